This design comes from an exercise in tuning for small area, a short achievable clock period and few clock cycles on the open sky130 flow, not from production work.
Where RTL was checked, it was by simulation tests only, not by an equivalence proof against the original.
Runs are listed by start time; runs that overlapped did not see each other's results, and the first one shown may already differ from the original design.
Some runs may be left out. An edit can pass the tests and still lose a function that they never use.
Function not checked in runs 5 and 9 to 16: the RTL went through the layout flow alone.

File: design/flow/config.mk
export PLATFORM = sky130hd
export DESIGN_NAME = JAM
export DESIGN_NICKNAME = JAM
export VERILOG_FILES = /design/flow/design.v
export SDC_FILE = /design/flow/constraint.sdc
export NUM_CORES = 4
export LEC_CHECK = 0
export CAP_MARGIN = 20
export CORE_MARGIN = 2
export CORE_UTILIZATION = 40
export PLACE_DENSITY = 0.6
export SLEW_MARGIN = 20
File: design/flow/constraint.sdc
create_clock -name core_clock -period 4.5 [get_ports {CLK}]
set_input_delay 0.9000 -clock core_clock [delete_from_list [all_inputs] [get_ports {CLK}]]
set_output_delay 0.9000 -clock core_clock [all_outputs]
set_load 0.01 [all_outputs]
File: design/flow/design.v
module JAM (
    input CLK,
    input RST,
    output reg [2:0] W,
    output reg [2:0] J,
    input [6:0] Cost,
    output reg [3:0] MatchCount,
    output reg [9:0] MinCost,
    output Valid
);
    parameter [2:0] IDLE = 3'd0, DELAY_CLK = 3'd1, CAL = 3'd2, FIND_PNT = 3'd3, FIND_CPNT =3'd4,SORT = 3'd5, RESULT = 3'd6;
    reg [2:0] state,next_state;
    reg [2:0] n[0:7];
    reg [3:0] cal_counter; 
    reg finish,find_fin,change_fin;
    reg [9:0] sum;
    integer i;
    assign Valid = (state==RESULT);
    always @(posedge CLK or posedge RST) begin
        if(RST) state <= IDLE;
        else state <= next_state;
    end
    always @(*) begin
        case(state)
            IDLE: next_state = DELAY_CLK;
            DELAY_CLK: next_state = CAL;
            CAL: next_state = (cal_counter == 4'd8)? FIND_PNT : CAL;  
            FIND_PNT: 
                if(finish) next_state = RESULT; 
                else if(find_fin) next_state = FIND_CPNT;
                else next_state = FIND_PNT;
            FIND_CPNT: next_state = (change_fin)? SORT:FIND_CPNT;
            SORT: next_state = CAL;
            RESULT: next_state = RESULT;
            default: next_state = IDLE;
        endcase
    end
    always @(posedge CLK) begin
        if(state==IDLE) cal_counter <= 4'd0;
        else if(state==CAL) cal_counter <= cal_counter + 4'd1;
        else cal_counter <= 4'd0;
    end
    always @(*) begin
        W = cal_counter[2:0];
        J = n[cal_counter[2:0]];
    end
    always @(posedge CLK) begin
        case(state)
            CAL: sum <= sum + Cost;
            default: sum <= 10'd0;
        endcase
    end
    always @(posedge CLK) begin
        if(state==IDLE) MinCost <= 10'd0;
        else if(state==CAL && cal_counter==4'd8) begin
            if(MinCost==10'd0) MinCost <= sum;
            else if(sum < MinCost) MinCost <= sum;
            else;
        end
        else;
    end
    always @(posedge CLK) begin
        if(state==IDLE) MatchCount <= 4'd1;
        else if(state==CAL && cal_counter==4'd8 && MinCost != 10'd0) begin
            if(sum == MinCost) MatchCount <= MatchCount + 4'd1;
            else if(sum < MinCost) MatchCount <= 1'b1;
            else;
        end
        else;
    end
    reg [2:0] point;
    reg [2:0] p_counter;
    wire [2:0] p_counter_minus1;
    assign p_counter_minus1 = p_counter - 3'd1;
    always @(posedge CLK) begin  
        if(next_state==FIND_PNT) p_counter <= p_counter - 3'd1;  
        else p_counter <= 3'd7;
    end
    always @(posedge CLK) begin
        if(state==IDLE) {point,find_fin} <= 4'd0;
        else if(next_state==FIND_PNT) begin  
            if(n[p_counter] > n[p_counter_minus1]) begin
                point <= p_counter_minus1;
                find_fin <= 1'b1;
            end
            else;
        end
        else find_fin <= 1'b0;
    end
    always @(posedge CLK) begin
        if(next_state==FIND_PNT&&p_counter==3'd0) finish <= 1'b1;  
        else finish <= 1'b0;
    end
    reg [2:0] c_counter;
    reg [2:0] mini_max;
    reg [2:0] c_point;
    always @(posedge CLK) begin
        if(next_state==FIND_CPNT) c_counter <= c_counter + 3'd1;  
        else c_counter <= 3'd0;
    end
    always @(posedge CLK) begin
        if(state==IDLE) {c_point,mini_max} <= {3'd0,3'd7};
        else if(next_state==FIND_CPNT) begin  
            if(n[point + c_counter] > n[point]) begin
                if(mini_max >= n[point + c_counter]) begin
                    mini_max <= n[point + c_counter];
                    c_point <= point + c_counter;
                end
                else;
            end
            else;
        end
        else mini_max <= 3'd7;
    end
    always @(posedge CLK) begin
        if(state==IDLE) change_fin <= 1'b0;
        else if(next_state==FIND_CPNT && point + c_counter == 3'd7) change_fin <= 1'b1;  
        else if(next_state==FIND_CPNT && (mini_max == n[point] + 3'd1) && mini_max != 3'd7) change_fin <= 1'b1;
        else change_fin <= 1'b0;
    end
    always @(posedge CLK) begin
        if(state==IDLE) for(i=0;i<8;i=i+1) n[i] <= i;
        else if(next_state==SORT) begin
            n[point] <= n[c_point];
            n[c_point] <= n[point];
        end
        else if(state==SORT) begin
            case(point)
                3'd0:begin
                    n[1] <= n[7];
                    n[2] <= n[6];
                    n[3] <= n[5];
                    n[7] <= n[1];
                    n[6] <= n[2];
                    n[5] <= n[3];
                end
                3'd1:begin
                    n[2] <= n[7];
                    n[3] <= n[6];
                    n[4] <= n[5];
                    n[7] <= n[2];
                    n[6] <= n[3];
                    n[5] <= n[4];
                end
                3'd2:begin
                    n[3] <= n[7];
                    n[4] <= n[6];
                    n[7] <= n[3];
                    n[6] <= n[4];
                end
                3'd3:begin
                    n[4] <= n[7];
                    n[5] <= n[6];
                    n[7] <= n[4];
                    n[6] <= n[5];
                end
                3'd4:begin
                    n[5] <= n[7];
                    n[7] <= n[5];
                end
                3'd5:begin
                    n[6] <= n[7];
                    n[7] <= n[6];
                end
                default:;
            endcase
        end
        else;
    end
endmodule
File: design/flow/run.sh
#!/bin/bash
# synth_recipe.tcl (not shown) runs the flow's synth.tcl, then flattens the netlist and writes it again
# the make line also repeats each setting of config.mk as NAME=value (left out here)
make -C /OpenROAD-flow-scripts/flow DESIGN_CONFIG=/design/flow/config.mk WORK_HOME=/design/flow/orfs CLKGATE_MAP_FILE= SYNTH_SCRIPT=/design/flow/synth_recipe.tcl finish
==> results of run 1 <==
[layout make-up]
class	instances	area, sq um	share of cell area
clock buffers	10	239	0.0365
clock inverters	6	67.6	0.0103
inverters	37	139	0.0212
multi-input cells	452	3720	0.567
flip-flops and latches	79	1840	0.280
well taps	184	230	0.0351
repair buffers	34	328	0.0500
[logic make-up after synthesis]
| logic type | after synthesis | synth area share |
|---|---|---|
| AOI/OAI and AO/OA | 152 | 0.181 |
| xor gates and xnor gates | 14 | 0.0209 |
| adders and majority gates | 36 | 0.0795 |
| buffers and inverters | 75 | 0.0528 |
| DFF | 79 | 0.314 |
| muxes | 66 | 0.192 |
| and+or+nand+nor | 184 | 0.161 |
[layer usage]
metal | global-route usage | up-vias
li1 | - | 2310
met1 | 0.299 | 2401
met4 | 0.129 | 0
met5 | 0 | -
met3 | 0.0424 | 71
met2 | 0.344 | 291
[flip-flops by register name (all words and copies together) (netlist names), 3 cells and up, named ones only]
| name | count |
|---|---|
| cal_counter | 4 |
| state | 3 |
| MatchCount | 4 |
| c_counter | 3 |
| p_counter | 3 |
| sum | 10 |
| point | 3 |
| mini_max | 3 |
| MinCost | 10 |
| c_point | 3 |
| n | 24 |
[synthesized netlist by cell type, drive strengths merged, types with 9 or more instances]
cell | instances | area, sq um
ha | 34 | 425
nand2 | 49 | 184
mux2 | 16 | 180
a22o | 9 | 78.8
buf | 15 | 83.8
nor2b | 13 | 81.3
mux2i | 16 | 176
mux4 | 34 | 766
o22ai | 9 | 56.3
nor3 | 16 | 96.4
o21ai | 31 | 155
inv | 37 | 139
nor2 | 45 | 169
and2 | 10 | 62.6
a21oi | 26 | 134
edfxtp | 24 | 721
dfxtp | 52 | 1040
nand3 | 12 | 60.1
clkbuf | 23 | 86.3
[how the worst max path moves through the flow]
stage	slack, ns	to
detailed placement	0.73	c_point[0]$_SDFFE_PP0P_
global route	0.36	flop
global placement	0.85	flop
finish	0.69	c_point[0]$_SDFFE_PP0P_
floorplan	0.98	flop
CTS	0.68	c_point[0]$_SDFFE_PP0P_
[per-stage QoR]
| stage | hold WS (ns) | cells | instance area [sq um] |
|---|---|---|---|
| 3_5_place_dp | 0.448 | 786 | 6250 |
| 4_1_cts | 0.467 | 802 | 6560 |
| 2_1_floorplan | 0.421 | 606 | 5860 |
| 6_report | 0.465 | 802 | 6560 |
| 5_1_grt | 0.494 | 802 | 6560 |
| 3_3_place_gp | 0.433 | 786 | 6250 |
==> flow_summary.toml, run 1 <==
[route]
postRouteWirelength_um = 17200
first_pass_iters = 7
ant_nets = 0
wl_per_cell_um = 21.5
topRoutingLayerUsed = "met4"
drc = 0
via_per_inst = 6.33
drt_iter0_markers = 563
vias = 5073
met3_length_um = 1620
dr_wl_met2_um = 7700
wl_met1_um = 7050

[floorplanning]
dieHeight_um = 125
dieWidth_um = 125
ios = 30
dieArea_sq_mm = 0.0156
coreArea_sq_mm = 0.0144
rows = 44
start_util = 0.406

[clock_network]
cts_resized = 0
worstSkewPairLatency_ns = 0.35
cts-root-buf = "clkbuf_16"
clkSinkCount = 79
cts_tree = "built"
cts_made_buffers = 9
cts_hold_buf = 0
path_clk_slew_ns = 0.07
post_cts_buffers = 0
clockBufferDepth = 2
htreeDepth = 3

[sta]
period_share = 0.847
setup_tns_ns = 0
finalSetupViolations = 0
fmax_mhz = 262
tightest_slew_ns = 0.994
relSlewSlack = 0.319
rsz0062_at_grt = "no"
finClkSkew_ns = 0.00980
finalWorstSetupSlack_ns = 0.689
hold_violations = 0
final_max_slew_viol_count = 0
period_minus_slack_ns = 3.81

[finish]
syn_to_final_growth_pct = 11.9
num_antenna_cells = 0
final_core_util = 0.455
fin_nets = 658
fillers = 1371
drive_above_1_share = 0.136
final_common_cell = "dfxtp_1"
layout_common_cells = "dfxtp_1, nand2_1, nor2_1"

[critical_path]
cp.depth = 14
crit_top_cell = "ha_1"
end_kind = "flop"
r2r_setup_slack_ns = 0.69
cp.required_ns = 4.76
worst_r2r_path_depth = 14
critPathMaxStageDelay_ns = 0.73
critPathMaxFanout = 9
crit_arrival_ns = 4.07
r2r_start = "point[0]$_SDFFE_PP0P_"
critPathKind = "reg -> reg"
cp-startpoint = "point[0]$_SDFFE_PP0P_"
critPathBufInv = 1
cpMaxStageDelayCell = "fa_1"
cp_top_family = "adder cells"
cp-start-kind = "flop"
cp_cell_sequence = "ha_1 -> fa_1 -> mux2_2 -> o22ai_1 -> o21ai_0 -> o21ai_1 -> inv_1 -> ha_1 -> nand2b_1 -> a21oi_1 -> nor2b_1 -> o221ai_1 -> or2_4 -> mux2i_1"
r2r_end = "c_point[0]$_SDFFE_PP0P_"

[synth]
async_flop_share = 0.0380
ys.flop_type = "dfxtp_1"
synth_edf_count = 24
avgSynthCellArea_sq_um = 9.66
synthCells = 606
ys_seq_elements = 79
syn_area_sq_mm = 0.00586
ys_types = 71
yosys_warnings = 1
ys_seq_area_frac = 0.314

[global_route]
antenna_found_initial = 0
grt_pass1_vias = 5068
grt_max_degree = 24
grt_util_all_layers = 0.225
grt_first_pass_wirelength_um = 27600
grt-ovfl-total = 0

[worst_hold_path]
whs_endpoint = "c_counter[0]$_SDFF_PN0_"
hp-class = "reg -> reg"
worstHoldStart = "c_counter[0]$_SDFF_PN0_"
hold_depth = 1

[job]
max-cap-violations = 0

[place]
dp_hpwl_um = 12100
preCtsSetupSlack_ns = 0.727
port_buffers = 29
place.gp.congestion = 0.973

[status]
status = "timing/DRC/antenna clean"
Testbench counts, summed over its fixed seeds: cycles 18,591,584.
Power of run 1 is not shown: the default activity estimate is doubtful for this run.
==> run 2, diff against run 1 <==
==> design/flow/design.v (replaced) <==
module JAM (
    input CLK,
    input RST,
    output [2:0] W,
    output [2:0] J,
    input [6:0] Cost,
    output [3:0] MatchCount,
    output [9:0] MinCost,
    output Valid
);
    localparam [1:0] P1 = 2'd0, P2 = 2'd1, DFS = 2'd2, DONE = 2'd3;
    reg [1:0] ph;
    reg [5:0] t;           
    reg       jv;          
    reg [7:0] used;        
    reg [6:0] u [0:7];
    reg [6:0] v [0:7];
    reg [9:0] lb [1:7];    
    reg [9:0] lb0;         
    reg [2:0] js [0:6];    
    reg [6:0] last;        
    reg [9:0] best;
    reg [3:0] cnt;
    reg [6:0] gmin;
    reg [2:0] gj;
    reg [9:0] g2;
    assign Valid = (ph == DONE);
    assign MinCost = best;
    assign MatchCount = cnt;
    wire [2:0] hi = t[5:3];
    wire [2:0] lo = t[2:0];
    assign W = (ph == P2) ? lo : hi;
    assign J = (ph == P2) ? hi : lo;
    wire [6:0] uw = u[W];
    wire [6:0] vj = v[J];
    wire [6:0] red = Cost - uw;                  
    wire [6:0] pv  = (ph == P2) ? red : Cost;    
    wire [6:0] acc = (ph == P2) ? vj : uw;       
    wire       first = (lo == 3'd0);
    wire       lastc = (lo == 3'd7);
    wire [6:0] rmin = (first || pv < acc) ? pv : acc;
    wire       gfree = (ph == P2) ? used[lo] : (~used[lo] || hi == 3'd0);
    wire [6:0] gcur = first ? 7'd127 : gmin;
    wire       gtake = gfree && (pv <= gcur);
    wire [6:0] gval = gtake ? pv : gcur;
    wire [2:0] gidx = gtake ? lo : gj;
    wire [2:0] k = hi;
    wire [2:0] j = lo;
    wire [9:0] lbk = (k == 3'd0) ? lb0 : lb[k];
    wire [9:0] base = lbk - {3'd0, uw} - {3'd0, vj};        
    wire [10:0] room = {1'b0, best} - {1'b0, base};       
    wire       rneg = room[10];
    wire       rbig = !rneg && (room[9:7] != 3'd0);           
    wire       le = rbig || (!rneg && Cost <= room[6:0]);
    wire       eq = !rneg && !rbig && (Cost == room[6:0]);
    wire [9:0] s = base + {3'd0, Cost};
    wire       leaf = (k == 3'd7);
    wire       desc = jv && !leaf && le;
    function [2:0] lowest;
        input [7:0] m;
        begin
            casez (m)
                8'b???????1: lowest = 3'd0;
                8'b??????10: lowest = 3'd1;
                8'b?????100: lowest = 3'd2;
                8'b????1000: lowest = 3'd3;
                8'b???10000: lowest = 3'd4;
                8'b??100000: lowest = 3'd5;
                8'b?1000000: lowest = 3'd6;
                default:     lowest = 3'd7;
            endcase
        end
    endfunction
    function [7:0] above;    
        input [2:0] x;
        begin
            above = 8'hfe << x;
        end
    endfunction
    wire [7:0] jbit = 8'd1 << j;
    wire [7:0] nextm = ~used & above(j);          
    wire       has_next = jv && (nextm != 8'd0);
    wire [2:0] nextj = lowest(nextm);
    wire [2:0] downj = lowest(~(used | jbit));    
    wire [2:0] km1 = k - 3'd1;
    wire [2:0] jsp = js[km1];
    wire [2:0] popj = lowest(~used & above(jsp));
    wire       popv = ~last[km1];
    integer i;
    always @(posedge CLK or posedge RST) begin
        if (RST) begin
            ph <= P1;
            t <= 6'd0;
        end else begin
            case (ph)
                P1: begin
                    t <= t + 6'd1;
                    if (t == 6'd63) ph <= P2;
                end
                P2: begin
                    t <= t + 6'd1;
                    if (t == 6'd63) ph <= DFS;
                end
                DFS: begin
                    if (desc) t <= {k + 3'd1, downj};
                    else if (has_next) t <= {k, nextj};
                    else if (k == 3'd0) ph <= DONE;
                    else t <= {km1, popj};
                end
                default: ;
            endcase
        end
    end
    always @(posedge CLK) begin
        case (ph)
            P1: begin
                u[hi] <= rmin;
                gmin <= gval;
                gj <= gidx;
                if (lastc) begin
                    lb0 <= (hi == 3'd0) ? {3'd0, rmin} : lb0 + {3'd0, rmin};
                    best <= ((hi == 3'd0) ? 10'd0 : best) + {3'd0, gval};
                    used <= ((hi == 3'd0) ? 8'd0 : used) | (8'd1 << gidx);
                end
            end
            P2: begin
                v[hi] <= rmin;
                gmin <= gval;
                gj <= gidx;
                if (lastc) begin
                    lb0 <= lb0 + {3'd0, rmin};
                    g2 <= ((hi == 3'd0) ? lb0 : g2) + {3'd0, gval};
                    used <= used & ~(8'd1 << gidx);
                    if (hi == 3'd7) begin
                        if (g2 + {3'd0, gval} < best) best <= g2 + {3'd0, gval};
                        cnt <= 4'd0;
                        jv <= 1'b1;
                    end
                end
            end
            DFS: begin
                if (jv && leaf) begin
                    if (le && !eq) begin
                        best <= s;
                        cnt <= 4'd1;
                    end else if (eq) cnt <= cnt + 4'd1;
                end
                if (desc) begin
                    lb[k + 3'd1] <= s;
                    js[k] <= j;
                    last[k] <= ~has_next;
                    used <= used | jbit;
                    jv <= 1'b1;
                end else if (has_next) begin
                    jv <= 1'b1;
                end else begin
                    used <= used & ~(8'd1 << jsp);
                    jv <= popv;
                end
            end
            default: ;
        endcase
    end
endmodule
==> run 2 against run 1 <==
- now fails the layout checks on negative setup slack
- area after synthesis grew to 2.8 times the previous value
- setup slack worse by 2.9 ns
- sequential share of layout area is 6.4 points higher
- first-iteration DRC count is 110% higher
- die area grew to 2.8 times the previous value
- highest routed layer unchanged
==> flow_summary.toml, run 2 <==
[clock_network]
cts-root-buf = "clkbuf_16"
cts_made_buffers = 30
path_clk_slew_ns = 0.06
cts_hold_buf = 0
worstSkewPairLatency_ns = 0.59
htreeDepth = 1
clockBufferDepth = 3
cts_tree = "built"
clkSinkCount = 271

[finish]
layout_common_cells = "buf_4, edfxtp_1, inv_1"
num_antenna_cells = 0
largest-register = "lb"
final_common_cell = "buf_4"
fin_nets = 1975
drive_above_1_share = 0.425
largest_register_ffs = 70
syn_to_final_growth_pct = 42.2
largestRegisters = "lb x70, u x56, v x56"
final_core_util = 0.576

[job]
max-cap-violations = 0

[synth]
synth_adder_area_share = 0.0945
ys_seq_area_frac = 0.489
yosysMostFrequentCell = "edfxtp_1"
synth_commonest_cells = "edfxtp_1, inv_1, ha_1"
ys_types = 101
synth_edf_count = 263
ys_seq_elements = 271
synth_compound_area_frac = 0.165
yosys_warnings = 1
yosys.area_share.simple = 0.0973
yosysTopAreaCell = "edfxtp_1"
synth_area_leaders = "edfxtp_1, ha_1, mux4_2, a21oi_1, inv_1"
synth_mux_area_frac = 0.0792
async_flop_share = 0.0295
synthCells = 1415
ys.flop_type = "edfxtp_1"
synth_xor_area_frac = 0.0299
avgSynthCellArea_sq_um = 11.7
synth.top_cell.area_share = 0.477
synth_top_family_by_area = "compound AO/OA/AOI/OAI gates"
syn_area_sq_mm = 0.0165

[sta]
finalSetupViolations = 340
finalWorstSetupSlack_ns = -2.20
relSlewSlack = 0.298
rsz0062_at_grt = "yes"
period_minus_slack_ns = 6.70
hold_violations = 0
final_max_slew_viol_count = 0
setup_tns_ns = -456.75
period_share = 1.49
fmax_mhz = 149
tightest_slew_ns = 1.05
hold_ws_ns = 0.567
finClkSkew_ns = 0.0278

[critical_path]
cp.required_ns = 4.80
critPathBufInv = 13
cp_top_family = "buffers and inverters"
cp.depth = 31
critPathMaxStageDelay_ns = 0.53
end_kind = "flop"
critPathMaxFanout = 10
worst_r2r_path_depth = 31
critPathKind = "reg -> reg"
cp-start-kind = "flop"
cpMaxStageDelayCell = "mux4_2"
crit_arrival_ns = 7.00

[floorplanning]
dieHeight_um = 207
start_util = 0.405
ios = 30
dieWidth_um = 207
dieArea_sq_mm = 0.0430
rows = 74
coreArea_sq_mm = 0.0408

[route]
postRouteWirelength_um = 53200
drt_iter0_markers = 1165
via_per_inst = 5.64
drc = 0
first_pass_iters = 7
wl_per_cell_um = 22.1
vias = 13600
ant_nets = 0

[global_route]
grt_first_pass_wirelength_um = 79200
grt_pass1_vias = 13400
grt_util_all_layers = 0.237
antenna_found_initial = 0
grt-ovfl-total = 0
grt_max_degree = 31

[worst_hold_path]
hp-class = "reg -> reg"
hold_depth = 2

[place]
dp_hpwl_um = 38600
port_buffers = 29
place.gp.congestion = 0.897
preCtsSetupSlack_ns = -2.44

[status]
so.violations = "negative setup slack"
status = "finished with violations"
[run 2: cell types whose count changed after synthesis, moves of 48 or more]
cell / before / now
edfxtp_1: 24 / 263
dfxtp_1: 52 / 0
inv_1: 35 / 107
o21ai_0: 26 / 74
ha_1: 34 / 105
a21oi_1: 25 / 83
nor2_1: 45 / 96
[run 2: metal layers]
layer,vias up,global-route usage,part of all wire
met2,392,0.405,0.49
met4,0,0.0596,0.027
met1,6814,0.317,0.43
met3,92,0.0336,0.049
li1,6269,-,-
met5,-,0,0
[run 2: metrics by stage]
stage,std cells,area (sq um)
after CTS,2383,22400
after floorplan,1415,16800
after global placement,2272,20200
after detailed placement,2272,20200
after global routing,2405,23500
final,2405,23500
[run 2: worst reg2reg max path: cells and delay by family (launching register included)]
family,cells,cell delay (ns)
AOI/OAI and AO/OA,4,0.61
muxes,3,1.05
buffers and inverters,13,1.79
DFF,1,0.39
and+or+nand+nor,7,1.24
adders and majority gates,4,1.34
[run 2: kinds of logic after synthesis]
group                    Yosys count
multiplexers                      86
AO/OA/AOI/OAI                    386
AND/OR/NAND/NOR                  326
buffers and inverters            174
flip-flops                       271
adder cells (fa/ha/maj)          118
XOR/XNOR                          54
[run 2: final cells by class]
cell class | instances | area (sq um)
clock buffers | 32 | 779
flip-flops and latches | 271 | 8100
well taps | 532 | 666
inverters | 113 | 430
fillers | 3211 | 17300
repair buffers | 462 | 3950
multi-input cells | 971 | 9300
clock inverters | 24 | 303
[run 2: worst paths after layout]
path / endpoint / start / slack (ns)
min: last[3]$_DFFE_PP_ / last[3]$_DFFE_PP_ / 0.57
max reg2reg: lb[4][2]$_DFFE_PP_ / ph[1]$_DFFE_PP0P_ / -2.20
min reg2reg: last[3]$_DFFE_PP_ / last[3]$_DFFE_PP_ / 0.57
min in group asynchronous: t[0]$_DFFE_PP0P_ / RST / 0.61
max: lb[4][2]$_DFFE_PP_ / ph[1]$_DFFE_PP0P_ / -2.20
max in group asynchronous: t[3]$_DFFE_PP0P_ / RST / 3.58
[run 2: timing repair]
action / CTS / global route
pin swaps: 55 / 114
setup endpoints to repair: 340 / 349
resized for setup: 130 / 188
gates cloned: 2 / 3
setup buffers: 54 / 30
Testbench counts for the RTL of run 2, summed over its fixed seeds: cycles 29,529.
Power of run 2 is left out: the tool's default activity adds up to more than one toggle a clock period on the data nets, which glitch-free logic cannot reach.
==> run 3, diff against run 2 <==
==> design/flow/design.v (replaced) <==
module JAM (
    input CLK,
    input RST,
    output [2:0] W,
    output [2:0] J,
    input [6:0] Cost,
    output [3:0] MatchCount,
    output [9:0] MinCost,
    output Valid
);
    localparam [2:0] P1 = 3'd0, P2 = 3'd1, GAP = 3'd2, GAP2 = 3'd5, DFS = 3'd3, DONE = 3'd4;
    reg [2:0]  ph;
    reg [5:0]  t;           
    reg [5:0]  tq;          
    reg [6:0]  Creg;
    reg [6:0]  u [0:7];
    reg [6:0]  v [0:7];
    reg [7:0]  tb;          
    reg [63:0] tm;          
    reg [9:0]  lb0;         
    reg [9:0]  lb [1:7];    
    reg [10:0] sg;          
    reg [9:0]  best;
    reg [3:0]  cnt;
    reg [2:0]  js [0:6];    
    reg [6:0]  rds;         
    reg [7:0]  used;
    reg        jv;          
    reg        rd;          
    assign Valid = (ph == DONE);
    assign MinCost = best;
    assign MatchCount = cnt;
    wire [2:0] hi = t[5:3];
    wire [2:0] lo = t[2:0];
    assign W = (ph == P2) ? lo : hi;
    assign J = (ph == P2) ? hi : lo;
    integer i;
    function [2:0] lowest;
        input [7:0] m;
        begin
            casez (m)
                8'b???????1: lowest = 3'd0;
                8'b??????10: lowest = 3'd1;
                8'b?????100: lowest = 3'd2;
                8'b????1000: lowest = 3'd3;
                8'b???10000: lowest = 3'd4;
                8'b??100000: lowest = 3'd5;
                8'b?1000000: lowest = 3'd6;
                default:     lowest = 3'd7;
            endcase
        end
    endfunction
    wire [2:0] qhi = tq[5:3];
    wire [2:0] qlo = tq[2:0];
    wire [6:0] uq  = u[qlo];
    wire [6:0] red = Creg - uq;
    wire [6:0] vq  = v[qhi];
    wire       qfirst = (qlo == 3'd0);
    wire       qlast  = (qlo == 3'd7);
    wire [6:0] umin = (qfirst || Creg < u[qhi]) ? Creg : u[qhi];
    wire       vlt = qfirst || red < vq;
    wire       veq = !qfirst && red == vq;
    wire [6:0] vmin = vlt ? red : vq;
    wire [7:0] qbit = 8'd1 << qlo;
    wire [7:0] tbn = vlt ? qbit : veq ? (tb | qbit) : tb;
    reg        qp;          
    reg        qv;          
    wire [2:0] k = hi;
    wire [2:0] j = lo;
    wire       leaf = (k == 3'd7);
    wire [7:0] jbit = 8'd1 << j;
    wire [7:0] above = 8'hfe << j;
    wire [7:0] Tk  = tm[{k, 3'd0} +: 8];
    wire [2:0] kp1 = k + 3'd1;
    wire [2:0] km1 = k - 3'd1;
    wire [7:0] Tk1 = tm[{kp1, 3'd0} +: 8];
    wire [7:0] Tkm = tm[{km1, 3'd0} +: 8];
    wire [10:0] room = sg + {4'd0, u[k]} + {4'd0, v[j]};
    wire       rneg = room[10];
    wire       rbig = !rneg && (room[9:7] != 3'd0);
    wire       le = rbig || (!rneg && Cost <= room[6:0]);
    wire       eq = !rneg && !rbig && (Cost == room[6:0]);
    wire [10:0] sgd = room - {4'd0, Cost};             
    wire [9:0] s = best - sgd[9:0];                    
    wire       nzk = (sg != 11'd0);
    wire [7:0] m0 = Tk & ~used & above;
    wire [7:0] m1a = ~Tk & ~used & {8{nzk}};
    wire [7:0] m1b = m1a & above;
    wire       st_v = jv && (rd ? (m1b != 8'd0) : (m0 != 8'd0 || m1a != 8'd0));
    wire [2:0] st_j = rd ? lowest(m1b) : (m0 != 8'd0) ? lowest(m0) : lowest(m1a);
    wire       st_r = rd || (m0 == 8'd0);
    wire [7:0] usedn = used | jbit;
    wire [7:0] d0 = Tk1 & ~usedn;
    wire       d0v = (d0 != 8'd0);
    wire [2:0] dn_j = d0v ? lowest(d0) : lowest(~usedn);
    wire       desc = jv && !leaf && le && !(eq && !d0v);
    wire [2:0] jsp = js[km1];
    wire       rdp = rds[km1];
    wire [9:0] lbp = (km1 == 3'd0) ? lb0 : lb[km1];
    wire [10:0] sgp = {1'b0, best} - {1'b0, lbp};
    wire       nzp = (sgp != 11'd0);
    wire [7:0] abp = 8'hfe << jsp;
    wire [7:0] p0 = Tkm & ~used & abp;
    wire [7:0] p1a = ~Tkm & ~used & {8{nzp}};
    wire [7:0] p1b = p1a & abp;
    wire       pp_v = !sgp[10] && (rdp ? (p1b != 8'd0) : (p0 != 8'd0 || p1a != 8'd0));
    wire [2:0] pp_j = rdp ? lowest(p1b) : (p0 != 8'd0) ? lowest(p0) : lowest(p1a);
    wire       pp_r = rdp || (p0 == 8'd0);
    wire       better = jv && leaf && le && !eq;
    always @(posedge CLK or posedge RST) begin
        if (RST) begin
            ph <= P1;
            t <= 6'd0;
            qv <= 1'b0;
        end else begin
            qv <= (ph == P1) || (ph == P2);
            case (ph)
                P1: begin
                    t <= t + 6'd1;
                    if (t == 6'd63) ph <= P2;
                end
                P2: begin
                    t <= t + 6'd1;
                    if (t == 6'd63) ph <= GAP;
                end
                GAP: ph <= GAP2;
                GAP2: begin
                    ph <= DFS;
                    t <= {3'd0, (tm[7:0] != 8'd0) ? lowest(tm[7:0]) : 3'd0};
                end
                DFS: begin
                    if (better) ;                     
                    else if (desc) t <= {kp1, dn_j};
                    else if (st_v) t <= {k, st_j};
                    else if (k == 3'd0) ph <= DONE;
                    else t <= {km1, pp_j};
                end
                default: ;
            endcase
        end
    end
    always @(posedge CLK) begin
        Creg <= Cost;
        tq <= t;
        qp <= (ph != P1);
        if (qv && !qp) begin
            u[qhi] <= umin;
            if (qlast) lb0 <= ((qhi == 3'd0) ? 10'd0 : lb0) + {3'd0, umin};
        end
        if (qv && qp) begin
            v[qhi] <= vmin;
            tb <= tbn;
            if (qlast) begin
                lb0 <= lb0 + {3'd0, vmin};
                for (i = 0; i < 8; i = i + 1) tm[8*i + qhi] <= tbn[i];
            end
        end
        case (ph)
            GAP2: begin
                best <= 10'h3ff;
                sg <= {1'b0, ~lb0};
                cnt <= 4'd0;
                used <= 8'd0;
                jv <= 1'b1;
                rd <= (tm[7:0] == 8'd0);
            end
            DFS: begin
                if (jv && leaf) begin
                    if (le && !eq) begin
                        best <= s;
                        cnt <= 4'd1;
                    end else if (eq) cnt <= cnt + 4'd1;
                end
                if (better) begin
                    jv <= 1'b0;
                end else if (desc) begin
                    lb[kp1] <= s;
                    sg <= sgd;
                    js[k] <= j;
                    rds[k] <= rd;
                    used <= usedn;
                    rd <= !d0v;
                    jv <= 1'b1;
                end else if (st_v) begin
                    rd <= st_r;
                    jv <= 1'b1;
                end else begin
                    used <= used & ~(8'd1 << jsp);
                    sg <= sgp;
                    rd <= pp_r;
                    jv <= pp_v;
                end
            end
            default: ;
        endcase
    end
endmodule
==> run 3 against run 2 <==
- the layout still fails its checks (negative setup slack)
- die area is 38% higher
- final area up 34%
- setup slack better by 1.3 ns
- area after synthesis up 38%
- first-iteration DRC count grew 62%
- hold slack lost 0.0012 ns
- register-to-register slack improved by 1.3 ns
- sequential share of layout area is 1.9 points lower
- clock skew fell by 0.0077 ns
- count of clock-buffer cells in the layout is 19 higher
- wire length grew 51%
- critical path type unchanged
==> flow_summary.toml, run 3 <==
[finish]
final_common_cell = "buf_4"
fin_cells = 3370
drive_above_1_share = 0.390
fin_nets = 2702
final_core_util = 0.559
largest_register_ffs = 70
syn_to_final_growth_pct = 37.8
num_antenna_cells = 0
layout_common_cells = "buf_4, edfxtp_1, nand2_1"
largest-register = "lb"
largestRegisters = "lb x70, tm x64"

[route]
via_per_inst = 5.95
first_pass_iters = 6
wl_per_cell_um = 23.9
drc = 0
postRouteWirelength_um = 80500
ant_nets = 0
drt_iter0_markers = 1889
vias = 20100

[global_route]
antenna_found_initial = 1
grt_first_pass_wirelength_um = 121000
grt_max_degree = 44
grt_util_all_layers = 0.266
grt-ovfl-total = 0
grt_pass1_vias = 19800

[clock_network]
cts-root-buf = "clkbuf_16"
cts_hold_buf = 0
cts_made_buffers = 41
htreeDepth = 2
worstSkewPairLatency_ns = 0.57
clkSinkCount = 351
cts_tree = "built"
path_clk_slew_ns = 0.07
clockBufferDepth = 3

[synth]
synth_xor_area_frac = 0.0138
syn_area_sq_mm = 0.0229
ys_seq_area_frac = 0.447
async_flop_share = 0.0285
ys_seq_elements = 351
synth_top_family_by_area = "compound AO/OA/AOI/OAI gates"
synth_area_leaders = "edfxtp_1, mux4_2, ha_1, mux2i_1, o21ai_0"
synth.top_cell.area_share = 0.416
synth_compound_area_frac = 0.164
avgSynthCellArea_sq_um = 10.8
ys.flop_type = "edfxtp_1"
yosysMostFrequentCell = "edfxtp_1"
yosys.area_share.simple = 0.124
synth_mux_area_frac = 0.141
yosys_warnings = 1
yosysTopAreaCell = "edfxtp_1"
synth_commonest_cells = "edfxtp_1, nand2_1, nor2_1"
ys_types = 100
synth_adder_area_share = 0.0647
synthCells = 2113
synth_edf_count = 317

[worst_hold_path]
hp-class = "reg -> reg"
whs_endpoint = "lb0[8]$_DFF_P_"
hold_depth = 1
worstHoldStart = "lb0[8]$_DFF_P_"

[sta]
relSlewSlack = 0.277
finalSetupViolations = 284
finClkSkew_ns = 0.0201
tightest_slew_ns = 1.08
final_max_slew_viol_count = 0
rsz0062_at_grt = "yes"
period_share = 1.19
finalWorstSetupSlack_ns = -0.863
period_minus_slack_ns = 5.36
hold_violations = 0
fmax_mhz = 186
setup_tns_ns = -146.70

[critical_path]
r2r_start = "t[0]$_DFFE_PP0P_"
r2r_setup_slack_ns = -0.86
cpMaxStageDelayCell = "or4_4"
crit_arrival_ns = 5.87
crit_top_cell = "buf_6"
critPathKind = "reg -> reg"
critPathMaxFanout = 7
cp.required_ns = 5.01
end_kind = "flop"
r2r_end = "t[3]$_DFFE_PP0P_"
cp-start-kind = "flop"
worst_r2r_path_depth = 24
cp_cell_sequence = "buf_12 -> buf_4 -> mux4_2 -> mux2i_4 -> fa_1 -> inv_2 -> ha_4 -> fa_2 -> a21o_1 -> a21oi_2 -> xnor2_2 -> ha_4 -> buf_6 -> nand3_4 -> o21bai_4 -> a211oi_4 -> o21a_1 -> and3b_2 -> buf_6 -> buf_6 -> o21ai_2 -> o211ai_1 -> or4_4 -> nand2_4"
critPathMaxStageDelay_ns = 0.55

[floorplanning]
ios = 30
coreArea_sq_mm = 0.0565
start_util = 0.405
dieWidth_um = 243
rows = 87
dieHeight_um = 243
dieArea_sq_mm = 0.0592

[place]
dp_hpwl_um = 58800
preCtsSetupSlack_ns = -1.25
dp.cells = 3201
place.gp.congestion = 0.953
port_buffers = 29

[status]
so.violations = "negative setup slack"
status = "finished with violations"

[job]
max-cap-violations = 0
[run 3: changes by cell type after synthesis, moves of 51 or more]
cell      delta
mux4_2      +51
nor2_1      +65
nand2_1     +90
clkbuf_1    +54
mux2i_1     +72
edfxtp_1    +54
o21ai_0     +72
[run 3: worst max-delay path by stage]
| stage | from | to | slack [ns] | depth (start not counted) |
|---|---|---|---|---|
| global route | t[0]$_DFFE_PP0P_ | t[3]$_DFFE_PP0P_ | -1.07 | 24 |
| floorplan | t[3]$_DFFE_PP0P_ | best[9]$_SDFFCE_PN1P_ | -1.09 | 29 |
| global placement | t[1]$_DFFE_PP0P_ | t[0]$_DFFE_PP0P_ | -1.19 | 24 |
| CTS | t[0]$_DFFE_PP0P_ | best[9]$_SDFFCE_PN1P_ | -0.78 | 23 |
| finish | t[0]$_DFFE_PP0P_ | t[3]$_DFFE_PP0P_ | -0.86 | 24 |
| detailed placement | t[1]$_DFFE_PP0P_ | t[0]$_DFFE_PP0P_ | -1.25 | 25 |
[run 3: worst max-delay path, delay by kind of cell (launching register included)]
family | cells | cell delay, ns
multiplexers | 2 | 0.43
adder cells (fa/ha/maj) | 4 | 1.39
XOR/XNOR | 1 | 0.15
buffers and inverters | 6 | 0.66
AND/OR/NAND/NOR | 4 | 0.90
AO/OA/AOI/OAI | 7 | 1.35
flip-flops | 1 | 0.39
[run 3: repair_timing]
action,in CTS,in global routing
gates resized for setup,231,197
setup buffers,75,53
endpoints found under the setup margin,291,323
pin swaps,86,115
gates cloned,3,0
[run 3: kinds of logic after synthesis]
family	after synthesis
multiplexers	220
AO/OA/AOI/OAI	570
AND/OR/NAND/NOR	586
adder cells (fa/ha/maj)	110
XOR/XNOR	36
buffers and inverters	240
flip-flops	351
[run 3: layer usage]
layer / vias to the layer above / wire (um) / global-route usage
li1: 8998 / - / -
met1: 10000 / 34200 / 0.365
met2: 842 / 37900 / 0.431
met3: 163 / 5610 / 0.0432
met4: 0 / 2750 / 0.0891
met5: - / 0 / 0
[run 3: layout make-up]
class / instances / area (sq um)
fill: 4632 / 24900
timing repair buffer: 548 / 4860
clock inverter: 23 / 253
tap: 756 / 946
multi-input combinational: 1522 / 13700
sequential: 351 / 10300
inverter: 119 / 455
clock buffer: 51 / 1110
[run 3: metrics by stage]
stage	instance area [sq um]	hold WS [ns]
6_report	31600	0.566
5_1_grt	31600	0.593
4_1_cts	30600	0.564
3_5_place_dp	27500	0.552
3_3_place_gp	27500	0.539
2_1_floorplan	23600	0.396
Testbench counts for the RTL of run 3, summed over its fixed seeds: cycles 16,838.
Power of run 3 is not shown: the default activity estimate is doubtful for this run.
==> run 4, diff against run 3 <==
==> design/flow/design.v (replaced) <==
module JAM (
    input CLK,
    input RST,
    output [2:0] W,
    output [2:0] J,
    input [6:0] Cost,
    output [3:0] MatchCount,
    output [9:0] MinCost,
    output Valid
);
    localparam [2:0] P1 = 3'd0, P2 = 3'd1, GAP = 3'd2, GAP2 = 3'd5, DFS = 3'd3, DONE = 3'd4;
    reg [2:0]  ph;
    reg [5:0]  t;           
    reg [5:0]  tq;          
    reg        qp;          
    reg        qv;          
    reg [6:0]  Creg;
    reg [6:0]  u [0:7];
    reg [6:0]  v [0:7];
    reg [7:0]  tb;          
    reg [63:0] tm;          
    reg [9:0]  lb0;         
    reg [9:0]  lb [1:6];    
    reg [10:0] S;           
    reg [6:0]  U;           
    reg [6:0]  V;           
    reg [9:0]  best;
    reg [3:0]  cnt;
    reg [2:0]  js [0:6];    
    reg [2:0]  nj [0:6];    
    reg [6:0]  nr;          
    reg [6:0]  lastf;       
    reg [7:0]  used;
    reg        jv;          
    reg        rd;          
    reg        upd;         
    assign Valid = (ph == DONE);
    assign MinCost = best;
    assign MatchCount = cnt;
    wire [2:0] hi = t[5:3];
    wire [2:0] lo = t[2:0];
    assign W = (ph == P2) ? lo : hi;
    assign J = (ph == P2) ? hi : lo;
    integer i, a, b;
    function [2:0] lowest;
        input [7:0] m;
        begin
            casez (m)
                8'b???????1: lowest = 3'd0;
                8'b??????10: lowest = 3'd1;
                8'b?????100: lowest = 3'd2;
                8'b????1000: lowest = 3'd3;
                8'b???10000: lowest = 3'd4;
                8'b??100000: lowest = 3'd5;
                8'b?1000000: lowest = 3'd6;
                default:     lowest = 3'd7;
            endcase
        end
    endfunction
    wire       indfs = (ph == DFS);
    wire [2:0] k = hi;
    wire [2:0] j = lo;
    wire [2:0] kp1 = k + 3'd1;
    wire [2:0] qhi = tq[5:3];
    wire [2:0] qlo = tq[2:0];
    wire [6:0] udn = u[indfs ? kp1 : qlo];           
    wire [6:0] red = Creg - udn;
    wire       qfirst = (qlo == 3'd0);
    wire       qlast  = (qlo == 3'd7);
    wire [6:0] umin = (qfirst || Creg < U) ? Creg : U;
    wire       vlt = qfirst || red < V;
    wire       veq = !qfirst && red == V;
    wire [6:0] vmin = vlt ? red : V;
    wire [7:0] qbit = 8'd1 << qlo;
    wire [7:0] tbn = vlt ? qbit : veq ? (tb | qbit) : tb;
    wire       leaf = (k == 3'd7);
    wire [7:0] jbit = 8'd1 << j;
    wire [7:0] above = 8'hfe << j;
    wire [7:0] Tk  = tm[{k, 3'd0} +: 8];
    wire [7:0] Tk1 = tm[{kp1, 3'd0} +: 8];
    wire [10:0] room = S + {4'd0, U} + {4'd0, V};
    wire       rneg = room[10];
    wire       rbig = !rneg && (room[9:7] != 3'd0);
    wire       le = rbig || (!rneg && Cost <= room[6:0]);
    wire       eq = !rneg && !rbig && (Cost == room[6:0]);
    wire [10:0] sgd = room - {4'd0, Cost};             
    wire       sok = !S[10];
    wire       nzk = sok && (S != 11'd0);
    wire [7:0] m0 = Tk & ~used & above & {8{sok}};
    wire [7:0] m1a = ~Tk & ~used & {8{nzk}};
    wire [7:0] m1b = m1a & above;
    wire       st_v = jv && (rd ? (m1b != 8'd0) : (m0 != 8'd0 || m1a != 8'd0));
    wire [2:0] st_j = rd ? lowest(m1b) : (m0 != 8'd0) ? lowest(m0) : lowest(m1a);
    wire       st_r = rd || (m0 == 8'd0);
    wire [7:0] usedn = used | jbit;
    wire [7:0] d0 = Tk1 & ~usedn;
    wire       d0v = (d0 != 8'd0);
    wire [2:0] dn_j = d0v ? lowest(d0) : lowest(~usedn);
    wire       desc = jv && !leaf && le && !(eq && !d0v);
    wire       better = jv && leaf && le && !eq;
    wire [7:0] below = ~(8'hff << k);                  
    wire [7:0] openl = {1'b0, ~lastf} & below;
    wire       popok = (openl != 8'd0);
    reg  [2:0] pl;
    always @(*) begin
        pl = 3'd0;
        for (a = 0; a < 7; a = a + 1) if (openl[a]) pl = a;
    end
    reg  [7:0] freed;       
    always @(*) begin
        freed = 8'd0;
        for (b = 0; b < 7; b = b + 1)
            if (b >= pl && b < k) freed = freed | (8'd1 << js[b]);
    end
    wire [2:0] pj = nj[pl];
    wire [9:0] lbp = (pl == 3'd0) ? lb0 : lb[pl];
    wire [2:0] fj = (tm[7:0] != 8'd0) ? lowest(tm[7:0]) : 3'd0;
    wire [2:0] vs = indfs ? (st_v ? st_j : pj) : fj;
    wire [6:0] vstay = v[vs];
    wire [6:0] vdown = v[dn_j];
    wire [6:0] upop = u[pl];
    always @(posedge CLK or posedge RST) begin
        if (RST) begin
            ph <= P1;
            t <= 6'd0;
            qv <= 1'b0;
        end else begin
            qv <= (ph == P1) || (ph == P2);
            case (ph)
                P1: begin
                    t <= t + 6'd1;
                    if (t == 6'd63) ph <= P2;
                end
                P2: begin
                    t <= t + 6'd1;
                    if (t == 6'd63) ph <= GAP;
                end
                GAP: ph <= GAP2;
                GAP2: begin
                    ph <= DFS;
                    t <= {3'd0, fj};
                end
                DFS: begin
                    if (upd || better) ;
                    else if (desc) t <= {kp1, dn_j};
                    else if (st_v) t <= {k, st_j};
                    else if (!popok) ph <= DONE;
                    else t <= {pl, pj};
                end
                default: ;
            endcase
        end
    end
    always @(posedge CLK) begin
        Creg <= Cost;
        tq <= t;
        qp <= (ph != P1);
        if (qv && !qp) begin
            U <= umin;
            if (qlast) begin
                u[qhi] <= umin;
                lb0 <= ((qhi == 3'd0) ? 10'd0 : lb0) + {3'd0, umin};
            end
        end
        if (qv && qp) begin
            V <= vmin;
            tb <= tbn;
            if (qlast) begin
                v[qhi] <= vmin;
                lb0 <= lb0 + {3'd0, vmin};
                for (i = 0; i < 8; i = i + 1) tm[8*i + qhi] <= tbn[i];
            end
        end
        case (ph)
            GAP2: begin
                best <= 10'h3ff;
                S <= {1'b0, ~lb0};
                U <= u[0];
                V <= vstay;
                cnt <= 4'd0;
                used <= 8'd0;
                jv <= 1'b1;
                upd <= 1'b0;
                rd <= (tm[7:0] == 8'd0);
            end
            DFS: begin
                if (k != 3'd0 && k != 3'd7) lb[k] <= best - S[9:0];
                if (upd) begin
                    best <= best - S[9:0];
                    cnt <= 4'd1;
                    upd <= 1'b0;
                end else if (better) begin
                    S <= sgd;
                    jv <= 1'b0;
                    upd <= 1'b1;
                end else begin
                    if (jv && leaf && eq) cnt <= cnt + 4'd1;
                    if (desc) begin
                        S <= sgd;
                        U <= udn;
                        V <= vdown;
                        js[k] <= j;
                        nj[k] <= st_j;
                        nr[k] <= st_r;
                        lastf[k] <= !st_v;
                        used <= usedn;
                        rd <= !d0v;
                        jv <= 1'b1;
                    end else if (st_v) begin
                        V <= vstay;
                        rd <= st_r;
                        jv <= 1'b1;
                    end else begin
                        S <= {1'b0, best} - {1'b0, lbp};
                        U <= upop;
                        V <= vstay;
                        used <= used & ~freed;
                        rd <= nr[pl];
                        jv <= 1'b1;
                    end
                end
            end
            default: ;
        endcase
    end
endmodule
==> run 4 against run 3 <==
- the layout still fails its checks (negative setup slack)
- via count rose by 4.9%
- fmax decreased by 5.8%
- final cell count rose by 3.1%
- hold slack got worse by 0.0039 ns
- critical path depth up 8
- synthesized cell count rose by 11%
- critical endpoint is now lb0[9]$_DFF_P_
==> flow_summary.toml, run 4 <==
[critical_path]
critPathKind = "reg -> reg"
cpMaxStageDelayCell = "dfrtp_4"
crit_arrival_ns = 6.17
cp-startpoint = "t[3]$_DFFE_PP0P_"
critPathMaxFanout = 11
cp-start-kind = "flop"
cp.required_ns = 4.98
critPathMaxStageDelay_ns = 0.52
end_kind = "flop"
r2r_start = "t[3]$_DFFE_PP0P_"

[synth]
yosys_warnings = 1
synth_commonest_cells = "edfxtp_1, nand2_1, nor2_1"
async_flop_share = 0.0260
synth_area_leaders = "edfxtp_1, ha_1, mux2i_1, nand2_1, o21ai_0"
synth_edf_count = 336
syn_area_sq_mm = 0.0238
avgSynthCellArea_sq_um = 10.2
ys_seq_elements = 384
synthCells = 2342
ys.flop_type = "edfxtp_1"
synth.top_cell.area_share = 0.424
ys_types = 97
ys_seq_area_frac = 0.467
yosysTopAreaCell = "edfxtp_1"
yosysMostFrequentCell = "edfxtp_1"

[clock_network]
htreeDepth = 2
cts-root-buf = "clkbuf_16"
cts_tree = "built"
clockBufferDepth = 3
path_clk_slew_ns = 0.07
clkSinkCount = 384
worstSkewPairLatency_ns = 0.59
cts_made_buffers = 43

[sta]
relSlewSlack = 0.213
tightest_slew_ns = 1.18
final_max_slew_viol_count = 0
finClkSkew_ns = 0.0328
finalSetupViolations = 146
rsz0062_at_grt = "yes"
period_minus_slack_ns = 5.70
period_share = 1.27
fmax_mhz = 176
finalWorstSetupSlack_ns = -1.20
hold_ws_ns = 0.562
hold_violations = 0

[finish]
num_antenna_cells = 0
fillers = 5246
fin_nets = 2788
final_common_cell = "edfxtp_1"
drive_above_1_share = 0.255
largestRegisters = "tm x64, lb x60"
largest_register_ffs = 64
syn_to_final_growth_pct = 26.5
final_core_util = 0.511
layout_common_cells = "edfxtp_1, buf_4, nand2_1"
largest-register = "tm"

[global_route]
grt_max_degree = 79
antenna_found_initial = 1
grt_util_all_layers = 0.272
grt_first_pass_wirelength_um = 126000
grt_pass1_vias = 20700
grt-ovfl-total = 0

[job]
max-cap-violations = 0

[place]
port_buffers = 29
place.gp.congestion = 0.966
dp_hpwl_um = 63600

[route]
wl_per_cell_um = 24.5
drc = 0
first_pass_iters = 6
vias = 21000
drt_iter0_markers = 2043
postRouteWirelength_um = 85000
ant_nets = 0
via_per_inst = 6.05

[floorplanning]
coreArea_sq_mm = 0.0589
rows = 89
dieWidth_um = 248
start_util = 0.404
dieArea_sq_mm = 0.0614
dieHeight_um = 248
ios = 30

[worst_hold_path]
hp-class = "reg -> reg"
worstHoldStart = "nr[5]$_DFFE_PP_"

[status]
status = "finished with violations"
so.violations = "negative setup slack"
[run 4: cell count changes in the layout (fill, tap and decap cells not counted), moves of 15 or more]
cell,delta
dfxtp_1,+18
o21ai_0,+16
mux4_2,-64
a21o_1,+31
edfxtp_1,+19
a211oi_1,+22
a31oi_1,+28
nand2_1,+82
xnor2_1,+15
nor2_1,+43
a21oi_2,-15
a21oi_1,+42
buf_4,-100
buf_6,-26
[run 4: critical path, delay by kind of cell (launching register included)]
| family | cells | cell delay [ns] |
|---|---|---|
| xor gates and xnor gates | 2 | 0.35 |
| DFF | 1 | 0.52 |
| AOI/OAI and AO/OA | 14 | 2.30 |
| and+or+nand+nor | 6 | 0.58 |
| buffers and inverters | 7 | 0.90 |
| adders and majority gates | 3 | 0.92 |
[run 4: cells by family (layout without fill, tap and decap cells)]
kind of cell / count (synthesis) / in the layout / share of synthesized area
buffers and inverters: 232 / 591 / 0.0418
AO/OA/AOI/OAI: 695 / 695 / 0.194
XOR/XNOR: 47 / 47 / 0.0173
flip-flops: 384 / 384 / 0.467
AND/OR/NAND/NOR: 714 / 714 / 0.140
adder cells (fa/ha/maj): 110 / 110 / 0.0623
multiplexers: 160 / 160 / 0.0782
[run 4: final cells by class]
type | count | area [sq um] | area share
Tap cell | 773 | 967 | 0.0322
Sequential cell | 384 | 11100 | 0.369
Clock inverter | 22 | 166 | 0.00553
Multi-Input combinational cell | 1726 | 12700 | 0.422
Clock buffer | 55 | 1140 | 0.0379
Timing Repair Buffer | 409 | 3600 | 0.120
Inverter | 105 | 403 | 0.0134
[run 4: what timing repair did]
action                     CTS  global route
hold buffers                 0             0
cloned                       3             1
gates resized for setup    119           147
setup buffers               47            13
setup endpoints to repair  213           225
pin swaps                   46            54
[run 4: path summary, 6_finish.rpt]
path | end | depth (start not counted) | slack [ns]
setup / recovery | lb0[9]$_DFF_P_ | 32 | -1.20
hold / removal | nr[5]$_DFFE_PP_ | 2 | 0.56
setup reg to reg | lb0[9]$_DFF_P_ | 32 | -1.20
hold reg to reg | nr[5]$_DFFE_PP_ | 2 | 0.56
max in group asynchronous | t[3]$_DFFE_PP0P_ | 2 | 3.36
min in group asynchronous | t[5]$_DFFE_PP0P_ | 2 | 0.79
[run 4: metrics by stage]
stage                     area (sq um)  std cells  TNS, ns  setup WS [ns]
after floorplan                  24100       2342  -169.07          -2.24
after global placement           27300       3346   -80.56          -1.21
after detailed placement         27300       3346   -94.74          -1.31
after CTS                        29400       3469   -59.40          -1.08
after global routing             30100       3474  -127.50          -1.60
final                            30100       3474   -75.50          -1.20
[run 4: routing by layer]
layer  part of all wire  track usage  vias to the layer above  wire length (um)
met4              0.044        0.119                        2              3730
met1               0.40        0.351                    10300             34400
met5            0.00015            0                        -                13
met2               0.47        0.450                      984             40400
li1                   -            -                     9527                 -
met3              0.076       0.0437                      208              6500
Testbench counts for the RTL of run 4, summed over its fixed seeds: cycles 14,703.
Power of run 4 is not shown: the default activity estimate is doubtful for this run.
==> run 5, diff against run 4 <==
--- a/design/flow/design.v
+++ b/design/flow/design.v
@@ -8,13 +8,15 @@
     output [9:0] MinCost,
     output Valid
 );
-    localparam [2:0] P1 = 3'd0, P2 = 3'd1, GAP = 3'd2, GAP2 = 3'd5, DFS = 3'd3, DONE = 3'd4;
+    localparam [2:0] P1 = 3'd0, P2 = 3'd1, GAP = 3'd2, GAP2 = 3'd5, GAP3 = 3'd6, DFS = 3'd3, DONE = 3'd4;
     reg [2:0]  ph;
     reg [5:0]  t;           
     reg [5:0]  tq;          
     reg        qp;          
     reg        qv;          
-    reg [6:0]  Creg;
+    reg [6:0]  Creg;        
+    reg        pendq;       
+    reg        pend;        
     reg [6:0]  u [0:7];
     reg [6:0]  v [0:7];
     reg [7:0]  tb;          
@@ -63,14 +65,13 @@
     wire [2:0] kp1 = k + 3'd1;
     wire [2:0] qhi = tq[5:3];
     wire [2:0] qlo = tq[2:0];
-    wire [6:0] udn = u[indfs ? kp1 : qlo];           
-    wire [6:0] red = Creg - udn;
+    wire [6:0] udn = u[indfs ? kp1 : lo];            
     wire       qfirst = (qlo == 3'd0);
     wire       qlast  = (qlo == 3'd7);
     wire [6:0] umin = (qfirst || Creg < U) ? Creg : U;
-    wire       vlt = qfirst || red < V;
-    wire       veq = !qfirst && red == V;
-    wire [6:0] vmin = vlt ? red : V;
+    wire       vlt = qfirst || Creg < V;
+    wire       veq = !qfirst && Creg == V;
+    wire [6:0] vmin = vlt ? Creg : V;
     wire [7:0] qbit = 8'd1 << qlo;
     wire [7:0] tbn = vlt ? qbit : veq ? (tb | qbit) : tb;
     wire       leaf = (k == 3'd7);
@@ -136,7 +137,8 @@
                     if (t == 6'd63) ph <= GAP;
                 end
                 GAP: ph <= GAP2;
-                GAP2: begin
+                GAP2: ph <= GAP3;
+                GAP3: begin
                     ph <= DFS;
                     t <= {3'd0, fj};
                 end
@@ -152,27 +154,27 @@
         end
     end
     always @(posedge CLK) begin
-        Creg <= Cost;
+        Creg <= (ph == P2) ? Cost - udn : Cost;
         tq <= t;
         qp <= (ph != P1);
+        pend <= qv && qlast;
+        pendq <= qp;
+        if (pend) lb0 <= lb0 + {3'd0, pendq ? V : U};
         if (qv && !qp) begin
             U <= umin;
-            if (qlast) begin
-                u[qhi] <= umin;
-                lb0 <= ((qhi == 3'd0) ? 10'd0 : lb0) + {3'd0, umin};
-            end
+            if (qlast) u[qhi] <= umin;
+            if (tq == 6'd0) lb0 <= 10'd0;
         end
         if (qv && qp) begin
             V <= vmin;
             tb <= tbn;
             if (qlast) begin
                 v[qhi] <= vmin;
-                lb0 <= lb0 + {3'd0, vmin};
                 for (i = 0; i < 8; i = i + 1) tm[8*i + qhi] <= tbn[i];
             end
         end
         case (ph)
-            GAP2: begin
+            GAP3: begin
                 best <= 10'h3ff;
                 S <= {1'b0, ~lb0};
                 U <= u[0];
==> run 5 against run 4 <==
- still fails the layout checks on negative setup slack
- area after synthesis fell by 0.58%
- count of clock-buffer cells in the layout increased by 7
- fmax grew 26%
- clock skew is 0.014 ns lower
- non-clock buffer count is 178 lower
- die area down 0.57%
- hold slack got worse by 0.16 ns
- utilization down 3.0 points
- critical path type unchanged
- critical endpoint is now S[9]$_DFFE_PP_
- largest cell class unchanged
==> flow_summary.toml, run 5 <==
[critical_path]
critPathMaxFanout = 4
critPathKind = "reg -> reg"
cpMaxStageDelayCell = "dfrtp_1"
crit_top_cell = "o21ai_2"
worst_r2r_path_depth = 26
cp_top_family = "compound AO/OA/AOI/OAI gates"
cp-start-kind = "flop"
crit_arrival_ns = 4.86
cp.required_ns = 4.83
end_kind = "flop"
r2r_start = "t[4]$_DFFE_PP0P_"
critPathBufInv = 4
r2r_end = "S[9]$_DFFE_PP_"
r2r_setup_slack_ns = -0.03
critPathMaxStageDelay_ns = 0.39

[finish]
syn_to_final_growth_pct = 19.2
drive_above_1_share = 0.180
num_antenna_cells = 0
final_core_util = 0.480
largest_register_ffs = 64
postLayoutCellArea_sq_mm = 0.0282
regArea_sq_mm = 0.0111
fin_nets = 2582
fillers = 5265
multi_input_area_sq_mm = 0.0120
largestRegisters = "tm x64, lb x60"
largest-register = "tm"
layout_common_cells = "edfxtp_1, nand2_1, buf_4"
fin_cells = 3281
final_common_cell = "edfxtp_1"

[clock_network]
cts_tree = "built"
clkSinkCount = 386
worstSkewPairLatency_ns = 0.59
cts_hold_buf = 0
clockBufferDepth = 3
cts_made_buffers = 46
cts-root-buf = "clkbuf_16"
path_clk_slew_ns = 0.06
htreeDepth = 2

[synth]
synth_xor_area_frac = 0.0148
ys.flop_type = "edfxtp_1"
yosys.area_share.simple = 0.143
yosys_warnings = 1
yosysTopAreaCell = "edfxtp_1"
ys_types = 94
synth.top_cell.area_share = 0.427
synth_edf_count = 336
synth_adder_area_share = 0.0586
synth_commonest_cells = "edfxtp_1, nand2_1, nor2_1"
ys_seq_elements = 386
syn_area_sq_mm = 0.0236
synth_top_family_by_area = "compound AO/OA/AOI/OAI gates"
ys_seq_area_frac = 0.471
synthCells = 2305
synth_mux_area_frac = 0.0887
synth_compound_area_frac = 0.182
avgSynthCellArea_sq_um = 10.3
synth_area_leaders = "edfxtp_1, ha_1, mux2i_1, nand2_1, o21ai_0"
yosysMostFrequentCell = "edfxtp_1"
async_flop_share = 0.0259

[place]
port_buffers = 29
dpl_cell_area_sq_mm = 0.0260
dp_hpwl_um = 56900
dp.cells = 3162
place.gp.congestion = 0.914

[route]
postRouteWirelength_um = 76900
drt_iter0_markers = 2094
wl_per_cell_um = 23.4
via_per_inst = 6.01
first_pass_iters = 7
vias = 19700
drc = 0
ant_nets = 0

[sta]
tightest_slew_ns = 1.20
finalSetupViolations = 2
rsz0062_at_grt = "yes"
fmax_mhz = 221
period_minus_slack_ns = 4.53
relSlewSlack = 0.197
finalWorstSetupSlack_ns = -0.0306
finClkSkew_ns = 0.0190
period_share = 1.01
hold_violations = 0
final_max_slew_viol_count = 0

[worst_hold_path]
whs_endpoint = "pendq$_DFF_P_"
hold_depth = 0
hp-class = "reg -> reg"
worstHoldStart = "qp$_DFF_P_"

[floorplanning]
ios = 30
dieHeight_um = 247
start_util = 0.403
dieWidth_um = 247
dieArea_sq_mm = 0.0611
rows = 89
coreArea_sq_mm = 0.0587

[job]
max-cap-violations = 0

[global_route]
antenna_found_initial = 0
grt_util_met1 = 0.332
grt_first_pass_wirelength_um = 116000
use_met3 = 0.0349
grt_max_degree = 65
use_met2 = 0.413
grt-ovfl-total = 0
grt_util_all_layers = 0.250
grt.busiest_layer = "met2"
grt_pass1_vias = 19000

[status]
status = "finished with violations"
so.violations = "negative setup slack"
## run 5: cell types whose count changed in the layout (fill, tap and decap cells not counted), moves of 18 or more
cell	change
a31oi_1	-23
buf_4	-136
buf_6	-32
nand2_1	+32
nand3_1	+28
o21ai_0	+68
o21ai_1	-18
o22ai_1	+19
## run 5: kinds of logic after synthesis
logic type,Yosys count
buf+inv,231
flops,386
fa+ha+maj,103
compound gates,648
mux,167
simple gates,730
xor+xnor,40
## run 5: layout make-up
class,count,share of cell area
multi-input cells,1688,0.427
flip-flops and latches,386,0.395
repair buffers,231,0.0707
clock buffers,62,0.0463
well taps,773,0.0343
inverters,117,0.0162
clock inverters,24,0.0103
## run 5: what timing repair did
item / in CTS / in global routing
pin swaps: 16 / 36
setup buffers: 14 / 16
resized for setup: 14 / 59
setup endpoints to repair: 83 / 97
cloned: 0 / 2
## run 5: worst reg2reg max path: cells and delay by family, from the launching register on
family | cells | cell delay, ns
and+or+nand+nor | 4 | 0.48
adders and majority gates | 3 | 0.52
buffers and inverters | 4 | 0.40
xor gates and xnor gates | 1 | 0.16
AOI/OAI and AO/OA | 12 | 1.93
DFF | 1 | 0.39
muxes | 2 | 0.40
## run 5: routing by layer
metal,vias to the layer above,part of all wire
met5,-,0
met4,0,0.040
met3,180,0.062
met2,828,0.47
met1,9675,0.43
li1,9030,-
## run 5: how the worst max path moves through the flow
stage | slack, ns | cells past startpoint | end | startpoint
6_report | -0.03 | 26 | S[9]$_DFFE_PP_ | t[4]$_DFFE_PP0P_
3_5_place_dp | -0.16 | 18 | js[1][0]$_DFFE_PP_ | S[2]$_DFFE_PP_
2_1_floorplan | -0.13 | 28 | S[9]$_DFFE_PP_ | t[4]$_DFFE_PP0P_
4_1_cts | -0.002 | 26 | S[9]$_DFFE_PP_ | t[4]$_DFFE_PP0P_
5_1_grt | -0.26 | 26 | S[9]$_DFFE_PP_ | t[4]$_DFFE_PP0P_
3_3_place_gp | -0.07 | 18 | S[1]$_DFFE_PP_ | S[2]$_DFFE_PP_
## run 5: per-stage QoR
stage	worst slack, ns	setup TNS [ns]	hold WS (ns)
3_5_place_dp	-0.159	-6.98	0.394
6_report	-0.0306	-0.0443	0.405
3_3_place_gp	-0.0684	-1.65	0.390
4_1_cts	-0.00181	-0.00181	0.402
2_1_floorplan	-0.127	-0.522	0.373
5_1_grt	-0.262	-2.50	0.410
Power of run 5 is not shown: default switching activity piles up to over one toggle a cycle in this logic, so the estimate is an artifact.
==> run 6, diff against run 5 <==
--- a/design/flow/design.v
+++ b/design/flow/design.v
@@ -15,7 +15,6 @@
     reg        qp;          
     reg        qv;          
     reg [6:0]  Creg;        
-    reg        pendq;       
     reg        pend;        
     reg [6:0]  u [0:7];
     reg [6:0]  v [0:7];
@@ -24,7 +23,7 @@
     reg [9:0]  lb0;         
     reg [9:0]  lb [1:6];    
     reg [10:0] S;           
-    reg [6:0]  U;           
+    reg [10:0] A;           
     reg [6:0]  V;           
     reg [9:0]  best;
     reg [3:0]  cnt;
@@ -32,6 +31,8 @@
     reg [2:0]  nj [0:6];    
     reg [6:0]  nr;          
     reg [6:0]  lastf;       
+    reg [2:0]  PL;          
+    reg        PLv;         
     reg [7:0]  used;
     reg        jv;          
     reg        rd;          
@@ -68,7 +69,6 @@
     wire [6:0] udn = u[indfs ? kp1 : lo];            
     wire       qfirst = (qlo == 3'd0);
     wire       qlast  = (qlo == 3'd7);
-    wire [6:0] umin = (qfirst || Creg < U) ? Creg : U;
     wire       vlt = qfirst || Creg < V;
     wire       veq = !qfirst && Creg == V;
     wire [6:0] vmin = vlt ? Creg : V;
@@ -79,13 +79,13 @@
     wire [7:0] above = 8'hfe << j;
     wire [7:0] Tk  = tm[{k, 3'd0} +: 8];
     wire [7:0] Tk1 = tm[{kp1, 3'd0} +: 8];
-    wire [10:0] room = S + {4'd0, U} + {4'd0, V};
-    wire       rneg = room[10];
-    wire       rbig = !rneg && (room[9:7] != 3'd0);
-    wire       le = rbig || (!rneg && Cost <= room[6:0]);
-    wire       eq = !rneg && !rbig && (Cost == room[6:0]);
-    wire [10:0] sgd = room - {4'd0, Cost};             
     wire       sok = !S[10];
+    wire [7:0] r7 = {1'b0, A[6:0]} + {1'b0, V};
+    wire       rbig = (A[10:7] != 4'd0) || r7[7];
+    wire       le = sok && (rbig || Cost <= r7[6:0]);
+    wire       eq = sok && !rbig && (Cost == r7[6:0]);
+    wire [10:0] sgd = A + {4'd0, V} - {4'd0, Cost};    
+    wire [10:0] adn = sgd + {4'd0, udn};                
     wire       nzk = sok && (S != 11'd0);
     wire [7:0] m0 = Tk & ~used & above & {8{sok}};
     wire [7:0] m1a = ~Tk & ~used & {8{nzk}};
@@ -99,27 +99,26 @@
     wire [2:0] dn_j = d0v ? lowest(d0) : lowest(~usedn);
     wire       desc = jv && !leaf && le && !(eq && !d0v);
     wire       better = jv && leaf && le && !eq;
-    wire [7:0] below = ~(8'hff << k);                  
-    wire [7:0] openl = {1'b0, ~lastf} & below;
-    wire       popok = (openl != 8'd0);
-    reg  [2:0] pl;
+    wire [7:0] openl = {1'b0, ~lastf} & ~(8'hff << PL);    
+    reg  [2:0] pl2;
     always @(*) begin
-        pl = 3'd0;
-        for (a = 0; a < 7; a = a + 1) if (openl[a]) pl = a;
+        pl2 = 3'd0;
+        for (a = 0; a < 7; a = a + 1) if (openl[a]) pl2 = a;
     end
     reg  [7:0] freed;       
     always @(*) begin
         freed = 8'd0;
         for (b = 0; b < 7; b = b + 1)
-            if (b >= pl && b < k) freed = freed | (8'd1 << js[b]);
-    end
-    wire [2:0] pj = nj[pl];
-    wire [9:0] lbp = (pl == 3'd0) ? lb0 : lb[pl];
+            if (b >= PL && b < k) freed = freed | (8'd1 << js[b]);
+    end
+    wire [2:0] pj = nj[PL];
+    wire [9:0] lbp = (PL == 3'd0) ? lb0 : lb[PL];
+    wire [10:0] sp = {1'b0, best} - {1'b0, lbp};
+    wire [10:0] ap = sp + {4'd0, u[PL]};
     wire [2:0] fj = (tm[7:0] != 8'd0) ? lowest(tm[7:0]) : 3'd0;
     wire [2:0] vs = indfs ? (st_v ? st_j : pj) : fj;
     wire [6:0] vstay = v[vs];
     wire [6:0] vdown = v[dn_j];
-    wire [6:0] upop = u[pl];
     always @(posedge CLK or posedge RST) begin
         if (RST) begin
             ph <= P1;
@@ -146,8 +145,8 @@
                     if (upd || better) ;
                     else if (desc) t <= {kp1, dn_j};
                     else if (st_v) t <= {k, st_j};
-                    else if (!popok) ph <= DONE;
-                    else t <= {pl, pj};
+                    else if (!PLv) ph <= DONE;
+                    else t <= {PL, pj};
                 end
                 default: ;
             endcase
@@ -158,31 +157,31 @@
         tq <= t;
         qp <= (ph != P1);
         pend <= qv && qlast;
-        pendq <= qp;
-        if (pend) lb0 <= lb0 + {3'd0, pendq ? V : U};
-        if (qv && !qp) begin
-            U <= umin;
-            if (qlast) u[qhi] <= umin;
-            if (tq == 6'd0) lb0 <= 10'd0;
-        end
-        if (qv && qp) begin
+        if (pend) lb0 <= lb0 + {3'd0, V};
+        if (qv) begin
             V <= vmin;
-            tb <= tbn;
-            if (qlast) begin
-                v[qhi] <= vmin;
-                for (i = 0; i < 8; i = i + 1) tm[8*i + qhi] <= tbn[i];
+            if (!qp) begin
+                if (qlast) u[qhi] <= vmin;
+                if (tq == 6'd0) lb0 <= 10'd0;
+            end else begin
+                tb <= tbn;
+                if (qlast) begin
+                    v[qhi] <= vmin;
+                    for (i = 0; i < 8; i = i + 1) tm[8*i + qhi] <= tbn[i];
+                end
             end
         end
         case (ph)
             GAP3: begin
                 best <= 10'h3ff;
                 S <= {1'b0, ~lb0};
-                U <= u[0];
+                A <= {1'b0, ~lb0} + {4'd0, u[0]};
                 V <= vstay;
                 cnt <= 4'd0;
                 used <= 8'd0;
                 jv <= 1'b1;
                 upd <= 1'b0;
+                PLv <= 1'b0;
                 rd <= (tm[7:0] == 8'd0);
             end
             DFS: begin
@@ -199,12 +198,16 @@
                     if (jv && leaf && eq) cnt <= cnt + 4'd1;
                     if (desc) begin
                         S <= sgd;
-                        U <= udn;
+                        A <= adn;
                         V <= vdown;
                         js[k] <= j;
                         nj[k] <= st_j;
                         nr[k] <= st_r;
                         lastf[k] <= !st_v;
+                        if (st_v) begin
+                            PL <= k;
+                            PLv <= 1'b1;
+                        end
                         used <= usedn;
                         rd <= !d0v;
                         jv <= 1'b1;
@@ -213,12 +216,14 @@
                         rd <= st_r;
                         jv <= 1'b1;
                     end else begin
-                        S <= {1'b0, best} - {1'b0, lbp};
-                        U <= upop;
+                        S <= sp;
+                        A <= ap;
                         V <= vstay;
                         used <= used & ~freed;
-                        rd <= nr[pl];
+                        rd <= nr[PL];
                         jv <= 1'b1;
+                        PL <= pl2;
+                        PLv <= (openl != 8'd0);
                     end
                 end
             end
==> run 6 against run 5 <==
- now clean on timing, DRC and antenna
- utilization is 1.2 points lower
- sequential share of layout area is 1.2 points higher
- global-route usage is 2.0 points lower
- synthesized cell count is 3.3% lower
- non-clock buffer count is 34 lower
- die area is 2.9% higher
- critical endpoint is now V[6]$_DFF_P_
==> flow_summary.toml, run 6 <==
[worst_hold_path]
worstHoldStart = "lb0[9]$_DFF_P_"
hold_depth = 2
hp-class = "reg -> reg"

[critical_path]
r2r_start = "t[4]$_DFFE_PP0P_"
critPathBufInv = 1
cp.depth = 13
crit_top_cell = "mux2i_2"
cp-startpoint = "t[4]$_DFFE_PP0P_"
critPathMaxFanout = 22
crit_arrival_ns = 4.90
cp_top_family = "compound AO/OA/AOI/OAI gates"
cpMaxStageDelayCell = "mux4_1"
critPathMaxStageDelay_ns = 0.60
end_kind = "flop"
critPathKind = "reg -> reg"
cp-start-kind = "flop"
cp.required_ns = 4.98
cp_cell_sequence = "buf_12 -> mux2_1 -> o22a_1 -> a2111o_1 -> a21o_1 -> a211oi_1 -> a311oi_2 -> mux2i_2 -> o21a_1 -> mux4_1 -> mux2i_2 -> nand3_1 -> a221o_1"
worst_r2r_path_depth = 13

[route]
drt_iter0_markers = 2020
first_pass_iters = 5
postRouteWirelength_um = 72700
ant_nets = 0
via_per_inst = 5.87
wl_per_cell_um = 22.9
vias = 18700
drc = 0

[clock_network]
cts_tree = "built"
cts_made_buffers = 45
path_clk_slew_ns = 0.06
htreeDepth = 2
clockBufferDepth = 3
clkSinkCount = 396
worstSkewPairLatency_ns = 0.60
cts-root-buf = "clkbuf_16"

[job]
max-cap-violations = 0

[sta]
period_minus_slack_ns = 4.42
rsz0062_at_grt = "yes"
hold_violations = 0
period_share = 0.982
final_max_slew_viol_count = 0
fmax_mhz = 226
relSlewSlack = 0.258
setup_tns_ns = 0
finClkSkew_ns = 0.0362
finalSetupViolations = 0
tightest_slew_ns = 1.11

[synth]
syn_area_sq_mm = 0.0244
ys_seq_area_frac = 0.472
async_flop_share = 0.0253
synth_commonest_cells = "edfxtp_1, nand2_1, nor2_1"
yosys_warnings = 1
yosysTopAreaCell = "edfxtp_1"
avgSynthCellArea_sq_um = 10.9
ys_types = 94
ys.flop_type = "edfxtp_1"
ys_seq_elements = 396
synth_area_leaders = "edfxtp_1, ha_1, mux4_2, mux2i_1, o21ai_0"
synth.top_cell.area_share = 0.433
yosysMostFrequentCell = "edfxtp_1"
synthCells = 2228
synth_edf_count = 351

[place]
place.gp.congestion = 0.923
port_buffers = 29
dp_hpwl_um = 54500

[finish]
syn_to_final_growth_pct = 15.9
layout_common_cells = "edfxtp_1, nand2_1, nor2_1"
final_common_cell = "edfxtp_1"
largestRegisters = "tm x64, lb x60"
largest-register = "tm"
fin_nets = 2494
largest_register_ffs = 64
drive_above_1_share = 0.168

[status]
status = "timing/DRC/antenna clean"

[global_route]
grt_first_pass_wirelength_um = 111000
grt_pass1_vias = 18500
grt-ovfl-total = 0
grt_max_degree = 65
grt_util_all_layers = 0.230
antenna_found_initial = 0

[floorplanning]
dieWidth_um = 251
coreArea_sq_mm = 0.0602
ios = 30
dieHeight_um = 251
dieArea_sq_mm = 0.0629
rows = 90
start_util = 0.404
-- run 6: cell types whose count changed after synthesis, sizes merged, moves of 20 or more --
cell	before	now
nand2	270	186
o21ai	191	152
nand3	65	29
mux4	30	61
o22ai	36	10
mux2	31	51
-- run 6: area by class of cell --
class | count | area, sq um
fillers | 5443 | 32000
diodes | 1 | 2.50
clock inverters | 25 | 223
inverters | 129 | 487
clock buffers | 58 | 1210
flip-flops and latches | 396 | 11500
multi-input cells | 1592 | 12100
well taps | 782 | 978
repair buffers | 197 | 1750
-- run 6: through the flow --
step	cells	util	hold WS [ns]	area (sq um)	setup slack (ns)
after detailed placement	3084	0.441	0.548	26600	-0.187
after global placement	3084	0.441	0.545	26600	-0.133
after floorplan	2228	-	0.407	24500	-0.00185
after CTS	3167	0.465	0.556	28000	0.0189
final	3180	0.469	0.559	28200	0.0806
after global routing	3179	0.468	0.590	28200	-0.0650
-- run 6: worst register-to-register path, cell delays in order, from the launching register on --
cell,delay (ns)
dfrtp_1,0.40
buf_12,0.21
mux2_1,0.41
o22a_1,0.26
a2111o_1,0.44
a21o_1,0.17
a211oi_1,0.35
a311oi_2,0.16
mux2i_2,0.31
o21a_1,0.29
mux4_1,0.60
mux2i_2,0.26
nand3_1,0.12
a221o_1,0.32
-- run 6: worst paths after layout --
check                                          to  slack, ns
worst min-delay path               lb0[9]$_DFF_P_       0.56
worst max-delay path                 V[6]$_DFF_P_       0.08
max in group asynchronous        t[3]$_DFFE_PP0P_       3.37
min in group asynchronous       ph[0]$_DFFE_PP0P_       0.76
worst min register to register     lb0[9]$_DFF_P_       0.56
worst max register to register       V[6]$_DFF_P_       0.08
-- run 6: cell families (layout without fill, tap and decap cells) --
| group | after synthesis | in the layout | synth area share |
|---|---|---|---|
| buffers and inverters | 240 | 409 | 0.0402 |
| multiplexers | 218 | 218 | 0.124 |
| adder cells (fa/ha/maj) | 124 | 124 | 0.0683 |
| AND/OR/NAND/NOR | 601 | 601 | 0.116 |
| AO/OA/AOI/OAI | 583 | 583 | 0.157 |
| XOR/XNOR | 66 | 66 | 0.0237 |
| flip-flops | 396 | 396 | 0.472 |
| other | 0 | 1 | 0 |
-- run 6: per-layer routing --
layer | GRT usage | vias to the layer above | wire, um
met4 | 0.0754 | 0 | 1980
met1 | 0.322 | 9227 | 32400
met5 | 0 | - | 0
li1 | - | 8664 | -
met3 | 0.0277 | 113 | 4580
met2 | 0.371 | 677 | 33800
-- run 6: repair_timing --
item / CTS / global route
hold buffers: 0 / 0
endpoints found under the hold margin: 0 / 0
cloned: 0 / 1
pin swaps: 0 / 5
resized for setup: 2 / 32
endpoints found under the setup margin: 8 / 77
setup buffers: 0 / 11
Testbench counts for the RTL of run 6, summed over its fixed seeds: cycles 14,735.
Power of run 6 is not shown: the default activity estimate is doubtful for this run.
==> run 7, diff against run 6 <==
--- a/design/flow/config.mk
+++ b/design/flow/config.mk
@@ -5,8 +5,10 @@
 export SDC_FILE = /design/flow/constraint.sdc
 export NUM_CORES = 4
 export LEC_CHECK = 0
+export ABC_CLOCK_PERIOD_IN_PS = 3500
 export CAP_MARGIN = 20
 export CORE_MARGIN = 2
 export CORE_UTILIZATION = 40
 export PLACE_DENSITY = 0.6
+export SETUP_SLACK_MARGIN = 1.0
 export SLEW_MARGIN = 20
==> run 7 against run 6 <==
- via count increased by 4.6%
- area after synthesis is the same
- clock skew hardly changed
- global-route usage is 1.2 points higher
- final cell count is 3.1% higher
- hold slack got worse by 0.048 ns
==> flow_summary.toml, run 7 <==
[status]
status = "timing/DRC/antenna clean"

[finish]
fin_cells = 3277
regArea_sq_mm = 0.0115
multi_input_area_sq_mm = 0.0133
final_common_cell = "edfxtp_1"
syn_to_final_growth_pct = 27.0
fillers = 5167
largestRegisters = "tm x64, lb x60"
drive_above_1_share = 0.285
fin_nets = 2592
largest-register = "tm"
largest_register_ffs = 64
postLayoutCellArea_sq_mm = 0.0309
num_antenna_cells = 0
layout_common_cells = "edfxtp_1, buf_4, nand2_1"

[synth]
synth_compound_area_frac = 0.157
synth_xor_area_frac = 0.0237
avgSynthCellArea_sq_um = 10.9
ys_types = 94
yosysTopAreaCell = "edfxtp_1"
synth_adder_area_share = 0.0683
yosys.area_share.simple = 0.116
synth_area_leaders = "edfxtp_1, ha_1, mux4_2, mux2i_1, o21ai_0"
synth_top_family_by_area = "compound AO/OA/AOI/OAI gates"
synth_edf_count = 351
async_flop_share = 0.0253
ys_seq_area_frac = 0.472
yosys_warnings = 1
syn_area_sq_mm = 0.0244
ys_seq_elements = 396
synth_commonest_cells = "edfxtp_1, nand2_1, nor2_1"
synth.top_cell.area_share = 0.433
synthCells = 2228
ys.flop_type = "edfxtp_1"
yosysMostFrequentCell = "edfxtp_1"
synth_mux_area_frac = 0.124

[route]
vias = 19500
drc = 0
wl_per_cell_um = 23.5
postRouteWirelength_um = 77200
drt_iter0_markers = 1950
ant_nets = 0
via_per_inst = 5.96
first_pass_iters = 5

[sta]
tightest_slew_ns = 1.21
fmax_mhz = 239
finalSetupViolations = 0
final_max_slew_viol_count = 0
hold_violations = 0
relSlewSlack = 0.193
finClkSkew_ns = 0.0361
period_minus_slack_ns = 4.18
rsz0062_at_grt = "yes"
period_share = 0.928

[global_route]
antenna_found_initial = 0
grt_max_degree = 65
grt_pass1_vias = 19200
grt-ovfl-total = 0
grt_util_all_layers = 0.241
grt_first_pass_wirelength_um = 117000

[critical_path]
end_kind = "flop"
worst_r2r_path_depth = 16
cp.required_ns = 4.99
crit_arrival_ns = 4.67
r2r_setup_slack_ns = 0.32
r2r_end = "V[6]$_DFF_P_"
cp-start-kind = "flop"
critPathKind = "reg -> reg"
r2r_start = "t[2]$_DFFE_PP0P_"
critPathMaxFanout = 7

[worst_hold_path]
hp-class = "reg -> reg"
whs_endpoint = "tq[1]$_DFF_P_"
worstHoldStart = "t[1]$_DFFE_PP0P_"
hold_depth = 0

[place]
dp.cells = 3080
dp_hpwl_um = 54600
port_buffers = 29
dpl_cell_area_sq_mm = 0.0268
place.gp.congestion = 0.931

[floorplanning]
rows = 90
dieHeight_um = 251
start_util = 0.404
dieArea_sq_mm = 0.0629
coreArea_sq_mm = 0.0602
dieWidth_um = 251
ios = 30

[clock_network]
htreeDepth = 2
worstSkewPairLatency_ns = 0.60
cts_made_buffers = 44
path_clk_slew_ns = 0.07
clkSinkCount = 396
cts-root-buf = "clkbuf_16"
cts_tree = "built"
clockBufferDepth = 3

[job]
max-cap-violations = 0
[run 7: cell counts after synthesis]
No cell type changed its count.
[run 7: area by class of cell]
| class | instances | share of cell area |
|---|---|---|
| multi-input cells | 1592 | 0.431 |
| flip-flops and latches | 396 | 0.372 |
| repair buffers | 296 | 0.0965 |
| clock buffers | 49 | 0.0372 |
| well taps | 782 | 0.0316 |
| inverters | 129 | 0.0165 |
| clock inverters | 33 | 0.0153 |
[run 7: how the worst max path moves through the flow]
stage                           startpoint             end  slack [ns]  cells after the start
final                     t[2]$_DFFE_PP0P_    V[6]$_DFF_P_        0.32                     16
after global routing        A[0]$_DFFE_PP_  S[1]$_DFFE_PP_        0.23                     23
after CTS                 t[4]$_DFFE_PP0P_    V[6]$_DFF_P_        0.43                     16
after detailed placement           Cost[1]  A[9]$_DFFE_PP_       -0.10                     18
after global placement             Cost[1]  A[9]$_DFFE_PP_       -0.06                     18
after floorplan           t[3]$_DFFE_PP0P_  A[9]$_DFFE_PP_        0.08                     26
[run 7: kinds of logic (layout without fill, tap and decap cells)]
group	count (synthesis)	in the layout
AO/OA/AOI/OAI	583	583
AND/OR/NAND/NOR	601	601
adder cells (fa/ha/maj)	124	124
XOR/XNOR	66	66
flip-flops	396	396
buffers and inverters	240	507
multiplexers	218	218
[run 7: critical path, cell delays in order (launching register included)]
cell and delay [ns]:
dfrtp_1 0.52, clkinv_1 0.39, o21ai_1 0.34, buf_4 0.17
o32a_1 0.18, and3_4 0.20, buf_6 0.11, nand3_4 0.08
o211ai_4 0.26, mux2i_1 0.26, buf_4 0.16, o21a_4 0.16
mux4_2 0.51, mux2i_2 0.18, buf_4 0.16, nand3_2 0.06
a221o_1 0.33
[run 7: stage by stage]
stage	util	hold slack [ns]	setup WS, ns	setup TNS (ns)
after CTS	0.498	0.484	0.431	0
after global placement	0.445	0.471	-0.0566	-0.198
after global routing	0.513	0.507	0.228	0
final	0.513	0.511	0.324	0
after detailed placement	0.445	0.457	-0.103	-1.43
after floorplan	-	0.407	0.0839	0
[run 7: repair_timing]
item	in CTS	in global routing
hold buffers	0	0
gates cloned	8	1
setup buffers	66	40
endpoints found under the setup margin	339	219
pin swaps	70	86
gates resized for setup	186	160
[run 7: layer usage]
metal,vias to the layer above,routed length [um],GRT usage
met2,772,36500,0.399
met5,-,0,0
met3,130,5030,0.0294
li1,8877,-,-
met4,0,1920,0.0616
met1,9764,33700,0.337
Power of run 7 is not shown: the default activity estimate is doubtful for this run.
==> run 8, diff against run 7 <==
--- a/design/flow/design.v
+++ b/design/flow/design.v
@@ -8,7 +8,7 @@
     output [9:0] MinCost,
     output Valid
 );
-    localparam [2:0] P1 = 3'd0, P2 = 3'd1, GAP = 3'd2, GAP2 = 3'd5, GAP3 = 3'd6, DFS = 3'd3, DONE = 3'd4;
+    localparam [2:0] P1 = 3'd0, P2 = 3'd1, GAP = 3'd2, GAP2 = 3'd5, GAP3 = 3'd6, DFS = 3'd3, FIN = 3'd7, DONE = 3'd4;
     reg [2:0]  ph;
     reg [5:0]  t;           
     reg [5:0]  tq;          
@@ -37,6 +37,7 @@
     reg        jv;          
     reg        rd;          
     reg        upd;         
+    reg [3:0]  pc;          
     assign Valid = (ph == DONE);
     assign MinCost = best;
     assign MatchCount = cnt;
@@ -97,8 +98,28 @@
     wire [7:0] d0 = Tk1 & ~usedn;
     wire       d0v = (d0 != 8'd0);
     wire [2:0] dn_j = d0v ? lowest(d0) : lowest(~usedn);
-    wire       desc = jv && !leaf && le && !(eq && !d0v);
+    wire       bulk = (k == 3'd3) && eq;
+    wire       desc = jv && !leaf && le && !(eq && (!d0v || k == 3'd3));
     wire       better = jv && leaf && le && !eq;
+    reg  [1:0] rk [0:7];    
+    reg  [3:0] M [0:3];     
+    reg  [4:0] p4;
+    integer c, r, s0, s1, s2;
+    always @(*) begin
+        rk[0] = 2'd0;
+        for (c = 1; c < 8; c = c + 1) rk[c] = rk[c-1] + {1'b0, ~usedn[c-1]};
+        for (r = 0; r < 4; r = r + 1) begin
+            M[r] = 4'd0;
+            for (c = 0; c < 8; c = c + 1)
+                if (!usedn[c] && tm[8*(4+r) + c]) M[r] = M[r] | (4'd1 << rk[c]);
+        end
+        p4 = 5'd0;
+        for (s0 = 0; s0 < 4; s0 = s0 + 1)
+            for (s1 = 0; s1 < 4; s1 = s1 + 1)
+                for (s2 = 0; s2 < 4; s2 = s2 + 1)
+                    if (s0 != s1 && s0 != s2 && s1 != s2)
+                        p4 = p4 + {4'd0, M[0][s0] & M[1][s1] & M[2][s2] & M[3][6 - s0 - s1 - s2]};
+    end
     wire [7:0] openl = {1'b0, ~lastf} & ~(8'hff << PL);    
     reg  [2:0] pl2;
     always @(*) begin
@@ -137,6 +158,7 @@
                 end
                 GAP: ph <= GAP2;
                 GAP2: ph <= GAP3;
+                FIN: ph <= DONE;
                 GAP3: begin
                     ph <= DFS;
                     t <= {3'd0, fj};
@@ -145,7 +167,7 @@
                     if (upd || better) ;
                     else if (desc) t <= {kp1, dn_j};
                     else if (st_v) t <= {k, st_j};
-                    else if (!PLv) ph <= DONE;
+                    else if (!PLv) ph <= FIN;
                     else t <= {PL, pj};
                 end
                 default: ;
@@ -181,11 +203,13 @@
                 used <= 8'd0;
                 jv <= 1'b1;
                 upd <= 1'b0;
+                pc <= 4'd0;
                 PLv <= 1'b0;
                 rd <= (tm[7:0] == 8'd0);
             end
             DFS: begin
                 if (k != 3'd0 && k != 3'd7) lb[k] <= best - S[9:0];
+                pc <= (jv && bulk) ? p4[3:0] : 4'd0;
                 if (upd) begin
                     best <= best - S[9:0];
                     cnt <= 4'd1;
@@ -195,7 +219,7 @@
                     jv <= 1'b0;
                     upd <= 1'b1;
                 end else begin
-                    if (jv && leaf && eq) cnt <= cnt + 4'd1;
+                    cnt <= cnt + pc + {3'd0, jv && leaf && eq};
                     if (desc) begin
                         S <= sgd;
                         A <= adn;
@@ -227,6 +251,7 @@
                     end
                 end
             end
+            FIN: cnt <= cnt + pc;
             default: ;
         endcase
     end
==> design/flow/config.mk (replaced) <==
export PLATFORM = sky130hd
export DESIGN_NAME = JAM
export DESIGN_NICKNAME = JAM
export VERILOG_FILES = /design/flow/design.v
export SDC_FILE = /design/flow/constraint.sdc
export NUM_CORES = 4
export LEC_CHECK = 0
export CAP_MARGIN = 20
export CORE_MARGIN = 2
export CORE_UTILIZATION = 40
export PLACE_DENSITY = 0.6
export SLEW_MARGIN = 20
==> run 8 against run 7 <==
- now fails the layout checks on negative setup slack
- fmax fell by 40%
- hold slack improved by 0.043 ns
- non-clock buffer count grew 83
- highest routed layer unchanged
==> flow_summary.toml, run 8 <==
[status]
status = "finished with violations"
so.violations = "negative setup slack"

[synth]
yosys_warnings = 3
avgSynthCellArea_sq_um = 10.1
ys_seq_elements = 400
yosysMostFrequentCell = "edfxtp_1"
synth.top_cell.area_share = 0.394
async_flop_share = 0.0250
ys_types = 91
synth_commonest_cells = "edfxtp_1, nor2_1, nand2_1"
synth_edf_count = 355
syn_area_sq_mm = 0.0271
yosysTopAreaCell = "edfxtp_1"
ys_seq_area_frac = 0.429
synthCells = 2677
ys.flop_type = "edfxtp_1"
synth_area_leaders = "edfxtp_1, ha_1, mux4_2, o21ai_0, nor2_1"

[global_route]
grt.busiest_layer = "met2"
antenna_found_initial = 2
use_met3 = 0.0378
grt_max_degree = 65
grt_first_pass_wirelength_um = 141000
grt_util_met1 = 0.352
use_met2 = 0.434
grt-ovfl-total = 0
grt_pass1_vias = 23100
grt_util_all_layers = 0.262

[sta]
finalSetupViolations = 5
hold_ws_ns = 0.554
period_share = 1.55
relSlewSlack = 0.289
hold_violations = 0
fmax_mhz = 144
rsz0062_at_grt = "yes"
tightest_slew_ns = 1.06
final_max_slew_viol_count = 0
period_minus_slack_ns = 6.96
finClkSkew_ns = 0.0222
finalWorstSetupSlack_ns = -2.46

[critical_path]
critPathBufInv = 4
critPathKind = "reg -> reg"
r2r_setup_slack_ns = -2.46
cp_cell_sequence = "buf_6 -> ha_4 -> a21oi_4 -> inv_2 -> fa_1 -> inv_2 -> ha_4 -> ha_4 -> ha_4 -> xor2_4 -> xor2_2 -> nand2_2 -> o221ai_4 -> nand2_2 -> or3b_4 -> fa_1 -> inv_2 -> fa_2 -> fa_1 -> fa_1 -> fa_1 -> ha_4 -> fa_2 -> and2_4"
crit_arrival_ns = 7.32
cp-start-kind = "flop"
critPathMaxFanout = 5
cpMaxStageDelayCell = "fa_1"
critPathMaxStageDelay_ns = 0.56
cp.required_ns = 4.86
cp_top_family = "adder cells"
end_kind = "flop"

[route]
drc = 0
first_pass_iters = 6
wl_per_cell_um = 23.9
postRouteWirelength_um = 93000
ant_nets = 0
drt_iter0_markers = 2687
vias = 23300
via_per_inst = 6.01

[worst_hold_path]
hp-class = "reg -> reg"

[finish]
drive_above_1_share = 0.215
fin_nets = 3138
regArea_sq_mm = 0.0116
multi_input_area_sq_mm = 0.0148
final_core_util = 0.490
fillers = 6164
layout_common_cells = "edfxtp_1, buf_4, nand2_1, nor2_1, o21ai_0"
syn_to_final_growth_pct = 21.2
largest-register = "tm"
largestRegisters = "tm x64, lb x60"
final_common_cell = "edfxtp_1"
largest_register_ffs = 64

[clock_network]
cts_tree = "built"
path_clk_slew_ns = 0.06
cts_made_buffers = 47
cts-root-buf = "clkbuf_16"
cts_hold_buf = 0
clockBufferDepth = 3
worstSkewPairLatency_ns = 0.61
htreeDepth = 2
clkSinkCount = 400

[floorplanning]
start_util = 0.404
dieWidth_um = 264
ios = 30
dieArea_sq_mm = 0.0698
dieHeight_um = 264
rows = 95
coreArea_sq_mm = 0.0670

[place]
port_buffers = 29
dp_hpwl_um = 70800
place.gp.congestion = 0.958

[job]
max-cap-violations = 0
[run 8: worst paths after layout]
path	depth (start not counted)	start	endpoint
setup / recovery	24	t[0]$_DFFE_PP0P_	pc[1]$_SDFFCE_PN0N_
hold / removal	1	ph[1]$_DFFE_PP0P_	qv$_DFF_PP0_
setup reg to reg	24	t[0]$_DFFE_PP0P_	pc[1]$_SDFFCE_PN0N_
hold reg to reg	1	ph[1]$_DFFE_PP0P_	qv$_DFF_PP0_
max in group asynchronous	2	RST	t[1]$_DFFE_PP0P_
min in group asynchronous	2	RST	t[4]$_DFFE_PP0P_
[run 8: logic make-up after synthesis]
logic type / count (synthesis) / synth area share
DFF: 400 / 0.429
xor gates and xnor gates: 76 / 0.0246
muxes: 174 / 0.0943
buffers and inverters: 302 / 0.0450
AOI/OAI and AO/OA: 769 / 0.188
adders and majority gates: 159 / 0.0829
and+or+nand+nor: 797 / 0.136
[run 8: metal layers]
| metal | wire length [um] | vias up |
|---|---|---|
| li1 | - | 10700 |
| met1 | 38900 | 11400 |
| met2 | 43800 | 1037 |
| met3 | 6880 | 183 |
| met4 | 3320 | 0 |
| met5 | 0 | - |
[run 8: final cells by class]
class | count | area share
diodes | 1 | 0.0000762
clock buffers | 60 | 0.0385
clock inverters | 28 | 0.00984
inverters | 167 | 0.0194
multi-input cells | 1975 | 0.450
flip-flops and latches | 400 | 0.354
well taps | 873 | 0.0333
repair buffers | 379 | 0.0945
[run 8: repair_timing]
item	in CTS	in global routing
buffers inserted	9	16
pin swaps	19	17
cloned	0	2
endpoints found under the setup margin	108	136
resized for setup	29	52
[run 8: through the flow]
stage / area, sq um / TNS [ns] / instances / setup WS [ns]
final: 32800 / -9.43 / 3883 / -2.46
after global routing: 32800 / -12.82 / 3882 / -2.72
after CTS: 32400 / -9.43 / 3864 / -2.46
after detailed placement: 30600 / -21.50 / 3767 / -2.61
after global placement: 30600 / -21.13 / 3767 / -2.59
after floorplan: 27300 / -9.50 / 2677 / -2.44
Testbench counts for the RTL of run 8, summed over its fixed seeds: cycles 10,483.
Power of run 8 is not shown: the default activity estimate is doubtful for this run.
==> run 9, diff against run 8 <==
--- a/design/flow/design.v
+++ b/design/flow/design.v
@@ -34,6 +34,7 @@
     reg [2:0]  PL;          
     reg        PLv;         
     reg [7:0]  used;
+    reg [7:0]  Trow;        
     reg        jv;          
     reg        rd;          
     reg        upd;         
@@ -46,6 +47,21 @@
     assign W = (ph == P2) ? lo : hi;
     assign J = (ph == P2) ? hi : lo;
     integer i, a, b;
+    function [7:0] lowbit;
+        input [7:0] m;
+        begin
+            lowbit = m & (~m + 8'd1);
+        end
+    endfunction
+    function [6:0] pick;
+        input [7:0] oh;
+        input [55:0] vals;
+        integer x;
+        begin
+            pick = 7'd0;
+            for (x = 0; x < 8; x = x + 1) pick = pick | (vals[7*x +: 7] & {7{oh[x]}});
+        end
+    endfunction
     function [2:0] lowest;
         input [7:0] m;
         begin
@@ -78,13 +94,20 @@
     wire       leaf = (k == 3'd7);
     wire [7:0] jbit = 8'd1 << j;
     wire [7:0] above = 8'hfe << j;
-    wire [7:0] Tk  = tm[{k, 3'd0} +: 8];
+    wire [7:0] Tk  = Trow;
     wire [7:0] Tk1 = tm[{kp1, 3'd0} +: 8];
     wire       sok = !S[10];
-    wire [7:0] r7 = {1'b0, A[6:0]} + {1'b0, V};
-    wire       rbig = (A[10:7] != 4'd0) || r7[7];
-    wire       le = sok && (rbig || Cost <= r7[6:0]);
-    wire       eq = sok && !rbig && (Cost == r7[6:0]);
+    wire [7:0] xa = {1'b0, A[6:0]};
+    wire [7:0] xb = {1'b0, V};
+    wire [7:0] xc = ~{1'b0, Cost};
+    wire [7:0] cs_s = xa ^ xb ^ xc;
+    wire [7:0] cs_c = (xa & xb) | (xa & xc) | (xb & xc);
+    wire [8:0] geq = {1'b0, cs_s} + {cs_c, 1'b1};     
+    wire [7:0] zs = xa ^ xb ^ {1'b0, Cost};             
+    wire [7:0] zc = {(xa[6:0] & xb[6:0]) | ((xa[6:0] | xb[6:0]) & zs[6:0]), 1'b0};
+    wire       abig = (A[10:7] != 4'd0);
+    wire       le = sok && (abig || geq[8]);
+    wire       eq = sok && !abig && (zs == zc) && !((xa[7] & xb[7]) | ((xa[7] | xb[7]) & zs[7]));
     wire [10:0] sgd = A + {4'd0, V} - {4'd0, Cost};    
     wire [10:0] adn = sgd + {4'd0, udn};                
     wire       nzk = sok && (S != 11'd0);
@@ -92,12 +115,14 @@
     wire [7:0] m1a = ~Tk & ~used & {8{nzk}};
     wire [7:0] m1b = m1a & above;
     wire       st_v = jv && (rd ? (m1b != 8'd0) : (m0 != 8'd0 || m1a != 8'd0));
-    wire [2:0] st_j = rd ? lowest(m1b) : (m0 != 8'd0) ? lowest(m0) : lowest(m1a);
+    wire [7:0] st_m = rd ? m1b : (m0 != 8'd0) ? m0 : m1a;
+    wire [2:0] st_j = lowest(st_m);
     wire       st_r = rd || (m0 == 8'd0);
     wire [7:0] usedn = used | jbit;
     wire [7:0] d0 = Tk1 & ~usedn;
     wire       d0v = (d0 != 8'd0);
-    wire [2:0] dn_j = d0v ? lowest(d0) : lowest(~usedn);
+    wire [7:0] dn_m = d0v ? d0 : ~usedn;
+    wire [2:0] dn_j = lowest(dn_m);
     wire       bulk = (k == 3'd3) && eq;
     wire       desc = jv && !leaf && le && !(eq && (!d0v || k == 3'd3));
     wire       better = jv && leaf && le && !eq;
@@ -137,9 +162,11 @@
     wire [10:0] sp = {1'b0, best} - {1'b0, lbp};
     wire [10:0] ap = sp + {4'd0, u[PL]};
     wire [2:0] fj = (tm[7:0] != 8'd0) ? lowest(tm[7:0]) : 3'd0;
-    wire [2:0] vs = indfs ? (st_v ? st_j : pj) : fj;
-    wire [6:0] vstay = v[vs];
-    wire [6:0] vdown = v[dn_j];
+    wire [55:0] vall = {v[7], v[6], v[5], v[4], v[3], v[2], v[1], v[0]};
+    wire [6:0] vst  = pick(lowbit(st_m), vall);
+    wire [6:0] vpop = v[indfs ? pj : fj];
+    wire [6:0] vstay = st_v ? vst : vpop;
+    wire [6:0] vdown = pick(lowbit(dn_m), vall);
     always @(posedge CLK or posedge RST) begin
         if (RST) begin
             ph <= P1;
@@ -198,7 +225,7 @@
                 best <= 10'h3ff;
                 S <= {1'b0, ~lb0};
                 A <= {1'b0, ~lb0} + {4'd0, u[0]};
-                V <= vstay;
+                V <= vpop;
                 cnt <= 4'd0;
                 used <= 8'd0;
                 jv <= 1'b1;
@@ -206,6 +233,7 @@
                 pc <= 4'd0;
                 PLv <= 1'b0;
                 rd <= (tm[7:0] == 8'd0);
+                Trow <= tm[7:0];
             end
             DFS: begin
                 if (k != 3'd0 && k != 3'd7) lb[k] <= best - S[9:0];
@@ -233,6 +261,7 @@
                             PLv <= 1'b1;
                         end
                         used <= usedn;
+                        Trow <= Tk1;
                         rd <= !d0v;
                         jv <= 1'b1;
                     end else if (st_v) begin
@@ -242,7 +271,8 @@
                     end else begin
                         S <= sp;
                         A <= ap;
-                        V <= vstay;
+                        V <= vpop;
+                        Trow <= tm[{PL, 3'd0} +: 8];
                         used <= used & ~freed;
                         rd <= nr[PL];
                         jv <= 1'b1;
==> run 9 against run 8 <==
- the layout still fails its checks (negative setup slack)
- clock skew up 0.027 ns
- utilization down 0.41 points
- die area up 0.71%
- flip-flop and latch count up 8
- critical path depth up 8
- final cell count down 1.7%
- count of clock-buffer cells in the layout up 2
- wire length up 1.4%
- non-clock buffer count down 47
- fmax about the same
- synthesized cell count down 0.71%
==> flow_summary.toml, run 9 <==
[route]
wl_per_cell_um = 24.7
vias = 22900
first_pass_iters = 6
drt_iter0_markers = 2172
postRouteWirelength_um = 94300
via_per_inst = 6.00
drc = 0
ant_nets = 0

[finish]
regArea_sq_mm = 0.0119
num_antenna_cells = 0
largestRegisters = "tm x64, lb x60"
drive_above_1_share = 0.197
largest_register_ffs = 64
layout_common_cells = "edfxtp_1, buf_4, nor2_1"
final_common_cell = "edfxtp_1"
largest-register = "tm"
fin_nets = 3064
fillers = 6199
fin_cells = 3818
syn_to_final_growth_pct = 20.0
multi_input_area_sq_mm = 0.0147

[sta]
period_share = 1.55
finalWorstSetupSlack_ns = -2.45
rsz0062_at_grt = "yes"
tightest_slew_ns = 1.16
hold_violations = 0
period_minus_slack_ns = 6.95
relSlewSlack = 0.215
fmax_mhz = 144
finalSetupViolations = 4
finClkSkew_ns = 0.0490
final_max_slew_viol_count = 0

[floorplanning]
rows = 95
dieWidth_um = 265
dieHeight_um = 265
start_util = 0.405
coreArea_sq_mm = 0.0674
ios = 30
dieArea_sq_mm = 0.0703

[clock_network]
htreeDepth = 2
path_clk_slew_ns = 0.06
cts_tree = "built"
cts_made_buffers = 49
cts-root-buf = "clkbuf_16"
cts_hold_buf = 0
clkSinkCount = 408
worstSkewPairLatency_ns = 0.63
clockBufferDepth = 3

[place]
place.gp.congestion = 0.945
dp_hpwl_um = 72100
dp.cells = 3721
preCtsSetupSlack_ns = -2.55
port_buffers = 29

[synth]
avgSynthCellArea_sq_um = 10.3
synthCells = 2658
synth_area_leaders = "edfxtp_1, ha_1, mux2i_1, mux4_2, nor2_1"
synth.top_cell.area_share = 0.400
yosysMostFrequentCell = "edfxtp_1"
ys_types = 87
yosys_warnings = 3
ys.flop_type = "edfxtp_1"
synth_commonest_cells = "edfxtp_1, nor2_1, nand2_1"
synth_edf_count = 363
syn_area_sq_mm = 0.0273
ys_seq_elements = 408
yosysTopAreaCell = "edfxtp_1"
async_flop_share = 0.0245
ys_seq_area_frac = 0.434

[status]
so.violations = "negative setup slack"
status = "finished with violations"

[global_route]
grt_pass1_vias = 22700
grt_first_pass_wirelength_um = 143000
grt-ovfl-total = 0
grt_util_all_layers = 0.266
grt_max_degree = 65
antenna_found_initial = 1

[worst_hold_path]
hp-class = "reg -> reg"

[critical_path]
critPathMaxFanout = 5
crit_arrival_ns = 7.33
cp-start-kind = "flop"
cp.required_ns = 4.87
cpMaxStageDelayCell = "fa_1"
end_kind = "flop"
critPathMaxStageDelay_ns = 0.52
critPathKind = "reg -> reg"

[job]
max-cap-violations = 0
-- run 9: cell type report --
cell class	count	area share
Sequential cell	408	0.362
Multi-Input combinational cell	1948	0.449
Timing Repair Buffer	332	0.0826
Clock buffer	62	0.0390
Tap cell	873	0.0334
Inverter	165	0.0190
Clock inverter	30	0.0147
-- run 9: what timing repair did --
item                       4_1_cts  5_1_grt
buffers inserted                 1        3
resized for setup                9       22
gates cloned                     0        0
pin swaps                        7        0
setup endpoints to repair        4       27
-- run 9: cell families after synthesis --
group,share of synthesized area
AO/OA/AOI/OAI,0.160
XOR/XNOR,0.0238
adder cells (fa/ha/maj),0.0789
buffers and inverters,0.0434
flip-flops,0.434
multiplexers,0.112
AND/OR/NAND/NOR,0.148
-- run 9: worst max-delay path, delay by kind of cell (launching register included) --
kind / cells / cell delay, ns
flip-flops: 1 / 0.41
buffers and inverters: 10 / 0.85
XOR/XNOR: 3 / 0.49
AO/OA/AOI/OAI: 4 / 0.73
adder cells (fa/ha/maj): 11 / 3.90
AND/OR/NAND/NOR: 4 / 0.29
-- run 9: routing by layer --
layer,vias up,wire length [um],global-route usage,share of wire
met5,-,0,0,0
met1,11300,40200,0.356,0.43
met4,0,3190,0.0863,0.034
met3,177,6190,0.0369,0.066
li1,10400,-,-,-
met2,950,44700,0.446,0.47
-- run 9: metrics by stage --
stage / cell area [sq um] / hold slack [ns] / setup TNS [ns] / utilization
finish: 32700 / 0.557 / -9.31 / 0.485
global route: 32700 / 0.607 / -10.48 / 0.485
CTS: 32600 / 0.567 / -9.36 / 0.484
detailed placement: 30800 / 0.552 / -47.62 / 0.457
global placement: 30800 / 0.537 / -37.62 / 0.457
floorplan: 27600 / 0.449 / -10.11 / -
-- run 9: path summary, 6_finish.rpt --
path	slack (ns)	depth (start not counted)	startpoint	end
min in group asynchronous	0.69	2	RST	t[3]$_DFFE_PP0P_
worst max register to register	-2.45	32	t[1]$_DFFE_PP0P_	pc[3]$_SDFFCE_PN0N_
worst min register to register	0.56	2	nr[3]$_DFFE_PP_	nr[3]$_DFFE_PP_
worst max-delay path	-2.45	32	t[1]$_DFFE_PP0P_	pc[3]$_SDFFCE_PN0N_
worst min-delay path	0.56	2	nr[3]$_DFFE_PP_	nr[3]$_DFFE_PP_
max in group asynchronous	3.46	2	RST	t[2]$_DFFE_PP0P_
Power of run 9 is not shown: the default activity estimate is doubtful for this run.
==> run 10, diff against run 9 <==
--- a/design/flow/design.v
+++ b/design/flow/design.v
@@ -8,8 +8,8 @@
     output [9:0] MinCost,
     output Valid
 );
-    localparam [2:0] P1 = 3'd0, P2 = 3'd1, GAP = 3'd2, GAP2 = 3'd5, GAP3 = 3'd6, DFS = 3'd3, FIN = 3'd7, DONE = 3'd4;
-    reg [2:0]  ph;
+    localparam [3:0] P1 = 4'd0, P2 = 4'd1, GAP = 4'd2, GAP2 = 4'd5, GAP3 = 4'd6, DFS = 4'd3, FIN = 4'd7, FIN2 = 4'd8, DONE = 4'd4;
+    reg [3:0]  ph;
     reg [5:0]  t;           
     reg [5:0]  tq;          
     reg        qp;          
@@ -39,6 +39,8 @@
     reg        rd;          
     reg        upd;         
     reg [3:0]  pc;          
+    reg [7:0]  F4;          
+    reg        f4v;         
     assign Valid = (ph == DONE);
     assign MinCost = best;
     assign MatchCount = cnt;
@@ -93,21 +95,19 @@
     wire [7:0] tbn = vlt ? qbit : veq ? (tb | qbit) : tb;
     wire       leaf = (k == 3'd7);
     wire [7:0] jbit = 8'd1 << j;
+    wire [7:0] usedn = used | jbit;
     wire [7:0] above = 8'hfe << j;
     wire [7:0] Tk  = Trow;
     wire [7:0] Tk1 = tm[{kp1, 3'd0} +: 8];
     wire       sok = !S[10];
     wire [7:0] xa = {1'b0, A[6:0]};
     wire [7:0] xb = {1'b0, V};
-    wire [7:0] xc = ~{1'b0, Cost};
-    wire [7:0] cs_s = xa ^ xb ^ xc;
-    wire [7:0] cs_c = (xa & xb) | (xa & xc) | (xb & xc);
-    wire [8:0] geq = {1'b0, cs_s} + {cs_c, 1'b1};     
     wire [7:0] zs = xa ^ xb ^ {1'b0, Cost};             
     wire [7:0] zc = {(xa[6:0] & xb[6:0]) | ((xa[6:0] | xb[6:0]) & zs[6:0]), 1'b0};
     wire       abig = (A[10:7] != 4'd0);
-    wire       le = sok && (abig || geq[8]);
     wire       eq = sok && !abig && (zs == zc) && !((xa[7] & xb[7]) | ((xa[7] | xb[7]) & zs[7]));
+    wire [9:0] gsum = {2'b0, A[7:0]} + {3'b0, V} - {3'b0, Cost} - {7'b0, dfc};
+    wire       le = sok && ((A[10:8] != 3'd0) || !gsum[9]);
     wire [10:0] sgd = A + {4'd0, V} - {4'd0, Cost};    
     wire [10:0] adn = sgd + {4'd0, udn};                
     wire       nzk = sok && (S != 11'd0);
@@ -118,32 +118,53 @@
     wire [7:0] st_m = rd ? m1b : (m0 != 8'd0) ? m0 : m1a;
     wire [2:0] st_j = lowest(st_m);
     wire       st_r = rd || (m0 == 8'd0);
-    wire [7:0] usedn = used | jbit;
     wire [7:0] d0 = Tk1 & ~usedn;
     wire       d0v = (d0 != 8'd0);
     wire [7:0] dn_m = d0v ? d0 : ~usedn;
     wire [2:0] dn_j = lowest(dn_m);
     wire       bulk = (k == 3'd3) && eq;
+    reg  [7:0] drow, dcol, colany;
+    reg  [2:0] ndr, ndc;
+    integer e, f;
+    always @(*) begin
+        colany = 8'd0;
+        for (e = 0; e < 8; e = e + 1) begin
+            drow[e] = (e > k) && ((tm[8*e +: 8] & ~usedn) == 8'd0);
+            if (e > k) colany = colany | tm[8*e +: 8];
+        end
+        dcol = ~usedn & ~colany;
+        ndr = 3'd0;
+        ndc = 3'd0;
+        for (f = 0; f < 8; f = f + 1) begin
+            ndr = ndr + {2'd0, drow[f]};
+            ndc = ndc + {2'd0, dcol[f]};
+        end
+    end
+    wire [2:0] dfc = (ndr > ndc) ? ndr : ndc;
     wire       desc = jv && !leaf && le && !(eq && (!d0v || k == 3'd3));
     wire       better = jv && leaf && le && !eq;
     reg  [1:0] rk [0:7];    
     reg  [3:0] M [0:3];     
+    reg  [2:0] p3 [0:3];    
     reg  [4:0] p4;
     integer c, r, s0, s1, s2;
     always @(*) begin
         rk[0] = 2'd0;
-        for (c = 1; c < 8; c = c + 1) rk[c] = rk[c-1] + {1'b0, ~usedn[c-1]};
+        for (c = 1; c < 8; c = c + 1) rk[c] = rk[c-1] + {1'b0, F4[c-1]};
         for (r = 0; r < 4; r = r + 1) begin
             M[r] = 4'd0;
             for (c = 0; c < 8; c = c + 1)
-                if (!usedn[c] && tm[8*(4+r) + c]) M[r] = M[r] | (4'd1 << rk[c]);
+                if (F4[c] && tm[8*(4+r) + c]) M[r] = M[r] | (4'd1 << rk[c]);
         end
         p4 = 5'd0;
-        for (s0 = 0; s0 < 4; s0 = s0 + 1)
+        for (s0 = 0; s0 < 4; s0 = s0 + 1) begin
+            p3[s0] = 3'd0;
             for (s1 = 0; s1 < 4; s1 = s1 + 1)
                 for (s2 = 0; s2 < 4; s2 = s2 + 1)
                     if (s0 != s1 && s0 != s2 && s1 != s2)
-                        p4 = p4 + {4'd0, M[0][s0] & M[1][s1] & M[2][s2] & M[3][6 - s0 - s1 - s2]};
+                        p3[s0] = p3[s0] + {2'd0, M[1][s1] & M[2][s2] & M[3][6 - s0 - s1 - s2]};
+            p4 = p4 + (M[0][s0] ? {2'd0, p3[s0]} : 5'd0);
+        end
     end
     wire [7:0] openl = {1'b0, ~lastf} & ~(8'hff << PL);    
     reg  [2:0] pl2;
@@ -185,7 +206,8 @@
                 end
                 GAP: ph <= GAP2;
                 GAP2: ph <= GAP3;
-                FIN: ph <= DONE;
+                FIN: ph <= FIN2;
+                FIN2: ph <= DONE;
                 GAP3: begin
                     ph <= DFS;
                     t <= {3'd0, fj};
@@ -231,13 +253,16 @@
                 jv <= 1'b1;
                 upd <= 1'b0;
                 pc <= 4'd0;
+                f4v <= 1'b0;
                 PLv <= 1'b0;
                 rd <= (tm[7:0] == 8'd0);
                 Trow <= tm[7:0];
             end
             DFS: begin
                 if (k != 3'd0 && k != 3'd7) lb[k] <= best - S[9:0];
-                pc <= (jv && bulk) ? p4[3:0] : 4'd0;
+                F4 <= ~usedn;
+                f4v <= jv && bulk;
+                pc <= f4v ? p4[3:0] : 4'd0;
                 if (upd) begin
                     best <= best - S[9:0];
                     cnt <= 4'd1;
@@ -281,7 +306,11 @@
                     end
                 end
             end
-            FIN: cnt <= cnt + pc;
+            FIN: begin
+                cnt <= cnt + pc;
+                pc <= f4v ? p4[3:0] : 4'd0;
+            end
+            FIN2: cnt <= cnt + pc;
             default: ;
         endcase
     end
==> run 10 against run 9 <==
- the layout still fails its checks (negative setup slack)
- synthesized cell count up 7.2%
- fmax down 14%
- largest cell class unchanged
- critical endpoint is now nj[4][2]$_DFFE_PP_
- global-route usage up 2.5 points
==> flow_summary.toml, run 10 <==
[status]
status = "finished with violations"
so.violations = "negative setup slack"

[critical_path]
cpMaxStageDelayCell = "fa_2"
critPathMaxStageDelay_ns = 0.57
crit_top_cell = "fa_1"
critPathKind = "reg -> reg"
cp.required_ns = 4.81
end_kind = "flop"
crit_arrival_ns = 8.42
critPathMaxFanout = 6
cp-start-kind = "flop"

[clock_network]
clkSinkCount = 418
cts_made_buffers = 50
worstSkewPairLatency_ns = 0.60
cts_hold_buf = 0
path_clk_slew_ns = 0.06
cts-root-buf = "clkbuf_16"
htreeDepth = 2
cts_tree = "built"
clockBufferDepth = 3

[job]
max-cap-violations = 0

[synth]
ys_seq_area_frac = 0.422
syn_area_sq_mm = 0.0288
ys_seq_elements = 418
async_flop_share = 0.0263
ys_types = 87
synth_area_leaders = "edfxtp_1, ha_1, mux4_2, mux2i_1, fa_1"
yosysTopAreaCell = "edfxtp_1"
yosysMostFrequentCell = "edfxtp_1"
yosys_warnings = 4
avgSynthCellArea_sq_um = 10.1
synth_edf_count = 372
ys.flop_type = "edfxtp_1"
synthCells = 2849
synth_commonest_cells = "edfxtp_1, nand2_1, nor2_1"
synth.top_cell.area_share = 0.388

[floorplanning]
ios = 30
rows = 98
start_util = 0.403
dieArea_sq_mm = 0.0741
dieHeight_um = 272
dieWidth_um = 272
coreArea_sq_mm = 0.0714

[route]
vias = 25500
first_pass_iters = 10
ant_nets = 0
postRouteWirelength_um = 110000
wl_per_cell_um = 26.0
drc = 0
via_per_inst = 6.06
drt_iter0_markers = 2840

[global_route]
grt-ovfl-total = 0
grt_max_degree = 65
antenna_found_initial = 4
grt_first_pass_wirelength_um = 162000
grt_util_all_layers = 0.291
grt_pass1_vias = 25100

[sta]
finalWorstSetupSlack_ns = -3.61
period_share = 1.80
fmax_mhz = 123
tightest_slew_ns = 1.17
rsz0062_at_grt = "yes"
finalSetupViolations = 169
setup_tns_ns = -580.85
hold_violations = 0
relSlewSlack = 0.217
finClkSkew_ns = 0.0206
final_max_slew_viol_count = 0
period_minus_slack_ns = 8.11

[place]
port_buffers = 29
place.gp.congestion = 0.986
preCtsSetupSlack_ns = -3.67
dp_hpwl_um = 85800
dpl_cell_area_sq_mm = 0.0336

[finish]
final_core_util = 0.502
postLayoutCellArea_sq_mm = 0.0358
fin_nets = 3417
final_common_cell = "buf_4"
syn_to_final_growth_pct = 24.4
largest-register = "tm"
drive_above_1_share = 0.237
regArea_sq_mm = 0.0122
largest_register_ffs = 64
multi_input_area_sq_mm = 0.0161
largestRegisters = "tm x64, lb x60"
layout_common_cells = "buf_4, edfxtp_1, nand2_1"
fillers = 6503

[worst_hold_path]
hp-class = "reg -> reg"
[run 10: changes by cell type in the layout (fill, tap and decap cells not counted), moves of 17 or more]
cell,change
nand2_1,+44
fa_1,+17
inv_1,+27
mux2i_1,-19
nor2_1,-22
o21ai_1,+20
o21ai_0,+19
a22o_1,+17
a22oi_1,+37
buf_4,+131
[run 10: critical path, delay by kind of cell (launching register included)]
family | cells | cell delay (ns)
simple gates | 7 | 0.99
compound gates | 8 | 1.53
flops | 1 | 0.48
fa+ha+maj | 10 | 3.63
mux | 1 | 0.33
buf+inv | 7 | 0.84
[run 10: per-layer routing]
metal / part of all wire / track usage
met5: 0.00025 / 0
met4: 0.036 / 0.0957
met3: 0.087 / 0.0499
met2: 0.45 / 0.465
met1: 0.42 / 0.403
[run 10: timing repair]
item	in CTS	in global routing
setup endpoints to repair	169	169
pin swaps	23	7
cloned	0	2
resized for setup	35	14
buffers inserted	9	7
[run 10: kinds of logic after synthesis]
family | Yosys count | share of synthesized area
xor+xnor | 76 | 0.0231
simple gates | 835 | 0.136
mux | 211 | 0.0997
buf+inv | 345 | 0.0458
fa+ha+maj | 188 | 0.0958
flops | 418 | 0.422
compound gates | 776 | 0.177
[run 10: path summary, 6_finish.rpt]
check / start / to / slack (ns) / depth (start not counted)
max in group asynchronous: RST / t[2]$_DFFE_PP0P_ / 3.20 / 2
worst max-delay path: t[1]$_DFFE_PP0P_ / nj[4][2]$_DFFE_PP_ / -3.61 / 33
min in group asynchronous: RST / ph[3]$_DFFE_PP0P_ / 0.86 / 2
worst min register to register: ph[2]$_DFFE_PP0P_ / qp$_DFF_P_ / 0.52 / 2
worst max register to register: t[1]$_DFFE_PP0P_ / nj[4][2]$_DFFE_PP_ / -3.61 / 33
worst min-delay path: ph[2]$_DFFE_PP0P_ / qp$_DFF_P_ / 0.52 / 2
[run 10: per-stage QoR]
step,hold slack [ns],std cells
2_1_floorplan,0.398,2849
3_3_place_gp,0.501,4100
3_5_place_dp,0.503,4100
4_1_cts,0.504,4201
5_1_grt,0.527,4211
6_report,0.522,4212
[run 10: area by class of cell]
cell class              count  share of cell area
diodes                      2            0.000140
well taps                 950              0.0332
clock inverters            33              0.0142
clock buffers              59              0.0368
flip-flops and latches    418               0.339
inverters                 195              0.0212
multi-input cells        2086               0.449
repair buffers            469               0.106
Power of run 10 is not shown: the default activity estimate is doubtful for this run.
==> run 11, diff against run 10 <==
--- a/design/flow/design.v
+++ b/design/flow/design.v
@@ -8,17 +8,15 @@
     output [9:0] MinCost,
     output Valid
 );
-    localparam [3:0] P1 = 4'd0, P2 = 4'd1, GAP = 4'd2, GAP2 = 4'd5, GAP3 = 4'd6, DFS = 4'd3, FIN = 4'd7, FIN2 = 4'd8, DONE = 4'd4;
+    localparam [3:0] P1 = 4'd0, P2 = 4'd1, GAP = 4'd2, GAP3 = 4'd6, DFS = 4'd3, FIN = 4'd7, FIN2 = 4'd8, DONE = 4'd4;
     reg [3:0]  ph;
     reg [5:0]  t;           
-    reg [5:0]  tq;          
     reg        qp;          
     reg        qv;          
     reg [6:0]  Creg;        
     reg        pend;        
     reg [6:0]  u [0:7];
     reg [6:0]  v [0:7];
-    reg [7:0]  tb;          
     reg [63:0] tm;          
     reg [9:0]  lb0;         
     reg [9:0]  lb [1:6];    
@@ -83,6 +81,8 @@
     wire [2:0] k = hi;
     wire [2:0] j = lo;
     wire [2:0] kp1 = k + 3'd1;
+    wire [5:0] tq = t - 6'd1;                        
+    wire [7:0] tb = Trow;                            
     wire [2:0] qhi = tq[5:3];
     wire [2:0] qlo = tq[2:0];
     wire [6:0] udn = u[indfs ? kp1 : lo];            
@@ -92,6 +92,7 @@
     wire       veq = !qfirst && Creg == V;
     wire [6:0] vmin = vlt ? Creg : V;
     wire [7:0] qbit = 8'd1 << qlo;
+    wire [9:0] lb0s = lb0 + {3'd0, V};               
     wire [7:0] tbn = vlt ? qbit : veq ? (tb | qbit) : tb;
     wire       leaf = (k == 3'd7);
     wire [7:0] jbit = 8'd1 << j;
@@ -102,12 +103,15 @@
     wire       sok = !S[10];
     wire [7:0] xa = {1'b0, A[6:0]};
     wire [7:0] xb = {1'b0, V};
+    wire [7:0] xc = ~{1'b0, Cost};
+    wire [7:0] cs_s = xa ^ xb ^ xc;
+    wire [7:0] cs_c = (xa & xb) | (xa & xc) | (xb & xc);
+    wire [8:0] geq = {1'b0, cs_s} + {cs_c, 1'b1};     
     wire [7:0] zs = xa ^ xb ^ {1'b0, Cost};             
     wire [7:0] zc = {(xa[6:0] & xb[6:0]) | ((xa[6:0] | xb[6:0]) & zs[6:0]), 1'b0};
     wire       abig = (A[10:7] != 4'd0);
     wire       eq = sok && !abig && (zs == zc) && !((xa[7] & xb[7]) | ((xa[7] | xb[7]) & zs[7]));
-    wire [9:0] gsum = {2'b0, A[7:0]} + {3'b0, V} - {3'b0, Cost} - {7'b0, dfc};
-    wire       le = sok && ((A[10:8] != 3'd0) || !gsum[9]);
+    wire       le = sok && (abig || geq[8]);
     wire [10:0] sgd = A + {4'd0, V} - {4'd0, Cost};    
     wire [10:0] adn = sgd + {4'd0, udn};                
     wire       nzk = sok && (S != 11'd0);
@@ -124,25 +128,27 @@
     wire [2:0] dn_j = lowest(dn_m);
     wire       bulk = (k == 3'd3) && eq;
     reg  [7:0] drow, dcol, colany;
-    reg  [2:0] ndr, ndc;
+    reg  [3:0] ndr, ndc;
     integer e, f;
     always @(*) begin
         colany = 8'd0;
         for (e = 0; e < 8; e = e + 1) begin
-            drow[e] = (e > k) && ((tm[8*e +: 8] & ~usedn) == 8'd0);
-            if (e > k) colany = colany | tm[8*e +: 8];
+            drow[e] = (e >= k) && ((tm[8*e +: 8] & ~used) == 8'd0);
+            if (e >= k) colany = colany | tm[8*e +: 8];
         end
-        dcol = ~usedn & ~colany;
-        ndr = 3'd0;
-        ndc = 3'd0;
+        dcol = ~used & ~colany;
+        ndr = 4'd0;
+        ndc = 4'd0;
         for (f = 0; f < 8; f = f + 1) begin
-            ndr = ndr + {2'd0, drow[f]};
-            ndc = ndc + {2'd0, dcol[f]};
+            ndr = ndr + {3'd0, drow[f]};
+            ndc = ndc + {3'd0, dcol[f]};
         end
     end
-    wire [2:0] dfc = (ndr > ndc) ? ndr : ndc;
-    wire       desc = jv && !leaf && le && !(eq && (!d0v || k == 3'd3));
-    wire       better = jv && leaf && le && !eq;
+    wire [3:0] dfc = (ndr > ndc) ? ndr : ndc;
+    wire       dead = (S[10:4] == 7'd0) && (S[3:0] < dfc);
+    wire       desc = jv && !dead && !leaf && le && !(eq && (!d0v || k == 3'd3));
+    wire       better = jv && !dead && leaf && le && !eq;
+    wire       stay = st_v && !dead;
     reg  [1:0] rk [0:7];    
     reg  [3:0] M [0:3];     
     reg  [2:0] p3 [0:3];    
@@ -204,8 +210,7 @@
                     t <= t + 6'd1;
                     if (t == 6'd63) ph <= GAP;
                 end
-                GAP: ph <= GAP2;
-                GAP2: ph <= GAP3;
+                GAP: ph <= GAP3;
                 FIN: ph <= FIN2;
                 FIN2: ph <= DONE;
                 GAP3: begin
@@ -215,8 +220,8 @@
                 DFS: begin
                     if (upd || better) ;
                     else if (desc) t <= {kp1, dn_j};
-                    else if (st_v) t <= {k, st_j};
-                    else if (!PLv) ph <= FIN;
+                    else if (stay) t <= {k, st_j};
+                    else if (!PLv) ph <= (f4v || bulk || pc != 4'd0) ? FIN : DONE;
                     else t <= {PL, pj};
                 end
                 default: ;
@@ -225,17 +230,16 @@
     end
     always @(posedge CLK) begin
         Creg <= (ph == P2) ? Cost - udn : Cost;
-        tq <= t;
         qp <= (ph != P1);
         pend <= qv && qlast;
-        if (pend) lb0 <= lb0 + {3'd0, V};
+        if (pend) lb0 <= lb0s;
         if (qv) begin
             V <= vmin;
             if (!qp) begin
                 if (qlast) u[qhi] <= vmin;
                 if (tq == 6'd0) lb0 <= 10'd0;
             end else begin
-                tb <= tbn;
+                Trow <= tbn;
                 if (qlast) begin
                     v[qhi] <= vmin;
                     for (i = 0; i < 8; i = i + 1) tm[8*i + qhi] <= tbn[i];
@@ -245,8 +249,8 @@
         case (ph)
             GAP3: begin
                 best <= 10'h3ff;
-                S <= {1'b0, ~lb0};
-                A <= {1'b0, ~lb0} + {4'd0, u[0]};
+                S <= {1'b0, ~lb0s};
+                A <= {1'b0, ~lb0s} + {4'd0, u[0]};
                 V <= vpop;
                 cnt <= 4'd0;
                 used <= 8'd0;
@@ -261,7 +265,7 @@
             DFS: begin
                 if (k != 3'd0 && k != 3'd7) lb[k] <= best - S[9:0];
                 F4 <= ~usedn;
-                f4v <= jv && bulk;
+                f4v <= jv && !dead && bulk;
                 pc <= f4v ? p4[3:0] : 4'd0;
                 if (upd) begin
                     best <= best - S[9:0];
@@ -272,7 +276,7 @@
                     jv <= 1'b0;
                     upd <= 1'b1;
                 end else begin
-                    cnt <= cnt + pc + {3'd0, jv && leaf && eq};
+                    cnt <= cnt + pc + {3'd0, jv && !dead && leaf && eq};
                     if (desc) begin
                         S <= sgd;
                         A <= adn;
@@ -289,7 +293,7 @@
                         Trow <= Tk1;
                         rd <= !d0v;
                         jv <= 1'b1;
-                    end else if (st_v) begin
+                    end else if (stay) begin
                         V <= vstay;
                         rd <= st_r;
                         jv <= 1'b1;
==> run 11 against run 10 <==
- still fails the layout checks on negative setup slack
- final area increased by 2.4%
- final cell count is 3.9% higher
- global-route usage is 2.2 points higher
- count of clock-buffer cells in the layout is 1 higher
- fmax up 15%
- highest routed layer is now met4
==> flow_summary.toml, run 11 <==
[status]
status = "finished with violations"
so.violations = "negative setup slack"

[clock_network]
path_clk_slew_ns = 0.06
cts_made_buffers = 47
cts-root-buf = "clkbuf_16"
clkSinkCount = 404
worstSkewPairLatency_ns = 0.60
clockBufferDepth = 3
cts_hold_buf = 0
htreeDepth = 2
cts_tree = "built"

[synth]
synth_commonest_cells = "edfxtp_1, nand2_1, nor2_1"
ys_types = 94
ys.flop_type = "edfxtp_1"
ys_seq_elements = 404
yosys_warnings = 4
async_flop_share = 0.0272
yosysTopAreaCell = "edfxtp_1"
ys_seq_area_frac = 0.407
synth.top_cell.area_share = 0.371
yosysMostFrequentCell = "edfxtp_1"
synthCells = 2981
avgSynthCellArea_sq_um = 9.66
synth_edf_count = 356
syn_area_sq_mm = 0.0288
synth_area_leaders = "edfxtp_1, ha_1, nand2_1, o21ai_0, mux2i_1"

[floorplanning]
start_util = 0.403
rows = 98
ios = 30
coreArea_sq_mm = 0.0714
dieHeight_um = 272
dieWidth_um = 272
dieArea_sq_mm = 0.0741

[global_route]
grt_first_pass_wirelength_um = 173000
grt-ovfl-total = 0
grt_max_degree = 65
antenna_found_initial = 3
grt_util_all_layers = 0.313
grt_pass1_vias = 26400

[sta]
rsz0062_at_grt = "yes"
final_max_slew_viol_count = 0
setup_tns_ns = -403.27
hold_violations = 0
finalWorstSetupSlack_ns = -2.54
tightest_slew_ns = 1.10
period_share = 1.56
finalSetupViolations = 168
hold_ws_ns = 0.532
finClkSkew_ns = 0.0162
period_minus_slack_ns = 7.04
fmax_mhz = 142
relSlewSlack = 0.263

[critical_path]
critPathMaxFanout = 7
worst_r2r_path_depth = 27
cpMaxStageDelayCell = "fa_2"
end_kind = "flop"
crit_arrival_ns = 7.51
crit_top_cell = "fa_1"
r2r_setup_slack_ns = -2.54
critPathKind = "reg -> reg"
critPathBufInv = 4
cp_top_family = "adder cells"
critPathMaxStageDelay_ns = 0.55
cp.depth = 27
cp-start-kind = "flop"
cp.required_ns = 4.97

[job]
max-cap-violations = 0

[finish]
largest-register = "tm"
largest_register_ffs = 64
largestRegisters = "tm x64, lb x60"
drive_above_1_share = 0.251
syn_to_final_growth_pct = 27.3
regArea_sq_mm = 0.0117
fin_nets = 3581
fillers = 6440
layout_common_cells = "buf_4, edfxtp_1, nand2_1"
multi_input_area_sq_mm = 0.0170
final_common_cell = "buf_4"
fin_cells = 4376

[route]
first_pass_iters = 7
wl_per_cell_um = 27.1
ant_nets = 0
drc = 0
postRouteWirelength_um = 119000
via_per_inst = 6.14
drt_iter0_markers = 3220
vias = 26900

[place]
dp_hpwl_um = 91500
port_buffers = 29
place.gp.congestion = 1.07
dp.cells = 4243

[worst_hold_path]
hp-class = "reg -> reg"
hold_depth = 2
[run 11: cell count changes after synthesis, moves of 16 or more]
cell      previous run  this run
a22o_1              37        20
o21ai_0            194       212
nand2_1            283       320
a21oi_1            165       181
nand3_1             57        73
and3_1              20        39
edfxtp_1           372       356
[run 11: path summary, 6_finish.rpt]
| check | from | to |
|---|---|---|
| setup reg to reg | t[4]$_DFFE_PP0P_ | flop |
| hold reg to reg | lb0[9]$_DFF_P_ | lb0[9]$_DFF_P_ |
| setup / recovery | t[4]$_DFFE_PP0P_ | flop |
| hold / removal | lb0[9]$_DFF_P_ | lb0[9]$_DFF_P_ |
| max in group asynchronous | RST | t[5]$_DFFE_PP0P_ |
| min in group asynchronous | RST | t[1]$_DFFE_PP0P_ |
[run 11: per-layer routing]
| metal | GRT usage | routed length [um] |
|---|---|---|
| met1 | 0.443 | 51300 |
| met2 | 0.478 | 51700 |
| met3 | 0.0567 | 11000 |
| met4 | 0.119 | 4760 |
| met5 | 0 | 0 |
[run 11: repair_timing]
action                     in CTS  in global routing
pin swaps                      62                 45
setup endpoints to repair     168                169
cloned                          1                  1
gates resized for setup       136                 96
buffers inserted               32                 19
[run 11: per-stage QoR]
stage               instance area, sq um  utilization  setup WS [ns]
floorplan                          29400            -          -2.80
global placement                   33600        0.471          -2.99
detailed placement                 33600        0.471          -3.17
CTS                                36100        0.506          -2.56
global route                       36700        0.514          -2.80
finish                             36700        0.514          -2.54
[run 11: cells by family after synthesis]
family                   after synthesis  synth area share
AO/OA/AOI/OAI                        841             0.192
AND/OR/NAND/NOR                      936             0.153
buffers and inverters                352            0.0480
adder cells (fa/ha/maj)              183            0.0910
XOR/XNOR                              75            0.0228
flip-flops                           404             0.407
multiplexers                         190            0.0868
[run 11: final cells by class]
cell class                 instances  area share
multi-input combinational       2225       0.464
sequential                       404       0.319
timing repair buffer             513       0.119
clock buffer                      60      0.0354
tap                              950      0.0324
inverter                         198      0.0209
clock inverter                    25     0.00847
antenna                            1   0.0000683
[run 11: worst register-to-register path, delay by kind of cell (launching register included)]
| kind | cells | cell delay, ns |
|---|---|---|
| adder cells (fa/ha/maj) | 8 | 2.89 |
| multiplexers | 1 | 0.31 |
| AO/OA/AOI/OAI | 9 | 2.30 |
| buffers and inverters | 4 | 0.46 |
| AND/OR/NAND/NOR | 5 | 0.62 |
| flip-flops | 1 | 0.38 |
Power of run 11 is not shown: the default activity estimate is doubtful for this run.
==> run 12, diff against run 11 <==
--- a/design/flow/config.mk
+++ b/design/flow/config.mk
@@ -5,6 +5,7 @@
 export SDC_FILE = /design/flow/constraint.sdc
 export NUM_CORES = 4
 export LEC_CHECK = 0
+export ABC_AREA = 1
 export CAP_MARGIN = 20
 export CORE_MARGIN = 2
 export CORE_UTILIZATION = 40
==> run 12 against run 11 <==
- the layout still fails its checks (negative setup slack)
- synthesized cell count grew 33%
- non-clock buffer count grew 12
- wire length grew 2.9%
- final cell count grew 23%
- hold slack gained 0.028 ns
- setup slack gained 0.27 ns
- register-to-register slack gained 0.27 ns
- highest routed layer is now met5
==> flow_summary.toml, run 12 <==
[status]
status = "finished with violations"
so.violations = "negative setup slack"

[place]
place.gp.congestion = 1.06
dpl_cell_area_sq_mm = 0.0351
port_buffers = 29
dp_hpwl_um = 93300

[synth]
synth_area_leaders = "edfxtp_1, nand2_1, inv_1, nand3_1, ha_1"
ys_types = 68
ys_seq_elements = 404
async_flop_share = 0.0272
avgSynthCellArea_sq_um = 7.65
synth_edf_count = 356
ys.flop_type = "edfxtp_1"
synth.top_cell.area_share = 0.353
yosysTopAreaCell = "edfxtp_1"
synth_commonest_cells = "nand2_1, inv_1, edfxtp_1"
syn_area_sq_mm = 0.0302
ys_seq_area_frac = 0.387
synthCells = 3953
yosysMostFrequentCell = "nand2_1"
yosys_warnings = 4

[route]
drc = 0
ant_nets = 0
via_per_inst = 5.77
drt_iter0_markers = 3608
vias = 31100
wl_met1_um = 51800
postRouteWirelength_um = 122000
topRoutingLayerUsed = "met5"
first_pass_iters = 8
dr_wl_met2_um = 52500
wl_per_cell_um = 22.6
met3_length_um = 13400

[sta]
relSlewSlack = 0.345
finClkSkew_ns = 0.0429
period_minus_slack_ns = 6.77
period_share = 1.51
final_max_slew_viol_count = 0
tightest_slew_ns = 0.978
fmax_mhz = 148
finalSetupViolations = 169
finalWorstSetupSlack_ns = -2.27
rsz0062_at_grt = "yes"
hold_violations = 0

[critical_path]
cpMaxStageDelayCell = "fa_1"
crit_arrival_ns = 7.14
cp-start-kind = "flop"
cp.required_ns = 4.87
critPathMaxFanout = 7
critPathMaxStageDelay_ns = 0.52
critPathKind = "reg -> reg"
end_kind = "flop"

[clock_network]
cts-root-buf = "clkbuf_16"
worstSkewPairLatency_ns = 0.63
clkSinkCount = 404
path_clk_slew_ns = 0.06
htreeDepth = 2
cts_hold_buf = 0
cts_made_buffers = 49
cts_tree = "built"
clockBufferDepth = 3

[finish]
drive_above_1_share = 0.195
num_antenna_cells = 0
largest_register_ffs = 64
syn_to_final_growth_pct = 26.5
fin_nets = 4578
layout_common_cells = "nand2_1, inv_1, buf_4"
largestRegisters = "tm x64, lb x60"
final_core_util = 0.512
postLayoutCellArea_sq_mm = 0.0383
final_common_cell = "nand2_1"
largest-register = "tm"

[floorplanning]
dieWidth_um = 279
coreArea_sq_mm = 0.0747
rows = 100
start_util = 0.405
dieHeight_um = 279
ios = 30
dieArea_sq_mm = 0.0778

[global_route]
grt_util_all_layers = 0.308
grt_pass1_vias = 29200
grt_first_pass_wirelength_um = 182000
grt_max_degree = 65
antenna_found_initial = 1
grt-ovfl-total = 0

[job]
max-cap-violations = 0

[worst_hold_path]
hp-class = "reg -> reg"
run 12: cell count changes in the layout (fill, tap and decap cells not counted), sizes merged, moves of 41 or more:
cell	change
inv	+292
mux2	-46
mux2i	-102
mux4	-42
nand2	+674
nand3	+281
nand4	+46
nor2	+146
o21ai	+88
o22ai	+41
run 12: worst paths after layout:
path / start / end / slack, ns / cells past startpoint
max: t[4]$_DFFE_PP0P_ / A[5]$_DFFE_PP_ / -2.27 / 36
min: ph[0]$_DFFE_PP0P_ / qp$_DFF_P_ / 0.56 / 2
max reg2reg: t[4]$_DFFE_PP0P_ / A[5]$_DFFE_PP_ / -2.27 / 36
min reg2reg: ph[0]$_DFFE_PP0P_ / qp$_DFF_P_ / 0.56 / 2
max in group asynchronous: RST / t[3]$_DFFE_PP0P_ / 3.31 / 2
min in group asynchronous: RST / ph[0]$_DFFE_PP0P_ / 0.70 / 2
run 12: what timing repair did:
item / 4_1_cts / 5_1_grt
gates resized for setup: 155 / 82
pin swaps: 58 / 48
setup endpoints to repair: 169 / 170
setup buffers: 43 / 14
gates cloned: 7 / 1
run 12: layout make-up:
type	instances	area [sq um]
fillers	7050	36400
multi-input cells	2912	17200
flip-flops and latches	404	11700
repair buffers	525	4530
inverters	494	1880
clock buffers	59	1260
well taps	969	1210
clock inverters	32	457
run 12: worst max-delay path, delay by kind of cell, from the launching register on:
family | cells | cell delay (ns)
fa+ha+maj | 9 | 3.04
simple gates | 12 | 1.48
compound gates | 8 | 0.98
buf+inv | 7 | 0.62
flops | 1 | 0.39
run 12: through the flow:
stage | TNS (ns) | std cells | worst slack [ns] | hold WS (ns)
3_3_place_gp | -328.13 | 5248 | -2.42 | 0.528
5_1_grt | -389.78 | 5395 | -2.50 | 0.586
2_1_floorplan | -323.84 | 3953 | -2.31 | 0.478
6_report | -355.21 | 5395 | -2.27 | 0.560
3_5_place_dp | -345.57 | 5248 | -2.45 | 0.550
4_1_cts | -331.96 | 5386 | -2.28 | 0.559
run 12: cell families (layout without fill, tap and decap cells):
kind of cell    after synthesis  after routing  synth area share
fa+ha+maj                   183            183            0.0866
compound gates              792            793             0.157
simple gates               1871           1873             0.265
xor+xnor                     63             63            0.0196
buf+inv                     640           1110            0.0843
flops                       404            404             0.387
run 12: routing by layer:
metal / global-route usage / vias to the layer above
met5: 0 / -
met4: 0.0984 / 4
met3: 0.0572 / 281
met2: 0.470 / 1749
met1: 0.441 / 14600
li1: - / 14400
Power of run 12 is not shown: the default activity estimate is doubtful for this run.
==> run 13, diff against run 12 <==
--- a/design/flow/design.v
+++ b/design/flow/design.v
@@ -8,10 +8,11 @@
     output [9:0] MinCost,
     output Valid
 );
-    localparam [3:0] P1 = 4'd0, P2 = 4'd1, GAP = 4'd2, GAP3 = 4'd6, DFS = 4'd3, FIN = 4'd7, FIN2 = 4'd8, DONE = 4'd4;
+    localparam [3:0] P1 = 4'd0, CH = 4'd5, P2 = 4'd1, GAP = 4'd2, GAP3 = 4'd6, DFS = 4'd3, FIN = 4'd7, FIN2 = 4'd8, DONE = 4'd4;
     reg [3:0]  ph;
     reg [5:0]  t;           
     reg        qp;          
+    reg [5:0]  tq;          
     reg        qv;          
     reg [6:0]  Creg;        
     reg        pend;        
@@ -81,7 +82,6 @@
     wire [2:0] k = hi;
     wire [2:0] j = lo;
     wire [2:0] kp1 = k + 3'd1;
-    wire [5:0] tq = t - 6'd1;                        
     wire [7:0] tb = Trow;                            
     wire [2:0] qhi = tq[5:3];
     wire [2:0] qlo = tq[2:0];
@@ -92,7 +92,15 @@
     wire       veq = !qfirst && Creg == V;
     wire [6:0] vmin = vlt ? Creg : V;
     wire [7:0] qbit = 8'd1 << qlo;
-    wire [9:0] lb0s = lb0 + {3'd0, V};               
+    wire [9:0] lb0s = lb0 + {3'd0, pend ? V : 7'd0};    
+    reg  [7:0] color;
+    integer g;
+    always @(*) begin
+        color = (ph == CH) ? tbn : tm[63:56];
+        for (g = 0; g < 7; g = g + 1) color = color | tm[8*g +: 8];
+    end
+    wire [7:0] need = ~color;
+    wire [7:0] needn = need & (8'hfe << hi);        
     wire [7:0] tbn = vlt ? qbit : veq ? (tb | qbit) : tb;
     wire       leaf = (k == 3'd7);
     wire [7:0] jbit = 8'd1 << j;
@@ -127,9 +135,16 @@
     wire [7:0] dn_m = d0v ? d0 : ~usedn;
     wire [2:0] dn_j = lowest(dn_m);
     wire       bulk = (k == 3'd3) && eq;
+    function two;           
+        input [7:0] m;
+        begin
+            two = (m[0] & (|m[7:1])) | (m[1] & (|m[7:2])) | (m[2] & (|m[7:3])) |
+                  (m[3] & (|m[7:4])) | (m[4] & (|m[7:5])) | (m[5] & (|m[7:6])) |
+                  (m[6] & m[7]);
+        end
+    endfunction
     reg  [7:0] drow, dcol, colany;
-    reg  [3:0] ndr, ndc;
-    integer e, f;
+    integer e;
     always @(*) begin
         colany = 8'd0;
         for (e = 0; e < 8; e = e + 1) begin
@@ -137,15 +152,10 @@
             if (e >= k) colany = colany | tm[8*e +: 8];
         end
         dcol = ~used & ~colany;
-        ndr = 4'd0;
-        ndc = 4'd0;
-        for (f = 0; f < 8; f = f + 1) begin
-            ndr = ndr + {3'd0, drow[f]};
-            ndc = ndc + {3'd0, dcol[f]};
-        end
     end
-    wire [3:0] dfc = (ndr > ndc) ? ndr : ndc;
-    wire       dead = (S[10:4] == 7'd0) && (S[3:0] < dfc);
+    wire       sz0 = (S == 11'd0);
+    wire       sz1 = (S == 11'd1);
+    wire       dead = (sz0 && (drow != 8'd0 || dcol != 8'd0)) || (sz1 && (two(drow) || two(dcol)));
     wire       desc = jv && !dead && !leaf && le && !(eq && (!d0v || k == 3'd3));
     wire       better = jv && !dead && leaf && le && !eq;
     wire       stay = st_v && !dead;
@@ -204,11 +214,18 @@
             case (ph)
                 P1: begin
                     t <= t + 6'd1;
-                    if (t == 6'd63) ph <= P2;
+                    if (t == 6'd63) ph <= CH;
+                end
+                CH: begin
+                    if (need != 8'd0) begin
+                        ph <= P2;
+                        t <= {lowest(need), 3'd0};
+                    end else ph <= GAP3;
                 end
                 P2: begin
-                    t <= t + 6'd1;
-                    if (t == 6'd63) ph <= GAP;
+                    if (lo != 3'd7) t <= t + 6'd1;
+                    else if (needn != 8'd0) t <= {lowest(needn), 3'd0};
+                    else ph <= GAP;
                 end
                 GAP: ph <= GAP3;
                 FIN: ph <= FIN2;
@@ -231,15 +248,20 @@
     always @(posedge CLK) begin
         Creg <= (ph == P2) ? Cost - udn : Cost;
         qp <= (ph != P1);
+        tq <= t;
         pend <= qv && qlast;
         if (pend) lb0 <= lb0s;
         if (qv) begin
             V <= vmin;
+            Trow <= tbn;
             if (!qp) begin
-                if (qlast) u[qhi] <= vmin;
+                if (qhi == 3'd0) v[qlo] <= 7'd0;
+                if (qlast) begin
+                    u[qhi] <= vmin;
+                    tm[8*qhi +: 8] <= tbn;
+                end
                 if (tq == 6'd0) lb0 <= 10'd0;
             end else begin
-                Trow <= tbn;
                 if (qlast) begin
                     v[qhi] <= vmin;
                     for (i = 0; i < 8; i = i + 1) tm[8*i + qhi] <= tbn[i];
--- a/design/flow/config.mk
+++ b/design/flow/config.mk
@@ -5,7 +5,6 @@
 export SDC_FILE = /design/flow/constraint.sdc
 export NUM_CORES = 4
 export LEC_CHECK = 0
-export ABC_AREA = 1
 export CAP_MARGIN = 20
 export CORE_MARGIN = 2
 export CORE_UTILIZATION = 40
==> run 13 against run 12 <==
- the layout still fails its checks (negative setup slack)
- first-iteration DRC count grew 6.5%
- flip-flop and latch count grew 6
- utilization shrank 2.8 points
- synthesized cell count shrank 18%
- final cell count shrank 15%
- final area shrank 4.0%
- highest routed layer unchanged
==> flow_summary.toml, run 13 <==
[critical_path]
cpMaxStageDelayCell = "fa_2"
critPathBufInv = 6
end_kind = "flop"
r2r_start = "F4[1]$_DFFE_PP_"
critPathKind = "reg -> reg"
cp.required_ns = 4.89
cp.depth = 28
cp_top_family = "adder cells"
worst_r2r_path_depth = 28
cp-startpoint = "F4[1]$_DFFE_PP_"
critPathMaxStageDelay_ns = 0.64
cp-start-kind = "flop"
critPathMaxFanout = 6
crit_arrival_ns = 7.29

[synth]
synth_area_leaders = "edfxtp_1, ha_1, mux4_2, nand2_1, mux2i_1"
synth_edf_count = 356
avgSynthCellArea_sq_um = 9.49
ys_seq_elements = 410
ys_seq_area_frac = 0.386
yosys_warnings = 4
synth_commonest_cells = "edfxtp_1, nand2_1, nor2_1"
yosysTopAreaCell = "edfxtp_1"
synth.top_cell.area_share = 0.349
yosysMostFrequentCell = "edfxtp_1"
ys_types = 107
ys.flop_type = "edfxtp_1"
synthCells = 3229
syn_area_sq_mm = 0.0307
async_flop_share = 0.0268

[finish]
fillers = 7158
largest_register_ffs = 64
largestRegisters = "tm x64, lb x60"
largest-register = "tm"
syn_to_final_growth_pct = 19.9
final_common_cell = "buf_4"
layout_common_cells = "buf_4, edfxtp_1, nand2_1"
fin_nets = 3694
drive_above_1_share = 0.207

[status]
so.violations = "negative setup slack"
status = "finished with violations"

[floorplanning]
start_util = 0.404
dieArea_sq_mm = 0.0789
dieWidth_um = 281
rows = 101
coreArea_sq_mm = 0.0759
ios = 30
dieHeight_um = 281

[route]
ant_nets = 0
vias = 29300
drt_iter0_markers = 3844
first_pass_iters = 8
drc = 0
wl_per_cell_um = 26.8
postRouteWirelength_um = 123000
via_per_inst = 6.36

[place]
place.gp.congestion = 1.06
dp_hpwl_um = 93100
port_buffers = 29

[sta]
fmax_mhz = 145
hold_violations = 0
period_share = 1.53
setup_tns_ns = -7.40
tightest_slew_ns = 1.05
finClkSkew_ns = 0.0245
rsz0062_at_grt = "yes"
finalSetupViolations = 4
final_max_slew_viol_count = 0
period_minus_slack_ns = 6.90
relSlewSlack = 0.296
finalWorstSetupSlack_ns = -2.40

[worst_hold_path]
worstHoldStart = "lb0[9]$_DFF_P_"
hold_depth = 2
hp-class = "reg -> reg"

[clock_network]
path_clk_slew_ns = 0.06
cts_tree = "built"
clkSinkCount = 410
cts_hold_buf = 0
cts_made_buffers = 49
cts-root-buf = "clkbuf_16"
clockBufferDepth = 3
worstSkewPairLatency_ns = 0.63
htreeDepth = 2

[global_route]
grt_util_all_layers = 0.308
grt_max_degree = 71
grt-ovfl-total = 0
antenna_found_initial = 5
grt_first_pass_wirelength_um = 181000
grt_pass1_vias = 28200

[job]
max-cap-violations = 0
==> run 13: cell types whose count changed after synthesis, sizes merged, moves of 47 or more <==
cell / delta
mux2i: +111
clkbuf: +79
mux2: +50
nor2b: +49
inv: -308
a22oi: +48
nand3: -255
o21ai: -138
nand2: -689
a221oi: +74
nor2: -81
mux4: +56
a31oi: +47
==> run 13: worst register-to-register path, delay by kind of cell, from the launching register on <==
family                     cells  cell delay [ns]
adders and majority gates     12             4.39
xor gates and xnor gates       3             0.51
AOI/OAI and AO/OA              3             0.48
and+or+nand+nor                4             0.46
buffers and inverters          6             0.42
DFF                            1             0.41
==> run 13: timing repair <==
item | in CTS | in global routing
pin swaps | 8 | 8
setup endpoints to repair | 6 | 44
setup buffers | 3 | 5
gates resized for setup | 14 | 38
==> run 13: through the flow <==
step / std cells / cell area, sq um / hold WS, ns / setup WS (ns) / utilization
floorplan: 3229 / 30900 / 0.461 / -2.40 / -
global placement: 4499 / 34900 / 0.511 / -2.53 / 0.459
CTS: 4592 / 36600 / 0.524 / -2.41 / 0.481
global route: 4597 / 36800 / 0.528 / -2.62 / 0.484
detailed placement: 4499 / 34900 / 0.515 / -2.52 / 0.459
finish: 4598 / 36800 / 0.524 / -2.40 / 0.484
==> run 13: final timing paths <==
check | to | slack [ns]
worst max register to register | pc[3]$_SDFFCE_PN0P_ | -2.40
max in group asynchronous | t[3]$_DFFE_PP0P_ | 3.34
worst min-delay path | lb0[9]$_DFF_P_ | 0.52
worst max-delay path | pc[3]$_SDFFCE_PN0P_ | -2.40
min in group asynchronous | ph[3]$_DFFE_PP0P_ | 0.71
worst min register to register | lb0[9]$_DFF_P_ | 0.52
==> run 13: cells by family (layout without fill, tap and decap cells) <==
family	count (synthesis)	after routing	synth area share
simple gates	1038	1038	0.163
flops	410	410	0.386
mux	217	217	0.0964
buf+inv	388	726	0.0512
xor+xnor	83	83	0.0237
fa+ha+maj	158	158	0.0732
compound gates	935	935	0.207
other cells	0	1	0
==> run 13: layer usage <==
layer  vias up  track usage  part of all wire
li1      12900            -                 -
met1     14000        0.390              0.39
met2      1835        0.473              0.44
met3       505       0.0858              0.11
met4         6        0.172             0.066
met5         -            0           0.00039
==> run 13: layout make-up <==
class                      instances  area, sq um  area share
timing repair buffer             453         3590      0.0977
clock inverter                    36          360     0.00980
multi-input combinational       2431        17700       0.482
clock buffer                      54         1260      0.0344
inverter                         183          687      0.0187
sequential                       410        11800       0.322
antenna                            1         2.50   0.0000681
tap                             1030         1290      0.0351
Power of run 13 is not shown: the default activity estimate is doubtful for this run.
==> run 14, diff against run 13 <==
--- a/design/flow/design.v
+++ b/design/flow/design.v
@@ -38,7 +38,7 @@
     reg        rd;          
     reg        upd;         
     reg [3:0]  pc;          
-    reg [7:0]  F4;          
+    reg [15:0] M4;          
     reg        f4v;         
     assign Valid = (ph == DONE);
     assign MinCost = best;
@@ -159,29 +159,44 @@
     wire       desc = jv && !dead && !leaf && le && !(eq && (!d0v || k == 3'd3));
     wire       better = jv && !dead && leaf && le && !eq;
     wire       stay = st_v && !dead;
-    reg  [1:0] rk [0:7];    
-    reg  [3:0] M [0:3];     
-    reg  [2:0] p3 [0:3];    
-    reg  [4:0] p4;
-    integer c, r, s0, s1, s2;
+    reg  [7:0] fs [0:3];    
+    reg  [7:0] rest;
+    reg [15:0] M4n;         
+    integer c, r, q;
     always @(*) begin
-        rk[0] = 2'd0;
-        for (c = 1; c < 8; c = c + 1) rk[c] = rk[c-1] + {1'b0, F4[c-1]};
-        for (r = 0; r < 4; r = r + 1) begin
-            M[r] = 4'd0;
-            for (c = 0; c < 8; c = c + 1)
-                if (F4[c] && tm[8*(4+r) + c]) M[r] = M[r] | (4'd1 << rk[c]);
-        end
-        p4 = 5'd0;
-        for (s0 = 0; s0 < 4; s0 = s0 + 1) begin
-            p3[s0] = 3'd0;
-            for (s1 = 0; s1 < 4; s1 = s1 + 1)
-                for (s2 = 0; s2 < 4; s2 = s2 + 1)
-                    if (s0 != s1 && s0 != s2 && s1 != s2)
-                        p3[s0] = p3[s0] + {2'd0, M[1][s1] & M[2][s2] & M[3][6 - s0 - s1 - s2]};
-            p4 = p4 + (M[0][s0] ? {2'd0, p3[s0]} : 5'd0);
+        rest = ~usedn;
+        for (q = 0; q < 4; q = q + 1) begin
+            for (c = 0; c < 8; c = c + 1) fs[q][c] = rest[c] && ((rest & ~(8'hff << c)) == 8'd0);
+            rest = rest & ~fs[q];
         end
+        for (r = 0; r < 4; r = r + 1)
+            for (q = 0; q < 4; q = q + 1)
+                M4n[4*r + q] = |(tm[8*(4+r) +: 8] & fs[q]);
     end
+    function [2:0] perm3;
+        input [15:0] m;
+        input [1:0] x;
+        reg [1:0] a, b, cc;
+        reg [5:0] tt;
+        begin
+            a = (x == 2'd0) ? 2'd1 : 2'd0;
+            b = (x <= 2'd1) ? 2'd2 : 2'd1;
+            cc = (x == 2'd3) ? 2'd2 : 2'd3;
+            tt[0] = m[4+a] & m[8+b] & m[12+cc];
+            tt[1] = m[4+a] & m[8+cc] & m[12+b];
+            tt[2] = m[4+b] & m[8+a] & m[12+cc];
+            tt[3] = m[4+b] & m[8+cc] & m[12+a];
+            tt[4] = m[4+cc] & m[8+a] & m[12+b];
+            tt[5] = m[4+cc] & m[8+b] & m[12+a];
+            perm3 = ({2'd0, tt[0]} + {2'd0, tt[1]} + {2'd0, tt[2]}) +
+                    ({2'd0, tt[3]} + {2'd0, tt[4]} + {2'd0, tt[5]});
+        end
+    endfunction
+    wire [3:0] q0 = M4[0] ? {1'b0, perm3(M4, 2'd0)} : 4'd0;
+    wire [3:0] q1 = M4[1] ? {1'b0, perm3(M4, 2'd1)} : 4'd0;
+    wire [3:0] q2 = M4[2] ? {1'b0, perm3(M4, 2'd2)} : 4'd0;
+    wire [3:0] q3 = M4[3] ? {1'b0, perm3(M4, 2'd3)} : 4'd0;
+    wire [3:0] p4 = (q0 + q1) + (q2 + q3);
     wire [7:0] openl = {1'b0, ~lastf} & ~(8'hff << PL);    
     reg  [2:0] pl2;
     always @(*) begin
@@ -286,9 +301,9 @@
             end
             DFS: begin
                 if (k != 3'd0 && k != 3'd7) lb[k] <= best - S[9:0];
-                F4 <= ~usedn;
+                M4 <= M4n;
                 f4v <= jv && !dead && bulk;
-                pc <= f4v ? p4[3:0] : 4'd0;
+                pc <= f4v ? p4 : 4'd0;
                 if (upd) begin
                     best <= best - S[9:0];
                     cnt <= 4'd1;
@@ -334,7 +349,7 @@
             end
             FIN: begin
                 cnt <= cnt + pc;
-                pc <= f4v ? p4[3:0] : 4'd0;
+                pc <= f4v ? p4 : 4'd0;
             end
             FIN2: cnt <= cnt + pc;
             default: ;
==> run 14 against run 13 <==
- still fails the layout checks on negative setup slack
- via count up 1.7%
- final cell count is 1.0% higher
- fmax is 47% higher
- register-to-register slack better by 2.2 ns
- critical path type unchanged
==> flow_summary.toml, run 14 <==
[route]
postRouteWirelength_um = 125000
wl_per_cell_um = 26.9
drc = 0
first_pass_iters = 6
via_per_inst = 6.40
ant_nets = 0
vias = 29700
drt_iter0_markers = 4262

[global_route]
grt_pass1_vias = 27900
grt_first_pass_wirelength_um = 184000
antenna_found_initial = 3
grt_util_all_layers = 0.302
grt-ovfl-total = 0
grt_max_degree = 101

[synth]
synth_compound_area_frac = 0.219
yosys_warnings = 2
synth.top_cell.area_share = 0.350
synth_xor_area_frac = 0.0221
yosys.area_share.simple = 0.176
synth_edf_count = 364
synth_area_leaders = "edfxtp_1, ha_1, nand2_1, nor2_1, a21oi_1"
syn_area_sq_mm = 0.0312
ys_seq_elements = 418
ys_types = 103
ys_seq_area_frac = 0.386
synth_mux_area_frac = 0.0775
ys.flop_type = "edfxtp_1"
avgSynthCellArea_sq_um = 9.30
async_flop_share = 0.0263
synth_commonest_cells = "edfxtp_1, nand2_1, nor2_1"
yosysTopAreaCell = "edfxtp_1"
synthCells = 3361
synth_top_family_by_area = "compound AO/OA/AOI/OAI gates"
yosysMostFrequentCell = "edfxtp_1"
synth_adder_area_share = 0.0681

[place]
preCtsSetupSlack_ns = -0.446
port_buffers = 29
dp.cells = 4547
place.gp.congestion = 1.05
dp_hpwl_um = 95700

[sta]
finClkSkew_ns = 0.0458
relSlewSlack = 0.313
period_minus_slack_ns = 4.71
hold_violations = 0
rsz0062_at_grt = "yes"
finalWorstSetupSlack_ns = -0.207
tightest_slew_ns = 1.02
finalSetupViolations = 2
fmax_mhz = 212
period_share = 1.05
hold_ws_ns = 0.528
final_max_slew_viol_count = 0

[finish]
final_common_cell = "edfxtp_1"
largestRegisters = "tm x64, lb x60"
largest_register_ffs = 64
fillers = 7313
drive_above_1_share = 0.174
fin_cells = 4646
layout_common_cells = "edfxtp_1, buf_4, nand2_1"
syn_to_final_growth_pct = 17.5
largest-register = "tm"
fin_nets = 3721
final_core_util = 0.475

[clock_network]
clockBufferDepth = 3
worstSkewPairLatency_ns = 0.65
cts_tree = "built"
htreeDepth = 2
cts-root-buf = "clkbuf_16"
path_clk_slew_ns = 0.06
clkSinkCount = 418
cts_made_buffers = 50

[floorplanning]
start_util = 0.404
dieWidth_um = 283
dieHeight_um = 283
dieArea_sq_mm = 0.0804
ios = 30
coreArea_sq_mm = 0.0773
rows = 102

[critical_path]
critPathKind = "reg -> reg"
cp-start-kind = "flop"
end_kind = "flop"
worst_r2r_path_depth = 17
critPathMaxFanout = 4
cp.required_ns = 4.87
crit_arrival_ns = 5.08
r2r_setup_slack_ns = -0.21
r2r_end = "pc[3]$_SDFFCE_PN0P_"
r2r_start = "M4[5]$_DFFE_PP_"

[status]
so.violations = "negative setup slack"
status = "finished with violations"

[worst_hold_path]
worstHoldStart = "lb0[2]$_DFF_P_"
hp-class = "reg -> reg"
whs_endpoint = "lb0[2]$_DFF_P_"
hold_depth = 2

[job]
max-cap-violations = 0
-- run 14: cell types whose count changed in the layout (fill, tap and decap cells not counted), sizes merged, moves of 12 or more --
| cell | change |
|---|---|
| and2 | +28 |
| o22ai | +12 |
| a221oi | -12 |
| a21oi | -13 |
| o31ai | +16 |
| o21ai | +14 |
| buf | -81 |
| o221ai | -13 |
| mux4 | -18 |
| nand2 | +28 |
| nor4 | +18 |
| nor2b | +23 |
-- run 14: through the flow --
| stage | area, sq um | TNS (ns) |
|---|---|---|
| 6_report | 36700 | -0.276 |
| 2_1_floorplan | 31300 | -0.215 |
| 5_1_grt | 36700 | -0.559 |
| 3_5_place_dp | 34700 | -51.47 |
| 4_1_cts | 36500 | -0.253 |
| 3_3_place_gp | 34700 | -55.06 |
-- run 14: timing repair --
item | CTS | global route
setup endpoints to repair | 33 | 133
hold buffers | 0 | 0
pin swaps | 15 | 19
endpoints found under the hold margin | 0 | 0
resized for setup | 7 | 54
buffers inserted | 0 | 4
-- run 14: how the worst max path moves through the flow --
stage,to,slack (ns),start,depth (start not counted)
2_1_floorplan,A[10]$_DFFE_PP_,-0.12,flop,23
3_3_place_gp,flop,-0.48,Cost[1],16
3_5_place_dp,flop,-0.45,Cost[1],16
4_1_cts,pc[3]$_SDFFCE_PN0P_,-0.19,M4[11]$_DFFE_PP_,17
5_1_grt,pc[3]$_SDFFCE_PN0P_,-0.36,M4[5]$_DFFE_PP_,17
6_report,pc[3]$_SDFFCE_PN0P_,-0.21,M4[5]$_DFFE_PP_,17
-- run 14: cell type report --
class                      instances  area, sq um  area share
clock buffer                      59         1310      0.0355
clock inverter                    35          423      0.0115
multi-input combinational       2537        17900       0.488
tap                             1040         1300      0.0354
sequential                       418        12100       0.329
antenna                            1         2.50   0.0000682
timing repair buffer             372         3010      0.0819
inverter                         184          691      0.0188
-- run 14: logic make-up (layout without fill, tap and decap cells) --
| logic type | count (synthesis) | count (layout) |
|---|---|---|
| compound gates | 986 | 986 |
| mux | 188 | 188 |
| xor+xnor | 79 | 79 |
| flops | 418 | 418 |
| fa+ha+maj | 149 | 149 |
| simple gates | 1135 | 1135 |
| other cells | 0 | 1 |
| buf+inv | 406 | 650 |
-- run 14: worst max-delay path, stage by stage, from the launching register on --
cell,delay (ns)
edfxtp_1,0.44
and3_4,0.22
fa_1,0.52
inv_1,0.05
fa_1,0.48
inv_1,0.05
ha_2,0.16
fa_1,0.50
nand2_2,0.07
fa_1,0.56
inv_2,0.04
fa_1,0.50
ha_2,0.17
inv_2,0.03
fa_2,0.32
xor2_1,0.15
xnor2_1,0.15
nor2_1,0.05
-- run 14: per-layer routing --
metal / routed length, um / share of wire / vias to the layer above / GRT usage
met1: 50300 / 0.40 / 14300 / 0.413
met4: 7080 / 0.057 / 4 / 0.146
met2: 53900 / 0.43 / 1884 / 0.456
met5: 57 / 0.00046 / - / 0
li1: - / - / 13100 / -
met3: 13700 / 0.11 / 411 / 0.0607
Power of run 14 is not shown: the default activity estimate is doubtful for this run.
==> run 15, diff against run 14 <==
--- a/design/flow/design.v
+++ b/design/flow/design.v
@@ -8,7 +8,7 @@
     output [9:0] MinCost,
     output Valid
 );
-    localparam [3:0] P1 = 4'd0, CH = 4'd5, P2 = 4'd1, GAP = 4'd2, GAP3 = 4'd6, DFS = 4'd3, FIN = 4'd7, FIN2 = 4'd8, DONE = 4'd4;
+    localparam [3:0] P1 = 4'd0, CH = 4'd5, P2 = 4'd1, GAP = 4'd2, GAP3 = 4'd6, DFS = 4'd3, FIN = 4'd7, DONE = 4'd4;
     reg [3:0]  ph;
     reg [5:0]  t;           
     reg        qp;          
@@ -40,6 +40,8 @@
     reg [3:0]  pc;          
     reg [15:0] M4;          
     reg        f4v;         
+    reg [11:0] qr;          
+    reg        qv2;         
     assign Valid = (ph == DONE);
     assign MinCost = best;
     assign MatchCount = cnt;
@@ -192,11 +194,11 @@
                     ({2'd0, tt[3]} + {2'd0, tt[4]} + {2'd0, tt[5]});
         end
     endfunction
-    wire [3:0] q0 = M4[0] ? {1'b0, perm3(M4, 2'd0)} : 4'd0;
-    wire [3:0] q1 = M4[1] ? {1'b0, perm3(M4, 2'd1)} : 4'd0;
-    wire [3:0] q2 = M4[2] ? {1'b0, perm3(M4, 2'd2)} : 4'd0;
-    wire [3:0] q3 = M4[3] ? {1'b0, perm3(M4, 2'd3)} : 4'd0;
-    wire [3:0] p4 = (q0 + q1) + (q2 + q3);
+    wire [2:0] q0 = M4[0] ? perm3(M4, 2'd0) : 3'd0;
+    wire [2:0] q1 = M4[1] ? perm3(M4, 2'd1) : 3'd0;
+    wire [2:0] q2 = M4[2] ? perm3(M4, 2'd2) : 3'd0;
+    wire [2:0] q3 = M4[3] ? perm3(M4, 2'd3) : 3'd0;
+    wire [3:0] p4 = ({1'b0, qr[2:0]} + {1'b0, qr[5:3]}) + ({1'b0, qr[8:6]} + {1'b0, qr[11:9]});
     wire [7:0] openl = {1'b0, ~lastf} & ~(8'hff << PL);    
     reg  [2:0] pl2;
     always @(*) begin
@@ -243,8 +245,7 @@
                     else ph <= GAP;
                 end
                 GAP: ph <= GAP3;
-                FIN: ph <= FIN2;
-                FIN2: ph <= DONE;
+                FIN: if (!f4v && !qv2) ph <= DONE;
                 GAP3: begin
                     ph <= DFS;
                     t <= {3'd0, fj};
@@ -253,7 +254,7 @@
                     if (upd || better) ;
                     else if (desc) t <= {kp1, dn_j};
                     else if (stay) t <= {k, st_j};
-                    else if (!PLv) ph <= (f4v || bulk || pc != 4'd0) ? FIN : DONE;
+                    else if (!PLv) ph <= (f4v || qv2 || (jv && !dead && bulk)) ? FIN : DONE;
                     else t <= {PL, pj};
                 end
                 default: ;
@@ -262,6 +263,11 @@
     end
     always @(posedge CLK) begin
         Creg <= (ph == P2) ? Cost - udn : Cost;
+        M4 <= M4n;
+        f4v <= indfs && jv && !dead && bulk && !upd;
+        qr <= {q3, q2, q1, q0};
+        qv2 <= f4v;
+        pc <= qv2 ? p4 : 4'd0;
         qp <= (ph != P1);
         tq <= t;
         pend <= qv && qlast;
@@ -293,17 +299,12 @@
                 used <= 8'd0;
                 jv <= 1'b1;
                 upd <= 1'b0;
-                pc <= 4'd0;
-                f4v <= 1'b0;
                 PLv <= 1'b0;
                 rd <= (tm[7:0] == 8'd0);
                 Trow <= tm[7:0];
             end
             DFS: begin
                 if (k != 3'd0 && k != 3'd7) lb[k] <= best - S[9:0];
-                M4 <= M4n;
-                f4v <= jv && !dead && bulk;
-                pc <= f4v ? p4 : 4'd0;
                 if (upd) begin
                     best <= best - S[9:0];
                     cnt <= 4'd1;
@@ -347,11 +348,7 @@
                     end
                 end
             end
-            FIN: begin
-                cnt <= cnt + pc;
-                pc <= f4v ? p4 : 4'd0;
-            end
-            FIN2: cnt <= cnt + pc;
+            FIN: cnt <= cnt + pc;
             default: ;
         endcase
     end
==> run 15 against run 14 <==
- the run now finishes clean
- die area decreased by 0.31%
- global-route usage increased by 0.27 points
- area after synthesis decreased by 0.31%
==> flow_summary.toml, run 15 <==
[synth]
yosysTopAreaCell = "edfxtp_1"
synth_edf_count = 343
syn_area_sq_mm = 0.0311
ys_seq_area_frac = 0.388
async_flop_share = 0.0233
ys_seq_elements = 430
yosys_warnings = 2
ys_types = 107
synth_area_leaders = "edfxtp_1, dfxtp_1, ha_1, nand2_1, mux4_2"
yosysMostFrequentCell = "edfxtp_1"
synth_commonest_cells = "edfxtp_1, nand2_1, nor2_1"
synthCells = 3306
ys.flop_type = "edfxtp_1"
avgSynthCellArea_sq_um = 9.42
synth.top_cell.area_share = 0.331

[finish]
layout_common_cells = "edfxtp_1, nand2_1, buf_4"
num_antenna_cells = 0
largestRegisters = "tm x64, lb x60"
drive_above_1_share = 0.168
final_common_cell = "edfxtp_1"
syn_to_final_growth_pct = 17.0
largest-register = "tm"
largest_register_ffs = 64
postLayoutCellArea_sq_mm = 0.0365
fin_nets = 3651

[route]
drc = 0
via_per_inst = 6.42
ant_nets = 0
first_pass_iters = 9
postRouteWirelength_um = 126000
wl_per_cell_um = 27.5
drt_iter0_markers = 3928
vias = 29400

[sta]
finalWorstSetupSlack_ns = 0.201
finClkSkew_ns = 0.0254
period_minus_slack_ns = 4.30
period_share = 0.955
relSlewSlack = 0.270
hold_violations = 0
final_max_slew_viol_count = 0
hold_ws_ns = 0.397
setup_tns_ns = 0
finalSetupViolations = 0
tightest_slew_ns = 1.09
fmax_mhz = 233

[critical_path]
cp-startpoint = "t[3]$_DFFE_PP0P_"
end_kind = "flop"
critPathKind = "reg -> reg"
critPathMaxFanout = 15
cp.required_ns = 4.75
r2r_start = "t[3]$_DFFE_PP0P_"
cp-start-kind = "flop"
critPathMaxStageDelay_ns = 0.47
cp_cell_sequence = "inv_2 -> buf_4 -> ha_1 -> nand3b_4 -> a21oi_1 -> o221ai_1 -> a211oi_1 -> a22oi_1 -> nand3_1 -> or3_1 -> o21ai_1 -> nand4_1 -> buf_4 -> buf_4 -> nor2_1"
crit_top_cell = "buf_4"
cpMaxStageDelayCell = "or3_1"
crit_arrival_ns = 4.55
critPathBufInv = 4
cp_top_family = "simple AND/OR/NAND/NOR gates"

[floorplanning]
dieWidth_um = 283
dieHeight_um = 283
rows = 102
coreArea_sq_mm = 0.0772
dieArea_sq_mm = 0.0801
start_util = 0.403
ios = 30

[global_route]
grt_util_met1 = 0.409
use_met3 = 0.0640
grt_first_pass_wirelength_um = 185000
grt_max_degree = 76
antenna_found_initial = 2
grt_pass1_vias = 28200
grt.busiest_layer = "met2"
grt-ovfl-total = 0
grt_util_all_layers = 0.304
use_met2 = 0.464

[clock_network]
clockBufferDepth = 3
cts_tree = "built"
clkSinkCount = 430
worstSkewPairLatency_ns = 0.63
cts-root-buf = "clkbuf_16"
cts_made_buffers = 51
path_clk_slew_ns = 0.07
htreeDepth = 2

[place]
port_buffers = 29
dp_hpwl_um = 94300
dpl_cell_area_sq_mm = 0.0345
preCtsSetupSlack_ns = -0.371
place.gp.congestion = 1.02

[job]
max-cap-violations = 0

[status]
status = "timing/DRC/antenna clean"

[worst_hold_path]
worstHoldStart = "f4v$_DFF_P_"
hp-class = "reg -> reg"
==> run 15: changes by cell type in the layout (fill, tap and decap cells not counted), sizes merged, moves of 17 or more <==
cell / change
nor2: -35
mux4: +18
nand3: -24
mux2: -18
edfxtp: -21
and2: -20
a21oi: +27
o21ai: -26
dfxtp: +34
a22oi: +17
a211oi: +23
buf: -18
==> run 15: path summary, 6_finish.rpt <==
kind,slack [ns],to,cells after the start
min in group asynchronous,0.76,ph[0]$_DFFE_PP0P_,2
worst min-delay path,0.40,qv2$_DFF_P_,0
max in group asynchronous,3.33,t[4]$_DFFE_PP0P_,2
worst max-delay path,0.20,nj[1][1]$_DFFE_PP_,15
worst min register to register,0.40,qv2$_DFF_P_,0
worst max register to register,0.20,nj[1][1]$_DFFE_PP_,15
==> run 15: area by class of cell <==
cell class | count | area, sq um
Multi-Input combinational cell | 2460 | 17500
Clock buffer | 62 | 1380
Inverter | 195 | 732
Tap cell | 1040 | 1300
Clock inverter | 34 | 415
Sequential cell | 430 | 12100
Timing Repair Buffer | 355 | 2980
Fill cell | 7349 | 40800
==> run 15: cell families after synthesis <==
logic type / share of synthesized area
AOI/OAI and AO/OA: 0.224
xor gates and xnor gates: 0.0211
adders and majority gates: 0.0683
buffers and inverters: 0.0549
DFF: 0.388
muxes: 0.0826
and+or+nand+nor: 0.161
==> run 15: what timing repair did <==
item                                    4_1_cts  5_1_grt
hold buffers                                  0        0
pin swaps                                     0        2
resized for setup                             6       29
endpoints found under the setup margin       20       95
buffers inserted                              1        1
gates cloned                                  0        1
==> run 15: per-stage QoR <==
stage,util,cells
floorplan,-,3306
global placement,0.446,4477
detailed placement,0.446,4477
CTS,0.470,4574
global route,0.472,4576
finish,0.472,4576
==> run 15: metal layers <==
layer  vias to the layer above  part of all wire
met5                         -                 0
met4                         0             0.058
met3                       412              0.10
met2                      1826              0.44
met1                     14200              0.40
li1                      13000                 -
Power of run 15 is not shown: the default activity estimate is doubtful for this run.
==> run 16, diff against run 15 <==
--- a/design/flow/config.mk
+++ b/design/flow/config.mk
@@ -9,4 +9,5 @@
 export CORE_MARGIN = 2
 export CORE_UTILIZATION = 40
 export PLACE_DENSITY = 0.6
+export SETUP_SLACK_MARGIN = 0.4
 export SLEW_MARGIN = 20
==> run 16 against run 15 <==
- still clean
- via count is 0.48% higher
- global-route usage is 0.58 points lower
- hold slack better by 0.0055 ns
- wire length is 1.6% lower
- utilization is 1.3 points higher
- count of clock-buffer cells in the layout is 2 lower
- synthesized cell count stayed put
- clock skew is 0.011 ns higher
- setup slack better by 0.19 ns
- final cell count is 0.59% higher
- flip-flop and latch count stayed put
- critical endpoint is now S[0]$_DFFE_PP_
- highest routed layer unchanged
==> flow_summary.toml, run 16 <==
[sta]
final_max_slew_viol_count = 0
period_share = 0.914
relSlewSlack = 0.270
period_minus_slack_ns = 4.11
hold_violations = 0
tightest_slew_ns = 1.09
fmax_mhz = 243
rsz0062_at_grt = "yes"
finClkSkew_ns = 0.0364
finalSetupViolations = 0

[global_route]
grt_max_degree = 89
grt_first_pass_wirelength_um = 183000
antenna_found_initial = 0
grt_util_all_layers = 0.299
grt-ovfl-total = 0
grt_pass1_vias = 28400

[finish]
final_common_cell = "edfxtp_1"
drive_above_1_share = 0.200
largest-register = "tm"
layout_common_cells = "edfxtp_1, nand2_1, buf_4"
num_antenna_cells = 0
largestRegisters = "tm x64, lb x60"
largest_register_ffs = 64
postLayoutCellArea_sq_mm = 0.0375
fin_cells = 4603
final_core_util = 0.485
syn_to_final_growth_pct = 20.3
fin_nets = 3677

[floorplanning]
dieWidth_um = 283
coreArea_sq_mm = 0.0772
start_util = 0.403
dieArea_sq_mm = 0.0801
rows = 102
ios = 30
dieHeight_um = 283

[critical_path]
end_kind = "flop"
cpMaxStageDelayCell = "mux4_2"
cp-start-kind = "flop"
critPathMaxStageDelay_ns = 0.51
critPathKind = "reg -> reg"
cp_top_family = "compound AO/OA/AOI/OAI gates"
critPathBufInv = 6
crit_top_cell = "buf_6"
cp_cell_sequence = "buf_6 -> inv_4 -> ha_4 -> buf_6 -> mux4_2 -> mux2i_2 -> buf_4 -> o32ai_4 -> a211oi_4 -> nand2_4 -> a31o_4 -> buf_6 -> o21a_4 -> a21o_4 -> a21oi_4 -> clkbuf_16 -> mux2i_1 -> o21ai_1"
critPathMaxFanout = 5
crit_arrival_ns = 4.50
cp.required_ns = 4.89

[route]
ant_nets = 0
vias = 29500
postRouteWirelength_um = 124000
drc = 0
via_per_inst = 6.41
first_pass_iters = 9
drt_iter0_markers = 3818
wl_per_cell_um = 26.9

[synth]
synth_edf_count = 343
synth_area_leaders = "edfxtp_1, dfxtp_1, ha_1, nand2_1, mux4_2"
synth_commonest_cells = "edfxtp_1, nand2_1, nor2_1"
synthCells = 3306
avgSynthCellArea_sq_um = 9.42
syn_area_sq_mm = 0.0311
ys_types = 107
synth.top_cell.area_share = 0.331
ys_seq_area_frac = 0.388
async_flop_share = 0.0233
yosysMostFrequentCell = "edfxtp_1"
yosysTopAreaCell = "edfxtp_1"
yosys_warnings = 2
ys.flop_type = "edfxtp_1"
ys_seq_elements = 430

[place]
place.gp.congestion = 1.04
dp_hpwl_um = 92300
dp.cells = 4452
port_buffers = 29
dpl_cell_area_sq_mm = 0.0343

[clock_network]
clockBufferDepth = 3
clkSinkCount = 430
cts-root-buf = "clkbuf_16"
worstSkewPairLatency_ns = 0.65
cts_tree = "built"
cts_made_buffers = 52
path_clk_slew_ns = 0.06
htreeDepth = 2

[worst_hold_path]
hp-class = "reg -> reg"

[status]
status = "timing/DRC/antenna clean"

[job]
max-cap-violations = 0
## run 16: cell counts after synthesis
No cell type changed its count.
## run 16: path summary, 6_finish.rpt
check | from | end | slack, ns | depth (start not counted)
min in group asynchronous | RST | qv$_DFF_PP0_ | 0.71 | 2
min reg2reg | f4v$_DFF_P_ | qv2$_DFF_P_ | 0.40 | 0
max | t[4]$_DFFE_PP0P_ | S[0]$_DFFE_PP_ | 0.39 | 18
max in group asynchronous | RST | t[4]$_DFFE_PP0P_ | 3.38 | 2
min | f4v$_DFF_P_ | qv2$_DFF_P_ | 0.40 | 0
max reg2reg | t[4]$_DFFE_PP0P_ | S[0]$_DFFE_PP_ | 0.39 | 18
## run 16: stage by stage
| stage | hold WS (ns) | TNS [ns] | setup slack, ns |
|---|---|---|---|
| CTS | 0.395 | 0 | 0.342 |
| detailed placement | 0.387 | -23.98 | -0.419 |
| global route | 0.407 | 0 | 0.209 |
| finish | 0.403 | 0 | 0.387 |
| global placement | 0.384 | -14.34 | -0.355 |
| floorplan | 0.364 | 0 | 0.354 |
## run 16: layout make-up
cell class                 instances  area, sq um
clock buffer                      60         1390
sequential                       430        12100
clock inverter                    38          528
multi-input combinational       2460        18100
timing repair buffer             380         3300
fill                            7269        39700
tap                             1040         1300
inverter                         195          743
## run 16: metal layers
layer	share of wire	wire length, um	vias up	track usage
li1	-	-	13000	-
met1	0.40	48900	14200	0.396
met2	0.43	53300	1841	0.453
met3	0.10	12900	492	0.0596
met4	0.070	8600	0	0.175
met5	0	0	-	0
## run 16: cells by family (layout without fill, tap and decap cells)
group | Yosys count | in the layout | share of synthesized area
flip-flops | 430 | 430 | 0.388
AO/OA/AOI/OAI | 1015 | 1015 | 0.224
adder cells (fa/ha/maj) | 149 | 149 | 0.0683
AND/OR/NAND/NOR | 1038 | 1038 | 0.161
buffers and inverters | 416 | 673 | 0.0549
multiplexers | 183 | 183 | 0.0826
XOR/XNOR | 75 | 75 | 0.0211
## run 16: what timing repair did
action                                 4_1_cts  5_1_grt
setup endpoints to repair                  119      121
setup buffers                               18       33
hold buffers                                 0        0
endpoints found under the hold margin        0        0
cloned                                       2        0
gates resized for setup                     61      120
pin swaps                                   13       53
Power of run 16 is not shown: the default activity estimate is doubtful for this run.
==> run 17, diff against run 16 <==
--- a/design/flow/design.v
+++ b/design/flow/design.v
@@ -42,6 +42,9 @@
     reg        f4v;         
     reg [11:0] qr;          
     reg        qv2;         
+    reg        r2;          
+    reg        g3;          
+    reg        found;       
     assign Valid = (ph == DONE);
     assign MinCost = best;
     assign MatchCount = cnt;
@@ -245,7 +248,7 @@
                     else ph <= GAP;
                 end
                 GAP: ph <= GAP3;
-                FIN: if (!f4v && !qv2) ph <= DONE;
+                FIN: if (!f4v && !qv2) ph <= (found || r2) ? DONE : GAP3;
                 GAP3: begin
                     ph <= DFS;
                     t <= {3'd0, fj};
@@ -254,7 +257,8 @@
                     if (upd || better) ;
                     else if (desc) t <= {kp1, dn_j};
                     else if (stay) t <= {k, st_j};
-                    else if (!PLv) ph <= (f4v || qv2 || (jv && !dead && bulk)) ? FIN : DONE;
+                    else if (!PLv) ph <= (f4v || qv2 || (jv && !dead && bulk)) ? FIN :
+                                        (found || r2 || (jv && !dead && leaf && le)) ? DONE : GAP3;
                     else t <= {PL, pj};
                 end
                 default: ;
@@ -264,6 +268,12 @@
     always @(posedge CLK) begin
         Creg <= (ph == P2) ? Cost - udn : Cost;
         M4 <= M4n;
+        if (ph == P1) g3 <= 1'b0;
+        else if (ph == GAP3) begin
+            g3 <= 1'b1;
+            r2 <= g3;
+        end
+        if (qv2 && qr != 12'd0) found <= 1'b1;
         f4v <= indfs && jv && !dead && bulk && !upd;
         qr <= {q3, q2, q1, q0};
         qv2 <= f4v;
@@ -291,9 +301,10 @@
         end
         case (ph)
             GAP3: begin
-                best <= 10'h3ff;
-                S <= {1'b0, ~lb0s};
-                A <= {1'b0, ~lb0s} + {4'd0, u[0]};
+                best <= g3 ? 10'h3ff : lb0s;
+                S <= g3 ? {1'b0, ~lb0s} : 11'd0;
+                A <= (g3 ? {1'b0, ~lb0s} : 11'd0) + {4'd0, u[0]};
+                found <= 1'b0;
                 V <= vpop;
                 cnt <= 4'd0;
                 used <= 8'd0;
@@ -310,11 +321,13 @@
                     cnt <= 4'd1;
                     upd <= 1'b0;
                 end else if (better) begin
+                    found <= 1'b1;
                     S <= sgd;
                     jv <= 1'b0;
                     upd <= 1'b1;
                 end else begin
                     cnt <= cnt + pc + {3'd0, jv && !dead && leaf && eq};
+                    if (jv && !dead && leaf && eq) found <= 1'b1;
                     if (desc) begin
                         S <= sgd;
                         A <= adn;
--- a/design/flow/config.mk
+++ b/design/flow/config.mk
@@ -9,5 +9,4 @@
 export CORE_MARGIN = 2
 export CORE_UTILIZATION = 40
 export PLACE_DENSITY = 0.6
-export SETUP_SLACK_MARGIN = 0.4
 export SLEW_MARGIN = 20
==> run 17 against run 16 <==
- still clean on timing, DRC and antenna
- hold slack worse by 0.043 ns
- fmax shrank 7.0%
- area after synthesis barely moved
- wire length is 0.42% lower
- count of clock-buffer cells in the layout rose by 7
- first-iteration DRC count fell by 4.9%
- sequential share of layout area up 1.1 points
- critical endpoint is now t[4]$_DFFE_PP0P_
==> flow_summary.toml, run 17 <==
[clock_network]
worstSkewPairLatency_ns = 0.64
htreeDepth = 2
clockBufferDepth = 3
cts_tree = "built"
path_clk_slew_ns = 0.07
clkSinkCount = 433
cts_made_buffers = 51
cts-root-buf = "clkbuf_16"

[sta]
finalSetupViolations = 0
rsz0062_at_grt = "yes"
period_share = 0.983
final_max_slew_viol_count = 0
period_minus_slack_ns = 4.42
tightest_slew_ns = 1.13
relSlewSlack = 0.238
fmax_mhz = 226
hold_violations = 0
finClkSkew_ns = 0.0309

[critical_path]
r2r_start = "t[3]$_DFFE_PP0P_"
cp-startpoint = "t[3]$_DFFE_PP0P_"
cp.required_ns = 5.01
crit_arrival_ns = 4.93
cp_top_family = "multiplexers"
critPathKind = "reg -> reg"
cp-start-kind = "flop"
end_kind = "flop"
critPathMaxFanout = 11
cpMaxStageDelayCell = "mux4_2"
critPathBufInv = 4
critPathMaxStageDelay_ns = 0.55
cp_cell_sequence = "inv_2 -> ha_1 -> buf_12 -> mux4_2 -> mux2_2 -> and2_4 -> a2111o_1 -> nor2_4 -> nor2b_4 -> o21ai_4 -> buf_4 -> nor3_2 -> buf_4 -> and2_0 -> a2111o_1 -> mux2_2"

[synth]
yosysTopAreaCell = "edfxtp_1"
synthCells = 3274
ys_types = 107
synth_commonest_cells = "edfxtp_1, nor2_1, nand2_1"
ys_seq_area_frac = 0.390
synth_edf_count = 344
syn_area_sq_mm = 0.0312
yosysMostFrequentCell = "edfxtp_1"
synth.top_cell.area_share = 0.331
synth_area_leaders = "edfxtp_1, dfxtp_1, mux4_2, ha_1, nor2_1"
async_flop_share = 0.0231
ys_seq_elements = 433
ys.flop_type = "edfxtp_1"
avgSynthCellArea_sq_um = 9.52
yosys_warnings = 2

[route]
postRouteWirelength_um = 123000
wl_per_cell_um = 27.2
drc = 0
vias = 29000
first_pass_iters = 11
via_per_inst = 6.38
ant_nets = 0
drt_iter0_markers = 3632

[place]
port_buffers = 29
place.gp.congestion = 1.05
dpl_cell_area_sq_mm = 0.0345
dp_hpwl_um = 93600

[status]
status = "timing/DRC/antenna clean"

[worst_hold_path]
worstHoldStart = "f4v$_DFF_P_"
hp-class = "reg -> reg"

[finish]
largestRegisters = "tm x64, lb x60"
num_antenna_cells = 0
layout_common_cells = "edfxtp_1, nor2_1, buf_4"
syn_to_final_growth_pct = 16.9
postLayoutCellArea_sq_mm = 0.0364
drive_above_1_share = 0.171
final_common_cell = "edfxtp_1"
largest_register_ffs = 64
largest-register = "tm"
fin_nets = 3611

[floorplanning]
dieHeight_um = 283
dieWidth_um = 283
rows = 102
start_util = 0.403
coreArea_sq_mm = 0.0773
ios = 30
dieArea_sq_mm = 0.0802

[job]
max-cap-violations = 0

[global_route]
antenna_found_initial = 2
grt_pass1_vias = 27500
grt-ovfl-total = 0
grt_util_all_layers = 0.297
grt_first_pass_wirelength_um = 181000
grt_max_degree = 66
run 17: cell types whose count changed in the layout (fill, tap and decap cells not counted), moves of 17 or more:
cell,delta
o2111ai_1,-17
buf_6,-17
and2_1,+17
a21oi_1,-26
o21ai_0,+31
nand2_1,-53
nor2b_1,-20
nor2_1,+67
run 17: stage by stage:
stage                     worst slack [ns]  cells  setup TNS (ns)  utilization  hold WS [ns]
after floorplan                   0.000409   3274               0            -         0.332
final                               0.0769   4536               0        0.471         0.360
after global routing               -0.0150   4536         -0.0150        0.471         0.361
after CTS                           0.0198   4530               0        0.470         0.359
after detailed placement            -0.349   4434          -16.79        0.445         0.348
after global placement              -0.267   4434          -10.31        0.445         0.334
run 17: path summary, 6_finish.rpt:
check                           cells after the start  slack [ns]               end
min in group asynchronous                           2        0.77  t[2]$_DFFE_PP0P_
worst max-delay path                               16        0.08  t[4]$_DFFE_PP0P_
worst max register to register                     16        0.08  t[4]$_DFFE_PP0P_
worst min-delay path                                0        0.36       qv2$_DFF_P_
worst min register to register                      0        0.36       qv2$_DFF_P_
max in group asynchronous                           2        3.34  t[3]$_DFFE_PP0P_
run 17: logic make-up after synthesis:
logic type,synth area share
simple gates,0.160
xor+xnor,0.0205
compound gates,0.217
mux,0.0922
flops,0.390
buf+inv,0.0513
fa+ha+maj,0.0686
run 17: area by class of cell:
cell class              instances  area (sq um)
fillers                      7378         40900
clock inverters                29           377
multi-input cells            2433         17600
flip-flops and latches        433         12200
repair buffers                336          2750
well taps                    1040          1300
inverters                     198           743
clock buffers                  67          1470
run 17: what timing repair did:
| action | in CTS | in global routing |
|---|---|---|
| setup buffers | 0 | 6 |
| pin swaps | 0 | 2 |
| resized for setup | 1 | 18 |
| hold buffers | 0 | 0 |
| setup endpoints to repair | 6 | 75 |
| hold endpoints to repair | 0 | 0 |
run 17: layer usage:
| metal | track usage | wire (um) |
|---|---|---|
| met5 | 0 | 0 |
| met4 | 0.166 | 8160 |
| met3 | 0.0539 | 12100 |
| met2 | 0.463 | 54200 |
| met1 | 0.390 | 48700 |
Testbench counts for the RTL of run 17, summed over its fixed seeds: cycles 7,709.
Power of run 17 is not shown: the default activity estimate is doubtful for this run.
==> run 18, diff against run 17 <==
==> design/flow/design.v (replaced) <==
module JAM (
    input CLK,
    input RST,
    output [2:0] W,
    output [2:0] J,
    input [6:0] Cost,
    output [3:0] MatchCount,
    output [9:0] MinCost,
    output Valid
);
    localparam [3:0] P1 = 4'd0, CH = 4'd1, P2 = 4'd2, GAP = 4'd3, HI = 4'd4, HB = 4'd5,
                     HA = 4'd6, HS = 4'd7, HW = 4'd8, HU = 4'd9, DI = 4'd10, DFS = 4'd11,
                     FIN = 4'd12, DONE = 4'd13;
    reg [3:0]  ph;
    reg [5:0]  t;           
    reg [5:0]  tq;          
    reg        qp;          
    reg        qv;          
    reg        sv;          
    reg [7:0]  Creg;        
    reg        pend;        
    reg [6:0]  rmin;        
    reg [6:0]  u [0:7];     
    reg [7:0]  v [0:7];     
    reg [63:0] tm;          
    reg [9:0]  lb0;         
    reg [2:0]  mr [0:7];    
    reg [2:0]  mc [0:7];    
    reg [7:0]  rm;          
    reg [7:0]  cm;          
    reg [7:0]  Sm;          
    reg [7:0]  Tm;          
    reg [2:0]  par [0:7];   
    reg [2:0]  jc;          
    reg [7:0]  dl;          
    reg        sfirst;      
    reg [3:0]  cnt;
    reg [2:0]  js [0:6];    
    reg [2:0]  nj [0:6];    
    reg [6:0]  lastf;       
    reg [2:0]  PL;          
    reg        PLv;         
    reg [7:0]  used;
    reg [7:0]  Trow;        
    reg [3:0]  pc;          
    reg [15:0] M4;          
    reg        f4v;         
    reg [11:0] qr;          
    reg        qv2;         
    assign Valid = (ph == DONE);
    assign MinCost = lb0;
    assign MatchCount = cnt;
    wire [2:0] hi = t[5:3];
    wire [2:0] lo = t[2:0];
    assign W = (ph == P2) ? lo : hi;
    assign J = (ph == P2) ? hi : lo;
    integer i, a, b, x, y, g1, g2, h2, h3, g4, h4, g6, h7;
    function [2:0] lowest;
        input [7:0] m;
        begin
            casez (m)
                8'b???????1: lowest = 3'd0;
                8'b??????10: lowest = 3'd1;
                8'b?????100: lowest = 3'd2;
                8'b????1000: lowest = 3'd3;
                8'b???10000: lowest = 3'd4;
                8'b??100000: lowest = 3'd5;
                8'b?1000000: lowest = 3'd6;
                default:     lowest = 3'd7;
            endcase
        end
    endfunction
    wire       indfs = (ph == DFS);
    wire       inhs = (ph == HS);
    wire [2:0] k = hi;
    wire [2:0] j = lo;
    wire       inhu = (ph == HU);
    wire [6:0] ur = u[(inhs || inhu) ? hi : lo];     
    wire [7:0] vr = v[lo];                           
    wire [8:0] redn = {2'b0, Cost} - {2'b0, ur} - {vr[7], vr};
    wire [2:0] qhi = tq[5:3];
    wire [2:0] qlo = tq[2:0];
    wire       qfirst = (qlo == 3'd0);
    wire       qlast  = (qlo == 3'd7);
    wire       vlt = qfirst || Creg[6:0] < rmin;
    wire       veq = !qfirst && Creg[6:0] == rmin;
    wire [6:0] vmin = vlt ? Creg[6:0] : rmin;
    wire [7:0] qbit = 8'd1 << qlo;
    wire [7:0] tbn = vlt ? qbit : veq ? (Trow | qbit) : Trow;
    wire [7:0] gfc = tbn & ~cm;                      
    wire [7:0] gfr = tbn & ~rm;                      
    reg  [7:0] color;
    always @(*) begin
        color = (ph == CH) ? tbn : tm[63:56];
        for (g1 = 0; g1 < 7; g1 = g1 + 1) color = color | tm[8*g1 +: 8];
    end
    wire [7:0] need = ~color;
    wire [7:0] needn = need & (8'hfe << hi);        
    reg  [7:0] nsm;         
    reg  [7:0] sadd;        
    reg  [2:0] parn [0:7];
    always @(*) begin
        nsm = 8'd0;
        for (g2 = 0; g2 < 8; g2 = g2 + 1) if (Sm[g2]) nsm = nsm | tm[8*g2 +: 8];
        for (h2 = 0; h2 < 8; h2 = h2 + 1) begin
            parn[h2] = 3'd0;
            for (g2 = 7; g2 >= 0; g2 = g2 - 1) if (Sm[g2] && tm[8*g2 + h2]) parn[h2] = g2;
        end
    end
    wire [7:0] newT = nsm & ~Tm;
    wire [7:0] fh = newT & ~cm;
    always @(*) begin
        sadd = 8'd0;
        for (h3 = 0; h3 < 8; h3 = h3 + 1) if (newT[h3]) sadd = sadd | (8'd1 << mc[h3]);
    end
    wire [2:0] pi = par[jc];
    wire [7:0] ntm = ~Tm;
    wire [7:0] sj = ntm & (8'hfe << lo);
    wire [7:0] si = Sm & (8'hfe << hi);
    reg [63:0] sxn;         
    reg [63:0] nsxt;        
    always @(*) begin
        for (g4 = 0; g4 < 8; g4 = g4 + 1)
            for (h4 = 0; h4 < 8; h4 = h4 + 1) begin
                sxn[8*g4 + h4] = Sm[g4] & ~Tm[h4];
                nsxt[8*g4 + h4] = ~Sm[g4] & Tm[h4];
            end
    end
    wire [7:0] su = Sm & ~(8'd1 << hi);             
    wire [7:0] tu = Tm & ~(8'd1 << lo);
    wire       leaf = (k == 3'd7);
    wire [7:0] jbit = 8'd1 << j;
    wire [7:0] usedn = used | jbit;
    wire [2:0] kp1 = k + 3'd1;
    wire [7:0] Tk1 = tm[{kp1, 3'd0} +: 8];
    reg  [7:0] colany;
    reg        drow;
    always @(*) begin
        colany = 8'd0;
        drow = 1'b0;
        for (g6 = 0; g6 < 8; g6 = g6 + 1)
            if (g6 >= k) begin
                colany = colany | tm[8*g6 +: 8];
                if ((tm[8*g6 +: 8] & ~used) == 8'd0) drow = 1'b1;
            end
    end
    wire       dead = drow || ((~used & ~colany) != 8'd0);
    wire [7:0] m0 = Trow & ~used & (8'hfe << j);
    wire       st_v = (m0 != 8'd0);
    wire [2:0] st_j = lowest(m0);
    wire [7:0] d0 = Tk1 & ~usedn;
    wire       d0v = (d0 != 8'd0);
    wire       bulk = (k == 3'd3);
    wire       desc = !dead && !leaf && !bulk && d0v;
    wire       stay = !dead && st_v;
    wire       lcnt = !dead && leaf;
    reg  [7:0] fs [0:3];    
    reg  [7:0] rest;
    reg [15:0] M4n;         
    always @(*) begin
        rest = ~usedn;
        for (x = 0; x < 4; x = x + 1) begin
            for (y = 0; y < 8; y = y + 1) fs[x][y] = rest[y] && ((rest & ~(8'hff << y)) == 8'd0);
            rest = rest & ~fs[x];
        end
        for (x = 0; x < 4; x = x + 1)
            for (y = 0; y < 4; y = y + 1)
                M4n[4*x + y] = |(tm[8*(4+x) +: 8] & fs[y]);
    end
    function [2:0] perm3;
        input [15:0] m;
        input [1:0] s;
        reg [1:0] p, q, r;
        reg [5:0] tt;
        begin
            p = (s == 2'd0) ? 2'd1 : 2'd0;
            q = (s <= 2'd1) ? 2'd2 : 2'd1;
            r = (s == 2'd3) ? 2'd2 : 2'd3;
            tt[0] = m[4+p] & m[8+q] & m[12+r];
            tt[1] = m[4+p] & m[8+r] & m[12+q];
            tt[2] = m[4+q] & m[8+p] & m[12+r];
            tt[3] = m[4+q] & m[8+r] & m[12+p];
            tt[4] = m[4+r] & m[8+p] & m[12+q];
            tt[5] = m[4+r] & m[8+q] & m[12+p];
            perm3 = ({2'd0, tt[0]} + {2'd0, tt[1]} + {2'd0, tt[2]}) +
                    ({2'd0, tt[3]} + {2'd0, tt[4]} + {2'd0, tt[5]});
        end
    endfunction
    wire [2:0] q0 = M4[0] ? perm3(M4, 2'd0) : 3'd0;
    wire [2:0] q1 = M4[1] ? perm3(M4, 2'd1) : 3'd0;
    wire [2:0] q2 = M4[2] ? perm3(M4, 2'd2) : 3'd0;
    wire [2:0] q3 = M4[3] ? perm3(M4, 2'd3) : 3'd0;
    wire [3:0] p4 = ({1'b0, qr[2:0]} + {1'b0, qr[5:3]}) + ({1'b0, qr[8:6]} + {1'b0, qr[11:9]});
    wire [7:0] openl = {1'b0, ~lastf} & ~(8'hff << PL);    
    reg  [2:0] pl2;
    always @(*) begin
        pl2 = 3'd0;
        for (a = 0; a < 7; a = a + 1) if (openl[a]) pl2 = a;
    end
    reg  [7:0] freed;       
    always @(*) begin
        freed = 8'd0;
        for (b = 0; b < 7; b = b + 1)
            if (b >= PL && b < k) freed = freed | (8'd1 << js[b]);
    end
    wire [2:0] pj = nj[PL];
    always @(posedge CLK or posedge RST) begin
        if (RST) begin
            ph <= P1;
            t <= 6'd0;
            qv <= 1'b0;
        end else begin
            qv <= (ph == P1) || (ph == P2);
            case (ph)
                P1: begin
                    t <= t + 6'd1;
                    if (t == 6'd63) ph <= CH;
                end
                CH: begin
                    if (need != 8'd0) begin
                        ph <= P2;
                        t <= {lowest(need), 3'd0};
                    end else ph <= HI;
                end
                P2: begin
                    if (lo != 3'd7) t <= t + 6'd1;
                    else if (needn != 8'd0) t <= {lowest(needn), 3'd0};
                    else ph <= GAP;
                end
                GAP: ph <= HI;
                HI: ph <= (rm == 8'hff) ? DI : HB;
                HB: begin
                    if (fh != 8'd0) ph <= HA;
                    else if (newT == 8'd0) begin
                        ph <= HS;
                        t <= {lowest(Sm), lowest(ntm)};
                    end
                end
                HA: if (!rm[pi]) ph <= HI;
                HS: begin
                    if (sj != 8'd0) t <= {hi, lowest(sj)};
                    else if (si != 8'd0) t <= {lowest(si), lowest(ntm)};
                    else ph <= HW;
                end
                HW: begin
                    ph <= HU;
                    t <= {lowest(Sm), lowest(Tm)};
                end
                HU: begin
                    t <= {lowest(su), lowest(tu)};
                    if (su == 8'd0 && tu == 8'd0) ph <= HI;
                end
                DI: begin
                    ph <= DFS;
                    t <= {3'd0, lowest(tm[7:0])};
                end
                DFS: begin
                    if (desc) t <= {kp1, lowest(d0)};
                    else if (stay) t <= {k, st_j};
                    else if (!PLv) ph <= (f4v || qv2 || (!dead && bulk)) ? FIN : DONE;
                    else t <= {PL, pj};
                end
                FIN: if (!f4v && !qv2) ph <= DONE;
                default: ;
            endcase
        end
    end
    always @(posedge CLK) begin
        Creg <= inhs ? redn[7:0] : (ph == P2) ? {1'b0, Cost - ur} : {1'b0, Cost};
        tq <= t;
        qp <= (ph != P1);
        sv <= inhs;
        pend <= qv && qlast;
        if (pend) lb0 <= lb0 + {3'd0, rmin};
        if (qv) begin
            rmin <= vmin;
            Trow <= tbn;
            if (!qp) begin
                if (qhi == 3'd0) v[qlo] <= 8'd0;
                if (tq == 6'd0) begin
                    lb0 <= 10'd0;
                    rm <= 8'd0;
                    cm <= 8'd0;
                end
                if (qlast) begin
                    u[qhi] <= vmin;
                    tm[8*qhi +: 8] <= tbn;
                    if (gfc != 8'd0) begin
                        mr[qhi] <= lowest(gfc);
                        mc[lowest(gfc)] <= qhi;
                        rm[qhi] <= 1'b1;
                        cm[lowest(gfc)] <= 1'b1;
                    end
                end
            end else begin
                if (qlast) begin
                    v[qhi] <= {1'b0, vmin};
                    for (i = 0; i < 8; i = i + 1) tm[8*i + qhi] <= tbn[i];
                    if (gfr != 8'd0) begin
                        mr[lowest(gfr)] <= qhi;
                        mc[qhi] <= lowest(gfr);
                        rm[lowest(gfr)] <= 1'b1;
                        cm[qhi] <= 1'b1;
                    end
                end
            end
        end
        case (ph)
            HI: begin
                Sm <= ~rm;
                Tm <= 8'd0;
            end
            HB: begin
                for (h7 = 0; h7 < 8; h7 = h7 + 1) if (newT[h7]) par[h7] <= parn[h7];
                jc <= lowest(fh);
                Tm <= Tm | newT;
                Sm <= Sm | sadd;
                sfirst <= 1'b1;
            end
            HA: begin
                mr[pi] <= jc;
                mc[jc] <= pi;
                rm[pi] <= 1'b1;
                cm[jc] <= 1'b1;
                jc <= mr[pi];
            end
            HU: begin
                if (Sm[hi]) u[hi] <= ur + dl[6:0];
                if (Tm[lo]) v[lo] <= vr - dl;
                lb0 <= lb0 + (Sm[hi] ? {2'd0, dl} : 10'd0) - (Tm[lo] ? {2'd0, dl} : 10'd0);
                Sm <= su;
                Tm <= tu;
            end
            default: ;
        endcase
        if (sv) begin
            if (sfirst || Creg < dl) begin
                dl <= Creg;
                sfirst <= 1'b0;
            end
            tm <= (((sfirst || Creg < dl) ? (tm & ~sxn) : tm) | ((sfirst || Creg <= dl) ? (64'd1 << tq) : 64'd0))
                  & ~((ph == HW) ? nsxt : 64'd0);
        end
        M4 <= M4n;
        f4v <= indfs && !dead && bulk;
        qr <= {q3, q2, q1, q0};
        qv2 <= f4v;
        pc <= qv2 ? p4 : 4'd0;
        case (ph)
            DI: begin
                cnt <= 4'd0;
                used <= 8'd0;
                PLv <= 1'b0;
                Trow <= tm[7:0];
            end
            DFS: begin
                cnt <= cnt + pc + {3'd0, lcnt};
                if (desc) begin
                    js[k] <= j;
                    nj[k] <= st_j;
                    lastf[k] <= !st_v;
                    if (st_v) begin
                        PL <= k;
                        PLv <= 1'b1;
                    end
                    used <= usedn;
                    Trow <= Tk1;
                end else if (!stay) begin
                    Trow <= tm[{PL, 3'd0} +: 8];
                    used <= used & ~freed;
                    PL <= pl2;
                    PLv <= (openl != 8'd0);
                end
            end
            FIN: cnt <= cnt + pc;
            default: ;
        endcase
    end
endmodule
==> run 18 against run 17 <==
- final area up 13%
- final cell count grew 22%
- setup slack better by 0.095 ns
- area after synthesis rose by 15%
- largest cell class unchanged
==> flow_summary.toml, run 18 <==
[job]
max-cap-violations = 0

[synth]
synth_area_leaders = "edfxtp_1, nand2_1, dfxtp_1, a21oi_1, o21ai_0"
synth_commonest_cells = "nand2_1, edfxtp_1, a21oi_1"
synth_edf_count = 355
yosysMostFrequentCell = "nand2_1"
ys_types = 107
ys_seq_elements = 455
avgSynthCellArea_sq_um = 8.61
synthCells = 4175
syn_area_sq_mm = 0.0360
async_flop_share = 0.0242
ys.flop_type = "edfxtp_1"
yosys_warnings = 4
ys_seq_area_frac = 0.354
yosysTopAreaCell = "edfxtp_1"
synth.top_cell.area_share = 0.296

[finish]
layout_common_cells = "nand2_1, edfxtp_1, a21oi_1"
fillers = 8671
final_common_cell = "nand2_1"
fin_cells = 5513
final_core_util = 0.465
syn_to_final_growth_pct = 14.7
fin_nets = 4449
drive_above_1_share = 0.134
largestRegisters = "tm x64, v x64, u x56"

[floorplanning]
start_util = 0.405
dieHeight_um = 304
rows = 109
ios = 30
coreArea_sq_mm = 0.0888
dieArea_sq_mm = 0.0923
dieWidth_um = 304

[critical_path]
crit_end = "M4[11]$_DFF_P_"
r2r_setup_slack_ns = 0.17
cp-start-kind = "flop"
worst_r2r_path_depth = 14
r2r_start = "t[1]$_DFFE_PP0P_"
critPathKind = "reg -> reg"
critPathMaxFanout = 13
crit_arrival_ns = 4.91
end_kind = "flop"
cp-startpoint = "t[1]$_DFFE_PP0P_"
r2r_end = "M4[11]$_DFF_P_"
cp.required_ns = 5.09

[sta]
tightest_slew_ns = 1.13
period_share = 0.962
finalSetupViolations = 0
hold_violations = 0
relSlewSlack = 0.245
final_max_slew_viol_count = 0
rsz0062_at_grt = "no"
fmax_mhz = 231
finClkSkew_ns = 0.0382
hold_ws_ns = 0.358
period_minus_slack_ns = 4.33

[global_route]
grt-ovfl-total = 0
grt_util_all_layers = 0.369
grt_pass1_vias = 35400
grt_max_degree = 73
antenna_found_initial = 13
grt_first_pass_wirelength_um = 252000

[place]
dp_hpwl_um = 130000
place.gp.congestion = 1.03
dp.cells = 5394
port_buffers = 29

[worst_hold_path]
hp-class = "reg -> reg"

[status]
status = "timing/DRC/antenna clean"

[route]
postRouteWirelength_um = 177000
vias = 38100
first_pass_iters = 9
drt_iter0_markers = 6391
ant_nets = 0
via_per_inst = 6.91
drc = 0
wl_per_cell_um = 32.2

[clock_network]
cts_made_buffers = 57
cts_hold_buf = 0
cts-root-buf = "clkbuf_16"
worstSkewPairLatency_ns = 0.69
clockBufferDepth = 3
path_clk_slew_ns = 0.07
cts_tree = "built"
clkSinkCount = 455
htreeDepth = 2
==> run 18: cell count changes in the layout (fill, tap and decap cells not counted), moves of 35 or more <==
| cell | before | now |
|---|---|---|
| nand2_1 | 286 | 483 |
| a221oi_1 | 63 | 103 |
| o21ai_0 | 167 | 297 |
| a21oi_1 | 186 | 347 |
| a22oi_1 | 79 | 118 |
| buf_4 | 294 | 334 |
| nor3_1 | 74 | 109 |
| a21o_1 | 27 | 78 |
==> run 18: layer usage <==
metal | part of all wire | GRT usage | vias to the layer above
met4 | 0.067 | 0.207 | 6
met1 | 0.39 | 0.499 | 18200
met2 | 0.41 | 0.524 | 3060
li1 | - | - | 16000
met5 | 0.00026 | 0 | -
met3 | 0.13 | 0.110 | 746
==> run 18: cell families after synthesis <==
| logic type | synth area share |
|---|---|
| AOI/OAI and AO/OA | 0.270 |
| adders and majority gates | 0.0604 |
| muxes | 0.0665 |
| and+or+nand+nor | 0.180 |
| DFF | 0.354 |
| other | 0.000104 |
| buffers and inverters | 0.0551 |
| xor gates and xnor gates | 0.0144 |
==> run 18: how the worst min path moves through the flow <==
stage | from | end | slack, ns | depth (start not counted)
after floorplan | f4v$_DFF_P_ | qv2$_DFF_P_ | 0.33 | 0
after global placement | f4v$_DFF_P_ | qv2$_DFF_P_ | 0.34 | 0
after detailed placement | f4v$_DFF_P_ | qv2$_DFF_P_ | 0.35 | 0
after CTS | f4v$_DFF_P_ | qv2$_DFF_P_ | 0.36 | 0
after global routing | f4v$_DFF_P_ | qv2$_DFF_P_ | 0.36 | 0
final | f4v$_DFF_P_ | qv2$_DFF_P_ | 0.36 | 0
==> run 18: timing repair <==
item,CTS,global route
buffers inserted,0,2
gates resized for setup,0,8
endpoints found under the setup margin,0,71
==> run 18: final cells by class <==
cell class                 count  area, sq um  area share
multi-input combinational   3216        21300       0.517
sequential                   455        12700       0.309
timing repair buffer         375         3040      0.0736
clock buffer                  73         1570      0.0380
tap                         1165         1460      0.0353
inverter                     185          694      0.0168
clock inverter                35          407     0.00986
antenna                        9         22.5    0.000546
==> run 18: critical path, cell delays in order, from the launching register on <==
cell       delay (ns)
dfrtp_2          0.43
buf_4            0.22
inv_1            0.47
ha_2             0.47
nor2b_1          0.21
nor2_1           0.13
buf_4            0.16
maj3_1           0.38
o2bb2ai_1        0.17
nor2_1           0.11
nor2_1           0.06
o21ai_0          0.37
nor3b_1          0.58
o211a_1          0.31
a221o_1          0.18
==> run 18: through the flow <==
| stage | worst slack [ns] | TNS, ns | area [sq um] |
|---|---|---|---|
| detailed placement | 0.0511 | 0 | 39200 |
| finish | 0.171 | 0 | 41300 |
| CTS | 0.0653 | 0 | 41200 |
| floorplan | -0.0691 | -0.0691 | 36000 |
| global route | 0.00394 | 0 | 41200 |
| global placement | 0.115 | 0 | 39200 |
Testbench counts for the RTL of run 18, summed over its fixed seeds: cycles 4,758.
Power of run 18 is not shown: the default activity estimate is doubtful for this run.
==> run 19, diff against run 18 <==
--- a/design/flow/design.v
+++ b/design/flow/design.v
@@ -236,7 +236,7 @@
                         t <= {lowest(Sm), lowest(ntm)};
                     end
                 end
-                HA: if (!rm[pi]) ph <= HI;
+                HA: if (!rm[pi]) ph <= ((rm | (8'd1 << pi)) == 8'hff) ? DI : HB;
                 HS: begin
                     if (sj != 8'd0) t <= {hi, lowest(sj)};
                     else if (si != 8'd0) t <= {lowest(si), lowest(ntm)};
@@ -248,7 +248,7 @@
                 end
                 HU: begin
                     t <= {lowest(su), lowest(tu)};
-                    if (su == 8'd0 && tu == 8'd0) ph <= HI;
+                    if (su == 8'd0 && tu == 8'd0) ph <= HB;
                 end
                 DI: begin
                     ph <= DFS;
@@ -296,12 +296,6 @@
                 if (qlast) begin
                     v[qhi] <= {1'b0, vmin};
                     for (i = 0; i < 8; i = i + 1) tm[8*i + qhi] <= tbn[i];
-                    if (gfr != 8'd0) begin
-                        mr[lowest(gfr)] <= qhi;
-                        mc[qhi] <= lowest(gfr);
-                        rm[lowest(gfr)] <= 1'b1;
-                        cm[qhi] <= 1'b1;
-                    end
                 end
             end
         end
@@ -323,13 +317,15 @@
                 rm[pi] <= 1'b1;
                 cm[jc] <= 1'b1;
                 jc <= mr[pi];
+                Sm <= ~(rm | (8'd1 << pi));
+                Tm <= 8'd0;
             end
             HU: begin
                 if (Sm[hi]) u[hi] <= ur + dl[6:0];
                 if (Tm[lo]) v[lo] <= vr - dl;
                 lb0 <= lb0 + (Sm[hi] ? {2'd0, dl} : 10'd0) - (Tm[lo] ? {2'd0, dl} : 10'd0);
-                Sm <= su;
-                Tm <= tu;
+                Sm <= (su == 8'd0 && tu == 8'd0) ? ~rm : su;
+                Tm <= (su == 8'd0 && tu == 8'd0) ? 8'd0 : tu;
             end
             default: ;
         endcase
==> run 19 against run 18 <==
- hold slack better by 0.011 ns
- critical path type unchanged
- utilization is 0.72 points lower
- die area shrank 0.69%
- non-clock buffer count down 39
- sequential share of layout area is 0.63 points higher
- flip-flop and latch count is the same
- via count fell by 2.1%
- fmax is essentially flat
- final area fell by 2.0%
- setup slack gained 0.0020 ns
- global-route usage increased by 0.89 points
==> flow_summary.toml, run 19 <==
[floorplanning]
rows = 109
ios = 30
dieWidth_um = 303
coreArea_sq_mm = 0.0884
start_util = 0.404
dieHeight_um = 303
dieArea_sq_mm = 0.0917

[global_route]
grt-ovfl-total = 0
antenna_found_initial = 8
grt_util_all_layers = 0.378
grt_max_degree = 83
grt_first_pass_wirelength_um = 251000
grt_pass1_vias = 34800

[critical_path]
worst_r2r_path_depth = 16
cp.required_ns = 5.01
crit_end = "ph[0]$_DFFE_PP0P_"
r2r_start = "jc[0]$_DFFE_PP_"
cp-startpoint = "jc[0]$_DFFE_PP_"
r2r_end = "ph[0]$_DFFE_PP0P_"
r2r_setup_slack_ns = 0.17
critPathKind = "reg -> reg"
end_kind = "flop"
critPathMaxFanout = 13
cp-start-kind = "flop"
crit_arrival_ns = 4.84

[route]
first_pass_iters = 7
drc = 0
ant_nets = 0
drt_iter0_markers = 6209
via_per_inst = 6.90
postRouteWirelength_um = 177000
vias = 37300
wl_per_cell_um = 32.8

[sta]
hold_violations = 0
finClkSkew_ns = 0.0655
finalWorstSetupSlack_ns = 0.173
hold_ws_ns = 0.369
relSlewSlack = 0.187
finalSetupViolations = 0
period_minus_slack_ns = 4.33
final_max_slew_viol_count = 0
setup_tns_ns = 0
tightest_slew_ns = 1.21
period_share = 0.961
fmax_mhz = 231

[synth]
synth_edf_count = 355
async_flop_share = 0.0242
synth_commonest_cells = "nand2_1, o21ai_0, edfxtp_1"
yosys_warnings = 4
synthCells = 4105
ys.flop_type = "edfxtp_1"
synth_area_leaders = "edfxtp_1, o21ai_0, nand2_1, dfxtp_1, ha_1"
avgSynthCellArea_sq_um = 8.70
ys_types = 100
ys_seq_area_frac = 0.356
synth.top_cell.area_share = 0.299
yosysMostFrequentCell = "nand2_1"
ys_seq_elements = 455
yosysTopAreaCell = "edfxtp_1"
syn_area_sq_mm = 0.0357

[clock_network]
clockBufferDepth = 3
htreeDepth = 2
cts-root-buf = "clkbuf_16"
cts_tree = "built"
clkSinkCount = 455
path_clk_slew_ns = 0.06
worstSkewPairLatency_ns = 0.69
cts_made_buffers = 55

[place]
dp_hpwl_um = 130000
place.gp.congestion = 1.06
dpl_cell_area_sq_mm = 0.0386
preCtsSetupSlack_ns = 0.0751
port_buffers = 29

[finish]
largestRegisters = "tm x64, v x64, u x56"
layout_common_cells = "nand2_1, o21ai_0, edfxtp_1"
final_common_cell = "nand2_1"
multi_input_area_sq_mm = 0.0212
fin_nets = 4344
regArea_sq_mm = 0.0127
drive_above_1_share = 0.135
syn_to_final_growth_pct = 13.2
fillers = 8736
postLayoutCellArea_sq_mm = 0.0404

[worst_hold_path]
hp-class = "reg -> reg"

[status]
status = "timing/DRC/antenna clean"

[job]
max-cap-violations = 0
## run 19: cell types whose count changed after synthesis, sizes merged, moves of 19 or more
cell / previous run / this run
a211oi: 52 / 31
a21o: 78 / 37
a21oi: 351 / 254
a221oi: 103 / 76
a22o: 52 / 23
a31o: 1 / 39
inv: 180 / 158
mux2i: 104 / 129
nand3: 104 / 123
nor2: 332 / 296
o21ai: 306 / 396
## run 19: kinds of logic after synthesis
| logic type | Yosys count | share of synthesized area |
|---|---|---|
| xor gates and xnor gates | 54 | 0.0132 |
| other | 1 | 0.000105 |
| muxes | 206 | 0.0740 |
| AOI/OAI and AO/OA | 1406 | 0.266 |
| and+or+nand+nor | 1347 | 0.177 |
| adders and majority gates | 152 | 0.0612 |
| buffers and inverters | 484 | 0.0522 |
| DFF | 455 | 0.356 |
## run 19: metrics by stage
step | std cells | util
global placement | 5289 | 0.437
detailed placement | 5289 | 0.437
CTS | 5389 | 0.457
floorplan | 4110 | -
finish | 5398 | 0.457
global route | 5392 | 0.457
## run 19: what timing repair did
item                       in CTS  in global routing
setup endpoints to repair       0                 11
hold buffers                    0                  0
resized for setup               0                  7
buffers inserted                0                  3
hold endpoints to repair        0                  0
## run 19: worst min-delay path by stage
stage / cells after the start / end / start
6_report: 0 / qv2$_DFF_P_ / f4v$_DFF_P_
5_1_grt: 0 / qv2$_DFF_P_ / f4v$_DFF_P_
4_1_cts: 0 / qv2$_DFF_P_ / f4v$_DFF_P_
3_5_place_dp: 0 / qv2$_DFF_P_ / f4v$_DFF_P_
3_3_place_gp: 0 / qv2$_DFF_P_ / f4v$_DFF_P_
2_1_floorplan: 0 / qv2$_DFF_P_ / f4v$_DFF_P_
## run 19: metal layers
metal,vias to the layer above,track usage,part of all wire
met4,6,0.215,0.070
met1,17900,0.481,0.38
li1,15700,-,-
met3,729,0.112,0.12
met2,2855,0.572,0.43
met5,-,0,0.00020
## run 19: layout make-up
cell class / count / area share
antenna: 6 / 0.000371
clock buffer: 66 / 0.0358
clock inverter: 34 / 0.00752
inverter: 165 / 0.0154
multi-input combinational: 3171 / 0.525
sequential: 455 / 0.315
tap: 1165 / 0.0361
timing repair buffer: 336 / 0.0648
## run 19: worst max-delay path, stage by stage, from the launching register on
cell        delay (ns)
edfxtp_1          0.40
inv_1             0.08
ha_1              0.20
ha_1              0.24
or4_4             0.60
nor2_1            0.14
a31oi_2           0.09
buf_4             0.24
clkinvlp_4        0.15
ha_2              0.24
o2111a_1          0.18
a32oi_1           0.07
a221oi_2          0.39
a21oi_1           0.15
and3_1            0.22
or4_1             0.51
mux2_2            0.27
Testbench counts for the RTL of run 19, summed over its fixed seeds: cycles 4,716.
Power of run 19 is not shown: the default activity estimate is doubtful for this run.
==> run 20, diff against run 19 <==
--- a/design/flow/config.mk
+++ b/design/flow/config.mk
@@ -9,4 +9,5 @@
 export CORE_MARGIN = 2
 export CORE_UTILIZATION = 40
 export PLACE_DENSITY = 0.6
+export SETUP_SLACK_MARGIN = 0.3
 export SLEW_MARGIN = 20
==> run 20 against run 19 <==
- highest routed layer unchanged
- clock skew is 0.016 ns lower
- area after synthesis stayed put
- register-to-register slack improved by 0.18 ns
- utilization rose by 0.21 points
- critical endpoint unchanged
- count of clock-buffer cells in the layout rose by 12
==> flow_summary.toml, run 20 <==
[floorplanning]
dieHeight_um = 303
ios = 30
start_util = 0.404
coreArea_sq_mm = 0.0884
dieArea_sq_mm = 0.0917
rows = 109
dieWidth_um = 303

[sta]
fmax_mhz = 241
rsz0062_at_grt = "yes"
period_share = 0.922
hold_ws_ns = 0.378
final_max_slew_viol_count = 0
hold_violations = 0
finalSetupViolations = 0
setup_tns_ns = 0
finClkSkew_ns = 0.0495
period_minus_slack_ns = 4.15
tightest_slew_ns = 1.18
relSlewSlack = 0.191

[finish]
layout_common_cells = "nand2_1, o21ai_0, edfxtp_1"
fin_nets = 4331
final_common_cell = "nand2_1"
fin_cells = 5387
drive_above_1_share = 0.138
fillers = 8608
largestRegisters = "tm x64, v x64, u x56"
syn_to_final_growth_pct = 13.7
postLayoutCellArea_sq_mm = 0.0406

[critical_path]
end_kind = "flop"
critPathBufInv = 1
cp_top_family = "compound AO/OA/AOI/OAI gates"
critPathMaxFanout = 9
critPathKind = "reg -> reg"
crit_arrival_ns = 4.76
critPathMaxStageDelay_ns = 1.04
cpMaxStageDelayCell = "a2111oi_0"
cp_cell_sequence = "inv_2 -> ha_2 -> ha_1 -> or2_1 -> a22o_1 -> a2111oi_0 -> nor4_2 -> and3_1 -> a2111oi_0 -> or4_1 -> mux2_2"
cp.required_ns = 5.11
cp-start-kind = "flop"
crit_top_cell = "a2111oi_0"

[clock_network]
cts_hold_buf = 0
cts_made_buffers = 55
cts-root-buf = "clkbuf_16"
worstSkewPairLatency_ns = 0.69
htreeDepth = 2
clockBufferDepth = 3
clkSinkCount = 455
cts_tree = "built"
path_clk_slew_ns = 0.06

[synth]
syn_area_sq_mm = 0.0357
yosysTopAreaCell = "edfxtp_1"
synthCells = 4105
synth_area_leaders = "edfxtp_1, o21ai_0, nand2_1, dfxtp_1, ha_1"
synth.top_cell.area_share = 0.299
ys_types = 100
yosysMostFrequentCell = "nand2_1"
ys_seq_elements = 455
ys_seq_area_frac = 0.356
yosys_warnings = 4
async_flop_share = 0.0242
avgSynthCellArea_sq_um = 8.70
synth_commonest_cells = "nand2_1, o21ai_0, edfxtp_1"
ys.flop_type = "edfxtp_1"
synth_edf_count = 355

[place]
place.gp.congestion = 1.11
dpl_cell_area_sq_mm = 0.0385
dp_hpwl_um = 124000
port_buffers = 29
dp.cells = 5262

[route]
ant_nets = 0
vias = 37400
first_pass_iters = 10
drt_iter0_markers = 6484
wl_per_cell_um = 31.7
postRouteWirelength_um = 171000
drc = 0
via_per_inst = 6.94

[global_route]
antenna_found_initial = 8
grt_pass1_vias = 34900
grt-ovfl-total = 0
grt_max_degree = 88
grt_first_pass_wirelength_um = 244000
grt_util_all_layers = 0.363

[job]
max-cap-violations = 0

[status]
status = "timing/DRC/antenna clean"

[worst_hold_path]
hp-class = "reg -> reg"
## run 20: cell counts after synthesis
Identical to the previous run, type by type.
## run 20: cells by family after synthesis
group                    count (synthesis)  share of synthesized area
AO/OA/AOI/OAI                         1406                      0.266
flip-flops                             455                      0.356
XOR/XNOR                                54                     0.0132
multiplexers                           206                     0.0740
AND/OR/NAND/NOR                       1347                      0.177
other                                    1                   0.000105
buffers and inverters                  484                     0.0522
adder cells (fa/ha/maj)                152                     0.0612
## run 20: worst paths after layout
kind	slack, ns	start	to	cells after the start
max reg2reg	0.35	t[3]$_DFFE_PP0P_	ph[0]$_DFFE_PP0P_	11
min reg2reg	0.38	f4v$_DFF_P_	qv2$_DFF_P_	0
min in group asynchronous	0.73	RST	t[2]$_DFFE_PP0P_	2
max	0.35	t[3]$_DFFE_PP0P_	ph[0]$_DFFE_PP0P_	11
max in group asynchronous	3.23	RST	t[0]$_DFFE_PP0P_	2
min	0.38	f4v$_DFF_P_	qv2$_DFF_P_	0
## run 20: per-layer routing
metal	share of wire	track usage	vias to the layer above	wire [um]
li1	-	-	15700	-
met1	0.36	0.456	17800	61800
met2	0.42	0.541	3057	72400
met3	0.14	0.123	821	23800
met4	0.074	0.211	12	12700
met5	0.00097	0	-	165
## run 20: final cells by class
| cell class | instances | area [sq um] | share of cell area |
|---|---|---|---|
| repair buffers | 323 | 2580 | 0.0636 |
| flip-flops and latches | 455 | 12700 | 0.314 |
| clock inverters | 26 | 240 | 0.00591 |
| clock buffers | 78 | 1610 | 0.0396 |
| multi-input cells | 3171 | 21400 | 0.526 |
| well taps | 1165 | 1460 | 0.0359 |
| diodes | 4 | 10.0 | 0.000246 |
| inverters | 165 | 622 | 0.0153 |
## run 20: worst reg2reg max path, cell delays in order, from the launching register on
cell and delay, ns:
dfrtp_2 0.48, inv_2 0.11, ha_2 0.21, ha_1 0.25, or2_1 0.40, a22o_1 0.29, a2111oi_0 0.50, nor4_2 0.19
and3_1 0.26, a2111oi_0 1.04, or4_1 0.22, mux2_2 0.15
## run 20: timing repair
item	in CTS	in global routing
gates cloned	0	1
resized for setup	2	34
setup buffers	1	15
endpoints found under the setup margin	9	95
pin swaps	1	4
## run 20: metrics by stage
stage | utilization | worst slack (ns)
after floorplan | - | 0.272
after global placement | 0.435 | 0.114
after detailed placement | 0.435 | 0.0704
after CTS | 0.456 | 0.302
after global routing | 0.459 | 0.184
final | 0.460 | 0.350
Power of run 20 is not shown: the default activity estimate is doubtful for this run.
==> run 21, diff against run 20 <==
--- a/design/flow/design.v
+++ b/design/flow/design.v
@@ -8,13 +8,13 @@
     output [9:0] MinCost,
     output Valid
 );
-    localparam [3:0] P1 = 4'd0, CH = 4'd1, P2 = 4'd2, GAP = 4'd3, HI = 4'd4, HB = 4'd5,
+    localparam [3:0] P1 = 4'd0, CH = 4'd1, PU = 4'd2, HI = 4'd4, HB = 4'd5,
                      HA = 4'd6, HS = 4'd7, HW = 4'd8, HU = 4'd9, DI = 4'd10, DFS = 4'd11,
                      FIN = 4'd12, DONE = 4'd13;
     reg [3:0]  ph;
     reg [5:0]  t;           
     reg [5:0]  tq;          
-    reg        qp;          
+    reg        p2m;         
     reg        qv;          
     reg        sv;          
     reg [7:0]  Creg;        
@@ -35,25 +35,16 @@
     reg [7:0]  dl;          
     reg        sfirst;      
     reg [3:0]  cnt;
-    reg [2:0]  js [0:6];    
-    reg [2:0]  nj [0:6];    
-    reg [6:0]  lastf;       
-    reg [2:0]  PL;          
-    reg        PLv;         
-    reg [7:0]  used;
     reg [7:0]  Trow;        
-    reg [3:0]  pc;          
-    reg [15:0] M4;          
     reg        f4v;         
-    reg [11:0] qr;          
     reg        qv2;         
     assign Valid = (ph == DONE);
     assign MinCost = lb0;
     assign MatchCount = cnt;
     wire [2:0] hi = t[5:3];
     wire [2:0] lo = t[2:0];
-    assign W = (ph == P2) ? lo : hi;
-    assign J = (ph == P2) ? hi : lo;
+    assign W = hi;
+    assign J = lo;
     integer i, a, b, x, y, g1, g2, h2, h3, g4, h4, g6, h7;
     function [2:0] lowest;
         input [7:0] m;
@@ -75,7 +66,7 @@
     wire [2:0] k = hi;
     wire [2:0] j = lo;
     wire       inhu = (ph == HU);
-    wire [6:0] ur = u[(inhs || inhu) ? hi : lo];     
+    wire [6:0] ur = u[hi];                           
     wire [7:0] vr = v[lo];                           
     wire [8:0] redn = {2'b0, Cost} - {2'b0, ur} - {vr[7], vr};
     wire [2:0] qhi = tq[5:3];
@@ -88,23 +79,22 @@
     wire [7:0] qbit = 8'd1 << qlo;
     wire [7:0] tbn = vlt ? qbit : veq ? (Trow | qbit) : Trow;
     wire [7:0] gfc = tbn & ~cm;                      
-    wire [7:0] gfr = tbn & ~rm;                      
     reg  [7:0] color;
     always @(*) begin
         color = (ph == CH) ? tbn : tm[63:56];
         for (g1 = 0; g1 < 7; g1 = g1 + 1) color = color | tm[8*g1 +: 8];
     end
     wire [7:0] need = ~color;
-    wire [7:0] needn = need & (8'hfe << hi);        
     reg  [7:0] nsm;         
     reg  [7:0] sadd;        
     reg  [2:0] parn [0:7];
+    reg  [7:0] colm;
     always @(*) begin
         nsm = 8'd0;
         for (g2 = 0; g2 < 8; g2 = g2 + 1) if (Sm[g2]) nsm = nsm | tm[8*g2 +: 8];
         for (h2 = 0; h2 < 8; h2 = h2 + 1) begin
-            parn[h2] = 3'd0;
-            for (g2 = 7; g2 >= 0; g2 = g2 - 1) if (Sm[g2] && tm[8*g2 + h2]) parn[h2] = g2;
+            for (g2 = 0; g2 < 8; g2 = g2 + 1) colm[g2] = Sm[g2] & tm[8*g2 + h2];
+            parn[h2] = lowest(colm);
         end
     end
     wire [7:0] newT = nsm & ~Tm;
@@ -128,6 +118,13 @@
     end
     wire [7:0] su = Sm & ~(8'd1 << hi);             
     wire [7:0] tu = Tm & ~(8'd1 << lo);
+    wire [7:0] used = Tm;
+    wire [2:0] PL = jc;
+    wire       PLv = sfirst;
+    wire [6:0] lastf = Sm[6:0];
+    wire [15:0] M4 = {cm, rm};    
+    wire [11:0] qr = {dl, rmin[3:0]};    
+    wire [3:0] pc = Creg[3:0];    
     wire       leaf = (k == 3'd7);
     wire [7:0] jbit = 8'd1 << j;
     wire [7:0] usedn = used | jbit;
@@ -197,37 +194,29 @@
         pl2 = 3'd0;
         for (a = 0; a < 7; a = a + 1) if (openl[a]) pl2 = a;
     end
-    reg  [7:0] freed;       
+    reg  [7:0] keep;        
     always @(*) begin
-        freed = 8'd0;
-        for (b = 0; b < 7; b = b + 1)
-            if (b >= PL && b < k) freed = freed | (8'd1 << js[b]);
+        for (b = 0; b < 8; b = b + 1) keep[b] = used[b] && (par[b] < PL);
     end
-    wire [2:0] pj = nj[PL];
+    wire [2:0] pj = mc[PL];
     always @(posedge CLK or posedge RST) begin
         if (RST) begin
             ph <= P1;
             t <= 6'd0;
             qv <= 1'b0;
         end else begin
-            qv <= (ph == P1) || (ph == P2);
+            qv <= (ph == P1);
             case (ph)
                 P1: begin
                     t <= t + 6'd1;
                     if (t == 6'd63) ph <= CH;
                 end
-                CH: begin
+                CH, PU: begin
                     if (need != 8'd0) begin
-                        ph <= P2;
-                        t <= {lowest(need), 3'd0};
+                        ph <= HS;
+                        t <= {3'd0, lowest(need)};
                     end else ph <= HI;
                 end
-                P2: begin
-                    if (lo != 3'd7) t <= t + 6'd1;
-                    else if (needn != 8'd0) t <= {lowest(needn), 3'd0};
-                    else ph <= GAP;
-                end
-                GAP: ph <= HI;
                 HI: ph <= (rm == 8'hff) ? DI : HB;
                 HB: begin
                     if (fh != 8'd0) ph <= HA;
@@ -243,8 +232,8 @@
                     else ph <= HW;
                 end
                 HW: begin
-                    ph <= HU;
-                    t <= {lowest(Sm), lowest(Tm)};
+                    ph <= p2m ? PU : HU;
+                    t <= p2m ? {3'd0, lowest(ntm)} : {lowest(Sm), lowest(Tm)};
                 end
                 HU: begin
                     t <= {lowest(su), lowest(tu)};
@@ -266,16 +255,16 @@
         end
     end
     always @(posedge CLK) begin
-        Creg <= inhs ? redn[7:0] : (ph == P2) ? {1'b0, Cost - ur} : {1'b0, Cost};
+        Creg <= (indfs || ph == FIN || ph == DI) ? {4'd0, qv2 ? p4 : 4'd0} :
+                inhs ? redn[7:0] : {1'b0, Cost};
         tq <= t;
-        qp <= (ph != P1);
         sv <= inhs;
         pend <= qv && qlast;
         if (pend) lb0 <= lb0 + {3'd0, rmin};
         if (qv) begin
             rmin <= vmin;
             Trow <= tbn;
-            if (!qp) begin
+            begin
                 if (qhi == 3'd0) v[qlo] <= 8'd0;
                 if (tq == 6'd0) begin
                     lb0 <= 10'd0;
@@ -292,17 +281,23 @@
                         cm[lowest(gfc)] <= 1'b1;
                     end
                 end
-            end else begin
-                if (qlast) begin
-                    v[qhi] <= {1'b0, vmin};
-                    for (i = 0; i < 8; i = i + 1) tm[8*i + qhi] <= tbn[i];
-                end
             end
         end
         case (ph)
+            CH, PU: begin
+                Sm <= 8'hff;
+                Tm <= ~(8'd1 << lowest(need));
+                sfirst <= 1'b1;
+                p2m <= 1'b1;
+                if (ph == PU) begin
+                    v[lo] <= vr + dl;
+                    lb0 <= lb0 + {2'd0, dl};
+                end
+            end
             HI: begin
                 Sm <= ~rm;
                 Tm <= 8'd0;
+                p2m <= 1'b0;
             end
             HB: begin
                 for (h7 = 0; h7 < 8; h7 = h7 + 1) if (newT[h7]) par[h7] <= parn[h7];
@@ -337,35 +332,34 @@
             tm <= (((sfirst || Creg < dl) ? (tm & ~sxn) : tm) | ((sfirst || Creg <= dl) ? (64'd1 << tq) : 64'd0))
                   & ~((ph == HW) ? nsxt : 64'd0);
         end
-        M4 <= M4n;
+        if (indfs) {cm, rm} <= M4n;
         f4v <= indfs && !dead && bulk;
-        qr <= {q3, q2, q1, q0};
+        if (indfs || ph == FIN) {dl, rmin[3:0]} <= {q3, q2, q1, q0};
         qv2 <= f4v;
-        pc <= qv2 ? p4 : 4'd0;
         case (ph)
             DI: begin
                 cnt <= 4'd0;
-                used <= 8'd0;
-                PLv <= 1'b0;
+                Tm <= 8'd0;
+                sfirst <= 1'b0;
                 Trow <= tm[7:0];
             end
             DFS: begin
                 cnt <= cnt + pc + {3'd0, lcnt};
                 if (desc) begin
-                    js[k] <= j;
-                    nj[k] <= st_j;
-                    lastf[k] <= !st_v;
+                    par[j] <= k;
+                    mc[k] <= st_j;
+                    Sm[k] <= !st_v;
                     if (st_v) begin
-                        PL <= k;
-                        PLv <= 1'b1;
+                        jc <= k;
+                        sfirst <= 1'b1;
                     end
-                    used <= usedn;
+                    Tm <= usedn;
                     Trow <= Tk1;
                 end else if (!stay) begin
                     Trow <= tm[{PL, 3'd0} +: 8];
-                    used <= used & ~freed;
-                    PL <= pl2;
-                    PLv <= (openl != 8'd0);
+                    Tm <= keep;
+                    jc <= pl2;
+                    sfirst <= (openl != 8'd0);
                 end
             end
             FIN: cnt <= cnt + pc;
--- a/design/flow/config.mk
+++ b/design/flow/config.mk
@@ -9,5 +9,4 @@
 export CORE_MARGIN = 2
 export CORE_UTILIZATION = 40
 export PLACE_DENSITY = 0.6
-export SETUP_SLACK_MARGIN = 0.3
 export SLEW_MARGIN = 20
==> run 21 against run 20 <==
- setup slack got worse by 0.28 ns
- critical path depth rose by 3
- hold slack got worse by 0.014 ns
- global-route usage rose by 2.6 points
- register-to-register slack got worse by 0.28 ns
- final area fell by 13%
- flip-flop and latch count fell by 96
- critical path type unchanged
- highest routed layer unchanged
==> flow_summary.toml, run 21 <==
[status]
status = "timing/DRC/antenna clean"

[clock_network]
clockBufferDepth = 3
post_cts_buffers = 0
htreeDepth = 2
cts_tree = "built"
cts-root-buf = "clkbuf_16"
cts_hold_buf = 0
path_clk_slew_ns = 0.07
clkSinkCount = 359
cts_made_buffers = 44
worstSkewPairLatency_ns = 0.62

[finish]
fin_nets = 3911
final_common_cell = "nand2_1"
layout_common_cells = "nand2_1, buf_4, a21oi_1"
syn_to_final_growth_pct = 15.5
largestRegisters = "tm x64, v x64, u x56"
drive_above_1_share = 0.154

[critical_path]
cp.required_ns = 4.85
end_kind = "flop"
cp_top_family = "simple AND/OR/NAND/NOR gates"
critPathBufInv = 3
critPathMaxFanout = 11
critPathKind = "reg -> reg"
cp-start-kind = "flop"
crit_arrival_ns = 4.78
critPathMaxStageDelay_ns = 0.50
cp_cell_sequence = "ha_1 -> inv_1 -> ha_1 -> and2_1 -> a22o_1 -> or3_1 -> and4bb_1 -> a211oi_2 -> and3_4 -> nand2_2 -> buf_4 -> nor3_4 -> buf_4 -> mux2_2"
cpMaxStageDelayCell = "dfrtp_4"

[place]
place.gp.congestion = 1.10
port_buffers = 29
dp_hpwl_um = 119000

[synth]
synth_commonest_cells = "nand2_1, a21oi_1, nor2_1"
ys_seq_area_frac = 0.326
ys_seq_elements = 359
async_flop_share = 0.0306
syn_area_sq_mm = 0.0307
ys.flop_type = "edfxtp_1"
yosysTopAreaCell = "edfxtp_1"
yosys_warnings = 3
avgSynthCellArea_sq_um = 8.54
synth_edf_count = 276
yosysMostFrequentCell = "nand2_1"
ys_types = 102
synthCells = 3590
synth_area_leaders = "edfxtp_1, ha_1, a21oi_1, dfxtp_1, o21ai_0"
synth.top_cell.area_share = 0.270

[sta]
rsz0062_at_grt = "no"
finalSetupViolations = 0
setup_tns_ns = 0
final_max_slew_viol_count = 0
fmax_mhz = 226
period_minus_slack_ns = 4.43
relSlewSlack = 0.191
hold_violations = 0
tightest_slew_ns = 1.21
finClkSkew_ns = 0.0227
period_share = 0.985

[floorplanning]
dieArea_sq_mm = 0.0789
start_util = 0.404
dieHeight_um = 281
dieWidth_um = 281
rows = 101
coreArea_sq_mm = 0.0759
ios = 30

[job]
max-cap-violations = 0

[route]
vias = 33200
postRouteWirelength_um = 157000
drt_iter0_markers = 5474
drc = 0
wl_per_cell_um = 32.7
first_pass_iters = 6
ant_nets = 0
via_per_inst = 6.92

[global_route]
grt_pass1_vias = 30800
antenna_found_initial = 4
grt_first_pass_wirelength_um = 222000
grt-ovfl-total = 0
grt_max_degree = 90
grt_util_all_layers = 0.389

[worst_hold_path]
hp-class = "reg -> reg"
run 21: stage by stage:
stage	std cells	hold WS (ns)	setup WS, ns	cell area [sq um]	util
after floorplan	3590	0.331	0.177	30700	-
after global placement	4715	0.332	0.104	33900	0.447
after detailed placement	4715	0.340	0.121	33900	0.447
after global routing	4793	0.372	0.0325	35400	0.466
after CTS	4792	0.348	0.0871	35400	0.466
final	4796	0.364	0.0679	35400	0.466
run 21: cells by family after synthesis:
kind of cell | Yosys count | share of synthesized area
AOI/OAI and AO/OA | 1267 | 0.276
and+or+nand+nor | 1112 | 0.171
buffers and inverters | 464 | 0.0593
DFF | 359 | 0.326
adders and majority gates | 170 | 0.0787
muxes | 158 | 0.0713
xor gates and xnor gates | 60 | 0.0171
run 21: routing by layer:
layer | track usage | wire (um) | vias up
met1 | 0.513 | 59600 | 15900
met5 | 0.00938 | 117 | -
met2 | 0.564 | 63700 | 2700
met3 | 0.0998 | 20500 | 691
met4 | 0.246 | 12600 | 8
li1 | - | - | 13900
run 21: final cells by class:
type | instances | area (sq um)
clock buffers | 47 | 1130
clock inverters | 30 | 295
fillers | 7414 | 40500
well taps | 1030 | 1290
inverters | 168 | 631
diodes | 3 | 7.51
flip-flops and latches | 359 | 10000
repair buffers | 392 | 3100
multi-input cells | 2767 | 18900
run 21: final timing paths:
kind | startpoint | to | slack [ns] | cells after the start
max | t[3]$_DFFE_PP0P_ | par[6][2]$_DFFE_PP_ | 0.07 | 14
min | f4v$_DFF_P_ | qv2$_DFF_P_ | 0.36 | 0
max reg2reg | t[3]$_DFFE_PP0P_ | par[6][2]$_DFFE_PP_ | 0.07 | 14
min reg2reg | f4v$_DFF_P_ | qv2$_DFF_P_ | 0.36 | 0
max in group asynchronous | RST | t[3]$_DFFE_PP0P_ | 3.34 | 2
min in group asynchronous | RST | t[0]$_DFFE_PP0P_ | 0.74 | 2
run 21: repair_timing:
item | 4_1_cts | 5_1_grt
endpoints found under the setup margin | 0 | 17
resized for setup | 0 | 4
endpoints found under the hold margin | 0 | 0
Testbench counts for the RTL of run 21, summed over its fixed seeds: cycles 4,791.
Power of run 21 is not shown: the default activity estimate is doubtful for this run.
==> run 22, diff against run 21 <==
--- a/design/flow/config.mk
+++ b/design/flow/config.mk
@@ -9,4 +9,5 @@
 export CORE_MARGIN = 2
 export CORE_UTILIZATION = 40
 export PLACE_DENSITY = 0.6
+export SETUP_SLACK_MARGIN = 0.7
 export SLEW_MARGIN = 20
==> run 22 against run 21 <==
- highest routed layer unchanged
- synthesized cell count did not move
- global-route usage rose by 0.30 points
- fmax rose by 9.9%
- wire length rose by 2.2%
- critical path type unchanged
- sequential share of layout area fell by 1.1 points
- non-clock buffer count rose by 2
- final cell count rose by 0.38%
==> flow_summary.toml, run 22 <==
[synth]
ys_seq_elements = 359
synth_commonest_cells = "nand2_1, a21oi_1, nor2_1"
synth_area_leaders = "edfxtp_1, ha_1, a21oi_1, dfxtp_1, o21ai_0"
yosys_warnings = 3
yosysMostFrequentCell = "nand2_1"
ys.flop_type = "edfxtp_1"
synth.top_cell.area_share = 0.270
ys_types = 102
ys_seq_area_frac = 0.326
avgSynthCellArea_sq_um = 8.54
syn_area_sq_mm = 0.0307
synthCells = 3590
async_flop_share = 0.0306
synth_edf_count = 276
yosysTopAreaCell = "edfxtp_1"

[sta]
finalSetupViolations = 0
fmax_mhz = 248
period_share = 0.896
setup_tns_ns = 0
rsz0062_at_grt = "yes"
tightest_slew_ns = 1.03
final_max_slew_viol_count = 0
relSlewSlack = 0.293
period_minus_slack_ns = 4.03
finClkSkew_ns = 0.0467
hold_violations = 0

[critical_path]
critPathKind = "reg -> reg"
end_kind = "flop"
critPathMaxFanout = 31
critPathMaxStageDelay_ns = 0.71
cp_cell_sequence = "buf_16 -> mux2i_1 -> a22oi_1 -> nand3_1 -> and4bb_2 -> a211oi_4 -> and3_4 -> and2_4 -> buf_6 -> o31ai_4 -> nand2_2 -> mux2_4"
cp-start-kind = "flop"
r2r_end = "mc[5][0]$_DFFE_PP_"
crit_arrival_ns = 4.39
cpMaxStageDelayCell = "mux2i_1"
r2r_setup_slack_ns = 0.47
cp_top_family = "simple AND/OR/NAND/NOR gates"
critPathBufInv = 2
worst_r2r_path_depth = 12
cp.required_ns = 4.86
r2r_start = "t[3]$_DFFE_PP0P_"

[floorplanning]
dieWidth_um = 281
dieHeight_um = 281
start_util = 0.404
rows = 101
coreArea_sq_mm = 0.0759
dieArea_sq_mm = 0.0789
ios = 30

[route]
wl_per_cell_um = 33.3
first_pass_iters = 9
drt_iter0_markers = 5136
ant_nets = 0
vias = 33400
drc = 0
postRouteWirelength_um = 160000
via_per_inst = 6.94

[place]
place.gp.congestion = 1.15
port_buffers = 29
dp_hpwl_um = 118000

[clock_network]
worstSkewPairLatency_ns = 0.64
cts_made_buffers = 47
clkSinkCount = 359
path_clk_slew_ns = 0.06
cts_hold_buf = 0
cts-root-buf = "clkbuf_16"
clockBufferDepth = 3
htreeDepth = 2
cts_tree = "built"

[global_route]
grt_util_all_layers = 0.392
grt-ovfl-total = 0
grt_first_pass_wirelength_um = 223000
grt_pass1_vias = 30900
grt_max_degree = 128
antenna_found_initial = 15

[finish]
fin_nets = 3917
fillers = 7360
largestRegisters = "tm x64, v x64, u x56"
final_common_cell = "nand2_1"
layout_common_cells = "nand2_1, buf_4, a21oi_1"
syn_to_final_growth_pct = 20.3
drive_above_1_share = 0.195

[worst_hold_path]
hold_depth = 0
hp-class = "reg -> reg"
whs_endpoint = "qv2$_DFF_P_"
worstHoldStart = "f4v$_DFF_P_"

[status]
status = "timing/DRC/antenna clean"

[job]
max-cap-violations = 0
run 22: cell counts after synthesis:
Identical to the previous run, type by type.
run 22: through the flow:
step	std cells	cell area (sq um)	setup WS [ns]	hold WS (ns)	util
2_1_floorplan	3590	30800	0.691	0.331	-
3_3_place_gp	4648	33500	0.225	0.335	0.441
3_5_place_dp	4649	33500	0.235	0.341	0.441
4_1_cts	4760	35600	0.524	0.362	0.468
5_1_grt	4808	36800	0.466	0.374	0.485
6_report	4814	36900	0.469	0.365	0.485
run 22: cell type report:
class / instances / area (sq um) / share of cell area
Tap cell: 1030 / 1290 / 0.0350
Antenna cell: 7 / 17.5 / 0.000475
Multi-Input combinational cell: 2768 / 19900 / 0.539
Timing Repair Buffer: 394 / 3410 / 0.0926
Inverter: 168 / 656 / 0.0178
Sequential cell: 359 / 10000 / 0.272
Clock buffer: 54 / 1220 / 0.0332
Clock inverter: 34 / 388 / 0.0105
run 22: how the worst max path moves through the flow:
stage,from,end,slack [ns],cells after the start
after floorplan,t[3]$_DFFE_PP0P_,Creg[7]$_SDFF_PP0_,0.69,19
after global placement,rmin[6]$_DFFE_PP_,cm[1]$_DFF_P_,0.22,15
after detailed placement,rmin[6]$_DFFE_PP_,cm[1]$_DFF_P_,0.23,15
after CTS,t[3]$_DFFE_PP0P_,ph[2]$_DFFE_PP0P_,0.52,13
after global routing,t[4]$_DFFE_PP0P_,mc[5][0]$_DFFE_PP_,0.47,14
final,t[3]$_DFFE_PP0P_,mc[5][0]$_DFFE_PP_,0.47,12
run 22: layer usage:
metal / vias to the layer above / part of all wire / global-route usage
li1: 14000 / - / -
met1: 16100 / 0.37 / 0.489
met2: 2691 / 0.40 / 0.562
met3: 715 / 0.14 / 0.140
met4: 16 / 0.088 / 0.270
met5: - / 0.0022 / 0.00813
run 22: logic make-up (layout without fill, tap and decap cells):
logic type / Yosys count / in the layout / synth area share
buffers and inverters: 464 / 650 / 0.0593
and+or+nand+nor: 1112 / 1113 / 0.171
muxes: 158 / 158 / 0.0713
AOI/OAI and AO/OA: 1267 / 1267 / 0.276
adders and majority gates: 170 / 170 / 0.0787
other: 0 / 7 / 0
DFF: 359 / 359 / 0.326
xor gates and xnor gates: 60 / 60 / 0.0171
run 22: repair_timing:
action	4_1_cts	5_1_grt
pin swaps	12	59
setup endpoints to repair	198	268
setup buffers	22	44
cloned	1	3
resized for setup	72	212
Power of run 22 is not shown: the default activity estimate is doubtful for this run.
==> run 23, diff against run 22 <==
--- a/design/flow/config.mk
+++ b/design/flow/config.mk
@@ -7,7 +7,7 @@
 export LEC_CHECK = 0
 export CAP_MARGIN = 20
 export CORE_MARGIN = 2
-export CORE_UTILIZATION = 40
-export PLACE_DENSITY = 0.6
-export SETUP_SLACK_MARGIN = 0.7
+export CORE_UTILIZATION = 55
+export PLACE_DENSITY = 0.7
+export SETUP_SLACK_MARGIN = 0.3
 export SLEW_MARGIN = 20
==> run 23 against run 22 <==
- global-route usage rose by 16 points
- critical endpoint is now ph[2]$_DFFE_PP0P_
- first-iteration DRC count is 38% higher
- largest cell class unchanged
- critical path type unchanged
- fmax decreased by 6.6%
- area after synthesis is the same
- setup slack lost 0.28 ns
- still clean
==> flow_summary.toml, run 23 <==
[status]
status = "timing/DRC/antenna clean"

[synth]
synth_area_leaders = "edfxtp_1, ha_1, a21oi_1, dfxtp_1, o21ai_0"
yosysTopAreaCell = "edfxtp_1"
synthCells = 3590
avgSynthCellArea_sq_um = 8.54
synth_edf_count = 276
syn_area_sq_mm = 0.0307
ys.flop_type = "edfxtp_1"
synth.top_cell.area_share = 0.270
ys_seq_area_frac = 0.326
yosys_warnings = 3
synth_commonest_cells = "nand2_1, a21oi_1, nor2_1"
yosysMostFrequentCell = "nand2_1"
async_flop_share = 0.0306
ys_seq_elements = 359
ys_types = 102

[sta]
period_minus_slack_ns = 4.31
hold_violations = 0
final_max_slew_viol_count = 0
relSlewSlack = 0.176
rsz0062_at_grt = "yes"
period_share = 0.959
setup_tns_ns = 0
finClkSkew_ns = 0.0487
tightest_slew_ns = 1.22
finalSetupViolations = 0
fmax_mhz = 232

[clock_network]
htreeDepth = 2
clockBufferDepth = 3
cts_tree = "built"
cts-root-buf = "clkbuf_16"
clkSinkCount = 359
path_clk_slew_ns = 0.07
cts_made_buffers = 42
worstSkewPairLatency_ns = 0.63

[floorplanning]
dieWidth_um = 240
dieHeight_um = 240
ios = 30
coreArea_sq_mm = 0.0551
rows = 86
dieArea_sq_mm = 0.0576
start_util = 0.556

[finish]
final_core_util = 0.636
drive_above_1_share = 0.155
fin_nets = 3882
layout_common_cells = "nand2_1, buf_4, a21oi_1"
largestRegisters = "tm x64, v x64, u x56"
fillers = 4524
syn_to_final_growth_pct = 14.3
final_common_cell = "nand2_1"

[critical_path]
critPathMaxStageDelay_ns = 0.86
end_kind = "flop"
crit_top_cell = "buf_4"
cp-start-kind = "flop"
r2r_end = "ph[2]$_DFFE_PP0P_"
cp_top_family = "compound AO/OA/AOI/OAI gates"
cpMaxStageDelayCell = "a22oi_1"
r2r_start = "Sm[2]$_DFF_P_"
cp.required_ns = 5.00
critPathBufInv = 3
worst_r2r_path_depth = 11
cp_cell_sequence = "buf_12 -> buf_4 -> a22oi_1 -> a41o_1 -> o21ai_0 -> or3_1 -> o2111ai_1 -> a2111o_1 -> buf_4 -> a21oi_1 -> a221o_1"
critPathMaxFanout = 27
r2r_setup_slack_ns = 0.19
critPathKind = "reg -> reg"
crit_arrival_ns = 4.81

[route]
ant_nets = 0
via_per_inst = 7.88
drc = 0
postRouteWirelength_um = 162000
drt_iter0_markers = 7072
first_pass_iters = 8
wl_per_cell_um = 36.0
vias = 35400

[global_route]
grt-ovfl-total = 0
grt_pass1_vias = 33000
grt_max_degree = 117
grt_util_all_layers = 0.551
antenna_found_initial = 18
grt_first_pass_wirelength_um = 229000

[worst_hold_path]
worstHoldStart = "f4v$_DFF_P_"
whs_endpoint = "qv2$_DFF_P_"
hold_depth = 0
hp-class = "reg -> reg"

[place]
port_buffers = 29
place.gp.congestion = 1.11
dp_hpwl_um = 119000

[job]
max-cap-violations = 0
run 23: metrics by stage:
stage	setup WS (ns)	instances	cell area [sq um]	hold slack [ns]
floorplan	0.327	3590	30700	0.331
global placement	0.281	4396	33300	0.339
detailed placement	0.196	4396	33300	0.339
CTS	0.263	4473	34700	0.375
global route	0.221	4487	35000	0.378
finish	0.186	4491	35000	0.368
run 23: cells by family (layout without fill, tap and decap cells):
group / Yosys count / count (layout) / share of synthesized area
AO/OA/AOI/OAI: 1267 / 1267 / 0.276
AND/OR/NAND/NOR: 1112 / 1112 / 0.171
buffers and inverters: 464 / 610 / 0.0593
flip-flops: 359 / 359 / 0.326
adder cells (fa/ha/maj): 170 / 170 / 0.0787
multiplexers: 158 / 158 / 0.0713
XOR/XNOR: 60 / 60 / 0.0171
other: 0 / 7 / 0
run 23: layer usage:
metal,track usage,wire [um],vias up
met5,0.0104,230,-
met4,0.404,16200,22
met3,0.242,28300,1168
met2,0.775,63700,3794
met1,0.665,53100,16500
li1,-,-,13900
run 23: what timing repair did:
action | in CTS | in global routing
endpoints found under the setup margin | 15 | 151
hold buffers | 0 | 0
gates resized for setup | 5 | 56
pin swaps | 0 | 4
buffers inserted | 0 | 11
run 23: worst max-delay path by stage:
stage | from | to | slack [ns] | cells after the start
after CTS | t[0]$_DFFE_PP0P_ | cm[2]$_DFF_P_ | 0.26 | 12
after floorplan | t[3]$_DFFE_PP0P_ | mc[0][0]$_DFFE_PP_ | 0.33 | 15
after global routing | t[3]$_DFFE_PP0P_ | par[6][2]$_DFFE_PP_ | 0.22 | 15
after detailed placement | t[0]$_DFFE_PP0P_ | v[3][7]$_SDFFCE_PN0P_ | 0.20 | 17
final | Sm[2]$_DFF_P_ | ph[2]$_DFFE_PP0P_ | 0.19 | 11
after global placement | t[3]$_DFFE_PP0P_ | par[6][2]$_DFFE_PP_ | 0.28 | 14
run 23: cell type report:
class                   instances  area [sq um]  area share
diodes                          7          17.5    0.000500
clock buffers                  51          1100      0.0315
clock inverters                26           264     0.00754
inverters                     168           634      0.0181
multi-input cells            2767         19100       0.545
flip-flops and latches        359         10000       0.286
well taps                     748           936      0.0267
repair buffers                365          2960      0.0844
Power of run 23 is not shown: the default activity estimate is doubtful for this run.
==> run 24, diff against run 23 <==
--- a/design/flow/config.mk
+++ b/design/flow/config.mk
@@ -7,7 +7,7 @@
 export LEC_CHECK = 0
 export CAP_MARGIN = 20
 export CORE_MARGIN = 2
-export CORE_UTILIZATION = 55
-export PLACE_DENSITY = 0.7
-export SETUP_SLACK_MARGIN = 0.3
+export CORE_UTILIZATION = 40
+export PLACE_DENSITY = 0.6
+export SETUP_SLACK_MARGIN = 1.2
 export SLEW_MARGIN = 20
==> run 24 against run 23 <==
- count of clock-buffer cells in the layout is 4 lower
- area after synthesis stayed put
- utilization is 11 points lower
- sequential share of layout area is 3.5 points lower
- hold slack worse by 0.0088 ns
- global-route usage is 15 points lower
- flip-flop and latch count stayed put
- die area is 37% higher
- largest cell class unchanged
- highest routed layer unchanged
==> flow_summary.toml, run 24 <==
[status]
status = "timing/DRC/antenna clean"

[finish]
largestRegisters = "tm x64, v x64, u x56"
fin_cells = 4954
syn_to_final_growth_pct = 30.5
final_common_cell = "buf_4"
postLayoutCellArea_sq_mm = 0.0400
layout_common_cells = "buf_4, nand2_1, a21oi_1"
fillers = 6947
fin_nets = 4061
drive_above_1_share = 0.278

[route]
via_per_inst = 6.95
drc = 0
postRouteWirelength_um = 163000
first_pass_iters = 10
wl_per_cell_um = 32.9
drt_iter0_markers = 5487
vias = 34400
ant_nets = 0

[synth]
synth.top_cell.area_share = 0.270
ys_types = 102
ys_seq_area_frac = 0.326
avgSynthCellArea_sq_um = 8.54
synth_edf_count = 276
yosysTopAreaCell = "edfxtp_1"
yosys_warnings = 3
ys_seq_elements = 359
async_flop_share = 0.0306
ys.flop_type = "edfxtp_1"
syn_area_sq_mm = 0.0307
synthCells = 3590
synth_commonest_cells = "nand2_1, a21oi_1, nor2_1"
yosysMostFrequentCell = "nand2_1"
synth_area_leaders = "edfxtp_1, ha_1, a21oi_1, dfxtp_1, o21ai_0"

[global_route]
grt_util_all_layers = 0.399
antenna_found_initial = 8
grt_max_degree = 73
grt_pass1_vias = 31400
grt_first_pass_wirelength_um = 227000
grt-ovfl-total = 0

[sta]
finalSetupViolations = 0
hold_violations = 0
tightest_slew_ns = 1.14
setup_tns_ns = 0
period_minus_slack_ns = 4.00
finClkSkew_ns = 0.0587
fmax_mhz = 250
relSlewSlack = 0.241
final_max_slew_viol_count = 0
rsz0062_at_grt = "yes"
period_share = 0.889

[clock_network]
path_clk_slew_ns = 0.07
cts_made_buffers = 46
cts_tree = "built"
htreeDepth = 2
worstSkewPairLatency_ns = 0.65
clockBufferDepth = 3
cts_hold_buf = 0
clkSinkCount = 359
cts-root-buf = "clkbuf_16"

[critical_path]
critPathMaxFanout = 9
cpMaxStageDelayCell = "o21ai_1"
crit_arrival_ns = 4.53
critPathBufInv = 1
critPathKind = "reg -> reg"
cp_top_family = "compound AO/OA/AOI/OAI gates"
cp-startpoint = "tm[25]$_DFFE_PP_"
end_kind = "flop"
critPathMaxStageDelay_ns = 0.65
cp_cell_sequence = "a22oi_1 -> nand4b_1 -> o21ai_1 -> o221ai_1 -> nand2b_1 -> or3_1 -> o2111ai_1 -> a2111o_1 -> buf_4 -> a21oi_1 -> a221o_1"
cp-start-kind = "flop"
r2r_start = "tm[25]$_DFFE_PP_"
cp.required_ns = 5.03

[worst_hold_path]
hp-class = "reg -> reg"
worstHoldStart = "f4v$_DFF_P_"

[floorplanning]
dieHeight_um = 281
coreArea_sq_mm = 0.0759
dieArea_sq_mm = 0.0789
dieWidth_um = 281
rows = 101
ios = 30
start_util = 0.404

[place]
dp_hpwl_um = 118000
dpl_cell_area_sq_mm = 0.0341
port_buffers = 29
dp.cells = 4688
place.gp.congestion = 1.12

[job]
max-cap-violations = 0
[run 24: cell counts after synthesis]
No cell type changed its count.
[run 24: per-layer routing]
| metal | up-vias | GRT usage | wire, um |
|---|---|---|---|
| li1 | 14200 | - | - |
| met1 | 16400 | 0.503 | 59400 |
| met2 | 2848 | 0.576 | 66300 |
| met3 | 871 | 0.139 | 22200 |
| met4 | 16 | 0.259 | 14500 |
| met5 | - | 0.00938 | 410 |
[run 24: repair_timing]
item | 4_1_cts | 5_1_grt
setup buffers | 96 | 74
pin swaps | 87 | 101
resized for setup | 348 | 257
cloned | 4 | 2
setup endpoints to repair | 318 | 372
[run 24: cell type report]
class | instances | area [sq um] | share of cell area
Multi-Input combinational cell | 2768 | 21400 | 0.536
Sequential cell | 359 | 10000 | 0.251
Timing Repair Buffer | 539 | 4870 | 0.122
Tap cell | 1030 | 1290 | 0.0322
Clock buffer | 47 | 1150 | 0.0289
Inverter | 168 | 679 | 0.0170
Clock inverter | 38 | 514 | 0.0129
Antenna cell | 5 | 12.5 | 0.000313
[run 24: per-stage QoR]
step	hold slack [ns]	util	setup WS, ns
finish	0.359	0.527	0.498
CTS	0.357	0.504	0.614
detailed placement	0.335	0.449	0.236
global route	0.371	0.526	0.519
global placement	0.334	0.449	0.233
floorplan	0.331	-	0.813
[run 24: logic make-up (layout without fill, tap and decap cells)]
kind of cell / count (synthesis) / in the layout / synth area share
buffers and inverters: 464 / 792 / 0.0593
adders and majority gates: 170 / 170 / 0.0787
muxes: 158 / 158 / 0.0713
and+or+nand+nor: 1112 / 1113 / 0.171
AOI/OAI and AO/OA: 1267 / 1267 / 0.276
xor gates and xnor gates: 60 / 60 / 0.0171
DFF: 359 / 359 / 0.326
other: 0 / 5 / 0
[run 24: final timing paths]
check,slack [ns],endpoint,depth (start not counted)
max,0.50,ph[2]$_DFFE_PP0P_,11
min,0.36,qv2$_DFF_P_,0
max reg2reg,0.50,ph[2]$_DFFE_PP0P_,11
min reg2reg,0.36,qv2$_DFF_P_,0
max in group asynchronous,3.35,t[3]$_DFFE_PP0P_,2
min in group asynchronous,0.65,t[5]$_DFFE_PP0P_,2
Power of run 24 is not shown: the default activity estimate is doubtful for this run.
==> run 25, diff against run 24 <==
--- a/design/flow/config.mk
+++ b/design/flow/config.mk
@@ -9,5 +9,5 @@
 export CORE_MARGIN = 2
 export CORE_UTILIZATION = 40
 export PLACE_DENSITY = 0.6
-export SETUP_SLACK_MARGIN = 1.2
+export SETUP_SLACK_MARGIN = 0.5
 export SLEW_MARGIN = 20
==> run 25 against run 24 <==
- still clean
- hold slack lost 0.018 ns
- register-to-register slack worse by 0.06 ns
- fmax fell by 1.4%
- final cell count decreased by 3.2%
- count of clock-buffer cells in the layout grew 3
- final area is 10% lower
- die area unchanged
- area after synthesis stayed put
- via count fell by 3.7%
- highest routed layer is now met4
==> flow_summary.toml, run 25 <==
[status]
status = "timing/DRC/antenna clean"

[synth]
synth_edf_count = 276
ys_seq_area_frac = 0.326
yosysMostFrequentCell = "nand2_1"
synth.top_cell.area_share = 0.270
async_flop_share = 0.0306
synthCells = 3590
synth_commonest_cells = "nand2_1, a21oi_1, nor2_1"
ys.flop_type = "edfxtp_1"
avgSynthCellArea_sq_um = 8.54
synth_area_leaders = "edfxtp_1, ha_1, a21oi_1, dfxtp_1, o21ai_0"
ys_types = 102
syn_area_sq_mm = 0.0307
yosysTopAreaCell = "edfxtp_1"
ys_seq_elements = 359
yosys_warnings = 3

[finish]
regArea_sq_mm = 0.0100
fin_nets = 3906
final_common_cell = "nand2_1"
syn_to_final_growth_pct = 17.0
multi_input_area_sq_mm = 0.0192
largestRegisters = "tm x64, v x64, u x56"
layout_common_cells = "nand2_1, buf_4, a21oi_1"
fillers = 7413
drive_above_1_share = 0.168

[sta]
finalSetupViolations = 0
setup_tns_ns = 0
fmax_mhz = 246
final_max_slew_viol_count = 0
hold_violations = 0
period_share = 0.902
tightest_slew_ns = 1.06
rsz0062_at_grt = "yes"
relSlewSlack = 0.291
finClkSkew_ns = 0.0416
period_minus_slack_ns = 4.06

[route]
ant_nets = 0
drc = 0
via_per_inst = 6.91
postRouteWirelength_um = 158000
first_pass_iters = 9
wl_per_cell_um = 33.0
vias = 33100
drt_iter0_markers = 5538

[global_route]
grt_max_degree = 87
grt-ovfl-total = 0
grt_first_pass_wirelength_um = 223000
grt_util_all_layers = 0.391
grt_pass1_vias = 30800
antenna_found_initial = 4

[place]
dp_hpwl_um = 120000
port_buffers = 29
place.gp.congestion = 1.14

[clock_network]
cts_hold_buf = 0
htreeDepth = 2
cts-root-buf = "clkbuf_16"
clkSinkCount = 359
clockBufferDepth = 3
cts_tree = "built"
cts_made_buffers = 46
path_clk_slew_ns = 0.07
worstSkewPairLatency_ns = 0.63

[critical_path]
cp-start-kind = "flop"
critPathMaxFanout = 21
r2r_start = "Tm[2]$_DFF_P_"
critPathKind = "reg -> reg"
cp.required_ns = 5.00
end_kind = "flop"
r2r_setup_slack_ns = 0.44
crit_arrival_ns = 4.55
worst_r2r_path_depth = 12
r2r_end = "ph[2]$_DFFE_PP0P_"

[floorplanning]
coreArea_sq_mm = 0.0759
dieWidth_um = 281
start_util = 0.404
dieHeight_um = 281
dieArea_sq_mm = 0.0789
ios = 30
rows = 101

[worst_hold_path]
whs_endpoint = "qv2$_DFF_P_"
worstHoldStart = "f4v$_DFF_P_"
hp-class = "reg -> reg"
hold_depth = 0

[job]
max-cap-violations = 0
[run 25: how the worst max path moves through the flow]
stage,endpoint,cells past startpoint,start
floorplan,Creg[7]$_SDFF_PP0_,19,t[3]$_DFFE_PP0P_
global placement,t[3]$_DFFE_PP0P_,14,Sm[2]$_DFF_P_
detailed placement,par[7][2]$_DFFE_PP_,13,t[3]$_DFFE_PP0P_
CTS,mc[0][2]$_DFFE_PP_,13,t[3]$_DFFE_PP0P_
global route,lb0[8]$_DFF_P_,18,t[3]$_DFFE_PP0P_
finish,ph[2]$_DFFE_PP0P_,12,Tm[2]$_DFF_P_
[run 25: worst max-delay path: stages (launching register included)]
cell      delay [ns]
dfxtp_1         0.58
buf_4           0.45
inv_1           0.38
a22o_1          0.31
a221oi_1        0.39
nand4_1         0.17
and4_4          0.25
and3_4          0.20
and2_4          0.23
buf_12          0.14
a2111o_1        0.33
a21o_1          0.17
a221o_1         0.34
[run 25: routing by layer]
metal | vias to the layer above | GRT usage | wire (um)
li1 | 13900 | - | -
met1 | 15900 | 0.499 | 59400
met2 | 2665 | 0.560 | 64200
met3 | 666 | 0.135 | 21800
met4 | 0 | 0.255 | 12800
met5 | - | 0 | 0
[run 25: timing repair]
item	in CTS	in global routing
setup endpoints to repair	125	144
pin swaps	2	12
gates cloned	0	1
gates resized for setup	34	61
hold endpoints to repair	0	0
buffers inserted	4	29
[run 25: area by class of cell]
| type | count | share of cell area |
|---|---|---|
| tap | 1030 | 0.0359 |
| multi-input combinational | 2768 | 0.536 |
| clock inverter | 35 | 0.0128 |
| timing repair buffer | 384 | 0.0852 |
| clock buffer | 50 | 0.0325 |
| inverter | 168 | 0.0177 |
| antenna | 3 | 0.000209 |
| sequential | 359 | 0.280 |
[run 25: cells by family after synthesis]
logic type                 Yosys count  synth area share
xor gates and xnor gates            60            0.0171
adders and majority gates          170            0.0787
muxes                              158            0.0713
buffers and inverters              464            0.0593
and+or+nand+nor                   1112             0.171
DFF                                359             0.326
AOI/OAI and AO/OA                 1267             0.276
[run 25: through the flow]
step / instances / utilization / setup WS, ns / cell area, sq um / hold WS, ns
after global routing: 4794 / 0.472 / 0.445 / 35900 / 0.358
after floorplan: 3590 / - / 0.498 / 30700 / 0.331
after CTS: 4763 / 0.466 / 0.490 / 35400 / 0.343
after detailed placement: 4674 / 0.442 / 0.200 / 33600 / 0.336
after global placement: 4674 / 0.442 / 0.280 / 33600 / 0.334
final: 4797 / 0.472 / 0.443 / 35900 / 0.341
Power of run 25 is not shown: the default activity estimate is doubtful for this run.
==> run 26, diff against run 25 <==
--- a/design/flow/design.v
+++ b/design/flow/design.v
@@ -104,6 +104,7 @@
         for (h3 = 0; h3 < 8; h3 = h3 + 1) if (newT[h3]) sadd = sadd | (8'd1 << mc[h3]);
     end
     wire [2:0] pi = par[jc];
+    wire       gofs = (ph == HI && rm == 8'hff) || (ph == HA && !rm[pi] && (rm | (8'd1 << pi)) == 8'hff);
     wire [7:0] ntm = ~Tm;
     wire [7:0] sj = ntm & (8'hfe << lo);
     wire [7:0] si = Sm & (8'hfe << hi);
@@ -217,7 +218,10 @@
                         t <= {3'd0, lowest(need)};
                     end else ph <= HI;
                 end
-                HI: ph <= (rm == 8'hff) ? DI : HB;
+                HI: begin
+                    ph <= gofs ? DFS : HB;
+                    t <= {3'd0, lowest(tm[7:0])};
+                end
                 HB: begin
                     if (fh != 8'd0) ph <= HA;
                     else if (newT == 8'd0) begin
@@ -225,7 +229,10 @@
                         t <= {lowest(Sm), lowest(ntm)};
                     end
                 end
-                HA: if (!rm[pi]) ph <= ((rm | (8'd1 << pi)) == 8'hff) ? DI : HB;
+                HA: if (!rm[pi]) begin
+                    ph <= gofs ? DFS : HB;
+                    t <= {3'd0, lowest(tm[7:0])};
+                end
                 HS: begin
                     if (sj != 8'd0) t <= {hi, lowest(sj)};
                     else if (si != 8'd0) t <= {lowest(si), lowest(ntm)};
@@ -239,10 +246,6 @@
                     t <= {lowest(su), lowest(tu)};
                     if (su == 8'd0 && tu == 8'd0) ph <= HB;
                 end
-                DI: begin
-                    ph <= DFS;
-                    t <= {3'd0, lowest(tm[7:0])};
-                end
                 DFS: begin
                     if (desc) t <= {kp1, lowest(d0)};
                     else if (stay) t <= {k, st_j};
@@ -255,7 +258,7 @@
         end
     end
     always @(posedge CLK) begin
-        Creg <= (indfs || ph == FIN || ph == DI) ? {4'd0, qv2 ? p4 : 4'd0} :
+        Creg <= (indfs || ph == FIN || gofs) ? {4'd0, qv2 ? p4 : 4'd0} :
                 inhs ? redn[7:0] : {1'b0, Cost};
         tq <= t;
         sv <= inhs;
@@ -332,17 +335,17 @@
             tm <= (((sfirst || Creg < dl) ? (tm & ~sxn) : tm) | ((sfirst || Creg <= dl) ? (64'd1 << tq) : 64'd0))
                   & ~((ph == HW) ? nsxt : 64'd0);
         end
+        if (gofs) begin
+            cnt <= 4'd0;
+            Tm <= 8'd0;
+            sfirst <= 1'b0;
+            Trow <= tm[7:0];
+        end
         if (indfs) {cm, rm} <= M4n;
         f4v <= indfs && !dead && bulk;
         if (indfs || ph == FIN) {dl, rmin[3:0]} <= {q3, q2, q1, q0};
         qv2 <= f4v;
         case (ph)
-            DI: begin
-                cnt <= 4'd0;
-                Tm <= 8'd0;
-                sfirst <= 1'b0;
-                Trow <= tm[7:0];
-            end
             DFS: begin
                 cnt <= cnt + pc + {3'd0, lcnt};
                 if (desc) begin
==> run 26 against run 25 <==
- still clean on timing, DRC and antenna
- sequential share of layout area is 0.18 points lower
- utilization is 0.57 points lower
- register-to-register slack better by 0.07 ns
- non-clock buffer count is 37 lower
- synthesized cell count is 2.2% higher
- final area is 0.59% higher
- first-iteration DRC count is 8.4% lower
- fmax is 1.7% higher
- final cell count is 0.81% higher
- flip-flop and latch count stayed put
- die area is 1.7% higher
- setup slack better by 0.069 ns
- highest routed layer is now met5
==> flow_summary.toml, run 26 <==
[sta]
finalSetupViolations = 0
setup_tns_ns = 0
tightest_slew_ns = 1.02
period_minus_slack_ns = 3.99
fmax_mhz = 251
relSlewSlack = 0.312
final_max_slew_viol_count = 0
finClkSkew_ns = 0.0335
rsz0062_at_grt = "yes"
period_share = 0.886
hold_violations = 0

[critical_path]
crit_arrival_ns = 4.48
critPathBufInv = 0
cp.required_ns = 5.00
critPathMaxFanout = 8
critPathKind = "reg -> reg"
end_kind = "flop"
cp_cell_sequence = "nor4b_4 -> o211ai_1 -> a311o_1 -> o21ai_1 -> nor3_1 -> a2111o_1 -> a311oi_4 -> nor2_1 -> a21oi_1"
cp-start-kind = "flop"
critPathMaxStageDelay_ns = 0.81
cpMaxStageDelayCell = "nor4b_4"
cp_top_family = "compound AO/OA/AOI/OAI gates"
worst_r2r_path_depth = 9
cp.depth = 9

[synth]
avgSynthCellArea_sq_um = 8.50
synthCells = 3669
synth_area_leaders = "edfxtp_1, ha_1, a21oi_1, nand2_1, dfxtp_1"
ys_seq_elements = 359
synth_edf_count = 276
syn_area_sq_mm = 0.0312
ys_seq_area_frac = 0.321
ys.flop_type = "edfxtp_1"
yosysTopAreaCell = "edfxtp_1"
ys_types = 111
yosysMostFrequentCell = "nand2_1"
yosys_warnings = 3
synth.top_cell.area_share = 0.266
async_flop_share = 0.0306
synth_commonest_cells = "nand2_1, nor2_1, a21oi_1"

[floorplanning]
coreArea_sq_mm = 0.0773
start_util = 0.403
rows = 102
dieHeight_um = 283
ios = 30
dieWidth_um = 283
dieArea_sq_mm = 0.0802

[clock_network]
clockBufferDepth = 3
cts_tree = "built"
cts_made_buffers = 43
worstSkewPairLatency_ns = 0.63
path_clk_slew_ns = 0.07
clkSinkCount = 359
cts-root-buf = "clkbuf_16"
htreeDepth = 2

[route]
drt_iter0_markers = 5073
first_pass_iters = 7
wl_per_cell_um = 33.2
via_per_inst = 6.91
ant_nets = 0
drc = 0
vias = 33400
postRouteWirelength_um = 161000

[global_route]
antenna_found_initial = 14
grt_pass1_vias = 31000
grt_max_degree = 82
grt_first_pass_wirelength_um = 226000
grt-ovfl-total = 0
grt_util_all_layers = 0.385

[finish]
fin_nets = 3933
fillers = 7598
largestRegisters = "tm x64, v x64, u x56"
drive_above_1_share = 0.159
final_core_util = 0.467
syn_to_final_growth_pct = 15.7
layout_common_cells = "nand2_1, nor2_1, a21oi_1"
final_common_cell = "nand2_1"
postLayoutCellArea_sq_mm = 0.0361

[status]
status = "timing/DRC/antenna clean"

[job]
max-cap-violations = 0

[place]
dpl_cell_area_sq_mm = 0.0338
place.gp.congestion = 1.10
dp_hpwl_um = 120000
port_buffers = 29

[worst_hold_path]
hp-class = "reg -> reg"
hold_depth = 0
[run 26: final cells by class]
| class | count | area [sq um] | share of cell area |
|---|---|---|---|
| inverters | 174 | 658 | 0.0182 |
| clock buffers | 56 | 1160 | 0.0323 |
| repair buffers | 347 | 2850 | 0.0789 |
| flip-flops and latches | 359 | 10000 | 0.278 |
| clock inverters | 24 | 287 | 0.00794 |
| diodes | 8 | 20.0 | 0.000555 |
| well taps | 1040 | 1300 | 0.0361 |
| multi-input cells | 2828 | 19800 | 0.548 |
[run 26: timing repair]
item / in CTS / in global routing
hold buffers: 0 / 0
setup buffers: 1 / 29
gates cloned: 0 / 2
gates resized for setup: 33 / 80
endpoints found under the setup margin: 128 / 147
pin swaps: 4 / 15
[run 26: worst reg2reg max path: stages (launching register included)]
cell and delay, ns:
dfrtp_1 0.50, nor4b_4 0.81, o211ai_1 0.45, a311o_1 0.43, o21ai_1 0.23, nor3_1 0.19, a2111o_1 0.49, a311oi_4 0.45
nor2_1 0.07, a21oi_1 0.25
[run 26: cells by family (layout without fill, tap and decap cells)]
| family | after synthesis | after routing | synth area share |
|---|---|---|---|
| mux | 187 | 187 | 0.0813 |
| simple gates | 1198 | 1198 | 0.180 |
| compound gates | 1208 | 1209 | 0.261 |
| flops | 359 | 359 | 0.321 |
| fa+ha+maj | 173 | 173 | 0.0784 |
| xor+xnor | 61 | 61 | 0.0171 |
| other cells | 0 | 8 | 0 |
| buf+inv | 483 | 601 | 0.0612 |
[run 26: final timing paths]
path / from / to / slack, ns
min in group asynchronous: RST / qv$_DFF_PP0_ / 0.70
max in group asynchronous: RST / t[1]$_DFFE_PP0P_ / 3.30
worst max-delay path: ph[1]$_DFFE_PP0P_ / t[3]$_DFFE_PP0P_ / 0.51
worst max register to register: ph[1]$_DFFE_PP0P_ / t[3]$_DFFE_PP0P_ / 0.51
worst min register to register: f4v$_DFF_P_ / qv2$_DFF_P_ / 0.37
worst min-delay path: f4v$_DFF_P_ / qv2$_DFF_P_ / 0.37
[run 26: per-stage QoR]
stage                     instances  setup WS (ns)  hold slack (ns)
after floorplan                3669          0.505            0.347
after global placement         4716          0.226            0.352
after detailed placement       4716          0.155            0.357
after CTS                      4797          0.505            0.369
after global routing           4829          0.441            0.386
final                          4836          0.512            0.373
[run 26: metal layers]
layer | up-vias | GRT usage | wire length (um)
met2 | 2629 | 0.559 | 66000
met3 | 750 | 0.114 | 20800
met1 | 16100 | 0.488 | 59800
met5 | - | 0 | 43
li1 | 14000 | - | -
met4 | 8 | 0.270 | 14100
Testbench counts for the RTL of run 26, summed over its fixed seeds: cycles 4,759.
Power of run 26 is not shown: the default activity estimate is doubtful for this run.
==> run 27, diff against run 26 <==
--- a/design/flow/design.v
+++ b/design/flow/design.v
@@ -9,7 +9,7 @@
     output Valid
 );
     localparam [3:0] P1 = 4'd0, CH = 4'd1, PU = 4'd2, HI = 4'd4, HB = 4'd5,
-                     HA = 4'd6, HS = 4'd7, HW = 4'd8, HU = 4'd9, DI = 4'd10, DFS = 4'd11,
+                     HA = 4'd6, HS = 4'd7, HU = 4'd9, DI = 4'd10, DFS = 4'd11,
                      FIN = 4'd12, DONE = 4'd13;
     reg [3:0]  ph;
     reg [5:0]  t;           
@@ -117,6 +117,7 @@
                 nsxt[8*g4 + h4] = ~Sm[g4] & Tm[h4];
             end
     end
+    wire [7:0] dle = (sv && (sfirst || Creg < dl)) ? Creg : dl;
     wire [7:0] su = Sm & ~(8'd1 << hi);             
     wire [7:0] tu = Tm & ~(8'd1 << lo);
     wire [7:0] used = Tm;
@@ -125,7 +126,7 @@
     wire [6:0] lastf = Sm[6:0];
     wire [15:0] M4 = {cm, rm};    
     wire [11:0] qr = {dl, rmin[3:0]};    
-    wire [3:0] pc = Creg[3:0];    
+    wire [3:0] pc = qv2 ? p4 : 4'd0;    
     wire       leaf = (k == 3'd7);
     wire [7:0] jbit = 8'd1 << j;
     wire [7:0] usedn = used | jbit;
@@ -236,11 +237,10 @@
                 HS: begin
                     if (sj != 8'd0) t <= {hi, lowest(sj)};
                     else if (si != 8'd0) t <= {lowest(si), lowest(ntm)};
-                    else ph <= HW;
-                end
-                HW: begin
-                    ph <= p2m ? PU : HU;
-                    t <= p2m ? {3'd0, lowest(ntm)} : {lowest(Sm), lowest(Tm)};
+                    else begin
+                        ph <= p2m ? PU : HU;
+                        t <= p2m ? {3'd0, lowest(ntm)} : {lowest(Sm), lowest(Tm)};
+                    end
                 end
                 HU: begin
                     t <= {lowest(su), lowest(tu)};
@@ -249,17 +249,16 @@
                 DFS: begin
                     if (desc) t <= {kp1, lowest(d0)};
                     else if (stay) t <= {k, st_j};
-                    else if (!PLv) ph <= (f4v || qv2 || (!dead && bulk)) ? FIN : DONE;
+                    else if (!PLv) ph <= (f4v || (!dead && bulk)) ? FIN : DONE;
                     else t <= {PL, pj};
                 end
-                FIN: if (!f4v && !qv2) ph <= DONE;
+                FIN: if (!f4v) ph <= DONE;
                 default: ;
             endcase
         end
     end
     always @(posedge CLK) begin
-        Creg <= (indfs || ph == FIN || gofs) ? {4'd0, qv2 ? p4 : 4'd0} :
-                inhs ? redn[7:0] : {1'b0, Cost};
+        Creg <= inhs ? redn[7:0] : {1'b0, Cost};
         tq <= t;
         sv <= inhs;
         pend <= qv && qlast;
@@ -293,8 +292,8 @@
                 sfirst <= 1'b1;
                 p2m <= 1'b1;
                 if (ph == PU) begin
-                    v[lo] <= vr + dl;
-                    lb0 <= lb0 + {2'd0, dl};
+                    v[lo] <= vr + dle;
+                    lb0 <= lb0 + {2'd0, dle};
                 end
             end
             HI: begin
@@ -319,9 +318,9 @@
                 Tm <= 8'd0;
             end
             HU: begin
-                if (Sm[hi]) u[hi] <= ur + dl[6:0];
-                if (Tm[lo]) v[lo] <= vr - dl;
-                lb0 <= lb0 + (Sm[hi] ? {2'd0, dl} : 10'd0) - (Tm[lo] ? {2'd0, dl} : 10'd0);
+                if (Sm[hi]) u[hi] <= ur + dle[6:0];
+                if (Tm[lo]) v[lo] <= vr - dle;
+                lb0 <= lb0 + (Sm[hi] ? {2'd0, dle} : 10'd0) - (Tm[lo] ? {2'd0, dle} : 10'd0);
                 Sm <= (su == 8'd0 && tu == 8'd0) ? ~rm : su;
                 Tm <= (su == 8'd0 && tu == 8'd0) ? 8'd0 : tu;
             end
@@ -333,7 +332,7 @@
                 sfirst <= 1'b0;
             end
             tm <= (((sfirst || Creg < dl) ? (tm & ~sxn) : tm) | ((sfirst || Creg <= dl) ? (64'd1 << tq) : 64'd0))
-                  & ~((ph == HW) ? nsxt : 64'd0);
+                  & ~((ph == HU) ? nsxt : 64'd0);
         end
         if (gofs) begin
             cnt <= 4'd0;
==> run 27 against run 26 <==
- utilization increased by 1.1 points
- clock skew decreased by 0.012 ns
- area after synthesis shrank 0.26%
- sequential share of layout area fell by 0.62 points
- via count decreased by 1.4%
- register-to-register slack got worse by 0.38 ns
- final area rose by 2.3%
- flip-flop and latch count is the same
- critical path type unchanged
==> flow_summary.toml, run 27 <==
[sta]
fmax_mhz = 229
rsz0062_at_grt = "yes"
tightest_slew_ns = 1.07
relSlewSlack = 0.277
finalSetupViolations = 0
hold_violations = 0
finalWorstSetupSlack_ns = 0.134
hold_ws_ns = 0.396
final_max_slew_viol_count = 0
period_share = 0.970
finClkSkew_ns = 0.0214
period_minus_slack_ns = 4.37

[critical_path]
critPathKind = "reg -> reg"
crit_arrival_ns = 4.71
critPathMaxFanout = 8
cp.required_ns = 4.84
end_kind = "flop"
cp-start-kind = "flop"

[finish]
multi_input_area_sq_mm = 0.0203
drive_above_1_share = 0.182
syn_to_final_growth_pct = 18.6
fin_cells = 4908
fin_nets = 4008
final_common_cell = "nand2_1"
fillers = 7439
final_core_util = 0.478
regArea_sq_mm = 0.0100
largestRegisters = "tm x64, v x64, u x56"
layout_common_cells = "nand2_1, buf_4, nor2_1"

[floorplanning]
rows = 102
coreArea_sq_mm = 0.0772
start_util = 0.403
dieArea_sq_mm = 0.0800
dieHeight_um = 283
dieWidth_um = 283
ios = 30

[synth]
synth_area_leaders = "edfxtp_1, ha_1, nand2_1, mux2i_1, a21oi_1"
ys_seq_area_frac = 0.322
yosysTopAreaCell = "edfxtp_1"
yosys_warnings = 3
synthCells = 3663
syn_area_sq_mm = 0.0311
async_flop_share = 0.0306
synth_edf_count = 276
ys_seq_elements = 359
avgSynthCellArea_sq_um = 8.49
synth_commonest_cells = "nand2_1, nor2_1, a21oi_1"
ys.flop_type = "edfxtp_1"
ys_types = 98
yosysMostFrequentCell = "nand2_1"
synth.top_cell.area_share = 0.266

[clock_network]
cts_made_buffers = 45
htreeDepth = 2
cts_hold_buf = 0
clockBufferDepth = 3
path_clk_slew_ns = 0.07
cts-root-buf = "clkbuf_16"
cts_tree = "built"
worstSkewPairLatency_ns = 0.61
clkSinkCount = 359

[global_route]
grt_util_all_layers = 0.371
grt_first_pass_wirelength_um = 220000
antenna_found_initial = 2
grt_max_degree = 85
grt-ovfl-total = 0
grt_pass1_vias = 30500

[status]
status = "timing/DRC/antenna clean"

[place]
port_buffers = 29
place.gp.congestion = 1.11
preCtsSetupSlack_ns = -0.00546
dp.cells = 4774
dp_hpwl_um = 116000

[route]
via_per_inst = 6.72
wl_per_cell_um = 31.5
vias = 33000
drc = 0
drt_iter0_markers = 5191
first_pass_iters = 10
postRouteWirelength_um = 155000
ant_nets = 0

[worst_hold_path]
hp-class = "reg -> reg"

[job]
max-cap-violations = 0
-- run 27: kinds of logic (layout without fill, tap and decap cells) --
group,after synthesis,in the layout,synth area share
DFF,359,359,0.322
buffers and inverters,437,638,0.0546
other,0,4,0
adders and majority gates,172,172,0.0783
xor gates and xnor gates,62,62,0.0175
AOI/OAI and AO/OA,1192,1192,0.255
and+or+nand+nor,1210,1210,0.181
muxes,231,231,0.0925
-- run 27: metal layers --
metal | part of all wire | wire [um] | vias up | track usage
met5 | 0 | 0 | - | 0
met4 | 0.073 | 11300 | 0 | 0.212
met3 | 0.13 | 19400 | 554 | 0.0915
met2 | 0.41 | 63400 | 2479 | 0.538
met1 | 0.39 | 60600 | 15800 | 0.501
li1 | - | - | 14100 | -
-- run 27: worst max-delay path: stages (launching register included) --
cell and delay (ns):
edfxtp_1 0.38, inv_1 0.07, ha_1 0.22, nor2b_1 0.13, o21a_1 0.18, o21ai_2 0.12, a21oi_2 0.08, o31ai_4 0.24
nand2_4 0.14, buf_8 0.17, buf_4 0.13, nor3_1 0.17, a21oi_1 0.11, o21ai_0 0.24, xnor2_1 0.11, ha_1 0.35
a21oi_1 0.08, o21bai_1 0.22, a31oi_1 0.15, xor2_1 0.17, xnor2_1 0.27, xnor2_2 0.15, buf_6 0.16, nor2_1 0.05
-- run 27: layout make-up --
cell class | instances | area share
antenna | 4 | 0.000271
clock buffer | 56 | 0.0324
clock inverter | 27 | 0.00743
inverter | 156 | 0.0163
multi-input combinational | 2867 | 0.550
sequential | 359 | 0.272
tap | 1040 | 0.0353
timing repair buffer | 399 | 0.0871
-- run 27: path summary, 6_finish.rpt --
kind | slack, ns | cells past startpoint | from | endpoint
max | 0.13 | 23 | dl[1]$_DFFE_PP_ | v[6][7]$_SDFFCE_PN0P_
min | 0.40 | 0 | f4v$_DFF_P_ | qv2$_DFF_P_
max reg2reg | 0.13 | 23 | dl[1]$_DFFE_PP_ | v[6][7]$_SDFFCE_PN0P_
min reg2reg | 0.40 | 0 | f4v$_DFF_P_ | qv2$_DFF_P_
max in group asynchronous | 3.40 | 2 | RST | t[2]$_DFFE_PP0P_
min in group asynchronous | 0.66 | 2 | RST | t[3]$_DFFE_PP0P_
-- run 27: stage by stage --
stage	setup TNS, ns	cell area, sq um
5_1_grt	-0.586	36900
3_5_place_dp	-0.00546	34200
3_3_place_gp	0	34200
4_1_cts	0	36100
2_1_floorplan	-1.01	31300
6_report	0	36900
-- run 27: what timing repair did --
item / CTS / global route
buffers inserted: 25 / 22
pin swaps: 23 / 39
resized for setup: 56 / 124
endpoints found under the setup margin: 135 / 204
Testbench counts for the RTL of run 27, summed over its fixed seeds: cycles 4,650.
Power of run 27 is not shown: the default activity estimate is doubtful for this run.
==> run 28, diff against run 27 <==
--- a/design/flow/design.v
+++ b/design/flow/design.v
@@ -117,7 +117,15 @@
                 nsxt[8*g4 + h4] = ~Sm[g4] & Tm[h4];
             end
     end
-    wire [7:0] dle = (sv && (sfirst || Creg < dl)) ? Creg : dl;
+    wire       dsel = sv && (sfirst || Creg < dl);
+    wire [7:0] vpa = vr + dl;
+    wire [7:0] vpb = vr + Creg;
+    wire [7:0] vma = vr - dl;
+    wire [7:0] vmb = vr - Creg;
+    wire [6:0] upa = ur + dl[6:0];
+    wire [6:0] upb = ur + Creg[6:0];
+    wire [9:0] la = lb0 + ((ph == PU || Sm[hi]) ? {2'd0, dl} : 10'd0) - ((ph != PU && Tm[lo]) ? {2'd0, dl} : 10'd0);
+    wire [9:0] lb = lb0 + ((ph == PU || Sm[hi]) ? {2'd0, Creg} : 10'd0) - ((ph != PU && Tm[lo]) ? {2'd0, Creg} : 10'd0);
     wire [7:0] su = Sm & ~(8'd1 << hi);             
     wire [7:0] tu = Tm & ~(8'd1 << lo);
     wire [7:0] used = Tm;
@@ -292,8 +300,8 @@
                 sfirst <= 1'b1;
                 p2m <= 1'b1;
                 if (ph == PU) begin
-                    v[lo] <= vr + dle;
-                    lb0 <= lb0 + {2'd0, dle};
+                    v[lo] <= dsel ? vpb : vpa;
+                    lb0 <= dsel ? lb : la;
                 end
             end
             HI: begin
@@ -318,9 +326,9 @@
                 Tm <= 8'd0;
             end
             HU: begin
-                if (Sm[hi]) u[hi] <= ur + dle[6:0];
-                if (Tm[lo]) v[lo] <= vr - dle;
-                lb0 <= lb0 + (Sm[hi] ? {2'd0, dle} : 10'd0) - (Tm[lo] ? {2'd0, dle} : 10'd0);
+                if (Sm[hi]) u[hi] <= dsel ? upb : upa;
+                if (Tm[lo]) v[lo] <= dsel ? vmb : vma;
+                lb0 <= dsel ? lb : la;
                 Sm <= (su == 8'd0 && tu == 8'd0) ? ~rm : su;
                 Tm <= (su == 8'd0 && tu == 8'd0) ? 8'd0 : tu;
             end
==> run 28 against run 27 <==
- die area up 0.57%
- global-route usage up 0.58 points
- final cell count up 0.96%
- critical path depth unchanged
- count of clock-buffer cells in the layout down 3
- final area up 1.5%
- still clean on timing, DRC and antenna
- wire length up 1.6%
- area after synthesis up 0.58%
- sequential share of layout area down 0.41 points
- setup slack better by 0.058 ns
- utilization up 0.57 points
==> flow_summary.toml, run 28 <==
[status]
status = "timing/DRC/antenna clean"

[finish]
drive_above_1_share = 0.194
final_core_util = 0.484
postLayoutCellArea_sq_mm = 0.0375
layout_common_cells = "nand2_1, buf_4, nor2_1"
syn_to_final_growth_pct = 19.7
final_common_cell = "nand2_1"
fin_nets = 4063
largestRegisters = "tm x64, v x64, u x56"

[sta]
finalSetupViolations = 0
finalWorstSetupSlack_ns = 0.191
fmax_mhz = 232
period_minus_slack_ns = 4.31
relSlewSlack = 0.268
period_share = 0.957
rsz0062_at_grt = "yes"
final_max_slew_viol_count = 0
finClkSkew_ns = 0.0164
hold_violations = 0
tightest_slew_ns = 1.10

[floorplanning]
dieArea_sq_mm = 0.0805
ios = 30
dieWidth_um = 284
dieHeight_um = 284
rows = 102
coreArea_sq_mm = 0.0775
start_util = 0.404

[clock_network]
cts-root-buf = "clkbuf_16"
cts_made_buffers = 46
worstSkewPairLatency_ns = 0.62
path_clk_slew_ns = 0.06
htreeDepth = 2
cts_tree = "built"
clkSinkCount = 359
clockBufferDepth = 3

[critical_path]
cp-start-kind = "flop"
crit_arrival_ns = 4.66
critPathMaxStageDelay_ns = 0.40
cp.required_ns = 4.85
cpMaxStageDelayCell = "edfxtp_1"
cp_top_family = "compound AO/OA/AOI/OAI gates"
end_kind = "flop"
crit_top_cell = "a21o_1"
critPathMaxFanout = 8
cp_cell_sequence = "inv_2 -> ha_4 -> nor2b_4 -> o21a_1 -> o21a_1 -> o21bai_1 -> a21o_1 -> nand2_8 -> mux2_4 -> inv_2 -> ha_4 -> mux2i_4 -> ha_1 -> a21o_1 -> a21o_1 -> a21oi_2 -> o21bai_1 -> a21o_1 -> a21oi_2 -> xnor3_1 -> xor2_2 -> buf_6 -> nor2_1"
critPathKind = "reg -> reg"
critPathBufInv = 3

[place]
dpl_cell_area_sq_mm = 0.0346
port_buffers = 29
preCtsSetupSlack_ns = 0.0726
place.gp.congestion = 1.06
dp_hpwl_um = 118000

[synth]
yosys_warnings = 3
synthCells = 3671
yosysMostFrequentCell = "nand2_1"
yosysTopAreaCell = "edfxtp_1"
syn_area_sq_mm = 0.0313
synth_commonest_cells = "nand2_1, nor2_1, a21oi_1"
ys_types = 98
avgSynthCellArea_sq_um = 8.53
synth_edf_count = 276
ys_seq_area_frac = 0.320
synth.top_cell.area_share = 0.265
ys.flop_type = "edfxtp_1"
async_flop_share = 0.0306
ys_seq_elements = 359
synth_area_leaders = "edfxtp_1, ha_1, nand2_1, a21oi_1, dfxtp_1"

[route]
postRouteWirelength_um = 157000
wl_per_cell_um = 31.7
via_per_inst = 6.74
drt_iter0_markers = 5112
drc = 0
vias = 33400
first_pass_iters = 10
ant_nets = 0

[global_route]
grt_first_pass_wirelength_um = 224000
grt_max_degree = 107
use_met3 = 0.111
grt_util_all_layers = 0.376
grt_pass1_vias = 31500
antenna_found_initial = 4
use_met2 = 0.545
grt-ovfl-total = 0
grt_util_met1 = 0.493
grt.busiest_layer = "met2"

[job]
max-cap-violations = 0

[worst_hold_path]
hp-class = "reg -> reg"
run 28: repair_timing:
action,4_1_cts,5_1_grt
hold buffers,0,0
setup endpoints to repair,115,198
setup buffers,25,39
resized for setup,51,167
gates cloned,1,2
pin swaps,22,49
run 28: worst paths after layout:
kind                                      start               endpoint  slack [ns]  cells after the start
worst max-delay path            dl[1]$_DFFE_PP_  v[1][7]$_SDFFCE_PN0P_        0.19                     23
worst min-delay path                f4v$_DFF_P_            qv2$_DFF_P_        0.49                      0
worst max register to register  dl[1]$_DFFE_PP_  v[1][7]$_SDFFCE_PN0P_        0.19                     23
worst min register to register      f4v$_DFF_P_            qv2$_DFF_P_        0.49                      0
max in group asynchronous                   RST       t[3]$_DFFE_PP0P_        3.26                      2
min in group asynchronous                   RST       t[3]$_DFFE_PP0P_        0.74                      2
run 28: cell type report:
class	count	area [sq um]
repair buffers	432	3560
fillers	7473	40000
flip-flops and latches	359	10000
multi-input cells	2855	20400
repair inverters	1	5.00
clock buffers	53	1200
diodes	4	10.0
clock inverters	31	264
inverters	180	704
well taps	1040	1300
run 28: logic make-up after synthesis:
kind of cell / after synthesis / share of synthesized area
AND/OR/NAND/NOR: 1218 / 0.181
AO/OA/AOI/OAI: 1182 / 0.250
buffers and inverters: 457 / 0.0570
flip-flops: 359 / 0.320
multiplexers: 217 / 0.0921
adder cells (fa/ha/maj): 179 / 0.0824
XOR/XNOR: 59 / 0.0170
run 28: layer usage:
metal / routed length (um) / vias to the layer above
li1: - / 14200
met1: 60200 / 16000
met2: 64500 / 2530
met3: 20300 / 620
met4: 11900 / 8
met5: 182 / -
run 28: per-stage QoR:
step | cells | setup TNS, ns | hold WS (ns)
final | 4955 | 0 | 0.491
after global routing | 4951 | -0.0434 | 0.465
after CTS | 4910 | 0 | 0.483
after detailed placement | 4800 | 0 | 0.479
after global placement | 4800 | 0 | 0.488
after floorplan | 3671 | -0.405 | 0.351
Testbench counts for the RTL of run 28, summed over its fixed seeds: cycles 4,650.
Power of run 28 is not shown: the default activity estimate is doubtful for this run.
==> run 29, diff against run 28 <==
==> design/flow/design.v: back to that of run 26 <==
--- a/design/flow/config.mk
+++ b/design/flow/config.mk
@@ -9,5 +9,5 @@
 export CORE_MARGIN = 2
 export CORE_UTILIZATION = 40
 export PLACE_DENSITY = 0.6
-export SETUP_SLACK_MARGIN = 0.5
+export SETUP_SLACK_MARGIN = 0.65
 export SLEW_MARGIN = 20
==> run 29 against run 28 <==
- via count decreased by 0.46%
- clock skew increased by 0.013 ns
- fmax increased by 9.9%
- final area decreased by 1.8%
==> flow_summary.toml, run 29 <==
[route]
drt_iter0_markers = 4773
via_per_inst = 6.85
ant_nets = 0
vias = 33200
wl_per_cell_um = 33.3
first_pass_iters = 7
drc = 0
postRouteWirelength_um = 162000

[finish]
largestRegisters = "tm x64, v x64, u x56"
final_common_cell = "nand2_1"
drive_above_1_share = 0.179
fin_nets = 3959
layout_common_cells = "nand2_1, nor2_1, buf_4"
syn_to_final_growth_pct = 17.9
fin_cells = 4855

[clock_network]
cts_tree = "built"
path_clk_slew_ns = 0.06
clockBufferDepth = 3
clkSinkCount = 359
cts_made_buffers = 44
worstSkewPairLatency_ns = 0.62
htreeDepth = 2
cts-root-buf = "clkbuf_16"

[global_route]
antenna_found_initial = 9
grt_first_pass_wirelength_um = 226000
grt_pass1_vias = 30500
grt_util_all_layers = 0.385
grt_max_degree = 84
grt-ovfl-total = 0

[sta]
finalWorstSetupSlack_ns = 0.580
tightest_slew_ns = 1.09
hold_ws_ns = 0.370
hold_violations = 0
setup_tns_ns = 0
period_share = 0.871
rsz0062_at_grt = "yes"
finalSetupViolations = 0
final_max_slew_viol_count = 0
fmax_mhz = 255
relSlewSlack = 0.268
finClkSkew_ns = 0.0292
period_minus_slack_ns = 3.92

[synth]
ys_seq_area_frac = 0.321
yosys_warnings = 3
synth_compound_area_frac = 0.261
ys_types = 111
synth_top_family_by_area = "compound AO/OA/AOI/OAI gates"
avgSynthCellArea_sq_um = 8.50
synth.top_cell.area_share = 0.266
synth_commonest_cells = "nand2_1, nor2_1, a21oi_1"
synth_mux_area_frac = 0.0813
async_flop_share = 0.0306
yosys.area_share.simple = 0.180
syn_area_sq_mm = 0.0312
synthCells = 3669
synth_area_leaders = "edfxtp_1, ha_1, a21oi_1, nand2_1, dfxtp_1"
synth_xor_area_frac = 0.0171
yosysTopAreaCell = "edfxtp_1"
synth_adder_area_share = 0.0784
synth_edf_count = 276
ys_seq_elements = 359
yosysMostFrequentCell = "nand2_1"
ys.flop_type = "edfxtp_1"

[status]
status = "timing/DRC/antenna clean"

[place]
dp_hpwl_um = 122000
preCtsSetupSlack_ns = 0.137
dp.cells = 4717
port_buffers = 29
place.gp.congestion = 1.09

[floorplanning]
dieWidth_um = 283
coreArea_sq_mm = 0.0773
dieHeight_um = 283
dieArea_sq_mm = 0.0802
ios = 30
rows = 102
start_util = 0.403

[critical_path]
crit_arrival_ns = 4.27
cp_cell_sequence = "buf_6 -> inv_6 -> ha_4 -> mux4_2 -> mux2i_4 -> nor2_1 -> o41a_4 -> nor3b_4 -> or3_4 -> o31ai_4 -> mux2_4"
cp-startpoint = "t[3]$_DFFE_PP0P_"
cp_top_family = "multiplexers"
cp.required_ns = 4.85
critPathMaxFanout = 6
critPathMaxStageDelay_ns = 0.55
r2r_start = "t[3]$_DFFE_PP0P_"
cp.depth = 11
cp-start-kind = "flop"
critPathKind = "reg -> reg"
worst_r2r_path_depth = 11
cpMaxStageDelayCell = "mux4_2"
end_kind = "flop"
critPathBufInv = 2

[worst_hold_path]
worstHoldStart = "f4v$_DFF_P_"
hold_depth = 0
hp-class = "reg -> reg"

[job]
max-cap-violations = 0
[run 29: changes by cell type after synthesis, sizes merged, moves of 13 or more]
cell and delta:
nor4 -14, nor3 -19, o22ai -15, nor2 +28
o221ai +13, a22oi +27, a31oi -15, and2 -15
a221o +15, mux2i -26, clkbuf +21, a21oi +18
nand2 -18
[run 29: final timing paths]
check | slack [ns] | to
worst max-delay path | 0.58 | mc[2][1]$_DFFE_PP_
worst min-delay path | 0.37 | qv2$_DFF_P_
worst max register to register | 0.58 | mc[2][1]$_DFFE_PP_
worst min register to register | 0.37 | qv2$_DFF_P_
max in group asynchronous | 3.36 | t[3]$_DFFE_PP0P_
min in group asynchronous | 0.67 | t[0]$_DFFE_PP0P_
[run 29: metrics by stage]
stage | area, sq um | utilization
6_report | 36800 | 0.476
3_3_place_gp | 33900 | 0.438
5_1_grt | 36800 | 0.476
3_5_place_dp | 33900 | 0.438
2_1_floorplan | 31300 | -
4_1_cts | 35900 | 0.464
[run 29: per-layer routing]
layer / vias up / global-route usage / part of all wire
met5: - / 0 / 0.00046
met4: 10 / 0.252 / 0.083
li1: 14000 / - / -
met3: 676 / 0.0969 / 0.12
met1: 16100 / 0.494 / 0.38
met2: 2483 / 0.575 / 0.42
[run 29: area by class of cell]
| type | count | area, sq um |
|---|---|---|
| Antenna cell | 1 | 2.50 |
| Clock buffer | 50 | 1120 |
| Clock inverter | 31 | 428 |
| Fill cell | 7566 | 40600 |
| Inverter | 174 | 664 |
| Multi-Input combinational cell | 2828 | 20200 |
| Sequential cell | 359 | 10000 |
| Tap cell | 1040 | 1300 |
| Timing Repair Buffer | 372 | 3070 |
[run 29: worst reg2reg max path: cells and delay by family (launching register included)]
family | cells | cell delay (ns)
compound gates | 2 | 0.91
simple gates | 3 | 0.71
fa+ha+maj | 1 | 0.36
buf+inv | 2 | 0.18
flops | 1 | 0.44
mux | 3 | 1.08
[run 29: kinds of logic (layout without fill, tap and decap cells)]
| kind of cell | after synthesis | in the layout |
|---|---|---|
| AO/OA/AOI/OAI | 1208 | 1209 |
| XOR/XNOR | 61 | 61 |
| adder cells (fa/ha/maj) | 173 | 173 |
| buffers and inverters | 483 | 627 |
| flip-flops | 359 | 359 |
| multiplexers | 187 | 187 |
| other | 0 | 1 |
| AND/OR/NAND/NOR | 1198 | 1198 |
[run 29: what timing repair did]
item	in CTS	in global routing
pin swaps	9	34
hold buffers	0	0
resized for setup	82	113
cloned	0	3
buffers inserted	15	38
setup endpoints to repair	183	170
hold endpoints to repair	0	0
Testbench counts for the RTL of run 29, summed over its fixed seeds: cycles 4,759.
Power of run 29 is not shown: the default activity estimate is doubtful for this run.

what the ideal ports hide:
The flow's constraints put no driver on any port. The routed layouts listed below were extracted and timed again, unchanged, in two steps. Step 1 sets driving cells, clkbuf_16 on the clock port and buf_2 on the other inputs (assumed; they add their load-dependent delay and slew). Step 2 adds t to the input delays and takes it off the output delays; t is the mean of the earliest and latest rising clock arrival at the registers after step 1. Input paths then give back, and output paths get back, about the clock's delay inside the block. a / b / c = ideal / step 1 / step 2; a / b = the first two.
| run | shift t [ns] | setup slack, ns | worst setup path at the end | worst register clock-pin slew, ns | pins driven straight from the clock port |
|---|---|---|---|---|---|
| run 1 | 0.387 | 0.689 / 0.689 / 0.689 | register to register | 0.07 / 0.07 | 1 |
| run 2 | 0.633 | -2.204 / -2.204 / -2.204 | register to register | 0.07 / 0.07 | 1 |
| run 3 | 0.618 | -0.863 / -0.863 / -0.863 | register to register | 0.07 / 0.07 | 1 |
| run 4 | 0.637 | -1.195 / -1.195 / -1.195 | register to register | 0.07 / 0.07 | 1 |
| run 5 | 0.642 | -0.031 / -0.031 / -0.031 | register to register | 0.06 / 0.06 | 1 |
| run 6 | 0.642 | 0.081 / 0.081 / -0.192 | input to register | 0.07 / 0.07 | 1 |
| run 7 | 0.648 | 0.324 / 0.324 / -0.100 | input to register | 0.07 / 0.07 | 1 |
| run 8 | 0.661 | -2.458 / -2.458 / -2.458 | register to register | 0.07 / 0.07 | 1 |
| run 9 | 0.670 | -2.454 / -2.454 / -2.454 | register to register | 0.07 / 0.07 | 1 |
| run 10 | 0.658 | -3.609 / -3.609 / -3.609 | register to register | 0.07 / 0.07 | 1 |
| run 11 | 0.661 | -2.540 / -2.540 / -2.540 | register to register | 0.07 / 0.07 | 1 |
| run 12 | 0.673 | -2.274 / -2.274 / -2.274 | register to register | 0.07 / 0.07 | 1 |
| run 13 | 0.689 | -2.398 / -2.398 / -2.398 | register to register | 0.07 / 0.07 | 1 |
| run 14 | 0.694 | -0.207 / -0.207 / -0.428 | input to register | 0.07 / 0.07 | 1 |
| run 15 | 0.682 | 0.201 / 0.191 / -0.327 | input to register | 0.07 / 0.07 | 1 |
| run 16 | 0.698 | 0.387 / 0.387 / -0.136 | input to register | 0.07 / 0.07 | 1 |
| run 17 | 0.689 | 0.077 / 0.077 / -0.405 | input to register | 0.07 / 0.07 | 1 |
| run 18 | 0.744 | 0.171 / 0.171 / 0.171 | register to register | 0.07 / 0.07 | 1 |
| run 19 | 0.718 | 0.173 / 0.173 / 0.173 | register to register | 0.07 / 0.07 | 1 |
| run 20 | 0.731 | 0.350 / 0.350 / 0.350 | register to register | 0.07 / 0.07 | 1 |
| run 21 | 0.675 | 0.068 / 0.068 / 0.068 | register to register | 0.07 / 0.07 | 1 |
| run 22 | 0.684 | 0.469 / 0.469 / 0.469 | register to register | 0.07 / 0.07 | 1 |
| run 23 | 0.672 | 0.186 / 0.186 / 0.186 | register to register | 0.07 / 0.07 | 1 |
| run 24 | 0.691 | 0.498 / 0.498 / 0.498 | register to register | 0.07 / 0.07 | 1 |
| run 25 | 0.680 | 0.443 / 0.443 / 0.443 | register to register | 0.07 / 0.07 | 1 |
| run 26 | 0.689 | 0.512 / 0.512 / 0.512 | register to register | 0.08 / 0.08 | 1 |
| run 27 | 0.675 | 0.134 / 0.134 / 0.134 | register to register | 0.07 / 0.07 | 1 |
| run 28 | 0.683 | 0.191 / 0.191 / 0.191 | register to register | 0.06 / 0.06 | 1 |
| run 29 | 0.676 | 0.580 / 0.580 / 0.580 | register to register | 0.07 / 0.07 | 1 |
Met with ideal ports but missed after step 2: setup timing in 5 of these runs. For run 15, which loses most, drivers alone change the setup slack by -0.010 ns; drivers and shift together by -0.528 ns.
